What follows belongs to an exercise in optimizing a design on an open flow for small area; a production flow would make more cautious choices.
Function was checked by simulation only, so behaviour that the tests miss may differ from the original.
Runs are listed by start time; runs that overlapped did not see each other's results, and the first one shown may already differ from the original design.
The series may have gaps, and a smaller design here may also do less where the tests do not look.

==> design.v <==
module add_4 (A, B, C_OUT, ADD, S);
input  [3:0] A, B;
input  ADD;
output C_OUT;
output [3:0] S;
assign {C_OUT, S} = ADD ? ({1'b0, A} + {1'b0, B}) : ({1'b0, A} + {1'b0, ~B} + 5'd1);
endmodule
module add_4c (A, B, C_IN, C_OUT, ADD, S);
input  [3:0] A, B;
input  C_IN, ADD;
output C_OUT;
output [3:0] S;
assign {C_OUT, S} = ADD ? ({1'b0, A} + {1'b0, B} + {4'd0, C_IN}) : ({1'b0, A} + {1'b0, ~B} + {4'd0, C_IN});
endmodule
module mux3 (MA, MB, MC, S, O);
input  [15:0] MA, MB, MC;
input  [1:0] S;
output reg [15:0] O;
always @(*)
  case (S)
    2'd0: O = MA;
    2'd1: O = MB;
    2'd2: O = MC;
    default: O = 16'd0;
  endcase
endmodule
module mux4 (MA, MB, MC, MD, S, O);
input  [15:0] MA, MB, MC, MD;
input  [1:0] S;
output reg [15:0] O;
always @(*)
  case (S)
    2'd0: O = MA;
    2'd1: O = MB;
    2'd2: O = MC;
    default: O = MD;
  endcase
endmodule
module mux5 (MA, MB, MC, MD, ME, S, O);
input  [7:0] MA, MB, MC, MD, ME;
input  [2:0] S;
output reg [7:0] O;
always @(*)
  case (S)
    3'd0: O = MA;
    3'd1: O = MB;
    3'd2: O = MC;
    3'd3: O = MD;
    3'd4: O = ME;
    default: O = 8'd0;
  endcase
endmodule
module fifo (CLK, SINIT, DIN, WR_EN, RD_EN, DOUT, FULL, EMPTY);
input CLK, SINIT, WR_EN, RD_EN;
input [38:0] DIN;
output reg [38:0] DOUT;
output FULL, EMPTY;
reg [38:0] mem [0:3];
reg [1:0] wp, rp;
reg [2:0] count;
wire do_wr = WR_EN & ~FULL;
wire do_rd = RD_EN & ~EMPTY;
assign FULL  = (count == 3'd4);
assign EMPTY = (count == 3'd0);
always @(posedge CLK)
begin
  if (SINIT)
    begin
      wp <= 2'd0;
      rp <= 2'd0;
      count <= 3'd0;
      DOUT <= 39'd0;
    end
  else
    begin
      if (do_wr)
        wp <= wp + 2'd1;
      if (do_rd)
        begin
          rp <= rp + 2'd1;
          DOUT <= mem[rp];
        end
      count <= count + {2'd0, do_wr} - {2'd0, do_rd};
    end
end
always @(posedge CLK)
  if (do_wr)
    mem[wp] <= DIN;
endmodule
module risc_core(CLK, RST, extern_INT, extern_NMI, Iword,                                    
                 pipe_stall, targetPC, intern_INT, intern_NMI, flush0,                       
                 D_addr, D_data_in, D_data_out, IORQ, MREQ, RD, WR, D_wait);                 
input CLK, RST, extern_INT, extern_NMI;
input [38:0] Iword;  
output pipe_stall;   
output [15:0] targetPC;  
output intern_INT, intern_NMI, flush0;  
output [15:0] D_addr;
input  [7:0] D_data_in;
output [7:0] D_data_out;
output IORQ, MREQ, RD, WR;
input  D_wait;
wire [5:0] opcode_fdup;
wire [15:0] IMM;
wire [4:0] Wr_id_in;
wire [7:0] Fmask_in;
wire EOI_EXE_stage;
wire [15:0]Rd_data0;
wire [4:0] Rd0_id;
wire [15:0] Rd_data1;
wire [4:0] Rd1_id;
wire [15:0] PC_EXE_stage;
wire bubble;
wire EOI_RF_stage;
wire [4:0] Wr_id_out;
wire [7:0]Fmask_out;
wire [6:0]MEMctrl;
wire [7:0] Flags;
wire [15:0]Result;
wire [15:0]Src1;
wire [15:0]seqNPC;
wire EOI_out;
wire flush0;
wire flush1;
wire flush2;
wire [15:0]targetPC_out;
wire PCupdate;
wire [4:0] Wr_id;
wire [7:0] Fmask;
wire [15:0] Result_out;
wire [7:0] Flags_out;
wire mem_pipe_stall;
wire paging_RQ;
RF_Stage rf1(Iword, mem_pipe_stall, flush1, PCupdate, targetPC_out, 
					 Wr_id, Fmask, Result_out, Flags_out,
						 CLK, RST, 
						opcode_fdup, IMM, Wr_id_in, Fmask_in, EOI_EXE_stage, Rd_data0, 
						Rd0_id, Rd_data1, Rd1_id,PC_EXE_stage , pipe_stall, 
						targetPC, bubble, EOI_RF_stage);
exe_stage ex1(Wr_id_in,Fmask_in,opcode_fdup,IMM,Rd_data0,Rd0_id,
							Rd_data1,Rd1_id,PC_EXE_stage,EOI_EXE_stage,mem_pipe_stall,
							Result_out,Wr_id,Flags_out,Fmask,paging_RQ,
							bubble,EOI_RF_stage,CLK,RST,extern_INT, extern_NMI,
							Wr_id_out,MEMctrl,Flags,Result,Src1, seqNPC,Fmask_out,
							EOI_out,flush0,flush1,targetPC_out,PCupdate,intern_INT, intern_NMI);		
MEM_stage me1(Wr_id_out, Fmask_out, MEMctrl, Src1, Result, seqNPC, EOI_out, Flags, flush0, CLK, RST,  
                 D_addr, D_data_in, D_data_out, IORQ, MREQ, RD, WR, D_wait,                  
		 Wr_id, Fmask, Result_out, Flags_out,     
                 mem_pipe_stall, paging_RQ);              
endmodule
module RF_Stage(Iword, mem_pipe_stall, flush1, PCupdate, EXE_targetPC,
							MEM_Wr_id, MEM_Fmask, MEM_Result, MEM_Flags, CLK, RST, 
							opcode_help, Imm, Wr_id, Fmask, EOI, 
							Rd_data0, Rd0_id, Rd_data1, Rd1_id, seqNPC, pipe_stall, targetPC, bubble, EOI_RF_stage);
input [38:0] Iword;
input mem_pipe_stall;
input flush1;
input PCupdate;
input [15:0] EXE_targetPC;
input [4:0] MEM_Wr_id;
input [7:0] MEM_Fmask;		
input [15:0] MEM_Result;
input [7:0] MEM_Flags; 
input CLK;
input RST;
output [5:0] opcode_help;
output [15:0] Imm;
output [4:0] Wr_id;
output [7:0] Fmask;
output EOI;
output [15:0] Rd_data0;
output [4:0] Rd0_id;
output [15:0] Rd_data1;
output [4:0] Rd1_id;
output [15:0] seqNPC;
output pipe_stall;
output [15:0] targetPC;
output bubble;
output EOI_RF_stage;
wire [15:0] Imm_in;
wire [4:0] Wr_id_in;
wire [4:0] Rd0_id_in;
wire [4:0] Rd1_id_in;
wire [15:0] Rd_data0_in;
wire [15:0] Rd_data1_in;
wire flush_in;
wire [5:0] opcode_help;
fields_decoder fd(Iword, Rd0_id_in, Rd1_id_in, Imm_in, Wr_id_in);
or or1(pipe_stall, mem_pipe_stall, bubble);
wire [15:0] NULL;
PC_update pc_up(CLK, RST, Iword[38:36], NULL, targetPC, EXE_targetPC, PCupdate, pipe_stall);
RF r_file(CLK, RST, Rd0_id_in, Rd1_id_in, Rd_data0_in, Rd_data1_in, MEM_Wr_id, MEM_Result, MEM_Fmask, MEM_Flags);
dep_check dpchk(opcode_help, Wr_id, Fmask, Rd0_id_in, Rd1_id_in, bubble);
or or2(flush_in, bubble, flush1);
RF_stage_latch latch1(CLK,RST,
                      Iword[26:21],Wr_id_in,Iword[35:28],Imm_in,
                      Iword[27],Rd_data0_in,Rd0_id_in,
                      Rd_data1_in,Rd1_id_in,targetPC,
                      flush_in,mem_pipe_stall,
                      opcode_help,Wr_id,Fmask,Imm,
                      EOI,Rd_data0,Rd0_id,
                      Rd_data1,Rd1_id,seqNPC);
buf buff1(EOI_RF_stage, Iword[27]);
endmodule
module RF(CLK, RST, Rd0_id, Rd1_id, Rd_data0, Rd_data1, Wr_id, Wr_data, Fmask, F_data);
input CLK, RST;
input [4:0] Rd0_id, Rd1_id, Wr_id;
input [7:0] Fmask, F_data;
input [15:0] Wr_data;
output [15:0] Rd_data0, Rd_data1;
parameter
rR0 = 5'b00000,
rA  = 5'b01111,
rF  = 5'b01101,
rB  = 5'b00001,
rC  = 5'b00011,
rD  = 5'b00101,
rE  = 5'b00111,
rH  = 5'b01001,
rL  = 5'b01011,
rI  = 5'b00100,
rR  = 5'b01000,
rT0 = 5'b00010,
rT1 = 5'b00110,
rT2 = 5'b01010,
rT3 = 5'b01110,
rSP = 5'b11001,
rAF = 5'b11100,
rBC = 5'b10000,
rDE = 5'b10100,
rHL = 5'b11000,
rIX = 5'b10001,
rIY = 5'b10101,
rT10 = 5'b10010,
rT32 = 5'b11010,
rAFs = 5'b11111,   
rBCs = 5'b10011,   
rDEs = 5'b10111,   
rHLs = 5'b11011;   
parameter
ADD_op  	= 6'H00,
ADDI_op  	= 6'H01,
SUB_op  	= 6'H02,
ADD16_op  	= 6'H03,
ADDI16_op  	= 6'H04,
SUB16_op  	= 6'H05,
AND_op  	= 6'H06,
ANDI_op  	= 6'H07,
OR_op  		= 6'H08,
ORI_op  	= 6'H09,
XOR_op  	= 6'H0A,
XORI_op  	= 6'H0B,
NOT_op  	= 6'H0C,
SHIFTROTATE_op  = 6'H0D,
GET4_op  	= 6'H0E,
MERGE44_op  	= 6'H0F,
MVPC_op  	= 6'H10,
DAA_op  	= 6'H11,
GETBIT_op  	= 6'H12,
NGETBIT_op  	= 6'H13,
SETBIT_op  	= 6'H14,
NSETBIT_op  	= 6'H15,
J_op  		= 6'H20,
JR_op  		= 6'H21,
JC_op  		= 6'H22,
JRC_op  	= 6'H23,
BNE_op  	= 6'H24,
BEQ_op  	= 6'H25,
LD_op  		= 6'H30,
ST_op  		= 6'H31,
LIMM_op  	= 6'H16,
EI_op  		= 6'H17,
DI_op  		= 6'H18,
IM_op  		= 6'H19,
IN_op  		= 6'H32,
OUT_op  	= 6'H33,
SUBI_op     = 6'H1A,
SUBI16_op   = 6'H1B,
MVIFF_op    = 6'H1C,
IFF2IFF1_op = 6'H1D;
reg [15:0] Rd_data0, Rd_data1;
reg [7:0] FF_A, FF_F, FF_B, FF_C, FF_D, FF_E, FF_H, FF_L, FF_I, FF_R, FF_T0, FF_T1, FF_T2, FF_T3;
reg [15:0] FF_SP, FF_IX, FF_IY, FF_AFs, FF_BCs, FF_DEs, FF_HLs;
wire [15:0] Reg0;
assign Reg0 = 16'b0;
reg [7:0] nFF_A, nFF_F, nFF_B, nFF_C, nFF_D, nFF_E, nFF_H, nFF_L, nFF_I, nFF_R, nFF_T0, nFF_T1, nFF_T2, nFF_T3;
reg [15:0] nFF_SP, nFF_IX, nFF_IY, nFF_AFs, nFF_BCs, nFF_DEs, nFF_HLs;
always@(posedge CLK)
begin
  if(RST)
  begin
      FF_A <= 8'H00;
      FF_F <= 8'H40;
      FF_B <= 8'b0;
      FF_C <= 8'b0;
      FF_D <= 8'b0;
      FF_E <= 8'b0;
      FF_H <= 8'b0;
      FF_L <= 8'b0;
      FF_I <= 8'b0;
      FF_R <= 8'b0;
      FF_T0 <= 8'b0;
      FF_T1 <= 8'b0;
      FF_T2 <= 8'b0;
      FF_T3 <= 8'b0;
      FF_SP <= 16'HDFF0;
      FF_IX <= 16'HFFFF;
      FF_IY <= 16'HFFFF;
      FF_AFs <= 16'b0;
      FF_BCs <= 16'b0;
      FF_DEs <= 16'b0;
      FF_HLs <= 16'b0;
    end
  else
    begin
      FF_A <= nFF_A;
      FF_F <= nFF_F;
      FF_B <= nFF_B;
      FF_C <= nFF_C;
      FF_D <= nFF_D;
      FF_E <= nFF_E;
      FF_H <= nFF_H;
      FF_L <= nFF_L;
      FF_I <= nFF_I;
      FF_R <= nFF_R;
      FF_T0 <= nFF_T0;
      FF_T1 <= nFF_T1;
      FF_T2 <= nFF_T2;
      FF_T3 <= nFF_T3;
      FF_SP <= nFF_SP;
      FF_IX <= nFF_IX;
      FF_IY <= nFF_IY;
      FF_AFs <= nFF_AFs;
      FF_BCs <= nFF_BCs;
      FF_DEs <= nFF_DEs;
      FF_HLs <= nFF_HLs;
    end
end
function [15:0] SIGN_EXT;
input [7:0] i;
begin
  SIGN_EXT = {i[7],i[7],i[7],i[7],i[7],i[7],i[7],i[7],i[7:0]};
end
endfunction
task FWRITE;
input [7:0] FMASK;
input [7:0] FDATA;
begin
  nFF_F = (FF_F & (~FMASK)) | (FDATA & FMASK);
end
endtask
task REGWRITE;
input [4:0] REG_ID;
input [15:0] VALUE;
begin
  case(REG_ID)
    rR0:
      begin
      end
    rA:
      nFF_A = VALUE[7:0];
    rF:
      nFF_F = VALUE[7:0];
    rB:
      nFF_B = VALUE[7:0];
    rC:
      nFF_C = VALUE[7:0];
    rD:
      nFF_D = VALUE[7:0];
    rE:
      nFF_E = VALUE[7:0];
    rH:
      nFF_H = VALUE[7:0];
    rL:
      nFF_L = VALUE[7:0];
    rI:
      nFF_I = VALUE[7:0];
    rR:
      nFF_R = VALUE[7:0];
    rT0:
      nFF_T0 = VALUE[7:0];
    rT1:
      nFF_T1 = VALUE[7:0];
    rT2:
      nFF_T2 = VALUE[7:0];
    rT3:
      nFF_T3 = VALUE[7:0];
    rSP:
      nFF_SP = VALUE[15:0];
    rAF:
      begin
        nFF_A = VALUE[15:8];
        nFF_F = VALUE[7:0];
      end
    rBC:
      begin
        nFF_B = VALUE[15:8];
        nFF_C = VALUE[7:0];
      end
    rDE:
      begin
        nFF_D = VALUE[15:8];
        nFF_E = VALUE[7:0];
      end
    rHL:
      begin
        nFF_H = VALUE[15:8];
        nFF_L = VALUE[7:0];
      end
    rIX:
      nFF_IX = VALUE[15:0];
    rIY:
      nFF_IY = VALUE[15:0];
    rT10:
      begin
        nFF_T1 = VALUE[15:8];
        nFF_T0 = VALUE[7:0];
      end
    rT32:
      begin
        nFF_T3 = VALUE[15:8];
        nFF_T2 = VALUE[7:0];
      end
    rAFs:
      nFF_AFs = VALUE[15:0];
    rBCs:
      nFF_BCs = VALUE[15:0];
    rDEs:
      nFF_DEs = VALUE[15:0];
    rHLs:
      nFF_HLs = VALUE[15:0];
    default:
      begin
      end
  endcase
end
endtask
always @(*)
begin
  nFF_A = FF_A;
  nFF_F = FF_F;
  nFF_B = FF_B;
  nFF_C = FF_C;
  nFF_D = FF_D;
  nFF_E = FF_E;
  nFF_H = FF_H;
  nFF_L = FF_L;
  nFF_I = FF_I;
  nFF_R = FF_R;
  nFF_T0 = FF_T0;
  nFF_T1 = FF_T1;
  nFF_T2 = FF_T2;
  nFF_T3 = FF_T3;
  nFF_SP = FF_SP;
  nFF_IX = FF_IX;
  nFF_IY = FF_IY;
  nFF_AFs = FF_AFs;
  nFF_BCs = FF_BCs;
  nFF_DEs = FF_DEs;
  nFF_HLs = FF_HLs;
  FWRITE  (Fmask, F_data);
  REGWRITE(Wr_id, Wr_data);
end
function [15:0] REGREAD;
input [4:0] REG_ID;
begin
  case(REG_ID)
    rR0:
      REGREAD = 16'b0;
    rA:
      REGREAD = SIGN_EXT(nFF_A);
    rF:
      REGREAD = SIGN_EXT(nFF_F);
    rB:
      REGREAD = SIGN_EXT(nFF_B);
    rC:
      REGREAD = SIGN_EXT(nFF_C);
    rD:
      REGREAD = SIGN_EXT(nFF_D);
    rE:
      REGREAD = SIGN_EXT(nFF_E);
    rH:
      REGREAD = SIGN_EXT(nFF_H);
    rL:
      REGREAD = SIGN_EXT(nFF_L);
    rI:
      REGREAD = SIGN_EXT(nFF_I);
    rR:
      REGREAD = SIGN_EXT(nFF_R);
    rT0:
      REGREAD = SIGN_EXT(nFF_T0);
    rT1:
      REGREAD = SIGN_EXT(nFF_T1);
    rT2:
      REGREAD = SIGN_EXT(nFF_T2);
    rT3:
      REGREAD = SIGN_EXT(nFF_T3);
    rSP:
      REGREAD = nFF_SP;
    rAF:
      REGREAD = {nFF_A, nFF_F};
    rBC:
      REGREAD = {nFF_B, nFF_C};
    rDE:
      REGREAD = {nFF_D, nFF_E};
    rHL:
      REGREAD = {nFF_H, nFF_L};
    rIX:
      REGREAD = nFF_IX;
    rIY:
      REGREAD = nFF_IY;
    rT10:
      REGREAD = {nFF_T1, nFF_T0};
    rT32:
      REGREAD = {nFF_T3, nFF_T2};
    rAFs:
      REGREAD = nFF_AFs;
    rBCs:
      REGREAD = nFF_BCs;
    rDEs:
      REGREAD = nFF_DEs;
    rHLs:
      REGREAD = nFF_HLs;
    default:
      REGREAD = 16'b0;
  endcase
end
endfunction
always @(*)
begin
  Rd_data0 = REGREAD(Rd0_id);
  Rd_data1 = REGREAD(Rd1_id);
end
endmodule
module RF_stage_latch(CLK,RST,
                      opcode_in,Wr_id_in,Fmask_in,IMM_in,
                      EOI_in,Rd_data0_in,Rd0_id_in,
                      Rd_data1_in,Rd1_id_in,seqNPC_in,
                      flush,stall,
                      opcode_out,Wr_id_out,Fmask_out,IMM_out,
                      EOI_out,Rd_data0_out,Rd0_id_out,
                      Rd_data1_out,Rd1_id_out,seqNPC_out);
input CLK,RST;
input [5:0] opcode_in;
input [4:0] Wr_id_in;
input [7:0] Fmask_in;
input [15:0] IMM_in;
input EOI_in;
input [15:0] Rd_data0_in;
input [4:0] Rd0_id_in;
input [15:0] Rd_data1_in;
input [4:0] Rd1_id_in;
input [15:0] seqNPC_in;
input flush,stall;
output  [5:0] opcode_out;
output [4:0] Wr_id_out;
output [7:0] Fmask_out;
output [15:0] IMM_out;
output EOI_out;
output [15:0] Rd_data0_out;
output [4:0] Rd0_id_out;
output [15:0] Rd_data1_out;
output [4:0] Rd1_id_out;
output [15:0] seqNPC_out;
reg [5:0] opcode_out;
reg [4:0] Wr_id_out;
reg [7:0] Fmask_out;
reg [15:0] IMM_out;
reg EOI_out;
reg [15:0] Rd_data0_out;
reg [4:0] Rd0_id_out;
reg [15:0] Rd_data1_out;
reg [4:0] Rd1_id_out;
reg [15:0] seqNPC_out;
  always@(posedge CLK)
  begin
    if (RST == 1'b1)
    begin
      opcode_out <= 6'b000000;
      Wr_id_out <= 5'b00000;
      Fmask_out <= 8'b00000000;
      IMM_out <= 16'b0000000000000000;
      EOI_out <= 1'b0;
      Rd_data0_out <= 16'b0000000000000000;
      Rd0_id_out <= 5'b00000;
      Rd_data1_out <= 16'b0000000000000000;
      Rd1_id_out <= 5'b00000;
      seqNPC_out <= 16'b0000000000000000;
    end 
    else
      if (stall == 1'b1)  
      begin
        opcode_out <= opcode_out;
        Wr_id_out <= Wr_id_out;
        Fmask_out <= Fmask_out;
        IMM_out <= IMM_out;
        EOI_out <= EOI_out; 
        Rd_data0_out <= Rd_data0_out;
        Rd0_id_out <= Rd0_id_out;
        Rd_data1_out <= Rd_data1_out;
        Rd1_id_out <= Rd1_id_out;
        seqNPC_out <= seqNPC_out;
      end 
    else 
      if (flush == 1'b1)
      begin
        opcode_out <= 6'b000000;
        Wr_id_out <= 5'b00000;
        Fmask_out <= 8'b00000000;
        IMM_out <= 16'b0000000000000000;
        EOI_out <= 1'b0;
        Rd_data0_out <= 16'b0000000000000000;
        Rd0_id_out <= 5'b00000;
        Rd_data1_out <= 16'b0000000000000000;
        Rd1_id_out <= 5'b00000;
        seqNPC_out <= 16'b0000000000000000;
      end 
    else
        begin  
        opcode_out <= opcode_in;
        Wr_id_out <= Wr_id_in;
        Fmask_out <= Fmask_in;
        IMM_out <= IMM_in;
        EOI_out <= EOI_in; 
        Rd_data0_out <= Rd_data0_in;
        Rd0_id_out <= Rd0_id_in;
        Rd_data1_out <= Rd_data1_in;
        Rd1_id_out <= Rd1_id_in;
        seqNPC_out <= seqNPC_in;
      end 
  end
endmodule 
module fields_decoder (Iword, Rd0_id, Rd1_id, Imm, Wr_id) ;
input [38:0] Iword ;
output [4:0] Rd0_id ;
output [4:0] Rd1_id ;
output [15:0] Imm ;
output [4:0] Wr_id ;
reg [4:0] Rd0_id;
reg [4:0] Rd1_id;
reg [15:0] Imm;
reg [4:0] Wr_id;
reg [2:0]	itype;
always @(*)
begin
	case(Iword[26:21])		 
		6'h00:begin itype = 3'b000; end  
		6'h02:begin itype = 3'b000; end
		6'h03:begin itype = 3'b000; end
		6'h05:begin itype = 3'b000; end
		6'h06:begin itype = 3'b000; end
		6'h08:begin itype = 3'b000; end
		6'h0A:begin itype = 3'b000; end
		6'h0F:begin itype = 3'b000; end
		6'h17:begin itype = 3'b000; end
		6'h18:begin itype = 3'b000; end
		6'h01:begin itype = 3'b001; end		 
		6'h04:begin itype = 3'b001; end
		6'h1A:begin itype = 3'b001; end
		6'h1B:begin itype = 3'b001; end
		6'h07:begin itype = 3'b001; end
		6'h09:begin itype = 3'b001; end
		6'h0B:begin itype = 3'b001; end
		6'h0C:begin itype = 3'b001; end
		6'h0E:begin itype = 3'b001; end
		6'h10:begin itype = 3'b001; end
		6'h1C:begin itype = 3'b001; end
		6'h12:begin itype = 3'b001; end
		6'h13:begin itype = 3'b001; end
		6'h14:begin itype = 3'b110; end	 
		6'h15:begin itype = 3'b110; end  
		6'h23:  begin itype = 3'b100; end
		6'h24:	 begin itype = 3'b100; end
		6'h25:		begin itype = 3'b100; end
		6'h30:begin itype = 3'b001; end   
		6'h31:begin itype = 3'b111; end		 
		6'h32:begin itype = 3'b001; end		 
		6'h33:begin itype = 3'b111; end   
		6'h20:  begin itype = 3'b101; end		
		6'h21:  begin itype = 3'b101; end
		6'h22:  begin itype = 3'b101; end
		6'h16:begin itype = 3'b010; end   
		6'h19:begin itype = 3'b010; end
		6'h0D:begin itype = 3'b011; end		 
		6'h11:begin itype = 3'b011; end
		default: begin itype = 3'b111; end
	endcase
	case(itype)
		3'b000:		 
					begin
					Rd0_id = Iword[15:11];
					Rd1_id = Iword[10:6];
					Imm = 16'b0;
					Wr_id = Iword[20:16];
					end
		3'b001:		 
					begin
					Rd0_id = Iword[15:11];
					Rd1_id = 5'b0;
					Imm = {{8{Iword[7]}},Iword[7:0]}; 
					Wr_id = Iword[20:16];
					end
		3'b010:		 
					begin
					Rd0_id = 5'b0;
					Rd1_id = 5'b0;
					Imm = Iword[15:0];
					Wr_id = Iword[20:16];
					end
		3'b011:		 
					begin
					Rd0_id = Iword[15:11];
					Rd1_id = 5'b01101;		 
					Imm = {{8{Iword[7]}},Iword[7:0]}; 
					Wr_id = Iword[20:16];
					end
		3'b100:		 
					begin 
					Rd0_id = Iword[20:16];
					Rd1_id = Iword[15:11];
					if (Iword[26:21] == 6'h23) Imm = 16'b0;
					else Imm = {{8{Iword[7]}},Iword[7:0]};
					Wr_id = 5'b0;
					end
		3'b101:
					begin
					if (Iword[26:21] == 6'h20) Rd0_id = 5'b0;
					else 	Rd0_id = Iword[20:16];
					Rd1_id = 5'b0;
					if (Iword[26:21] == 6'h21) Imm = 16'b0;
					else Imm = Iword[15:0];
					Wr_id = 5'b0; 
					end
		3'b110:
					begin
					Rd0_id = Iword[20:16];
					Rd1_id = Iword[15:11];
					Imm = {{8{Iword[7]}},Iword[7:0]};
					Wr_id = Iword[20:16];					
					end
		3'b111:		 
					begin 
					Rd0_id = Iword[15:11];
					Rd1_id = Iword[20:16];
					Imm = {{8{Iword[7]}},Iword[7:0]};
					Wr_id = 5'b0;
					end
		default:
					begin
					Rd0_id = 5'b0;
					Rd1_id = 5'b0;
					Imm = 16'b0;
					Wr_id = 5'b0;
					end
	endcase
end 
endmodule
module dep_check(EXE_opcode, EXE_Wr_id, EXE_Fmask, Rd0_id, Rd1_id, bubble);
input [5:0] EXE_opcode;
input [4:0] EXE_Wr_id, Rd0_id, Rd1_id;
input [7:0] EXE_Fmask;
output bubble;
reg bubble;
parameter
rR0 = 5'b00000,
rA  = 5'b01111,
rF  = 5'b01101,
rB  = 5'b00001,
rC  = 5'b00011,
rD  = 5'b00101,
rE  = 5'b00111,
rH  = 5'b01001,
rL  = 5'b01011,
rI  = 5'b00100,
rR  = 5'b01000,
rT0 = 5'b00010,
rT1 = 5'b00110,
rT2 = 5'b01010,
rT3 = 5'b01110,
rSP = 5'b11001,
rAF = 5'b11100,
rBC = 5'b10000,
rDE = 5'b10100,
rHL = 5'b11000,
rIX = 5'b10001,
rIY = 5'b10101,
rT10 = 5'b10010,
rT32 = 5'b11010,
rAFs = 5'b11111,   
rBCs = 5'b10011,   
rDEs = 5'b10111,   
rHLs = 5'b11011;   
parameter
ADD_op  	= 6'H00,
ADDI_op  	= 6'H01,
SUB_op  	= 6'H02,
ADD16_op  	= 6'H03,
ADDI16_op  	= 6'H04,
SUB16_op  	= 6'H05,
AND_op  	= 6'H06,
ANDI_op  	= 6'H07,
OR_op  		= 6'H08,
ORI_op  	= 6'H09,
XOR_op  	= 6'H0A,
XORI_op  	= 6'H0B,
NOT_op  	= 6'H0C,
SHIFTROTATE_op  = 6'H0D,
GET4_op  	= 6'H0E,
MERGE44_op  	= 6'H0F,
MVPC_op  	= 6'H10,
DAA_op  	= 6'H11,
GETBIT_op  	= 6'H12,
NGETBIT_op  	= 6'H13,
SETBIT_op  	= 6'H14,
NSETBIT_op  	= 6'H15,
J_op  		= 6'H20,
JR_op  		= 6'H21,
JC_op  		= 6'H22,
JRC_op  	= 6'H23,
BNE_op  	= 6'H24,
BEQ_op  	= 6'H25,
LD_op  		= 6'H30,
ST_op  		= 6'H31,
LIMM_op  	= 6'H16,
EI_op  		= 6'H17,
DI_op  		= 6'H18,
IM_op  		= 6'H19,
IN_op  		= 6'H32,
OUT_op  	= 6'H33,
SUBI_op     = 6'H1A,
SUBI16_op   = 6'H1B,
MVIFF_op    = 6'H1C,
IFF2IFF1_op = 6'H1D;
function [4:0] CONV_REG_H;
input [4:0] REGID;
begin
  casez(REGID)
    5'b0????:
      CONV_REG_H = rR0;
    rAF:
      CONV_REG_H = rA;
    rBC:
      CONV_REG_H = rB;
    rDE:
      CONV_REG_H = rD;
    rHL:
      CONV_REG_H = rH;
    rT10:
      CONV_REG_H = rT1;
    rT32:
      CONV_REG_H = rT3;
    default:
      CONV_REG_H = REGID;
   endcase
end
endfunction
function [4:0] CONV_REG_L;
input [4:0] REGID;
begin
  casez(REGID)
    rAF:
      CONV_REG_L = rF;
    rBC:
      CONV_REG_L = rC;
    rDE:
      CONV_REG_L = rE;
    rHL:
      CONV_REG_L = rL;
    rT10:
      CONV_REG_L = rT0;
    rT32:
      CONV_REG_L = rT2;
    default:
      CONV_REG_L = REGID;
   endcase
end
endfunction
function REG_ALIASED_L;
input [4:0] TARGETID_L;
input [4:0] SRCID_L;
input [4:0] SRCID_H;
input [7:0] FMASK;
begin
  case(TARGETID_L)
    rR0:
      REG_ALIASED_L = 1'b0;
    rF:
      REG_ALIASED_L = (FMASK != 8'b0);
    default:
      REG_ALIASED_L = (TARGETID_L == SRCID_L) || (TARGETID_L == SRCID_H);
  endcase
end
endfunction
function REG_ALIASED_H;
input [4:0] TARGETID_H;
input [4:0] SRCID_L;
input [4:0] SRCID_H;
begin
  if(TARGETID_H == rR0)
    REG_ALIASED_H = 1'b0;
  else
    REG_ALIASED_H = (TARGETID_H == SRCID_L) || (TARGETID_H == SRCID_H);
end
endfunction
function REG_ALIASED;
input [4:0] TARGETID;
input [4:0] SRCID;
input [7:0] FMASK;
begin
  REG_ALIASED = REG_ALIASED_L(CONV_REG_L(TARGETID), CONV_REG_L(SRCID), CONV_REG_H(SRCID), FMASK) ||
                REG_ALIASED_H(CONV_REG_H(TARGETID), CONV_REG_L(SRCID), CONV_REG_H(SRCID));
end
endfunction
always @(*)
begin
  if((EXE_opcode != LD_op) && (EXE_opcode != IN_op))
    bubble <= 1'b0;
  else
    begin
      if((REG_ALIASED(Rd0_id, EXE_Wr_id, EXE_Fmask) == 1'b1) 
         || (REG_ALIASED(Rd1_id, EXE_Wr_id, EXE_Fmask) == 1'b1))
        bubble <= 1'b1;
      else
        bubble <= 1'b0;
    end
end
endmodule
module exe_stage(Wr_id_in,Fmask_in,opcode,IMM,Rd_data0,Rd0_id,
							Rd_data1,Rd1_id,PC_EXE_stage,EOI_EXE_stage,mem_pipe_stall,
							WB_Result,
							WB_Wr_id,WB_Flags,WB_Fmask,paging_RQ,
							bubble,EOI_RF_stage,CLK,RST,extern_INT, extern_NMI,
							Wr_id_out,MEMctrl,Flags,Result,Src1, seqNPC,Fmask_out,
							EOI_out,flush0,flush1,targetPC,PCupdate,intern_INT, intern_NMI);				
input [4:0] Wr_id_in;
input [7:0] Fmask_in;
input [5:0] opcode;
input [15:0] IMM;
input [15:0] Rd_data0;
input [4:0] Rd0_id;
input [15:0] Rd_data1;
input [4:0] Rd1_id;
input [15:0] PC_EXE_stage; 
input EOI_EXE_stage;
input mem_pipe_stall;
input [15:0] WB_Result;
input [4:0] WB_Wr_id;
input [7:0] WB_Flags;
input [7:0] WB_Fmask;
input paging_RQ;
input bubble;
input EOI_RF_stage;
input CLK;
input RST;
input extern_INT ;
input extern_NMI;
output [4:0] Wr_id_out;
output [7:0] Fmask_out;
output [6:0] MEMctrl;
output [7:0] Flags;
output [15:0] Result;
output [15:0] Src1;
output [15:0] seqNPC;
output EOI_out;
output flush0;
output flush1;
output [15:0] targetPC;
output PCupdate;
output intern_INT;
output intern_NMI;
wire flush2;
wire [15:0] Src0;
wire [15:0] br_targetPC;
wire br_taken;
wire [15:0] ALU_Result;
wire interrupt_RQ;
wire [6:0]MEMctrl_in;
wire [7:0]Flags_in;
wire [15:0]Result_in;
wire [15:0]Src1_in;
wire IFF1,IFF2;
ALU_input_sel ais1(Src0, Src1_in,
       Rd_data0, Rd0_id, Rd_data1, Rd1_id,
       Result, Wr_id_out, Flags, Fmask_out,
       WB_Result, WB_Wr_id, WB_Flags, WB_Fmask);
alu a1(opcode,Src0,Src1_in,IMM,ALU_Result,Flags_in);
EXE_result_mux exr1(opcode, ALU_Result, IFF1, IFF2, IMM[1:0], PC_EXE_stage, Result_in);
branch_unit b1(Src0, Src1_in, IMM, opcode, PC_EXE_stage, br_targetPC, br_taken);
flush_unit fu1(flush0, flush1, flush2, targetPC, PCupdate,
                   br_targetPC, br_taken, paging_RQ, interrupt_RQ, mem_pipe_stall,
                   bubble, EOI_RF_stage, EOI_EXE_stage, EOI_out,
                   PC_EXE_stage, seqNPC);
interrupt_handler ih1(CLK, RST, extern_INT, extern_NMI, intern_INT, intern_NMI, interrupt_RQ, flush0,
                         IFF1, IFF2, opcode, mem_pipe_stall);
memstage_ctrl mc1(MEMctrl_in, opcode, flush1);
EXE_stage_latch esl1(CLK,RST,
                       Wr_id_in,Fmask_in,MEMctrl_in,
                       Flags_in,Result_in,Src1_in,
                       PC_EXE_stage,EOI_EXE_stage, flush2,mem_pipe_stall,
                       Wr_id_out,Fmask_out,MEMctrl,
                       Flags,Result,Src1,
                       EOI_out,seqNPC);
endmodule
module ALU_input_sel (Src0, Src1,
       Rd_data0, Rd0_id, Rd_data1, Rd1_id,
       MEM_Result, MEM_Wr_id, MEM_Flags, MEM_Fmask,
       WB_Result, WB_Wr_id, WB_Flags, WB_Fmask);
output [15:0] Src0, Src1;
input [15:0] Rd_data0, Rd_data1;
input [4:0] Rd0_id, Rd1_id;
input [15:0] MEM_Result, WB_Result;
input [4:0] MEM_Wr_id, WB_Wr_id;
input [7:0] MEM_Flags, MEM_Fmask, WB_Flags, WB_Fmask;
reg [15:0] Src0, Src1;
reg [15:0] out0, out1;
parameter
rR0 = 5'b00000,
rA  = 5'b01111,
rF  = 5'b01101,
rB  = 5'b00001,
rC  = 5'b00011,
rD  = 5'b00101,
rE  = 5'b00111,
rH  = 5'b01001,
rL  = 5'b01011,
rI  = 5'b00100,
rR  = 5'b01000,
rT0 = 5'b00010,
rT1 = 5'b00110,
rT2 = 5'b01010,
rT3 = 5'b01110,
rSP = 5'b11001,
rAF = 5'b11100,
rBC = 5'b10000,
rDE = 5'b10100,
rHL = 5'b11000,
rIX = 5'b10001,
rIY = 5'b10101,
rT10 = 5'b10010,
rT32 = 5'b11010,
rAFs = 5'b11111,   
rBCs = 5'b10011,   
rDEs = 5'b10111,   
rHLs = 5'b11011;   
parameter
ADD_op  	= 6'H00,
ADDI_op  	= 6'H01,
SUB_op  	= 6'H02,
ADD16_op  	= 6'H03,
ADDI16_op  	= 6'H04,
SUB16_op  	= 6'H05,
AND_op  	= 6'H06,
ANDI_op  	= 6'H07,
OR_op  		= 6'H08,
ORI_op  	= 6'H09,
XOR_op  	= 6'H0A,
XORI_op  	= 6'H0B,
NOT_op  	= 6'H0C,
SHIFTROTATE_op  = 6'H0D,
GET4_op  	= 6'H0E,
MERGE44_op  	= 6'H0F,
MVPC_op  	= 6'H10,
DAA_op  	= 6'H11,
GETBIT_op  	= 6'H12,
NGETBIT_op  	= 6'H13,
SETBIT_op  	= 6'H14,
NSETBIT_op  	= 6'H15,
J_op  		= 6'H20,
JR_op  		= 6'H21,
JC_op  		= 6'H22,
JRC_op  	= 6'H23,
BNE_op  	= 6'H24,
BEQ_op  	= 6'H25,
LD_op  		= 6'H30,
ST_op  		= 6'H31,
LIMM_op  	= 6'H16,
EI_op  		= 6'H17,
DI_op  		= 6'H18,
IM_op  		= 6'H19,
IN_op  		= 6'H32,
OUT_op  	= 6'H33,
SUBI_op     = 6'H1A,
SUBI16_op   = 6'H1B,
MVIFF_op    = 6'H1C,
IFF2IFF1_op = 6'H1D;
function [4:0] CONV_REG_H;
input [4:0] REGID;
begin
  casez(REGID)
    5'b0????:
      CONV_REG_H = rR0;
    rAF:
      CONV_REG_H = rA;
    rBC:
      CONV_REG_H = rB;
    rDE:
      CONV_REG_H = rD;
    rHL:
      CONV_REG_H = rH;
    rT10:
      CONV_REG_H = rT1;
    rT32:
      CONV_REG_H = rT3;
    default:
      CONV_REG_H = REGID;
   endcase
end
endfunction
function [4:0] CONV_REG_L;
input [4:0] REGID;
begin
  casez(REGID)
    rAF:
      CONV_REG_L = rF;
    rBC:
      CONV_REG_L = rC;
    rDE:
      CONV_REG_L = rE;
    rHL:
      CONV_REG_L = rL;
    rT10:
      CONV_REG_L = rT0;
    rT32:
      CONV_REG_L = rT2;
    default:
      CONV_REG_L = REGID;
   endcase
end
endfunction
function [7:0] BYPASS_L;
input[4:0] REGID_EXE_L;
input[4:0] REGID_MEM_L;
input[4:0] REGID_MEM_H;
input[4:0] REGID_WB_L;
input[4:0] REGID_WB_H;
input[7:0] VAL_EXE_L;
input[7:0] VAL_MEM_L;
input[7:0] VAL_MEM_H;
input[7:0] VAL_WB_L;
input[7:0] VAL_WB_H;
begin
  casez({(REGID_EXE_L == REGID_MEM_L), (REGID_EXE_L == REGID_MEM_H),
         (REGID_EXE_L == REGID_WB_L), (REGID_EXE_L == REGID_WB_H)})
    4'b1???:
      BYPASS_L = VAL_MEM_L;
    4'b01??:
      BYPASS_L = VAL_MEM_H;
    4'b001?:
      BYPASS_L = VAL_WB_L;
    4'b0001:
      BYPASS_L = VAL_WB_H;
    default:
      BYPASS_L = VAL_EXE_L;
  endcase
end
endfunction
function [7:0] BYPASS_H;
input[4:0] REGID_EXE_H;
input[4:0] REGID_MEM_L;
input[4:0] REGID_MEM_H;
input[4:0] REGID_WB_L;
input[4:0] REGID_WB_H;
input[7:0] VAL_EXE_H;
input[7:0] VAL_MEM_L;
input[7:0] VAL_MEM_H;
input[7:0] VAL_WB_L;
input[7:0] VAL_WB_H;
begin
  casez({(REGID_EXE_H == REGID_MEM_H), (REGID_EXE_H == REGID_MEM_L),
         (REGID_EXE_H == REGID_WB_H), (REGID_EXE_H == REGID_WB_L)})
    4'b1???:
      BYPASS_H = VAL_MEM_H;
    4'b01??:
      BYPASS_H = VAL_MEM_L;
    4'b001?:
      BYPASS_H = VAL_WB_H;
    4'b0001:
      BYPASS_H = VAL_WB_L;
    default:
      BYPASS_H = VAL_EXE_H;
  endcase
end
endfunction
function BYPASS_F;
input      FMASK_MEM;
input[4:0] REGID_MEM_L;
input      FMASK_WB;
input[4:0] REGID_WB_L;
input      FLAG_EXE;
input      FLAG_MEM;
input      VAL_MEM_L;
input      FLAG_WB;
input      VAL_WB_L;
begin
  casez({FMASK_MEM, (REGID_MEM_L == rF), FMASK_WB, (REGID_WB_L == rF)})
    4'b1???:
      BYPASS_F = FLAG_MEM;
    4'b01??:
      BYPASS_F = VAL_MEM_L;
    4'b001?:
      BYPASS_F = FLAG_WB;
    4'b0001:
      BYPASS_F = VAL_WB_L;
    default:
      BYPASS_F = FLAG_EXE;
  endcase
end
endfunction
reg[4:0] reg0_exe_l, reg0_exe_h, reg1_exe_l, reg1_exe_h, reg_mem_l, reg_mem_h, reg_wb_l, reg_wb_h;
always @(*)
begin
  reg0_exe_l = CONV_REG_L(Rd0_id);
  reg0_exe_h = CONV_REG_H(Rd0_id);
  reg1_exe_l = CONV_REG_L(Rd1_id);
  reg1_exe_h = CONV_REG_H(Rd1_id);
  reg_mem_l = CONV_REG_L(MEM_Wr_id);
  reg_mem_h = CONV_REG_H(MEM_Wr_id);
  reg_wb_l = CONV_REG_L(WB_Wr_id);
  reg_wb_h = CONV_REG_H(WB_Wr_id);
  if(reg0_exe_l == rF)
    begin
      out0[0] = BYPASS_F (             MEM_Fmask[0], reg_mem_l,     WB_Fmask[0], reg_wb_l, 
                          Rd_data0[0], MEM_Flags[0], MEM_Result[0], WB_Flags[0], WB_Result[0]);
      out0[1] = BYPASS_F (             MEM_Fmask[1], reg_mem_l,     WB_Fmask[1], reg_wb_l, 
                          Rd_data0[1], MEM_Flags[1], MEM_Result[1], WB_Flags[1], WB_Result[1]);
      out0[2] = BYPASS_F (             MEM_Fmask[2], reg_mem_l,     WB_Fmask[2], reg_wb_l, 
                          Rd_data0[2], MEM_Flags[2], MEM_Result[2], WB_Flags[2], WB_Result[2]);
      out0[3] = BYPASS_F (             MEM_Fmask[3], reg_mem_l,     WB_Fmask[3], reg_wb_l, 
                          Rd_data0[3], MEM_Flags[3], MEM_Result[3], WB_Flags[3], WB_Result[3]);
      out0[4] = BYPASS_F (             MEM_Fmask[4], reg_mem_l,     WB_Fmask[4], reg_wb_l, 
                          Rd_data0[4], MEM_Flags[4], MEM_Result[4], WB_Flags[4], WB_Result[4]);
      out0[5] = BYPASS_F (             MEM_Fmask[5], reg_mem_l,     WB_Fmask[5], reg_wb_l, 
                          Rd_data0[5], MEM_Flags[5], MEM_Result[5], WB_Flags[5], WB_Result[5]);
      out0[6] = BYPASS_F (             MEM_Fmask[6], reg_mem_l,     WB_Fmask[6], reg_wb_l, 
                          Rd_data0[6], MEM_Flags[6], MEM_Result[6], WB_Flags[6], WB_Result[6]);
      out0[7] = BYPASS_F (             MEM_Fmask[7], reg_mem_l,     WB_Fmask[7], reg_wb_l, 
                          Rd_data0[7], MEM_Flags[7], MEM_Result[7], WB_Flags[7], WB_Result[7]);
    end
  else
    begin
      out0[7:0] = BYPASS_L(reg0_exe_l,    reg_mem_l,       reg_mem_h,        reg_wb_l,       reg_wb_h, 
                           Rd_data0[7:0], MEM_Result[7:0], MEM_Result[15:8], WB_Result[7:0], WB_Result[15:8]);
    end
  if(reg1_exe_l == rF)
    begin
      out1[0] = BYPASS_F (             MEM_Fmask[0], reg_mem_l,     WB_Fmask[0], reg_wb_l, 
                          Rd_data1[0], MEM_Flags[0], MEM_Result[0], WB_Flags[0], WB_Result[0]);
      out1[1] = BYPASS_F (             MEM_Fmask[1], reg_mem_l,     WB_Fmask[1], reg_wb_l, 
                          Rd_data1[1], MEM_Flags[1], MEM_Result[1], WB_Flags[1], WB_Result[1]);
      out1[2] = BYPASS_F (             MEM_Fmask[2], reg_mem_l,     WB_Fmask[2], reg_wb_l, 
                          Rd_data1[2], MEM_Flags[2], MEM_Result[2], WB_Flags[2], WB_Result[2]);
      out1[3] = BYPASS_F (             MEM_Fmask[3], reg_mem_l,     WB_Fmask[3], reg_wb_l, 
                          Rd_data1[3], MEM_Flags[3], MEM_Result[3], WB_Flags[3], WB_Result[3]);
      out1[4] = BYPASS_F (             MEM_Fmask[4], reg_mem_l,     WB_Fmask[4], reg_wb_l, 
                          Rd_data1[4], MEM_Flags[4], MEM_Result[4], WB_Flags[4], WB_Result[4]);
      out1[5] = BYPASS_F (             MEM_Fmask[5], reg_mem_l,     WB_Fmask[5], reg_wb_l, 
                          Rd_data1[5], MEM_Flags[5], MEM_Result[5], WB_Flags[5], WB_Result[5]);
      out1[6] = BYPASS_F (             MEM_Fmask[6], reg_mem_l,     WB_Fmask[6], reg_wb_l, 
                          Rd_data1[6], MEM_Flags[6], MEM_Result[6], WB_Flags[6], WB_Result[6]);
      out1[7] = BYPASS_F (             MEM_Fmask[7], reg_mem_l,     WB_Fmask[7], reg_wb_l, 
                          Rd_data1[7], MEM_Flags[7], MEM_Result[7], WB_Flags[7], WB_Result[7]);
    end
  else
    begin
      out1[7:0] = BYPASS_L(reg1_exe_l,    reg_mem_l,       reg_mem_h,        reg_wb_l,       reg_wb_h, 
                           Rd_data1[7:0], MEM_Result[7:0], MEM_Result[15:8], WB_Result[7:0], WB_Result[15:8]);
    end
   out0[15:8] = BYPASS_H(reg0_exe_h,    reg_mem_l,       reg_mem_h,        reg_wb_l,       reg_wb_h, 
                        Rd_data0[15:8], MEM_Result[7:0], MEM_Result[15:8], WB_Result[7:0], WB_Result[15:8]);
   out1[15:8] = BYPASS_H(reg1_exe_h,    reg_mem_l,       reg_mem_h,        reg_wb_l,       reg_wb_h, 
                        Rd_data1[15:8], MEM_Result[7:0], MEM_Result[15:8], WB_Result[7:0], WB_Result[15:8]);
end
always @(*)
begin
  if(Rd0_id == rR0)
    Src0[7:0] = 8'b0;
  else
    Src0[7:0] = out0[7:0];
  if(Rd1_id == rR0)
    Src1[7:0] = 8'b0;
  else
    Src1[7:0] = out1[7:0];
  if(Rd0_id[4] == 1'b0)	 
    Src0[15:8] = {Src0[7],Src0[7],Src0[7],Src0[7],Src0[7],Src0[7],Src0[7],Src0[7]};
  else
    Src0[15:8] = out0[15:8];
  if(Rd1_id[4] == 1'b0)	 
    Src1[15:8] = {Src1[7],Src1[7],Src1[7],Src1[7],Src1[7],Src1[7],Src1[7],Src1[7]};
  else
    Src1[15:8] = out1[15:8];
end
endmodule
module alu(opcode,Src0,Src1,IMM,Result,Flags);
input[5:0] opcode;
input [15:0] Src0,Src1,IMM;
output [15:0] Result;
output [7:0] Flags;
wire [5:0] opcode;
wire [15:0] Src0,Src1,IMM; 
wire [15:0] daa_out; 
wire [1:0] cadd_alu; 
wire [15:0] add_in; 
wire [15:0] add_out,bits_out,logic_out,rotate_out; 
wire	[1:0] calu_out_alu;
wire [7:0] add_flag,bits_flag,logic_flag,daa_flag,rotate_flag;
wire [2:0] cflag_out_alu;
wire daa_carry_out,daa_n_out;
wire op_add_alu;
wire [1:0]op_logic_alu;
wire [2:0]op_bitops_alu;
wire add_size_alu;
mux3 m3(
	.MA(Src1),
	.MB(IMM),
	.MC(daa_out),
	.S(cadd_alu),
	.O(add_in));
mux4 m4(
	.MA(add_out),
	.MB(bits_out),
	.MC(logic_out),
	.MD(rotate_out),
	.S(calu_out_alu),
	.O(Result));
mux5 m5(
	.MA(add_flag),
	.MB(bits_flag),
	.MC(logic_flag),
	.MD(rotate_flag),
	.ME(daa_flag),
	.S(cflag_out_alu),
	.O(Flags));
adder a1(Src0,add_in,op_add_alu, add_size_alu  ,add_out,add_flag);
bitops b1(Src0, Src1, IMM, op_bitops_alu , bits_out, bits_flag);
logic_block l1(Src0, add_in,op_logic_alu , logic_out, logic_flag);
rotate_shift r1(Src0[7:0], IMM[7:0], Src1[7:0], rotate_out,rotate_flag);
daa d1(Src0[7:0],Src1[7:0], daa_out ,daa_carry_out, daa_n_out);
alu_control c1(opcode, cadd_alu, cflag_out_alu,calu_out_alu,op_add_alu,op_logic_alu,op_bitops_alu,add_size_alu); 
daa_flags_out df1(add_out,add_flag,daa_n_out,daa_carry_out,daa_flag);
endmodule
module adder(A, B, opp, size, OUT, flags) ;
input [15:0] A;	 
input [15:0] B;	 
input opp;				   
input size; 				 
wire [15:0] A;
wire [15:0] B;
wire opp;
wire size;
output [15:0] OUT;   
output [7:0] flags;  
reg [7:0] flags;
wire cout_a, cout_b, cout_c, cout_d;
add_4 add_nibA (
	.A(A[3:0]),
	.B(B[3:0]),
	.C_OUT(cout_a),
	.ADD(~opp),
	.S(OUT[3:0]));
add_4c add_nibB (
	.A(A[7:4]),
	.B(B[7:4]),
	.C_IN(cout_a),
	.C_OUT(cout_b),
	.ADD(~opp),
	.S(OUT[7:4]));
add_4c add_nibC (
	.A(A[11:8]),
	.B(B[11:8]),
	.C_IN(cout_b),
	.C_OUT(cout_c),
	.ADD(~opp),
	.S(OUT[11:8]));
add_4c add_nibD (
	.A(A[15:12]),
	.B(B[15:12]),
	.C_IN(cout_c),
	.C_OUT(cout_d),
	.ADD(~opp),
	.S(OUT[15:12]));
always @(*)
begin
flags[1] = opp;
flags[3] = OUT[3];
flags[5] = OUT[5];
case(size)
1'b0:	
	begin  
	flags[0] = (opp) ? ~cout_b : cout_b;	  
	if (~opp) flags[2] = (~A[7] & ~B[7] & OUT[7]) | (A[7] & B[7] & ~OUT[7]);   
	else	flags[2] = (~A[7] & B[7] & OUT[7]) | (A[7] & ~B[7] & ~OUT[7]);   
	flags[4] = (opp) ? ~cout_a : cout_a;		 
	flags[6] = ~|(OUT[7:0]);	 
	flags[7] = OUT[7];			 
	end
1'b1:
	begin  
	flags[0] = (opp) ? ~cout_d : cout_d;
	if(~opp) flags[2] = (~A[15] & ~B[15] & OUT[15]) | (A[15] & B[15] & ~OUT[15]);   
	else	flags[2] = (~A[15] & B[15] & OUT[15]) | (A[15] & ~B[15] & ~OUT[15]);   
	flags[4] = (opp) ? ~cout_c : cout_c;
	flags[6] = ~|(OUT[15:0]) ;
	flags[7] = OUT[15];
	end
default:	flags = 8'b0;
endcase
end 
endmodule
module bitops (A, B, C, opp, OUT, flags) ;
input [15:0] A;	 
input [15:0] B;  
input [15:0] C;  
input [2:0] opp ;  
output [15:0] OUT ;   
output [7:0] flags;
wire [15:0] A;
wire [15:0] B;
wire [2:0] opp;
reg [15:0] OUT;
reg [7:0] flags;
reg [7:0] temp;
reg zero;
reg parity;
always @(*)
begin
	temp = 8'b0;
	OUT = 16'b0;
	zero=1'b0;
	parity=1'b0;
	case(opp)
		3'b000:	
			begin   
			OUT = {15'b0, A[C[3:0]]};
			zero = ~|({15'b0, A[C[3:0]]});
			flags = {1'b0,zero, OUT[5], 1'b1, OUT[3], 1'b0, 1'b0, 1'b1}; 
			end
		3'b001:  
			begin   
			OUT = {15'b0, ~A[C[3:0]]};
			zero = ~|({15'b0, ~A[C[3:0]]});
			flags = {1'b0,zero, OUT[5], 1'b1, OUT[3], 1'b0, 1'b0, 1'b1}; 
			end
		3'b010:	
			begin   
			temp = A[7:0];
			temp[C[2:0]] = |(B);
			OUT = {A[15:8], temp[7:0]};
			flags = 8'b0;
			end		
		3'b011:	
			begin   
			temp = A[7:0];
	 		temp[C[2:0]] = ~|(B);
			OUT = {A[15:8], temp[7:0]};
			flags = 8'b0;
			end
		3'b100:
			begin   
			flags = 8'b0;
			if(C == 16'b0)
				OUT[15:0] = {12'b0, A[3:0]};
			else 
				OUT[15:0] = {12'b0, A[7:4]};
			end
		3'b101:
			begin   
		 	OUT = {8'b0, A[3:0], B[3:0]};			
			parity = ~^({8'b0, A[3:0], B[3:0]});
			zero = ~|({8'b0, A[3:0], B[3:0]});
			flags = {OUT[7],zero, OUT[5], 1'b0, OUT[3], parity, 1'b0, 1'b1}; 
			end
			default:  
			begin
			OUT = 16'b0;
			zero=1'b0;
			parity=1'b0;
			flags = 8'b0;
			end	
	endcase
end 
endmodule 
module logic_block (A, B, opp, OUT, flags) ;
input [15:0] A ;
input [15:0] B ;
input [1:0] opp ;
output [15:0] OUT ;
output [7:0] flags;
wire [15:0] A;
wire [15:0] B;
wire [1:0] opp;
reg [15:0] OUT;
reg [7:0] flags;
reg zero;
reg parity;
always @(*)
begin
	zero = 1'b0;
	parity = 1'b0;
	case(opp)
		2'b00:	begin		 
					OUT = A & B;
					zero = ~|(A & B);
					parity = ~^(A & B);
					flags = {OUT[7], zero, OUT[5], 1'b1, OUT[3], parity, 1'b0, 1'b0};
					end
		2'b01: begin   
					OUT = A | B;
					zero = ~|(A | B);
					parity = ~^(A|B);
					flags = {OUT[7], zero, OUT[5], 1'b0, OUT[3], parity, 1'b0, 1'b0};
					end
		2'b10:	begin   
					OUT = A ^ B;
					zero = ~|(A ^ B);
					parity = ~^(A^B);   
					flags = {OUT[7], zero, OUT[5], 1'b0, OUT[3], parity, 1'b0, 1'b0};
					end
		2'b11:	begin   
					OUT = ~A;
					flags = 8'b00010010;
					end
		default: begin
					  OUT = 16'b0;
						flags = 8'b0;
						end
	endcase
end 
endmodule 
module rotate_shift(data_in, op8, flags, data_out,flags_out);
input [7:0] data_in, op8;
input [7:0]flags;
output [15:0] data_out;
output [7:0] flags_out;
wire [7:0] data_in, op8;
wire [7:0] flags;
reg [15:0] data_out;
reg [7:0] flags_out;
reg par,zero;
	always @(*)  
	begin
	zero=1'b0;
	par=1'b0;
	case(op8[3:0])
		4'b0: begin 
					data_out= {{8{data_in[6]}},data_in[6:0],data_in[7]};
					zero=~|({data_in[6:0],data_in[7]});
					par=~^({data_in[6:0],data_in[7]});
					flags_out= {data_in[6],zero,flags[5],1'b0,flags[3],par,1'b0,data_in[7]};
					end					
		4'h1: begin 
					data_out={{8{data_in[6]}},data_in[6:0],data_in[7]};
					flags_out= {flags[7],flags[6],flags[5],1'b0,flags[3],flags[2],1'b0,data_in[7]};
					end
		4'h2: begin 
					data_out={{8{data_in[0]}},data_in[0],data_in[7:1]};
					zero=~|({data_in[0],data_in[7:1]});
					par=~^({data_in[0],data_in[7:1]});
					flags_out= {data_in[0],zero,flags[5],1'b0,flags[3],par,1'b0,data_in[0]};
					end
		4'h3: begin 
					data_out={{8{data_in[0]}},data_in[0],data_in[7:1]};
					flags_out= {flags[7],flags[6],flags[5],1'b0,flags[3],flags[2],1'b0,data_in[0]};
					end
		4'h4: begin 
					data_out= {{8{data_in[6]}},data_in[6:0],flags[0]};
					zero=~|({data_in[6:0],flags[0]});
					par=~^({data_in[6:0],flags[0]});
					flags_out= {data_in[6],zero,flags[5],1'b0,flags[3],par,1'b0,data_in[7]};
					end	
		4'h5: begin 
					data_out= {{8{data_in[6]}},data_in[6:0],flags[0]};
					flags_out= {flags[7],flags[6],flags[5],1'b0,flags[3],flags[2],1'b0,data_in[7]};
					end	
		4'h6: begin 
					data_out={{8{flags[0]}},flags[0],data_in[7:1]};
					zero=~|({flags[0],data_in[7:1]});
					par=~^({flags[0],data_in[7:1]});
					flags_out= {flags[0],zero,flags[5],1'b0,flags[3],par,1'b0,data_in[0]};
					end
		4'h7: begin 
					data_out={{8{flags[0]}},flags[0],data_in[7:1]};
					flags_out= {flags[7],flags[6],flags[5],1'b0,flags[3],flags[2],1'b0,data_in[0]};
					end
		4'h8: begin 
					data_out= {{8{data_in[6]}},data_in[6:0],1'b0};
					zero=~|( {data_in[6:0],1'b0});
					par=~^({data_in[6:0],1'b0});
					flags_out= {data_in[6],zero,flags[5],1'b0,flags[3],par,1'b0,data_in[7]};
					end
		4'h9: begin 
					data_out={{8{data_in[7]}},data_in[7],data_in[7:1]};
					zero=~|({data_in[7],data_in[7:1]});
					par=~^({data_in[7],data_in[7:1]});
					flags_out= {data_in[7],zero,flags[5],1'b0,flags[3],par,1'b0,data_in[0]};
					end
		4'hA: begin 
					data_out={{8{1'b0}},1'b0,data_in[7:1]};
					zero=~|({1'b0,data_in[7:1]});
					par=~^({1'b0,data_in[7:1]});
					flags_out= {1'b0,zero,flags[5],1'b0,flags[3],par,1'b0,data_in[0]};
					end
		4'hB: begin 
					data_out= {{8{data_in[6]}},data_in[6:0],1'b1};
					zero=~|({data_in[6:0],1'b0});
					par=~^({data_in[6:0],1'b0});
					flags_out= {data_in[6],zero,flags[5],1'b0,flags[3],par,1'b0,data_in[7]};
					end
		default:  begin
						data_out= 8'b0;
						zero=1'b0;
						par=1'b0;
						flags_out=8'b0;
						end
		endcase		
	end 
endmodule
module daa(data_in,flags, add_op, carry_out,n_out);
input [7:0] data_in;
input [7:0] flags;
output [15:0] add_op;
output carry_out,n_out;
reg [15:0] add_op;
reg carry_out,n_out;
always @(*)
begin
	if(flags[0]==1'b0 && data_in[7:4]<=4'b1001 && data_in[3:0]<=4'b1001 && flags[4]==1'b0)
		begin
		add_op=16'b0;
		carry_out=1'b0;
		n_out=flags[7];
		end	
	else if(flags[0]==1'b0 && data_in[7:4]<=4'b1000 && data_in[3:0]<=4'b1111 && data_in[3:0]>=4'b1010 && flags[4]==1'b0)
		begin
		add_op=16'h0006;
		carry_out=1'b0;
		n_out=flags[7];
		end
	else if(flags[0]==1'b0 && data_in[7:4]<=4'b1001 && data_in[3:0]<=4'b0011 && flags[4]==1'b1)
		begin
		add_op=16'h0006;
		carry_out=1'b0;
		n_out=flags[7];
		end
	else if(flags[0]==1'b0 && data_in[7:4]<=4'b1111 && data_in[7:4] >= 4'b1010 && data_in[3:0]<=4'b1001 && flags[4]==1'b0)
		begin
		add_op=16'h0060;
		carry_out=1'b1;
		n_out=flags[7];
		end
	else if(flags[0]==1'b0 && data_in[7:4]<=4'b1111 && data_in[7:4] >= 4'b1001 && data_in[3:0]<=4'b1111 && data_in[3:0]>=4'b1010 && flags[4]==1'b0)
		begin		
		add_op=16'h66;
		carry_out=1'b1;
		n_out=flags[7];
		end
	else if(flags[0]==1'b0 && data_in[7:4]<=4'b1111 && data_in[7:4] >= 4'b1010 && data_in[3:0]<=4'b0011 && flags[4]==1'b1)
		begin
		add_op=16'h0066;
		carry_out=1'b1;		
		n_out=flags[7];
		end
	else if(flags[0]==1'b1 && data_in[7:4]<=4'b0010 && data_in[3:0]<=4'b1001 && flags[4]==1'b0)
		begin
		add_op=16'h0060;
		carry_out=1'b1;		
		n_out=flags[7];
		end
	else if(flags[0]==1'b1 && data_in[7:4]<=4'b0010 && data_in[3:0]<=4'b1111 && data_in[3:0]>=4'b1010 && flags[4]==1'b0)
		begin
		add_op=16'h0066;
		carry_out=1'b1;		
		n_out=flags[7];
		end
	else if(flags[0]==1'b1 && data_in[7:4]<=4'b0011 && data_in[3:0]<=4'b0011 && flags[4]==1'b1)
		begin
		add_op=16'h0066;
		carry_out=1'b1;		
		n_out=flags[7];
		end
	else if(flags[0]==1'b0 && data_in[7:4]<=4'b1001 && data_in[3:0]<=4'b1001 && flags[4]==1'b0)
		begin
		add_op=16'h0;
		carry_out=1'b0;		
		n_out=flags[7];
		end
	else if(flags[0]==1'b0 && data_in[7:4]<=4'b1000 && data_in[3:0]<=4'b1111 && data_in[3:0]>=4'b0110 && flags[4]==1'b1)
		begin
		add_op=16'h00fa;
		carry_out=1'b0;		
		n_out=flags[7];
		end
	else if(flags[0]==1'b1 && data_in[7:4]<=4'b1111 && data_in[7:4] >= 4'b0111 && data_in[3:0]<=4'b1001 && flags[4]==1'b0)
		begin
		add_op=16'h00a0;
		carry_out=1'b1;		
		n_out=flags[7];
		end
	else if(flags[0]==1'b1 && data_in[7:4]<=4'b0111 && data_in[7:4] >= 4'b0110 && data_in[3:0]<=4'b1111 && data_in[3:0]>=4'b0110 && flags[4]==1'b1)
		begin
		add_op=16'h009a;
		carry_out=1'b1;		
		n_out=flags[7];
		end
	else
	begin
	add_op=16'h00;	
	carry_out=1'b0;
	n_out=flags[7];
	end
end 
endmodule
module daa_flags_out(add_in,add_flags,n_in,carry_in,flags_out);
input [15:0] add_in;
input [7:0] add_flags;
input carry_in;
input n_in;
output [7:0] flags_out;
reg [7:0] flags_out;
reg par;
always @(*)
begin
par=~^(add_in);
flags_out={add_flags[7:3],par,n_in,carry_in};
end
endmodule
module alu_control(opcode,cadd, cflag_out,calu_out,op_adder,op_logic,op_bitops,add_size);
input [5:0]opcode;
output [2:0] cflag_out;
output [1:0] calu_out;
output op_adder;
output [1:0] op_logic;
output [2:0] op_bitops;
output [1:0] cadd;
output add_size;
reg [1:0] cadd;
reg [2:0] cflag_out;
reg [1:0] calu_out;
reg op_adder;
reg [1:0] op_logic;
reg [2:0] op_bitops;
reg add_size;
always @(*)
begin
	case(opcode)
	6'h00:begin 
				cflag_out=3'b000;
				calu_out=2'b00;
				op_adder=1'b0;
				cadd=2'b00;
				add_size=1'b0;
				op_logic=2'b0;
				op_bitops=3'b0;
				end
	6'h01:begin 
				cflag_out=3'b000;
				calu_out=2'b00;
				op_adder=1'b0;
				cadd=2'b01;
				add_size=1'b0;
				op_logic=2'b0;
				op_bitops=3'b0;
				end
	6'h02:begin 
				cflag_out=3'b000;
				calu_out=2'b00;
				op_adder=1'b1;
				cadd=2'b00;
				add_size=1'b0;
				op_logic=2'b0;
				op_bitops=3'b0;
				end
	6'h03:begin 
				cflag_out=3'b000;
				calu_out=2'b00;
				op_adder=1'b0;
				cadd=2'b00;
				add_size=1'b1;
				op_logic=2'b0;
				op_bitops=3'b0;
				end
	6'h04:begin 
				cflag_out=3'b000;
				calu_out=2'b00;
				op_adder=1'b0;
				cadd=2'b01;
				add_size=1'b1;
				op_logic=2'b0;
				op_bitops=3'b0;
				end
	6'h05:begin 
				cflag_out=3'b000;
				calu_out=2'b00;
				op_adder=1'b1;
				cadd=2'b00;
				add_size=1'b1;
				op_logic=2'b0;
				op_bitops=3'b0;
				end
	6'h1a:begin 
				cflag_out=3'b000;
				calu_out=2'b00;
				op_adder=1'b1;
				cadd=2'b01;
				add_size=1'b0;
				op_logic=2'b0;
				op_bitops=3'b0;
				end
	6'h1b:begin 
				cflag_out=3'b000;
				calu_out=2'b00;
				op_adder=1'b1;
				cadd=2'b01;
				add_size=1'b1;
				op_logic=2'b0;
				op_bitops=3'b0;
				end
	6'h06:begin 
				cflag_out=3'b010;
				calu_out=2'b10;
				op_logic=2'b00;
				cadd=2'b00;
				op_adder=1'b0;
				op_bitops=3'b0;
				add_size=1'b0;
				end
	6'h07:begin 
				cflag_out=3'b010;
				op_adder=1'b0;
				op_logic=2'b00;
				cadd=2'b01;
				calu_out=2'b10;
				op_bitops=3'b0;
				add_size=1'b0;
				end
	6'h08:begin 
				cflag_out=3'b010;
				calu_out=2'b10;
				op_logic=2'b01;
				cadd=2'b00;
				op_adder=1'b0;
				op_bitops=3'b0;
				add_size=1'b0;
				end
	6'h09:begin 
				cflag_out=3'b010;
				calu_out=2'b10;
				op_logic=2'b01;
				cadd=2'b01;
				op_adder=1'b0;
				op_bitops=3'b0;
				add_size=1'b0;
				end
	6'h0a:begin 
				cflag_out=3'b010;
				calu_out=2'b10;
				op_logic=2'b10;
				cadd=2'b00;
				op_adder=1'b0;
				op_bitops=3'b0;
				add_size=1'b0;
				end
	6'h0b:begin 
				cflag_out=3'b010;
				calu_out=2'b10;
				op_logic=2'b10;
				cadd=2'b01;
				op_adder=1'b0;
				op_bitops=3'b0;
				add_size=1'b0;
				end
	6'h0c:begin 
				cflag_out=3'b010;
				calu_out=2'b10;
				op_logic=2'b11;
				cadd=2'b00;
				op_adder=1'b0;
				op_bitops=3'b0;
				add_size=1'b0;
				end
	6'h0d:begin 
				cflag_out=3'b011;
				calu_out=2'b11;
				op_logic=2'b00;
				op_adder=1'b0;
				op_bitops=3'b0;
				cadd=2'b0;
				add_size=1'b0;
				end
	6'h0e:begin 
				cflag_out=3'b001;
				calu_out=2'b01;
				op_bitops=3'b100;
				op_logic=2'b00;
				op_adder=1'b0;
				cadd=2'b0;
				add_size=1'b0;
				end
	6'h0f:begin 
				cflag_out=3'b001;
				calu_out=2'b01;
				op_bitops=3'b101;
				op_logic=2'b00;
				op_adder=1'b0;
				cadd=2'b0;
				add_size=1'b0;
				end
	6'h11:begin 
				cflag_out=3'b100;
				calu_out=2'b00;
				op_adder=1'b0;
				cadd=2'b10;
				add_size=1'b0; 
				op_bitops=3'b000;
				op_logic=2'b00;
				end
	6'h12:begin 
				cflag_out=3'b001;
				calu_out=2'b01;
				op_bitops=3'b000;
				op_logic=2'b00;
				op_adder=1'b0;
				cadd=2'b0;
				add_size=1'b0;
				end
	6'h13:begin 
				cflag_out=3'b001;
				calu_out=2'b01;
				op_bitops=3'b001;
				op_logic=2'b00;
				op_adder=1'b0;
				cadd=2'b0;
				add_size=1'b0;
				end
	6'h14:begin 
				cflag_out=3'b001;
				calu_out=2'b01;
				op_bitops=3'b010;
				op_logic=2'b00;
				op_adder=1'b0;
				cadd=2'b0;
				add_size=1'b0;
				end
	6'h15:begin 
				cflag_out=3'b001;
				calu_out=2'b01;
				op_bitops=3'b011;
				op_logic=2'b00;
				op_adder=1'b0;
				cadd=2'b0;
				add_size=1'b0;
				end
	6'h30:begin 
				cflag_out=3'b000;
				calu_out=2'b00;
				op_adder=1'b0;
				cadd=2'b01;
				add_size=1'b0;
				op_bitops=3'b000;
				op_logic=2'b00;
				end
	6'h31:begin 
				cflag_out=3'b000;
				calu_out=2'b00;
				op_adder=1'b0;
				cadd=2'b01;
				add_size=1'b0;
				op_bitops=3'b000;
				op_logic=2'b00;
				end
	6'h16:begin 
				cflag_out=3'b000;
				calu_out=2'b00;
				op_adder=1'b0;
				cadd=2'b01;
				add_size=1'b1;
				op_bitops=3'b000;
				op_logic=2'b00;
				end
	6'h32:begin 
				cflag_out=3'b000;
				calu_out=2'b00;
				op_adder=1'b0;
				cadd=2'b01;
				add_size=1'b0;
				op_bitops=3'b000;
				op_logic=2'b00;
				end
	6'h33:begin 
				cflag_out=3'b000;
				calu_out=2'b00;
				op_adder=1'b0;
				cadd=2'b01;
				add_size=1'b0;
				op_bitops=3'b000;
				op_logic=2'b00;
				end
	default:begin
				cflag_out=3'b000;
				calu_out=2'b00;
				op_adder=1'b0;
				op_logic=2'b00;
				op_bitops=3'b00;
				cadd=2'b00;
				add_size=1'b0;
				end
	endcase
end 
endmodule
module branch_unit(Src0, Src1, Imm, Opcode, seqNPC, targetPC, taken);
input [15:0] Src0, Src1, Imm;
input [5:0] Opcode;
input [15:0] seqNPC;
output [15:0] targetPC;
output taken;
reg [15:0] targetPC;
reg taken;
always @(*)
begin
case(Opcode)
	6'h20:	 
		begin
		taken = 1'b1;
		targetPC = Imm;
		end
	6'h21:	 
		begin
		taken = 1'b1;
		targetPC = Src0;
		end
	6'h22:	 
		begin
		targetPC = Imm;
		if (~|(Src0)) taken = 1'b0;
		else taken = 1'b1;
		end
	6'h23:	 
		begin
		targetPC = Src1;
		if (~|(Src0)) taken = 1'b0;
		else taken = 1'b1;
		end
	6'h24:	 
		begin
		targetPC = seqNPC + Imm;
		if (Src0 == Src1) taken = 1'b0;
		else taken = 1'b1;
		end
	6'h25:	 
		begin
		targetPC = seqNPC + Imm;
		if (Src0 == Src1) taken = 1'b1;
		else taken = 1'b0;
		end
	default:		begin taken = 1'b0; targetPC = seqNPC; end
endcase
end 
endmodule
module PC_update (CLK, RST, PC_disp, archPC, next_archPC, targetPC, PCupdate, pipe_stall) ;
input CLK ;
input RST ;
input [2:0] PC_disp ;
input [15:0] targetPC ;
input PCupdate ;
input pipe_stall ;
output [15:0] archPC ;
output [15:0] next_archPC;
reg [15:0] archPC;
reg [15:0] next_archPC;
always@(posedge CLK)
begin
  if(RST)
    begin
      archPC<=16'b0000_0000_0000_0000;    
    end
  else
    begin
      if(pipe_stall)
        archPC<=archPC;  
      else
        archPC<=next_archPC;
    end
end
always @(*)
begin
  if(PCupdate == 1'b1)
    next_archPC <= targetPC;
  else
    next_archPC <={13'b0000_0000_0000_0,PC_disp[2:0]}+archPC;
end
endmodule 
module flush_unit (flush0, flush1, flush2, targetPC, PCupdate,
                   br_targetPC, br_taken, paging_RQ, interrupt_RQ, mem_pipe_stall,
                   bubble, EOI_RF_stage, EOI_EXE_stage, EOI_MEM_stage,
                   PC_EXE_stage, PC_MEM_stage);
output flush0, flush1, flush2, PCupdate;
output [15:0] targetPC;
input [15:0] br_targetPC, PC_EXE_stage, PC_MEM_stage;
input br_taken, paging_RQ, interrupt_RQ, mem_pipe_stall, bubble,
      EOI_RF_stage, EOI_EXE_stage, EOI_MEM_stage;
reg flush0, flush1, flush2, PCupdate;
reg [15:0] targetPC;
always @(*)
begin
  flush2 <= 0;
  flush1 <= 0;
  flush0 <= 0;
  targetPC <= 0;
  PCupdate <= 0;
  if(mem_pipe_stall == 1'b1)  
    begin
    end
  else if(paging_RQ == 1'b1)  
    begin
      if(EOI_MEM_stage == 1'b1)
        begin
          flush2 <= 1;
          flush1 <= 1;
          flush0 <= 1;
          targetPC <= PC_MEM_stage;
          PCupdate <= 1;
        end
      else if((EOI_EXE_stage == 1'b1) || (br_taken == 1'b1))  
        begin
          flush2 <= 0;
          flush1 <= 1;
          flush0 <= 1;
          targetPC <= (br_taken == 1'b1) ? br_targetPC : PC_EXE_stage;
          PCupdate <= 1;
        end
      else  
        begin
        end
    end   
  else if (br_taken == 1'b1)  
    begin
      flush2 <= 0;
      flush1 <= 1;
      flush0 <= 1;
      targetPC <= br_targetPC;
      PCupdate <= 1;
    end  
  else if (interrupt_RQ == 1'b1)
    begin
      if((EOI_EXE_stage == 1'b1))  
        begin
          flush2 <= 0;
          flush1 <= 1;
          flush0 <= 1;
          targetPC <= PC_EXE_stage;
          PCupdate <= 1;
        end
      else  
        begin
        end
    end  
  else
    begin
    end
end	 
endmodule
module interrupt_handler(CLK, RST, extern_INT, extern_NMI, intern_INT, intern_NMI, interrupt_RQ, flush0,
                         IFF1, IFF2, opcode, mem_pipe_stall);
input CLK, RST, extern_INT, extern_NMI, flush0;
input [5:0] opcode;
input mem_pipe_stall;
output intern_INT, intern_NMI, interrupt_RQ, IFF1, IFF2;
wire intern_INT, intern_NMI, interrupt_RQ;
wire IFF1, IFF2;
parameter stby_s = 2'b00, INT_s = 2'b01, NMI_s = 2'b10; 
reg [1:0]state, n_state;
reg [1:0] IFF1_state, IFF2_state, n_IFF1_state, n_IFF2_state;
parameter
rR0 = 5'b00000,
rA  = 5'b01111,
rF  = 5'b01101,
rB  = 5'b00001,
rC  = 5'b00011,
rD  = 5'b00101,
rE  = 5'b00111,
rH  = 5'b01001,
rL  = 5'b01011,
rI  = 5'b00100,
rR  = 5'b01000,
rT0 = 5'b00010,
rT1 = 5'b00110,
rT2 = 5'b01010,
rT3 = 5'b01110,
rSP = 5'b11001,
rAF = 5'b11100,
rBC = 5'b10000,
rDE = 5'b10100,
rHL = 5'b11000,
rIX = 5'b10001,
rIY = 5'b10101,
rT10 = 5'b10010,
rT32 = 5'b11010,
rAFs = 5'b11111,   
rBCs = 5'b10011,   
rDEs = 5'b10111,   
rHLs = 5'b11011;   
parameter
ADD_op  	= 6'H00,
ADDI_op  	= 6'H01,
SUB_op  	= 6'H02,
ADD16_op  	= 6'H03,
ADDI16_op  	= 6'H04,
SUB16_op  	= 6'H05,
AND_op  	= 6'H06,
ANDI_op  	= 6'H07,
OR_op  		= 6'H08,
ORI_op  	= 6'H09,
XOR_op  	= 6'H0A,
XORI_op  	= 6'H0B,
NOT_op  	= 6'H0C,
SHIFTROTATE_op  = 6'H0D,
GET4_op  	= 6'H0E,
MERGE44_op  	= 6'H0F,
MVPC_op  	= 6'H10,
DAA_op  	= 6'H11,
GETBIT_op  	= 6'H12,
NGETBIT_op  	= 6'H13,
SETBIT_op  	= 6'H14,
NSETBIT_op  	= 6'H15,
J_op  		= 6'H20,
JR_op  		= 6'H21,
JC_op  		= 6'H22,
JRC_op  	= 6'H23,
BNE_op  	= 6'H24,
BEQ_op  	= 6'H25,
LD_op  		= 6'H30,
ST_op  		= 6'H31,
LIMM_op  	= 6'H16,
EI_op  		= 6'H17,
DI_op  		= 6'H18,
IM_op  		= 6'H19,
IN_op  		= 6'H32,
OUT_op  	= 6'H33,
SUBI_op     = 6'H1A,
SUBI16_op   = 6'H1B,
MVIFF_op    = 6'H1C,
IFF2IFF1_op = 6'H1D;
assign intern_INT = (state == INT_s) && (n_state == stby_s);
assign intern_NMI = (state == NMI_s) && (n_state == stby_s);
assign interrupt_RQ = (state == INT_s) || (state == NMI_s);
assign IFF1 = IFF1_state[1];
assign IFF2 = IFF2_state[1];
always@(posedge CLK)
begin
  if(RST == 1'b1)
    begin
      state <= stby_s;
      IFF1_state <= 2'b0;
      IFF2_state <= 2'b0;
    end
  else if(mem_pipe_stall == 1'b1)
    begin
      state <= state;
      IFF1_state <= IFF1_state;
      IFF2_state <= IFF2_state;
    end
  else
    begin
      state <= n_state;
      IFF1_state <= n_IFF1_state;
      IFF2_state <= n_IFF2_state;
    end
end
always @(*)
begin
  if(opcode == IFF2IFF1_op)
    n_IFF1_state <= IFF2_state;
  else
  case(IFF1_state)
    2'b00:
      if(opcode == EI_op)
        n_IFF1_state <= 2'b01;
      else
        n_IFF1_state <= IFF1_state;
    2'b01:
      if(opcode != ADD_op)
        n_IFF1_state <= 2'b10;
      else
        n_IFF1_state <= IFF1_state;
    2'b10:
      if((opcode == DI_op) || (extern_NMI == 1'b1) || (extern_INT == 1'b1))
        n_IFF1_state <= 2'b00;
      else
        n_IFF1_state <= IFF1_state;
    default:
      n_IFF1_state <= 2'b00;
  endcase
  case(IFF2_state)
    2'b00:
      if(opcode == EI_op)
        n_IFF2_state <= 2'b01;
      else
        n_IFF2_state <= IFF2_state;
    2'b01:
      if(opcode != ADD_op)
        n_IFF2_state <= 2'b10;
      else
        n_IFF2_state <= IFF2_state;
    2'b10:
      if((opcode == DI_op) || ((extern_INT == 1'b1) && (extern_NMI == 1'b0)))
        n_IFF2_state <= 2'b00;
      else
        n_IFF2_state <= IFF2_state;
    default:
      n_IFF2_state <= 2'b00;
  endcase
end
always @(*)
begin
  case(state)
    stby_s:
      if(opcode == IFF2IFF1_op || opcode == DI_op)
        n_state <= state;
      else if((IFF1 == 1'b1) && (extern_INT == 1'b1)) 
        n_state <= INT_s;
      else if(extern_NMI == 1'b1)
        n_state <= NMI_s;
      else
        n_state <= state;          
    INT_s:
      if(flush0 == 1'b1)
        n_state <= stby_s;
      else
        n_state <= state;
    NMI_s:
      if(flush0 == 1'b1)
        n_state <= stby_s;
      else
        n_state <= state;
    default:
      n_state <= stby_s;
  endcase
end
endmodule
module EXE_result_mux(opcode, ALU_result, IFF1, IFF2, Imm, seqNPC, Result);
input [5:0] opcode;
input [15:0] ALU_result;
input IFF1, IFF2;
input [1:0] Imm;
input [15:0] seqNPC;
output	[15:0] Result;
reg [15:0] Result;
always @(*)
begin
case(opcode)
	6'h10:		 
			begin
				Result = seqNPC;
			end
6'h1C:		 
			begin
				if (Imm == 2'h1) Result = {15'b0, IFF1};
				else if (Imm == 2'h2) Result = {15'b0, IFF2};
				else Result = 16'b0; 
			end
default:		 
			begin
			Result = ALU_result;
			end
endcase
end 
endmodule
module EXE_stage_latch(CLK,RST,
                       Wr_id_in,Fmask_in,MEMctrl_in,
                       Flags_in,Result_in,Src1_in,
                       seqNPC_in,EOI_in, flush,stall,
                       Wr_id_out,Fmask_out,MEMctrl_out,
                       Flags_out,Result_out,Src1_out,
                       EOI_out,seqNPC_out);
input CLK,RST;
input [4:0] Wr_id_in;
input [7:0] Fmask_in;
input [6:0] MEMctrl_in;
input [7:0] Flags_in; 
input [15:0] Result_in;
input [15:0] Src1_in;
input [15:0] seqNPC_in;
input EOI_in, flush,stall;
output [4:0] Wr_id_out;
output [7:0] Fmask_out;
output [6:0] MEMctrl_out;
output [7:0] Flags_out; 
output [15:0] Result_out;
output [15:0] Src1_out;
output [15:0] seqNPC_out;
output EOI_out;
reg [4:0] Wr_id_out;
reg [7:0] Fmask_out;
reg [6:0] MEMctrl_out;
reg [7:0] Flags_out; 
reg [15:0] Result_out;
reg [15:0] Src1_out;
reg [15:0] seqNPC_out;
reg EOI_out;
  always@(posedge CLK)
  begin
    if (RST == 1'b1)
    begin
      Wr_id_out <= 5'b00000;
      Fmask_out <= 8'b00000000;
      MEMctrl_out <= 7'b000000;
      Flags_out <= 8'b00000000;
      Result_out <= 16'b0000000000000000;
      Src1_out <= 16'b0000000000000000;
      seqNPC_out <= 16'b0000000000000000;
      EOI_out <= 1'b0;
    end
    else
      if (stall == 1'b1)  
      begin
        Wr_id_out <= Wr_id_out;
        Fmask_out <= Fmask_out;
        MEMctrl_out <= MEMctrl_out;
        Flags_out <= Flags_out;
        Result_out <= Result_out;
        Src1_out <= Src1_out;
        seqNPC_out <= seqNPC_out;   
        EOI_out <= EOI_out;
      end
    else
      if ((flush == 1'b1)&&
          (stall == 1'b0))
      begin
        Wr_id_out <= 5'b00000;
        Fmask_out <= 8'b00000000;
        MEMctrl_out <= 7'b000000;
        Flags_out <= 8'b00000000;
        Result_out <= 16'b0000000000000000;
        Src1_out <= 16'b0000000000000000;
        seqNPC_out <= 16'b0000000000000000;
        EOI_out <= 1'b0;
      end
    else
      if((stall == 1'b0)&&
         (flush == 1'b0))  
      begin
        Wr_id_out <= Wr_id_in;
        Fmask_out <= Fmask_in;
        MEMctrl_out <= MEMctrl_in;
        Flags_out <= Flags_in;
        Result_out <= Result_in;
        Src1_out <= Src1_in;
        seqNPC_out <= seqNPC_in;   
        EOI_out <= EOI_in;
      end
  end
endmodule 
module MEM_stage(Wr_id, Fmask, MEMctrl, Src1, Result, seqNPC, EOI, Flags, flush0, CLK, RST,  
                 D_addr, D_data_in, D_data_out, IORQ, MREQ, RD, WR, D_wait,                  
		 Wr_id_out, Fmask_out, Result_out, Flags_out, mem_pipe_stall, paging_RQ);    
input [4:0] Wr_id;
input [7:0] Fmask;
input [6:0] MEMctrl;
input [15:0] Src1;
input [15:0] Result;
input [15:0] seqNPC;
input EOI;
input [7:0] Flags;
input flush0;
input CLK, RST;
output [15:0] D_addr;
input  [7:0]  D_data_in;  
output [7:0]  D_data_out;  
output IORQ, MREQ;
output RD, WR;
input  D_wait;
output [4:0] Wr_id_out;
output [7:0] Fmask_out;
output [15:0] Result_out;
output [7:0] Flags_out;
output mem_pipe_stall;
output paging_RQ;
wire [7:0] flags_int;
wire [15:0] muxout_int;
assign D_addr = ((IORQ | MREQ) == 1) ? Result : 16'b0;
assign D_data_out = ((IORQ | MREQ) & WR) ? Src1[7:0] : 8'b0;
assign IORQ = MEMctrl[2];
assign MREQ = MEMctrl[4];
assign RD   = MEMctrl[1];
assign WR   = MEMctrl[6];
paging_handler page(CLK, RST, MEMctrl[4], Result, MEMctrl[0], flush0, paging_RQ);	
assign mem_pipe_stall = D_wait & (MEMctrl[2]   | MEMctrl[4]  );
assign muxout_int = ((MEMctrl[3] == 1'b1) ? {D_data_in[7],D_data_in[7],D_data_in[7],D_data_in[7],D_data_in[7],D_data_in[7],D_data_in[7],D_data_in[7],D_data_in} : Result);
parity_F_correction parity(flags_int, Flags, D_data_in, MEMctrl[5]);
MEM_stage_latch thelatch(CLK,RST,
                       Wr_id,Fmask,muxout_int, flags_int,
                       mem_pipe_stall,
                       Wr_id_out,Fmask_out,Result_out,Flags_out);
endmodule
module MEM_stage_latch(CLK,RST,
                       Wr_id_in,Fmask_in,Result_in,
                       Flags_in,stall,
                       Wr_id_out,Fmask_out,Result_out,Flags_out);
input CLK,RST;
input [4:0] Wr_id_in;
input [7:0] Fmask_in;
input [15:0] Result_in;
input [7:0] Flags_in;
input stall;
output [4:0] Wr_id_out;
output [7:0] Fmask_out;
output [15:0] Result_out;
output [7:0] Flags_out;
reg [4:0] Wr_id_out;
reg [7:0] Fmask_out;
reg [15:0] Result_out;
reg [7:0] Flags_out;
  always@(posedge CLK)
  begin 
    if (RST == 1'b1)
    begin
      Wr_id_out <= 4'b0000;
      Fmask_out <= 8'b00000000;
      Result_out <= 16'b0000000000000000;
      Flags_out <= 8'b00000000;
    end
    else
      if (stall == 1'b1)
      begin
        Wr_id_out <= Wr_id_out;
        Fmask_out <= Fmask_out;
        Result_out <= Result_out;
        Flags_out <= Flags_out;
      end
    else
      if (stall == 1'b0)
      begin
        Wr_id_out <= Wr_id_in;
        Fmask_out <= Fmask_in;
        Result_out <= Result_in;
        Flags_out <= Flags_in;
      end
  end
endmodule 
module memstage_ctrl(MEMctrl, opcode, flush1);
input [5:0] opcode;
output [6:0] MEMctrl;
input flush1;
reg [6:0] MEMctrl;
parameter
rR0 = 5'b00000,
rA  = 5'b01111,
rF  = 5'b01101,
rB  = 5'b00001,
rC  = 5'b00011,
rD  = 5'b00101,
rE  = 5'b00111,
rH  = 5'b01001,
rL  = 5'b01011,
rI  = 5'b00100,
rR  = 5'b01000,
rT0 = 5'b00010,
rT1 = 5'b00110,
rT2 = 5'b01010,
rT3 = 5'b01110,
rSP = 5'b11001,
rAF = 5'b11100,
rBC = 5'b10000,
rDE = 5'b10100,
rHL = 5'b11000,
rIX = 5'b10001,
rIY = 5'b10101,
rT10 = 5'b10010,
rT32 = 5'b11010,
rAFs = 5'b11111,   
rBCs = 5'b10011,   
rDEs = 5'b10111,   
rHLs = 5'b11011;   
parameter
ADD_op  	= 6'H00,
ADDI_op  	= 6'H01,
SUB_op  	= 6'H02,
ADD16_op  	= 6'H03,
ADDI16_op  	= 6'H04,
SUB16_op  	= 6'H05,
AND_op  	= 6'H06,
ANDI_op  	= 6'H07,
OR_op  		= 6'H08,
ORI_op  	= 6'H09,
XOR_op  	= 6'H0A,
XORI_op  	= 6'H0B,
NOT_op  	= 6'H0C,
SHIFTROTATE_op  = 6'H0D,
GET4_op  	= 6'H0E,
MERGE44_op  	= 6'H0F,
MVPC_op  	= 6'H10,
DAA_op  	= 6'H11,
GETBIT_op  	= 6'H12,
NGETBIT_op  	= 6'H13,
SETBIT_op  	= 6'H14,
NSETBIT_op  	= 6'H15,
J_op  		= 6'H20,
JR_op  		= 6'H21,
JC_op  		= 6'H22,
JRC_op  	= 6'H23,
BNE_op  	= 6'H24,
BEQ_op  	= 6'H25,
LD_op  		= 6'H30,
ST_op  		= 6'H31,
LIMM_op  	= 6'H16,
EI_op  		= 6'H17,
DI_op  		= 6'H18,
IM_op  		= 6'H19,
IN_op  		= 6'H32,
OUT_op  	= 6'H33,
SUBI_op     = 6'H1A,
SUBI16_op   = 6'H1B,
MVIFF_op    = 6'H1C,
IFF2IFF1_op = 6'H1D;
always @(*)
begin
  case(opcode)
    LD_op:
      MEMctrl = 7'b0011011;
    ST_op:
      MEMctrl = {6'b101000, flush1};  
    IN_op:
      MEMctrl = 7'b0101111;
    OUT_op:
      MEMctrl = 7'b1000101;
    default:
      MEMctrl = 7'b0000000;
  endcase
end
endmodule
module parity_F_correction (Flag_out, Flag_in, Data_in, enable);
input [7:0] Flag_in, Data_in;
input enable;
output [7:0] Flag_out;
reg [7:0] Flag_out;
always @(*)
begin
  if(enable == 1'b0)
    Flag_out = Flag_in;
  else
    begin
      Flag_out[7] = Data_in[7];		 
      Flag_out[6] = (Data_in == 8'b0 ? 1'b1 : 1'b0);  
      Flag_out[5] = Flag_in[5];
      Flag_out[4] = 1'b0;						 
      Flag_out[3] = Flag_in[3];
      Flag_out[2] = ~(((Data_in[0] ^ Data_in[1]) ^ (Data_in[2] ^ Data_in[3])) 
                     ^ ((Data_in[4] ^ Data_in[5]) ^ (Data_in[6] ^ Data_in[7])));  
      Flag_out[1] = 1'b0;						 
      Flag_out[0] = Flag_in[0];					 
    end
end
endmodule
module paging_handler(CLK, RST, MREQ, addr, Rd_Wr, flush0, paging_RQ);
input CLK, RST, MREQ, Rd_Wr, flush0;
input [15:0] addr;
output paging_RQ;
wire paging_RQ;
reg Flipflop, nFlipflop;
wire paging_condition;
assign paging_condition = (addr[15:2] == 14'b11111111111111) && (MREQ == 1'b1) && (Rd_Wr == 1'b0);
always@(posedge CLK)
begin
  if(RST)
    Flipflop <= 0;
  else
    Flipflop <= nFlipflop;
end
always @(*)
begin
  case({paging_condition, flush0})
    2'b00:
      nFlipflop <= Flipflop;
    2'b01:
      nFlipflop <= 1'b0;
    2'b10:
      nFlipflop <= 1'b1;
    2'b11:
      nFlipflop <= 1'b0;
  endcase
end
assign paging_RQ = ((Flipflop == 1'b0) && (paging_condition == 1'b1)) || (Flipflop == 1'b1);
endmodule
module z80fetcher (CLK, RST, flush, I_wait, z80dec_stall, targetPC, MREQ, I_Addr) ;
input CLK ;
input RST ;
input flush ;
input I_wait ;
input z80dec_stall ;
input [15:0] targetPC ;
output MREQ ;
output [15:0] I_Addr ;
reg [15:0] I_Addr;
reg MREQ;
reg [2:0] warming_up;
always@(posedge CLK)
begin
  if(RST==1)
  begin
    I_Addr<=16'b1111_1111_1111_1111;
    warming_up<=3'b000;
    MREQ<=1'b0;
  end
  else 
  begin
    if(warming_up != 3'b111)
      begin
        warming_up<=warming_up+1;
        MREQ<=1'b0;
        I_Addr<=I_Addr;
      end
    else
    if(flush==0)
    begin
      if((I_wait==1) || (z80dec_stall==1))
      begin
        I_Addr<=I_Addr;
        MREQ<=MREQ;
      end    
      else
      begin
        I_Addr<=I_Addr+1;
        MREQ<=1'b1;
      end
    end
    else  
    begin
      I_Addr<=targetPC;
      MREQ<=1'b1;
    end
  end
end
endmodule 
module z80_decoder (CLK, RST, flush, I_wait, I_byte, xlator_stall, z80dec_stall, I_word, I_word_rdy, z80_I_ID, invalid_inst) ;
input CLK ;
input RST ;
input flush ;
input I_wait ;
input [7:0] I_byte ;
input xlator_stall ;
output z80dec_stall ;
output [31:0] I_word ;
output I_word_rdy ;
output [7:0] z80_I_ID ;
output invalid_inst;
reg z80dec_stall;
wire [2:0] num_bytes;
reg invalid_inst;
z80_I_decode DEC(num_bytes, I_word, I_word_rdy, z80_I_ID);
z80_Q QUEUE(CLK, RST, flush, I_wait, I_byte, xlator_stall, I_word, I_word_rdy, num_bytes);
always @(*)
begin
  if((I_word_rdy == 1'b1) && (xlator_stall == 1'b1))
    z80dec_stall <= 1'b1;
  else
    z80dec_stall <= 1'b0;
end
always @(*)
begin
  if((num_bytes == 3'b100) && (I_word_rdy == 1'b0))
    invalid_inst <= 1'b1;
  else
    invalid_inst <= 1'b0;
end
endmodule 
module z80_Q (CLK, RST, flush, I_wait, I_byte, xlator_stall, I_word, I_word_rdy, num_bytes) ;
input CLK ;
input RST ;
input flush ;
input I_wait ;
input [7:0] I_byte ;
input xlator_stall ;
input I_word_rdy ;
output [31:0] I_word ;
output [2:0] num_bytes;
reg [2:0] curr_state, next_state;
reg [31:0] I_word;
reg [2:0] num_bytes;
reg [2:0] num_bytes_q;   
always@(posedge CLK)
begin
  if(RST == 1'b1)
    num_bytes_q <= 3'b000;
  else
    num_bytes_q <= num_bytes;
end
parameter init_s = 3'b000, byte1_s = 3'b001, byte2_s = 3'b010, byte3_s = 3'b011, byte4_s = 3'b100,
	  stall_s = 3'b101;
always@(posedge CLK)
begin
  if((RST == 1'b1) || (flush == 1'b1))
  begin
    curr_state <= init_s;
    I_word <= 32'H0;	 
  end	 
  else
  begin
    I_word <= I_word;    
    if(I_wait == 1'b0)
    begin
      case(next_state)	 
        init_s: begin	 
          end
        byte1_s: 		 
          I_word[31:24] <= I_byte;
        byte2_s:
    	  I_word[23:16] <= I_byte;
        byte3_s:
       	  I_word[15:8]  <= I_byte;
        byte4_s:
    	  I_word[7:0]   <= I_byte;
        stall_s: begin	 
    	         end
        default: begin	 
    	         end
      endcase
    end
    curr_state <= next_state;
  end
end
always @(*)  
begin
  case(curr_state)
    init_s:
      begin
        num_bytes <= 3'b000; 
        if(I_wait == 1'b0)	 
          next_state <= byte1_s;
        else
          next_state <= init_s;
      end
    byte1_s:
      begin
        num_bytes <= 3'b001;
        if(I_word_rdy == 1'b1)	 
        begin
          if(xlator_stall == 1'b1)
            next_state <= stall_s;
          else
          begin
            if(I_wait == 1'b0)
              next_state <= byte1_s;
            else
              next_state <= init_s;
          end
        end
        else
        begin
          if(I_wait == 1'b0)
            next_state <= byte2_s;
          else
            next_state <= byte1_s;
        end
      end
    byte2_s:
      begin
        num_bytes <= 3'b010;
        if(I_word_rdy == 1'b1)
        begin
          if(xlator_stall == 1'b1)
            next_state <= stall_s;
          else
          begin
            if(I_wait == 1'b0)
              next_state <= byte1_s;
            else
              next_state <= init_s;
          end
        end
        else
        begin
          if(I_wait == 1'b0)
            next_state <= byte3_s;
          else
            next_state <= byte2_s;
        end
      end
    byte3_s:
      begin
        num_bytes <= 3'b011;      
        if(I_word_rdy == 1'b1)
        begin
          if(xlator_stall == 1'b1)
            next_state <= stall_s;
          else
          begin
            if(I_wait == 1'b0)
              next_state <= byte1_s;
            else
              next_state <= init_s;
          end
        end
        else
        begin
          if(I_wait == 1'b0)
            next_state <= byte4_s;
          else
            next_state <= byte3_s;
        end
      end
    byte4_s:
      begin
        num_bytes <= 3'b100;      
        if(I_word_rdy == 1'b1)
        begin
          if(xlator_stall == 1'b1)
            next_state <= stall_s;
          else
          begin
            if(I_wait == 1'b0)
              next_state <= byte1_s;
            else
              next_state <= init_s;
          end
        end
        else
        begin	 
          if(I_wait == 1'b0)
            next_state <= byte1_s;
          else
            next_state <= init_s;
        end
      end
    stall_s:
      begin
        num_bytes <= num_bytes_q;   
        if(xlator_stall == 1'b1)
          next_state <= stall_s;
        else
        begin
          if(I_wait == 1'b0)
            next_state <= byte1_s;
          else
            next_state <= init_s;
        end
      end
    default:
      begin
        num_bytes <= 3'b000;
        next_state <= init_s;
      end
  endcase
end	 
endmodule 
module z80_I_decode (num_bytes, I_word, I_word_rdy, z80_I_ID) ;
input [2:0] num_bytes;
input [31:0] I_word;
output I_word_rdy;
output [7:0] z80_I_ID;
reg I_word_rdy;
reg [7:0] z80_I_ID;
parameter 
NOP	  = 0,
ADC_A_s_1 = 1,
ADC_A_s_2 = 2,
ADC_A_s_3 = 3,
ADC_A_s_4 = 4,
ADC_A_s_5 = 5,
ADC_HL_ss = 6,
ADD_A_HL  = 7,
ADD_A_IX_d = 8,
ADD_A_IY_d = 9,
ADD_A_n    = 10,
ADD_A_r    = 11,
ADD_HL_ss  = 12,
ADD_IX_pp  = 13,
ADD_IY_rr  = 14,
AND_s_1    = 15,
AND_s_2    = 16,
AND_s_3    = 17,
AND_s_4    = 18,
AND_s_5    = 19,
BIT_b_HL   = 20,
BIT_b_IX_d = 21,
BIT_b_IY_d = 22,
BIT_b_r    = 23,
CALL_cc_nn = 24,
CALL_nn    = 25,
CCF        = 26,
CP_s_1     = 27,
CP_s_2     = 28,
CP_s_3     = 29,
CP_s_4     = 30,
CP_s_5     = 31,
CPD        = 32,
CPDR       = 33,
CPI        = 34,
CPIR       = 35,
CPL        = 36,
DAA        = 37,
DEC_IX     = 38,
DEC_IY     = 39,
DEC_m_1    = 40,
DEC_m_2    = 41,
DEC_m_3    = 42,
DEC_m_4    = 43,
DEC_ss     = 44,
DI         = 45,
DJNZ_e     = 46,
EI         = 47,
EX_SP_HL   = 48,
EX_SP_IX   = 49,
EX_SP_IY   = 50,
EX_AF_AF   = 51,
EX_DE_HL   = 52,
EXX        = 53,
HALT       = 54,
IM0        = 55,
IM1        = 56,
IM2        = 57,
IN_A_n     = 58,
IN_r_C     = 59,
INC_HL     = 60,
INC_IX_d   = 61,
INC_IY_d   = 62,
INC_IX     = 63,
INC_IY     = 64,
INC_r      = 65,
INC_ss     = 66,
IND        = 67,
INDR       = 68,
INI        = 69,
INIR       = 70,
JP_HL      = 71,
JP_IX      = 72,
JP_IY      = 73,
JP_cc_nn   = 74,
JP_nn      = 75,
JR_NC_e    = 76,
JR_C_e     = 77,
JR_e       = 78,
JR_NZ_e    = 79,
JR_Z_e     = 80,
LD_BC_A    = 81,
LD_DE_A    = 82,
LD_HL_n    = 83,
LD_HL_r    = 84,
LD_IX_d_n  = 85,
LD_IX_d_r  = 86,
LD_IY_d_n  = 87,
LD_IY_d_r  = 88,
LD_nn_A    = 89,
LD_nn_dd   = 90,
LD_nn_HL   = 91,
LD_nn_IX   = 92,
LD_nn_IY   = 93,
LD_A_BC    = 94,
LD_A_DE    = 95,
LD_A_nn    = 96,
LD_A_I     = 97,
LD_A_R     = 98,
LD_dd_nn   = 99,
LD_dd_nn2  = 100,
LD_HL_nn   = 101,
LD_I_A     = 102,
LD_IX_nn   = 103,
LD_IX_nn2  = 104,
LD_IY_nn   = 105,
LD_IY_nn2  = 106,
LD_r_HL    = 107,
LD_r_IX_d  = 108,
LD_r_IY_d  = 109,
LD_R_A     = 110,
LD_r_r     = 111,
LD_r_n     = 112,
LD_SP_HL   = 113,
LD_SP_IX   = 114,
LD_SP_IY   = 115,
LDD        = 116,
LDDR       = 117,
LDI        = 118,
LDIR       = 119,
NEG        = 120,
OR_s_1     = 121,
OR_s_2     = 122,
OR_s_3     = 123,
OR_s_4     = 124,
OR_s_5     = 125,
OTDR       = 126,
OTIR       = 127,
OUT_C_r    = 128,
OUT_n_A    = 129,
OUTD       = 130,
OUTI       = 131,
POP_IX     = 132,
POP_IY     = 133,
POP_qq     = 134,
PUSH_IX    = 135,
PUSH_IY    = 136,
PUSH_qq    = 137,
RES_b_m_1  = 138,
RES_b_m_2  = 139,
RES_b_m_3  = 140,
RES_b_m_4  = 141,
RET        = 142,
RET_cc     = 143,
RETI       = 144,
RETN       = 145,
RL_m_1     = 146,
RL_m_2     = 147,
RL_m_3     = 148,
RL_m_4     = 149,
RLA        = 150,
RLC_HL     = 151,
RLC_IX_d   = 152,
RLC_IY_d   = 153,
RLC_r      = 154,
RLCA       = 155,
RLD        = 156,
RR_m_1     = 157,
RR_m_2     = 158,
RR_m_3     = 159,
RR_m_4     = 160,
RRA        = 161,
RRC_m_1    = 162,
RRC_m_2    = 163,
RRC_m_3    = 164,
RRC_m_4    = 165,
RRCA       = 166,
RRD        = 167,
RST_p      = 168,
SBC_A_s_1  = 169,
SBC_A_s_2  = 170,
SBC_A_s_3  = 171,
SBC_A_s_4  = 172,
SBC_A_s_5  = 173,
SBC_HL_ss  = 174,
SCF        = 175,
SET_b_HL   = 176,
SET_b_IX_d = 177,
SET_b_IY_d = 178,
SET_b_r    = 179,
SLA_m_1    = 180,
SLA_m_2    = 181,
SLA_m_3    = 182,
SLA_m_4    = 183,
SRA_m_1    = 184,
SRA_m_2    = 185,
SRA_m_3    = 186,
SRA_m_4    = 187,
SRL_m_1    = 188,
SRL_m_2    = 189,
SRL_m_3    = 190,
SRL_m_4    = 191,
SUB_s_1    = 192,
SUB_s_2    = 193,
SUB_s_3    = 194,
SUB_s_4    = 195,
SUB_s_5    = 196,
XOR_s_1    = 197,
XOR_s_2    = 198,
XOR_s_3    = 199,
XOR_s_4    = 200,
XOR_s_5    = 201;
parameter 
SLL_m_1			= 202,
SLL_m_2			= 203,
SLL_m_3			= 204,
SLL_m_4			= 205;
task EMIT;
  input [7:0] I_ID;
  begin
    z80_I_ID <= I_ID;
    I_word_rdy <= 1'b1;
  end
endtask
always @(*)
begin
  I_word_rdy <= 1'b0;
  z80_I_ID <= 8'b0;
  case(num_bytes)
    3'b000: 	 
      begin
        I_word_rdy <= 1'b0;
        z80_I_ID <= 8'b0;	 
      end
    3'b001:
      begin
        casez(I_word[31:24])
          8'H00:
            EMIT(NOP);
          8'b01??????:
            begin
              if((I_word[29:27] != 3'b110) && (I_word[26:24] != 3'b110))
                EMIT(LD_r_r);
              else if((I_word[29:27] != 3'b110) && (I_word[26:24] == 3'b110))
                EMIT(LD_r_HL);
              else if((I_word[29:27] == 3'b110) && (I_word[26:24] != 3'b110))
                EMIT(LD_HL_r);
              else
                EMIT(HALT);
            end
          8'H0A:
            EMIT(LD_A_BC);
          8'H1A:
            EMIT(LD_A_DE);
          8'H02:
            EMIT(LD_BC_A);
          8'H12:
            EMIT(LD_DE_A);
          8'HF9:
            EMIT(LD_SP_HL);
          8'b11??0101:
            EMIT(PUSH_qq);
          8'b11??0001:
            EMIT(POP_qq);
          8'HEB:
            EMIT(EX_DE_HL);
          8'H08:
            EMIT(EX_AF_AF);
          8'HD9:
            EMIT(EXX);
          8'HE3:
            EMIT(EX_SP_HL);
          8'b10000???:
            begin
              if(I_word[26:24] != 3'b110)
                EMIT(ADD_A_r);
              else
                EMIT(ADD_A_HL);
            end
          8'b10001???:
            begin
              if(I_word[26:24] != 3'b110)
                EMIT(ADC_A_s_1);
              else
                EMIT(ADC_A_s_3);
            end
          8'b10010???:
            begin
              if(I_word[26:24] != 3'b110)
                EMIT(SUB_s_1);
              else
                EMIT(SUB_s_3);
            end
          8'b10011???:
            begin
              if(I_word[26:24] != 3'b110)
                EMIT(SBC_A_s_1);
              else
                EMIT(SBC_A_s_3);
            end
          8'b10100???:
            begin
              if(I_word[26:24] != 3'b110)
                EMIT(AND_s_1);
              else
                EMIT(AND_s_3);
            end
          8'b10110???:
            begin
              if(I_word[26:24] != 3'b110)
                EMIT(OR_s_1);
              else
                EMIT(OR_s_3);
            end
          8'b10101???:
            begin
              if(I_word[26:24] != 3'b110)
                EMIT(XOR_s_1);
              else
                EMIT(XOR_s_3);
            end
          8'b10111???:
            begin
              if(I_word[26:24] != 3'b110)
                EMIT(CP_s_1);
              else
                EMIT(CP_s_3);
            end
          8'b00???100:
            begin
              if(I_word[29:27] != 3'b110)
                EMIT(INC_r);
              else
                EMIT(INC_HL);
            end
          8'b00???101:
            begin
              if(I_word[29:27] != 3'b110)
                EMIT(DEC_m_1);
              else
                EMIT(DEC_m_2);
            end
          8'H27:
            EMIT(DAA);
          8'H2F:
            EMIT(CPL);
          8'H3F:
            EMIT(CCF);
          8'H37:
            EMIT(SCF);
          8'HF3:
            EMIT(DI);
          8'HFB:
            EMIT(EI);
          8'b00??1001:
            EMIT(ADD_HL_ss);
          8'b00??0011:
            EMIT(INC_ss);
          8'b00??1011:
            EMIT(DEC_ss);
          8'H07:
            EMIT(RLCA);
          8'H17:
            EMIT(RLA);
          8'H0F:
            EMIT(RRCA);
          8'H1F:
            EMIT(RRA);
          8'HE9:
            EMIT(JP_HL);
          8'HC9:
            EMIT(RET);
          8'b11???000:
            EMIT(RET_cc);
          8'b11???111:
            EMIT(RST_p);
          default: begin end
        endcase
      end
    3'b010:
      begin
        casez(I_word[31:24])
          8'b00???110:
            if(I_word[29:27] != 3'b110)
              EMIT(LD_r_n);
            else
              EMIT(LD_HL_n);
          8'HC6:
            EMIT(ADD_A_n);
          8'HCE:
            EMIT(ADC_A_s_2);
          8'HD6:
            EMIT(SUB_s_2);
          8'HDE:
            EMIT(SBC_A_s_2);
          8'HE6:
            EMIT(AND_s_2);
          8'HF6:
            EMIT(OR_s_2);
          8'HEE:
            EMIT(XOR_s_2);
          8'HFE:
            EMIT(CP_s_2);
          8'H18:
            EMIT(JR_e);
          8'H38:
            EMIT(JR_C_e);
          8'H30:
            EMIT(JR_NC_e);
          8'H28:
            EMIT(JR_Z_e);
          8'H20:
            EMIT(JR_NZ_e);
          8'H10:
            EMIT(DJNZ_e);
          8'HDB:
            EMIT(IN_A_n);
          8'HD3:
            EMIT(OUT_n_A);
	      8'HCB:
	        begin
	          casez(I_word[23:16])
	            8'b00000???:
	              if(I_word[18:16] != 3'b110)
	                EMIT(RLC_r);
	              else
	                EMIT(RLC_HL);
	            8'b00010???:
	              if(I_word[18:16] != 3'b110)
	                EMIT(RL_m_1);
	              else
	                EMIT(RL_m_2);
	            8'b00001???:
	              if(I_word[18:16] != 3'b110)
	                EMIT(RRC_m_1);
	              else
	                EMIT(RRC_m_2);
	            8'b00011???:
	              if(I_word[18:16] != 3'b110)
	                EMIT(RR_m_1);
	              else
	                EMIT(RR_m_2);
	            8'b00100???:
	              if(I_word[18:16] != 3'b110)
	                EMIT(SLA_m_1);
	              else
	                EMIT(SLA_m_2);
	            8'b00101???:
	              if(I_word[18:16] != 3'b110)
	                EMIT(SRA_m_1);
	              else
	                EMIT(SRA_m_2);
	            8'b00110???:							 
	              if(I_word[18:16] != 3'b110)
	                EMIT(SLL_m_1);
	              else
	                EMIT(SLL_m_2);
	            8'b00111???:
	              if(I_word[18:16] != 3'b110)
	                EMIT(SRL_m_1);
	              else
	                EMIT(SRL_m_2);
	            8'b01??????:
	              if(I_word[18:16] != 3'b110)
	                EMIT(BIT_b_r);
	              else
	                EMIT(BIT_b_HL);
	            8'b11??????:
	              if(I_word[18:16] != 3'b110)
	                EMIT(SET_b_r);
	              else
	                EMIT(SET_b_HL);
	            8'b10??????:
	              if(I_word[18:16] != 3'b110)
	                EMIT(RES_b_m_1);
	              else
	                EMIT(RES_b_m_2);
	            default: begin end
	          endcase
	        end         
	      8'HDD:
	        begin
	          casez(I_word[23:16])
	            8'HF9:
	              EMIT(LD_SP_IX);
	            8'HE5:
	              EMIT(PUSH_IX);
	            8'HE1:
	              EMIT(POP_IX);
	            8'HE3:
	              EMIT(EX_SP_IX);
	            8'b00??1001:					 
	              EMIT(ADD_IX_pp);
	            8'H23:
	              EMIT(INC_IX);
	            8'H2B:
	              EMIT(DEC_IX);
	            8'HE9:
	              EMIT(JP_IX);    	              
	            default: begin end
	          endcase
	        end         
          8'HED:
            begin
              casez(I_word[23:16])
                8'H57:
                  EMIT(LD_A_I);
                8'H5F:
                  EMIT(LD_A_R);
                8'H47:
                  EMIT(LD_I_A);
                8'H4F:
                  EMIT(LD_R_A);
                8'HA0:
                  EMIT(LDI);
                8'HB0:
                  EMIT(LDIR);
                8'HA8:
                  EMIT(LDD);
                8'HB8:
                  EMIT(LDDR);
                8'HA1:
                  EMIT(CPI);
                8'HB1:
                  EMIT(CPIR);
                8'HA9:
                  EMIT(CPD);
                8'HB9:
                  EMIT(CPDR);
          		8'b01???100:
          		  EMIT(NEG);
          		8'H46:
          		  EMIT(IM0);
          		8'H56:
          		  EMIT(IM1);
          		8'H5E:
          		  EMIT(IM2);
          		8'b01??1010:
          		  EMIT(ADC_HL_ss);
          		8'b01??0010:
          		  EMIT(SBC_HL_ss);
          		8'H6F:
          		  EMIT(RLD);
          		8'H67:
          		  EMIT(RRD);
          		8'H4D:
          		  EMIT(RETI);
          		8'H45:
          		  EMIT(RETN);
          		8'b01???000:
          		  EMIT(IN_r_C);
          	    8'HA2:
          	      EMIT(INI);
          	    8'HB2:
          	      EMIT(INIR);
          	    8'HAA:
          	      EMIT(IND);
          	    8'HBA:
          	      EMIT(INDR);
          	    8'b01???001:
          	      EMIT(OUT_C_r);
          	    8'HA3:
          	      EMIT(OUTI);
          	    8'HB3:
          	      EMIT(OTIR);
          	    8'HAB:
          	      EMIT(OUTD);
          	    8'HBB:
          	      EMIT(OTDR);
				8'H65:
				  EMIT(RETN);
				8'H66:
				  EMIT(IM0);
				8'H6D:
				  EMIT(RETN);
				8'H4E:
				  EMIT(IM0);
				8'H6E:
				  EMIT(IM0);
				8'H55:
				  EMIT(RETN);
				8'H75:
				  EMIT(RETN);
				8'H76:
				  EMIT(IM1);
				8'H77:
				  EMIT(NOP);
				8'H5D:
				  EMIT(RETN);
				8'H7D:
				  EMIT(RETN);
				8'H7E:
				  EMIT(IM2);
				8'H7F:
				  EMIT(NOP);
                default: begin end
              endcase
            end
	      8'HFD:
	        begin
	          casez(I_word[23:16])
	            8'HF9:
	              EMIT(LD_SP_IY);
	            8'HE5:
	              EMIT(PUSH_IY);
	            8'HE1:
	              EMIT(POP_IY);
	            8'HE3:
	              EMIT(EX_SP_IY);
	            8'b00??1001:				 
	              EMIT(ADD_IY_rr);  
	            8'H23:
	              EMIT(INC_IY);
	            8'H2B:
	              EMIT(DEC_IY);
	            8'HE9:
	              EMIT(JP_IY);
	            default: begin end
	          endcase
	        end         
          default: begin end    
        endcase
      end
    3'b011:
      begin
        casez(I_word[31:24])
		  8'H3A:
		    EMIT(LD_A_nn);
		  8'H32:
		    EMIT(LD_nn_A);
		  8'b00??0001:
		    EMIT(LD_dd_nn2);
		  8'H2A:
		    EMIT(LD_HL_nn);
		  8'H22:
		    EMIT(LD_nn_HL);
		  8'HC3:
		    EMIT(JP_nn);
		  8'b11???010:
		    EMIT(JP_cc_nn);
		  8'HCD:
		    EMIT(CALL_nn);
		  8'b11???100:
		    EMIT(CALL_cc_nn);
          8'HDD:
            begin
              casez(I_word[23:16])
                8'b01??????:
                  if((I_word[21:19] != 3'b110) && (I_word[18:16] == 3'b110))
                    EMIT(LD_r_IX_d);
                  else if((I_word[21:19] == 3'b110) && (I_word[18:16] != 3'b110))
                    EMIT(LD_IX_d_r);
                8'H86:
                  EMIT(ADD_A_IX_d);
                8'H8E:
                  EMIT(ADC_A_s_4);
                8'H96:
                  EMIT(SUB_s_4);
                8'H9E:
                  EMIT(SBC_A_s_4);
                8'HA6:
                  EMIT(AND_s_4);  
                8'HB6:
                  EMIT(OR_s_4);
                8'HAE:
                  EMIT(XOR_s_4);
                8'HBE:
                  EMIT(CP_s_4);
                8'H34:
                  EMIT(INC_IX_d);
                8'H35:
                  EMIT(DEC_m_3);  
                default: begin end
              endcase
            end
          8'HFD:
            begin
              casez(I_word[23:16])
                8'b01??????:
                  if((I_word[21:19] != 3'b110) && (I_word[18:16] == 3'b110))
                    EMIT(LD_r_IY_d);
                  else if((I_word[21:19] == 3'b110) && (I_word[18:16] != 3'b110))
                    EMIT(LD_IY_d_r);
                8'H86:
                  EMIT(ADD_A_IY_d);
                8'H8E:
                  EMIT(ADC_A_s_5);     
                8'H96:
                  EMIT(SUB_s_5);
                8'H9E:
                  EMIT(SBC_A_s_5);
                8'HA6:
                  EMIT(AND_s_5);
                8'HB6:
                  EMIT(OR_s_5);
                8'HAE:
                  EMIT(XOR_s_5);
                8'HBE:
                  EMIT(CP_s_5);
                8'H34:
                  EMIT(INC_IY_d);
                8'H35:
                  EMIT(DEC_m_4);
                default: begin end
              endcase
            end
          default: begin end
        endcase      
      end
    3'b100:
      begin	 
	    casez(I_word[31:24])
	      8'HDD:
	        begin
	          casez(I_word[23:16])
	            8'H36:
	              EMIT(LD_IX_d_n);
	            8'H21:
	              EMIT(LD_IX_nn2);
	            8'H2A:
	              EMIT(LD_IX_nn);
	            8'H22:
	              EMIT(LD_nn_IX);
	            8'HCB:
	              begin							 
	                casez(I_word[7:0])
	                  8'b00000???:				 
	                    EMIT(RLC_IX_d);
	                  8'b00010???: 				 
	                    EMIT(RL_m_3);
	                  8'b00001???: 				 
	                    EMIT(RRC_m_3);
	                  8'b00011???: 				 
	                    EMIT(RR_m_3);
	                  8'b00100???:				 
	                    EMIT(SLA_m_3);
	                  8'H36:
	                    EMIT(SLL_m_3);
	                  8'b00101???: 				 
	                    EMIT(SRA_m_3);
	                  8'b00111???:				 
	                    EMIT(SRL_m_3);
	                  8'b01??????:				 
	                    EMIT(BIT_b_IX_d);
	                  8'b11??????:				 
	                    EMIT(SET_b_IX_d);
	                  8'b10??????:				 
	                    EMIT(RES_b_m_3);
	                  default: begin end
	                endcase
	              end
	            default: begin end
	          endcase
	        end
	      8'HED:
	        begin
	          casez(I_word[23:16])
	            8'b01??1011:
	              EMIT(LD_dd_nn);
	            8'b01??0011:					 
	              EMIT(LD_nn_dd);
	            default: begin end
	          endcase
	        end
	      8'HFD:
	        begin
	          casez(I_word[23:16])
	            8'H36:
	              EMIT(LD_IY_d_n);
	            8'H21:
	              EMIT(LD_IY_nn2);
	            8'H2A:
	              EMIT(LD_IY_nn);
	            8'H22:
	              EMIT(LD_nn_IY);
	            8'HCB:
	              begin								 
	                casez(I_word[7:0])
	                  8'b00000???:					 
	                    EMIT(RLC_IY_d);
	                  8'b00010???:					 
	                    EMIT(RL_m_4);
	                  8'b00001???: 					 
	                    EMIT(RRC_m_4);
	                  8'b00011???:					 
	                    EMIT(RR_m_4);
	                  8'b00100???:					 
	                    EMIT(SLA_m_4);
	                  8'H36:
	                    EMIT(SLL_m_4);
	                  8'b00101???:					 
	                    EMIT(SRA_m_4);
	                  8'b00111???:					 
	                    EMIT(SRL_m_4);
	                  8'b01??????:					 
	                    EMIT(BIT_b_IY_d);
	                  8'b11??????:					 
	                    EMIT(SET_b_IY_d);
	                  8'b10??????:					 
	                    EMIT(RES_b_m_4);
	                  default: begin end
	                endcase
	              end
	            default: begin end
	          endcase
	        end
	      default: begin end
	    endcase
      end
    default:	 
      begin
        I_word_rdy <= 1'b0;
        z80_I_ID <= 8'b0;
      end
  endcase  
end
endmodule   
module xlator (CLK, RST, flush, NMI, INT, I_word, I_word_rdy, z80_I_ID, Q_full,
               uop0, uop1, uop2, uop3, WR_EN0, WR_EN1, WR_EN2, WR_EN3,
               xlator_stall);
input CLK, RST, flush, NMI, INT, I_word_rdy, Q_full;
input [31:0] I_word;
input [7:0] z80_I_ID;
output [38:0] uop0, uop1, uop2, uop3;  
output WR_EN0, WR_EN1, WR_EN2, WR_EN3;  
output xlator_stall;
reg [38:0] uop0, uop1, uop2, uop3;  
reg WR_EN0, WR_EN1, WR_EN2, WR_EN3;  
reg xlator_stall;
reg [1:0] curr_state, next_state;
reg [31:0] I_word_latch;	 
reg [7:0]  I_ID_latch;	     
wire [38:0] xlate0, xlate1, xlate2, xlate3, 
           xlate4, xlate5, xlate6, xlate7,
           xlate8, xlate9, xlate10, xlate11;
wire [11:0] xlate_valid;
wire [1:0]  num_frame;
xlate_core CORE (I_word_latch, I_ID_latch, xlate0, xlate1, xlate2, xlate3
                  , xlate4, xlate5, xlate6, xlate7, xlate8, xlate9
                  , xlate10, xlate11, xlate_valid, num_frame);
reg xlate_outofsync;
parameter init_s = 2'b00, frame1_s = 2'b01, frame2_s = 2'b10, frame3_s = 2'b11;
parameter INT_handler = 254, NMI_handler = 255;
always@(posedge CLK)
begin
  if(RST == 1'b1)
    begin
      curr_state <= init_s;
      I_word_latch <= 32'b0;
      I_ID_latch <= 8'b0;
    end
  else if((NMI == 1'b1) || (INT == 1'b1))
    begin
      curr_state <= frame1_s;
      I_word_latch <= 32'b0;
      I_ID_latch <= ((NMI == 1'b1) ? NMI_handler : INT_handler);
    end
  else if(flush == 1'b1)
    begin
      curr_state <= init_s;
      I_word_latch<= 32'b0;
      I_ID_latch <=8'b0;
    end
  else
    begin
      if(I_word_rdy == 1'b1)
        if(next_state == frame1_s)
          if((curr_state != frame1_s) || (Q_full == 1'b0))
            begin   
              I_word_latch <= I_word;
              I_ID_latch <= z80_I_ID;
            end
      curr_state <= next_state; 
    end
end
always @(*)
begin
  next_state <= init_s;
  xlate_outofsync <= 1'b0;
  xlator_stall <= 1'b0;
  case(curr_state)
    init_s:
      begin
        if(I_word_rdy == 1'b0)
          next_state <= init_s;
        else
          next_state <= frame1_s;
      end
    frame1_s:
      begin
        if(Q_full == 1'b1)
          begin
            next_state <= frame1_s;
            xlator_stall <= 1'b1;
          end
        else if(num_frame == 2'b01)
          begin
            if(I_word_rdy == 1'b1)
              next_state <= frame1_s;
            else
              next_state <= init_s;
          end
        else
          begin
            next_state <= frame2_s;
            xlator_stall <= 1'b1;
          end
      end   
    frame2_s:
      begin
        if(Q_full == 1'b1)
          begin
            next_state <= frame2_s;
            xlator_stall <= 1'b1;
          end
        else if(num_frame == 2'b10)
          begin
            if(I_word_rdy == 1'b1)
              next_state <= frame1_s;
            else
              next_state <= init_s;
          end
        else
          begin
            next_state <= frame3_s;
            xlator_stall <= 1'b1;
          end
      end
    frame3_s:
      begin
        if(Q_full == 1'b1)
          begin
            next_state <= frame3_s;
            xlator_stall <= 1'b1;
          end
        else if(num_frame == 2'b11)
          begin
            if(I_word_rdy == 1'b1)
              next_state <= frame1_s;
            else
              next_state <= init_s;
          end
        else
          begin
            next_state <= init_s;
            xlate_outofsync <= 1'b1;
          end
      end
    default: begin end
  endcase
end
always @(*)
begin
  uop0 <= 38'b0;
  uop1 <= 38'b0;
  uop2 <= 38'b0;
  uop3 <= 38'b0;
  WR_EN0 <= 1'b0;
  WR_EN1 <= 1'b0;
  WR_EN2 <= 1'b0;
  WR_EN3 <= 1'b0;
  case(curr_state)
    init_s: begin end
    frame1_s:
      begin
        uop0 <= xlate0;
        uop1 <= xlate1;
        uop2 <= xlate2;
        uop3 <= xlate3;
        WR_EN0 <= xlate_valid[0];
        WR_EN1 <= xlate_valid[1];
        WR_EN2 <= xlate_valid[2];
        WR_EN3 <= xlate_valid[3];
      end
    frame2_s:
      begin
        uop0 <= xlate4;
        uop1 <= xlate5;
        uop2 <= xlate6;
        uop3 <= xlate7;
        WR_EN0 <= xlate_valid[4];
        WR_EN1 <= xlate_valid[5];
        WR_EN2 <= xlate_valid[6];
        WR_EN3 <= xlate_valid[7];
      end
    frame3_s:
      begin
        uop0 <= xlate8;
        uop1 <= xlate9;
        uop2 <= xlate10;
        uop3 <= xlate11;
        WR_EN0 <= xlate_valid[8];
        WR_EN1 <= xlate_valid[9];
        WR_EN2 <= xlate_valid[10];
        WR_EN3 <= xlate_valid[11];
      end
    default: begin end
  endcase
end
endmodule
module xlate_core(I_word, z80_I_ID, xlate0, xlate1, xlate2, xlate3
                  , xlate4, xlate5, xlate6, xlate7, xlate8, xlate9
                  , xlate10, xlate11, xlate_valid, num_frame);
input [31:0] I_word;
input [7:0] z80_I_ID;
output [38:0] xlate0, xlate1, xlate2, xlate3, 
              xlate4, xlate5, xlate6, xlate7,
              xlate8, xlate9, xlate10, xlate11;
output [11:0] xlate_valid;  
output [1:0]  num_frame;
reg [38:0] xlate0, xlate1, xlate2, xlate3, 
              xlate4, xlate5, xlate6, xlate7,
              xlate8, xlate9, xlate10, xlate11;
reg [11:0] xlate_valid;  
reg [1:0] num_frame;
always @(*)
begin
  if(xlate_valid[8] == 1'b1)
    num_frame <= 2'b11;
  else if(xlate_valid[4] == 1'b1)
    num_frame <= 2'b10;
  else if(xlate_valid[0] == 1'b1)
    num_frame <= 2'b01;
  else
    num_frame <= 0;
end
parameter 
NOP	  = 0,
ADC_A_s_1 = 1,
ADC_A_s_2 = 2,
ADC_A_s_3 = 3,
ADC_A_s_4 = 4,
ADC_A_s_5 = 5,
ADC_HL_ss = 6,
ADD_A_HL  = 7,
ADD_A_IX_d = 8,
ADD_A_IY_d = 9,
ADD_A_n    = 10,
ADD_A_r    = 11,
ADD_HL_ss  = 12,
ADD_IX_pp  = 13,
ADD_IY_rr  = 14,
AND_s_1    = 15,
AND_s_2    = 16,
AND_s_3    = 17,
AND_s_4    = 18,
AND_s_5    = 19,
BIT_b_HL   = 20,
BIT_b_IX_d = 21,
BIT_b_IY_d = 22,
BIT_b_r    = 23,
CALL_cc_nn = 24,
CALL_nn    = 25,
CCF        = 26,
CP_s_1     = 27,
CP_s_2     = 28,
CP_s_3     = 29,
CP_s_4     = 30,
CP_s_5     = 31,
CPD        = 32,
CPDR       = 33,
CPI        = 34,
CPIR       = 35,
CPL        = 36,
DAA        = 37,
DEC_IX     = 38,
DEC_IY     = 39,
DEC_m_1    = 40,
DEC_m_2    = 41,
DEC_m_3    = 42,
DEC_m_4    = 43,
DEC_ss     = 44,
DI         = 45,
DJNZ_e     = 46,
EI         = 47,
EX_SP_HL   = 48,
EX_SP_IX   = 49,
EX_SP_IY   = 50,
EX_AF_AF   = 51,
EX_DE_HL   = 52,
EXX        = 53,
HALT       = 54,
IM0        = 55,
IM1        = 56,
IM2        = 57,
IN_A_n     = 58,
IN_r_C     = 59,
INC_HL     = 60,
INC_IX_d   = 61,
INC_IY_d   = 62,
INC_IX     = 63,
INC_IY     = 64,
INC_r      = 65,
INC_ss     = 66,
IND        = 67,
INDR       = 68,
INI        = 69,
INIR       = 70,
JP_HL      = 71,
JP_IX      = 72,
JP_IY      = 73,
JP_cc_nn   = 74,
JP_nn      = 75,
JR_NC_e    = 76,
JR_C_e     = 77,
JR_e       = 78,
JR_NZ_e    = 79,
JR_Z_e     = 80,
LD_BC_A    = 81,
LD_DE_A    = 82,
LD_HL_n    = 83,
LD_HL_r    = 84,
LD_IX_d_n  = 85,
LD_IX_d_r  = 86,
LD_IY_d_n  = 87,
LD_IY_d_r  = 88,
LD_nn_A    = 89,
LD_nn_dd   = 90,
LD_nn_HL   = 91,
LD_nn_IX   = 92,
LD_nn_IY   = 93,
LD_A_BC    = 94,
LD_A_DE    = 95,
LD_A_nn    = 96,
LD_A_I     = 97,
LD_A_R     = 98,
LD_dd_nn   = 99,
LD_dd_nn2  = 100,
LD_HL_nn   = 101,
LD_I_A     = 102,
LD_IX_nn   = 103,
LD_IX_nn2  = 104,
LD_IY_nn   = 105,
LD_IY_nn2  = 106,
LD_r_HL    = 107,
LD_r_IX_d  = 108,
LD_r_IY_d  = 109,
LD_R_A     = 110,
LD_r_r     = 111,
LD_r_n     = 112,
LD_SP_HL   = 113,
LD_SP_IX   = 114,
LD_SP_IY   = 115,
LDD        = 116,
LDDR       = 117,
LDI        = 118,
LDIR       = 119,
NEG        = 120,
OR_s_1     = 121,
OR_s_2     = 122,
OR_s_3     = 123,
OR_s_4     = 124,
OR_s_5     = 125,
OTDR       = 126,
OTIR       = 127,
OUT_C_r    = 128,
OUT_n_A    = 129,
OUTD       = 130,
OUTI       = 131,
POP_IX     = 132,
POP_IY     = 133,
POP_qq     = 134,
PUSH_IX    = 135,
PUSH_IY    = 136,
PUSH_qq    = 137,
RES_b_m_1  = 138,
RES_b_m_2  = 139,
RES_b_m_3  = 140,
RES_b_m_4  = 141,
RET        = 142,
RET_cc     = 143,
RETI       = 144,
RETN       = 145,
RL_m_1     = 146,
RL_m_2     = 147,
RL_m_3     = 148,
RL_m_4     = 149,
RLA        = 150,
RLC_HL     = 151,
RLC_IX_d   = 152,
RLC_IY_d   = 153,
RLC_r      = 154,
RLCA       = 155,
RLD        = 156,
RR_m_1     = 157,
RR_m_2     = 158,
RR_m_3     = 159,
RR_m_4     = 160,
RRA        = 161,
RRC_m_1    = 162,
RRC_m_2    = 163,
RRC_m_3    = 164,
RRC_m_4    = 165,
RRCA       = 166,
RRD        = 167,
RST_p      = 168,
SBC_A_s_1  = 169,
SBC_A_s_2  = 170,
SBC_A_s_3  = 171,
SBC_A_s_4  = 172,
SBC_A_s_5  = 173,
SBC_HL_ss  = 174,
SCF        = 175,
SET_b_HL   = 176,
SET_b_IX_d = 177,
SET_b_IY_d = 178,
SET_b_r    = 179,
SLA_m_1    = 180,
SLA_m_2    = 181,
SLA_m_3    = 182,
SLA_m_4    = 183,
SRA_m_1    = 184,
SRA_m_2    = 185,
SRA_m_3    = 186,
SRA_m_4    = 187,
SRL_m_1    = 188,
SRL_m_2    = 189,
SRL_m_3    = 190,
SRL_m_4    = 191,
SUB_s_1    = 192,
SUB_s_2    = 193,
SUB_s_3    = 194,
SUB_s_4    = 195,
SUB_s_5    = 196,
XOR_s_1    = 197,
XOR_s_2    = 198,
XOR_s_3    = 199,
XOR_s_4    = 200,
XOR_s_5    = 201;
parameter 
SLL_m_1			= 202,
SLL_m_2			= 203,
SLL_m_3			= 204,
SLL_m_4			= 205;
parameter INT_handler = 254, NMI_handler = 255;
parameter
rR0 = 5'b00000,
rA  = 5'b01111,
rF  = 5'b01101,
rB  = 5'b00001,
rC  = 5'b00011,
rD  = 5'b00101,
rE  = 5'b00111,
rH  = 5'b01001,
rL  = 5'b01011,
rI  = 5'b00100,
rR  = 5'b01000,
rT0 = 5'b00010,
rT1 = 5'b00110,
rT2 = 5'b01010,
rT3 = 5'b01110,
rSP = 5'b11001,
rAF = 5'b11100,
rBC = 5'b10000,
rDE = 5'b10100,
rHL = 5'b11000,
rIX = 5'b10001,
rIY = 5'b10101,
rT10 = 5'b10010,
rT32 = 5'b11010,
rAFs = 5'b11111,   
rBCs = 5'b10011,   
rDEs = 5'b10111,   
rHLs = 5'b11011;   
parameter
ADD_op  	= 6'H00,
ADDI_op  	= 6'H01,
SUB_op  	= 6'H02,
ADD16_op  	= 6'H03,
ADDI16_op  	= 6'H04,
SUB16_op  	= 6'H05,
AND_op  	= 6'H06,
ANDI_op  	= 6'H07,
OR_op  		= 6'H08,
ORI_op  	= 6'H09,
XOR_op  	= 6'H0A,
XORI_op  	= 6'H0B,
NOT_op  	= 6'H0C,
SHIFTROTATE_op  = 6'H0D,
GET4_op  	= 6'H0E,
MERGE44_op  	= 6'H0F,
MVPC_op  	= 6'H10,
DAA_op  	= 6'H11,
GETBIT_op  	= 6'H12,
NGETBIT_op  	= 6'H13,
SETBIT_op  	= 6'H14,
NSETBIT_op  	= 6'H15,
J_op  		= 6'H20,
JR_op  		= 6'H21,
JC_op  		= 6'H22,
JRC_op  	= 6'H23,
BNE_op  	= 6'H24,
BEQ_op  	= 6'H25,
LD_op  		= 6'H30,
ST_op  		= 6'H31,
LIMM_op  	= 6'H16,
EI_op  		= 6'H17,
DI_op  		= 6'H18,
IM_op  		= 6'H19,
IN_op  		= 6'H32,
OUT_op  	= 6'H33,
SUBI_op     = 6'H1A,
SUBI16_op   = 6'H1B,
MVIFF_op    = 6'H1C,
IFF2IFF1_op = 6'H1D;
function [11:0] F_XLATE_VALID_SET;
input [3:0] num_emitted;
begin
  case(num_emitted)
    4'D0:
      F_XLATE_VALID_SET = 12'b000000000000;
    4'D1:
      F_XLATE_VALID_SET = 12'b000000000001;
    4'D2:
      F_XLATE_VALID_SET = 12'b000000000011;
    4'D3:
      F_XLATE_VALID_SET = 12'b000000000111;
    4'D4:
      F_XLATE_VALID_SET = 12'b000000001111;
    4'D5:
      F_XLATE_VALID_SET = 12'b000000011111;
    4'D6:
      F_XLATE_VALID_SET = 12'b000000111111;
    4'D7:
      F_XLATE_VALID_SET = 12'b000001111111;
    4'D8:
      F_XLATE_VALID_SET = 12'b000011111111;
    4'D9:
      F_XLATE_VALID_SET = 12'b000111111111;
    4'D10:
      F_XLATE_VALID_SET = 12'b001111111111;
    4'D11:
      F_XLATE_VALID_SET = 12'b011111111111;
    4'D12:
      F_XLATE_VALID_SET = 12'b111111111111;
    default:
      F_XLATE_VALID_SET = 12'b000000000000;
  endcase
end
endfunction
function [2:0] Z80_REG;
input [31:0] z80_I_word;
input [2:0] location;
begin
  case(location)
    0:
      Z80_REG = z80_I_word [29:27];
    1:
      Z80_REG = z80_I_word [26:24];
    2:
      Z80_REG = z80_I_word [21:19];
    3:
      Z80_REG = z80_I_word [18:16];
    4:
      Z80_REG = z80_I_word [13:11];
    5:
      Z80_REG = z80_I_word [10:8];
    6:
      Z80_REG = z80_I_word [5:3];
    7:
      Z80_REG = z80_I_word [2:0];
    default:
      Z80_REG = z80_I_word [26:24];
  endcase
end
endfunction
function [7:0] Z80_BYTE;
input [31:0] z80_I_word;
input [1:0] byte_sel;
begin
  case(byte_sel)
    2'b00:
      Z80_BYTE = z80_I_word [31:24];
    2'b01:
      Z80_BYTE = z80_I_word [23:16];
    2'b10:
      Z80_BYTE = z80_I_word [15:8];
    2'b11:
      Z80_BYTE = z80_I_word [7:0];
    default: 
      Z80_BYTE = z80_I_word [31:24];
  endcase      
end
endfunction
function [2:0] Z80_REGL;
input [7:0] z80_I_byte;
begin
  Z80_REGL = z80_I_byte [5:3];
end
endfunction
function [2:0] Z80_REGR;
input [7:0] z80_I_byte;
begin
  Z80_REGR = z80_I_byte [2:0];
end
endfunction
function [4:0] REG_CONV8;
input [2:0] z80_reg;
begin
  if(z80_reg == 3'b110)
    REG_CONV8 = rR0;
  else
    REG_CONV8 = {1'b0,z80_reg,1'b1};
end
endfunction
function [4:0] REG_CONV_CELP;
input [1:0] z80_reg;
begin
  case(z80_reg)
    2'b00: REG_CONV_CELP = rBC;
    2'b01: REG_CONV_CELP = rDE;
    2'b10: REG_CONV_CELP = rHL;
    2'b11: REG_CONV_CELP = rSP;
    default: REG_CONV_CELP = rR0;
  endcase
end
endfunction
function [4:0] REG_CONV_CELF;
input [1:0] z80_reg;
begin
  case(z80_reg)
    2'b00: REG_CONV_CELF = rBC;
    2'b01: REG_CONV_CELF = rDE;
    2'b10: REG_CONV_CELF = rHL;
    2'b11: REG_CONV_CELF = rAF;
    default: REG_CONV_CELF = rR0;
  endcase
end
endfunction
function [4:0] REG_CONV_CEXP;
input [1:0] z80_reg;
begin
  case(z80_reg)
    2'b00: REG_CONV_CEXP = rBC;
    2'b01: REG_CONV_CEXP = rDE;
    2'b10: REG_CONV_CEXP = rIX;
    2'b11: REG_CONV_CEXP = rSP;
    default: REG_CONV_CEXP = rR0;
  endcase
end
endfunction
function [4:0] REG_CONV_CEYP;
input [1:0] z80_reg;
begin
  case(z80_reg)
    2'b00: REG_CONV_CEYP = rBC;
    2'b01: REG_CONV_CEYP = rDE;
    2'b10: REG_CONV_CEYP = rIY;
    2'b11: REG_CONV_CEYP = rSP;
    default: REG_CONV_CEYP = rR0;
  endcase
end
endfunction
function [2:0] Z80_CC_BPOS;
input [2:0] z80_cc;
begin
  case(z80_cc[2:1])
    2'b00: Z80_CC_BPOS = 3'b110;	 
    2'b01: Z80_CC_BPOS = 3'b000;	 
    2'b10: Z80_CC_BPOS = 3'b010;	 
    2'b11: Z80_CC_BPOS = 3'b111;	 
    default: Z80_CC_BPOS = 3'b000;
  endcase
end
endfunction
always @(*)
begin
  xlate_valid = 12'b0;
  xlate0 = 39'b0; xlate1 = 39'b0; xlate2 = 39'b0; xlate3 = 39'b0;
  xlate4 = 39'b0; xlate5 = 39'b0; xlate6 = 39'b0; xlate7 = 39'b0;
  xlate8 = 39'b0; xlate9 = 39'b0; xlate10 = 39'b0; xlate11 = 39'b0;
  case(z80_I_ID)
    NOP:  
      begin
        xlate_valid = 12'b000000000001;
        xlate0[38:27] = 12'b0; xlate0[26:21] = ADD_op; xlate0[20:16] = rR0; xlate0[15:11] = rR0; xlate0[10:6] = rR0; xlate0[5:0] = 6'b0;
        xlate0[38:36] = 1;
        xlate0[27] = 1'b1;
      end
	ADC_A_s_1:  
      begin
        xlate_valid = 12'b000000000111;
        xlate0[38:27] = 12'b0; xlate0[26:21] = GETBIT_op; xlate0[20:16] = rT0; xlate0[15:11] = rF; xlate0[10:8] = 3'b0; xlate0[7:0] = 0;
        xlate0[38:36] = 1;
        xlate1[38:27] = 12'b0; xlate1[26:21] = ADD_op; xlate1[20:16] = rT0; xlate1[15:11] = rT0; xlate1[10:6] = REG_CONV8(I_word[26:24]); xlate1[5:0] = 6'b0;
        xlate2[38:27] = 12'b0; xlate2[26:21] = ADD_op; xlate2[20:16] = rA; xlate2[15:11] = rA; xlate2[10:6] = rT0; xlate2[5:0] = 6'b0;
        xlate2[35:28] = 8'b11111111;
        xlate2[27] = 1'b1;
      end
	ADC_A_s_2:  
      begin
        xlate_valid = 12'b000000000111;
        xlate0[38:27] = 12'b0; xlate0[26:21] = GETBIT_op; xlate0[20:16] = rT0; xlate0[15:11] = rF; xlate0[10:8] = 3'b0; xlate0[7:0] = 0;
        xlate0[38:36] = 2;
        xlate1[38:27] = 12'b0; xlate1[26:21] = ADDI_op; xlate1[20:16] = rT0; xlate1[15:11] = rT0; xlate1[10:8] = 3'b0; xlate1[7:0] = I_word[23:16];      
        xlate2[38:27] = 12'b0; xlate2[26:21] = ADD_op; xlate2[20:16] = rA; xlate2[15:11] = rA; xlate2[10:6] = rT0; xlate2[5:0] = 6'b0;
        xlate2[35:28] = 8'b11111111;
        xlate2[27] = 1'b1;
      end
	ADC_A_s_3:  
      begin
        xlate_valid = 12'b000000001111;
        xlate0[38:27] = 12'b0; xlate0[26:21] = GETBIT_op; xlate0[20:16] = rT0; xlate0[15:11] = rF; xlate0[10:8] = 3'b0; xlate0[7:0] = 0;
        xlate0[38:36] = 1;
        xlate1[38:27] = 12'b0; xlate1[26:21] = LD_op; xlate1[20:16] = rT1; xlate1[15:11] = rHL; xlate1[10:8] = 3'b0; xlate1[7:0] = 0;
        xlate2[38:27] = 12'b0; xlate2[26:21] = ADD_op; xlate2[20:16] = rT0; xlate2[15:11] = rT0; xlate2[10:6] = rT1; xlate2[5:0] = 6'b0;  
        xlate3[38:27] = 12'b0; xlate3[26:21] = ADD_op; xlate3[20:16] = rA; xlate3[15:11] = rA; xlate3[10:6] = rT0; xlate3[5:0] = 6'b0;
        xlate3[35:28] = 8'b11111111;
        xlate3[27] = 1'b1;
      end
	ADC_A_s_4:  
      begin
        xlate_valid = 12'b000000001111;
        xlate0[38:27] = 12'b0; xlate0[26:21] = GETBIT_op; xlate0[20:16] = rT0; xlate0[15:11] = rF; xlate0[10:8] = 3'b0; xlate0[7:0] = 0;
        xlate0[38:36] = 3;
        xlate1[38:27] = 12'b0; xlate1[26:21] = LD_op; xlate1[20:16] = rT1; xlate1[15:11] = rIX; xlate1[10:8] = 3'b0; xlate1[7:0] = I_word[15:8];
        xlate2[38:27] = 12'b0; xlate2[26:21] = ADD_op; xlate2[20:16] = rT0; xlate2[15:11] = rT0; xlate2[10:6] = rT1; xlate2[5:0] = 6'b0;  
        xlate3[38:27] = 12'b0; xlate3[26:21] = ADD_op; xlate3[20:16] = rA; xlate3[15:11] = rA; xlate3[10:6] = rT0; xlate3[5:0] = 6'b0;
        xlate3[35:28] = 8'b11111111;
        xlate3[27] = 1'b1;
      end
	ADC_A_s_5:  
      begin
        xlate_valid = 12'b000000001111;
        xlate0[38:27] = 12'b0; xlate0[26:21] = GETBIT_op; xlate0[20:16] = rT0; xlate0[15:11] = rF; xlate0[10:8] = 3'b0; xlate0[7:0] = 0;
        xlate0[38:36] = 3;
        xlate1[38:27] = 12'b0; xlate1[26:21] = LD_op; xlate1[20:16] = rT1; xlate1[15:11] = rIY; xlate1[10:8] = 3'b0; xlate1[7:0] = I_word[15:8];
        xlate2[38:27] = 12'b0; xlate2[26:21] = ADD_op; xlate2[20:16] = rT0; xlate2[15:11] = rT0; xlate2[10:6] = rT1; xlate2[5:0] = 6'b0;  
        xlate3[38:27] = 12'b0; xlate3[26:21] = ADD_op; xlate3[20:16] = rA; xlate3[15:11] = rA; xlate3[10:6] = rT0; xlate3[5:0] = 6'b0;
        xlate3[35:28] = 8'b11111111;
        xlate3[27] = 1'b1;
      end
	ADC_HL_ss:  
      begin
        xlate_valid = 12'b000000000111;
        xlate0[38:27] = 12'b0; xlate0[26:21] = GETBIT_op; xlate0[20:16] = rT0; xlate0[15:11] = rF; xlate0[10:8] = 3'b0; xlate0[7:0] = 0;
        xlate0[38:36] = 2;
        xlate1[38:27] = 12'b0; xlate1[26:21] = ADD16_op; xlate1[20:16] = rT32; xlate1[15:11] = rT0; xlate1[10:6] = REG_CONV_CELP(I_word[21:20]); xlate1[5:0] = 6'b0;
        xlate2[38:27] = 12'b0; xlate2[26:21] = ADD16_op; xlate2[20:16] = rHL; xlate2[15:11] = rHL; xlate2[10:6] = rT32; xlate2[5:0] = 6'b0;
        xlate2[35:28] = 8'b11111111;
        xlate2[27] = 1'b1;
      end
	ADD_A_HL :  
      begin
        xlate_valid = 12'b000000000011;
        xlate0[38:27] = 12'b0; xlate0[26:21] = LD_op; xlate0[20:16] = rT0; xlate0[15:11] = rHL; xlate0[10:8] = 3'b0; xlate0[7:0] = 0;
        xlate0[38:36] = 1;
        xlate1[38:27] = 12'b0; xlate1[26:21] = ADD_op; xlate1[20:16] = rA; xlate1[15:11] = rA; xlate1[10:6] = rT0; xlate1[5:0] = 6'b0;
        xlate1[35:28] = 8'b11111111;
        xlate1[27] = 1'b1;
      end
	ADD_A_IX_d:  
      begin
        xlate_valid = 12'b000000000011;
        xlate0[38:27] = 12'b0; xlate0[26:21] = LD_op; xlate0[20:16] = rT0; xlate0[15:11] = rIX; xlate0[10:8] = 3'b0; xlate0[7:0] = Z80_BYTE(I_word, 2);
        xlate0[38:36] = 3;
        xlate1[38:27] = 12'b0; xlate1[26:21] = ADD_op; xlate1[20:16] = rA; xlate1[15:11] = rA; xlate1[10:6] = rT0; xlate1[5:0] = 6'b0;
        xlate1[35:28] = 8'b11111111;
        xlate1[27] = 1'b1;
      end
	ADD_A_IY_d:  
      begin
        xlate_valid = 12'b000000000011;
        xlate0[38:27] = 12'b0; xlate0[26:21] = LD_op; xlate0[20:16] = rT0; xlate0[15:11] = rIY; xlate0[10:8] = 3'b0; xlate0[7:0] = Z80_BYTE(I_word, 2);
        xlate0[38:36] = 3;
        xlate1[38:27] = 12'b0; xlate1[26:21] = ADD_op; xlate1[20:16] = rA; xlate1[15:11] = rA; xlate1[10:6] = rT0; xlate1[5:0] = 6'b0;
        xlate1[35:28] = 8'b11111111;
        xlate1[27] = 1'b1;
      end
	ADD_A_n :  
      begin
        xlate_valid = 12'b000000000001;
        xlate0[38:27] = 12'b0; xlate0[26:21] = ADDI_op; xlate0[20:16] = rA; xlate0[15:11] = rA; xlate0[10:8] = 3'b0; xlate0[7:0] = Z80_BYTE(I_word, 1);
        xlate0[35:28] = 8'b11111111;
        xlate0[38:36] = 2;	 
        xlate0[27] = 1'b1;
      end
	ADD_A_r   :  
      begin
        xlate_valid = 12'b000000000001;
        xlate0[38:27] = 12'b0; xlate0[26:21] = ADD_op; xlate0[20:16] = rA; xlate0[15:11] = rA; xlate0[10:6] = REG_CONV8(I_word[26:24]); xlate0[5:0] = 6'b0;
        xlate0[35:28] = 8'b11111111;
        xlate0[38:36] = 1;
        xlate0[27] = 1'b1;
      end
	ADD_HL_ss :  
      begin
        xlate_valid = 12'b000000000001;
        xlate0[38:27] = 12'b0; xlate0[26:21] = ADD16_op; xlate0[20:16] = rHL; xlate0[15:11] = rHL; xlate0[10:6] = REG_CONV_CELP(I_word[29:28]); xlate0[5:0] = 6'b0;
        xlate0[38:36] = 1;
        xlate0[35:28] = 8'b00111011;
        xlate0[27] = 1'b1;
      end
	ADD_IX_pp :  
      begin
        xlate_valid = 12'b000000000001;
        xlate0[38:27] = 12'b0; xlate0[26:21] = ADD16_op; xlate0[20:16] = rIX; xlate0[15:11] = rIX; xlate0[10:6] = REG_CONV_CEXP(I_word[21:20]); xlate0[5:0] = 6'b0;
        xlate0[38:36] = 2;
        xlate0[35:28] = 8'b00111011;
        xlate0[27] = 1'b1;
      end
	ADD_IY_rr :  
      begin
        xlate_valid = 12'b000000000001;
        xlate0[38:27] = 12'b0; xlate0[26:21] = ADD16_op; xlate0[20:16] = rIY; xlate0[15:11] = rIY; xlate0[10:6] = REG_CONV_CEYP(I_word[21:20]); xlate0[5:0] = 6'b0;
        xlate0[38:36] = 2;
        xlate0[35:28] = 8'b00111011;
        xlate0[27] = 1'b1;
      end
	AND_s_1   :  
      begin
        xlate_valid = 12'b000000000001;
        xlate0[38:27] = 12'b0; xlate0[26:21] = AND_op; xlate0[20:16] = rA; xlate0[15:11] = rA; xlate0[10:6] = REG_CONV8(I_word[26:24]); xlate0[5:0] = 6'b0;
        xlate0[38:36] = 1;
        xlate0[35:28] = 8'b11111111;
        xlate0[27] = 1'b1;
      end
	AND_s_2   :  
      begin
        xlate_valid = 12'b000000000001;
        xlate0[38:27] = 12'b0; xlate0[26:21] = ANDI_op; xlate0[20:16] = rA; xlate0[15:11] = rA; xlate0[10:8] = 3'b0; xlate0[7:0] = I_word[23:16];
        xlate0[38:36] = 2;
        xlate0[35:28] = 8'b11111111;
        xlate0[27] = 1'b1;
      end
	AND_s_3   :  
      begin
        xlate_valid = 12'b000000000011;
        xlate0[38:27] = 12'b0; xlate0[26:21] = LD_op; xlate0[20:16] = rT0; xlate0[15:11] = rHL; xlate0[10:8] = 3'b0; xlate0[7:0] = 0;
        xlate0[38:36] = 1;
        xlate1[38:27] = 12'b0; xlate1[26:21] = AND_op; xlate1[20:16] = rA; xlate1[15:11] = rA; xlate1[10:6] = rT0; xlate1[5:0] = 6'b0;
        xlate1[35:28] = 8'b11111111;
        xlate1[27] = 1'b1;
      end
	AND_s_4   :  
      begin
        xlate_valid = 12'b000000000011;
        xlate0[38:27] = 12'b0; xlate0[26:21] = LD_op; xlate0[20:16] = rT0; xlate0[15:11] = rIX; xlate0[10:8] = 3'b0; xlate0[7:0] = I_word[15:8];
        xlate0[38:36] = 3;
        xlate1[38:27] = 12'b0; xlate1[26:21] = AND_op; xlate1[20:16] = rA; xlate1[15:11] = rA; xlate1[10:6] = rT0; xlate1[5:0] = 6'b0;
        xlate1[35:28] = 8'b11111111;
        xlate1[27] = 1'b1;
      end
	AND_s_5   :  
      begin
        xlate_valid = 12'b000000000011;
        xlate0[38:27] = 12'b0; xlate0[26:21] = LD_op; xlate0[20:16] = rT0; xlate0[15:11] = rIY; xlate0[10:8] = 3'b0; xlate0[7:0] = I_word[15:8];
        xlate0[38:36] = 3;
        xlate1[38:27] = 12'b0; xlate1[26:21] = AND_op; xlate1[20:16] = rA; xlate1[15:11] = rA; xlate1[10:6] = rT0; xlate1[5:0] = 6'b0;
        xlate1[35:28] = 8'b11111111;
        xlate1[27] = 1'b1;
      end
	BIT_b_HL  :  
      begin
        xlate_valid = 12'b000000000011;
        xlate0[38:27] = 12'b0; xlate0[26:21] = LD_op; xlate0[20:16] = rT0; xlate0[15:11] = rHL; xlate0[10:8] = 3'b0; xlate0[7:0] = 0;
        xlate0[38:36] = 2;
        xlate1[38:27] = 12'b0; xlate1[26:21] = GETBIT_op; xlate1[20:16] = rR0; xlate1[15:11] = rT0; xlate1[10:8] = 3'b0; xlate1[7:0] = {5'b00000,I_word[21:19]};
        xlate1[35:28] = 8'b11111110;
        xlate1[27] = 1'b1;
      end
	BIT_b_IX_d:  
      begin
        xlate_valid = 12'b000000000011;
        xlate0[38:27] = 12'b0; xlate0[26:21] = LD_op; xlate0[20:16] = rT0; xlate0[15:11] = rIX; xlate0[10:8] = 3'b0; xlate0[7:0] = I_word[15:8];
        xlate0[38:36] = 4;
        xlate1[38:27] = 12'b0; xlate1[26:21] = GETBIT_op; xlate1[20:16] = rR0; xlate1[15:11] = rT0; xlate1[10:8] = 3'b0; xlate1[7:0] = {5'b00000,I_word[5:3]};
        xlate1[35:28] = 8'b11111110;
        xlate1[27] = 1'b1;
      end
	BIT_b_IY_d:  
      begin
        xlate_valid = 12'b000000000011;
        xlate0[38:27] = 12'b0; xlate0[26:21] = LD_op; xlate0[20:16] = rT0; xlate0[15:11] = rIY; xlate0[10:8] = 3'b0; xlate0[7:0] = I_word[15:8];
        xlate0[38:36] = 4;
        xlate1[38:27] = 12'b0; xlate1[26:21] = GETBIT_op; xlate1[20:16] = rR0; xlate1[15:11] = rT0; xlate1[10:8] = 3'b0; xlate1[7:0] = {5'b00000,I_word[5:3]};
        xlate1[35:28] = 8'b11111110;
        xlate1[27] = 1'b1;
      end
	BIT_b_r   :  
      begin
        xlate_valid = 12'b000000000001;
        xlate0[38:27] = 12'b0; xlate0[26:21] = GETBIT_op; xlate0[20:16] = rR0; xlate0[15:11] = REG_CONV8(I_word[18:16]); xlate0[10:8] = 3'b0; xlate0[7:0] = {5'b00000,I_word[21:19]};
        xlate0[38:36] = 2;
        xlate0[35:28] = 8'b11111110;
        xlate0[27] = 1'b1;
      end
	CALL_cc_nn:  
      begin
        xlate_valid = 12'b000001111111;	 
        xlate0[38:27] = 12'b0; xlate0[26:21] = (I_word[27] == 1'b1 ? GETBIT_op : NGETBIT_op); xlate0[20:16] = rT0; xlate0[15:11] = rF; xlate0[10:8] = 3'b0; xlate0[7:0] = Z80_CC_BPOS(I_word[29:27]);
        xlate0[38:36] = 3;
        xlate1[38:27] = 12'b0; xlate1[26:21] = BEQ_op; xlate1[20:16] = rT0; xlate1[15:11] = rR0; xlate1[10:8] = 3'b0; xlate1[7:0] = 0;	 
        xlate2[38:27] = 12'b0; xlate2[26:21] = MVPC_op; xlate2[20:16] = rT10; xlate2[15:11] = 0; xlate2[10:8] = 3'b0; xlate2[7:0] = 0;	
        xlate3[38:27] = 12'b0; xlate3[26:21] = ST_op; xlate3[20:16] = rT1; xlate3[15:11] = rSP; xlate3[10:8] = 3'b0; xlate3[7:0] = -1;
        xlate4[38:27] = 12'b0; xlate4[26:21] = ST_op; xlate4[20:16] = rT0; xlate4[15:11] = rSP; xlate4[10:8] = 3'b0; xlate4[7:0] = -2;	 
        xlate5[38:27] = 12'b0; xlate5[26:21] = ADDI16_op; xlate5[20:16] = rSP; xlate5[15:11] = rSP; xlate5[10:8] = 3'b0; xlate5[7:0] = -2;
        xlate6[38:27] = 12'b0; xlate6[26:21] = J_op; xlate6[20:16] = 0; xlate6[15:0] = I_word[23:8]; xlate6[15:0] = {xlate6[7:0], xlate6[15:8]};
        xlate6[27] = 1'b1;
      end
	CALL_nn   :  
      begin
        xlate_valid = 12'b000000011111;	 
        xlate0[38:27] = 12'b0; xlate0[26:21] = MVPC_op; xlate0[20:16] = rT10; xlate0[15:11] = 0; xlate0[10:8] = 3'b0; xlate0[7:0] = 0;
        xlate0[38:36] = 3;
        xlate1[38:27] = 12'b0; xlate1[26:21] = ST_op; xlate1[20:16] = rT1; xlate1[15:11] = rSP; xlate1[10:8] = 3'b0; xlate1[7:0] = -1;        
        xlate2[38:27] = 12'b0; xlate2[26:21] = ST_op; xlate2[20:16] = rT0; xlate2[15:11] = rSP; xlate2[10:8] = 3'b0; xlate2[7:0] = -2;   
        xlate3[38:27] = 12'b0; xlate3[26:21] = ADDI16_op; xlate3[20:16] = rSP; xlate3[15:11] = rSP; xlate3[10:8] = 3'b0; xlate3[7:0] = -2;
        xlate4[38:27] = 12'b0; xlate4[26:21] = J_op; xlate4[20:16] = 0; xlate4[15:0] = I_word[23:8]; xlate4[15:0] = {xlate4[7:0], xlate4[15:8]};
        xlate4[27] = 1'b1;
      end
	CCF       :  
      begin
        xlate_valid = 12'b000000000011;
        xlate0[38:27] = 12'b0; xlate0[26:21] = GETBIT_op; xlate0[20:16] = rT0; xlate0[15:11] = rF; xlate0[10:8] = 3'b0; xlate0[7:0] = 0;
        xlate0[38:36] = 1;
        xlate1[38:27] = 12'b0; xlate1[26:21] = NSETBIT_op; xlate1[20:16] = rF; xlate1[15:11] = rT0; xlate1[10:8] = 3'b0; xlate1[7:0] = 0;
        xlate1[35:28] = 8'b00000010;	 
        xlate1[27] = 1'b1;
      end
	CP_s_1    :  
      begin
        xlate_valid = 12'b000000000001;
        xlate0[38:27] = 12'b0; xlate0[26:21] = SUB_op; xlate0[20:16] = rR0; xlate0[15:11] = rA; xlate0[10:6] = REG_CONV8(I_word[26:24]); xlate0[5:0] = 6'b0;
        xlate0[38:36] = 1;
        xlate0[35:28] = 8'b11111111;
        xlate0[27] = 1'b1;
      end
	CP_s_2    :  
      begin
        xlate_valid = 12'b000000000001;
        xlate0[38:27] = 12'b0; xlate0[26:21] = SUBI_op; xlate0[20:16] = rR0; xlate0[15:11] = rA; xlate0[10:8] = 3'b0; xlate0[7:0] = I_word[23:16];
        xlate0[38:36] = 2;
        xlate0[35:28] = 8'b11111111;
        xlate0[27] = 1'b1;
      end
	CP_s_3    :  
      begin
        xlate_valid = 12'b000000000011;
        xlate0[38:27] = 12'b0; xlate0[26:21] = LD_op; xlate0[20:16] = rT0; xlate0[15:11] = rHL; xlate0[10:8] = 3'b0; xlate0[7:0] = 0;
        xlate0[38:36] = 1;
        xlate1[38:27] = 12'b0; xlate1[26:21] = SUB_op; xlate1[20:16] = rR0; xlate1[15:11] = rA; xlate1[10:6] = rT0; xlate1[5:0] = 6'b0;
        xlate1[35:28] = 8'b11111111;
        xlate1[27] = 1'b1;
      end
	CP_s_4    :  
      begin
        xlate_valid = 12'b000000000011;
        xlate0[38:27] = 12'b0; xlate0[26:21] = LD_op; xlate0[20:16] = rT0; xlate0[15:11] = rIX; xlate0[10:8] = 3'b0; xlate0[7:0] = I_word[15:8];
        xlate0[38:36] = 3;
        xlate1[38:27] = 12'b0; xlate1[26:21] = SUB_op; xlate1[20:16] = rR0; xlate1[15:11] = rA; xlate1[10:6] = rT0; xlate1[5:0] = 6'b0;
        xlate1[35:28] = 8'b11111111;
        xlate1[27] = 1'b1;
      end
	CP_s_5    :  
      begin
        xlate_valid = 12'b000000000011;
        xlate0[38:27] = 12'b0; xlate0[26:21] = LD_op; xlate0[20:16] = rT0; xlate0[15:11] = rIY; xlate0[10:8] = 3'b0; xlate0[7:0] = I_word[15:8];
        xlate0[38:36] = 3;
        xlate1[38:27] = 12'b0; xlate1[26:21] = SUB_op; xlate1[20:16] = rR0; xlate1[15:11] = rA; xlate1[10:6] = rT0; xlate1[5:0] = 6'b0;
        xlate1[35:28] = 8'b11111111;
        xlate1[27] = 1'b1;
      end
	CPD       :  
      begin
        xlate_valid = 12'b000000111111;
        xlate0[38:27] = 12'b0; xlate0[26:21] = LD_op; xlate0[20:16] = rT0; xlate0[15:11] = rHL; xlate0[10:8] = 3'b0; xlate0[7:0] = 0;
        xlate0[38:36] = 2;
        xlate1[38:27] = 12'b0; xlate1[26:21] = ADDI16_op; xlate1[20:16] = rHL; xlate1[15:11] = rHL; xlate1[10:8] = 3'b0; xlate1[7:0] = -1;
        xlate2[38:27] = 12'b0; xlate2[26:21] = ADDI16_op; xlate2[20:16] = rBC; xlate2[15:11] = rBC; xlate2[10:8] = 3'b0; xlate2[7:0] = -1;
        xlate2[35:28] = 8'b11111110;
        xlate3[38:27] = 12'b0; xlate3[26:21] = GETBIT_op; xlate3[20:16] = rT1; xlate3[15:11] = rF; xlate3[10:8] = 3'b0; xlate3[7:0] = 6;	 
        xlate4[38:27] = 12'b0; xlate4[26:21] = SUB_op; xlate4[20:16] = rT0; xlate4[15:11] = rA; xlate4[10:6] = rT0; xlate4[5:0] = 6'b0;
        xlate4[35:28] = 8'b11111110;
        xlate5[38:27] = 12'b0; xlate5[26:21] = NSETBIT_op; xlate5[20:16] = rF; xlate5[15:11] = rT1; xlate5[10:8] = 3'b0; xlate5[7:0] = 2;   
        xlate5[27] = 1'b1;
      end
	CPDR      :  
      begin
        xlate_valid = 12'b000111111111;
        xlate0[38:27] = 12'b0; xlate0[26:21] = LD_op; xlate0[20:16] = rT0; xlate0[15:11] = rHL; xlate0[10:8] = 3'b0; xlate0[7:0] = 0;
        xlate0[38:36] = 2;
        xlate1[38:27] = 12'b0; xlate1[26:21] = ADDI16_op; xlate1[20:16] = rHL; xlate1[15:11] = rHL; xlate1[10:8] = 3'b0; xlate1[7:0] = -1;
        xlate2[38:27] = 12'b0; xlate2[26:21] = ADDI16_op; xlate2[20:16] = rBC; xlate2[15:11] = rBC; xlate2[10:8] = 3'b0; xlate2[7:0] = -1;
        xlate2[35:28] = 8'b11111110;
        xlate3[38:27] = 12'b0; xlate3[26:21] = GETBIT_op; xlate3[20:16] = rT1; xlate3[15:11] = rF; xlate3[10:8] = 3'b0; xlate3[7:0] = 6;	 
        xlate4[38:27] = 12'b0; xlate4[26:21] = SUB_op; xlate4[20:16] = rT0; xlate4[15:11] = rA; xlate4[10:6] = rT0; xlate4[5:0] = 6'b0;    
        xlate4[35:28] = 8'b11111110;
        xlate5[38:27] = 12'b0; xlate5[26:21] = NSETBIT_op; xlate5[20:16] = rF; xlate5[15:11] = rT1; xlate5[10:8] = 3'b0; xlate5[7:0] = 2;	 
        xlate6[38:27] = 12'b0; xlate6[26:21] = BEQ_op; xlate6[20:16] = rT0; xlate6[15:11] = rR0; xlate6[10:8] = 3'b0; xlate6[7:0] = 0;	 
        xlate7[38:27] = 12'b0; xlate7[26:21] = BEQ_op; xlate7[20:16] = rBC; xlate7[15:11] = rR0; xlate7[10:8] = 3'b0; xlate7[7:0] = 0;	 
        xlate8[38:27] = 12'b0; xlate8[26:21] = BEQ_op; xlate8[20:16] = rR0; xlate8[15:11] = rR0; xlate8[10:8] = 3'b0; xlate8[7:0] = -2;    
        xlate8[27] = 1'b1;
      end
	CPI       :  
      begin
        xlate_valid = 12'b000000111111;
        xlate0[38:27] = 12'b0; xlate0[26:21] = LD_op; xlate0[20:16] = rT0; xlate0[15:11] = rHL; xlate0[10:8] = 3'b0; xlate0[7:0] = 0;
        xlate0[38:36] = 2;
        xlate1[38:27] = 12'b0; xlate1[26:21] = ADDI16_op; xlate1[20:16] = rHL; xlate1[15:11] = rHL; xlate1[10:8] = 3'b0; xlate1[7:0] = 1;
        xlate2[38:27] = 12'b0; xlate2[26:21] = ADDI16_op; xlate2[20:16] = rBC; xlate2[15:11] = rBC; xlate2[10:8] = 3'b0; xlate2[7:0] = -1;
        xlate2[35:28] = 8'b11111110;
        xlate3[38:27] = 12'b0; xlate3[26:21] = GETBIT_op; xlate3[20:16] = rT1; xlate3[15:11] = rF; xlate3[10:8] = 3'b0; xlate3[7:0] = 6;
        xlate4[38:27] = 12'b0; xlate4[26:21] = SUB_op; xlate4[20:16] = rT0; xlate4[15:11] = rA; xlate4[10:6] = rT0; xlate4[5:0] = 6'b0;
        xlate4[35:28] = 8'b11111110;
        xlate5[38:27] = 12'b0; xlate5[26:21] = NSETBIT_op; xlate5[20:16] = rF; xlate5[15:11] = rT1; xlate5[10:8] = 3'b0; xlate5[7:0] = 2;               
        xlate5[27] = 1'b1;
      end
	CPIR      :  
      begin
        xlate_valid = 12'b000111111111;
        xlate0[38:27] = 12'b0; xlate0[26:21] = LD_op; xlate0[20:16] = rT0; xlate0[15:11] = rHL; xlate0[10:8] = 3'b0; xlate0[7:0] = 0;
        xlate0[38:36] = 2;
        xlate1[38:27] = 12'b0; xlate1[26:21] = ADDI16_op; xlate1[20:16] = rHL; xlate1[15:11] = rHL; xlate1[10:8] = 3'b0; xlate1[7:0] = 1;
        xlate2[38:27] = 12'b0; xlate2[26:21] = ADDI16_op; xlate2[20:16] = rBC; xlate2[15:11] = rBC; xlate2[10:8] = 3'b0; xlate2[7:0] = -1;
        xlate2[35:28] = 8'b11111110;
        xlate3[38:27] = 12'b0; xlate3[26:21] = GETBIT_op; xlate3[20:16] = rT1; xlate3[15:11] = rF; xlate3[10:8] = 3'b0; xlate3[7:0] = 6;
        xlate4[38:27] = 12'b0; xlate4[26:21] = SUB_op; xlate4[20:16] = rT0; xlate4[15:11] = rA; xlate4[10:6] = rT0; xlate4[5:0] = 6'b0;
        xlate4[35:28] = 8'b11111110;
        xlate5[38:27] = 12'b0; xlate5[26:21] = NSETBIT_op; xlate5[20:16] = rF; xlate5[15:11] = rT1; xlate5[10:8] = 3'b0; xlate5[7:0] = 2;
        xlate6[38:27] = 12'b0; xlate6[26:21] = BEQ_op; xlate6[20:16] = rT0; xlate6[15:11] = rR0; xlate6[10:8] = 3'b0; xlate6[7:0] = 0;
        xlate7[38:27] = 12'b0; xlate7[26:21] = BEQ_op; xlate7[20:16] = rBC; xlate7[15:11] = rR0; xlate7[10:8] = 3'b0; xlate7[7:0] = 0;
        xlate8[38:27] = 12'b0; xlate8[26:21] = BEQ_op; xlate8[20:16] = rR0; xlate8[15:11] = rR0; xlate8[10:8] = 3'b0; xlate8[7:0] = -2;
        xlate8[27] = 1'b1;
      end
	CPL       :  
      begin
        xlate_valid = 12'b000000000001;
        xlate0[38:27] = 12'b0; xlate0[26:21] = NOT_op; xlate0[20:16] = rA; xlate0[15:11] = rA; xlate0[10:8] = 3'b0; xlate0[7:0] = 0;
        xlate0[38:36] = 1;
        xlate0[35:28] = 8'b00111010;
        xlate0[27] = 1'b1;
      end
	DAA       :  
      begin
        xlate_valid = 12'b000000000001;
        xlate0[38:27] = 12'b0; xlate0[26:21] = DAA_op; xlate0[20:16] = rA; xlate0[15:11] = rA; xlate0[10:8] = 3'b0; xlate0[7:0] = 0;	 
        xlate0[38:36] = 1;
        xlate0[35:28] = 8'b11111101;	 
        xlate0[27] = 1'b1;
      end
	DEC_IX    :  
      begin
        xlate_valid = 12'b000000000001;
        xlate0[38:27] = 12'b0; xlate0[26:21] = ADDI16_op; xlate0[20:16] = rIX; xlate0[15:11] = rIX; xlate0[10:8] = 3'b0; xlate0[7:0] = -1;
        xlate0[38:36] = 2;
        xlate0[27] = 1'b1;
      end
	DEC_IY    :  
      begin
        xlate_valid = 12'b000000000001;
        xlate0[38:27] = 12'b0; xlate0[26:21] = ADDI16_op; xlate0[20:16] = rIY; xlate0[15:11] = rIY; xlate0[10:8] = 3'b0; xlate0[7:0] = -1;
        xlate0[38:36] = 2;
        xlate0[27] = 1'b1;
      end
	DEC_m_1   :  
      begin
        xlate_valid = 12'b000000000001;
        xlate0[38:27] = 12'b0; xlate0[26:21] = SUBI_op; xlate0[20:16] = REG_CONV8(I_word[29:27]); xlate0[15:11] = REG_CONV8(I_word[29:27]); xlate0[10:8] = 3'b0; xlate0[7:0] = 1;   
        xlate0[38:36] = 1;
        xlate0[35:28] = 8'b11111110;
        xlate0[27] = 1'b1;
      end
	DEC_m_2  :  
      begin
        xlate_valid = 12'b000000000111;
        xlate0[38:27] = 12'b0; xlate0[26:21] = LD_op; xlate0[20:16] = rT0; xlate0[15:11] = rHL; xlate0[10:8] = 3'b0; xlate0[7:0] = 0;
        xlate0[38:36] = 1;
        xlate1[38:27] = 12'b0; xlate1[26:21] = SUBI_op; xlate1[20:16] = rT0; xlate1[15:11] = rT0; xlate1[10:8] = 3'b0; xlate1[7:0] = 1;   
        xlate1[35:28] = 8'b11111110;
        xlate2[38:27] = 12'b0; xlate2[26:21] = ST_op; xlate2[20:16] = rT0; xlate2[15:11] = rHL; xlate2[10:8] = 3'b0; xlate2[7:0] = 0;
        xlate2[27] = 1'b1;
      end
	DEC_m_3   :  
      begin
        xlate_valid = 12'b000000000111;
        xlate0[38:27] = 12'b0; xlate0[26:21] = LD_op; xlate0[20:16] = rT0; xlate0[15:11] = rIX; xlate0[10:8] = 3'b0; xlate0[7:0] = I_word[15:8];
        xlate0[38:36] = 3;
        xlate1[38:27] = 12'b0; xlate1[26:21] = SUBI_op; xlate1[20:16] = rT0; xlate1[15:11] = rT0; xlate1[10:8] = 3'b0; xlate1[7:0] = 1;  
        xlate1[35:28] = 8'b11111110;
        xlate2[38:27] = 12'b0; xlate2[26:21] = ST_op; xlate2[20:16] = rT0; xlate2[15:11] = rIX; xlate2[10:8] = 3'b0; xlate2[7:0] = I_word[15:8];
        xlate2[27] = 1'b1;
      end
	DEC_m_4   :  
      begin
        xlate_valid = 12'b000000000111;
        xlate0[38:27] = 12'b0; xlate0[26:21] = LD_op; xlate0[20:16] = rT0; xlate0[15:11] = rIY; xlate0[10:8] = 3'b0; xlate0[7:0] = I_word[15:8];
        xlate0[38:36] = 3;
        xlate1[38:27] = 12'b0; xlate1[26:21] = SUBI_op; xlate1[20:16] = rT0; xlate1[15:11] = rT0; xlate1[10:8] = 3'b0; xlate1[7:0] = 1;  
        xlate1[35:28] = 8'b11111110;
        xlate2[38:27] = 12'b0; xlate2[26:21] = ST_op; xlate2[20:16] = rT0; xlate2[15:11] = rIY; xlate2[10:8] = 3'b0; xlate2[7:0] = I_word[15:8];
        xlate2[27] = 1'b1;
      end
	DEC_ss    :  
      begin
        xlate_valid = 12'b000000000001;
        xlate0[38:27] = 12'b0; xlate0[26:21] = ADDI16_op; xlate0[20:16] = REG_CONV_CELP(I_word[29:28]); xlate0[15:11] = REG_CONV_CELP(I_word[29:28]); xlate0[10:8] = 3'b0; xlate0[7:0] = -1;
        xlate0[38:36] = 1;
        xlate0[27] = 1'b1;
      end
	DI        :  
      begin
        xlate_valid = 12'b000000000001;
        xlate0[38:27] = 12'b0; xlate0[26:21] = DI_op; xlate0[20:16] = rR0; xlate0[15:11] = rR0; xlate0[10:6] = rR0; xlate0[5:0] = 6'b0;
        xlate0[38:36] = 1;
        xlate0[27] = 1'b1;
      end
	DJNZ_e    :  
      begin
        xlate_valid = 12'b000000000011;
        xlate0[38:27] = 12'b0; xlate0[26:21] = ADDI_op; xlate0[20:16] = rB; xlate0[15:11] = rB; xlate0[10:8] = 3'b0; xlate0[7:0] = -1;
        xlate0[38:36] = 2;
        xlate1[38:27] = 12'b0; xlate1[26:21] = BNE_op; xlate1[20:16] = rB; xlate1[15:11] = rR0; xlate1[10:8] = 3'b0; xlate1[7:0] = I_word[23:16];
        xlate1[27] = 1'b1;
      end
	EI        :  
      begin
        xlate_valid = 12'b000000000001;
        xlate0[38:27] = 12'b0; xlate0[26:21] = EI_op; xlate0[20:16] = rR0; xlate0[15:11] = rR0; xlate0[10:6] = rR0; xlate0[5:0] = 6'b0;
        xlate0[38:36] = 1;
        xlate0[27] = 1'b1;
      end
	EX_SP_HL  :  
      begin
        xlate_valid = 12'b000000011111;
        xlate0[38:27] = 12'b0; xlate0[26:21] = LD_op; xlate0[20:16] = rT0; xlate0[15:11] = rSP; xlate0[10:8] = 3'b0; xlate0[7:0] = 0;
        xlate0[38:36] = 1;
        xlate1[38:27] = 12'b0; xlate1[26:21] = LD_op; xlate1[20:16] = rT1; xlate1[15:11] = rSP; xlate1[10:8] = 3'b0; xlate1[7:0] = 1;
        xlate2[38:27] = 12'b0; xlate2[26:21] = ST_op; xlate2[20:16] = rL; xlate2[15:11] = rSP; xlate2[10:8] = 3'b0; xlate2[7:0] = 0;
        xlate3[38:27] = 12'b0; xlate3[26:21] = ST_op; xlate3[20:16] = rH; xlate3[15:11] = rSP; xlate3[10:8] = 3'b0; xlate3[7:0] = 1;
        xlate4[38:27] = 12'b0; xlate4[26:21] = ADD16_op; xlate4[20:16] = rHL; xlate4[15:11] = rT10; xlate4[10:6] = 0; xlate4[5:0] = 6'b0;	 
        xlate4[27] = 1'b1;
      end
	EX_SP_IX  :  
      begin
        xlate_valid = 12'b000000111111;
        xlate0[38:27] = 12'b0; xlate0[26:21] = LD_op; xlate0[20:16] = rT0; xlate0[15:11] = rSP; xlate0[10:8] = 3'b0; xlate0[7:0] = 0;
        xlate0[38:36] = 2;
        xlate1[38:27] = 12'b0; xlate1[26:21] = LD_op; xlate1[20:16] = rT1; xlate1[15:11] = rSP; xlate1[10:8] = 3'b0; xlate1[7:0] = 1;
        xlate2[38:27] = 12'b0; xlate2[26:21] = ADD16_op; xlate2[20:16] = rT32; xlate2[15:11] = rIX; xlate2[10:6] = 0; xlate2[5:0] = 6'b0;	 
        xlate3[38:27] = 12'b0; xlate3[26:21] = ST_op; xlate3[20:16] = rT2; xlate3[15:11] = rSP; xlate3[10:8] = 3'b0; xlate3[7:0] = 0;	 
        xlate4[38:27] = 12'b0; xlate4[26:21] = ST_op; xlate4[20:16] = rT3; xlate4[15:11] = rSP; xlate4[10:8] = 3'b0; xlate4[7:0] = 1;   
        xlate5[38:27] = 12'b0; xlate5[26:21] = ADD16_op; xlate5[20:16] = rIX; xlate5[15:11] = rT10; xlate5[10:6] = 0; xlate5[5:0] = 6'b0;   
        xlate5[27] = 1'b1;
      end
	EX_SP_IY  :  
      begin
        xlate_valid = 12'b000000111111;
        xlate0[38:27] = 12'b0; xlate0[26:21] = LD_op; xlate0[20:16] = rT0; xlate0[15:11] = rSP; xlate0[10:8] = 3'b0; xlate0[7:0] = 0;
        xlate0[38:36] = 2;
        xlate1[38:27] = 12'b0; xlate1[26:21] = LD_op; xlate1[20:16] = rT1; xlate1[15:11] = rSP; xlate1[10:8] = 3'b0; xlate1[7:0] = 1;
        xlate2[38:27] = 12'b0; xlate2[26:21] = ADD16_op; xlate2[20:16] = rT32; xlate2[15:11] = rIY; xlate2[10:6] = 0; xlate2[5:0] = 6'b0;   
        xlate3[38:27] = 12'b0; xlate3[26:21] = ST_op; xlate3[20:16] = rT2; xlate3[15:11] = rSP; xlate3[10:8] = 3'b0; xlate3[7:0] = 0;   
        xlate4[38:27] = 12'b0; xlate4[26:21] = ST_op; xlate4[20:16] = rT3; xlate4[15:11] = rSP; xlate4[10:8] = 3'b0; xlate4[7:0] = 1;   
        xlate5[38:27] = 12'b0; xlate5[26:21] = ADD16_op; xlate5[20:16] = rIY; xlate5[15:11] = rT10; xlate5[10:6] = 0; xlate5[5:0] = 6'b0;   
        xlate5[27] = 1'b1;
      end
	EX_AF_AF  :  
      begin
        xlate_valid = 12'b000000000111;
        xlate0[38:27] = 12'b0; xlate0[26:21] = ADD16_op; xlate0[20:16] = rT10; xlate0[15:11] = rAF; xlate0[10:8] = 3'b0; xlate0[7:0] = 0;  
        xlate0[38:36] = 1;
        xlate1[38:27] = 12'b0; xlate1[26:21] = ADD16_op; xlate1[20:16] = rAF; xlate1[15:11] = rAFs; xlate1[10:8] = 3'b0; xlate1[7:0] = 0;   
        xlate2[38:27] = 12'b0; xlate2[26:21] = ADD16_op; xlate2[20:16] = rAFs; xlate2[15:11] = rT10; xlate2[10:8] = 3'b0; xlate2[7:0] = 0;   
        xlate2[27] = 1'b1;
      end
	EX_DE_HL  :  
      begin
        xlate_valid = 12'b000000000111;
        xlate0[38:27] = 12'b0; xlate0[26:21] = ADD16_op; xlate0[20:16] = rT10; xlate0[15:11] = rDE; xlate0[10:8] = 3'b0; xlate0[7:0] = 0;	 
        xlate0[38:36] = 1;
        xlate1[38:27] = 12'b0; xlate1[26:21] = ADD16_op; xlate1[20:16] = rDE; xlate1[15:11] = rHL; xlate1[10:8] = 3'b0; xlate1[7:0] = 0;   
        xlate2[38:27] = 12'b0; xlate2[26:21] = ADD16_op; xlate2[20:16] = rHL; xlate2[15:11] = rT10; xlate2[10:8] = 3'b0; xlate2[7:0] = 0;   
        xlate2[27] = 1'b1;
      end
	EXX       :  
      begin
        xlate_valid = 12'b000111111111;
        xlate0[38:27] = 12'b0; xlate0[26:21] = ADD16_op; xlate0[20:16] = rT10; xlate0[15:11] = rBC; xlate0[10:8] = 3'b0; xlate0[7:0] = 0;  
        xlate0[38:36] = 1;
        xlate1[38:27] = 12'b0; xlate1[26:21] = ADD16_op; xlate1[20:16] = rBC; xlate1[15:11] = rBCs; xlate1[10:8] = 3'b0; xlate1[7:0] = 0;  
        xlate2[38:27] = 12'b0; xlate2[26:21] = ADD16_op; xlate2[20:16] = rBCs; xlate2[15:11] = rT10; xlate2[10:8] = 3'b0; xlate2[7:0] = 0;  
        xlate3[38:27] = 12'b0; xlate3[26:21] = ADD16_op; xlate3[20:16] = rT10; xlate3[15:11] = rDE; xlate3[10:8] = 3'b0; xlate3[7:0] = 0;  
        xlate4[38:27] = 12'b0; xlate4[26:21] = ADD16_op; xlate4[20:16] = rDE; xlate4[15:11] = rDEs; xlate4[10:8] = 3'b0; xlate4[7:0] = 0;  
        xlate5[38:27] = 12'b0; xlate5[26:21] = ADD16_op; xlate5[20:16] = rDEs; xlate5[15:11] = rT10; xlate5[10:8] = 3'b0; xlate5[7:0] = 0;  
        xlate6[38:27] = 12'b0; xlate6[26:21] = ADD16_op; xlate6[20:16] = rT10; xlate6[15:11] = rHL; xlate6[10:8] = 3'b0; xlate6[7:0] = 0;  
        xlate7[38:27] = 12'b0; xlate7[26:21] = ADD16_op; xlate7[20:16] = rHL; xlate7[15:11] = rHLs; xlate7[10:8] = 3'b0; xlate7[7:0] = 0;  
        xlate8[38:27] = 12'b0; xlate8[26:21] = ADD16_op; xlate8[20:16] = rHLs; xlate8[15:11] = rT10; xlate8[10:8] = 3'b0; xlate8[7:0] = 0;  
        xlate8[27] = 1'b1;
      end
	HALT      :  
      begin
        xlate_valid = 12'b000000000001;
        xlate0[38:27] = 12'b0; xlate0[26:21] = BEQ_op; xlate0[20:16] = rR0; xlate0[15:11] = rR0; xlate0[10:8] = 3'b0; xlate0[7:0] = -1;
        xlate0[38:36] = 1;
        xlate0[27] = 1'b1;
      end
	IM0       :  
      begin
        xlate_valid = 12'b000000000001;
        xlate0[38:27] = 12'b0; xlate0[26:21] = ADD_op; xlate0[20:16] = rR0; xlate0[15:11] = rR0; xlate0[10:6] = rR0; xlate0[5:0] = 6'b0;
        xlate0[38:36] = 2;
        xlate0[27] = 1'b1;
      end
	IM1       :  
      begin
        xlate_valid = 12'b000000000001;
        xlate0[38:27] = 12'b0; xlate0[26:21] = ADD_op; xlate0[20:16] = rR0; xlate0[15:11] = rR0; xlate0[10:6] = rR0; xlate0[5:0] = 6'b0;
        xlate0[38:36] = 2;
        xlate0[27] = 1'b1;
      end
	IM2       :  
      begin
        xlate_valid = 12'b000000000001;
        xlate0[38:27] = 12'b0; xlate0[26:21] = ADD_op; xlate0[20:16] = rR0; xlate0[15:11] = rR0; xlate0[10:6] = rR0; xlate0[5:0] = 6'b0;
        xlate0[38:36] = 2;
        xlate0[27] = 1'b1;
      end
	IN_A_n    :  
      begin
        xlate_valid = 12'b000000000001;
        xlate0[38:27] = 12'b0; xlate0[26:21] = IN_op; xlate0[20:16] = rA; xlate0[15:11] = rR0; xlate0[10:8] = 3'b0; xlate0[7:0] = I_word[23:16];
        xlate0[38:36] = 2;
        xlate0[27] = 1'b1;
      end
	IN_r_C    :  
      begin
        xlate_valid = 12'b000000000001;
        xlate0[38:27] = 12'b0; xlate0[26:21] = IN_op; xlate0[20:16] = REG_CONV8(I_word[21:19]); xlate0[15:11] = rC; xlate0[10:8] = 3'b0; xlate0[7:0] = 0;
        xlate0[35:28] = 8'b11111110;
        xlate0[38:36] = 2;
        xlate0[27] = 1'b1;
      end
	INC_HL    :  
      begin
        xlate_valid = 12'b000000000111;
        xlate0[38:27] = 12'b0; xlate0[26:21] = LD_op; xlate0[20:16] = rT0; xlate0[15:11] = rHL; xlate0[10:8] = 3'b0; xlate0[7:0] = 0;
        xlate0[38:36] = 1;
        xlate1[38:27] = 12'b0; xlate1[26:21] = ADDI_op; xlate1[20:16] = rT0; xlate1[15:11] = rT0; xlate1[10:8] = 3'b0; xlate1[7:0] = 1;
        xlate1[35:28] = 8'b11111110;
        xlate2[38:27] = 12'b0; xlate2[26:21] = ST_op; xlate2[20:16] = rT0; xlate2[15:11] = rHL; xlate2[10:8] = 3'b0; xlate2[7:0] = 0;
        xlate2[27] = 1'b1;
      end
	INC_IX_d  :  
      begin
        xlate_valid = 12'b000000000111;
        xlate0[38:27] = 12'b0; xlate0[26:21] = LD_op; xlate0[20:16] = rT0; xlate0[15:11] = rIX; xlate0[10:8] = 3'b0; xlate0[7:0] = I_word[15:8];
        xlate0[38:36] = 3;
        xlate1[38:27] = 12'b0; xlate1[26:21] = ADDI_op; xlate1[20:16] = rT0; xlate1[15:11] = rT0; xlate1[10:8] = 3'b0; xlate1[7:0] = 1;
        xlate1[35:28] = 8'b11111110;
        xlate2[38:27] = 12'b0; xlate2[26:21] = ST_op; xlate2[20:16] = rT0; xlate2[15:11] = rIX; xlate2[10:8] = 3'b0; xlate2[7:0] = I_word[15:8];
        xlate2[27] = 1'b1;
      end
	INC_IY_d  :  
      begin
        xlate_valid = 12'b000000000111;
        xlate0[38:27] = 12'b0; xlate0[26:21] = LD_op; xlate0[20:16] = rT0; xlate0[15:11] = rIY; xlate0[10:8] = 3'b0; xlate0[7:0] = I_word[15:8];
        xlate0[38:36] = 3;
        xlate1[38:27] = 12'b0; xlate1[26:21] = ADDI_op; xlate1[20:16] = rT0; xlate1[15:11] = rT0; xlate1[10:8] = 3'b0; xlate1[7:0] = 1;
        xlate1[35:28] = 8'b11111110;
        xlate2[38:27] = 12'b0; xlate2[26:21] = ST_op; xlate2[20:16] = rT0; xlate2[15:11] = rIY; xlate2[10:8] = 3'b0; xlate2[7:0] = I_word[15:8];
        xlate2[27] = 1'b1;
      end
	INC_IX    :  
      begin
        xlate_valid = 12'b000000000001;
        xlate0[38:27] = 12'b0; xlate0[26:21] = ADDI16_op; xlate0[20:16] = rIX; xlate0[15:11] = rIX; xlate0[10:8] = 3'b0; xlate0[7:0] = 1;
        xlate0[38:36] = 2;
        xlate0[27] = 1'b1;
      end
	INC_IY    :  
      begin
        xlate_valid = 12'b000000000001;
        xlate0[38:27] = 12'b0; xlate0[26:21] = ADDI16_op; xlate0[20:16] = rIY; xlate0[15:11] = rIY; xlate0[10:8] = 3'b0; xlate0[7:0] = 1;  
        xlate0[38:36] = 2;
        xlate0[27] = 1'b1;
      end
	INC_r     :  
      begin
        xlate_valid = 12'b000000000001;
        xlate0[38:27] = 12'b0; xlate0[26:21] = ADDI_op; xlate0[20:16] = REG_CONV8(I_word[29:27]); xlate0[15:11] = REG_CONV8(I_word[29:27]); xlate0[10:8] = 3'b0; xlate0[7:0] = 1;
        xlate0[38:36] = 1;
        xlate0[35:28] = 8'b11111110;
        xlate0[27] = 1'b1;
      end
	INC_ss    :  
      begin
        xlate_valid = 12'b000000000001;
        xlate0[38:27] = 12'b0; xlate0[26:21] = ADDI16_op; xlate0[20:16] = REG_CONV_CELP(I_word[29:28]); xlate0[15:11] = REG_CONV_CELP(I_word[29:28]); xlate0[10:8] = 3'b0; xlate0[7:0] = 1;
        xlate0[38:36] = 1;
        xlate0[27] = 1'b1;
      end
	IND       :  
      begin
        xlate_valid = 12'b000000001111;
        xlate0[38:27] = 12'b0; xlate0[26:21] = IN_op; xlate0[20:16] = rT0; xlate0[15:11] = rC; xlate0[10:8] = 3'b0; xlate0[7:0] = 0;
        xlate0[38:36] = 2;
        xlate1[38:27] = 12'b0; xlate1[26:21] = SUBI_op; xlate1[20:16] = rB; xlate1[15:11] = rB; xlate1[10:8] = 3'b0; xlate1[7:0] = 1;	 
        xlate1[35:28] = 8'b11111110;
        xlate2[38:27] = 12'b0; xlate2[26:21] = ST_op; xlate2[20:16] = rT0; xlate2[15:11] = rHL; xlate2[10:8] = 3'b0; xlate2[7:0] = 0;
        xlate3[38:27] = 12'b0; xlate3[26:21] = SUBI16_op; xlate3[20:16] = rHL; xlate3[15:11] = rHL; xlate3[10:8] = 3'b0; xlate3[7:0] = 1;   
        xlate3[27] = 1'b1;
      end
	INDR      :  
      begin
        xlate_valid = 12'b000000011111;
        xlate0[38:27] = 12'b0; xlate0[26:21] = IN_op; xlate0[20:16] = rT0; xlate0[15:11] = rC; xlate0[10:8] = 3'b0; xlate0[7:0] = 0;	 
        xlate0[38:36] = 2;
        xlate1[38:27] = 12'b0; xlate1[26:21] = SUBI_op; xlate1[20:16] = rB; xlate1[15:11] = rB; xlate1[10:8] = 3'b0; xlate1[7:0] = 1;   
        xlate1[35:28] = 8'b11111110;
        xlate2[38:27] = 12'b0; xlate2[26:21] = ST_op; xlate2[20:16] = rT0; xlate2[15:11] = rHL; xlate2[10:8] = 3'b0; xlate2[7:0] = 0;
        xlate3[38:27] = 12'b0; xlate3[26:21] = SUBI16_op; xlate3[20:16] = rHL; xlate3[15:11] = rHL; xlate3[10:8] = 3'b0; xlate3[7:0] = 1;  
        xlate4[38:27] = 12'b0; xlate4[26:21] = BNE_op; xlate4[20:16] = rB; xlate4[15:11] = rR0; xlate4[10:8] = 3'b0; xlate4[7:0] = -2;
        xlate4[27] = 1'b1;
      end
	INI       :  
      begin
        xlate_valid = 12'b000000001111;
        xlate0[38:27] = 12'b0; xlate0[26:21] = IN_op; xlate0[20:16] = rT0; xlate0[15:11] = rC; xlate0[10:8] = 3'b0; xlate0[7:0] = 0;
        xlate0[38:36] = 2;
        xlate1[38:27] = 12'b0; xlate1[26:21] = SUBI_op; xlate1[20:16] = rB; xlate1[15:11] = rB; xlate1[10:8] = 3'b0; xlate1[7:0] = 1;  
        xlate1[35:28] = 8'b11111110;
        xlate2[38:27] = 12'b0; xlate2[26:21] = ST_op; xlate2[20:16] = rT0; xlate2[15:11] = rHL; xlate2[10:8] = 3'b0; xlate2[7:0] = 0;
        xlate3[38:27] = 12'b0; xlate3[26:21] = ADDI16_op; xlate3[20:16] = rHL; xlate3[15:11] = rHL; xlate3[10:8] = 3'b0; xlate3[7:0] = 1;
        xlate3[27] = 1'b1;
      end
	INIR      :  
      begin
        xlate_valid = 12'b000000011111;
        xlate0[38:27] = 12'b0; xlate0[26:21] = IN_op; xlate0[20:16] = rT0; xlate0[15:11] = rC; xlate0[10:8] = 3'b0; xlate0[7:0] = 0;  
        xlate0[38:36] = 2;
        xlate1[38:27] = 12'b0; xlate1[26:21] = SUBI_op; xlate1[20:16] = rB; xlate1[15:11] = rB; xlate1[10:8] = 3'b0; xlate1[7:0] = 1;  
        xlate1[35:28] = 8'b11111110;
        xlate2[38:27] = 12'b0; xlate2[26:21] = ST_op; xlate2[20:16] = rT0; xlate2[15:11] = rHL; xlate2[10:8] = 3'b0; xlate2[7:0] = 0;
        xlate3[38:27] = 12'b0; xlate3[26:21] = ADDI16_op; xlate3[20:16] = rHL; xlate3[15:11] = rHL; xlate3[10:8] = 3'b0; xlate3[7:0] = 1;
        xlate4[38:27] = 12'b0; xlate4[26:21] = BNE_op; xlate4[20:16] = rB; xlate4[15:11] = rR0; xlate4[10:8] = 3'b0; xlate4[7:0] = -2;
        xlate4[27] = 1'b1;
      end
	JP_HL     :  
      begin
        xlate_valid = 12'b000000000001;
        xlate0[38:27] = 12'b0; xlate0[26:21] = JR_op; xlate0[20:16] = rHL; xlate0[15:0] = 0; xlate0[15:0] = {xlate0[7:0], xlate0[15:8]};
        xlate0[38:36] = 1;        
        xlate0[27] = 1'b1;
      end
	JP_IX     :  
      begin
        xlate_valid = 12'b000000000001;
        xlate0[38:27] = 12'b0; xlate0[26:21] = JR_op; xlate0[20:16] = rIX; xlate0[15:0] = 0; xlate0[15:0] = {xlate0[7:0], xlate0[15:8]};
        xlate0[38:36] = 2;        
        xlate0[27] = 1'b1;
      end
	JP_IY     :  
      begin
        xlate_valid = 12'b000000000001;
        xlate0[38:27] = 12'b0; xlate0[26:21] = JR_op; xlate0[20:16] = rIY; xlate0[15:0] = 0; xlate0[15:0] = {xlate0[7:0], xlate0[15:8]};
        xlate0[38:36] = 2;        
        xlate0[27] = 1'b1;
      end
	JP_cc_nn  :  
      begin
        xlate_valid = 12'b000000000011;
        xlate0[38:27] = 12'b0; xlate0[26:21] = (I_word[27] == 1'b1 ? GETBIT_op : NGETBIT_op); xlate0[20:16] = rT0; xlate0[15:11] = rF; xlate0[10:8] = 3'b0; xlate0[7:0] = Z80_CC_BPOS(I_word[29:27]);
        xlate0[38:36] = 3;
        xlate1[38:27] = 12'b0; xlate1[26:21] = JC_op; xlate1[20:16] = rT0; xlate1[15:0] = I_word[23:8]; xlate1[15:0] = {xlate1[7:0], xlate1[15:8]};
        xlate1[27] = 1'b1;
      end
	JP_nn     :  
      begin
        xlate_valid = 12'b000000000001;
        xlate0[38:27] = 12'b0; xlate0[26:21] = J_op; xlate0[20:16] = 0; xlate0[15:0] = I_word[23:8]; xlate0[15:0] = {xlate0[7:0], xlate0[15:8]};
        xlate0[38:36] = 3;
        xlate0[27] = 1'b1;
      end
	JR_NC_e   :  
      begin
        xlate_valid = 12'b000000000011;
        xlate0[38:27] = 12'b0; xlate0[26:21] = GETBIT_op; xlate0[20:16] = rT0; xlate0[15:11] = rF; xlate0[10:8] = 3'b0; xlate0[7:0] = 0;
        xlate0[38:36] = 2;
        xlate1[38:27] = 12'b0; xlate1[26:21] = BEQ_op; xlate1[20:16] = rT0; xlate1[15:11] = rR0; xlate1[10:8] = 3'b0; xlate1[7:0] = I_word[23:16];
        xlate1[27] = 1'b1;
      end
	JR_C_e    :  
      begin
        xlate_valid = 12'b000000000011;
        xlate0[38:27] = 12'b0; xlate0[26:21] = GETBIT_op; xlate0[20:16] = rT0; xlate0[15:11] = rF; xlate0[10:8] = 3'b0; xlate0[7:0] = 0;
        xlate0[38:36] = 2;
        xlate1[38:27] = 12'b0; xlate1[26:21] = BNE_op; xlate1[20:16] = rT0; xlate1[15:11] = rR0; xlate1[10:8] = 3'b0; xlate1[7:0] = I_word[23:16];
        xlate1[27] = 1'b1;
      end
	JR_e      :  
      begin
        xlate_valid = 12'b000000000001;
        xlate0[38:27] = 12'b0; xlate0[26:21] = BEQ_op; xlate0[20:16] = rR0; xlate0[15:11] = rR0; xlate0[10:8] = 3'b0; xlate0[7:0] = I_word[23:16];
        xlate0[38:36] = 2;
        xlate0[27] = 1'b1;
      end
	JR_NZ_e   :  
      begin
        xlate_valid = 12'b000000000011;
        xlate0[38:27] = 12'b0; xlate0[26:21] = GETBIT_op; xlate0[20:16] = rT0; xlate0[15:11] = rF; xlate0[10:8] = 3'b0; xlate0[7:0] = 8'b00000110;	 
        xlate0[38:36] = 2;
        xlate1[38:27] = 12'b0; xlate1[26:21] = BEQ_op; xlate1[20:16] = rT0; xlate1[15:11] = rR0; xlate1[10:8] = 3'b0; xlate1[7:0] = I_word[23:16];
        xlate1[27] = 1'b1;
      end
	JR_Z_e    :  
      begin
        xlate_valid = 12'b000000000011;
        xlate0[38:27] = 12'b0; xlate0[26:21] = GETBIT_op; xlate0[20:16] = rT0; xlate0[15:11] = rF; xlate0[10:8] = 3'b0; xlate0[7:0] = 8'b00000110;  
        xlate0[38:36] = 2;
        xlate1[38:27] = 12'b0; xlate1[26:21] = BNE_op; xlate1[20:16] = rT0; xlate1[15:11] = rR0; xlate1[10:8] = 3'b0; xlate1[7:0] = I_word[23:16];
        xlate1[27] = 1'b1;
      end
	LD_BC_A   :  
      begin
        xlate_valid = 12'b000000000001;
        xlate0[38:27] = 12'b0; xlate0[26:21] = ST_op; xlate0[20:16] = rA; xlate0[15:11] = rBC; xlate0[10:8] = 3'b0; xlate0[7:0] = 0;
        xlate0[38:36] = 1;
        xlate0[27] = 1'b1;
      end
	LD_DE_A   :  
      begin
        xlate_valid = 12'b000000000001;
        xlate0[38:27] = 12'b0; xlate0[26:21] = ST_op; xlate0[20:16] = rA; xlate0[15:11] = rDE; xlate0[10:8] = 3'b0; xlate0[7:0] = 0;
        xlate0[38:36] = 1;
        xlate0[27] = 1'b1;
      end
	LD_HL_n   :  
      begin
        xlate_valid = 12'b000000000011;
        xlate0[38:27] = 12'b0; xlate0[26:21] = ADDI_op; xlate0[20:16] = rT0; xlate0[15:11] = rR0; xlate0[10:8] = 3'b0; xlate0[7:0] = I_word[23:16];	 
        xlate0[38:36] = 2;
        xlate1[38:27] = 12'b0; xlate1[26:21] = ST_op; xlate1[20:16] = rT0; xlate1[15:11] = rHL; xlate1[10:8] = 3'b0; xlate1[7:0] = 0;
        xlate1[27] = 1'b1;
      end
	LD_HL_r   :  
      begin
        xlate_valid = 12'b000000000001;
        xlate0[38:27] = 12'b0; xlate0[26:21] = ST_op; xlate0[20:16] = REG_CONV8(I_word[26:24]); xlate0[15:11] = rHL; xlate0[10:8] = 3'b0; xlate0[7:0] = 0;
        xlate0[38:36] = 1;
        xlate0[27] = 1'b1;
      end
	LD_IX_d_n :  
      begin
        xlate_valid = 12'b000000000011;
        xlate0[38:27] = 12'b0; xlate0[26:21] = ADDI_op; xlate0[20:16] = rT0; xlate0[15:11] = rR0; xlate0[10:8] = 3'b0; xlate0[7:0] = I_word[7:0];	 
        xlate0[38:36] = 4;
        xlate1[38:27] = 12'b0; xlate1[26:21] = ST_op; xlate1[20:16] = rT0; xlate1[15:11] = rIX; xlate1[10:8] = 3'b0; xlate1[7:0] = I_word[15:8];
        xlate1[27] = 1'b1;
      end
	LD_IX_d_r :  
      begin
        xlate_valid = 12'b000000000001;
        xlate0[38:27] = 12'b0; xlate0[26:21] = ST_op; xlate0[20:16] = REG_CONV8(I_word[18:16]); xlate0[15:11] = rIX; xlate0[10:8] = 3'b0; xlate0[7:0] = I_word[15:8];
        xlate0[38:36] = 3;
        xlate0[27] = 1'b1;
      end
	LD_IY_d_n :  
      begin
        xlate_valid = 12'b000000000011;
        xlate0[38:27] = 12'b0; xlate0[26:21] = ADDI_op; xlate0[20:16] = rT0; xlate0[15:11] = rR0; xlate0[10:8] = 3'b0; xlate0[7:0] = I_word[7:0];	 
        xlate0[38:36] = 4;
        xlate1[38:27] = 12'b0; xlate1[26:21] = ST_op; xlate1[20:16] = rT0; xlate1[15:11] = rIY; xlate1[10:8] = 3'b0; xlate1[7:0] = I_word[15:8];
        xlate1[27] = 1'b1;
      end
	LD_IY_d_r :  
      begin
        xlate_valid = 12'b000000000001;
        xlate0[38:27] = 12'b0; xlate0[26:21] = ST_op; xlate0[20:16] = REG_CONV8(I_word[18:16]); xlate0[15:11] = rIY; xlate0[10:8] = 3'b0; xlate0[7:0] = I_word[15:8];  
        xlate0[38:36] = 3;
        xlate0[27] = 1'b1;
      end
	LD_nn_A   :  
      begin
        xlate_valid = 12'b000000000011;
        xlate0[38:27] = 12'b0; xlate0[26:21] = LIMM_op; xlate0[20:16] = rT10; xlate0[15:0] = I_word[23:8]; xlate0[15:0] = {xlate0[7:0], xlate0[15:8]};
        xlate0[38:36] = 3;
        xlate1[38:27] = 12'b0; xlate1[26:21] = ST_op; xlate1[20:16] = rA; xlate1[15:11] = rT10; xlate1[10:8] = 3'b0; xlate1[7:0] = 0;
        xlate1[27] = 1'b1;
      end
	LD_nn_dd  :  
      begin
        xlate_valid = 12'b000000001111;
        xlate0[38:27] = 12'b0; xlate0[26:21] = LIMM_op; xlate0[20:16] = rT10; xlate0[15:0] = I_word[15:0]; xlate0[15:0] = {xlate0[7:0], xlate0[15:8]};
        xlate0[38:36] = 4;
        xlate1[38:27] = 12'b0; xlate1[26:21] = ADD16_op; xlate1[20:16] = rT32; xlate1[15:11] = rR0; xlate1[10:6] = REG_CONV_CELP(I_word[21:20]); xlate1[5:0] = 6'b0;
        xlate2[38:27] = 12'b0; xlate2[26:21] = ST_op; xlate2[20:16] = rT3; xlate2[15:11] = rT10; xlate2[10:8] = 3'b0; xlate2[7:0] = 1;
        xlate3[38:27] = 12'b0; xlate3[26:21] = ST_op; xlate3[20:16] = rT2; xlate3[15:11] = rT10; xlate3[10:8] = 3'b0; xlate3[7:0] = 0;
        xlate3[27] = 1'b1;
      end
	LD_nn_HL  :  
      begin
        xlate_valid = 12'b000000000111;
        xlate0[38:27] = 12'b0; xlate0[26:21] = LIMM_op; xlate0[20:16] = rT10; xlate0[15:0] = I_word[23:8]; xlate0[15:0] = {xlate0[7:0], xlate0[15:8]};
        xlate0[38:36] = 3;
        xlate1[38:27] = 12'b0; xlate1[26:21] = ST_op; xlate1[20:16] = rH; xlate1[15:11] = rT10; xlate1[10:8] = 3'b0; xlate1[7:0] = 1;
        xlate2[38:27] = 12'b0; xlate2[26:21] = ST_op; xlate2[20:16] = rL; xlate2[15:11] = rT10; xlate2[10:8] = 3'b0; xlate2[7:0] = 0;
        xlate2[27] = 1'b1;
      end
	LD_nn_IX  :  
      begin
        xlate_valid = 12'b000000001111;
        xlate0[38:27] = 12'b0; xlate0[26:21] = LIMM_op; xlate0[20:16] = rT10; xlate0[15:0] = I_word[15:0]; xlate0[15:0] = {xlate0[7:0], xlate0[15:8]};
        xlate0[38:36] = 4;
        xlate1[38:27] = 12'b0; xlate1[26:21] = ADD16_op; xlate1[20:16] = rT32; xlate1[15:11] = rR0; xlate1[10:6] = rIX; xlate1[5:0] = 6'b0;
        xlate2[38:27] = 12'b0; xlate2[26:21] = ST_op; xlate2[20:16] = rT3; xlate2[15:11] = rT10; xlate2[10:8] = 3'b0; xlate2[7:0] = 1;
        xlate3[38:27] = 12'b0; xlate3[26:21] = ST_op; xlate3[20:16] = rT2; xlate3[15:11] = rT10; xlate3[10:8] = 3'b0; xlate3[7:0] = 0;
        xlate3[27] = 1'b1;
      end
	LD_nn_IY  :  
      begin
        xlate_valid = 12'b000000001111;
        xlate0[38:27] = 12'b0; xlate0[26:21] = LIMM_op; xlate0[20:16] = rT10; xlate0[15:0] = I_word[15:0]; xlate0[15:0] = {xlate0[7:0], xlate0[15:8]};
        xlate0[38:36] = 4;
        xlate1[38:27] = 12'b0; xlate1[26:21] = ADD16_op; xlate1[20:16] = rT32; xlate1[15:11] = rR0; xlate1[10:6] = rIY; xlate1[5:0] = 6'b0;  
        xlate2[38:27] = 12'b0; xlate2[26:21] = ST_op; xlate2[20:16] = rT3; xlate2[15:11] = rT10; xlate2[10:8] = 3'b0; xlate2[7:0] = 1;
        xlate3[38:27] = 12'b0; xlate3[26:21] = ST_op; xlate3[20:16] = rT2; xlate3[15:11] = rT10; xlate3[10:8] = 3'b0; xlate3[7:0] = 0;
        xlate3[27] = 1'b1;
      end
	LD_A_BC   :  
      begin
        xlate_valid = 12'b000000000001;
        xlate0[38:27] = 12'b0; xlate0[26:21] = LD_op; xlate0[20:16] = rA; xlate0[15:11] = rBC; xlate0[10:8] = 3'b0; xlate0[7:0] = 0;
        xlate0[38:36] = 1;
        xlate0[27] = 1'b1;
      end
	LD_A_DE   :  
      begin
        xlate_valid = 12'b000000000001;
        xlate0[38:27] = 12'b0; xlate0[26:21] = LD_op; xlate0[20:16] = rA; xlate0[15:11] = rDE; xlate0[10:8] = 3'b0; xlate0[7:0] = 0;
        xlate0[38:36] = 1;
        xlate0[27] = 1'b1;
      end
	LD_A_nn   :  
      begin
        xlate_valid = 12'b000000000011;
        xlate0[38:27] = 12'b0; xlate0[26:21] = LIMM_op; xlate0[20:16] = rT10; xlate0[15:0] = I_word[23:8]; xlate0[15:0] = {xlate0[7:0], xlate0[15:8]};
        xlate0[38:36] = 3;
        xlate1[38:27] = 12'b0; xlate1[26:21] = LD_op; xlate1[20:16] = rA; xlate1[15:11] = rT10; xlate1[10:8] = 3'b0; xlate1[7:0] = 0;
        xlate1[27] = 1'b1;
      end
	LD_A_I    :  
      begin
        xlate_valid = 12'b000000000111;			 
        xlate0[38:27] = 12'b0; xlate0[26:21] = ADD_op; xlate0[20:16] = rA; xlate0[15:11] = rR0; xlate0[10:6] = rI; xlate0[5:0] = 6'b0;
        xlate0[35:28] = 8'b11111110; 
        xlate0[38:36] = 2;
        xlate1[38:27] = 12'b0; xlate1[26:21] = MVIFF_op; xlate1[20:16] = rT0; xlate1[15:11] = rR0; xlate1[10:8] = 3'b0; xlate1[7:0] = 2;	 
        xlate2[38:27] = 12'b0; xlate2[26:21] = SETBIT_op; xlate2[20:16] = rF; xlate2[15:11] = rT0; xlate2[10:8] = 3'b0; xlate2[7:0] = 2;    
        xlate2[27] = 1'b1;			 
      end
	LD_A_R    :  
      begin
        xlate_valid = 12'b000000000111;			 
        xlate0[38:27] = 12'b0; xlate0[26:21] = ADD_op; xlate0[20:16] = rA; xlate0[15:11] = rR0; xlate0[10:6] = rR; xlate0[5:0] = 6'b0;
        xlate0[35:28] = 8'b11111110; 
        xlate0[38:36] = 2;
        xlate1[38:27] = 12'b0; xlate1[26:21] = MVIFF_op; xlate1[20:16] = rT0; xlate1[15:11] = rR0; xlate1[10:8] = 3'b0; xlate1[7:0] = 2;	 
        xlate2[38:27] = 12'b0; xlate2[26:21] = SETBIT_op; xlate2[20:16] = rF; xlate2[15:11] = rT0; xlate2[10:8] = 3'b0; xlate2[7:0] = 2;    
        xlate2[27] = 1'b1;			 
      end
	LD_dd_nn  :  
      begin
        xlate_valid = 12'b000000001111;
        xlate0[38:27] = 12'b0; xlate0[26:21] = LIMM_op; xlate0[20:16] = rT10; xlate0[15:0] = I_word[15:0]; xlate0[15:0] = {xlate0[7:0], xlate0[15:8]};
        xlate0[38:36] = 4;
        xlate1[38:27] = 12'b0; xlate1[26:21] = LD_op; xlate1[20:16] = rT3; xlate1[15:11] = rT10; xlate1[10:8] = 3'b0; xlate1[7:0] = 1;
        xlate2[38:27] = 12'b0; xlate2[26:21] = LD_op; xlate2[20:16] = rT2; xlate2[15:11] = rT10; xlate2[10:8] = 3'b0; xlate2[7:0] = 0;
        xlate3[38:27] = 12'b0; xlate3[26:21] = ADD16_op; xlate3[20:16] = REG_CONV_CELP(I_word[21:20]); xlate3[15:11] = rT32; xlate3[10:6] = rR0; xlate3[5:0] = 6'b0;	 
        xlate3[27] = 1'b1;
      end
	LD_dd_nn2  :  
      begin
        xlate_valid = 12'b000000000001;
        xlate0[38:27] = 12'b0; xlate0[26:21] = LIMM_op; xlate0[20:16] = REG_CONV_CELP(I_word[29:28]); xlate0[15:0] = I_word[23:8]; xlate0[15:0] = {xlate0[7:0], xlate0[15:8]};   
        xlate0[38:36] = 3;   
        xlate0[27] = 1'b1;
      end
	LD_HL_nn   :  
      begin
        xlate_valid = 12'b000000000111;
        xlate0[38:27] = 12'b0; xlate0[26:21] = LIMM_op; xlate0[20:16] = rT10; xlate0[15:0] = I_word[23:8]; xlate0[15:0] = {xlate0[7:0], xlate0[15:8]};	 
        xlate0[38:36] = 3;
        xlate1[38:27] = 12'b0; xlate1[26:21] = LD_op; xlate1[20:16] = rH; xlate1[15:11] = rT10; xlate1[10:8] = 3'b0; xlate1[7:0] = 1;
        xlate2[38:27] = 12'b0; xlate2[26:21] = LD_op; xlate2[20:16] = rL; xlate2[15:11] = rT10; xlate2[10:8] = 3'b0; xlate2[7:0] = 0;
        xlate2[27] = 1'b1;
      end
	LD_I_A     :  
      begin
        xlate_valid = 12'b000000000001;
        xlate0[38:27] = 12'b0; xlate0[26:21] = ADD_op; xlate0[20:16] = rI; xlate0[15:11] = rA; xlate0[10:6] = rR0; xlate0[5:0] = 6'b0;
        xlate0[38:36] = 2;
        xlate0[27] = 1'b1;
      end
	LD_IX_nn   :  
      begin
        xlate_valid = 12'b000000001111;
        xlate0[38:27] = 12'b0; xlate0[26:21] = LIMM_op; xlate0[20:16] = rT10; xlate0[15:0] = I_word[15:0]; xlate0[15:0] = {xlate0[7:0], xlate0[15:8]};
        xlate0[38:36] = 4;
        xlate1[38:27] = 12'b0; xlate1[26:21] = LD_op; xlate1[20:16] = rT3; xlate1[15:11] = rT10; xlate1[10:8] = 3'b0; xlate1[7:0] = 1;
        xlate2[38:27] = 12'b0; xlate2[26:21] = LD_op; xlate2[20:16] = rT2; xlate2[15:11] = rT10; xlate2[10:8] = 3'b0; xlate2[7:0] = 0;
        xlate3[38:27] = 12'b0; xlate3[26:21] = ADD16_op; xlate3[20:16] = rIX; xlate3[15:11] = rT32; xlate3[10:6] = rR0; xlate3[5:0] = 6'b0;  
        xlate3[27] = 1'b1;
      end
	LD_IX_nn2  :  
      begin
        xlate_valid = 12'b000000000001;
        xlate0[38:27] = 12'b0; xlate0[26:21] = LIMM_op; xlate0[20:16] = rIX; xlate0[15:0] = I_word[15:0]; xlate0[15:0] = {xlate0[7:0], xlate0[15:8]};
        xlate0[38:36] = 4;
        xlate0[27] = 1'b1;
      end
	LD_IY_nn   :  
      begin
        xlate_valid = 12'b000000001111;
        xlate0[38:27] = 12'b0; xlate0[26:21] = LIMM_op; xlate0[20:16] = rT10; xlate0[15:0] = I_word[15:0]; xlate0[15:0] = {xlate0[7:0], xlate0[15:8]};
        xlate0[38:36] = 4;
        xlate1[38:27] = 12'b0; xlate1[26:21] = LD_op; xlate1[20:16] = rT3; xlate1[15:11] = rT10; xlate1[10:8] = 3'b0; xlate1[7:0] = 1;
        xlate2[38:27] = 12'b0; xlate2[26:21] = LD_op; xlate2[20:16] = rT2; xlate2[15:11] = rT10; xlate2[10:8] = 3'b0; xlate2[7:0] = 0;
        xlate3[38:27] = 12'b0; xlate3[26:21] = ADD16_op; xlate3[20:16] = rIY; xlate3[15:11] = rT32; xlate3[10:6] = rR0; xlate3[5:0] = 6'b0;  
        xlate3[27] = 1'b1;
      end
	LD_IY_nn2  :  
      begin
        xlate_valid = 12'b000000000001;		 
        xlate0[38:27] = 12'b0; xlate0[26:21] = LIMM_op; xlate0[20:16] = rIY; xlate0[15:0] = I_word[15:0]; xlate0[15:0] = {xlate0[7:0], xlate0[15:8]};
        xlate0[38:36] = 4;
        xlate0[27] = 1'b1;
      end
	LD_r_HL    :  
      begin
        xlate_valid = 12'b000000000001;
        xlate0[38:27] = 12'b0; xlate0[26:21] = LD_op; xlate0[20:16] = REG_CONV8(I_word[29:27]); xlate0[15:11] = rHL; xlate0[10:8] = 3'b0; xlate0[7:0] = 0;
        xlate0[38:36] = 1;
        xlate0[27] = 1'b1;
      end
	LD_r_IX_d  :  
      begin
        xlate_valid = 12'b000000000001;
        xlate0[38:27] = 12'b0; xlate0[26:21] = LD_op; xlate0[20:16] = REG_CONV8(I_word[21:19]); xlate0[15:11] = rIX; xlate0[10:8] = 3'b0; xlate0[7:0] = I_word[15:8];
        xlate0[38:36] = 3;
        xlate0[27] = 1'b1;
      end
	LD_r_IY_d  :  
      begin
        xlate_valid = 12'b000000000001;
        xlate0[38:27] = 12'b0; xlate0[26:21] = LD_op; xlate0[20:16] = REG_CONV8(I_word[21:19]); xlate0[15:11] = rIY; xlate0[10:8] = 3'b0; xlate0[7:0] = I_word[15:8];
        xlate0[38:36] = 3;
        xlate0[27] = 1'b1;
      end
	LD_R_A     :  
      begin
        xlate_valid = 12'b000000000001;
        xlate0[38:27] = 12'b0; xlate0[26:21] = ADD_op; xlate0[20:16] = rR; xlate0[15:11] = rA; xlate0[10:6] = rR0; xlate0[5:0] = 6'b0;
        xlate0[38:36] = 2;
        xlate0[27] = 1'b1;
      end
	LD_r_r     :  
      begin
        xlate_valid = 12'b000000000001;
        xlate0[38:27] = 12'b0; xlate0[26:21] = ADD_op; xlate0[20:16] = REG_CONV8(I_word[29:27]); xlate0[15:11] = REG_CONV8(I_word[26:24]); xlate0[10:6] = rR0; xlate0[5:0] = 6'b0;
        xlate0[38:36] = 1;
        xlate0[27] = 1'b1;
      end
	LD_r_n     :  
      begin
        xlate_valid = 12'b000000000001;
        xlate0[38:27] = 12'b0; xlate0[26:21] = ADDI_op; xlate0[20:16] = REG_CONV8(I_word[29:27]); xlate0[15:11] = rR0; xlate0[10:8] = 3'b0; xlate0[7:0] = I_word[23:16];  
        xlate0[38:36] = 2;
        xlate0[27] = 1'b1;
      end
	LD_SP_HL   :  
      begin
        xlate_valid = 12'b000000000001;
        xlate0[38:27] = 12'b0; xlate0[26:21] = ADD16_op; xlate0[20:16] = rSP; xlate0[15:11] = rR0; xlate0[10:6] = rHL; xlate0[5:0] = 6'b0;   
        xlate0[38:36] = 1;
        xlate0[27] = 1'b1;
      end
	LD_SP_IX   :  
      begin
        xlate_valid = 12'b000000000001;
        xlate0[38:27] = 12'b0; xlate0[26:21] = ADD16_op; xlate0[20:16] = rSP; xlate0[15:11] = rR0; xlate0[10:6] = rIX; xlate0[5:0] = 6'b0;   
        xlate0[38:36] = 2;
        xlate0[27] = 1'b1;
      end
	LD_SP_IY   :  
      begin
        xlate_valid = 12'b000000000001;
        xlate0[38:27] = 12'b0; xlate0[26:21] = ADD16_op; xlate0[20:16] = rSP; xlate0[15:11] = rR0; xlate0[10:6] = rIY; xlate0[5:0] = 6'b0;	 
        xlate0[38:36] = 2;
        xlate0[27] = 1'b1;
      end
	LDD        :  
      begin
        xlate_valid = 12'b000111111111;								 
        xlate0[38:27] = 12'b0; xlate0[26:21] = LD_op; xlate0[20:16] = rT0; xlate0[15:11] = rHL; xlate0[10:8] = 3'b0; xlate0[7:0] = 0;
        xlate0[38:36] = 2;
        xlate1[38:27] = 12'b0; xlate1[26:21] = ANDI_op; xlate1[20:16] = rT2; xlate1[15:11] = rF; xlate1[10:8] = 3'b0; xlate1[7:0] = 8'b11000001;		 
        xlate2[38:27] = 12'b0; xlate2[26:21] = ADDI16_op; xlate2[20:16] = rBC; xlate2[15:11] = rBC; xlate2[10:8] = 3'b0; xlate2[7:0] = -1;   
        xlate2[35:28] = 8'b01000000;
        xlate3[38:27] = 12'b0; xlate3[26:21] = GETBIT_op; xlate3[20:16] = rT1; xlate3[15:11] = rF; xlate3[10:8] = 3'b0; xlate3[7:0] = 6;
        xlate4[38:27] = 12'b0; xlate4[26:21] = ADDI16_op; xlate4[20:16] = rHL; xlate4[15:11] = rHL; xlate4[10:8] = 3'b0; xlate4[7:0] = -1;  
        xlate5[38:27] = 12'b0; xlate5[26:21] = ST_op; xlate5[20:16] = rT0; xlate5[15:11] = rDE; xlate5[10:8] = 3'b0; xlate5[7:0] = 0;
        xlate6[38:27] = 12'b0; xlate6[26:21] = ADD_op; xlate6[20:16] = rF; xlate6[15:11] = rT2; xlate6[10:6] = rR0; xlate6[5:0] = 6'b0;	   
        xlate7[38:27] = 12'b0; xlate7[26:21] = ADDI16_op; xlate7[20:16] = rDE; xlate7[15:11] = rDE; xlate7[10:8] = 3'b0; xlate7[7:0] = -1;
        xlate8[38:27] = 12'b0; xlate8[26:21] = NSETBIT_op; xlate8[20:16] = rF; xlate8[15:11] = rT1; xlate8[10:8] = 3'b0; xlate8[7:0] = 2;
        xlate8[27] = 1'b1;
      end
	LDDR       :  
      begin
        xlate_valid = 12'b001111111111;								 
        xlate0[38:27] = 12'b0; xlate0[26:21] = LD_op; xlate0[20:16] = rT0; xlate0[15:11] = rHL; xlate0[10:8] = 3'b0; xlate0[7:0] = 0;
        xlate0[38:36] = 2;
        xlate1[38:27] = 12'b0; xlate1[26:21] = ANDI_op; xlate1[20:16] = rT2; xlate1[15:11] = rF; xlate1[10:8] = 3'b0; xlate1[7:0] = 8'b11000001;		 
        xlate2[38:27] = 12'b0; xlate2[26:21] = ADDI16_op; xlate2[20:16] = rBC; xlate2[15:11] = rBC; xlate2[10:8] = 3'b0; xlate2[7:0] = -1;   
        xlate2[35:28] = 8'b01000000;
        xlate3[38:27] = 12'b0; xlate3[26:21] = GETBIT_op; xlate3[20:16] = rT1; xlate3[15:11] = rF; xlate3[10:8] = 3'b0; xlate3[7:0] = 6;
        xlate4[38:27] = 12'b0; xlate4[26:21] = ADDI16_op; xlate4[20:16] = rHL; xlate4[15:11] = rHL; xlate4[10:8] = 3'b0; xlate4[7:0] = -1;  
        xlate5[38:27] = 12'b0; xlate5[26:21] = ST_op; xlate5[20:16] = rT0; xlate5[15:11] = rDE; xlate5[10:8] = 3'b0; xlate5[7:0] = 0;
        xlate6[38:27] = 12'b0; xlate6[26:21] = ADD_op; xlate6[20:16] = rF; xlate6[15:11] = rT2; xlate6[10:6] = rR0; xlate6[5:0] = 6'b0;	   
        xlate7[38:27] = 12'b0; xlate7[26:21] = ADDI16_op; xlate7[20:16] = rDE; xlate7[15:11] = rDE; xlate7[10:8] = 3'b0; xlate7[7:0] = -1;
        xlate8[38:27] = 12'b0; xlate8[26:21] = NSETBIT_op; xlate8[20:16] = rF; xlate8[15:11] = rT1; xlate8[10:8] = 3'b0; xlate8[7:0] = 2;
        xlate9[38:27] = 12'b0; xlate9[26:21] = BNE_op; xlate9[20:16] = rBC; xlate9[15:11] = rR0; xlate9[10:8] = 3'b0; xlate9[7:0] = -2;
        xlate9[27] = 1'b1;
      end
	LDI        :  
      begin
        xlate_valid = 12'b000111111111;								 
        xlate0[38:27] = 12'b0; xlate0[26:21] = LD_op; xlate0[20:16] = rT0; xlate0[15:11] = rHL; xlate0[10:8] = 3'b0; xlate0[7:0] = 0;
        xlate0[38:36] = 2;
        xlate1[38:27] = 12'b0; xlate1[26:21] = ANDI_op; xlate1[20:16] = rT2; xlate1[15:11] = rF; xlate1[10:8] = 3'b0; xlate1[7:0] = 8'b11000001;		 
        xlate2[38:27] = 12'b0; xlate2[26:21] = ADDI16_op; xlate2[20:16] = rBC; xlate2[15:11] = rBC; xlate2[10:8] = 3'b0; xlate2[7:0] = -1;   
        xlate2[35:28] = 8'b01000000;
        xlate3[38:27] = 12'b0; xlate3[26:21] = GETBIT_op; xlate3[20:16] = rT1; xlate3[15:11] = rF; xlate3[10:8] = 3'b0; xlate3[7:0] = 6;
        xlate4[38:27] = 12'b0; xlate4[26:21] = ADDI16_op; xlate4[20:16] = rHL; xlate4[15:11] = rHL; xlate4[10:8] = 3'b0; xlate4[7:0] = 1;  
        xlate5[38:27] = 12'b0; xlate5[26:21] = ST_op; xlate5[20:16] = rT0; xlate5[15:11] = rDE; xlate5[10:8] = 3'b0; xlate5[7:0] = 0;
        xlate6[38:27] = 12'b0; xlate6[26:21] = ADD_op; xlate6[20:16] = rF; xlate6[15:11] = rT2; xlate6[10:6] = rR0; xlate6[5:0] = 6'b0;	   
        xlate7[38:27] = 12'b0; xlate7[26:21] = ADDI16_op; xlate7[20:16] = rDE; xlate7[15:11] = rDE; xlate7[10:8] = 3'b0; xlate7[7:0] = 1;
        xlate8[38:27] = 12'b0; xlate8[26:21] = NSETBIT_op; xlate8[20:16] = rF; xlate8[15:11] = rT1; xlate8[10:8] = 3'b0; xlate8[7:0] = 2;
        xlate8[27] = 1'b1;
      end
	LDIR       :  
      begin
        xlate_valid = 12'b001111111111;								 
        xlate0[38:27] = 12'b0; xlate0[26:21] = LD_op; xlate0[20:16] = rT0; xlate0[15:11] = rHL; xlate0[10:8] = 3'b0; xlate0[7:0] = 0;
        xlate0[38:36] = 2;
        xlate1[38:27] = 12'b0; xlate1[26:21] = ANDI_op; xlate1[20:16] = rT2; xlate1[15:11] = rF; xlate1[10:8] = 3'b0; xlate1[7:0] = 8'b11000001;		 
        xlate2[38:27] = 12'b0; xlate2[26:21] = ADDI16_op; xlate2[20:16] = rBC; xlate2[15:11] = rBC; xlate2[10:8] = 3'b0; xlate2[7:0] = -1;   
        xlate2[35:28] = 8'b01000000;
        xlate3[38:27] = 12'b0; xlate3[26:21] = GETBIT_op; xlate3[20:16] = rT1; xlate3[15:11] = rF; xlate3[10:8] = 3'b0; xlate3[7:0] = 6;
        xlate4[38:27] = 12'b0; xlate4[26:21] = ADDI16_op; xlate4[20:16] = rHL; xlate4[15:11] = rHL; xlate4[10:8] = 3'b0; xlate4[7:0] = 1;  
        xlate5[38:27] = 12'b0; xlate5[26:21] = ST_op; xlate5[20:16] = rT0; xlate5[15:11] = rDE; xlate5[10:8] = 3'b0; xlate5[7:0] = 0;
        xlate6[38:27] = 12'b0; xlate6[26:21] = ADD_op; xlate6[20:16] = rF; xlate6[15:11] = rT2; xlate6[10:6] = rR0; xlate6[5:0] = 6'b0;	   
        xlate7[38:27] = 12'b0; xlate7[26:21] = ADDI16_op; xlate7[20:16] = rDE; xlate7[15:11] = rDE; xlate7[10:8] = 3'b0; xlate7[7:0] = 1;
        xlate8[38:27] = 12'b0; xlate8[26:21] = NSETBIT_op; xlate8[20:16] = rF; xlate8[15:11] = rT1; xlate8[10:8] = 3'b0; xlate8[7:0] = 2;
        xlate9[38:27] = 12'b0; xlate9[26:21] = BNE_op; xlate9[20:16] = rBC; xlate9[15:11] = rR0; xlate9[10:8] = 3'b0; xlate9[7:0] = -2;
        xlate9[27] = 1'b1;
      end
	NEG        :  
      begin
        xlate_valid = 12'b000000000001;
        xlate0[38:27] = 12'b0; xlate0[26:21] = SUB_op; xlate0[20:16] = rA; xlate0[15:11] = rR0; xlate0[10:6] = rA; xlate0[5:0] = 6'b0;
        xlate0[38:36] = 2;
        xlate0[35:28] = 8'b11111111;
        xlate0[27] = 1'b1;
      end
	OR_s_1   :  
      begin
        xlate_valid = 12'b000000000001;
        xlate0[38:27] = 12'b0; xlate0[26:21] = OR_op; xlate0[20:16] = rA; xlate0[15:11] = rA; xlate0[10:6] = REG_CONV8(I_word[26:24]); xlate0[5:0] = 6'b0;
        xlate0[38:36] = 1;
        xlate0[35:28] = 8'b11111111;
        xlate0[27] = 1'b1;
      end
	OR_s_2   :  
      begin
        xlate_valid = 12'b000000000001;
        xlate0[38:27] = 12'b0; xlate0[26:21] = ORI_op; xlate0[20:16] = rA; xlate0[15:11] = rA; xlate0[10:8] = 3'b0; xlate0[7:0] = I_word[23:16];
        xlate0[38:36] = 2;
        xlate0[35:28] = 8'b11111111;
        xlate0[27] = 1'b1;
      end
	OR_s_3   :  
      begin
        xlate_valid = 12'b000000000011;
        xlate0[38:27] = 12'b0; xlate0[26:21] = LD_op; xlate0[20:16] = rT0; xlate0[15:11] = rHL; xlate0[10:8] = 3'b0; xlate0[7:0] = 0;
        xlate0[38:36] = 1;
        xlate1[38:27] = 12'b0; xlate1[26:21] = OR_op; xlate1[20:16] = rA; xlate1[15:11] = rA; xlate1[10:6] = rT0; xlate1[5:0] = 6'b0;
        xlate1[35:28] = 8'b11111111;
        xlate1[27] = 1'b1;
      end
	OR_s_4   :  
      begin
        xlate_valid = 12'b000000000011;
        xlate0[38:27] = 12'b0; xlate0[26:21] = LD_op; xlate0[20:16] = rT0; xlate0[15:11] = rIX; xlate0[10:8] = 3'b0; xlate0[7:0] = I_word[15:8];
        xlate0[38:36] = 3;
        xlate1[38:27] = 12'b0; xlate1[26:21] = OR_op; xlate1[20:16] = rA; xlate1[15:11] = rA; xlate1[10:6] = rT0; xlate1[5:0] = 6'b0;
        xlate1[35:28] = 8'b11111111;
        xlate1[27] = 1'b1;
      end
	OR_s_5   :  
      begin
        xlate_valid = 12'b000000000011;
        xlate0[38:27] = 12'b0; xlate0[26:21] = LD_op; xlate0[20:16] = rT0; xlate0[15:11] = rIY; xlate0[10:8] = 3'b0; xlate0[7:0] = I_word[15:8];
        xlate0[38:36] = 3;
        xlate1[38:27] = 12'b0; xlate1[26:21] = OR_op; xlate1[20:16] = rA; xlate1[15:11] = rA; xlate1[10:6] = rT0; xlate1[5:0] = 6'b0;
        xlate1[35:28] = 8'b11111111;
        xlate1[27] = 1'b1;
      end
	OTDR       :  
      begin
        xlate_valid = 12'b000000011111;
        xlate0[38:27] = 12'b0; xlate0[26:21] = LD_op; xlate0[20:16] = rT0; xlate0[15:11] = rHL; xlate0[10:8] = 3'b0; xlate0[7:0] = 0;
        xlate0[38:36] = 2;
        xlate1[38:27] = 12'b0; xlate1[26:21] = ADDI_op; xlate1[20:16] = rB; xlate1[15:11] = rB; xlate1[10:8] = 3'b0; xlate1[7:0] = -1;
        xlate1[35:28] = 8'b01000010;
        xlate2[38:27] = 12'b0; xlate2[26:21] = ADDI16_op; xlate2[20:16] = rHL; xlate2[15:11] = rHL; xlate2[10:8] = 3'b0; xlate2[7:0] = -1;	 
        xlate3[38:27] = 12'b0; xlate3[26:21] = OUT_op; xlate3[20:16] = rT0; xlate3[15:11] = rC; xlate3[10:8] = 3'b0; xlate3[7:0] = 0;
        xlate4[38:27] = 12'b0; xlate4[26:21] = BNE_op; xlate4[20:16] = rB; xlate4[15:11] = rR0; xlate4[10:8] = 3'b0; xlate4[7:0] = -2;
        xlate4[27] = 1'b1;
      end
	OTIR       :  
      begin
        xlate_valid = 12'b000000011111;
        xlate0[38:27] = 12'b0; xlate0[26:21] = LD_op; xlate0[20:16] = rT0; xlate0[15:11] = rHL; xlate0[10:8] = 3'b0; xlate0[7:0] = 0;
        xlate0[38:36] = 2;
        xlate1[38:27] = 12'b0; xlate1[26:21] = ADDI_op; xlate1[20:16] = rB; xlate1[15:11] = rB; xlate1[10:8] = 3'b0; xlate1[7:0] = -1;
        xlate1[35:28] = 8'b01000010;
        xlate2[38:27] = 12'b0; xlate2[26:21] = ADDI16_op; xlate2[20:16] = rHL; xlate2[15:11] = rHL; xlate2[10:8] = 3'b0; xlate2[7:0] = 1;   
        xlate3[38:27] = 12'b0; xlate3[26:21] = OUT_op; xlate3[20:16] = rT0; xlate3[15:11] = rC; xlate3[10:8] = 3'b0; xlate3[7:0] = 0;
        xlate4[38:27] = 12'b0; xlate4[26:21] = BNE_op; xlate4[20:16] = rB; xlate4[15:11] = rR0; xlate4[10:8] = 3'b0; xlate4[7:0] = -2;
        xlate4[27] = 1'b1;
      end
	OUT_C_r    :  
      begin
        xlate_valid = 12'b000000000001;
        xlate0[38:27] = 12'b0; xlate0[26:21] = OUT_op; xlate0[20:16] = REG_CONV8(I_word[21:19]); xlate0[15:11] = rC; xlate0[10:8] = 3'b0; xlate0[7:0] = 0;
        xlate0[38:36] = 2;
        xlate0[27] = 1'b1;
      end
	OUT_n_A    :  
      begin
        xlate_valid = 12'b000000000001;
        xlate0[38:27] = 12'b0; xlate0[26:21] = OUT_op; xlate0[20:16] = rA; xlate0[15:11] = rR0; xlate0[10:8] = 3'b0; xlate0[7:0] = I_word[23:16];
        xlate0[38:36] = 2;
        xlate0[27] = 1'b1;
      end
	OUTD       :  
      begin
        xlate_valid = 12'b000000001111;
        xlate0[38:27] = 12'b0; xlate0[26:21] = LD_op; xlate0[20:16] = rT0; xlate0[15:11] = rHL; xlate0[10:8] = 3'b0; xlate0[7:0] = 0;
        xlate0[38:36] = 2;
        xlate1[38:27] = 12'b0; xlate1[26:21] = ADDI_op; xlate1[20:16] = rB; xlate1[15:11] = rB; xlate1[10:8] = 3'b0; xlate1[7:0] = -1;
        xlate1[35:28] = 8'b01000010;
        xlate2[38:27] = 12'b0; xlate2[26:21] = ADDI16_op; xlate2[20:16] = rHL; xlate2[15:11] = rHL; xlate2[10:8] = 3'b0; xlate2[7:0] = -1;   
        xlate3[38:27] = 12'b0; xlate3[26:21] = OUT_op; xlate3[20:16] = rT0; xlate3[15:11] = rC; xlate3[10:8] = 3'b0; xlate3[7:0] = 0;
        xlate3[27] = 1'b1;
      end
	OUTI       :  
      begin
        xlate_valid = 12'b000000001111;
        xlate0[38:27] = 12'b0; xlate0[26:21] = LD_op; xlate0[20:16] = rT0; xlate0[15:11] = rHL; xlate0[10:8] = 3'b0; xlate0[7:0] = 0;
        xlate0[38:36] = 2;
        xlate1[38:27] = 12'b0; xlate1[26:21] = ADDI_op; xlate1[20:16] = rB; xlate1[15:11] = rB; xlate1[10:8] = 3'b0; xlate1[7:0] = -1;
        xlate1[35:28] = 8'b01000010;
        xlate2[38:27] = 12'b0; xlate2[26:21] = ADDI16_op; xlate2[20:16] = rHL; xlate2[15:11] = rHL; xlate2[10:8] = 3'b0; xlate2[7:0] = 1;  
        xlate3[38:27] = 12'b0; xlate3[26:21] = OUT_op; xlate3[20:16] = rT0; xlate3[15:11] = rC; xlate3[10:8] = 3'b0; xlate3[7:0] = 0;
        xlate3[27] = 1'b1;
      end
	POP_IX     :  
      begin
        xlate_valid = 12'b000000001111;
        xlate0[38:27] = 12'b0; xlate0[26:21] = LD_op; xlate0[20:16] = rT0; xlate0[15:11] = rSP; xlate0[10:8] = 3'b0; xlate0[7:0] = 0;
        xlate0[38:36] = 2;
        xlate1[38:27] = 12'b0; xlate1[26:21] = LD_op; xlate1[20:16] = rT1; xlate1[15:11] = rSP; xlate1[10:8] = 3'b0; xlate1[7:0] = 1;
        xlate2[38:27] = 12'b0; xlate2[26:21] = ADDI16_op; xlate2[20:16] = rSP; xlate2[15:11] = rSP; xlate2[10:8] = 3'b0; xlate2[7:0] = 2;   
        xlate3[38:27] = 12'b0; xlate3[26:21] = ADD16_op; xlate3[20:16] = rIX; xlate3[15:11] = rT10; xlate3[10:6] = rR0; xlate3[5:0] = 6'b0;   
        xlate3[27] = 1'b1;
      end
	POP_IY     :  
      begin
        xlate_valid = 12'b000000001111;
        xlate0[38:27] = 12'b0; xlate0[26:21] = LD_op; xlate0[20:16] = rT0; xlate0[15:11] = rSP; xlate0[10:8] = 3'b0; xlate0[7:0] = 0;
        xlate0[38:36] = 2;
        xlate1[38:27] = 12'b0; xlate1[26:21] = LD_op; xlate1[20:16] = rT1; xlate1[15:11] = rSP; xlate1[10:8] = 3'b0; xlate1[7:0] = 1;
        xlate2[38:27] = 12'b0; xlate2[26:21] = ADDI16_op; xlate2[20:16] = rSP; xlate2[15:11] = rSP; xlate2[10:8] = 3'b0; xlate2[7:0] = 2;   
        xlate3[38:27] = 12'b0; xlate3[26:21] = ADD16_op; xlate3[20:16] = rIY; xlate3[15:11] = rT10; xlate3[10:6] = rR0; xlate3[5:0] = 6'b0;   
        xlate3[27] = 1'b1;
      end
	POP_qq     :  
      begin
        xlate_valid = 12'b000000001111;
        xlate0[38:27] = 12'b0; xlate0[26:21] = LD_op; xlate0[20:16] = rT0; xlate0[15:11] = rSP; xlate0[10:8] = 3'b0; xlate0[7:0] = 0;
        xlate0[38:36] = 1;
        xlate1[38:27] = 12'b0; xlate1[26:21] = LD_op; xlate1[20:16] = rT1; xlate1[15:11] = rSP; xlate1[10:8] = 3'b0; xlate1[7:0] = 1;
        xlate2[38:27] = 12'b0; xlate2[26:21] = ADDI16_op; xlate2[20:16] = rSP; xlate2[15:11] = rSP; xlate2[10:8] = 3'b0; xlate2[7:0] = 2;   
        xlate3[38:27] = 12'b0; xlate3[26:21] = ADD16_op; xlate3[20:16] = REG_CONV_CELF(I_word[29:28]); xlate3[15:11] = rT10; xlate3[10:6] = rR0; xlate3[5:0] = 6'b0;   
        xlate3[27] = 1'b1;
      end
	PUSH_IX    :  
      begin
        xlate_valid = 12'b000000001111;
        xlate0[38:27] = 12'b0; xlate0[26:21] = ADD16_op; xlate0[20:16] = rT10; xlate0[15:11] = rIX; xlate0[10:6] = rR0; xlate0[5:0] = 6'b0;  
        xlate0[38:36] = 2;
        xlate1[38:27] = 12'b0; xlate1[26:21] = ST_op; xlate1[20:16] = rT1; xlate1[15:11] = rSP; xlate1[10:8] = 3'b0; xlate1[7:0] = -1;
        xlate2[38:27] = 12'b0; xlate2[26:21] = ST_op; xlate2[20:16] = rT0; xlate2[15:11] = rSP; xlate2[10:8] = 3'b0; xlate2[7:0] = -2;
        xlate3[38:27] = 12'b0; xlate3[26:21] = ADDI16_op; xlate3[20:16] = rSP; xlate3[15:11] = rSP; xlate3[10:8] = 3'b0; xlate3[7:0] = -2;   
        xlate3[27] = 1'b1;
      end
	PUSH_IY    :  
      begin
        xlate_valid = 12'b000000001111;
        xlate0[38:27] = 12'b0; xlate0[26:21] = ADD16_op; xlate0[20:16] = rT10; xlate0[15:11] = rIY; xlate0[10:6] = rR0; xlate0[5:0] = 6'b0;   
        xlate0[38:36] = 2;
        xlate1[38:27] = 12'b0; xlate1[26:21] = ST_op; xlate1[20:16] = rT1; xlate1[15:11] = rSP; xlate1[10:8] = 3'b0; xlate1[7:0] = -1;
        xlate2[38:27] = 12'b0; xlate2[26:21] = ST_op; xlate2[20:16] = rT0; xlate2[15:11] = rSP; xlate2[10:8] = 3'b0; xlate2[7:0] = -2;
        xlate3[38:27] = 12'b0; xlate3[26:21] = ADDI16_op; xlate3[20:16] = rSP; xlate3[15:11] = rSP; xlate3[10:8] = 3'b0; xlate3[7:0] = -2;   
        xlate3[27] = 1'b1;
      end
	PUSH_qq    :  
      begin
        xlate_valid = 12'b000000001111;
        xlate0[38:27] = 12'b0; xlate0[26:21] = ADD16_op; xlate0[20:16] = rT10; xlate0[15:11] = REG_CONV_CELF(I_word[29:28]); xlate0[10:6] = rR0; xlate0[5:0] = 6'b0;  
        xlate0[38:36] = 1;
        xlate1[38:27] = 12'b0; xlate1[26:21] = ST_op; xlate1[20:16] = rT1; xlate1[15:11] = rSP; xlate1[10:8] = 3'b0; xlate1[7:0] = -1;
        xlate2[38:27] = 12'b0; xlate2[26:21] = ST_op; xlate2[20:16] = rT0; xlate2[15:11] = rSP; xlate2[10:8] = 3'b0; xlate2[7:0] = -2;
        xlate3[38:27] = 12'b0; xlate3[26:21] = ADDI16_op; xlate3[20:16] = rSP; xlate3[15:11] = rSP; xlate3[10:8] = 3'b0; xlate3[7:0] = -2;   
        xlate3[27] = 1'b1;
      end
	RES_b_m_1  :  
      begin
        xlate_valid = 12'b000000000001;
        xlate0[38:27] = 12'b0; xlate0[26:21] = SETBIT_op; xlate0[20:16] = REG_CONV8(I_word[18:16]); xlate0[15:11] = rR0; xlate0[10:8] = 3'b0; xlate0[7:0] = {5'b00000,I_word[21:19]};
        xlate0[38:36] = 2;
        xlate0[27] = 1'b1;
      end
	RES_b_m_2  :  
      begin
        xlate_valid = 12'b000000000111;
        xlate0[38:27] = 12'b0; xlate0[26:21] = LD_op; xlate0[20:16] = rT0; xlate0[15:11] = rHL; xlate0[10:8] = 3'b0; xlate0[7:0] = 0;
        xlate0[38:36] = 2;
        xlate1[38:27] = 12'b0; xlate1[26:21] = SETBIT_op; xlate1[20:16] = rT0; xlate1[15:11] = rR0; xlate1[10:8] = 3'b0; xlate1[7:0] = {5'b00000,I_word[21:19]};
        xlate2[38:27] = 12'b0; xlate2[26:21] = ST_op; xlate2[20:16] = rT0; xlate2[15:11] = rHL; xlate2[10:8] = 3'b0; xlate2[7:0] = 0;
        xlate2[27] = 1'b1;
      end
	RES_b_m_3  :  
      begin
        xlate_valid = 12'b000000000111;
        xlate0[38:27] = 12'b0; xlate0[26:21] = LD_op; xlate0[20:16] = rT0; xlate0[15:11] = rIX; xlate0[10:8] = 3'b0; xlate0[7:0] = I_word[15:8];
        xlate0[38:36] = 4;
        xlate1[38:27] = 12'b0; xlate1[26:21] = SETBIT_op; xlate1[20:16] = rT0; xlate1[15:11] = rR0; xlate1[10:8] = 3'b0; xlate1[7:0] = {5'b00000,I_word[5:3]};
        xlate2[38:27] = 12'b0; xlate2[26:21] = ST_op; xlate2[20:16] = rT0; xlate2[15:11] = rIX; xlate2[10:8] = 3'b0; xlate2[7:0] = I_word[15:8];
        xlate2[27] = 1'b1;
      end
	RES_b_m_4  :  
      begin
        xlate_valid = 12'b000000000111;
        xlate0[38:27] = 12'b0; xlate0[26:21] = LD_op; xlate0[20:16] = rT0; xlate0[15:11] = rIY; xlate0[10:8] = 3'b0; xlate0[7:0] = I_word[15:8];
        xlate0[38:36] = 4;
        xlate1[38:27] = 12'b0; xlate1[26:21] = SETBIT_op; xlate1[20:16] = rT0; xlate1[15:11] = rR0; xlate1[10:8] = 3'b0; xlate1[7:0] = {5'b00000,I_word[5:3]};
        xlate2[38:27] = 12'b0; xlate2[26:21] = ST_op; xlate2[20:16] = rT0; xlate2[15:11] = rIY; xlate2[10:8] = 3'b0; xlate2[7:0] = I_word[15:8];
        xlate2[27] = 1'b1;
      end
	RET        :  
      begin
        xlate_valid = 12'b000000001111;
        xlate0[38:27] = 12'b0; xlate0[26:21] = LD_op; xlate0[20:16] = rT1; xlate0[15:11] = rSP; xlate0[10:8] = 3'b0; xlate0[7:0] = 1;
        xlate0[38:36] = 1;
        xlate1[38:27] = 12'b0; xlate1[26:21] = LD_op; xlate1[20:16] = rT0; xlate1[15:11] = rSP; xlate1[10:8] = 3'b0; xlate1[7:0] = 0;
        xlate2[38:27] = 12'b0; xlate2[26:21] = ADDI16_op; xlate2[20:16] = rSP; xlate2[15:11] = rSP; xlate2[10:8] = 3'b0; xlate2[7:0] = 2;   
        xlate3[38:27] = 12'b0; xlate3[26:21] = JR_op; xlate3[20:16] = rT10; xlate3[15:0] = 0; xlate3[15:0] = {xlate3[7:0], xlate3[15:8]};
        xlate3[27] = 1'b1;
      end
	RET_cc     :  
      begin
        xlate_valid = 12'b000000111111;
        xlate0[38:27] = 12'b0; xlate0[26:21] = (I_word[27] == 1'b1 ? GETBIT_op : NGETBIT_op); xlate0[20:16] = rT0; xlate0[15:11] = rF; xlate0[10:8] = 3'b0; xlate0[7:0] = Z80_CC_BPOS(I_word[29:27]);
        xlate0[38:36] = 1;
        xlate1[38:27] = 12'b0; xlate1[26:21] = BEQ_op; xlate1[20:16] = rT0; xlate1[15:11] = rR0; xlate1[10:8] = 3'b0; xlate1[7:0] = 0;   
        xlate2[38:27] = 12'b0; xlate2[26:21] = LD_op; xlate2[20:16] = rT1; xlate2[15:11] = rSP; xlate2[10:8] = 3'b0; xlate2[7:0] = 1;
        xlate3[38:27] = 12'b0; xlate3[26:21] = LD_op; xlate3[20:16] = rT0; xlate3[15:11] = rSP; xlate3[10:8] = 3'b0; xlate3[7:0] = 0;
        xlate4[38:27] = 12'b0; xlate4[26:21] = ADDI16_op; xlate4[20:16] = rSP; xlate4[15:11] = rSP; xlate4[10:8] = 3'b0; xlate4[7:0] = 2;  
        xlate5[38:27] = 12'b0; xlate5[26:21] = JR_op; xlate5[20:16] = rT10; xlate5[15:0] = 0; xlate5[15:0] = {xlate5[7:0], xlate5[15:8]};
        xlate5[27] = 1'b1;
      end
	RETI       :  
      begin
        xlate_valid = 12'b000000001111;
        xlate0[38:27] = 12'b0; xlate0[26:21] = LD_op; xlate0[20:16] = rT1; xlate0[15:11] = rSP; xlate0[10:8] = 3'b0; xlate0[7:0] = 1;
        xlate0[38:36] = 2;
        xlate1[38:27] = 12'b0; xlate1[26:21] = LD_op; xlate1[20:16] = rT0; xlate1[15:11] = rSP; xlate1[10:8] = 3'b0; xlate1[7:0] = 0;
        xlate2[38:27] = 12'b0; xlate2[26:21] = ADDI16_op; xlate2[20:16] = rSP; xlate2[15:11] = rSP; xlate2[10:8] = 3'b0; xlate2[7:0] = 2;  
        xlate3[38:27] = 12'b0; xlate3[26:21] = JR_op; xlate3[20:16] = rT10; xlate3[15:0] = 0; xlate3[15:0] = {xlate3[7:0], xlate3[15:8]};
        xlate3[27] = 1'b1;
      end
	RETN       :  
      begin
        xlate_valid = 12'b000000001111;
        xlate0[38:27] = 12'b0; xlate0[26:21] = LD_op; xlate0[20:16] = rT1; xlate0[15:11] = rSP; xlate0[10:8] = 3'b0; xlate0[7:0] = 1;
        xlate0[38:36] = 2;
        xlate1[38:27] = 12'b0; xlate1[26:21] = LD_op; xlate1[20:16] = rT0; xlate1[15:11] = rSP; xlate1[10:8] = 3'b0; xlate1[7:0] = 0;
        xlate2[38:27] = 12'b0; xlate2[26:21] = ADDI16_op; xlate2[20:16] = rSP; xlate2[15:11] = rSP; xlate2[10:8] = 3'b0; xlate2[7:0] = 2;  
        xlate3[38:27] = 12'b0; xlate3[26:21] = JR_op; xlate3[20:16] = rT10; xlate3[15:0] = 0; xlate3[15:0] = {xlate3[7:0], xlate3[15:8]};
        xlate3[27] = 1'b1;
      end
	RL_m_1     :  
      begin
        xlate_valid = 12'b000000000001;
        xlate0[38:27] = 12'b0; xlate0[26:21] = SHIFTROTATE_op; xlate0[20:16] = REG_CONV8(I_word[18:16]); xlate0[15:11] = REG_CONV8(I_word[18:16]); xlate0[10:8] = 3'b0; xlate0[7:0] = 8'H04;
        xlate0[38:36] = 2;
        xlate0[35:28] = 8'b11111111;   
        xlate0[27] = 1'b1;
      end
	RL_m_2     :  
      begin
        xlate_valid = 12'b000000000111;
        xlate0[38:27] = 12'b0; xlate0[26:21] = LD_op; xlate0[20:16] = rT0; xlate0[15:11] = rHL; xlate0[10:8] = 3'b0; xlate0[7:0] = 0;
        xlate0[38:36] = 2;
        xlate1[38:27] = 12'b0; xlate1[26:21] = SHIFTROTATE_op; xlate1[20:16] = rT0; xlate1[15:11] = rT0; xlate1[10:8] = 3'b0; xlate1[7:0] = 8'H04;
        xlate1[35:28] = 8'b11111111;   
        xlate2[38:27] = 12'b0; xlate2[26:21] = ST_op; xlate2[20:16] = rT0; xlate2[15:11] = rHL; xlate2[10:8] = 3'b0; xlate2[7:0] = 0;
        xlate2[27] = 1'b1;
      end
	RL_m_3     :  
      begin
        xlate_valid = 12'b000000000111;
        xlate0[38:27] = 12'b0; xlate0[26:21] = LD_op; xlate0[20:16] = rT0; xlate0[15:11] = rIX; xlate0[10:8] = 3'b0; xlate0[7:0] = I_word[15:8];
        xlate0[38:36] = 4;
        xlate1[38:27] = 12'b0; xlate1[26:21] = SHIFTROTATE_op; xlate1[20:16] = rT0; xlate1[15:11] = rT0; xlate1[10:8] = 3'b0; xlate1[7:0] = 8'H04;
        xlate1[35:28] = 8'b11111111;   
        xlate2[38:27] = 12'b0; xlate2[26:21] = ST_op; xlate2[20:16] = rT0; xlate2[15:11] = rIX; xlate2[10:8] = 3'b0; xlate2[7:0] = I_word[15:8];
        xlate2[27] = 1'b1;
      end
	RL_m_4     :  
      begin
        xlate_valid = 12'b000000000111;
        xlate0[38:27] = 12'b0; xlate0[26:21] = LD_op; xlate0[20:16] = rT0; xlate0[15:11] = rIY; xlate0[10:8] = 3'b0; xlate0[7:0] = I_word[15:8];  
        xlate0[38:36] = 4;
        xlate1[38:27] = 12'b0; xlate1[26:21] = SHIFTROTATE_op; xlate1[20:16] = rT0; xlate1[15:11] = rT0; xlate1[10:8] = 3'b0; xlate1[7:0] = 8'H04;
        xlate1[35:28] = 8'b11111111;   
        xlate2[38:27] = 12'b0; xlate2[26:21] = ST_op; xlate2[20:16] = rT0; xlate2[15:11] = rIY; xlate2[10:8] = 3'b0; xlate2[7:0] = I_word[15:8];
        xlate2[27] = 1'b1;
      end
	RLA        :  
      begin
        xlate_valid = 12'b000000000001;
        xlate0[38:27] = 12'b0; xlate0[26:21] = SHIFTROTATE_op; xlate0[20:16] = rA; xlate0[15:11] = rA; xlate0[10:8] = 3'b0; xlate0[7:0] = 8'H05;
        xlate0[38:36] = 1;
        xlate0[35:28] = 8'b00111011;   
        xlate0[27] = 1'b1;
      end
	RLC_HL     :  
      begin
        xlate_valid = 12'b000000000111;
        xlate0[38:27] = 12'b0; xlate0[26:21] = LD_op; xlate0[20:16] = rT0; xlate0[15:11] = rHL; xlate0[10:8] = 3'b0; xlate0[7:0] = 0;
        xlate0[38:36] = 2;
        xlate1[38:27] = 12'b0; xlate1[26:21] = SHIFTROTATE_op; xlate1[20:16] = rT0; xlate1[15:11] = rT0; xlate1[10:8] = 3'b0; xlate1[7:0] = 8'H00;
        xlate1[35:28] = 8'b11111111;   
        xlate2[38:27] = 12'b0; xlate2[26:21] = ST_op; xlate2[20:16] = rT0; xlate2[15:11] = rHL; xlate2[10:8] = 3'b0; xlate2[7:0] = 0;
        xlate2[27] = 1'b1;
      end
	RLC_IX_d   :  
      begin
        xlate_valid = 12'b000000000111;
        xlate0[38:27] = 12'b0; xlate0[26:21] = LD_op; xlate0[20:16] = rT0; xlate0[15:11] = rIX; xlate0[10:8] = 3'b0; xlate0[7:0] = I_word[15:8];
        xlate0[38:36] = 4;
        xlate1[38:27] = 12'b0; xlate1[26:21] = SHIFTROTATE_op; xlate1[20:16] = rT0; xlate1[15:11] = rT0; xlate1[10:8] = 3'b0; xlate1[7:0] = 8'H00;
        xlate1[35:28] = 8'b11111111;   
        xlate2[38:27] = 12'b0; xlate2[26:21] = ST_op; xlate2[20:16] = rT0; xlate2[15:11] = rIX; xlate2[10:8] = 3'b0; xlate2[7:0] = I_word[15:8];
        xlate2[27] = 1'b1;
      end
	RLC_IY_d   :  
      begin
        xlate_valid = 12'b000000000111;
        xlate0[38:27] = 12'b0; xlate0[26:21] = LD_op; xlate0[20:16] = rT0; xlate0[15:11] = rIY; xlate0[10:8] = 3'b0; xlate0[7:0] = I_word[15:8];
        xlate0[38:36] = 4;
        xlate1[38:27] = 12'b0; xlate1[26:21] = SHIFTROTATE_op; xlate1[20:16] = rT0; xlate1[15:11] = rT0; xlate1[10:8] = 3'b0; xlate1[7:0] = 8'H00;
        xlate1[35:28] = 8'b11111111;   
        xlate2[38:27] = 12'b0; xlate2[26:21] = ST_op; xlate2[20:16] = rT0; xlate2[15:11] = rIY; xlate2[10:8] = 3'b0; xlate2[7:0] = I_word[15:8];
        xlate2[27] = 1'b1;
      end
	RLC_r      :  
      begin
        xlate_valid = 12'b000000000001;
        xlate0[38:27] = 12'b0; xlate0[26:21] = SHIFTROTATE_op; xlate0[20:16] = REG_CONV8(I_word[18:16]); xlate0[15:11] = REG_CONV8(I_word[18:16]); xlate0[10:8] = 3'b0; xlate0[7:0] = 8'H00;
        xlate0[35:28] = 8'b11111111;   
        xlate0[38:36] = 2;
        xlate0[27] = 1'b1;
      end
	RLCA       :  
      begin
        xlate_valid = 12'b000000000001;
        xlate0[38:27] = 12'b0; xlate0[26:21] = SHIFTROTATE_op; xlate0[20:16] = rA; xlate0[15:11] = rA; xlate0[10:8] = 3'b0; xlate0[7:0] = 8'H01;
        xlate0[35:28] = 8'b00111011;   
        xlate0[38:36] = 1;
        xlate0[27] = 1'b1;
      end
	RLD        :  
      begin
        xlate_valid = 12'b000011111111;
        xlate0[38:27] = 12'b0; xlate0[26:21] = LD_op; xlate0[20:16] = rT2; xlate0[15:11] = rHL; xlate0[10:8] = 3'b0; xlate0[7:0] = 0;
        xlate0[38:36] = 2;
        xlate1[38:27] = 12'b0; xlate1[26:21] = GET4_op; xlate1[20:16] = rT1; xlate1[15:11] = rT2; xlate1[10:8] = 3'b0; xlate1[7:0] = 1;
        xlate2[38:27] = 12'b0; xlate2[26:21] = GET4_op; xlate2[20:16] = rT0; xlate2[15:11] = rT2; xlate2[10:8] = 3'b0; xlate2[7:0] = 0;
        xlate3[38:27] = 12'b0; xlate3[26:21] = GET4_op; xlate3[20:16] = rT3; xlate3[15:11] = rA; xlate3[10:8] = 3'b0; xlate3[7:0] = 1;
        xlate4[38:27] = 12'b0; xlate4[26:21] = GET4_op; xlate4[20:16] = rT2; xlate4[15:11] = rA; xlate4[10:8] = 3'b0; xlate4[7:0] = 0;
        xlate5[38:27] = 12'b0; xlate5[26:21] = MERGE44_op; xlate5[20:16] = rA; xlate5[15:11] = rT3; xlate5[10:6] = rT1; xlate5[5:0] = 6'b0;
        xlate5[35:28] = 8'b11111110;
        xlate6[38:27] = 12'b0; xlate6[26:21] = MERGE44_op; xlate6[20:16] = rT2; xlate6[15:11] = rT0; xlate6[10:6] = rT2; xlate6[5:0] = 6'b0;
        xlate7[38:27] = 12'b0; xlate7[26:21] = ST_op; xlate7[20:16] = rT2; xlate7[15:11] = rHL; xlate7[10:8] = 3'b0; xlate7[7:0] = 0;
        xlate7[27] = 1'b1;
      end
	RR_m_1     :  
      begin
        xlate_valid = 12'b000000000001;
        xlate0[38:27] = 12'b0; xlate0[26:21] = SHIFTROTATE_op; xlate0[20:16] = REG_CONV8(I_word[18:16]); xlate0[15:11] = REG_CONV8(I_word[18:16]); xlate0[10:8] = 3'b0; xlate0[7:0] = 8'H06;
        xlate0[38:36] = 2;
        xlate0[35:28] = 8'b11111111;   
        xlate0[27] = 1'b1;
      end
	RR_m_2     :  
      begin
        xlate_valid = 12'b000000000111;
        xlate0[38:27] = 12'b0; xlate0[26:21] = LD_op; xlate0[20:16] = rT0; xlate0[15:11] = rHL; xlate0[10:8] = 3'b0; xlate0[7:0] = 0;
        xlate0[38:36] = 2;
        xlate1[38:27] = 12'b0; xlate1[26:21] = SHIFTROTATE_op; xlate1[20:16] = rT0; xlate1[15:11] = rT0; xlate1[10:8] = 3'b0; xlate1[7:0] = 8'H06;
        xlate1[35:28] = 8'b11111111;   
        xlate2[38:27] = 12'b0; xlate2[26:21] = ST_op; xlate2[20:16] = rT0; xlate2[15:11] = rHL; xlate2[10:8] = 3'b0; xlate2[7:0] = 0;
        xlate2[27] = 1'b1;
      end
	RR_m_3     :  
      begin
        xlate_valid = 12'b000000000111;
        xlate0[38:27] = 12'b0; xlate0[26:21] = LD_op; xlate0[20:16] = rT0; xlate0[15:11] = rIX; xlate0[10:8] = 3'b0; xlate0[7:0] = I_word[15:8];
        xlate0[38:36] = 4;
        xlate1[38:27] = 12'b0; xlate1[26:21] = SHIFTROTATE_op; xlate1[20:16] = rT0; xlate1[15:11] = rT0; xlate1[10:8] = 3'b0; xlate1[7:0] = 8'H06;
        xlate1[35:28] = 8'b11111111;   
        xlate2[38:27] = 12'b0; xlate2[26:21] = ST_op; xlate2[20:16] = rT0; xlate2[15:11] = rIX; xlate2[10:8] = 3'b0; xlate2[7:0] = I_word[15:8];
        xlate2[27] = 1'b1;
      end
	RR_m_4     :  
      begin
        xlate_valid = 12'b000000000111;
        xlate0[38:27] = 12'b0; xlate0[26:21] = LD_op; xlate0[20:16] = rT0; xlate0[15:11] = rIY; xlate0[10:8] = 3'b0; xlate0[7:0] = I_word[15:8];
        xlate0[38:36] = 4;
        xlate1[38:27] = 12'b0; xlate1[26:21] = SHIFTROTATE_op; xlate1[20:16] = rT0; xlate1[15:11] = rT0; xlate1[10:8] = 3'b0; xlate1[7:0] = 8'H06;
        xlate0[35:28] = 8'b11111111;   
        xlate2[38:27] = 12'b0; xlate2[26:21] = ST_op; xlate2[20:16] = rT0; xlate2[15:11] = rIY; xlate2[10:8] = 3'b0; xlate2[7:0] = I_word[15:8];
        xlate2[27] = 1'b1;
      end
	RRA        :  
      begin
        xlate_valid = 12'b000000000001;
        xlate0[38:27] = 12'b0; xlate0[26:21] = SHIFTROTATE_op; xlate0[20:16] = rA; xlate0[15:11] = rA; xlate0[10:8] = 3'b0; xlate0[7:0] = 8'H07;
        xlate0[35:28] = 8'b00111011;   
        xlate0[38:36] = 1;
        xlate0[27] = 1'b1;
      end
	RRC_m_1     :  
      begin
        xlate_valid = 12'b000000000001;
        xlate0[38:27] = 12'b0; xlate0[26:21] = SHIFTROTATE_op; xlate0[20:16] = REG_CONV8(I_word[18:16]); xlate0[15:11] = REG_CONV8(I_word[18:16]); xlate0[10:8] = 3'b0; xlate0[7:0] = 8'H02;
        xlate0[35:28] = 8'b11111111;   
        xlate0[38:36] = 2;
        xlate0[27] = 1'b1;
      end
	RRC_m_2     :  
      begin
        xlate_valid = 12'b000000000111;
        xlate0[38:27] = 12'b0; xlate0[26:21] = LD_op; xlate0[20:16] = rT0; xlate0[15:11] = rHL; xlate0[10:8] = 3'b0; xlate0[7:0] = 0;
        xlate0[38:36] = 2;
        xlate1[38:27] = 12'b0; xlate1[26:21] = SHIFTROTATE_op; xlate1[20:16] = rT0; xlate1[15:11] = rT0; xlate1[10:8] = 3'b0; xlate1[7:0] = 8'H02;
        xlate1[35:28] = 8'b11111111;   
        xlate2[38:27] = 12'b0; xlate2[26:21] = ST_op; xlate2[20:16] = rT0; xlate2[15:11] = rHL; xlate2[10:8] = 3'b0; xlate2[7:0] = 0;
        xlate2[27] = 1'b1;
      end
	RRC_m_3     :  
      begin
        xlate_valid = 12'b000000000111;
        xlate0[38:27] = 12'b0; xlate0[26:21] = LD_op; xlate0[20:16] = rT0; xlate0[15:11] = rIX; xlate0[10:8] = 3'b0; xlate0[7:0] = I_word[15:8];
        xlate0[38:36] = 4;
        xlate1[38:27] = 12'b0; xlate1[26:21] = SHIFTROTATE_op; xlate1[20:16] = rT0; xlate1[15:11] = rT0; xlate1[10:8] = 3'b0; xlate1[7:0] = 8'H02;
        xlate1[35:28] = 8'b11111111;   
        xlate2[38:27] = 12'b0; xlate2[26:21] = ST_op; xlate2[20:16] = rT0; xlate2[15:11] = rIX; xlate2[10:8] = 3'b0; xlate2[7:0] = I_word[15:8];
        xlate2[27] = 1'b1;
      end
	RRC_m_4     :  
      begin
        xlate_valid = 12'b000000000111;
        xlate0[38:27] = 12'b0; xlate0[26:21] = LD_op; xlate0[20:16] = rT0; xlate0[15:11] = rIY; xlate0[10:8] = 3'b0; xlate0[7:0] = I_word[15:8];  
        xlate0[38:36] = 4;
        xlate1[38:27] = 12'b0; xlate1[26:21] = SHIFTROTATE_op; xlate1[20:16] = rT0; xlate1[15:11] = rT0; xlate1[10:8] = 3'b0; xlate1[7:0] = 8'H02;
        xlate1[35:28] = 8'b11111111;   
        xlate2[38:27] = 12'b0; xlate2[26:21] = ST_op; xlate2[20:16] = rT0; xlate2[15:11] = rIY; xlate2[10:8] = 3'b0; xlate2[7:0] = I_word[15:8];
        xlate2[27] = 1'b1;
      end
	RRCA       :  
      begin
        xlate_valid = 12'b000000000001;
        xlate0[38:27] = 12'b0; xlate0[26:21] = SHIFTROTATE_op; xlate0[20:16] = rA; xlate0[15:11] = rA; xlate0[10:8] = 3'b0; xlate0[7:0] = 8'H03;
        xlate0[35:28] = 8'b00111011;   
        xlate0[38:36] = 1;
        xlate0[27] = 1'b1;
      end
	RRD        :  
      begin
        xlate_valid = 12'b000011111111;
        xlate0[38:27] = 12'b0; xlate0[26:21] = LD_op; xlate0[20:16] = rT2; xlate0[15:11] = rHL; xlate0[10:8] = 3'b0; xlate0[7:0] = 0;
        xlate0[38:36] = 2;
        xlate1[38:27] = 12'b0; xlate1[26:21] = GET4_op; xlate1[20:16] = rT1; xlate1[15:11] = rT2; xlate1[10:8] = 3'b0; xlate1[7:0] = 1;
        xlate2[38:27] = 12'b0; xlate2[26:21] = GET4_op; xlate2[20:16] = rT0; xlate2[15:11] = rT2; xlate2[10:8] = 3'b0; xlate2[7:0] = 0;
        xlate3[38:27] = 12'b0; xlate3[26:21] = GET4_op; xlate3[20:16] = rT3; xlate3[15:11] = rA; xlate3[10:8] = 3'b0; xlate3[7:0] = 1;
        xlate4[38:27] = 12'b0; xlate4[26:21] = GET4_op; xlate4[20:16] = rT2; xlate4[15:11] = rA; xlate4[10:8] = 3'b0; xlate4[7:0] = 0;
        xlate5[38:27] = 12'b0; xlate5[26:21] = MERGE44_op; xlate5[20:16] = rA; xlate5[15:11] = rT3; xlate5[10:6] = rT0; xlate5[5:0] = 6'b0;
        xlate5[35:28] = 8'b11111110;
        xlate6[38:27] = 12'b0; xlate6[26:21] = MERGE44_op; xlate6[20:16] = rT2; xlate6[15:11] = rT2; xlate6[10:6] = rT1; xlate6[5:0] = 6'b0;
        xlate7[38:27] = 12'b0; xlate7[26:21] = ST_op; xlate7[20:16] = rT2; xlate7[15:11] = rHL; xlate7[10:8] = 3'b0; xlate7[7:0] = 0;
        xlate7[27] = 1'b1;
      end
	RST_p      :  
      begin
        xlate_valid = 12'b000000011111;
        xlate0[38:27] = 12'b0; xlate0[26:21] = MVPC_op; xlate0[20:16] = rT10; xlate0[15:11] = 0; xlate0[10:8] = 3'b0; xlate0[7:0] = 0;		 
        xlate0[38:36] = 1;
        xlate1[38:27] = 12'b0; xlate1[26:21] = ST_op; xlate1[20:16] = rT1; xlate1[15:11] = rSP; xlate1[10:8] = 3'b0; xlate1[7:0] = -1;
        xlate2[38:27] = 12'b0; xlate2[26:21] = ST_op; xlate2[20:16] = rT0; xlate2[15:11] = rSP; xlate2[10:8] = 3'b0; xlate2[7:0] = -2;		 
        xlate3[38:27] = 12'b0; xlate3[26:21] = ADDI16_op; xlate3[20:16] = rSP; xlate3[15:11] = rSP; xlate3[10:8] = 3'b0; xlate3[7:0] = -2;
        xlate4[38:27] = 12'b0; xlate4[26:21] = J_op; xlate4[20:16] = 0; xlate4[15:0] = {2'b0,I_word[29:27],3'b000,8'b0}; xlate4[15:0] = {xlate4[7:0], xlate4[15:8]};	 
        xlate4[27] = 1'b1;
      end
	SBC_A_s_1:  
      begin
        xlate_valid = 12'b000000000111;
        xlate0[38:27] = 12'b0; xlate0[26:21] = GETBIT_op; xlate0[20:16] = rT0; xlate0[15:11] = rF; xlate0[10:8] = 3'b0; xlate0[7:0] = 0;
        xlate0[38:36] = 1;
        xlate1[38:27] = 12'b0; xlate1[26:21] = ADD_op; xlate1[20:16] = rT0; xlate1[15:11] = rT0; xlate1[10:6] = REG_CONV8(I_word[26:24]); xlate1[5:0] = 6'b0;   
        xlate2[38:27] = 12'b0; xlate2[26:21] = SUB_op; xlate2[20:16] = rA; xlate2[15:11] = rA; xlate2[10:6] = rT0; xlate2[5:0] = 6'b0;
        xlate2[35:28] = 8'b11111111;
        xlate2[27] = 1'b1;
      end
	SBC_A_s_2:  
      begin
        xlate_valid = 12'b000000000111;
        xlate0[38:27] = 12'b0; xlate0[26:21] = GETBIT_op; xlate0[20:16] = rT0; xlate0[15:11] = rF; xlate0[10:8] = 3'b0; xlate0[7:0] = 0;
        xlate0[38:36] = 2;
        xlate1[38:27] = 12'b0; xlate1[26:21] = ADDI_op; xlate1[20:16] = rT0; xlate1[15:11] = rT0; xlate1[10:8] = 3'b0; xlate1[7:0] = I_word[23:16];  
        xlate2[38:27] = 12'b0; xlate2[26:21] = SUB_op; xlate2[20:16] = rA; xlate2[15:11] = rA; xlate2[10:6] = rT0; xlate2[5:0] = 6'b0;
        xlate2[35:28] = 8'b11111111;
        xlate2[27] = 1'b1;
      end
	SBC_A_s_3:  
      begin
        xlate_valid = 12'b000000001111;
        xlate0[38:27] = 12'b0; xlate0[26:21] = GETBIT_op; xlate0[20:16] = rT0; xlate0[15:11] = rF; xlate0[10:8] = 3'b0; xlate0[7:0] = 0;
        xlate0[38:36] = 1;
        xlate1[38:27] = 12'b0; xlate1[26:21] = LD_op; xlate1[20:16] = rT1; xlate1[15:11] = rHL; xlate1[10:8] = 3'b0; xlate1[7:0] = 0;
        xlate2[38:27] = 12'b0; xlate2[26:21] = ADD_op; xlate2[20:16] = rT0; xlate2[15:11] = rT0; xlate2[10:6] = rT1; xlate2[5:0] = 6'b0;   
        xlate3[38:27] = 12'b0; xlate3[26:21] = SUB_op; xlate3[20:16] = rA; xlate3[15:11] = rA; xlate3[10:6] = rT0; xlate3[5:0] = 6'b0;
        xlate3[35:28] = 8'b11111111;
        xlate3[27] = 1'b1;
      end
	SBC_A_s_4:  
      begin
        xlate_valid = 12'b000000001111;
        xlate0[38:27] = 12'b0; xlate0[26:21] = GETBIT_op; xlate0[20:16] = rT0; xlate0[15:11] = rF; xlate0[10:8] = 3'b0; xlate0[7:0] = 0;
        xlate0[38:36] = 3;
        xlate1[38:27] = 12'b0; xlate1[26:21] = LD_op; xlate1[20:16] = rT1; xlate1[15:11] = rIX; xlate1[10:8] = 3'b0; xlate1[7:0] = I_word[15:8];   
        xlate2[38:27] = 12'b0; xlate2[26:21] = ADD_op; xlate2[20:16] = rT0; xlate2[15:11] = rT0; xlate2[10:6] = rT1; xlate2[5:0] = 6'b0;   
        xlate3[38:27] = 12'b0; xlate3[26:21] = SUB_op; xlate3[20:16] = rA; xlate3[15:11] = rA; xlate3[10:6] = rT0; xlate3[5:0] = 6'b0;
        xlate3[35:28] = 8'b11111111;
        xlate3[27] = 1'b1;
      end
	SBC_A_s_5:  
      begin
        xlate_valid = 12'b000000001111;
        xlate0[38:27] = 12'b0; xlate0[26:21] = GETBIT_op; xlate0[20:16] = rT0; xlate0[15:11] = rF; xlate0[10:8] = 3'b0; xlate0[7:0] = 0;
        xlate0[38:36] = 3;
        xlate1[38:27] = 12'b0; xlate1[26:21] = LD_op; xlate1[20:16] = rT1; xlate1[15:11] = rIY; xlate1[10:8] = 3'b0; xlate1[7:0] = I_word[15:8];   
        xlate2[38:27] = 12'b0; xlate2[26:21] = ADD_op; xlate2[20:16] = rT0; xlate2[15:11] = rT0; xlate2[10:6] = rT1; xlate2[5:0] = 6'b0;   
        xlate3[38:27] = 12'b0; xlate3[26:21] = SUB_op; xlate3[20:16] = rA; xlate3[15:11] = rA; xlate3[10:6] = rT0; xlate3[5:0] = 6'b0;
        xlate3[35:28] = 8'b11111111;
        xlate3[27] = 1'b1;
      end
	SBC_HL_ss  :  
      begin
        xlate_valid = 12'b000000000111;
        xlate0[38:27] = 12'b0; xlate0[26:21] = GETBIT_op; xlate0[20:16] = rT0; xlate0[15:11] = rF; xlate0[10:8] = 3'b0; xlate0[7:0] = 0;
        xlate0[38:36] = 2;
        xlate1[38:27] = 12'b0; xlate1[26:21] = ADD16_op; xlate1[20:16] = rT32; xlate1[15:11] = rT0; xlate1[10:6] = REG_CONV_CELP(I_word[21:20]); xlate1[5:0] = 6'b0;   
        xlate2[38:27] = 12'b0; xlate2[26:21] = SUB16_op; xlate2[20:16] = rHL; xlate2[15:11] = rHL; xlate2[10:6] = rT32; xlate2[5:0] = 6'b0;
        xlate2[35:28] = 8'b11111111;
        xlate2[27] = 1'b1;
      end
	SCF        :  
      begin
        xlate_valid = 12'b000000000111;
        xlate0[38:27] = 12'b0; xlate0[26:21] = NSETBIT_op; xlate0[20:16] = rF; xlate0[15:11] = rR0; xlate0[10:8] = 3'b0; xlate0[7:0] = 0;
        xlate0[38:36] = 1;
        xlate1[38:27] = 12'b0; xlate1[26:21] = SETBIT_op; xlate1[20:16] = rF; xlate1[15:11] = rR0; xlate1[10:8] = 3'b0; xlate1[7:0] = 1;	 
        xlate2[38:27] = 12'b0; xlate2[26:21] = SETBIT_op; xlate2[20:16] = rF; xlate2[15:11] = rR0; xlate2[10:8] = 3'b0; xlate2[7:0] = 4;	 
        xlate2[27] = 1'b1;
      end
	SET_b_HL  :  
      begin
        xlate_valid = 12'b000000000111;
        xlate0[38:27] = 12'b0; xlate0[26:21] = LD_op; xlate0[20:16] = rT0; xlate0[15:11] = rHL; xlate0[10:8] = 3'b0; xlate0[7:0] = 0;
        xlate0[38:36] = 2;
        xlate1[38:27] = 12'b0; xlate1[26:21] = NSETBIT_op; xlate1[20:16] = rT0; xlate1[15:11] = rR0; xlate1[10:8] = 3'b0; xlate1[7:0] = {5'b00000,I_word[21:19]};  
        xlate2[38:27] = 12'b0; xlate2[26:21] = ST_op; xlate2[20:16] = rT0; xlate2[15:11] = rHL; xlate2[10:8] = 3'b0; xlate2[7:0] = 0;   
        xlate2[27] = 1'b1;
      end
	SET_b_IX_d:  
      begin
        xlate_valid = 12'b000000000111;
        xlate0[38:27] = 12'b0; xlate0[26:21] = LD_op; xlate0[20:16] = rT0; xlate0[15:11] = rIX; xlate0[10:8] = 3'b0; xlate0[7:0] = I_word[15:8];
        xlate0[38:36] = 4;
        xlate1[38:27] = 12'b0; xlate1[26:21] = NSETBIT_op; xlate1[20:16] = rT0; xlate1[15:11] = rR0; xlate1[10:8] = 3'b0; xlate1[7:0] = {5'b00000,I_word[5:3]};  
        xlate2[38:27] = 12'b0; xlate2[26:21] = ST_op; xlate2[20:16] = rT0; xlate2[15:11] = rIX; xlate2[10:8] = 3'b0; xlate2[7:0] = I_word[15:8];  
        xlate2[27] = 1'b1;
      end
	SET_b_IY_d:  
      begin
        xlate_valid = 12'b000000000111;
        xlate0[38:27] = 12'b0; xlate0[26:21] = LD_op; xlate0[20:16] = rT0; xlate0[15:11] = rIY; xlate0[10:8] = 3'b0; xlate0[7:0] = I_word[15:8];
        xlate0[38:36] = 4;
        xlate1[38:27] = 12'b0; xlate1[26:21] = NSETBIT_op; xlate1[20:16] = rT0; xlate1[15:11] = rR0; xlate1[10:8] = 3'b0; xlate1[7:0] = {5'b00000,I_word[5:3]};  
        xlate2[38:27] = 12'b0; xlate2[26:21] = ST_op; xlate2[20:16] = rT0; xlate2[15:11] = rIY; xlate2[10:8] = 3'b0; xlate2[7:0] = I_word[15:8];  
        xlate2[27] = 1'b1;
      end
	SET_b_r   :  
      begin
        xlate_valid = 12'b000000000001;
        xlate0[38:27] = 12'b0; xlate0[26:21] = NSETBIT_op; xlate0[20:16] = REG_CONV8(I_word[18:16]); xlate0[15:11] = rR0; xlate0[10:8] = 3'b0; xlate0[7:0] = {5'b00000,I_word[21:19]};
        xlate0[38:36] = 2;        
        xlate0[27] = 1'b1;
      end
	SLA_m_1     :  
      begin
        xlate_valid = 12'b000000000001;
        xlate0[38:27] = 12'b0; xlate0[26:21] = SHIFTROTATE_op; xlate0[20:16] = REG_CONV8(I_word[18:16]); xlate0[15:11] = REG_CONV8(I_word[18:16]); xlate0[10:8] = 3'b0; xlate0[7:0] = 8'H08;
        xlate0[38:36] = 2;
        xlate0[35:28] = 8'b11111111;   
        xlate0[27] = 1'b1;
      end
	SLA_m_2     :  
      begin
        xlate_valid = 12'b000000000111;
        xlate0[38:27] = 12'b0; xlate0[26:21] = LD_op; xlate0[20:16] = rT0; xlate0[15:11] = rHL; xlate0[10:8] = 3'b0; xlate0[7:0] = 0;
        xlate0[38:36] = 2;
        xlate1[38:27] = 12'b0; xlate1[26:21] = SHIFTROTATE_op; xlate1[20:16] = rT0; xlate1[15:11] = rT0; xlate1[10:8] = 3'b0; xlate1[7:0] = 8'H08;
        xlate1[35:28] = 8'b11111111;   
        xlate2[38:27] = 12'b0; xlate2[26:21] = ST_op; xlate2[20:16] = rT0; xlate2[15:11] = rHL; xlate2[10:8] = 3'b0; xlate2[7:0] = 0;
        xlate2[27] = 1'b1;
      end
	SLA_m_3     :  
      begin
        xlate_valid = 12'b000000000111;
        xlate0[38:27] = 12'b0; xlate0[26:21] = LD_op; xlate0[20:16] = rT0; xlate0[15:11] = rIX; xlate0[10:8] = 3'b0; xlate0[7:0] = I_word[15:8];
        xlate0[38:36] = 4;
        xlate1[38:27] = 12'b0; xlate1[26:21] = SHIFTROTATE_op; xlate1[20:16] = rT0; xlate1[15:11] = rT0; xlate1[10:8] = 3'b0; xlate1[7:0] = 8'H08;
        xlate1[35:28] = 8'b11111111;   
        xlate2[38:27] = 12'b0; xlate2[26:21] = ST_op; xlate2[20:16] = rT0; xlate2[15:11] = rIX; xlate2[10:8] = 3'b0; xlate2[7:0] = I_word[15:8];
        xlate2[27] = 1'b1;
      end
	SLA_m_4     :  
      begin
        xlate_valid = 12'b000000000111;
        xlate0[38:27] = 12'b0; xlate0[26:21] = LD_op; xlate0[20:16] = rT0; xlate0[15:11] = rIY; xlate0[10:8] = 3'b0; xlate0[7:0] = I_word[15:8];  
        xlate0[38:36] = 4;
        xlate1[38:27] = 12'b0; xlate1[26:21] = SHIFTROTATE_op; xlate1[20:16] = rT0; xlate1[15:11] = rT0; xlate1[10:8] = 3'b0; xlate1[7:0] = 8'H08;
        xlate1[35:28] = 8'b11111111;   
        xlate2[38:27] = 12'b0; xlate2[26:21] = ST_op; xlate2[20:16] = rT0; xlate2[15:11] = rIY; xlate2[10:8] = 3'b0; xlate2[7:0] = I_word[15:8];
        xlate2[27] = 1'b1;
      end
	SRA_m_1     :  
      begin
        xlate_valid = 12'b000000000001;
        xlate0[38:27] = 12'b0; xlate0[26:21] = SHIFTROTATE_op; xlate0[20:16] = REG_CONV8(I_word[18:16]); xlate0[15:11] = REG_CONV8(I_word[18:16]); xlate0[10:8] = 3'b0; xlate0[7:0] = 8'H09;
        xlate0[38:36] = 2;
        xlate0[35:28] = 8'b11111111;   
        xlate0[27] = 1'b1;
      end
	SRA_m_2     :  
      begin
        xlate_valid = 12'b000000000111;
        xlate0[38:27] = 12'b0; xlate0[26:21] = LD_op; xlate0[20:16] = rT0; xlate0[15:11] = rHL; xlate0[10:8] = 3'b0; xlate0[7:0] = 0;
        xlate0[38:36] = 2;
        xlate1[38:27] = 12'b0; xlate1[26:21] = SHIFTROTATE_op; xlate1[20:16] = rT0; xlate1[15:11] = rT0; xlate1[10:8] = 3'b0; xlate1[7:0] = 8'H09;
        xlate1[35:28] = 8'b11111111;   
        xlate2[38:27] = 12'b0; xlate2[26:21] = ST_op; xlate2[20:16] = rT0; xlate2[15:11] = rHL; xlate2[10:8] = 3'b0; xlate2[7:0] = 0;
        xlate2[27] = 1'b1;
      end
	SRA_m_3     :  
      begin
        xlate_valid = 12'b000000000111;
        xlate0[38:27] = 12'b0; xlate0[26:21] = LD_op; xlate0[20:16] = rT0; xlate0[15:11] = rIX; xlate0[10:8] = 3'b0; xlate0[7:0] = I_word[15:8];
        xlate0[38:36] = 4;
        xlate1[38:27] = 12'b0; xlate1[26:21] = SHIFTROTATE_op; xlate1[20:16] = rT0; xlate1[15:11] = rT0; xlate1[10:8] = 3'b0; xlate1[7:0] = 8'H09;
        xlate1[35:28] = 8'b11111111;   
        xlate2[38:27] = 12'b0; xlate2[26:21] = ST_op; xlate2[20:16] = rT0; xlate2[15:11] = rIX; xlate2[10:8] = 3'b0; xlate2[7:0] = I_word[15:8];
        xlate2[27] = 1'b1;
      end
	SRA_m_4     :  
      begin
        xlate_valid = 12'b000000000111;
        xlate0[38:27] = 12'b0; xlate0[26:21] = LD_op; xlate0[20:16] = rT0; xlate0[15:11] = rIY; xlate0[10:8] = 3'b0; xlate0[7:0] = I_word[15:8];  
        xlate0[38:36] = 4;
        xlate1[38:27] = 12'b0; xlate1[26:21] = SHIFTROTATE_op; xlate1[20:16] = rT0; xlate1[15:11] = rT0; xlate1[10:8] = 3'b0; xlate1[7:0] = 8'H09;
        xlate1[35:28] = 8'b11111111;   
        xlate2[38:27] = 12'b0; xlate2[26:21] = ST_op; xlate2[20:16] = rT0; xlate2[15:11] = rIY; xlate2[10:8] = 3'b0; xlate2[7:0] = I_word[15:8];
        xlate2[27] = 1'b1;
      end
	SRL_m_1     :  
      begin
        xlate_valid = 12'b000000000001;
        xlate0[38:27] = 12'b0; xlate0[26:21] = SHIFTROTATE_op; xlate0[20:16] = REG_CONV8(I_word[18:16]); xlate0[15:11] = REG_CONV8(I_word[18:16]); xlate0[10:8] = 3'b0; xlate0[7:0] = 8'H0A;
        xlate0[35:28] = 8'b11111111;   
        xlate0[38:36] = 2;
        xlate0[27] = 1'b1;
      end
	SRL_m_2     :  
      begin
        xlate_valid = 12'b000000000111;
        xlate0[38:27] = 12'b0; xlate0[26:21] = LD_op; xlate0[20:16] = rT0; xlate0[15:11] = rHL; xlate0[10:8] = 3'b0; xlate0[7:0] = 0;
        xlate0[38:36] = 2;
        xlate1[38:27] = 12'b0; xlate1[26:21] = SHIFTROTATE_op; xlate1[20:16] = rT0; xlate1[15:11] = rT0; xlate1[10:8] = 3'b0; xlate1[7:0] = 8'H0A;
        xlate1[35:28] = 8'b11111111;   
        xlate2[38:27] = 12'b0; xlate2[26:21] = ST_op; xlate2[20:16] = rT0; xlate2[15:11] = rHL; xlate2[10:8] = 3'b0; xlate2[7:0] = 0;
        xlate2[27] = 1'b1;
      end
	SRL_m_3     :  
      begin
        xlate_valid = 12'b000000000111;
        xlate0[38:27] = 12'b0; xlate0[26:21] = LD_op; xlate0[20:16] = rT0; xlate0[15:11] = rIX; xlate0[10:8] = 3'b0; xlate0[7:0] = I_word[15:8];
        xlate0[38:36] = 4;
        xlate1[38:27] = 12'b0; xlate1[26:21] = SHIFTROTATE_op; xlate1[20:16] = rT0; xlate1[15:11] = rT0; xlate1[10:8] = 3'b0; xlate1[7:0] = 8'H0A;
        xlate1[35:28] = 8'b11111111;   
        xlate2[38:27] = 12'b0; xlate2[26:21] = ST_op; xlate2[20:16] = rT0; xlate2[15:11] = rIX; xlate2[10:8] = 3'b0; xlate2[7:0] = I_word[15:8];
        xlate2[27] = 1'b1;
      end
	SRL_m_4     :  
      begin
        xlate_valid = 12'b000000000111;
        xlate0[38:27] = 12'b0; xlate0[26:21] = LD_op; xlate0[20:16] = rT0; xlate0[15:11] = rIY; xlate0[10:8] = 3'b0; xlate0[7:0] = I_word[15:8];  
        xlate0[38:36] = 4;
        xlate1[38:27] = 12'b0; xlate1[26:21] = SHIFTROTATE_op; xlate1[20:16] = rT0; xlate1[15:11] = rT0; xlate1[10:8] = 3'b0; xlate1[7:0] = 8'H0A;
        xlate1[35:28] = 8'b11111111;   
        xlate2[38:27] = 12'b0; xlate2[26:21] = ST_op; xlate2[20:16] = rT0; xlate2[15:11] = rIY; xlate2[10:8] = 3'b0; xlate2[7:0] = I_word[15:8];
        xlate2[27] = 1'b1;
      end
	SUB_s_1   :  
      begin
        xlate_valid = 12'b000000000001;
        xlate0[38:27] = 12'b0; xlate0[26:21] = SUB_op; xlate0[20:16] = rA; xlate0[15:11] = rA; xlate0[10:6] = REG_CONV8(I_word[26:24]); xlate0[5:0] = 6'b0;
        xlate0[38:36] = 1;
        xlate0[35:28] = 8'b11111111;
        xlate0[27] = 1'b1;
      end
	SUB_s_2   :  
      begin
        xlate_valid = 12'b000000000001;
        xlate0[38:27] = 12'b0; xlate0[26:21] = SUBI_op; xlate0[20:16] = rA; xlate0[15:11] = rA; xlate0[10:8] = 3'b0; xlate0[7:0] = I_word[23:16];  
        xlate0[38:36] = 2;
        xlate0[35:28] = 8'b11111111;
        xlate0[27] = 1'b1;
      end
	SUB_s_3   :  
      begin
        xlate_valid = 12'b000000000011;
        xlate0[38:27] = 12'b0; xlate0[26:21] = LD_op; xlate0[20:16] = rT0; xlate0[15:11] = rHL; xlate0[10:8] = 3'b0; xlate0[7:0] = 0;
        xlate0[38:36] = 1;
        xlate1[38:27] = 12'b0; xlate1[26:21] = SUB_op; xlate1[20:16] = rA; xlate1[15:11] = rA; xlate1[10:6] = rT0; xlate1[5:0] = 6'b0;
        xlate1[35:28] = 8'b11111111;
        xlate1[27] = 1'b1;
      end
	SUB_s_4   :  
      begin
        xlate_valid = 12'b000000000011;
        xlate0[38:27] = 12'b0; xlate0[26:21] = LD_op; xlate0[20:16] = rT0; xlate0[15:11] = rIX; xlate0[10:8] = 3'b0; xlate0[7:0] = I_word[15:8];
        xlate0[38:36] = 3;
        xlate1[38:27] = 12'b0; xlate1[26:21] = SUB_op; xlate1[20:16] = rA; xlate1[15:11] = rA; xlate1[10:6] = rT0; xlate1[5:0] = 6'b0;
        xlate1[35:28] = 8'b11111111;
        xlate1[27] = 1'b1;
      end
	SUB_s_5   :  
      begin
        xlate_valid = 12'b000000000011;
        xlate0[38:27] = 12'b0; xlate0[26:21] = LD_op; xlate0[20:16] = rT0; xlate0[15:11] = rIY; xlate0[10:8] = 3'b0; xlate0[7:0] = I_word[15:8];
        xlate0[38:36] = 3;
        xlate1[38:27] = 12'b0; xlate1[26:21] = SUB_op; xlate1[20:16] = rA; xlate1[15:11] = rA; xlate1[10:6] = rT0; xlate1[5:0] = 6'b0;
        xlate1[35:28] = 8'b11111111;
        xlate1[27] = 1'b1;
      end
	XOR_s_1   :  
      begin
        xlate_valid = 12'b000000000001;
        xlate0[38:27] = 12'b0; xlate0[26:21] = XOR_op; xlate0[20:16] = rA; xlate0[15:11] = rA; xlate0[10:6] = REG_CONV8(I_word[26:24]); xlate0[5:0] = 6'b0;
        xlate0[38:36] = 1;
        xlate0[35:28] = 8'b11111111;
        xlate0[27] = 1'b1;
      end
	XOR_s_2   :  
      begin
        xlate_valid = 12'b000000000001;
        xlate0[38:27] = 12'b0; xlate0[26:21] = XORI_op; xlate0[20:16] = rA; xlate0[15:11] = rA; xlate0[10:8] = 3'b0; xlate0[7:0] = I_word[23:16];
        xlate0[38:36] = 2;
        xlate0[35:28] = 8'b11111111;
        xlate0[27] = 1'b1;
      end
	XOR_s_3   :  
      begin
        xlate_valid = 12'b000000000011;
        xlate0[38:27] = 12'b0; xlate0[26:21] = LD_op; xlate0[20:16] = rT0; xlate0[15:11] = rHL; xlate0[10:8] = 3'b0; xlate0[7:0] = 0;
        xlate0[38:36] = 1;
        xlate1[38:27] = 12'b0; xlate1[26:21] = XOR_op; xlate1[20:16] = rA; xlate1[15:11] = rA; xlate1[10:6] = rT0; xlate1[5:0] = 6'b0;
        xlate1[35:28] = 8'b11111111;
        xlate1[27] = 1'b1;
      end
	XOR_s_4   :  
      begin
        xlate_valid = 12'b000000000011;
        xlate0[38:27] = 12'b0; xlate0[26:21] = LD_op; xlate0[20:16] = rT0; xlate0[15:11] = rIX; xlate0[10:8] = 3'b0; xlate0[7:0] = I_word[15:8];
        xlate0[38:36] = 3;
        xlate1[38:27] = 12'b0; xlate1[26:21] = XOR_op; xlate1[20:16] = rA; xlate1[15:11] = rA; xlate1[10:6] = rT0; xlate1[5:0] = 6'b0;
        xlate1[35:28] = 8'b11111111;
        xlate1[27] = 1'b1;
      end
	XOR_s_5   :  
      begin
        xlate_valid = 12'b000000000011;
        xlate0[38:27] = 12'b0; xlate0[26:21] = LD_op; xlate0[20:16] = rT0; xlate0[15:11] = rIY; xlate0[10:8] = 3'b0; xlate0[7:0] = I_word[15:8];
        xlate0[38:36] = 3;
        xlate1[38:27] = 12'b0; xlate1[26:21] = XOR_op; xlate1[20:16] = rA; xlate1[15:11] = rA; xlate1[10:6] = rT0; xlate1[5:0] = 6'b0;
        xlate1[35:28] = 8'b11111111;
        xlate1[27] = 1'b1;
      end
	SLL_m_1     :  
      begin
        xlate_valid = 12'b000000000001;
        xlate0[38:27] = 12'b0; xlate0[26:21] = SHIFTROTATE_op; xlate0[20:16] = REG_CONV8(I_word[18:16]); xlate0[15:11] = REG_CONV8(I_word[18:16]); xlate0[10:8] = 3'b0; xlate0[7:0] = 8'H0B;
        xlate0[35:28] = 8'b11111111;   
        xlate0[38:36] = 2;
        xlate0[27] = 1'b1;
      end
	SLL_m_2     :  
      begin
        xlate_valid = 12'b000000000111;
        xlate0[38:27] = 12'b0; xlate0[26:21] = LD_op; xlate0[20:16] = rT0; xlate0[15:11] = rHL; xlate0[10:8] = 3'b0; xlate0[7:0] = 0;
        xlate0[38:36] = 2;
        xlate1[38:27] = 12'b0; xlate1[26:21] = SHIFTROTATE_op; xlate1[20:16] = rT0; xlate1[15:11] = rT0; xlate1[10:8] = 3'b0; xlate1[7:0] = 8'H0B;
        xlate1[35:28] = 8'b11111111;   
        xlate2[38:27] = 12'b0; xlate2[26:21] = ST_op; xlate2[20:16] = rT0; xlate2[15:11] = rHL; xlate2[10:8] = 3'b0; xlate2[7:0] = 0;
        xlate2[27] = 1'b1;
      end
	SLL_m_3     :  
      begin
        xlate_valid = 12'b000000000111;
        xlate0[38:27] = 12'b0; xlate0[26:21] = LD_op; xlate0[20:16] = rT0; xlate0[15:11] = rIX; xlate0[10:8] = 3'b0; xlate0[7:0] = I_word[15:8];
        xlate0[38:36] = 4;
        xlate1[38:27] = 12'b0; xlate1[26:21] = SHIFTROTATE_op; xlate1[20:16] = rT0; xlate1[15:11] = rT0; xlate1[10:8] = 3'b0; xlate1[7:0] = 8'H0B;
        xlate1[35:28] = 8'b11111111;   
        xlate2[38:27] = 12'b0; xlate2[26:21] = ST_op; xlate2[20:16] = rT0; xlate2[15:11] = rIX; xlate2[10:8] = 3'b0; xlate2[7:0] = I_word[15:8];
        xlate2[27] = 1'b1;
      end
	SLL_m_4     :  
      begin
        xlate_valid = 12'b000000000111;
        xlate0[38:27] = 12'b0; xlate0[26:21] = LD_op; xlate0[20:16] = rT0; xlate0[15:11] = rIY; xlate0[10:8] = 3'b0; xlate0[7:0] = I_word[15:8];  
        xlate0[38:36] = 4;
        xlate1[38:27] = 12'b0; xlate1[26:21] = SHIFTROTATE_op; xlate1[20:16] = rT0; xlate1[15:11] = rT0; xlate1[10:8] = 3'b0; xlate1[7:0] = 8'H0B;
        xlate1[35:28] = 8'b11111111;   
        xlate2[38:27] = 12'b0; xlate2[26:21] = ST_op; xlate2[20:16] = rT0; xlate2[15:11] = rIY; xlate2[10:8] = 3'b0; xlate2[7:0] = I_word[15:8];
        xlate2[27] = 1'b1;
      end
	INT_handler     :  
      begin
        xlate_valid = 12'b000000011111;
        xlate0[38:27] = 12'b0; xlate0[26:21] = MVPC_op; xlate0[20:16] = rT10; xlate0[15:11] = 0; xlate0[10:8] = 3'b0; xlate0[7:0] = 0;
        xlate1[38:27] = 12'b0; xlate1[26:21] = ST_op; xlate1[20:16] = rT1; xlate1[15:11] = rSP; xlate1[10:8] = 3'b0; xlate1[7:0] = -1;        
        xlate2[38:27] = 12'b0; xlate2[26:21] = ST_op; xlate2[20:16] = rT0; xlate2[15:11] = rSP; xlate2[10:8] = 3'b0; xlate2[7:0] = -2;  
        xlate3[38:27] = 12'b0; xlate3[26:21] = ADDI16_op; xlate3[20:16] = rSP; xlate3[15:11] = rSP; xlate3[10:8] = 3'b0; xlate3[7:0] = -2;
        xlate4[38:27] = 12'b0; xlate4[26:21] = J_op; xlate4[20:16] = 0; xlate4[15:0] = 16'H3800; xlate4[15:0] = {xlate4[7:0], xlate4[15:8]};
        xlate4[27] = 1'b1;
      end
	NMI_handler     :  
      begin
        xlate_valid = 12'b000000011111;
        xlate0[38:27] = 12'b0; xlate0[26:21] = MVPC_op; xlate0[20:16] = rT10; xlate0[15:11] = 0; xlate0[10:8] = 3'b0; xlate0[7:0] = 0;
        xlate1[38:27] = 12'b0; xlate1[26:21] = ST_op; xlate1[20:16] = rT1; xlate1[15:11] = rSP; xlate1[10:8] = 3'b0; xlate1[7:0] = -1;        
        xlate2[38:27] = 12'b0; xlate2[26:21] = ST_op; xlate2[20:16] = rT0; xlate2[15:11] = rSP; xlate2[10:8] = 3'b0; xlate2[7:0] = -2;  
        xlate3[38:27] = 12'b0; xlate3[26:21] = ADDI16_op; xlate3[20:16] = rSP; xlate3[15:11] = rSP; xlate3[10:8] = 3'b0; xlate3[7:0] = -2;
        xlate4[38:27] = 12'b0; xlate4[26:21] = J_op; xlate4[20:16] = 0; xlate4[15:0] = 16'H6600; xlate4[15:0] = {xlate4[7:0], xlate4[15:8]};
        xlate4[27] = 1'b1;
      end
    default:  
      begin
        xlate_valid = 12'b000000000001;
        xlate0[38:27] = 12'b0; xlate0[26:21] = ADD_op; xlate0[20:16] = rR0; xlate0[15:11] = rR0; xlate0[10:6] = rR0; xlate0[5:0] = 6'b0;
        xlate0[38:36] = 4;		 
        xlate0[27] = 1'b1;
      end
  endcase
end
endmodule
module uop_queue (CLK, RST, flush, IN_uop0, IN_uop1, IN_uop2, IN_uop3, WR_EN0, WR_EN1, WR_EN2, WR_EN3, pipe_stall, OUT_uop, Q_full) ;
input CLK ;
input RST ;
input flush ;
input [38:0] IN_uop0 ;
input [38:0] IN_uop1 ;
input [38:0] IN_uop2 ;
input [38:0] IN_uop3 ;
input WR_EN0 ;
input WR_EN1 ;
input WR_EN2 ;
input WR_EN3 ;
input pipe_stall ;
output [38:0] OUT_uop ;
output Q_full ;
reg [38:0] OUT_uop;
reg RD_EN0, RD_EN1, RD_EN2, RD_EN3;
wire [38:0] DOUT0, DOUT1, DOUT2, DOUT3;  
wire FULL0, FULL1, FULL2, FULL3;
wire global_EMPTY, EMPTY0, EMPTY1, EMPTY2, EMPTY3;
wire EOI0, EOI1, EOI2, EOI3;
assign Q_full = FULL0 | FULL1 | FULL2 | FULL3;
assign global_EMPTY = EMPTY0 & EMPTY1 & EMPTY2 & EMPTY3;
assign EOI0 = DOUT0[27];
assign EOI1 = DOUT1[27];
assign EOI2 = DOUT2[27];
assign EOI3 = DOUT3[27];
reg [2:0] state, next_state;
parameter S_empty = 3'b100, S_emit0 = 3'b000, S_emit1 = 3'b001, S_emit2 = 3'b010, S_emit3 = 3'b011;
parameter NOP = 39'b000_0000_0000_1000_0000_0000_0000_0000_0000_0000;
always @(*)
begin
  case(state)
    S_empty: OUT_uop <= NOP;
    S_emit0: OUT_uop <= DOUT0;
    S_emit1: OUT_uop <= DOUT1;
    S_emit2: OUT_uop <= DOUT2;
    S_emit3: OUT_uop <= DOUT3;
    default: OUT_uop <= NOP;   
  endcase
end
always@(posedge CLK)
begin
  if(RST)
    begin
      state <= S_empty;
    end
  else if(flush)
    begin
      state <= S_empty;
    end
  else
    begin
      state <= next_state;
    end
end
always @(*)
begin
  RD_EN0 <= 1'b0;
  RD_EN1 <= 1'b0;
  RD_EN2 <= 1'b0;
  RD_EN3 <= 1'b0;
  next_state <= S_empty;   
  case(state)
    S_empty:
      begin
        if(!global_EMPTY && !pipe_stall)
          begin
            RD_EN0 <= 1'b1;
            next_state <= S_emit0;
         end 
       else
         begin
           next_state <= S_empty;
         end
      end
    S_emit0:
      begin
        if(pipe_stall)
          begin
            next_state <= S_emit0;
          end
        else
          begin
            case({global_EMPTY, EOI0})
              2'b00:
                begin
                  next_state <= S_emit1;
                  RD_EN1 <= 1'b1;
                end
              2'b01:
                begin
                  next_state <= S_emit0;
                  RD_EN0 <= 1'b1;
                end
              2'b10:
                begin
                  next_state <= S_empty;   
                end
              2'b11:
                begin
                  next_state <= S_empty;
                end
            endcase
          end
      end
    S_emit1:
      begin
        if(pipe_stall)
          begin
            next_state <= S_emit1;
          end
        else
          begin
            case({global_EMPTY, EOI1})
              2'b00:
                begin
                  next_state <= S_emit2;
                  RD_EN2 <= 1'b1;
                end
              2'b01:
                begin
                  next_state <= S_emit0;
                  RD_EN0 <= 1'b1;
                end
              2'b10:
                begin
                  next_state <= S_empty;   
                end
              2'b11:
                begin
                  next_state <= S_empty;
                end
            endcase
          end
      end
    S_emit2:
      begin
        if(pipe_stall)
          begin
            next_state <= S_emit2;
          end
        else
          begin
            case({global_EMPTY, EOI2})
              2'b00:
                begin
                  next_state <= S_emit3;
                  RD_EN3 <= 1'b1;
                end
              2'b01:
                begin
                  next_state <= S_emit0;
                  RD_EN0 <= 1'b1;
                end
              2'b10:
                begin
                  next_state <= S_empty;   
                end
              2'b11:
                begin
                  next_state <= S_empty;
                end
            endcase
          end
      end
    S_emit3:
      begin
        if(pipe_stall)
          begin
            next_state <= S_emit3;
          end
        else
          begin
            case({global_EMPTY, EOI3})
              2'b00:
                begin
                  next_state <= S_emit0;
                  RD_EN0 <= 1'b1;
                end
              2'b01:
                begin
                  next_state <= S_emit0;
                  RD_EN0 <= 1'b1;
                end
              2'b10:
                begin
                  next_state <= S_empty;   
                end
              2'b11:
                begin
                  next_state <= S_empty;
                end
            endcase
          end
      end
    default: begin end  
  endcase
end
fifo Q0(.CLK(CLK),.SINIT(RST|flush),.DIN(IN_uop0),.WR_EN(WR_EN0 & ~Q_full),.RD_EN(RD_EN0),.DOUT(DOUT0),.FULL(FULL0),.EMPTY(EMPTY0));
fifo Q1(.CLK(CLK),.SINIT(RST|flush),.DIN(IN_uop1),.WR_EN(WR_EN1 & ~Q_full),.RD_EN(RD_EN1),.DOUT(DOUT1),.FULL(FULL1),.EMPTY(EMPTY1));
fifo Q2(.CLK(CLK),.SINIT(RST|flush),.DIN(IN_uop2),.WR_EN(WR_EN2 & ~Q_full),.RD_EN(RD_EN2),.DOUT(DOUT2),.FULL(FULL2),.EMPTY(EMPTY2));
fifo Q3(.CLK(CLK),.SINIT(RST|flush),.DIN(IN_uop3),.WR_EN(WR_EN3 & ~Q_full),.RD_EN(RD_EN3),.DOUT(DOUT3),.FULL(FULL3),.EMPTY(EMPTY3));
endmodule 
module translator_part (CLK, RST, I_MREQ, I_wait, I_addr, I_data,      
                        flush, targetPC, intern_NMI, intern_INT, pipe_stall,    
                        OUT_uop);                                               
input CLK, RST, flush, intern_NMI, intern_INT, pipe_stall, I_wait;
input [15:0] targetPC;
input [7:0] I_data;
output [15:0] I_addr;
output [38:0] OUT_uop;
output I_MREQ;
wire z80dec_stall;
wire [38:0] uop0, uop1, uop2, uop3;
wire WR_EN0, WR_EN1, WR_EN2, WR_EN3;
wire [31:0] I_word;
wire I_word_rdy;
wire [7:0] z80_I_ID;
wire Q_full;
wire xlator_stall;
wire invalid_inst;
z80fetcher FETCHER (CLK, RST, flush, I_wait, z80dec_stall, targetPC, I_MREQ, I_addr) ;
z80_decoder DECODER (CLK, RST, flush, (I_wait | (~I_MREQ)), I_data, xlator_stall, z80dec_stall, I_word, I_word_rdy, z80_I_ID, invalid_inst) ;
xlator XLATOR (CLK, RST, flush, intern_NMI, intern_INT, I_word, I_word_rdy, z80_I_ID, Q_full,
               uop0, uop1, uop2, uop3, WR_EN0, WR_EN1, WR_EN2, WR_EN3,
               xlator_stall);
uop_queue UOP_Q (CLK, RST, flush, uop0, uop1, uop2, uop3, WR_EN0, WR_EN1, WR_EN2, WR_EN3, pipe_stall, OUT_uop, Q_full) ;
endmodule 
module Processor(CLK, RESET_b, WAIT_b, WR_b, RD_b, MREQ_b, IORQ_b, NMI_b, INT_b,
                 Data_OUT, Data_IN, Addr,
                 WAIT_F_b, Flush_b, FHRQ_b, Data_Fetch, Addr_Fetch);
input CLK, RESET_b, WAIT_b;
output WR_b, RD_b, MREQ_b, IORQ_b;
input NMI_b, INT_b;
output [7:0] Data_OUT;
input  [7:0] Data_IN;
output [15:0] Addr;
input WAIT_F_b;
output Flush_b, FHRQ_b;
input [7:0] Data_Fetch;
output [15:0] Addr_Fetch;
wire [38:0] Iword;     
wire pipestall;        
wire [15:0] targetPC;  
wire intern_INT, intern_NMI;  
wire flush;           
assign Flush_b = ~flush;  
wire IORQ, MREQ, RD, WR;  
assign IORQ_b = ~IORQ;
assign MREQ_b = ~MREQ;
assign RD_b   = ~RD;
assign WR_b   = ~WR;
wire I_MREQ;   
assign FHRQ_b = ~I_MREQ;
risc_core       CORE
                (.CLK(CLK), .RST(~RESET_b), .extern_INT(~INT_b), .extern_NMI(~NMI_b), .Iword(Iword),  
                 .pipe_stall(pipestall), .targetPC(targetPC), .intern_INT(intern_INT), .intern_NMI(intern_NMI), .flush0(flush),   
                 .D_addr(Addr), .D_data_in(Data_IN), .D_data_out(Data_OUT), .IORQ(IORQ), .MREQ(MREQ), .RD(RD), .WR(WR), .D_wait(~WAIT_b));  
translator_part TRANSLATOR
                (.CLK(CLK), .RST(~RESET_b), .I_MREQ(I_MREQ), .I_wait(~WAIT_F_b), .I_addr(Addr_Fetch), .I_data(Data_Fetch),      
                 .flush(flush), .targetPC(targetPC), .intern_NMI(intern_NMI), .intern_INT(intern_INT), .pipe_stall(pipestall),    
                 .OUT_uop(Iword));   
endmodule
==> run.sh <==
#!/bin/bash
# synth_recipe.tcl (not shown) runs the flow's synth.tcl, then flattens the netlist and writes it again
# the make line also repeats each setting of config.mk as NAME=value (left out here)
make -C /OpenROAD-flow-scripts/flow DESIGN_CONFIG=/design/flow/config.mk WORK_HOME=/design/flow/orfs CLKGATE_MAP_FILE= SYNTH_SCRIPT=/design/flow/synth_recipe.tcl finish
==> config.mk <==
export PLATFORM = sky130hd
export DESIGN_NAME = Processor
export DESIGN_NICKNAME = Processor
export VERILOG_FILES = /design/flow/design.v
export SDC_FILE = /design/flow/constraint.sdc
export NUM_CORES = 4
export LEC_CHECK = 0
export CAP_MARGIN = 35
export CORE_MARGIN = 2
export CORE_UTILIZATION = 40
export SLEW_MARGIN = 35
==> constraint.sdc <==
create_clock -name core_clock -period 20.0 [get_ports {CLK}]
set_input_delay 4.0000 -clock core_clock [delete_from_list [all_inputs] [get_ports {CLK}]]
set_output_delay 4.0000 -clock core_clock [all_outputs]
set_load 0.01 [all_outputs]
==> results of run 1 <==
## placed cells by master, fill, tap and decap left out, drive strengths merged, types with 132 or more instances in the layout
cell type,n
clkbuf,167
ha,191
nor2,1002
nand3,217
o22ai,286
buf,345
edfxtp,484
dfxtp,698
o21ai,465
a21oi,747
mux2i,277
mux4,132
nand2,1134
nor3,192
inv,242
## logic make-up (layout without fill, tap and decap cells)
kind of cell    count (synthesis)  in the layout
buf+inv                       881            898
simple gates                 3226           3226
fa+ha+maj                     211            211
mux                           427            427
flops                        1182           1182
compound gates               2514           2514
other cells                     0             14
xor+xnor                      185            185
## layout make-up
cell class                      instances  area, sq um  share of cell area [%]
Clock buffer                          166         3570                    4.36
Clock inverter                         80         1050                    1.29
Inverter                              240          908                    1.11
Tap cell                             2370         2970                    3.62
Multi-Input combinational cell       6563        41600                    50.8
Antenna cell                           14         35.0                  0.0427
Sequential cell                      1182        28500                    34.8
Timing Repair Buffer                  412         3280                    4.00
## state kept, by name, summed over array words and instances, names as in the netlist, 23 cells and up
name	count
TRANSLATOR.UOP_Q.Q1.DOUT	32
TRANSLATOR.XLATOR.I_word_latch	30
TRANSLATOR.DECODER.QUEUE.I_word	32
TRANSLATOR.UOP_Q.Q2.mem	124
TRANSLATOR.UOP_Q.Q0.mem	140
TRANSLATOR.UOP_Q.Q3.mem	92
TRANSLATOR.UOP_Q.Q0.DOUT	35
TRANSLATOR.UOP_Q.Q3.DOUT	23
TRANSLATOR.UOP_Q.Q2.DOUT	31
TRANSLATOR.UOP_Q.Q1.mem	128
## metrics by stage
| step | instance area [sq um] | instances | setup WS [ns] |
|---|---|---|---|
| floorplan | 73000 | 8626 | 10.46 |
| global placement | 77000 | 10761 | 7.94 |
| global route | 82000 | 11016 | 6.83 |
| CTS | 81800 | 11009 | 7.81 |
| detailed placement | 77200 | 10763 | 8.03 |
| finish | 82000 | 11027 | 7.70 |
## path summary, 6_finish.rpt
| kind | startpoint | end | depth (start not counted) |
|---|---|---|---|
| min reg2reg | CORE.ex1.esl1.seqNPC_out[0]$_SDFFE_PN0P_ | CORE.ex1.esl1.seqNPC_out[0]$_SDFFE_PN0P_ | 2 |
| min | CORE.ex1.esl1.seqNPC_out[0]$_SDFFE_PN0P_ | CORE.ex1.esl1.seqNPC_out[0]$_SDFFE_PN0P_ | 2 |
| max reg2reg | CORE.me1.thelatch.Wr_id_out[0]$_SDFFE_PN0N_ | CORE.ex1.esl1.Flags_out[2]$_SDFFE_PN0P_ | 48 |
| max | CORE.me1.thelatch.Wr_id_out[0]$_SDFFE_PN0N_ | Flush_b | 17 |
## metal layers
layer	vias to the layer above	GRT usage (%)	wire length (um)
met5	-	0	128
met4	20	26.1	30900
met3	1236	9.36	39100
met2	4996	61.9	170000
li1	31709	-	-
met1	36655	51.4	151000
## worst reg2reg max path, delay by kind of cell (launching register included)
kind,cells,cell delay [ns]
buffers and inverters,5,0.99
adder cells (fa/ha/maj),8,2.81
flip-flops,1,0.73
multiplexers,2,0.76
AO/OA/AOI/OAI,17,2.93
AND/OR/NAND/NOR,15,3.41
XOR/XNOR,1,0.46
## synth_stat cells, types with 24 or more instances
library cell  count
a221o_1          26
o21ai_0         457
nand2_1        1134
a22o_1           28
o2111ai_1        36
nor2_1         1001
a221oi_1         55
o41ai_1          25
a21o_1           37
o21a_1           24
a2111oi_0        35
nor2b_1          75
a222oi_1         31
a32oi_1          29
nor4_1           95
dfxtp_1         698
inv_1           226
or4_1            27
and3_1           63
and2_1           77
nand3_1         215
buf_2            47
mux4_2          132
a211o_1          27
nand4_1          81
a21oi_1         744
a31oi_1          88
ha_1            191
nand2b_1         91
or3_1            52
o31ai_1          44
o22ai_1         285
xor2_1           60
nor3_1          191
edfxtp_1        484
a211oi_1        104
a22oi_1         123
buf_1            68
o211ai_1         44
o221ai_1         57
or2_2            47
xnor2_1         125
clkbuf_1        520
mux2i_1         277
==> results.cfg, run 1 <==
[run]
max_cap_viol_count = 0

[route]
wl_um = 391000
drc = 0
first_pass_iters = 9
via_count = 74616
wl_per_cell_um = 35.4
ant_nets = 0
via_per_inst = 6.77
drt_iter0_drc = 11175

[clocking]
clk_path_buf_depth = 3
clock_latency_ns = 0.80
root_buffer = clkbuf_16
post_cts_resized = 0
h-tree-depth = 4
cts_hold_buf = 0
clk_pin_slew_ns = 0.06
cts_tree = yes
cts_buffers = 133
cts.sink_count = 1182
post_cts_buffers = 0

[die]
die_w_um = 431
die_y_um = 431
io_pins = 68
rows = 156
fp.coreArea_sq_um = 181000
start_util_pct = 40.3
die-area_sq_um = 186000

[synth]
syn_inst = 8626
synth_ff_type = dfxtp_1
yosys.area_share.simple_pct = 19.9
synth_fa_ha_area_share_pct = 3.82
mappedNetlistArea_sq_um = 73000
ys_top_cells_by_area = edfxtp_1, dfxtp_1, nand2_1
synth-xor-area-share_pct = 2.22
synth_top_family_by_area = compound AO/OA/AOI/OAI gates
yosys.area.top_type = edfxtp_1
synth_top_area_share_pct = 19.9
synth_nets = 8859
yosysUniqueCellTypes = 108
syn_area_per_cell_sq_um = 8.47
ys_seq_area_share_pct = 39.0
synthArstFlopShare_pct = 0
synth_compound_area_share_pct = 22.2
synthMuxAreaShare_pct = 8.14
synth_edf_count = 484
ys_ff_latch = 1182
yosysWarnings = 33

[worst_setup_path]
crit_path_end_kind = primary output
cp_num_buf_inv = 3
critical_path_arrival_ns = 8.30
slowest_delay_ns = 0.75
crit_type = flop to primary output
critPathLaunchType = flop
crit_family = simple AND/OR/NAND/NOR gates
path_cells = nand2b_1 -> o221ai_1 -> o311a_1 -> or4_1 -> nand4_2 -> o22ai_1 -> or2_2 -> inv_1 -> and3_1 -> o21ai_0 -> a222oi_1 -> nand4_1 -> a31o_2 -> nand2b_4 -> and2_4 -> inv_2 -> clkdlybuf4s50_1
regToRegSetupSlack_ns = 7.80
critPathSlowestCell = nand2b_1
cp_max_fo = 32
worst_ep_required_time_ns = 16.00

[global_routing]
antenna_found_initial = 24
grt_pass1_wl_um = 540000
grt_max_degree = 117
grt_overflow = 0
first_global_vias = 69150
grtUsageTotal_pct = 40.5

[sta]
whs_ns = 0.452
slew_headroom_pct = 30.7
tightestPinTransition_ns = 1.04
fin_setup_tns_ns = 0
fin_worst_skew_ns = 0.0439
timing.fmax_ghz = 0.0813
rsz0062_at_grt = no
timing.final.crit_share_pct = 61.5
drv_slew = 0
hold_violations = 0
setup_viol = 0
post-route-min-period_ns = 12.30

[cells_and_area]
utilization_pct = 45.3
final_layout_size_suffix_gt1_share_pct = 10.5
nNetsFinal = 8765
flow.area_growth_from_synthesis_pct = 12.3
fillCellCount = 17852

[placed_design]
dp_hpwl_um = 289000
place_congestion = 1.09
numPortBuffers = 67

[min_path]
hold_path.class = flop to flop

[run_status]
status = timing/DRC/antenna clean
Power of run 1 is not shown: the default activity estimate is doubtful for this run.
--- run 2: outline of the changes from run 1 ---
design.v: 6608 -> 9359 lines; modules unchanged: 30
  RF_Stage: edited, 54 -> 55 lines
  RF: edited, 330 -> 324 lines
  RF_stage_latch: edited, 98 -> 89 lines
  logic_block: edited, 47 -> 29 lines
  EXE_stage_latch: edited, 85 -> 77 lines
  MEM_stage: edited, 42 -> 42 lines
  MEM_stage_latch: edited, 45 -> 45 lines
  z80_I_decode: edited, 815 -> 815 lines
  xlator: edited, 183 -> 488 lines, not shown
  xlate_core: edited, 2403 -> 2403 lines, not shown
  uop_queue: edited, 204 -> 281 lines
  xlate_core_sh: new, 2407 lines, shown in part
  translator_part: edited, 25 -> 27 lines
==> module RF_Stage, changes in run 2 <==
@@ -38,14 +38,15 @@
 fields_decoder fd(Iword, Rd0_id_in, Rd1_id_in, Imm_in, Wr_id_in);
 or or1(pipe_stall, mem_pipe_stall, bubble);
 wire [15:0] NULL;
-PC_update pc_up(CLK, RST, Iword[38:36], NULL, targetPC, EXE_targetPC, PCupdate, pipe_stall);
+wire [15:0] archPC;
+PC_update pc_up(CLK, RST, Iword[38:36], archPC, targetPC, EXE_targetPC, PCupdate, pipe_stall);
 RF r_file(CLK, RST, Rd0_id_in, Rd1_id_in, Rd_data0_in, Rd_data1_in, MEM_Wr_id, MEM_Result, MEM_Fmask, MEM_Flags);
 dep_check dpchk(opcode_help, Wr_id, Fmask, Rd0_id_in, Rd1_id_in, bubble);
 or or2(flush_in, bubble, flush1);
 RF_stage_latch latch1(CLK,RST,
                       Iword[26:21],Wr_id_in,Iword[35:28],Imm_in,
                       Iword[27],Rd_data0_in,Rd0_id_in,
-                      Rd_data1_in,Rd1_id_in,targetPC,
+                      Rd_data1_in,Rd1_id_in,archPC,
                       flush_in,mem_pipe_stall,
                       opcode_help,Wr_id,Fmask,Imm,
                       EOI,Rd_data0,Rd0_id,
==> module RF, changes in run 2 <==
@@ -257,74 +257,68 @@
   FWRITE  (Fmask, F_data);
   REGWRITE(Wr_id, Wr_data);
 end
-function [15:0] REGREAD;
+function [7:0] RDLO;
 input [4:0] REG_ID;
 begin
   case(REG_ID)
-    rR0:
-      REGREAD = 16'b0;
-    rA:
-      REGREAD = SIGN_EXT(nFF_A);
-    rF:
-      REGREAD = SIGN_EXT(nFF_F);
-    rB:
-      REGREAD = SIGN_EXT(nFF_B);
-    rC:
-      REGREAD = SIGN_EXT(nFF_C);
-    rD:
-      REGREAD = SIGN_EXT(nFF_D);
-    rE:
-      REGREAD = SIGN_EXT(nFF_E);
-    rH:
-      REGREAD = SIGN_EXT(nFF_H);
-    rL:
-      REGREAD = SIGN_EXT(nFF_L);
-    rI:
-      REGREAD = SIGN_EXT(nFF_I);
-    rR:
-      REGREAD = SIGN_EXT(nFF_R);
-    rT0:
-      REGREAD = SIGN_EXT(nFF_T0);
-    rT1:
-      REGREAD = SIGN_EXT(nFF_T1);
-    rT2:
-      REGREAD = SIGN_EXT(nFF_T2);
-    rT3:
-      REGREAD = SIGN_EXT(nFF_T3);
-    rSP:
-      REGREAD = nFF_SP;
-    rAF:
-      REGREAD = {nFF_A, nFF_F};
-    rBC:
-      REGREAD = {nFF_B, nFF_C};
-    rDE:
-      REGREAD = {nFF_D, nFF_E};
-    rHL:
-      REGREAD = {nFF_H, nFF_L};
-    rIX:
-      REGREAD = nFF_IX;
-    rIY:
-      REGREAD = nFF_IY;
-    rT10:
-      REGREAD = {nFF_T1, nFF_T0};
-    rT32:
-      REGREAD = {nFF_T3, nFF_T2};
-    rAFs:
-      REGREAD = nFF_AFs;
-    rBCs:
-      REGREAD = nFF_BCs;
-    rDEs:
-      REGREAD = nFF_DEs;
-    rHLs:
-      REGREAD = nFF_HLs;
-    default:
-      REGREAD = 16'b0;
+    rA:   RDLO = nFF_A;
+    rF:   RDLO = nFF_F;
+    rB:   RDLO = nFF_B;
+    rC:   RDLO = nFF_C;
+    rD:   RDLO = nFF_D;
+    rE:   RDLO = nFF_E;
+    rH:   RDLO = nFF_H;
+    rL:   RDLO = nFF_L;
+    rI:   RDLO = nFF_I;
+    rR:   RDLO = nFF_R;
+    rT0:  RDLO = nFF_T0;
+    rT1:  RDLO = nFF_T1;
+    rT2:  RDLO = nFF_T2;
+    rT3:  RDLO = nFF_T3;
+    rSP:  RDLO = nFF_SP[7:0];
+    rAF:  RDLO = nFF_F;
+    rBC:  RDLO = nFF_C;
+    rDE:  RDLO = nFF_E;
+    rHL:  RDLO = nFF_L;
+    rIX:  RDLO = nFF_IX[7:0];
+    rIY:  RDLO = nFF_IY[7:0];
+    rT10: RDLO = nFF_T0;
+    rT32: RDLO = nFF_T2;
+    rAFs: RDLO = nFF_AFs[7:0];
+    rBCs: RDLO = nFF_BCs[7:0];
+    rDEs: RDLO = nFF_DEs[7:0];
+    rHLs: RDLO = nFF_HLs[7:0];
+    default: RDLO = 8'b0;
   endcase
 end
 endfunction
+function [7:0] RDHI16;
+input [4:0] REG_ID;
+begin
+  case(REG_ID)
+    rSP:  RDHI16 = nFF_SP[15:8];
+    rAF:  RDHI16 = nFF_A;
+    rBC:  RDHI16 = nFF_B;
+    rDE:  RDHI16 = nFF_D;
+    rHL:  RDHI16 = nFF_H;
+    rIX:  RDHI16 = nFF_IX[15:8];
+    rIY:  RDHI16 = nFF_IY[15:8];
+    rT10: RDHI16 = nFF_T1;
+    rT32: RDHI16 = nFF_T3;
+    rAFs: RDHI16 = nFF_AFs[15:8];
+    rBCs: RDHI16 = nFF_BCs[15:8];
+    rDEs: RDHI16 = nFF_DEs[15:8];
+    rHLs: RDHI16 = nFF_HLs[15:8];
+    default: RDHI16 = 8'b0;
+  endcase
+end
+endfunction
+reg [7:0] lo0, lo1;
 always @(*)
 begin
-  Rd_data0 = REGREAD(Rd0_id);
-  Rd_data1 = REGREAD(Rd1_id);
+  lo0 = RDLO(Rd0_id);
+  lo1 = RDLO(Rd1_id);
+  Rd_data0 = {(Rd0_id[4] ? RDHI16(Rd0_id) : {8{lo0[7]}}), lo0};
+  Rd_data1 = {(Rd1_id[4] ? RDHI16(Rd1_id) : {8{lo1[7]}}), lo1};
 end
 endmodule
==> module RF_stage_latch as of run 2 <==
module RF_stage_latch(CLK,RST,
                      opcode_in,Wr_id_in,Fmask_in,IMM_in,
                      EOI_in,Rd_data0_in,Rd0_id_in,
                      Rd_data1_in,Rd1_id_in,seqNPC_in,
                      flush,stall,
                      opcode_out,Wr_id_out,Fmask_out,IMM_out,
                      EOI_out,Rd_data0_out,Rd0_id_out,
                      Rd_data1_out,Rd1_id_out,seqNPC_out);
input CLK,RST;
input [5:0] opcode_in;
input [4:0] Wr_id_in;
input [7:0] Fmask_in;
input [15:0] IMM_in;
input EOI_in;
input [15:0] Rd_data0_in;
input [4:0] Rd0_id_in;
input [15:0] Rd_data1_in;
input [4:0] Rd1_id_in;
input [15:0] seqNPC_in;
input flush,stall;
output  [5:0] opcode_out;
output [4:0] Wr_id_out;
output [7:0] Fmask_out;
output [15:0] IMM_out;
output EOI_out;
output [15:0] Rd_data0_out;
output [4:0] Rd0_id_out;
output [15:0] Rd_data1_out;
output [4:0] Rd1_id_out;
output [15:0] seqNPC_out;
reg [5:0] opcode_out;
reg [4:0] Wr_id_out;
reg [7:0] Fmask_out;
reg [15:0] IMM_out;
reg EOI_out;
reg [15:0] Rd_data0_out;
reg [4:0] Rd0_id_out;
reg [15:0] Rd_data1_out;
reg [4:0] Rd1_id_out;
assign seqNPC_out = seqNPC_in;
  always@(posedge CLK)
  begin
    if (RST == 1'b1)
    begin
      opcode_out <= 6'b000000;
      Wr_id_out <= 5'b00000;
      Fmask_out <= 8'b00000000;
      EOI_out <= 1'b0;
      Rd0_id_out <= 5'b00000;
      Rd1_id_out <= 5'b00000;
    end 
    else
      if (stall == 1'b1)  
      begin
        opcode_out <= opcode_out;
        Wr_id_out <= Wr_id_out;
        Fmask_out <= Fmask_out;
        EOI_out <= EOI_out; 
        Rd0_id_out <= Rd0_id_out;
        Rd1_id_out <= Rd1_id_out;
      end 
    else 
      if (flush == 1'b1)
      begin
        opcode_out <= 6'b000000;
        Wr_id_out <= 5'b00000;
        Fmask_out <= 8'b00000000;
        EOI_out <= 1'b0;
        Rd0_id_out <= 5'b00000;
        Rd1_id_out <= 5'b00000;
      end 
    else
        begin  
        opcode_out <= opcode_in;
        Wr_id_out <= Wr_id_in;
        Fmask_out <= Fmask_in;
        EOI_out <= EOI_in; 
        Rd0_id_out <= Rd0_id_in;
        Rd1_id_out <= Rd1_id_in;
      end 
  end
always@(posedge CLK)
  if (stall == 1'b0)
    begin
      IMM_out <= IMM_in;
      Rd_data0_out <= Rd_data0_in;
      Rd_data1_out <= Rd_data1_in;
    end
endmodule 
==> module logic_block as of run 2 <==
module logic_block (A, B, opp, OUT, flags) ;
input [15:0] A ;
input [15:0] B ;
input [1:0] opp ;
output [15:0] OUT ;
output [7:0] flags;
wire [15:0] A;
wire [15:0] B;
wire [1:0] opp;
reg [15:0] OUT;
reg [7:0] flags;
reg zero;
reg parity;
always @(*)
begin
	case(opp)
		2'b00:	OUT = A & B;	 
		2'b01:	OUT = A | B;	 
		2'b10:	OUT = A ^ B;	 
		default: OUT = ~A;	 
	endcase
	zero = ~|OUT;
	parity = ~^OUT;
	if (opp == 2'b11)
		flags = 8'b00010010;
	else
		flags = {OUT[7], zero, OUT[5], (opp == 2'b00), OUT[3], parity, 1'b0, 1'b0};
end 
endmodule 
==> module EXE_stage_latch as of run 2 <==
module EXE_stage_latch(CLK,RST,
                       Wr_id_in,Fmask_in,MEMctrl_in,
                       Flags_in,Result_in,Src1_in,
                       seqNPC_in,EOI_in, flush,stall,
                       Wr_id_out,Fmask_out,MEMctrl_out,
                       Flags_out,Result_out,Src1_out,
                       EOI_out,seqNPC_out);
input CLK,RST;
input [4:0] Wr_id_in;
input [7:0] Fmask_in;
input [6:0] MEMctrl_in;
input [7:0] Flags_in; 
input [15:0] Result_in;
input [15:0] Src1_in;
input [15:0] seqNPC_in;
input EOI_in, flush,stall;
output [4:0] Wr_id_out;
output [7:0] Fmask_out;
output [6:0] MEMctrl_out;
output [7:0] Flags_out; 
output [15:0] Result_out;
output [15:0] Src1_out;
output [15:0] seqNPC_out;
output EOI_out;
reg [4:0] Wr_id_out;
reg [7:0] Fmask_out;
reg [6:0] MEMctrl_out;
reg [7:0] Flags_out; 
reg [15:0] Result_out;
reg [15:0] Src1_out;
reg [15:0] seqNPC_out;
reg EOI_out;
  always@(posedge CLK)
  begin
    if (RST == 1'b1)
    begin
      Wr_id_out <= 5'b00000;
      Fmask_out <= 8'b00000000;
      MEMctrl_out <= 7'b000000;
      EOI_out <= 1'b0;
    end
    else
      if (stall == 1'b1)  
      begin
        Wr_id_out <= Wr_id_out;
        Fmask_out <= Fmask_out;
        MEMctrl_out <= MEMctrl_out;   
        EOI_out <= EOI_out;
      end
    else
      if ((flush == 1'b1)&&
          (stall == 1'b0))
      begin
        Wr_id_out <= 5'b00000;
        Fmask_out <= 8'b00000000;
        MEMctrl_out <= 7'b000000;
        EOI_out <= 1'b0;
      end
    else
      if((stall == 1'b0)&&
         (flush == 1'b0))  
      begin
        Wr_id_out <= Wr_id_in;
        Fmask_out <= Fmask_in;
        MEMctrl_out <= MEMctrl_in;   
        EOI_out <= EOI_in;
      end
  end
always@(posedge CLK)
  if (stall == 1'b0)
    begin
      Flags_out <= Flags_in;
      Result_out <= Result_in;
      Src1_out <= Src1_in;
      seqNPC_out <= seqNPC_in;
    end
endmodule 
==> module MEM_stage, changes in run 2 <==
@@ -25,8 +25,8 @@
 output paging_RQ;
 wire [7:0] flags_int;
 wire [15:0] muxout_int;
-assign D_addr = ((IORQ | MREQ) == 1) ? Result : 16'b0;
-assign D_data_out = ((IORQ | MREQ) & WR) ? Src1[7:0] : 8'b0;
+assign D_addr = Result;    
+assign D_data_out = Src1[7:0];    
 assign IORQ = MEMctrl[2];
 assign MREQ = MEMctrl[4];
 assign RD   = MEMctrl[1];
==> module MEM_stage_latch as of run 2 <==
module MEM_stage_latch(CLK,RST,
                       Wr_id_in,Fmask_in,Result_in,
                       Flags_in,stall,
                       Wr_id_out,Fmask_out,Result_out,Flags_out);
input CLK,RST;
input [4:0] Wr_id_in;
input [7:0] Fmask_in;
input [15:0] Result_in;
input [7:0] Flags_in;
input stall;
output [4:0] Wr_id_out;
output [7:0] Fmask_out;
output [15:0] Result_out;
output [7:0] Flags_out;
reg [4:0] Wr_id_out;
reg [7:0] Fmask_out;
reg [15:0] Result_out;
reg [7:0] Flags_out;
  always@(posedge CLK)
  begin 
    if (RST == 1'b1)
    begin
      Wr_id_out <= 4'b0000;
      Fmask_out <= 8'b00000000;
    end
    else
      if (stall == 1'b1)
      begin
        Wr_id_out <= Wr_id_out;
        Fmask_out <= Fmask_out;
      end
    else
      if (stall == 1'b0)
      begin
        Wr_id_out <= Wr_id_in;
        Fmask_out <= Fmask_in;
      end
  end
always@(posedge CLK)
  if (stall == 1'b0)
    begin
      Result_out <= Result_in;
      Flags_out <= Flags_in;
    end
endmodule 
==> module z80_I_decode, changes in run 2 <==
@@ -6,213 +6,213 @@
 reg I_word_rdy;
 reg [7:0] z80_I_ID;
 parameter 
-NOP	  = 0,
-ADC_A_s_1 = 1,
-ADC_A_s_2 = 2,
-ADC_A_s_3 = 3,
-ADC_A_s_4 = 4,
-ADC_A_s_5 = 5,
-ADC_HL_ss = 6,
-ADD_A_HL  = 7,
-ADD_A_IX_d = 8,
-ADD_A_IY_d = 9,
-ADD_A_n    = 10,
-ADD_A_r    = 11,
-ADD_HL_ss  = 12,
-ADD_IX_pp  = 13,
-ADD_IY_rr  = 14,
-AND_s_1    = 15,
-AND_s_2    = 16,
-AND_s_3    = 17,
-AND_s_4    = 18,
-AND_s_5    = 19,
-BIT_b_HL   = 20,
-BIT_b_IX_d = 21,
-BIT_b_IY_d = 22,
-BIT_b_r    = 23,
-CALL_cc_nn = 24,
-CALL_nn    = 25,
-CCF        = 26,
-CP_s_1     = 27,
-CP_s_2     = 28,
-CP_s_3     = 29,
-CP_s_4     = 30,
-CP_s_5     = 31,
-CPD        = 32,
-CPDR       = 33,
-CPI        = 34,
-CPIR       = 35,
-CPL        = 36,
-DAA        = 37,
-DEC_IX     = 38,
-DEC_IY     = 39,
+NOP	  = 21,
+ADC_A_s_1 = 4,
+ADC_A_s_2 = 38,
+ADC_A_s_3 = 15,
+ADC_A_s_4 = 217,
+ADC_A_s_5 = 218,
+ADC_HL_ss = 35,
+ADD_A_HL  = 24,
+ADD_A_IX_d = 210,
+ADD_A_IY_d = 246,
+ADD_A_n    = 192,
+ADD_A_r    = 41,
+ADD_HL_ss  = 61,
+ADD_IX_pp  = 71,
+ADD_IY_rr  = 70,
+AND_s_1    = 46,
+AND_s_2    = 195,
+AND_s_3    = 26,
+AND_s_4    = 208,
+AND_s_5    = 244,
+BIT_b_HL   = 121,
+BIT_b_IX_d = 231,
+BIT_b_IY_d = 167,
+BIT_b_r    = 65,
+CALL_cc_nn = 216,
+CALL_nn    = 200,
+CCF        = 10,
+CP_s_1     = 43,
+CP_s_2     = 203,
+CP_s_3     = 25,
+CP_s_4     = 211,
+CP_s_5     = 247,
+CPD        = 101,
+CPDR       = 103,
+CPI        = 102,
+CPIR       = 98,
+CPL        = 60,
+DAA        = 57,
+DEC_IX     = 88,
+DEC_IY     = 73,
 DEC_m_1    = 40,
-DEC_m_2    = 41,
-DEC_m_3    = 42,
-DEC_m_4    = 43,
-DEC_ss     = 44,
-DI         = 45,
-DJNZ_e     = 46,
-EI         = 47,
-EX_SP_HL   = 48,
-EX_SP_IX   = 49,
-EX_SP_IY   = 50,
-EX_AF_AF   = 51,
-EX_DE_HL   = 52,
-EXX        = 53,
-HALT       = 54,
-IM0        = 55,
-IM1        = 56,
-IM2        = 57,
-IN_A_n     = 58,
-IN_r_C     = 59,
-INC_HL     = 60,
-INC_IX_d   = 61,
-INC_IY_d   = 62,
-INC_IX     = 63,
-INC_IY     = 64,
-INC_r      = 65,
-INC_ss     = 66,
-IND        = 67,
-INDR       = 68,
-INI        = 69,
-INIR       = 70,
-JP_HL      = 71,
-JP_IX      = 72,
-JP_IY      = 73,
-JP_cc_nn   = 74,
-JP_nn      = 75,
-JR_NC_e    = 76,
-JR_C_e     = 77,
-JR_e       = 78,
-JR_NZ_e    = 79,
-JR_Z_e     = 80,
-LD_BC_A    = 81,
-LD_DE_A    = 82,
-LD_HL_n    = 83,
-LD_HL_r    = 84,
-LD_IX_d_n  = 85,
-LD_IX_d_r  = 86,
-LD_IY_d_n  = 87,
-LD_IY_d_r  = 88,
-LD_nn_A    = 89,
-LD_nn_dd   = 90,
-LD_nn_HL   = 91,
-LD_nn_IX   = 92,
-LD_nn_IY   = 93,
-LD_A_BC    = 94,
-LD_A_DE    = 95,
-LD_A_nn    = 96,
-LD_A_I     = 97,
-LD_A_R     = 98,
-LD_dd_nn   = 99,
-LD_dd_nn2  = 100,
-LD_HL_nn   = 101,
-LD_I_A     = 102,
-LD_IX_nn   = 103,
-LD_IX_nn2  = 104,
-LD_IY_nn   = 105,
-LD_IY_nn2  = 106,
-LD_r_HL    = 107,
-LD_r_IX_d  = 108,
-LD_r_IY_d  = 109,
-LD_R_A     = 110,
-LD_r_r     = 111,
-LD_r_n     = 112,
-LD_SP_HL   = 113,
-LD_SP_IX   = 114,
-LD_SP_IY   = 115,
-LDD        = 116,
-LDDR       = 117,
-LDI        = 118,
-LDIR       = 119,
-NEG        = 120,
-OR_s_1     = 121,
-OR_s_2     = 122,
-OR_s_3     = 123,
-OR_s_4     = 124,
-OR_s_5     = 125,
-OTDR       = 126,
-OTIR       = 127,
-OUT_C_r    = 128,
-OUT_n_A    = 129,
-OUTD       = 130,
-OUTI       = 131,
-POP_IX     = 132,
-POP_IY     = 133,
-POP_qq     = 134,
-PUSH_IX    = 135,
-PUSH_IY    = 136,
-PUSH_qq    = 137,
-RES_b_m_1  = 138,
-RES_b_m_2  = 139,
-RES_b_m_3  = 140,
-RES_b_m_4  = 141,
-RET        = 142,
-RET_cc     = 143,
-RETI       = 144,
-RETN       = 145,
-RL_m_1     = 146,
-RL_m_2     = 147,
-RL_m_3     = 148,
-RL_m_4     = 149,
-RLA        = 150,
-RLC_HL     = 151,
-RLC_IX_d   = 152,
-RLC_IY_d   = 153,
-RLC_r      = 154,
-RLCA       = 155,
-RLD        = 156,
-RR_m_1     = 157,
-RR_m_2     = 158,
-RR_m_3     = 159,
-RR_m_4     = 160,
-RRA        = 161,
-RRC_m_1    = 162,
-RRC_m_2    = 163,
-RRC_m_3    = 164,
-RRC_m_4    = 165,
-RRCA       = 166,
-RRD        = 167,
-RST_p      = 168,
-SBC_A_s_1  = 169,
-SBC_A_s_2  = 170,
-SBC_A_s_3  = 171,
-SBC_A_s_4  = 172,
-SBC_A_s_5  = 173,
-SBC_HL_ss  = 174,
-SCF        = 175,
-SET_b_HL   = 176,
-SET_b_IX_d = 177,
-SET_b_IY_d = 178,
-SET_b_r    = 179,
-SLA_m_1    = 180,
-SLA_m_2    = 181,
-SLA_m_3    = 182,
-SLA_m_4    = 183,
-SRA_m_1    = 184,
-SRA_m_2    = 185,
-SRA_m_3    = 186,
-SRA_m_4    = 187,
-SRL_m_1    = 188,
-SRL_m_2    = 189,
-SRL_m_3    = 190,
-SRL_m_4    = 191,
-SUB_s_1    = 192,
-SUB_s_2    = 193,
-SUB_s_3    = 194,
-SUB_s_4    = 195,
-SUB_s_5    = 196,
-XOR_s_1    = 197,
+DEC_m_2    = 8,
+DEC_m_3    = 214,
+DEC_m_4    = 242,
+DEC_ss     = 19,
+DI         = 16,
+DJNZ_e     = 44,
+EI         = 17,
+EX_SP_HL   = 28,
+EX_SP_IX   = 119,
+EX_SP_IY   = 118,
+EX_AF_AF   = 7,
+EX_DE_HL   = 6,
+EXX        = 3,
+HALT       = 49,
+IM0        = 85,
+IM1        = 84,
+IM2        = 92,
+IN_A_n     = 76,
+IN_r_C     = 64,
+INC_HL     = 9,
+INC_IX_d   = 215,
+INC_IY_d   = 243,
+INC_IX     = 89,
+INC_IY     = 72,
+INC_r      = 56,
+INC_ss     = 18,
+IND        = 87,
+INDR       = 82,
+INI        = 86,
+INIR       = 83,
+JP_HL      = 48,
+JP_IX      = 78,
+JP_IY      = 79,
+JP_cc_nn   = 223,
+JP_nn      = 254,
+JR_NC_e    = 96,
+JR_C_e     = 32,
+JR_e       = 77,
+JR_NZ_e    = 99,
+JR_Z_e     = 97,
+LD_BC_A    = 53,
+LD_DE_A    = 52,
+LD_HL_n    = 36,
+LD_HL_r    = 55,
+LD_IX_d_n  = 232,
+LD_IX_d_r  = 249,
+LD_IY_d_n  = 233,
+LD_IY_d_r  = 248,
+LD_nn_A    = 213,
+LD_nn_dd   = 235,
+LD_nn_HL   = 220,
+LD_nn_IX   = 234,
+LD_nn_IY   = 238,
+LD_A_BC    = 50,
+LD_A_DE    = 54,
+LD_A_nn    = 212,
+LD_A_I     = 66,
+LD_A_R     = 67,
+LD_dd_nn   = 239,
+LD_dd_nn2  = 255,
+LD_HL_nn   = 221,
+LD_I_A     = 93,
+LD_IX_nn   = 237,
+LD_IX_nn2  = 171,
+LD_IY_nn   = 236,
+LD_IY_nn2  = 169,
+LD_r_HL    = 51,
+LD_r_IX_d  = 250,
+LD_r_IY_d  = 251,
+LD_R_A     = 95,
+LD_r_r     = 23,
+LD_r_n     = 94,
+LD_SP_HL   = 22,
+LD_SP_IX   = 90,
+LD_SP_IY   = 91,
+LDD        = 111,
+LDDR       = 109,
+LDI        = 108,
+LDIR       = 100,
+NEG        = 193,
+OR_s_1     = 47,
+OR_s_2     = 194,
+OR_s_3     = 30,
+OR_s_4     = 240,
+OR_s_5     = 252,
+OTDR       = 104,
+OTIR       = 107,
+OUT_C_r    = 68,
+OUT_n_A    = 69,
+OUTD       = 120,
+OUTI       = 105,
+POP_IX     = 114,
+POP_IY     = 115,
+POP_qq     = 29,
+PUSH_IX    = 37,
+PUSH_IY    = 39,
+PUSH_qq    = 2,
+RES_b_m_1  = 75,
+RES_b_m_2  = 110,
+RES_b_m_3  = 228,
+RES_b_m_4  = 162,
+RET        = 20,
+RET_cc     = 13,
+RETI       = 113,
+RETN       = 112,
+RL_m_1     = 196,
+RL_m_2     = 126,
+RL_m_3     = 227,
+RL_m_4     = 172,
+RLA        = 58,
+RLC_HL     = 123,
+RLC_IX_d   = 230,
+RLC_IY_d   = 165,
+RLC_r      = 199,
+RLCA       = 63,
+RLD        = 81,
+RR_m_1     = 204,
+RR_m_2     = 127,
+RR_m_3     = 225,
+RR_m_4     = 168,
+RRA        = 59,
+RRC_m_1    = 197,
+RRC_m_2    = 122,
+RRC_m_3    = 226,
+RRC_m_4    = 164,
+RRCA       = 62,
+RRD        = 80,
+RST_p      = 5,
+SBC_A_s_1  = 12,
+SBC_A_s_2  = 34,
+SBC_A_s_3  = 14,
+SBC_A_s_4  = 219,
+SBC_A_s_5  = 222,
+SBC_HL_ss  = 33,
+SCF        = 11,
+SET_b_HL   = 106,
+SET_b_IX_d = 229,
+SET_b_IY_d = 166,
+SET_b_r    = 74,
+SLA_m_1    = 205,
+SLA_m_2    = 125,
+SLA_m_3    = 224,
+SLA_m_4    = 173,
+SRA_m_1    = 207,
+SRA_m_2    = 124,
+SRA_m_3    = 160,
+SRA_m_4    = 175,
+SRL_m_1    = 206,
+SRL_m_2    = 116,
+SRL_m_3    = 161,
+SRL_m_4    = 174,
+SUB_s_1    = 42,
+SUB_s_2    = 201,
+SUB_s_3    = 27,
+SUB_s_4    = 209,
+SUB_s_5    = 245,
+XOR_s_1    = 45,
 XOR_s_2    = 198,
-XOR_s_3    = 199,
-XOR_s_4    = 200,
-XOR_s_5    = 201;
+XOR_s_3    = 31,
+XOR_s_4    = 241,
+XOR_s_5    = 253;
 parameter 
 SLL_m_1			= 202,
-SLL_m_2			= 203,
-SLL_m_3			= 204,
-SLL_m_4			= 205;
+SLL_m_2			= 117,
+SLL_m_3			= 163,
+SLL_m_4			= 170;
 task EMIT;
   input [7:0] I_ID;
   begin
==> module uop_queue, changes in run 2 <==
@@ -1,11 +1,10 @@
-module uop_queue (CLK, RST, flush, IN_uop0, IN_uop1, IN_uop2, IN_uop3, WR_EN0, WR_EN1, WR_EN2, WR_EN3, pipe_stall, OUT_uop, Q_full) ;
+module uop_queue (CLK, RST, flush, F_ID, F_word, F_frame, WR_EN0, WR_EN1, WR_EN2, WR_EN3, pipe_stall, OUT_uop, Q_full) ;
 input CLK ;
 input RST ;
 input flush ;
-input [38:0] IN_uop0 ;
-input [38:0] IN_uop1 ;
-input [38:0] IN_uop2 ;
-input [38:0] IN_uop3 ;
+input [7:0] F_ID ;       
+input [23:0] F_word ;    
+input [1:0] F_frame ;    
 input WR_EN0 ;
 input WR_EN1 ;
 input WR_EN2 ;
@@ -15,29 +14,111 @@
 output Q_full ;
 reg [38:0] OUT_uop;
 reg RD_EN0, RD_EN1, RD_EN2, RD_EN3;
-wire [38:0] DOUT0, DOUT1, DOUT2, DOUT3;  
 wire FULL0, FULL1, FULL2, FULL3;
 wire global_EMPTY, EMPTY0, EMPTY1, EMPTY2, EMPTY3;
 wire EOI0, EOI1, EOI2, EOI3;
 assign Q_full = FULL0 | FULL1 | FULL2 | FULL3;
 assign global_EMPTY = EMPTY0 & EMPTY1 & EMPTY2 & EMPTY3;
-assign EOI0 = DOUT0[27];
-assign EOI1 = DOUT1[27];
-assign EOI2 = DOUT2[27];
-assign EOI3 = DOUT3[27];
 reg [2:0] state, next_state;
 parameter S_empty = 3'b100, S_emit0 = 3'b000, S_emit1 = 3'b001, S_emit2 = 3'b010, S_emit3 = 3'b011;
 parameter NOP = 39'b000_0000_0000_1000_0000_0000_0000_0000_0000_0000;
+wire SINIT = RST | flush;
+reg [7:0]  st_id   [0:3];
+reg [23:0] st_word [0:3];
+reg [1:0]  st_frame[0:3];
+reg [1:0] wp, rp;
+reg [2:0] count0, count1, count2, count3;
+wire do_wr0 = WR_EN0 & ~Q_full & ~FULL0;
+wire do_wr1 = WR_EN1 & ~Q_full & ~FULL1;
+wire do_wr2 = WR_EN2 & ~Q_full & ~FULL2;
+wire do_wr3 = WR_EN3 & ~Q_full & ~FULL3;
+wire do_rd0 = RD_EN0 & ~EMPTY0;
+wire do_rd1 = RD_EN1 & ~EMPTY1;
+wire do_rd2 = RD_EN2 & ~EMPTY2;
+wire do_rd3 = RD_EN3 & ~EMPTY3;
+assign FULL0 = (count0 == 3'd4);
+assign FULL1 = (count1 == 3'd4);
+assign FULL2 = (count2 == 3'd4);
+assign FULL3 = (count3 == 3'd4);
+assign EMPTY0 = (count0 == 3'd0);
+assign EMPTY1 = (count1 == 3'd0);
+assign EMPTY2 = (count2 == 3'd0);
+assign EMPTY3 = (count3 == 3'd0);
+reg [7:0]  h_id;
+reg [23:0] h_word;
+reg [1:0]  h_frame;
+always @(posedge CLK)
+begin
+  if (SINIT)
+    begin
+      wp <= 2'd0;
+      rp <= 2'd0;
+      count0 <= 3'd0;
+      count1 <= 3'd0;
+      count2 <= 3'd0;
+      count3 <= 3'd0;
+    end
+  else
+    begin
+      if (do_wr0)
+        wp <= wp + 2'd1;
+      if (do_rd0)
+        begin
+          rp <= rp + 2'd1;
+        end
+      count0 <= count0 + {2'd0, do_wr0} - {2'd0, do_rd0};
+      count1 <= count1 + {2'd0, do_wr1} - {2'd0, do_rd1};
+      count2 <= count2 + {2'd0, do_wr2} - {2'd0, do_rd2};
+      count3 <= count3 + {2'd0, do_wr3} - {2'd0, do_rd3};
+    end
+end
+always @(posedge CLK)
+  if (do_rd0)
+    begin
+      h_id <= st_id[rp];
+      h_word <= st_word[rp];
+      h_frame <= st_frame[rp];
+    end
+always @(posedge CLK)
+  if (do_wr0)
+    begin
+      st_id[wp] <= F_ID;
+      st_word[wp] <= F_word;
+      st_frame[wp] <= F_frame;
+    end
+wire [38:0] x0, x1, x2, x3, x4, x5, x6, x7, x8, x9, x10, x11;
+wire [11:0] x_valid;
+wire [1:0] x_nframe;
+xlate_core_sh GEN (h_word, h_id, x0, x1, x2, x3, x4, x5, x6, x7, x8, x9, x10, x11, x_valid, x_nframe);
+reg [38:0] U;
 always @(*)
 begin
-  case(state)
-    S_empty: OUT_uop <= NOP;
-    S_emit0: OUT_uop <= DOUT0;
-    S_emit1: OUT_uop <= DOUT1;
-    S_emit2: OUT_uop <= DOUT2;
-    S_emit3: OUT_uop <= DOUT3;
-    default: OUT_uop <= NOP;   
+  case ({h_frame, state[1:0]})
+    4'b01_00: U = x0;
+    4'b01_01: U = x1;
+    4'b01_10: U = x2;
+    4'b01_11: U = x3;
+    4'b10_00: U = x4;
+    4'b10_01: U = x5;
+    4'b10_10: U = x6;
+    4'b10_11: U = x7;
+    4'b11_00: U = x8;
+    4'b11_01: U = x9;
+    4'b11_10: U = x10;
+    4'b11_11: U = x11;
+    default:  U = 39'd0;
   endcase
+end
+assign EOI0 = U[27];
+assign EOI1 = U[27];
+assign EOI2 = U[27];
+assign EOI3 = U[27];
+always @(*)
+begin
+  if (state == S_empty)
+    OUT_uop = NOP;
+  else
+    OUT_uop = U;
 end
 always@(posedge CLK)
 begin
@@ -197,8 +278,4 @@
     default: begin end  
   endcase
 end
-fifo Q0(.CLK(CLK),.SINIT(RST|flush),.DIN(IN_uop0),.WR_EN(WR_EN0 & ~Q_full),.RD_EN(RD_EN0),.DOUT(DOUT0),.FULL(FULL0),.EMPTY(EMPTY0));
-fifo Q1(.CLK(CLK),.SINIT(RST|flush),.DIN(IN_uop1),.WR_EN(WR_EN1 & ~Q_full),.RD_EN(RD_EN1),.DOUT(DOUT1),.FULL(FULL1),.EMPTY(EMPTY1));
-fifo Q2(.CLK(CLK),.SINIT(RST|flush),.DIN(IN_uop2),.WR_EN(WR_EN2 & ~Q_full),.RD_EN(RD_EN2),.DOUT(DOUT2),.FULL(FULL2),.EMPTY(EMPTY2));
-fifo Q3(.CLK(CLK),.SINIT(RST|flush),.DIN(IN_uop3),.WR_EN(WR_EN3 & ~Q_full),.RD_EN(RD_EN3),.DOUT(DOUT3),.FULL(FULL3),.EMPTY(EMPTY3));
-endmodule 
+endmodule
==> module xlate_core_sh as of run 2, first 78 of 2407 lines <==
module xlate_core_sh(W, z80_I_ID, xlate0, xlate1, xlate2, xlate3
                  , xlate4, xlate5, xlate6, xlate7, xlate8, xlate9
                  , xlate10, xlate11, xlate_valid, num_frame);
input [23:0] W;    
wire [31:0] Wsh0  = {W, 8'b0};
wire [31:0] Wsh8  = {8'b0, W};
wire [31:0] Wsh16 = {16'b0, W[23:8]};
wire [31:0] Wsh24 = {24'b0, W[23:16]};
input [7:0] z80_I_ID;
output [38:0] xlate0, xlate1, xlate2, xlate3, 
              xlate4, xlate5, xlate6, xlate7,
              xlate8, xlate9, xlate10, xlate11;
output [11:0] xlate_valid;  
output [1:0]  num_frame;
reg [38:0] xlate0, xlate1, xlate2, xlate3, 
              xlate4, xlate5, xlate6, xlate7,
              xlate8, xlate9, xlate10, xlate11;
reg [11:0] xlate_valid;  
reg [1:0] num_frame;
always @(*)
begin
  if(xlate_valid[8] == 1'b1)
    num_frame <= 2'b11;
  else if(xlate_valid[4] == 1'b1)
    num_frame <= 2'b10;
  else if(xlate_valid[0] == 1'b1)
    num_frame <= 2'b01;
  else
    num_frame <= 0;
end
parameter 
NOP	  = 21,
ADC_A_s_1 = 4,
ADC_A_s_2 = 38,
ADC_A_s_3 = 15,
ADC_A_s_4 = 217,
ADC_A_s_5 = 218,
ADC_HL_ss = 35,
ADD_A_HL  = 24,
ADD_A_IX_d = 210,
ADD_A_IY_d = 246,
ADD_A_n    = 192,
ADD_A_r    = 41,
ADD_HL_ss  = 61,
ADD_IX_pp  = 71,
ADD_IY_rr  = 70,
AND_s_1    = 46,
AND_s_2    = 195,
AND_s_3    = 26,
AND_s_4    = 208,
AND_s_5    = 244,
BIT_b_HL   = 121,
BIT_b_IX_d = 231,
BIT_b_IY_d = 167,
BIT_b_r    = 65,
CALL_cc_nn = 216,
CALL_nn    = 200,
CCF        = 10,
CP_s_1     = 43,
CP_s_2     = 203,
CP_s_3     = 25,
CP_s_4     = 211,
CP_s_5     = 247,
CPD        = 101,
CPDR       = 103,
CPI        = 102,
CPIR       = 98,
CPL        = 60,
DAA        = 57,
DEC_IX     = 88,
DEC_IY     = 73,
DEC_m_1    = 40,
DEC_m_2    = 8,
DEC_m_3    = 214,
DEC_m_4    = 242,
DEC_ss     = 19,
DI         = 16,
DJNZ_e     = 44,
==> module translator_part as of run 2 <==
module translator_part (CLK, RST, I_MREQ, I_wait, I_addr, I_data,      
                        flush, targetPC, intern_NMI, intern_INT, pipe_stall,    
                        OUT_uop);                                               
input CLK, RST, flush, intern_NMI, intern_INT, pipe_stall, I_wait;
input [15:0] targetPC;
input [7:0] I_data;
output [15:0] I_addr;
output [38:0] OUT_uop;
output I_MREQ;
wire z80dec_stall;
wire [7:0] F_ID;
wire [23:0] F_word;
wire [1:0] F_frame;
wire WR_EN0, WR_EN1, WR_EN2, WR_EN3;
wire [31:0] I_word;
wire I_word_rdy;
wire [7:0] z80_I_ID;
wire Q_full;
wire xlator_stall;
wire invalid_inst;
z80fetcher FETCHER (CLK, RST, flush, I_wait, z80dec_stall, targetPC, I_MREQ, I_addr) ;
z80_decoder DECODER (CLK, RST, flush, (I_wait | (~I_MREQ)), I_data, xlator_stall, z80dec_stall, I_word, I_word_rdy, z80_I_ID, invalid_inst) ;
xlator XLATOR (CLK, RST, flush, intern_NMI, intern_INT, I_word, I_word_rdy, z80_I_ID, Q_full,
               F_ID, F_word, F_frame, WR_EN0, WR_EN1, WR_EN2, WR_EN3,
               xlator_stall);
uop_queue UOP_Q (CLK, RST, flush, F_ID, F_word, F_frame, WR_EN0, WR_EN1, WR_EN2, WR_EN3, pipe_stall, OUT_uop, Q_full) ;
endmodule 
removed: run.sh
==> flow/run.sh (new file) <==
#!/bin/bash
# The standard layout, with clock-tree synthesis told to build fewer,
# larger leaf clusters and not to add dummy balancing loads.
set -euo pipefail
export CTS_ARGS="-sink_clustering_enable -repair_clock_nets -dont_use_dummy_load -buf_list sky130_fd_sc_hd__clkbuf_16 -sink_clustering_size 18 -sink_clustering_max_diameter 90"
bash standard.sh > standard.log 2>&1
==> standard.sh (new file) <==
#!/bin/bash
# synth_recipe.tcl (not shown) runs the flow's synth.tcl, then flattens the netlist and writes it again
# the make line also repeats each setting of config.mk as NAME=value (left out here)
make -C /OpenROAD-flow-scripts/flow DESIGN_CONFIG=/design/flow/config.mk WORK_HOME=/design/flow/orfs CLKGATE_MAP_FILE= SYNTH_SCRIPT=/design/flow/synth_recipe.tcl "${@:-finish}"
--- a/config.mk
+++ b/config.mk
@@ -5,7 +5,9 @@
 export SDC_FILE = /design/flow/constraint.sdc
 export NUM_CORES = 4
 export LEC_CHECK = 0
+export ABC_AREA = 1
 export CAP_MARGIN = 35
 export CORE_MARGIN = 2
 export CORE_UTILIZATION = 40
+export GPL_TIMING_DRIVEN = 0
 export SLEW_MARGIN = 35
==> run 2 against run 1 <==
Design area is 27% lower. Worst hold slack better by 0.027 ns. Die area is 24% lower. Non-clock buffer count is 35 lower. Setup slack worse by 2.2 ns. First-iteration DRC count is 7.7% lower. Routed wire length is 22% lower. Clock skew is 0.052 ns higher. Maximum frequency is 15% lower. Synthesized cell count is 4.2% lower. Global-route usage is 0.91 points higher. Largest cell class unchanged. Highest routed layer unchanged.
==> results.cfg, run 2 <==
[synth]
yosys.area.top_type = edfxtp_1
synth_ff_type = dfxtp_1
syn_area_per_cell_sq_um = 6.68
synth_top_area_share_pct = 17.5
synth_nets = 8463
ys_top_cells_by_area = edfxtp_1, dfxtp_1, nand2_1
mappedNetlistArea_sq_um = 55200
synth_common_cells = nand2_1, nor2_1, inv_1
synthArstFlopShare_pct = 0
ys_seq_area_share_pct = 31.7
yosysUniqueCellTypes = 78
synth_edf_count = 322
syn_inst = 8265
ys_ff_latch = 713
synth_most_common_cell = nand2_1
yosysWarnings = 33

[worst_setup_path]
regToRegSetupSlack_ns = 5.50
crit_end = CORE.ex1.esl1.Flags_out[2]$_SDFFCE_PN0N_
critPathLaunchType = flop
crit_path_frequent_cell = nand2_1
r2r_cells = 50
critical_path_arrival_ns = 14.88
slowest_delay_ns = 0.84
crit_path_end_kind = flop
rr_endpoint = CORE.ex1.esl1.Flags_out[2]$_SDFFCE_PN0N_
startpoint = CORE.me1.thelatch.Wr_id_out[2]$_SDFFE_PN0N_
worst_ep_required_time_ns = 20.38
rr_startpoint = CORE.me1.thelatch.Wr_id_out[2]$_SDFFE_PN0N_
crit_type = flop to flop
cp_max_fo = 12
critPathSlowestCell = a2111oi_0

[sta]
tightestPinTransition_ns = 1.09
fin_setup_tns_ns = 0
timing.final.crit_share_pct = 72.5
post-route-min-period_ns = 14.50
slew_headroom_pct = 27.2
rsz0062_at_grt = no
fin_worst_skew_ns = 0.0958
hold_violations = 0
drv_slew = 0
setup_viol = 0
timing.fmax_ghz = 0.0690

[cells_and_area]
top_register = TRANSLATOR.UOP_Q.st_word
fillCellCount = 14740
final_common_cell = nand2_1
largest_reg_flops = 96
final_layout_size_suffix_gt1_share_pct = 6.00
flow.area_growth_from_synthesis_pct = 8.85
nNetsFinal = 8612
reg_top3 = TRANSLATOR.UOP_Q.st_word: 96 flops, TRANSLATOR.DECODER.QUEUE.I_word: 32 flops, TRANSLATOR.UOP_Q.st_id: 32 flops
final_cell_mix = nand2_1, nor2_1, inv_1

[die]
die_y_um = 376
start_util_pct = 40.3
die-area_sq_um = 141000
fp.coreArea_sq_um = 137000
io_pins = 68
rows = 136
die_w_um = 376

[min_path]
holdCritStartpoint = TRANSLATOR.FETCHER.warming_up[0]$_SDFFE_PN0P_
hold_path.class = flop to flop

[global_routing]
antenna_found_initial = 19
grt_overflow = 0
grtUsageTotal_pct = 41.4
grt_pass1_wl_um = 428000
grt_max_degree = 43
first_global_vias = 59848

[clocking]
clk_pin_slew_ns = 0.08
cts_buffers = 52
h-tree-depth = 2
cts_hold_buf = 0
root_buffer = clkbuf_16
cts.sink_count = 713
post_cts_resized = 0
clk_path_buf_depth = 3
post_cts_buffers = 0
clock_latency_ns = 0.69
cts_tree = yes

[route]
drc = 0
via_per_inst = 6.40
wl_um = 304000
first_pass_iters = 9
ant_nets = 0
drt_iter0_drc = 10313
wl_per_cell_um = 29.8
via_count = 65359

[placed_design]
place_congestion = 1.14
numPortBuffers = 67
dp_hpwl_um = 244000

[run_status]
status = timing/DRC/antenna clean

[run]
max_cap_viol_count = 0
## run 2: changes by cell type in the layout (fill, tap and decap cells not counted), sizes merged, moves of 162 or more
cell / delta
inv: +752
edfxtp: -162
mux2i: -277
nand3: +186
a21oi: -357
dfxtp: -307
buf: -233
nand2: +557
nor2: +465
## run 2: worst max-delay path: cells and delay by family, from the launching register on
family	cells	cell delay (ns)
AND/OR/NAND/NOR	21	4.18
XOR/XNOR	3	0.66
buffers and inverters	7	1.34
flip-flops	1	0.51
adder cells (fa/ha/maj)	9	3.77
AO/OA/AOI/OAI	10	3.72
## run 2: metal layers
metal  up-vias  part of all wire (%)  global-route usage, %
li1      28625                     -                      -
met1     31209                    40                   55.7
met2      4545                    41                   60.9
met3       960                    12                   10.3
met4        20                   6.5                   21.9
met5         -                 0.038                      0
## run 2: metrics by stage
stage	instances	setup slack [ns]	utilization, %	hold slack, ns	instance area [sq um]
final	10209	5.50	43.8	0.479	60100
after detailed placement	10153	6.06	42.8	0.446	58800
after global placement	10126	6.17	42.4	0.450	58100
after CTS	10205	6.02	43.8	0.482	60100
after global routing	10206	4.95	43.8	0.499	60100
after floorplan	8265	9.54	-	0.427	55200
## run 2: worst min-delay path by stage
stage                                                               end  slack [ns]  depth (start not counted)
after floorplan                CORE.me1.thelatch.Flags_out[0]$_DFFE_PN_        0.43                          0
after global placement           CORE.ex1.esl1.seqNPC_out[13]$_DFFE_PN_        0.45                          0
after detailed placement         CORE.ex1.esl1.seqNPC_out[13]$_DFFE_PN_        0.45                          0
after CTS                       CORE.ex1.esl1.Fmask_out[5]$_SDFFE_PN0P_        0.48                          2
after global routing            CORE.ex1.esl1.Fmask_out[5]$_SDFFE_PN0P_        0.50                          2
final                     TRANSLATOR.FETCHER.warming_up[0]$_SDFFE_PN0P_        0.48                          1
## run 2: logic make-up (layout without fill, tap and decap cells)
kind of cell             count (synthesis)  after routing  synth area share (%)
adder cells (fa/ha/maj)                176            176                  4.26
AND/OR/NAND/NOR                       4127           4127                  32.5
XOR/XNOR                               129            129                  2.05
AO/OA/AOI/OAI                         1820           1820                  20.4
flip-flops                             713            713                  31.7
other                                    0              3                     0
buffers and inverters                 1300           1447                  9.14
## run 2: layout make-up
cell class                      instances  area (sq um)  share of cell area (%)
Timing Repair Buffer                   95           970                    1.61
Tap cell                             1794          2240                    3.74
Buffer                                282          1250                    2.09
Sequential cell                       713         17500                    29.1
Inverter                             1018          3820                    6.36
Clock buffer                           52          1300                    2.17
Multi-Input combinational cell       6252         33000                    54.9
Antenna cell                            3          7.51                  0.0125
Power of run 2 is not shown: the default activity estimate is doubtful for this run.
==> inputs of run 3 (changes only) <==
==> run.sh (new file) <==
#!/bin/bash
# synth_recipe.tcl (not shown) runs the flow's synth.tcl, then flattens the netlist and writes it again
# the make line also repeats each setting of config.mk as NAME=value (left out here)
make -C /OpenROAD-flow-scripts/flow DESIGN_CONFIG=/design/flow/config.mk WORK_HOME=/design/flow/orfs CLKGATE_MAP_FILE= SYNTH_SCRIPT=/design/flow/synth_recipe.tcl finish
--- a/config.mk
+++ b/config.mk
@@ -9,5 +9,8 @@
 export CAP_MARGIN = 35
 export CORE_MARGIN = 2
 export CORE_UTILIZATION = 40
+export CTS_BUF_LIST = sky130_fd_sc_hd__clkbuf_16
+export CTS_CLUSTER_DIAMETER = 90
+export CTS_CLUSTER_SIZE = 18
 export GPL_TIMING_DRIVEN = 0
 export SLEW_MARGIN = 35
removed: flow/run.sh
removed: standard.sh
==> run 3 against run 2 <==
Setup slack better by 0.029 ns. First-iteration DRC count grew 4.3%. Still clean on timing, DRC and antenna. Register-to-register slack better by 0.03 ns. Count of clock-buffer cells in the layout up 2. Highest routed layer unchanged. Die area stayed put. Critical path type unchanged. Critical endpoint unchanged. Final cell count up 0.41%. Maximum frequency is 0.20% higher. Clock skew is 0.031 ns lower.
==> results.cfg, run 3 <==
[sta]
rsz0062_at_grt = no
hold_violations = 0
timing.final.crit_share_pct = 72.4
timing.fmax_ghz = 0.0691
tightestPinTransition_ns = 1.13
slew_headroom_pct = 24.5
fin_setup_tns_ns = 0
post-route-min-period_ns = 14.47
drv_slew = 0
setup_viol = 0
fin_worst_skew_ns = 0.0643

[synth]
syn_area_per_cell_sq_um = 6.68
yosysWarnings = 33
syn_inst = 8265
ys_top_cells_by_area = edfxtp_1, dfxtp_1, nand2_1
synth_ff_type = dfxtp_1
synth_edf_count = 322
ys_ff_latch = 713
yosysUniqueCellTypes = 78
synth_most_common_cell = nand2_1
ys_seq_area_share_pct = 31.7
synthArstFlopShare_pct = 0
yosys.area.top_type = edfxtp_1
mappedNetlistArea_sq_um = 55200
synth_top_area_share_pct = 17.5
synth_common_cells = nand2_1, nor2_1, inv_1
synth_nets = 8463

[clocking]
post_cts_resized = 0
clk_path_buf_depth = 3
root_buffer = clkbuf_16
cts_hold_buf = 0
cts_buffers = 52
cts.sink_count = 713
clock_latency_ns = 0.71
h-tree-depth = 2
cts_tree = yes
clk_pin_slew_ns = 0.08
post_cts_buffers = 0

[worst_setup_path]
startpoint = CORE.me1.thelatch.Wr_id_out[2]$_SDFFE_PN0N_
crit_path_end_kind = flop
cp.depth = 50
crit_family = simple AND/OR/NAND/NOR gates
r2r_cells = 50
cp_max_fo = 12
rr_endpoint = CORE.ex1.esl1.Flags_out[2]$_SDFFCE_PN0N_
regToRegSetupSlack_ns = 5.53
slowest_delay_ns = 0.86
crit_type = flop to flop
crit_end = CORE.ex1.esl1.Flags_out[2]$_SDFFCE_PN0N_
crit_path_frequent_cell = nand2_1
worst_ep_required_time_ns = 20.43
critical_path_arrival_ns = 14.90
cp_num_buf_inv = 7
critPathLaunchType = flop
critPathSlowestCell = a2111oi_0
rr_startpoint = CORE.me1.thelatch.Wr_id_out[2]$_SDFFE_PN0N_

[global_routing]
grt_pass1_wl_um = 429000
first_global_vias = 59954
antenna_found_initial = 21
grt_overflow = 0
grtUsageTotal_pct = 41.4
grt_max_degree = 43

[die]
start_util_pct = 40.3
die_w_um = 376
rows = 136
die-area_sq_um = 141000
die_y_um = 376
fp.coreArea_sq_um = 137000
io_pins = 68

[cells_and_area]
nNetsFinal = 8613
final_cell_mix = nand2_1, nor2_1, inv_1
largest_reg_flops = 96
final_common_cell = nand2_1
flow.area_growth_from_synthesis_pct = 9.50
final_layout_size_suffix_gt1_share_pct = 6.19
reg_top3 = TRANSLATOR.UOP_Q.st_word: 96 flops, TRANSLATOR.DECODER.QUEUE.I_word: 32 flops, TRANSLATOR.UOP_Q.st_id: 32 flops
top_register = TRANSLATOR.UOP_Q.st_word

[run_status]
status = timing/DRC/antenna clean

[route]
drc = 0
first_pass_iters = 9
wl_per_cell_um = 29.7
via_count = 65544
via_per_inst = 6.39
ant_nets = 0
wl_um = 304000
drt_iter0_drc = 10759

[placed_design]
place_congestion = 1.14
numPortBuffers = 67
dp_hpwl_um = 244000

[min_path]
hold_path.class = flop to flop

[run]
max_cap_viol_count = 0
==> run 3: cell counts after synthesis <==
Identical to the previous run, type by type.
==> run 3: cell type report <==
type | count | area (sq um)
timing repair buffer | 96 | 975
antenna | 6 | 15.0
tap | 1794 | 2240
sequential | 713 | 17500
multi-input combinational | 6252 | 33000
inverter | 1018 | 3820
buffer | 282 | 1250
clock buffer | 54 | 1350
fill | 14709 | 76700
clock inverter | 36 | 295
==> run 3: worst register-to-register path, delay by kind of cell (launching register included) <==
family	cells	cell delay, ns
and+or+nand+nor	21	4.14
adders and majority gates	9	3.77
AOI/OAI and AO/OA	10	3.75
buffers and inverters	7	1.39
xor gates and xnor gates	3	0.65
DFF	1	0.52
==> run 3: cell families after synthesis <==
family | count (synthesis) | share of synthesized area, %
AND/OR/NAND/NOR | 4127 | 32.5
adder cells (fa/ha/maj) | 176 | 4.26
XOR/XNOR | 129 | 2.05
buffers and inverters | 1300 | 9.14
flip-flops | 713 | 31.7
AO/OA/AOI/OAI | 1820 | 20.4
==> run 3: stage by stage <==
stage               setup slack, ns  util, %  std cells  hold WS, ns  area, sq um
floorplan                      9.54        -       8265        0.427        55200
global placement               6.17     42.4      10126        0.450        58100
detailed placement             6.06     42.8      10153        0.446        58800
CTS                            6.04     44.0      10243        0.479        60400
global route                   4.96     44.1      10245        0.486        60400
finish                         5.53     44.1      10251        0.475        60400
==> run 3: worst min path at each step <==
stage	to	startpoint	cells after the start
global route	CORE.ex1.esl1.seqNPC_out[13]$_DFFE_PN_	CORE.rf1.pc_up.archPC[13]$_SDFFE_PN0N_	0
global placement	CORE.ex1.esl1.seqNPC_out[13]$_DFFE_PN_	CORE.rf1.pc_up.archPC[13]$_SDFFE_PN0N_	0
CTS	CORE.ex1.esl1.seqNPC_out[13]$_DFFE_PN_	CORE.rf1.pc_up.archPC[13]$_SDFFE_PN0N_	0
detailed placement	CORE.ex1.esl1.seqNPC_out[13]$_DFFE_PN_	CORE.rf1.pc_up.archPC[13]$_SDFFE_PN0N_	0
finish	CORE.ex1.esl1.seqNPC_out[13]$_DFFE_PN_	CORE.rf1.pc_up.archPC[13]$_SDFFE_PN0N_	0
floorplan	CORE.me1.thelatch.Flags_out[0]$_DFFE_PN_	CORE.ex1.esl1.Flags_out[0]$_SDFFCE_PN0N_	0
==> run 3: metal layers <==
layer / up-vias / track usage, % / part of all wire, %
li1: 28680 / - / -
met1: 31196 / 55.7 / 40
met2: 4648 / 61.1 / 41
met3: 1002 / 10.4 / 12
met4: 18 / 21.4 / 6.3
met5: - / 0 / 0.030
Power of run 3 is not shown: the default activity estimate is doubtful for this run.
--- run 4: outline of the changes from run 3 ---
design.v: 9359 -> 12053 lines; modules unchanged: 39
  xlator: edited, 488 -> 564 lines
  uop_queue: edited, 281 -> 255 lines
  uop_gen: new, 5052 lines, shown in part
  translator_part: edited, 27 -> 26 lines
  removed: xlate_core_sh
==> module xlator, changes in run 4 <==
@@ -1,12 +1,11 @@
 module xlator (CLK, RST, flush, NMI, INT, I_word, I_word_rdy, z80_I_ID, Q_full,
-               F_ID, F_word, F_frame, WR_EN0, WR_EN1, WR_EN2, WR_EN3,
+               F_ID, F_word, WR_EN0, WR_EN1, WR_EN2, WR_EN3,
                xlator_stall);
 input CLK, RST, flush, NMI, INT, I_word_rdy, Q_full;
 input [31:0] I_word;
 input [7:0] z80_I_ID;
 output [7:0] F_ID;
 output [23:0] F_word;
-output [1:0] F_frame;
 output WR_EN0, WR_EN1, WR_EN2, WR_EN3;  
 output xlator_stall;
 reg WR_EN0, WR_EN1, WR_EN2, WR_EN3;  
@@ -22,9 +21,8 @@
 xlate_core CORE ({I_word_latch, 8'b0}, I_ID_latch, xlate0, xlate1, xlate2, xlate3
                   , xlate4, xlate5, xlate6, xlate7, xlate8, xlate9
                   , xlate10, xlate11, xlate_valid, num_frame);
-assign F_ID = I_ID_latch;
+assign F_ID = FRAME_ID(I_ID_latch, curr_state);
 assign F_word = I_word_latch;
-assign F_frame = curr_state;
 reg xlate_outofsync;
 parameter init_s = 2'b00, frame1_s = 2'b01, frame2_s = 2'b10, frame3_s = 2'b11;
 parameter 
@@ -235,6 +233,84 @@
 SLL_m_2			= 117,
 SLL_m_3			= 163,
 SLL_m_4			= 170;
+parameter
+CALL_cc_nn_F2 = 128,
+CALL_nn_F2 = 129,
+CPD_F2 = 130,
+CPDR_F2 = 131,
+CPDR_F3 = 132,
+CPI_F2 = 133,
+CPIR_F2 = 134,
+CPIR_F3 = 135,
+EX_SP_HL_F2 = 136,
+EX_SP_IX_F2 = 137,
+EX_SP_IY_F2 = 138,
+EXX_F2 = 139,
+EXX_F3 = 140,
+INDR_F2 = 141,
+INIR_F2 = 142,
+LDD_F2 = 143,
+LDD_F3 = 144,
+LDDR_F2 = 145,
+LDDR_F3 = 146,
+LDI_F2 = 147,
+LDI_F3 = 148,
+LDIR_F2 = 149,
+LDIR_F3 = 150,
+OTDR_F2 = 151,
+OTIR_F2 = 152,
+RET_cc_F2 = 153,
+RLD_F2 = 154,
+RRD_F2 = 155,
+RST_p_F2 = 156,
+INT_handler_F2 = 157,
+NMI_handler_F2 = 158;
+function [7:0] FRAME_ID;
+input [7:0] id;
+input [1:0] frame;
+begin
+  FRAME_ID = id;
+  if (frame == 2'b10)
+    case(id)
+        CALL_cc_nn: FRAME_ID = CALL_cc_nn_F2;
+        CALL_nn: FRAME_ID = CALL_nn_F2;
+        CPD: FRAME_ID = CPD_F2;
+        CPDR: FRAME_ID = CPDR_F2;
+        CPI: FRAME_ID = CPI_F2;
+        CPIR: FRAME_ID = CPIR_F2;
+        EX_SP_HL: FRAME_ID = EX_SP_HL_F2;
+        EX_SP_IX: FRAME_ID = EX_SP_IX_F2;
+        EX_SP_IY: FRAME_ID = EX_SP_IY_F2;
+        EXX: FRAME_ID = EXX_F2;
+        INDR: FRAME_ID = INDR_F2;
+        INIR: FRAME_ID = INIR_F2;
+        LDD: FRAME_ID = LDD_F2;
+        LDDR: FRAME_ID = LDDR_F2;
+        LDI: FRAME_ID = LDI_F2;
+        LDIR: FRAME_ID = LDIR_F2;
+        OTDR: FRAME_ID = OTDR_F2;
+        OTIR: FRAME_ID = OTIR_F2;
+        RET_cc: FRAME_ID = RET_cc_F2;
+        RLD: FRAME_ID = RLD_F2;
+        RRD: FRAME_ID = RRD_F2;
+        RST_p: FRAME_ID = RST_p_F2;
+        INT_handler: FRAME_ID = INT_handler_F2;
+        NMI_handler: FRAME_ID = NMI_handler_F2;
+      default: FRAME_ID = id;
+    endcase
+  else if (frame == 2'b11)
+    case(id)
+        CPDR: FRAME_ID = CPDR_F3;
+        CPIR: FRAME_ID = CPIR_F3;
+        EXX: FRAME_ID = EXX_F3;
+        LDD: FRAME_ID = LDD_F3;
+        LDDR: FRAME_ID = LDDR_F3;
+        LDI: FRAME_ID = LDI_F3;
+        LDIR: FRAME_ID = LDIR_F3;
+      default: FRAME_ID = id;
+    endcase
+end
+endfunction
 function [1:0] WORD_SHIFT;
 input [7:0] id;
 begin
==> module uop_queue, changes in run 4 <==
@@ -1,10 +1,9 @@
-module uop_queue (CLK, RST, flush, F_ID, F_word, F_frame, WR_EN0, WR_EN1, WR_EN2, WR_EN3, pipe_stall, OUT_uop, Q_full) ;
+module uop_queue (CLK, RST, flush, F_ID, F_word, WR_EN0, WR_EN1, WR_EN2, WR_EN3, pipe_stall, OUT_uop, Q_full) ;
 input CLK ;
 input RST ;
 input flush ;
 input [7:0] F_ID ;       
 input [23:0] F_word ;    
-input [1:0] F_frame ;    
 input WR_EN0 ;
 input WR_EN1 ;
 input WR_EN2 ;
@@ -25,7 +24,6 @@
 wire SINIT = RST | flush;
 reg [7:0]  st_id   [0:3];
 reg [23:0] st_word [0:3];
-reg [1:0]  st_frame[0:3];
 reg [1:0] wp, rp;
 reg [2:0] count0, count1, count2, count3;
 wire do_wr0 = WR_EN0 & ~Q_full & ~FULL0;
@@ -46,7 +44,6 @@
 assign EMPTY3 = (count3 == 3'd0);
 reg [7:0]  h_id;
 reg [23:0] h_word;
-reg [1:0]  h_frame;
 always @(posedge CLK)
 begin
   if (SINIT)
@@ -77,38 +74,15 @@
     begin
       h_id <= st_id[rp];
       h_word <= st_word[rp];
-      h_frame <= st_frame[rp];
     end
 always @(posedge CLK)
   if (do_wr0)
     begin
       st_id[wp] <= F_ID;
       st_word[wp] <= F_word;
-      st_frame[wp] <= F_frame;
-    end
-wire [38:0] x0, x1, x2, x3, x4, x5, x6, x7, x8, x9, x10, x11;
-wire [11:0] x_valid;
-wire [1:0] x_nframe;
-xlate_core_sh GEN (h_word, h_id, x0, x1, x2, x3, x4, x5, x6, x7, x8, x9, x10, x11, x_valid, x_nframe);
-reg [38:0] U;
-always @(*)
-begin
-  case ({h_frame, state[1:0]})
-    4'b01_00: U = x0;
-    4'b01_01: U = x1;
-    4'b01_10: U = x2;
-    4'b01_11: U = x3;
-    4'b10_00: U = x4;
-    4'b10_01: U = x5;
-    4'b10_10: U = x6;
-    4'b10_11: U = x7;
-    4'b11_00: U = x8;
-    4'b11_01: U = x9;
-    4'b11_10: U = x10;
-    4'b11_11: U = x11;
-    default:  U = 39'd0;
-  endcase
-end
+    end
+wire [38:0] U;
+uop_gen GEN (h_word, h_id, state[1:0], U);
 assign EOI0 = U[27];
 assign EOI1 = U[27];
 assign EOI2 = U[27];
==> module uop_gen as of run 4, first 103 of 5052 lines <==
module uop_gen(W, z80_I_ID, slot, uop);
input [23:0] W;
input [7:0] z80_I_ID;
input [1:0] slot;
output [38:0] uop;
parameter 
NOP	  = 21,
ADC_A_s_1 = 4,
ADC_A_s_2 = 38,
ADC_A_s_3 = 15,
ADC_A_s_4 = 217,
ADC_A_s_5 = 218,
ADC_HL_ss = 35,
ADD_A_HL  = 24,
ADD_A_IX_d = 210,
ADD_A_IY_d = 246,
ADD_A_n    = 192,
ADD_A_r    = 41,
ADD_HL_ss  = 61,
ADD_IX_pp  = 71,
ADD_IY_rr  = 70,
AND_s_1    = 46,
AND_s_2    = 195,
AND_s_3    = 26,
AND_s_4    = 208,
AND_s_5    = 244,
BIT_b_HL   = 121,
BIT_b_IX_d = 231,
BIT_b_IY_d = 167,
BIT_b_r    = 65,
CALL_cc_nn = 216,
CALL_nn    = 200,
CCF        = 10,
CP_s_1     = 43,
CP_s_2     = 203,
CP_s_3     = 25,
CP_s_4     = 211,
CP_s_5     = 247,
CPD        = 101,
CPDR       = 103,
CPI        = 102,
CPIR       = 98,
CPL        = 60,
DAA        = 57,
DEC_IX     = 88,
DEC_IY     = 73,
DEC_m_1    = 40,
DEC_m_2    = 8,
DEC_m_3    = 214,
DEC_m_4    = 242,
DEC_ss     = 19,
DI         = 16,
DJNZ_e     = 44,
EI         = 17,
EX_SP_HL   = 28,
EX_SP_IX   = 119,
EX_SP_IY   = 118,
EX_AF_AF   = 7,
EX_DE_HL   = 6,
EXX        = 3,
HALT       = 49,
IM0        = 85,
IM1        = 84,
IM2        = 92,
IN_A_n     = 76,
IN_r_C     = 64,
INC_HL     = 9,
INC_IX_d   = 215,
INC_IY_d   = 243,
INC_IX     = 89,
INC_IY     = 72,
INC_r      = 56,
INC_ss     = 18,
IND        = 87,
INDR       = 82,
INI        = 86,
INIR       = 83,
JP_HL      = 48,
JP_IX      = 78,
JP_IY      = 79,
JP_cc_nn   = 223,
JP_nn      = 254,
JR_NC_e    = 96,
JR_C_e     = 32,
JR_e       = 77,
JR_NZ_e    = 99,
JR_Z_e     = 97,
LD_BC_A    = 53,
LD_DE_A    = 52,
LD_HL_n    = 36,
LD_HL_r    = 55,
LD_IX_d_n  = 232,
LD_IX_d_r  = 249,
LD_IY_d_n  = 233,
LD_IY_d_r  = 248,
LD_nn_A    = 213,
LD_nn_dd   = 235,
LD_nn_HL   = 220,
LD_nn_IX   = 234,
LD_nn_IY   = 238,
LD_A_BC    = 50,
LD_A_DE    = 54,
LD_A_nn    = 212,
==> module translator_part as of run 4 <==
module translator_part (CLK, RST, I_MREQ, I_wait, I_addr, I_data,      
                        flush, targetPC, intern_NMI, intern_INT, pipe_stall,    
                        OUT_uop);                                               
input CLK, RST, flush, intern_NMI, intern_INT, pipe_stall, I_wait;
input [15:0] targetPC;
input [7:0] I_data;
output [15:0] I_addr;
output [38:0] OUT_uop;
output I_MREQ;
wire z80dec_stall;
wire [7:0] F_ID;
wire [23:0] F_word;
wire WR_EN0, WR_EN1, WR_EN2, WR_EN3;
wire [31:0] I_word;
wire I_word_rdy;
wire [7:0] z80_I_ID;
wire Q_full;
wire xlator_stall;
wire invalid_inst;
z80fetcher FETCHER (CLK, RST, flush, I_wait, z80dec_stall, targetPC, I_MREQ, I_addr) ;
z80_decoder DECODER (CLK, RST, flush, (I_wait | (~I_MREQ)), I_data, xlator_stall, z80dec_stall, I_word, I_word_rdy, z80_I_ID, invalid_inst) ;
xlator XLATOR (CLK, RST, flush, intern_NMI, intern_INT, I_word, I_word_rdy, z80_I_ID, Q_full,
               F_ID, F_word, WR_EN0, WR_EN1, WR_EN2, WR_EN3,
               xlator_stall);
uop_queue UOP_Q (CLK, RST, flush, F_ID, F_word, WR_EN0, WR_EN1, WR_EN2, WR_EN3, pipe_stall, OUT_uop, Q_full) ;
endmodule 
==> run 4 against run 3 <==
Still clean on timing, DRC and antenna. Global-route usage rose by 1.3 points. Setup slack improved by 0.60 ns. Flip-flop and latch count fell by 10. Design area fell by 2.7%. Routed wire length rose by 0.25%. Worst hold slack improved by 0.0034 ns. Core utilization barely moved. Critical endpoint unchanged.
==> results.cfg, run 4 <==
[clocking]
cts_tree = yes
root_buffer = clkbuf_16
h-tree-depth = 2
clk_pin_slew_ns = 0.09
post_cts_resized = 0
clk_path_buf_depth = 3
cts_hold_buf = 0
clock_latency_ns = 0.70
post_cts_buffers = 0
cts.sink_count = 703
cts_buffers = 50

[sta]
fin_setup_tns_ns = 0
fin_worst_skew_ns = 0.0548
post-route-min-period_ns = 13.87
setup_viol = 0
timing.final.crit_share_pct = 69.3
rsz0062_at_grt = no
slew_headroom_pct = 22.3
timing.fmax_ghz = 0.0721
drv_slew = 0
hold_violations = 0
tightestPinTransition_ns = 1.16

[worst_setup_path]
cp_max_fo = 12
crit_path_frequent_cell = nand2_1
critical_path_arrival_ns = 14.22
cp_num_buf_inv = 7
slowest_delay_ns = 0.73
critPathLaunchType = flop
crit_type = flop to flop
crit_path_end_kind = flop
crit_family = simple AND/OR/NAND/NOR gates
worst_ep_required_time_ns = 20.35
critPathSlowestCell = nor2_1

[global_routing]
first_global_vias = 59082
grtUsageTotal_pct = 42.7
grt_overflow = 0
grt_pass1_wl_um = 426000
antenna_found_initial = 22
grt_max_degree = 46

[cells_and_area]
flow.area_growth_from_synthesis_pct = 9.38
largest_reg_flops = 96
reg_top3 = TRANSLATOR.UOP_Q.st_word: 96 flops, TRANSLATOR.DECODER.QUEUE.I_word: 32 flops, TRANSLATOR.UOP_Q.st_id: 32 flops
nNetsFinal = 8410
final_cell_mix = nand2_1, nor2_1, inv_1
final_common_cell = nand2_1
final_layout_size_suffix_gt1_share_pct = 5.12
fillCellCount = 14203
top_register = TRANSLATOR.UOP_Q.st_word

[run]
max_cap_viol_count = 0

[route]
drt_iter0_drc = 10802
via_per_inst = 6.44
via_count = 64537
first_pass_iters = 7
drc = 0
wl_um = 305000
wl_per_cell_um = 30.4
ant_nets = 0

[die]
start_util_pct = 40.3
die-area_sq_um = 137000
die_w_um = 371
io_pins = 68
rows = 134
fp.coreArea_sq_um = 133000
die_y_um = 371

[placed_design]
place_congestion = 1.11
numPortBuffers = 66
dp_hpwl_um = 245000

[synth]
synth_edf_count = 312
synthArstFlopShare_pct = 0
mappedNetlistArea_sq_um = 53800
yosysUniqueCellTypes = 79
synth_common_cells = nand2_1, nor2_1, inv_1
ys_ff_latch = 703
syn_inst = 8069
ys_seq_area_share_pct = 32.0
synth_ff_type = dfxtp_1
yosysWarnings = 33
syn_area_per_cell_sq_um = 6.67
synth_top_area_share_pct = 17.4
ys_top_cells_by_area = edfxtp_1, dfxtp_1, nand2_1
synth_most_common_cell = nand2_1
yosys.area.top_type = edfxtp_1
synth_nets = 8267

[min_path]
hold_path.class = flop to flop

[run_status]
status = timing/DRC/antenna clean
[run 4: logic make-up (layout without fill, tap and decap cells)]
group           after synthesis  after routing  synth area share [%]
compound gates             1836           1836                  21.1
flops                       703            703                  32.0
buf+inv                    1295           1470                  9.26
mux                           2              2                0.0372
simple gates               3935           3935                  31.3
other cells                   0              3                     0
fa+ha+maj                   176            176                  4.37
xor+xnor                    122            122                  1.99
[run 4: worst register-to-register path: cells and delay by family (launching register included)]
kind,cells,cell delay [ns]
buffers and inverters,7,1.24
and+or+nand+nor,26,5.94
DFF,1,0.30
adders and majority gates,8,3.11
xor gates and xnor gates,3,0.99
AOI/OAI and AO/OA,9,1.95
[run 4: layout make-up]
type	instances	area [sq um]	share of cell area, %
multi-input cells	6071	31900	54.2
flip-flops and latches	703	17200	29.2
inverters	1024	3850	6.54
well taps	1768	2210	3.76
clock buffers	50	1250	2.13
plain buffers	271	1160	1.98
repair buffers	91	968	1.65
clock inverters	34	298	0.506
diodes	3	7.51	0.0128
[run 4: stage by stage]
stage / setup slack, ns / utilization (%) / hold WS [ns] / instance area (sq um) / cells
floorplan: 10.35 / - / 0.427 / 53800 / 8069
global placement: 7.03 / 42.5 / 0.447 / 56700 / 9903
detailed placement: 6.95 / 42.9 / 0.459 / 57200 / 9927
CTS: 6.86 / 44.0 / 0.476 / 58800 / 10011
global route: 5.58 / 44.1 / 0.499 / 58800 / 10012
finish: 6.13 / 44.1 / 0.478 / 58800 / 10015
[run 4: routing by layer]
| layer | vias up | share of wire, % | GRT usage [%] |
|---|---|---|---|
| met5 | - | 0.11 | 0.315 |
| li1 | 28042 | - | - |
| met2 | 4818 | 42 | 63.6 |
| met3 | 1044 | 12 | 11.0 |
| met4 | 40 | 6.4 | 21.9 |
| met1 | 30593 | 40 | 56.6 |
[run 4: final timing paths]
kind,depth (start not counted),endpoint,startpoint,slack [ns]
setup / recovery,53,CORE.ex1.esl1.Flags_out[2]$_SDFFCE_PN0N_,CORE.me1.thelatch.Wr_id_out[3]$_SDFFE_PN0N_,6.13
hold / removal,1,TRANSLATOR.FETCHER.warming_up[0]$_SDFFE_PN0P_,TRANSLATOR.FETCHER.warming_up[0]$_SDFFE_PN0P_,0.48
setup reg to reg,53,CORE.ex1.esl1.Flags_out[2]$_SDFFCE_PN0N_,CORE.me1.thelatch.Wr_id_out[3]$_SDFFE_PN0N_,6.13
hold reg to reg,1,TRANSLATOR.FETCHER.warming_up[0]$_SDFFE_PN0P_,TRANSLATOR.FETCHER.warming_up[0]$_SDFFE_PN0P_,0.48
Power of run 4 is not shown: the default activity estimate is doubtful for this run.
==> inputs of run 5 (changes only) <==
==> flow/run.sh (new file) <==
#!/bin/bash
# The standard layout (standard.sh) with two changes in how it is made:
# * logic mapping: ORFS's ABC area script is swapped for flow/abc_area.script,
#   which maps for area with ABC's area mapper (three rounds of choice
#   computation and area mapping) instead of the delay-oriented mapper and
#   its buffering and upsizing; the clock period here leaves ample slack.
#   Everything else in synthesis (and the register names and cells) is as in
#   the standard synthesis: only the copy of the ORFS scripts that
#   SCRIPTS_DIR points to differs, in that one file.
# * clock-tree synthesis builds larger leaf clusters with clkbuf_16 and adds
#   no dummy balancing loads.
set -euo pipefail
rm -rf scripts_area
cp -r "$FLOW_HOME/scripts" scripts_area
cp flow/abc_area.script scripts_area/abc_area.script
export SCRIPTS_DIR="$PWD/scripts_area"
export CTS_ARGS="-sink_clustering_enable -repair_clock_nets -dont_use_dummy_load -buf_list sky130_fd_sc_hd__clkbuf_16 -sink_clustering_size 18 -sink_clustering_max_diameter 90"
bash standard.sh > standard.log 2>&1
==> flow/abc_area.script (new file) <==
strash
dch -f
amap
strash
dch -f
amap
strash
dch -f
amap
topo
==> standard.sh (new file) <==
#!/bin/bash
# synth_recipe.tcl (not shown) runs the flow's synth.tcl, then flattens the netlist and writes it again
# the make line also repeats each setting of config.mk as NAME=value (left out here)
make -C /OpenROAD-flow-scripts/flow DESIGN_CONFIG=/design/flow/config.mk WORK_HOME=/design/flow/orfs CLKGATE_MAP_FILE= SYNTH_SCRIPT=/design/flow/synth_recipe.tcl "${@:-finish}"
--- a/config.mk
+++ b/config.mk
@@ -9,8 +9,5 @@
 export CAP_MARGIN = 35
 export CORE_MARGIN = 2
 export CORE_UTILIZATION = 40
-export CTS_BUF_LIST = sky130_fd_sc_hd__clkbuf_16
-export CTS_CLUSTER_DIAMETER = 90
-export CTS_CLUSTER_SIZE = 18
 export GPL_TIMING_DRIVEN = 0
 export SLEW_MARGIN = 35
removed: run.sh
==> run 5 against run 4 <==
Via count decreased by 8.7%. Core utilization up 1.9 points. Die area fell by 9.9%.
==> results.cfg, run 5 <==
[synth]
synth_top_area_share_pct = 19.4
ys_top_cells_by_area = edfxtp_1, dfxtp_1, nor2_1
synth_ff_type = dfxtp_1
synth_common_cells = nor2_1, o22ai_1, clkinv_1
yosysUniqueCellTypes = 60
syn_area_per_cell_sq_um = 7.53
synthArstFlopShare_pct = 0
mappedNetlistArea_sq_um = 48400
syn_inst = 6424
yosys.area.top_type = edfxtp_1
yosysWarnings = 33
ys_seq_area_share_pct = 35.5
synth_nets = 6622
ys_ff_latch = 703
synth_edf_count = 312
synth_most_common_cell = nor2_1

[route]
first_pass_iters = 9
via_per_inst = 7.07
via_count = 58913
wl_per_cell_um = 33.2
drc = 0
ant_nets = 0
wl_um = 276000
drt_iter0_drc = 9951

[global_routing]
first_global_vias = 53904
grt_max_degree = 67
antenna_found_initial = 11
grt_overflow = 0
grt_pass1_wl_um = 388000
grtUsageTotal_pct = 43.0

[worst_setup_path]
crit_path_frequent_cell = nor2_1
startpoint = CORE.me1.thelatch.Wr_id_out[2]$_SDFFE_PN0N_
r2r_cells = 62
crit_path_end_kind = flop
crit_type = flop to flop
rr_endpoint = CORE.ex1.esl1.Flags_out[2]$_SDFFCE_PN0N_
critPathSlowestCell = a2111oi_0
critical_path_arrival_ns = 17.50
worst_ep_required_time_ns = 20.27
regToRegSetupSlack_ns = 2.77
critPathLaunchType = flop
slowest_delay_ns = 0.81
crit_end = CORE.ex1.esl1.Flags_out[2]$_SDFFCE_PN0N_
rr_startpoint = CORE.me1.thelatch.Wr_id_out[2]$_SDFFE_PN0N_
cp_max_fo = 13

[die]
start_util_pct = 40.3
rows = 127
fp.coreArea_sq_um = 120000
die_w_um = 352
die_y_um = 352
die-area_sq_um = 124000
io_pins = 68

[sta]
fin_setup_tns_ns = 0
hold_violations = 0
whs_ns = 0.470
post-route-min-period_ns = 17.23
timing.final.crit_share_pct = 86.1
slew_headroom_pct = 27.5
drv_slew = 0
setup_viol = 0
tightestPinTransition_ns = 1.09
timing.fmax_ghz = 0.0580
fin_worst_skew_ns = 0.102
setup_ws_ns = 2.77
rsz0062_at_grt = no

[clocking]
clk_path_buf_depth = 3
clock_latency_ns = 0.68
root_buffer = clkbuf_16
h-tree-depth = 2
clk_pin_slew_ns = 0.08
post_cts_resized = 0
cts_tree = yes
cts_hold_buf = 0
cts_buffers = 51
post_cts_buffers = 0
cts.sink_count = 703

[placed_design]
place_inst = 8262
place_congestion = 1.09
dp_slack_ns = 3.48
numPortBuffers = 67
dp_hpwl_um = 212000

[cells_and_area]
nNetsFinal = 6908
finalNonFillerCells = 8328
reg_top3 = TRANSLATOR.UOP_Q.st_word: 96 flops, TRANSLATOR.DECODER.QUEUE.I_word: 32 flops, TRANSLATOR.UOP_Q.st_id: 32 flops
largest_reg_flops = 96
final_cell_mix = nor2_1, o22ai_1, clkinv_1
flow.area_growth_from_synthesis_pct = 14.1
fillCellCount = 12123
top_register = TRANSLATOR.UOP_Q.st_word
final_common_cell = nor2_1
final_layout_size_suffix_gt1_share_pct = 5.65

[min_path]
holdCritStartpoint = TRANSLATOR.FETCHER.MREQ$_SDFFE_PP0P_
hold_path.class = flop to flop

[run_status]
status = timing/DRC/antenna clean

[run]
max_cap_viol_count = 0
[run 5: cell types whose count changed in the layout (fill, tap and decap cells not counted), sizes merged, moves of 239 or more]
cell | previous run | this run
o21ai | 566 | 327
clkinv | 44 | 663
o22ai | 324 | 760
nand3 | 389 | 129
inv | 1012 | 1
nand2 | 1545 | 299
[run 5: how the worst min path moves through the flow]
stage / to / slack, ns / depth (start not counted)
5_1_grt: TRANSLATOR.FETCHER.MREQ$_SDFFE_PP0P_ / 0.50 / 2
6_report: TRANSLATOR.FETCHER.MREQ$_SDFFE_PP0P_ / 0.47 / 2
3_5_place_dp: TRANSLATOR.FETCHER.MREQ$_SDFFE_PP0P_ / 0.46 / 2
2_1_floorplan: CORE.me1.thelatch.Flags_out[3]$_DFFE_PN_ / 0.43 / 0
4_1_cts: TRANSLATOR.FETCHER.MREQ$_SDFFE_PP0P_ / 0.48 / 2
3_3_place_gp: CORE.ex1.esl1.MEMctrl_out[0]$_SDFFE_PN0P_ / 0.46 / 2
[run 5: logic make-up after synthesis]
group / count (synthesis) / share of synthesized area [%]
adder cells (fa/ha/maj): 176 / 4.86
AND/OR/NAND/NOR: 2845 / 26.8
buffers and inverters: 667 / 5.17
XOR/XNOR: 1 / 0.0181
flip-flops: 703 / 35.5
AO/OA/AOI/OAI: 2032 / 27.6
[run 5: final cells by class]
| class | instances | area (sq um) | share of cell area (%) |
|---|---|---|---|
| Multi-Input combinational cell | 5054 | 29500 | 53.5 |
| Sequential cell | 703 | 17200 | 31.2 |
| Timing Repair Buffer | 233 | 2620 | 4.75 |
| Inverter | 664 | 2530 | 4.57 |
| Tap cell | 1612 | 2020 | 3.65 |
| Clock buffer | 51 | 1280 | 2.31 |
| Antenna cell | 8 | 20.0 | 0.0362 |
| Buffer | 3 | 11.3 | 0.0204 |
[run 5: stage by stage]
| step | util [%] | area [sq um] |
|---|---|---|
| after floorplan | - | 48400 |
| after detailed placement | 44.9 | 53800 |
| after global routing | 46.0 | 55200 |
| after CTS | 45.9 | 55100 |
| after global placement | 42.6 | 51100 |
| final | 46.0 | 55200 |
[run 5: worst max-delay path: cells and delay by family (launching register included)]
family	cells	cell delay, ns
AO/OA/AOI/OAI	16	4.43
flip-flops	1	0.43
adder cells (fa/ha/maj)	8	3.31
AND/OR/NAND/NOR	29	5.88
buffers and inverters	9	2.73
[run 5: per-layer routing]
layer / share of wire, % / track usage [%] / up-vias
li1: - / - / 25179
met1: 39 / 55.7 / 28259
met2: 42 / 64.7 / 4458
met3: 12 / 12.3 / 1009
met4: 6.6 / 22.7 / 8
met5: 0.015 / 0 / -
Power of run 5 is not shown: the default activity estimate is doubtful for this run.
==> inputs of run 6 (changes only) <==
--- a/flow/run.sh
+++ b/flow/run.sh
@@ -1,7 +1,7 @@
 #!/bin/bash
 # The standard layout (standard.sh) with two changes in how it is made:
 # * logic mapping: ORFS's ABC area script is swapped for flow/abc_area.script,
-#   which maps for area with ABC's area mapper (three rounds of choice
+#   which maps for area with ABC's area mapper (ten rounds of choice
 #   computation and area mapping) instead of the delay-oriented mapper and
 #   its buffering and upsizing; the clock period here leaves ample slack.
 #   Everything else in synthesis (and the register names and cells) is as in
==> flow/abc_area.script (replaced) <==
strash
dch -f
amap
strash
dch -f
amap
strash
dch -f
amap
strash
dch -f
amap
strash
dch -f
amap
strash
dch -f
amap
strash
dch -f
amap
strash
dch -f
amap
strash
dch -f
amap
strash
dch -f
amap
topo
==> run 6 against run 5 <==
Routed wire length decreased by 7.6%. Maximum frequency increased by 2.2%. Still clean. Count of clock-buffer cells in the layout down 3. Highest routed layer unchanged. Critical path type is now flop to primary output. Synthesized area down 1.6%. Critical path depth down 23.
==> results.cfg, run 6 <==
[sta]
drv_slew = 0
hold_violations = 0
timing.final.crit_share_pct = 84.3
post-route-min-period_ns = 16.86
timing.fmax_ghz = 0.0593
tightestPinTransition_ns = 1.10
rsz0062_at_grt = no
setup_viol = 0
fin_worst_skew_ns = 0.121
slew_headroom_pct = 25.4

[synth]
synth_ff_type = dfxtp_1
mappedNetlistArea_sq_um = 47600
synth_common_cells = nor2_1, o22ai_1, clkinv_1
synthMuxAreaShare_pct = 0
ys_top_cells_by_area = edfxtp_1, dfxtp_1, nor2_1
ys_seq_area_share_pct = 36.1
synth_top_area_share_pct = 19.7
synthArstFlopShare_pct = 0
syn_inst = 6283
synth_nets = 6481
yosys.area_share.simple_pct = 25.3
synth_top_family_by_area = compound AO/OA/AOI/OAI gates
synth-xor-area-share_pct = 0.0368
synth_most_common_cell = nor2_1
synth_compound_area_share_pct = 28.3
ys_ff_latch = 703
yosysWarnings = 33
yosys.area.top_type = edfxtp_1
synth_fa_ha_area_share_pct = 4.94
synth_edf_count = 312
yosysUniqueCellTypes = 63
syn_area_per_cell_sq_um = 7.58

[route]
first_pass_iters = 13
via_count = 56645
wl_um = 255000
drt_iter0_drc = 9037
drc = 0
ant_nets = 0
wl_per_cell_um = 31.6
via_per_inst = 7.01

[die]
die_w_um = 349
rows = 126
io_pins = 68
start_util_pct = 40.3
fp.coreArea_sq_um = 118000
die-area_sq_um = 122000
die_y_um = 349

[cells_and_area]
reg_top3 = TRANSLATOR.UOP_Q.st_word: 96 flops, TRANSLATOR.DECODER.QUEUE.I_word: 32 flops, TRANSLATOR.UOP_Q.st_id: 32 flops
nNetsFinal = 6734
final_layout_size_suffix_gt1_share_pct = 5.19
top_register = TRANSLATOR.UOP_Q.st_word
final_cell_mix = nor2_1, o22ai_1, clkinv_1
final_common_cell = nor2_1
utilization_pct = 45.7
largest_reg_flops = 96
fillCellCount = 12010
flow.area_growth_from_synthesis_pct = 13.2

[clocking]
cts_buffers = 48
cts_tree = yes
clock_latency_ns = 0.70
post_cts_buffers = 0
post_cts_resized = 0
clk_pin_slew_ns = 0.08
root_buffer = clkbuf_16
h-tree-depth = 2
cts.sink_count = 703
cts_hold_buf = 0
clk_path_buf_depth = 3

[worst_setup_path]
critPathSlowestCell = nor2_1
crit_type = flop to primary output
critPathLaunchType = flop
crit_path_frequent_cell = clkinv_1
worst_ep_required_time_ns = 16.00
critical_path_arrival_ns = 12.86
crit_path_end_kind = primary output
cp_max_fo = 24
slowest_delay_ns = 0.93

[global_routing]
grt_overflow = 0
grt_pass1_wl_um = 365000
grtUsageTotal_pct = 40.2
first_global_vias = 51558
grt_max_degree = 87
antenna_found_initial = 10

[placed_design]
dp_hpwl_um = 195000
place_congestion = 1.02
numPortBuffers = 67

[run]
max_cap_viol_count = 0

[min_path]
hold_path.class = flop to flop

[run_status]
status = timing/DRC/antenna clean
run 6: cell types whose count changed after synthesis, moves of 23 or more:
cell | before | now
nand4_1 | 73 | 50
a31oi_1 | 63 | 86
nand2_1 | 299 | 330
nor2_1 | 1458 | 1394
nor4_1 | 197 | 170
a21oi_1 | 289 | 244
run 6: layer usage:
| layer | track usage (%) | vias to the layer above | wire, um |
|---|---|---|---|
| met5 | 0 | - | 34 |
| met4 | 21.3 | 6 | 17200 |
| met3 | 9.04 | 878 | 29100 |
| met2 | 60.8 | 4175 | 108000 |
| met1 | 53.3 | 27062 | 101000 |
| li1 | - | 24524 | - |
run 6: worst paths after layout:
check                                               from                                      to  slack [ns]  depth (start not counted)
max          CORE.me1.thelatch.Wr_id_out[4]$_SDFFE_PN0N_                                 Flush_b        3.14                         39
min               CORE.rf1.pc_up.archPC[15]$_SDFFE_PN0N_  CORE.ex1.esl1.seqNPC_out[15]$_DFFE_PN_        0.47                          0
max reg2reg           TRANSLATOR.UOP_Q.h_id[1]$_DFFE_PP_          CORE.ex1.a1.a1.size$_SDFF_PP0_        4.29                         46
min reg2reg       CORE.rf1.pc_up.archPC[15]$_SDFFE_PN0N_  CORE.ex1.esl1.seqNPC_out[15]$_DFFE_PN_        0.47                          0
run 6: kinds of logic (layout without fill, tap and decap cells):
kind of cell / count (synthesis) / after routing
AO/OA/AOI/OAI: 2039 / 2039
other: 0 / 9
XOR/XNOR: 2 / 2
flip-flops: 703 / 703
AND/OR/NAND/NOR: 2688 / 2688
adder cells (fa/ha/maj): 176 / 176
buffers and inverters: 675 / 926
run 6: worst max-delay path: cells and delay by family, from the launching register on:
family,cells,cell delay [ns]
AO/OA/AOI/OAI,16,4.18
flip-flops,1,0.44
buffers and inverters,8,3.14
AND/OR/NAND/NOR,15,4.33
run 6: area by class of cell:
cell class	count	area (sq um)	share of cell area, %
Clock buffer	48	1200	2.23
Buffer	3	11.3	0.0209
Sequential cell	703	17200	31.9
Multi-Input combinational cell	4905	28800	53.4
Tap cell	1536	1920	3.57
Antenna cell	9	22.5	0.0418
Timing Repair Buffer	203	2240	4.15
Inverter	672	2550	4.73
run 6: stage by stage:
stage | hold slack (ns) | setup slack [ns] | TNS (ns) | area [sq um] | instances
floorplan | 0.427 | 0.0439 | 0 | 47600 | 6283
global placement | 0.450 | -8.50 | -824.61 | 50200 | 7886
detailed placement | 0.462 | 4.07 | 0 | 52500 | 8009
CTS | 0.473 | 3.33 | 0 | 53700 | 8057
global route | 0.478 | 2.81 | 0 | 53900 | 8070
finish | 0.470 | 3.14 | 0 | 53900 | 8079
Power of run 6 is not shown: the default activity estimate is doubtful for this run.
==> inputs of run 7 (changes only) <==
--- a/config.mk
+++ b/config.mk
@@ -8,6 +8,6 @@
 export ABC_AREA = 1
 export CAP_MARGIN = 35
 export CORE_MARGIN = 2
-export CORE_UTILIZATION = 40
+export CORE_UTILIZATION = 50
 export GPL_TIMING_DRIVEN = 0
 export SLEW_MARGIN = 35
==> run 7 against run 6 <==
Still clean on timing, DRC and antenna. Synthesized cell count unchanged. Sequential share of layout area up 0.47 points. Synthesized area unchanged. Critical path depth up 1. Count of clock-buffer cells in the layout unchanged. Setup slack better by 0.18 ns. Maximum frequency up 1.1%. Register-to-register slack worse by 0.93 ns. Clock skew up 0.023 ns. Design area down 1.4%. Flip-flop and latch count unchanged.
==> results.cfg, run 7 <==
[run_status]
status = timing/DRC/antenna clean

[route]
ant_nets = 0
drt_iter0_drc = 11660
via_count = 58745
wl_per_cell_um = 32.1
via_per_inst = 7.55
first_pass_iters = 14
drc = 0
wl_um = 250000

[synth]
yosysWarnings = 33
ys_ff_latch = 703
syn_inst = 6283
yosysUniqueCellTypes = 63
synth_ff_type = dfxtp_1
synth_nets = 6481
syn_area_per_cell_sq_um = 7.58
synth_common_cells = nor2_1, o22ai_1, clkinv_1
synth_top_area_share_pct = 19.7
mappedNetlistArea_sq_um = 47600
ys_top_cells_by_area = edfxtp_1, dfxtp_1, nor2_1
synth_most_common_cell = nor2_1
ys_seq_area_share_pct = 36.1
synth_edf_count = 312
synthArstFlopShare_pct = 0
yosys.area.top_type = edfxtp_1

[worst_setup_path]
critPathSlowestCell = nor2_1
crit_path_frequent_cell = clkinv_1
critical_path_arrival_ns = 12.67
crit_path_end_kind = primary output
worst_ep_required_time_ns = 16.00
crit_type = flop to primary output
critPathLaunchType = flop
slowest_delay_ns = 0.94
cp_max_fo = 24

[clocking]
cts_tree = yes
cts_buffers = 48
cts.sink_count = 703
clock_latency_ns = 0.72
clk_pin_slew_ns = 0.08
cts_hold_buf = 0
post_cts_buffers = 0
post_cts_resized = 0
h-tree-depth = 2
clk_path_buf_depth = 3
root_buffer = clkbuf_16

[sta]
setup_viol = 0
drv_slew = 0
post-route-min-period_ns = 16.67
hold_violations = 0
timing.fmax_ghz = 0.0600
slew_headroom_pct = 17.5
tightestPinTransition_ns = 1.23
rsz0062_at_grt = no
timing.final.crit_share_pct = 83.4
fin_worst_skew_ns = 0.144

[cells_and_area]
flow.area_growth_from_synthesis_pct = 11.5
utilization_pct = 56.1
fillCellCount = 8759
largest_reg_flops = 96
reg_top3 = TRANSLATOR.UOP_Q.st_word: 96 flops, TRANSLATOR.DECODER.QUEUE.I_word: 32 flops, TRANSLATOR.UOP_Q.st_id: 32 flops
final_cell_mix = nor2_1, o22ai_1, clkinv_1
nNetsFinal = 6710
top_register = TRANSLATOR.UOP_Q.st_word
fin_area_sq_um = 53100
final_layout_size_suffix_gt1_share_pct = 4.69
final_common_cell = nor2_1
multi_input_area_sq_um = 28700
finalNonFillerCells = 7784
regArea_sq_um = 17200

[placed_design]
numPortBuffers = 67
place_congestion = 1.16
placed_area_sq_um = 51700
place_inst = 7712
dp_hpwl_um = 185000

[die]
start_util_pct = 50.3
die_y_um = 313
die_w_um = 313
die-area_sq_um = 97800
fp.coreArea_sq_um = 94700
io_pins = 68
rows = 113

[run]
max_cap_viol_count = 0

[global_routing]
grt_max_degree = 81
grtUsageTotal_pct = 48.9
antenna_found_initial = 14
first_global_vias = 53760
grt_overflow = 0
grt_pass1_wl_um = 360000

[min_path]
hold_path.class = flop to flop
## run 7: cell families (layout without fill, tap and decap cells)
logic type	count (synthesis)	in the layout	share of synthesized area [%]
AOI/OAI and AO/OA	2039	2039	28.3
xor gates and xnor gates	2	2	0.0368
adders and majority gates	176	176	4.94
buffers and inverters	675	902	5.32
DFF	703	703	36.1
other	0	9	0
and+or+nand+nor	2688	2688	25.3
## run 7: stage by stage
step / setup TNS (ns) / setup slack (ns) / hold slack, ns
detailed placement: 0 / 4.70 / 0.449
finish: 0 / 3.33 / 0.467
CTS: 0 / 3.92 / 0.466
floorplan: 0 / 0.0439 / 0.427
global placement: -668.00 / -7.72 / 0.445
global route: 0 / 2.75 / 0.461
## run 7: area by class of cell
type                    count  area share [%]
inverters                 672            4.79
diodes                      9          0.0424
clock buffers              48            2.26
repair buffers            179            3.60
multi-input cells        4905            53.9
flip-flops and latches    703            32.4
well taps                1265            2.98
plain buffers               3          0.0212
## run 7: critical path, delay by kind of cell (launching register included)
family | cells | cell delay, ns
AO/OA/AOI/OAI | 15 | 3.43
buffers and inverters | 8 | 3.14
flip-flops | 1 | 0.37
AND/OR/NAND/NOR | 17 | 4.95
## run 7: path summary, 6_finish.rpt
kind                                       startpoint                                       end  slack [ns]  cells past startpoint
max           CORE.ex1.esl1.Wr_id_out[4]$_SDFFE_PN0P_                                   Flush_b        3.33                     40
min          CORE.ex1.esl1.Flags_out[5]$_SDFFCE_PN0N_  CORE.me1.thelatch.Flags_out[5]$_DFFE_PN_        0.47                      0
max reg2reg        TRANSLATOR.UOP_Q.h_id[3]$_DFFE_PP_            CORE.ex1.a1.a1.size$_SDFF_PP0_        3.36                     47
min reg2reg  CORE.ex1.esl1.Flags_out[5]$_SDFFCE_PN0N_  CORE.me1.thelatch.Flags_out[5]$_DFFE_PN_        0.47                      0
## run 7: layer usage
| metal | vias up | share of wire [%] | global-route usage [%] |
|---|---|---|---|
| met3 | 1423 | 15 | 16.3 |
| met1 | 27292 | 35 | 61.0 |
| met5 | - | 0.038 | 0 |
| li1 | 24477 | - | - |
| met2 | 5539 | 41 | 72.1 |
| met4 | 14 | 8.6 | 32.1 |
Power of run 7 is not shown: the default activity estimate is doubtful for this run.
==> inputs of run 8 (changes only) <==
--- a/design.v
+++ b/design.v
@@ -2748,34 +2748,25 @@
 always@(posedge CLK)
 begin
   if((RST == 1'b1) || (flush == 1'b1))
-  begin
     curr_state <= init_s;
-    I_word <= 32'H0;	 
-  end	 
   else
-  begin
-    I_word <= I_word;    
-    if(I_wait == 1'b0)
-    begin
-      case(next_state)	 
-        init_s: begin	 
-          end
-        byte1_s: 		 
-          I_word[31:24] <= I_byte;
-        byte2_s:
-    	  I_word[23:16] <= I_byte;
-        byte3_s:
-       	  I_word[15:8]  <= I_byte;
-        byte4_s:
-    	  I_word[7:0]   <= I_byte;
-        stall_s: begin	 
-    	         end
-        default: begin	 
-    	         end
-      endcase
-    end
     curr_state <= next_state;
-  end
+end
+always@(posedge CLK)
+begin
+  if((RST == 1'b0) && (flush == 1'b0) && (I_wait == 1'b0))
+    case(next_state)	 
+      byte1_s: 		 
+        I_word[31:24] <= I_byte;
+      byte2_s:
+        I_word[23:16] <= I_byte;
+      byte3_s:
+        I_word[15:8]  <= I_byte;
+      byte4_s:
+        I_word[7:0]   <= I_byte;
+      default: begin	 
+               end
+    endcase
 end
 always @(*)  
 begin
==> run 8 against run 7 <==
Design area hardly changed. Via count is 1.2% lower. Critical path depth is 11 lower. Final cell count decreased by 1.1%. Core utilization is 0.064 points higher.
==> results.cfg, run 8 <==
[clocking]
root_buffer = clkbuf_16
post_cts_resized = 0
clk_path_buf_depth = 3
clock_latency_ns = 0.70
h-tree-depth = 2
cts.sink_count = 703
cts_tree = yes
cts_buffers = 50
clk_pin_slew_ns = 0.08
post_cts_buffers = 0
cts_hold_buf = 0

[worst_setup_path]
critPathSlowestCell = nor3_1
critPathLaunchType = flop
crit_path_frequent_cell = clkinv_1
cp.depth = 29
crit_family = simple AND/OR/NAND/NOR gates
crit_path_end_kind = primary output
crit_type = flop to primary output
r2r_cells = 49
cp_num_buf_inv = 7
worst_ep_required_time_ns = 16.00
slowest_delay_ns = 0.70
cp_max_fo = 24
critical_path_arrival_ns = 12.45

[route]
via_count = 58053
wl_per_cell_um = 32.2
ant_nets = 0
via_per_inst = 7.54
drt_iter0_drc = 11977
first_pass_iters = 13
wl_um = 248000
drc = 0

[run_status]
status = timing/DRC/antenna clean

[cells_and_area]
fin_area_sq_um = 53100
fillCellCount = 8689
nNetsFinal = 6626
final_layout_size_suffix_gt1_share_pct = 4.64
final_cell_mix = nor2_1, o22ai_1, clkinv_1
top_register = TRANSLATOR.UOP_Q.st_word
reg_top3 = TRANSLATOR.UOP_Q.st_word: 96 flops, TRANSLATOR.DECODER.QUEUE.I_word: 32 flops, TRANSLATOR.UOP_Q.st_id: 32 flops
flow.area_growth_from_synthesis_pct = 11.7
largest_reg_flops = 96
final_common_cell = nor2_1
utilization_pct = 56.2

[synth]
yosysUniqueCellTypes = 62
ys_seq_area_share_pct = 36.9
ys_top_cells_by_area = edfxtp_1, dfxtp_1, nor2_1
ys_ff_latch = 703
yosysWarnings = 33
syn_area_per_cell_sq_um = 7.68
synth_edf_count = 344
synth_top_area_share_pct = 21.7
synthArstFlopShare_pct = 0
synth_most_common_cell = nor2_1
synth_common_cells = nor2_1, o22ai_1, clkinv_1
synth_nets = 6385
syn_inst = 6186
synth_ff_type = dfxtp_1
mappedNetlistArea_sq_um = 47500
yosys.area.top_type = edfxtp_1

[sta]
timing.final.crit_share_pct = 82.2
slew_headroom_pct = 25.8
setup_viol = 0
fin_worst_skew_ns = 0.0923
hold_violations = 0
post-route-min-period_ns = 16.45
timing.fmax_ghz = 0.0608
rsz0062_at_grt = no
tightestPinTransition_ns = 1.11
drv_slew = 0

[placed_design]
placed_area_sq_um = 51700
place_congestion = 1.15
dp_hpwl_um = 185000
numPortBuffers = 67

[min_path]
hold_path.class = flop to flop
hold_depth = 2

[die]
die_y_um = 312
rows = 113
die_w_um = 312
die-area_sq_um = 97600
io_pins = 68
fp.coreArea_sq_um = 94600
start_util_pct = 50.3

[global_routing]
grt_max_degree = 85
grtUsageTotal_pct = 48.5
grt_overflow = 0
antenna_found_initial = 13
grt_pass1_wl_um = 355000
first_global_vias = 52847

[run]
max_cap_viol_count = 0
==> run 8: changes by cell type after synthesis, sizes merged, moves of 31 or more <==
cell    delta
dfxtp     -32
edfxtp    +32
nand4     +31
nor2      -49
nor4      -31
o22ai     -36
==> run 8: layout make-up <==
class	instances	area (sq um)	area share, %
diodes	7	17.5	0.0330
plain buffers	3	11.3	0.0212
clock buffers	50	1250	2.36
inverters	675	2560	4.81
multi-input cells	4805	28100	53.0
flip-flops and latches	703	17500	33.0
well taps	1265	1580	2.98
repair buffers	189	2030	3.82
==> run 8: kinds of logic (layout without fill, tap and decap cells) <==
logic type	Yosys count	after routing	synth area share, %
simple gates	2613	2613	24.8
fa+ha+maj	177	177	4.97
buf+inv	678	917	5.35
other cells	0	7	0
flops	703	703	36.9
compound gates	2015	2015	28.0
==> run 8: worst register-to-register path: cells and delay by family (launching register included) <==
kind | cells | cell delay (ns)
simple gates | 19 | 5.36
compound gates | 14 | 4.93
buf+inv | 13 | 4.21
flops | 1 | 0.96
fa+ha+maj | 3 | 0.89
==> run 8: layer usage <==
metal  routed length, um  up-vias  global-route usage [%]
met1               87500    26933                    60.9
li1                    -    24166                       -
met5                 185        -                       0
met2               99200     5424                    70.0
met3               39600     1512                    18.6
met4               21300       18                    30.0
==> run 8: worst paths after layout <==
check        slack (ns)                                        start                                     endpoint
min reg2reg        0.48  CORE.me1.thelatch.Fmask_out[6]$_SDFFE_PN0N_  CORE.me1.thelatch.Fmask_out[6]$_SDFFE_PN0N_
max reg2reg        3.62           TRANSLATOR.UOP_Q.h_id[0]$_DFFE_PP_        TRANSLATOR.UOP_Q.count0[2]$_SDFF_PP0_
max                3.55   CORE.rf1.latch1.Rd0_id_out[4]$_SDFFE_PN0N_                                      Flush_b
min                0.48  CORE.me1.thelatch.Fmask_out[6]$_SDFFE_PN0N_  CORE.me1.thelatch.Fmask_out[6]$_SDFFE_PN0N_
==> run 8: stage by stage <==
| step | instances | hold WS, ns | TNS, ns | setup slack [ns] |
|---|---|---|---|---|
| finish | 7697 | 0.476 | 0 | 3.55 |
| global route | 7692 | 0.496 | 0 | 3.07 |
| CTS | 7678 | 0.475 | 0 | 4.23 |
| detailed placement | 7628 | 0.462 | 0 | 4.32 |
| floorplan | 6186 | 0.427 | 0 | 3.51 |
| global placement | 7518 | 0.460 | -44.32 | -3.89 |
Power of run 8 is not shown: the default activity estimate is doubtful for this run.
==> inputs of run 9 (changes only) <==
--- a/config.mk
+++ b/config.mk
@@ -8,6 +8,6 @@
 export ABC_AREA = 1
 export CAP_MARGIN = 35
 export CORE_MARGIN = 2
-export CORE_UTILIZATION = 50
+export CORE_UTILIZATION = 55
 export GPL_TIMING_DRIVEN = 0
 export SLEW_MARGIN = 35
==> run 9 against run 8 <==
Largest cell class unchanged. First-iteration DRC count is 3.2% higher. Via count increased by 1.8%. Clock skew increased by 0.00084 ns.
==> results.cfg, run 9 <==
[run_status]
status = timing/DRC/antenna clean

[sta]
timing.final.crit_share_pct = 84.5
post-route-min-period_ns = 16.89
slew_headroom_pct = 26.2
tightestPinTransition_ns = 1.10
fin_worst_skew_ns = 0.0931
setup_viol = 0
timing.fmax_ghz = 0.0592
hold_violations = 0
drv_slew = 0
rsz0062_at_grt = no

[die]
io_pins = 68
die_y_um = 298
die-area_sq_um = 88800
rows = 107
die_w_um = 298
fp.coreArea_sq_um = 85400
start_util_pct = 55.6

[clocking]
clk_path_buf_depth = 3
cts_buffers = 49
cts_tree = yes
h-tree-depth = 2
clock_latency_ns = 0.67
root_buffer = clkbuf_16
post_cts_buffers = 0
clk_pin_slew_ns = 0.08
cts.sink_count = 703
post_cts_resized = 0
cts_hold_buf = 0

[worst_setup_path]
crit_path_end_kind = flop
cp_num_buf_inv = 14
worst_ep_required_time_ns = 20.59
critPathLaunchType = flop
slowest_delay_ns = 0.89
crit_path_frequent_cell = clkinv_1
critPathSlowestCell = clkinv_1
crit_type = flop to flop
critical_path_arrival_ns = 17.48
r2r_cells = 51
regToRegSetupSlack_ns = 3.11
cp.depth = 51
cp_max_fo = 33
crit_family = simple AND/OR/NAND/NOR gates

[synth]
synth_most_common_cell = nor2_1
yosys.area.top_type = edfxtp_1
ys_top_cells_by_area = edfxtp_1, dfxtp_1, nor2_1
synth_ff_type = dfxtp_1
syn_area_per_cell_sq_um = 7.68
synthArstFlopShare_pct = 0
ys_ff_latch = 703
yosysWarnings = 33
mappedNetlistArea_sq_um = 47500
ys_seq_area_share_pct = 36.9
synth_edf_count = 344
synth_top_area_share_pct = 21.7
synth_nets = 6385
syn_inst = 6186
yosysUniqueCellTypes = 62
synth_common_cells = nor2_1, o22ai_1, clkinv_1

[global_routing]
first_global_vias = 53520
grt_pass1_wl_um = 348000
grt_overflow = 0
antenna_found_initial = 8
grt_max_degree = 80
grtUsageTotal_pct = 51.5

[cells_and_area]
final_layout_size_suffix_gt1_share_pct = 4.45
largest_reg_flops = 96
reg_top3 = TRANSLATOR.UOP_Q.st_word: 96 flops, TRANSLATOR.DECODER.QUEUE.I_word: 32 flops, TRANSLATOR.UOP_Q.st_id: 32 flops
flow.area_growth_from_synthesis_pct = 11.0
top_register = TRANSLATOR.UOP_Q.st_word
nNetsFinal = 6622
final_common_cell = nor2_1
final_cell_mix = nor2_1, o22ai_1, clkinv_1
finalNonFillerCells = 7571

[route]
drc = 0
drt_iter0_drc = 12362
ant_nets = 0
wl_per_cell_um = 31.6
via_count = 59071
wl_um = 239000
via_per_inst = 7.80
first_pass_iters = 15

[placed_design]
place_inst = 7504
place_congestion = 1.16
dp_hpwl_um = 177000
numPortBuffers = 67

[run]
max_cap_viol_count = 0

[min_path]
hold_path.class = flop to flop
hold_depth = 1
## run 9: path summary, 6_finish.rpt
check	from	end
max	TRANSLATOR.UOP_Q.h_id[0]$_DFFE_PP_	TRANSLATOR.UOP_Q.count0[2]$_SDFF_PP0_
min	TRANSLATOR.FETCHER.warming_up[0]$_SDFFE_PN0P_	TRANSLATOR.FETCHER.warming_up[0]$_SDFFE_PN0P_
max reg2reg	TRANSLATOR.UOP_Q.h_id[0]$_DFFE_PP_	TRANSLATOR.UOP_Q.count0[2]$_SDFF_PP0_
min reg2reg	TRANSLATOR.FETCHER.warming_up[0]$_SDFFE_PN0P_	TRANSLATOR.FETCHER.warming_up[0]$_SDFFE_PN0P_
## run 9: worst reg2reg max path, delay by kind of cell (launching register included)
| kind | cells | cell delay [ns] |
|---|---|---|
| and+or+nand+nor | 18 | 5.45 |
| buffers and inverters | 14 | 5.02 |
| AOI/OAI and AO/OA | 15 | 4.69 |
| adders and majority gates | 4 | 1.07 |
| DFF | 1 | 0.58 |
## run 9: stage by stage
step	setup WS (ns)	hold slack, ns	util (%)	TNS [ns]	cell area, sq um
after global placement	-2.67	0.455	58.1	-8.16	49600
final	3.11	0.481	61.8	0	52800
after detailed placement	4.63	0.470	60.1	0	51300
after CTS	4.40	0.483	61.5	0	52500
after global routing	3.14	0.507	61.8	0	52700
after floorplan	3.51	0.427	-	0	47500
## run 9: layout make-up
| class | instances | area, sq um |
|---|---|---|
| multi-input combinational | 4805 | 28100 |
| inverter | 675 | 2550 |
| fill | 7480 | 32700 |
| antenna | 6 | 15.0 |
| tap | 1144 | 1430 |
| clock buffer | 49 | 1230 |
| sequential | 703 | 17500 |
| buffer | 3 | 11.3 |
| timing repair buffer | 186 | 1890 |
## run 9: logic make-up (layout without fill, tap and decap cells)
| kind of cell | Yosys count | count (layout) | share of synthesized area (%) |
|---|---|---|---|
| AO/OA/AOI/OAI | 2015 | 2015 | 28.0 |
| adder cells (fa/ha/maj) | 177 | 177 | 4.97 |
| buffers and inverters | 678 | 913 | 5.35 |
| flip-flops | 703 | 703 | 36.9 |
| other | 0 | 6 | 0 |
| AND/OR/NAND/NOR | 2613 | 2613 | 24.8 |
## run 9: per-layer routing
| layer | vias up | global-route usage (%) | part of all wire, % |
|---|---|---|---|
| met5 | - | 0 | 0.035 |
| met4 | 12 | 31.0 | 8.6 |
| met3 | 1689 | 19.5 | 17 |
| met2 | 6177 | 74.1 | 40 |
| met1 | 27046 | 65.4 | 35 |
| li1 | 24147 | - | - |
Power of run 9 is not shown: the default activity estimate is doubtful for this run.

## port drivers added, routing unchanged
The results above use ideal ports. As a check the final layouts listed here were re-extracted and re-timed, cells and wires unchanged.
Step 1: set_driving_cell puts a clkbuf_16 on CLK and a buf_2 on each other input, an assumption about the parent block.
Step 2 also shifts input and output timing later by t, the mid clock arrival at the registers, as if the neighbouring blocks saw the same clock.
a / b / c = ideal ports / drivers / drivers and shift; a / b = the first two.
| run | t, ns | setup slack, ns | hold slack, ns | cell pins on the clock port's net |
|---|---|---|---|---|
| run 1 | 0.875 | 7.696 / 7.604 / 7.800 | 0.452 / 0.452 / 0.452 | 1 |
| run 2 | 0.728 | 5.498 / 5.498 / 5.498 | 0.479 / 0.479 / 0.479 | 1 |
| run 3 | 0.756 | 5.527 / 5.527 / 5.527 | 0.475 / 0.475 / 0.475 | 1 |
| run 4 | 0.751 | 6.131 / 6.131 / 6.131 | 0.478 / 0.478 / 0.478 | 1 |
| run 5 | 0.705 | 2.771 / 2.771 / 2.771 | 0.470 / 0.470 / 0.470 | 1 |
| run 6 | 0.714 | 3.143 / 3.071 / 3.785 | 0.470 / 0.470 / 0.470 | 1 |
| run 7 | 0.729 | 3.326 / 3.250 / 3.362 | 0.467 / 0.467 / 0.467 | 1 |
| run 8 | 0.724 | 3.551 / 3.481 / 3.619 | 0.476 / 0.476 / 0.476 | 1 |
| run 9 | 0.703 | 3.110 / 3.110 / 3.110 | 0.481 / 0.481 / 0.481 | 1 |
After both steps setup and hold are still met in every run listed.
